What follows belongs to an exercise in optimizing a design on an open flow for small area; a production flow would make more cautious choices. In this exercise RTL edits were held to simulation tests only and were not proved equivalent to the original. The runs stand in the order in which they began. Some may have run side by side, so a run need not build on the results above it, and the first need not be the original design. The series may have gaps, and a smaller design here may also do less where the tests do not look.

==> design.v <==
module full_adder (input logic a, input logic b, input logic c, output logic s, output logic co);
    assign s  = a ^ b ^ c;
    assign co = (a & b) | (a & c) | (b & c);
endmodule
module half_adder (input logic a, input logic b, output logic s, output logic co);
    assign s  = a ^ b;
    assign co = a & b;
endmodule
module mac_row0 (
    input  logic [7:0] d,
    input  logic da,
    input  logic [7:0] w,
    input  logic wb,
    output logic [16:0] s,
    output logic [1:0] cout
);
    logic n1, n2, n3, n4, n5, n6, n7, n8, n9, n10, n11, n12, n13, n14, n15, n16, n17, n18, n19, n20, n21, n22, n23, n24, n25, n26, n27, n28, n29, n30, n31, n32, n33, n34, n35, n36, n37, n38, n39, n40, n41, n42, n43, n44, n45, n46, n47, n48, n49, n50, n51, n52, n53, n54, n55, n56, n57, n58, n59, n60, n61, n62, n63, n64, n65, n66, n67, n68, n69, n70, n71, n72, n73, n74, n75, n76, n77, n78, n79, n80, n81, n82, n83, n84, n85, n86, n87, n88, n89, n90, n91, n92, n93, n94, n95, n96, n97, n98, n99, n100, n101, n102, n103, n104, n105, n106, n107, n108, n109, n110, n111, n112, n113, n114, n115, n116, n117, n118, n119, n120, n121, n122, n123, n124, n125, n126, n127, n128, n129, n130, n131, n132, n133, n134, n135, n136, n137, n138, n139, n140, n141, n142, n143, n144, n145, n146;
    full_adder u1 (.a(((d[1] & w[7]))), .b(((d[2] & w[6]))), .c(((d[3] & w[5]))), .s(n1), .co(n2));
    half_adder u2 (.a(((d[0] & w[6]))), .b(((d[1] & w[5]))), .s(n3), .co(n4));
    full_adder u3 (.a(((d[0] & w[7]))), .b(((d[1] & w[6]))), .c(((d[2] & w[5]))), .s(n5), .co(n6));
    half_adder u4 (.a(((d[3] & w[4]))), .b(((d[4] & w[3]))), .s(n7), .co(n8));
    full_adder u5 (.a(((d[4] & w[4]))), .b(((d[5] & w[3]))), .c(((d[6] & w[2]))), .s(n9), .co(n10));
    full_adder u6 (.a(((d[7] & w[1]))), .b(((da & ~w[0]))), .c(((wb & ~d[0]))), .s(n11), .co(n12));
    half_adder u7 (.a(da), .b(wb), .s(n13), .co(n14));
    full_adder u8 (.a(((d[2] & w[7]))), .b(((d[3] & w[6]))), .c(((d[4] & w[5]))), .s(n15), .co(n16));
    full_adder u9 (.a(((d[5] & w[4]))), .b(((d[6] & w[3]))), .c(((d[7] & w[2]))), .s(n17), .co(n18));
    full_adder u10 (.a(((da & ~w[1]))), .b(((wb & ~d[1]))), .c(n2), .s(n19), .co(n20));
    full_adder u11 (.a(((d[3] & w[7]))), .b(((d[4] & w[6]))), .c(((d[5] & w[5]))), .s(n21), .co(n22));
    full_adder u12 (.a(((d[6] & w[4]))), .b(((d[7] & w[3]))), .c(((da & ~w[2]))), .s(n23), .co(n24));
    full_adder u13 (.a(((d[4] & w[7]))), .b(((d[5] & w[6]))), .c(((d[6] & w[5]))), .s(n25), .co(n26));
    half_adder u14 (.a(((d[0] & w[4]))), .b(((d[1] & w[3]))), .s(n27), .co(n28));
    full_adder u15 (.a(((d[0] & w[5]))), .b(((d[1] & w[4]))), .c(((d[2] & w[3]))), .s(n29), .co(n30));
    half_adder u16 (.a(((d[3] & w[2]))), .b(((d[4] & w[1]))), .s(n31), .co(n32));
    full_adder u17 (.a(((d[2] & w[4]))), .b(((d[3] & w[3]))), .c(((d[4] & w[2]))), .s(n33), .co(n34));
    full_adder u18 (.a(((d[5] & w[1]))), .b(((d[6] & w[0]))), .c(n3), .s(n35), .co(n36));
    full_adder u19 (.a(((d[5] & w[2]))), .b(((d[6] & w[1]))), .c(((d[7] & w[0]))), .s(n37), .co(n38));
    full_adder u20 (.a(n4), .b(n7), .c(n5), .s(n39), .co(n40));
    full_adder u21 (.a(n8), .b(n13), .c(n6), .s(n41), .co(n42));
    full_adder u22 (.a(n9), .b(n11), .c(n1), .s(n43), .co(n44));
    full_adder u23 (.a(n14), .b(n10), .c(n12), .s(n45), .co(n46));
    full_adder u24 (.a(n15), .b(n17), .c(n19), .s(n47), .co(n48));
    full_adder u25 (.a(((wb & ~d[2]))), .b(n16), .c(n18), .s(n49), .co(n50));
    full_adder u26 (.a(n21), .b(n23), .c(n20), .s(n51), .co(n52));
    full_adder u27 (.a(((d[7] & w[4]))), .b(((da & ~w[3]))), .c(((wb & ~d[3]))), .s(n53), .co(n54));
    full_adder u28 (.a(n22), .b(n24), .c(n25), .s(n55), .co(n56));
    full_adder u29 (.a(((d[5] & w[7]))), .b(((d[6] & w[6]))), .c(((d[7] & w[5]))), .s(n57), .co(n58));
    full_adder u30 (.a(((da & ~w[4]))), .b(((wb & ~d[4]))), .c(n26), .s(n59), .co(n60));
    full_adder u31 (.a(((d[6] & w[7]))), .b(((d[7] & w[6]))), .c(((da & ~w[5]))), .s(n61), .co(n62));
    half_adder u32 (.a(((d[0] & w[3]))), .b(((d[1] & w[2]))), .s(n63), .co(n64));
    full_adder u33 (.a(((d[2] & w[2]))), .b(((d[3] & w[1]))), .c(((d[4] & w[0]))), .s(n65), .co(n66));
    full_adder u34 (.a(((d[5] & w[0]))), .b(n28), .c(n31), .s(n67), .co(n68));
    full_adder u35 (.a(n32), .b(n30), .c(n33), .s(n69), .co(n70));
    full_adder u36 (.a(n34), .b(n37), .c(n36), .s(n71), .co(n72));
    full_adder u37 (.a(n38), .b(n40), .c(n41), .s(n73), .co(n74));
    full_adder u38 (.a(n42), .b(n44), .c(n45), .s(n75), .co(n76));
    full_adder u39 (.a(n46), .b(n49), .c(n48), .s(n77), .co(n78));
    full_adder u40 (.a(n53), .b(n50), .c(n55), .s(n79), .co(n80));
    full_adder u41 (.a(n54), .b(n57), .c(n56), .s(n81), .co(n82));
    full_adder u42 (.a(((wb & ~d[5]))), .b(n58), .c(n61), .s(n83), .co(n84));
    full_adder u43 (.a(((d[7] & w[7]))), .b(((da & ~w[6]))), .c(((wb & ~d[6]))), .s(n85), .co(n86));
    half_adder u44 (.a(((d[0] & w[2]))), .b(((d[1] & w[1]))), .s(n87), .co(n88));
    full_adder u45 (.a(((d[2] & w[1]))), .b(((d[3] & w[0]))), .c(n63), .s(n89), .co(n90));
    full_adder u46 (.a(n64), .b(n27), .c(n65), .s(n91), .co(n92));
    full_adder u47 (.a(n66), .b(n29), .c(n67), .s(n93), .co(n94));
    full_adder u48 (.a(n68), .b(n35), .c(n69), .s(n95), .co(n96));
    full_adder u49 (.a(n70), .b(n39), .c(n71), .s(n97), .co(n98));
    full_adder u50 (.a(n43), .b(n72), .c(n73), .s(n99), .co(n100));
    full_adder u51 (.a(n74), .b(n75), .c(n47), .s(n101), .co(n102));
    full_adder u52 (.a(n76), .b(n51), .c(n77), .s(n103), .co(n104));
    full_adder u53 (.a(n52), .b(n79), .c(n78), .s(n105), .co(n106));
    full_adder u54 (.a(n59), .b(n80), .c(n81), .s(n107), .co(n108));
    full_adder u55 (.a(n60), .b(n83), .c(n82), .s(n109), .co(n110));
    full_adder u56 (.a(n62), .b(n85), .c(n84), .s(n111), .co(n112));
    full_adder u57 (.a(((da & ~w[7]))), .b(((wb & ~d[7]))), .c(n86), .s(n113), .co(n114));
    half_adder u58 (.a(((d[0] & w[1]))), .b(((d[1] & w[0]))), .s(n115), .co(n116));
    full_adder u59 (.a(n87), .b(((d[2] & w[0]))), .c(n116), .s(n117), .co(n118));
    full_adder u60 (.a(n88), .b(n89), .c(n118), .s(n119), .co(n120));
    full_adder u61 (.a(n90), .b(n91), .c(n120), .s(n121), .co(n122));
    full_adder u62 (.a(n92), .b(n93), .c(n122), .s(n123), .co(n124));
    full_adder u63 (.a(n94), .b(n95), .c(n124), .s(n125), .co(n126));
    full_adder u64 (.a(n96), .b(n97), .c(n126), .s(n127), .co(n128));
    full_adder u65 (.a(n98), .b(n99), .c(n128), .s(n129), .co(n130));
    half_adder u66 (.a(n100), .b(n101), .s(n131), .co(n132));
    full_adder u67 (.a(n102), .b(n103), .c(n132), .s(n133), .co(n134));
    full_adder u68 (.a(n104), .b(n105), .c(n134), .s(n135), .co(n136));
    full_adder u69 (.a(n106), .b(n107), .c(n136), .s(n137), .co(n138));
    half_adder u70 (.a(n108), .b(n109), .s(n139), .co(n140));
    full_adder u71 (.a(n110), .b(n111), .c(n140), .s(n141), .co(n142));
    full_adder u72 (.a(n112), .b(n113), .c(n142), .s(n143), .co(n144));
    full_adder u73 (.a(n114), .b((~(da | wb))), .c(n144), .s(n145), .co(n146));
    assign s = {n145, n143, n141, n139, n137, n135, n133, n131, n129, n127, n125, n123, n121, n119, n117, n115, (d[0] & w[0])};
    assign cout = {n138, n130};
endmodule
module mac_row1 (
    input  logic [7:0] d,
    input  logic da,
    input  logic [7:0] w,
    input  logic wb,
    input  logic [16:0] uin,
    input  logic [1:0] cin,
    output logic [17:0] s,
    output logic [1:0] cout
);
    logic n1, n2, n3, n4, n5, n6, n7, n8, n9, n10, n11, n12, n13, n14, n15, n16, n17, n18, n19, n20, n21, n22, n23, n24, n25, n26, n27, n28, n29, n30, n31, n32, n33, n34, n35, n36, n37, n38, n39, n40, n41, n42, n43, n44, n45, n46, n47, n48, n49, n50, n51, n52, n53, n54, n55, n56, n57, n58, n59, n60, n61, n62, n63, n64, n65, n66, n67, n68, n69, n70, n71, n72, n73, n74, n75, n76, n77, n78, n79, n80, n81, n82, n83, n84, n85, n86, n87, n88, n89, n90, n91, n92, n93, n94, n95, n96, n97, n98, n99, n100, n101, n102, n103, n104, n105, n106, n107, n108, n109, n110, n111, n112, n113, n114, n115, n116, n117, n118, n119, n120, n121, n122, n123, n124, n125, n126, n127, n128, n129, n130, n131, n132, n133, n134, n135, n136, n137, n138, n139, n140, n141, n142, n143, n144, n145, n146, n147, n148, n149, n150, n151, n152, n153, n154, n155, n156, n157, n158, n159, n160, n161, n162, n163, n164, n165, n166, n167, n168, n169, n170, n171, n172, n173, n174, n175, n176, n177, n178, n179, n180, n181, n182, n183, n184, n185, n186, n187, n188, n189, n190, n191, n192, n193, n194, n195, n196, n197, n198;
    full_adder u1 (.a(uin[8]), .b(((d[1] & w[7]))), .c(((d[2] & w[6]))), .s(n1), .co(n2));
    half_adder u2 (.a(((d[3] & w[5]))), .b(((d[4] & w[4]))), .s(n3), .co(n4));
    full_adder u3 (.a(uin[9]), .b(cin[0]), .c(((d[2] & w[7]))), .s(n5), .co(n6));
    half_adder u4 (.a(((d[3] & w[6]))), .b(((d[4] & w[5]))), .s(n7), .co(n8));
    half_adder u5 (.a(uin[10]), .b(((d[3] & w[7]))), .s(n9), .co(n10));
    half_adder u6 (.a(uin[5]), .b(((d[0] & w[5]))), .s(n11), .co(n12));
    full_adder u7 (.a(uin[6]), .b(((d[0] & w[6]))), .c(((d[1] & w[5]))), .s(n13), .co(n14));
    half_adder u8 (.a(((d[2] & w[4]))), .b(((d[3] & w[3]))), .s(n15), .co(n16));
    full_adder u9 (.a(uin[7]), .b(((d[0] & w[7]))), .c(((d[1] & w[6]))), .s(n17), .co(n18));
    full_adder u10 (.a(((d[2] & w[5]))), .b(((d[3] & w[4]))), .c(((d[4] & w[3]))), .s(n19), .co(n20));
    half_adder u11 (.a(((d[5] & w[2]))), .b(((d[6] & w[1]))), .s(n21), .co(n22));
    full_adder u12 (.a(((d[5] & w[3]))), .b(((d[6] & w[2]))), .c(((d[7] & w[1]))), .s(n23), .co(n24));
    full_adder u13 (.a(((da & ~w[0]))), .b(((wb & ~d[0]))), .c(da), .s(n25), .co(n26));
    full_adder u14 (.a(wb), .b(n3), .c(n1), .s(n27), .co(n28));
    full_adder u15 (.a(((d[5] & w[4]))), .b(((d[6] & w[3]))), .c(((d[7] & w[2]))), .s(n29), .co(n30));
    full_adder u16 (.a(((da & ~w[1]))), .b(((wb & ~d[1]))), .c(n4), .s(n31), .co(n32));
    full_adder u17 (.a(n7), .b(n2), .c(n5), .s(n33), .co(n34));
    full_adder u18 (.a(((d[4] & w[6]))), .b(((d[5] & w[5]))), .c(((d[6] & w[4]))), .s(n35), .co(n36));
    full_adder u19 (.a(((d[7] & w[3]))), .b(((da & ~w[2]))), .c(((wb & ~d[2]))), .s(n37), .co(n38));
    full_adder u20 (.a(n8), .b(n9), .c(n6), .s(n39), .co(n40));
    full_adder u21 (.a(uin[11]), .b(((d[4] & w[7]))), .c(((d[5] & w[6]))), .s(n41), .co(n42));
    full_adder u22 (.a(((d[6] & w[5]))), .b(((d[7] & w[4]))), .c(((da & ~w[3]))), .s(n43), .co(n44));
    half_adder u23 (.a(((wb & ~d[3]))), .b(n10), .s(n45), .co(n46));
    full_adder u24 (.a(uin[12]), .b(((d[5] & w[7]))), .c(((d[6] & w[6]))), .s(n47), .co(n48));
    half_adder u25 (.a(((d[7] & w[5]))), .b(((da & ~w[4]))), .s(n49), .co(n50));
    full_adder u26 (.a(uin[13]), .b(cin[1]), .c(((d[6] & w[7]))), .s(n51), .co(n52));
    half_adder u27 (.a(uin[3]), .b(((d[0] & w[3]))), .s(n53), .co(n54));
    full_adder u28 (.a(uin[4]), .b(((d[0] & w[4]))), .c(((d[1] & w[3]))), .s(n55), .co(n56));
    half_adder u29 (.a(((d[2] & w[2]))), .b(((d[3] & w[1]))), .s(n57), .co(n58));
    full_adder u30 (.a(((d[1] & w[4]))), .b(((d[2] & w[3]))), .c(((d[3] & w[2]))), .s(n59), .co(n60));
    full_adder u31 (.a(((d[4] & w[1]))), .b(((d[5] & w[0]))), .c(n11), .s(n61), .co(n62));
    full_adder u32 (.a(((d[4] & w[2]))), .b(((d[5] & w[1]))), .c(((d[6] & w[0]))), .s(n63), .co(n64));
    full_adder u33 (.a(n12), .b(n15), .c(n13), .s(n65), .co(n66));
    full_adder u34 (.a(((d[7] & w[0]))), .b(n16), .c(n21), .s(n67), .co(n68));
    full_adder u35 (.a(n14), .b(n17), .c(n19), .s(n69), .co(n70));
    full_adder u36 (.a(n22), .b(n18), .c(n20), .s(n71), .co(n72));
    full_adder u37 (.a(n23), .b(n25), .c(n27), .s(n73), .co(n74));
    full_adder u38 (.a(n24), .b(n26), .c(n29), .s(n75), .co(n76));
    full_adder u39 (.a(n31), .b(n28), .c(n33), .s(n77), .co(n78));
    full_adder u40 (.a(n30), .b(n35), .c(n37), .s(n79), .co(n80));
    full_adder u41 (.a(n32), .b(n34), .c(n39), .s(n81), .co(n82));
    full_adder u42 (.a(n36), .b(n38), .c(n41), .s(n83), .co(n84));
    full_adder u43 (.a(n43), .b(n45), .c(n40), .s(n85), .co(n86));
    full_adder u44 (.a(((wb & ~d[4]))), .b(n49), .c(n42), .s(n87), .co(n88));
    full_adder u45 (.a(n44), .b(n46), .c(n47), .s(n89), .co(n90));
    full_adder u46 (.a(((d[7] & w[6]))), .b(((da & ~w[5]))), .c(((wb & ~d[5]))), .s(n91), .co(n92));
    full_adder u47 (.a(n50), .b(n48), .c(n51), .s(n93), .co(n94));
    full_adder u48 (.a(uin[14]), .b(((d[7] & w[7]))), .c(((da & ~w[6]))), .s(n95), .co(n96));
    half_adder u49 (.a(((wb & ~d[6]))), .b(n52), .s(n97), .co(n98));
    half_adder u50 (.a(uin[15]), .b(((da & ~w[7]))), .s(n99), .co(n100));
    half_adder u51 (.a(uin[2]), .b(((d[0] & w[2]))), .s(n101), .co(n102));
    full_adder u52 (.a(((d[1] & w[2]))), .b(((d[2] & w[1]))), .c(((d[3] & w[0]))), .s(n103), .co(n104));
    full_adder u53 (.a(((d[4] & w[0]))), .b(n54), .c(n57), .s(n105), .co(n106));
    full_adder u54 (.a(n58), .b(n56), .c(n59), .s(n107), .co(n108));
    full_adder u55 (.a(n60), .b(n63), .c(n62), .s(n109), .co(n110));
    full_adder u56 (.a(n64), .b(n67), .c(n66), .s(n111), .co(n112));
    full_adder u57 (.a(n68), .b(n70), .c(n71), .s(n113), .co(n114));
    full_adder u58 (.a(n72), .b(n75), .c(n74), .s(n115), .co(n116));
    full_adder u59 (.a(n76), .b(n79), .c(n78), .s(n117), .co(n118));
    full_adder u60 (.a(n80), .b(n83), .c(n82), .s(n119), .co(n120));
    full_adder u61 (.a(n84), .b(n87), .c(n89), .s(n121), .co(n122));
    full_adder u62 (.a(n91), .b(n88), .c(n90), .s(n123), .co(n124));
    full_adder u63 (.a(n92), .b(n95), .c(n97), .s(n125), .co(n126));
    full_adder u64 (.a(((wb & ~d[7]))), .b(n99), .c(n96), .s(n127), .co(n128));
    half_adder u65 (.a(uin[16]), .b((~(da | wb))), .s(n129), .co(n130));
    half_adder u66 (.a(uin[1]), .b(((d[0] & w[1]))), .s(n131), .co(n132));
    full_adder u67 (.a(((d[1] & w[1]))), .b(((d[2] & w[0]))), .c(n101), .s(n133), .co(n134));
    full_adder u68 (.a(n102), .b(n53), .c(n103), .s(n135), .co(n136));
    full_adder u69 (.a(n104), .b(n55), .c(n105), .s(n137), .co(n138));
    full_adder u70 (.a(n106), .b(n61), .c(n107), .s(n139), .co(n140));
    full_adder u71 (.a(n108), .b(n65), .c(n109), .s(n141), .co(n142));
    full_adder u72 (.a(n69), .b(n110), .c(n111), .s(n143), .co(n144));
    full_adder u73 (.a(n112), .b(n113), .c(n73), .s(n145), .co(n146));
    full_adder u74 (.a(n114), .b(n77), .c(n115), .s(n147), .co(n148));
    full_adder u75 (.a(n81), .b(n116), .c(n117), .s(n149), .co(n150));
    full_adder u76 (.a(n85), .b(n118), .c(n119), .s(n151), .co(n152));
    full_adder u77 (.a(n86), .b(n121), .c(n120), .s(n153), .co(n154));
    full_adder u78 (.a(n93), .b(n122), .c(n123), .s(n155), .co(n156));
    full_adder u79 (.a(n94), .b(n125), .c(n124), .s(n157), .co(n158));
    full_adder u80 (.a(n98), .b(n127), .c(n126), .s(n159), .co(n160));
    full_adder u81 (.a(n100), .b(n129), .c(n128), .s(n161), .co(n162));
    half_adder u82 (.a(uin[0]), .b(((d[0] & w[0]))), .s(n163), .co(n164));
    full_adder u83 (.a(n131), .b(((d[1] & w[0]))), .c(n164), .s(n165), .co(n166));
    full_adder u84 (.a(n132), .b(n133), .c(n166), .s(n167), .co(n168));
    full_adder u85 (.a(n134), .b(n135), .c(n168), .s(n169), .co(n170));
    full_adder u86 (.a(n136), .b(n137), .c(n170), .s(n171), .co(n172));
    full_adder u87 (.a(n138), .b(n139), .c(n172), .s(n173), .co(n174));
    full_adder u88 (.a(n140), .b(n141), .c(n174), .s(n175), .co(n176));
    full_adder u89 (.a(n142), .b(n143), .c(n176), .s(n177), .co(n178));
    half_adder u90 (.a(n144), .b(n145), .s(n179), .co(n180));
    full_adder u91 (.a(n146), .b(n147), .c(n180), .s(n181), .co(n182));
    full_adder u92 (.a(n148), .b(n149), .c(n182), .s(n183), .co(n184));
    full_adder u93 (.a(n150), .b(n151), .c(n184), .s(n185), .co(n186));
    full_adder u94 (.a(n152), .b(n153), .c(n186), .s(n187), .co(n188));
    half_adder u95 (.a(n154), .b(n155), .s(n189), .co(n190));
    full_adder u96 (.a(n156), .b(n157), .c(n190), .s(n191), .co(n192));
    full_adder u97 (.a(n158), .b(n159), .c(n192), .s(n193), .co(n194));
    full_adder u98 (.a(n160), .b(n161), .c(n194), .s(n195), .co(n196));
    full_adder u99 (.a(n162), .b(n130), .c(n196), .s(n197), .co(n198));
    assign s = {n197, n195, n193, n191, n189, n187, n185, n183, n181, n179, n177, n175, n173, n171, n169, n167, n165, n163};
    assign cout = {n188, n178};
endmodule
module mac_row2 (
    input  logic [7:0] d,
    input  logic da,
    input  logic [7:0] w,
    input  logic wb,
    input  logic [17:0] uin,
    input  logic [1:0] cin,
    output logic [18:0] s,
    output logic [1:0] cout
);
    logic n1, n2, n3, n4, n5, n6, n7, n8, n9, n10, n11, n12, n13, n14, n15, n16, n17, n18, n19, n20, n21, n22, n23, n24, n25, n26, n27, n28, n29, n30, n31, n32, n33, n34, n35, n36, n37, n38, n39, n40, n41, n42, n43, n44, n45, n46, n47, n48, n49, n50, n51, n52, n53, n54, n55, n56, n57, n58, n59, n60, n61, n62, n63, n64, n65, n66, n67, n68, n69, n70, n71, n72, n73, n74, n75, n76, n77, n78, n79, n80, n81, n82, n83, n84, n85, n86, n87, n88, n89, n90, n91, n92, n93, n94, n95, n96, n97, n98, n99, n100, n101, n102, n103, n104, n105, n106, n107, n108, n109, n110, n111, n112, n113, n114, n115, n116, n117, n118, n119, n120, n121, n122, n123, n124, n125, n126, n127, n128, n129, n130, n131, n132, n133, n134, n135, n136, n137, n138, n139, n140, n141, n142, n143, n144, n145, n146, n147, n148, n149, n150, n151, n152, n153, n154, n155, n156, n157, n158, n159, n160, n161, n162, n163, n164, n165, n166, n167, n168, n169, n170, n171, n172, n173, n174, n175, n176, n177, n178, n179, n180, n181, n182, n183, n184, n185, n186, n187, n188, n189, n190, n191, n192, n193;
    full_adder u1 (.a(uin[8]), .b(cin[0]), .c(((d[1] & w[7]))), .s(n1), .co(n2));
    full_adder u2 (.a(((d[2] & w[6]))), .b(((d[3] & w[5]))), .c(((d[4] & w[4]))), .s(n3), .co(n4));
    full_adder u3 (.a(uin[9]), .b(((d[2] & w[7]))), .c(((d[3] & w[6]))), .s(n5), .co(n6));
    half_adder u4 (.a(uin[5]), .b(((d[0] & w[5]))), .s(n7), .co(n8));
    full_adder u5 (.a(uin[6]), .b(((d[0] & w[6]))), .c(((d[1] & w[5]))), .s(n9), .co(n10));
    half_adder u6 (.a(((d[2] & w[4]))), .b(((d[3] & w[3]))), .s(n11), .co(n12));
    full_adder u7 (.a(uin[7]), .b(((d[0] & w[7]))), .c(((d[1] & w[6]))), .s(n13), .co(n14));
    full_adder u8 (.a(((d[2] & w[5]))), .b(((d[3] & w[4]))), .c(((d[4] & w[3]))), .s(n15), .co(n16));
    half_adder u9 (.a(((d[5] & w[2]))), .b(((d[6] & w[1]))), .s(n17), .co(n18));
    full_adder u10 (.a(((d[5] & w[3]))), .b(((d[6] & w[2]))), .c(((d[7] & w[1]))), .s(n19), .co(n20));
    full_adder u11 (.a(((da & ~w[0]))), .b(((wb & ~d[0]))), .c(da), .s(n21), .co(n22));
    full_adder u12 (.a(wb), .b(n1), .c(n3), .s(n23), .co(n24));
    full_adder u13 (.a(((d[4] & w[5]))), .b(((d[5] & w[4]))), .c(((d[6] & w[3]))), .s(n25), .co(n26));
    full_adder u14 (.a(((d[7] & w[2]))), .b(((da & ~w[1]))), .c(((wb & ~d[1]))), .s(n27), .co(n28));
    full_adder u15 (.a(n2), .b(n4), .c(n5), .s(n29), .co(n30));
    full_adder u16 (.a(uin[10]), .b(((d[3] & w[7]))), .c(((d[4] & w[6]))), .s(n31), .co(n32));
    full_adder u17 (.a(((d[5] & w[5]))), .b(((d[6] & w[4]))), .c(((d[7] & w[3]))), .s(n33), .co(n34));
    full_adder u18 (.a(((da & ~w[2]))), .b(((wb & ~d[2]))), .c(n6), .s(n35), .co(n36));
    full_adder u19 (.a(uin[11]), .b(((d[4] & w[7]))), .c(((d[5] & w[6]))), .s(n37), .co(n38));
    full_adder u20 (.a(((d[6] & w[5]))), .b(((d[7] & w[4]))), .c(((da & ~w[3]))), .s(n39), .co(n40));
    full_adder u21 (.a(uin[12]), .b(((d[5] & w[7]))), .c(((d[6] & w[6]))), .s(n41), .co(n42));
    half_adder u22 (.a(uin[13]), .b(cin[1]), .s(n43), .co(n44));
    half_adder u23 (.a(uin[3]), .b(((d[0] & w[3]))), .s(n45), .co(n46));
    full_adder u24 (.a(uin[4]), .b(((d[0] & w[4]))), .c(((d[1] & w[3]))), .s(n47), .co(n48));
    half_adder u25 (.a(((d[2] & w[2]))), .b(((d[3] & w[1]))), .s(n49), .co(n50));
    full_adder u26 (.a(((d[1] & w[4]))), .b(((d[2] & w[3]))), .c(((d[3] & w[2]))), .s(n51), .co(n52));
    full_adder u27 (.a(((d[4] & w[1]))), .b(((d[5] & w[0]))), .c(n7), .s(n53), .co(n54));
    full_adder u28 (.a(((d[4] & w[2]))), .b(((d[5] & w[1]))), .c(((d[6] & w[0]))), .s(n55), .co(n56));
    full_adder u29 (.a(n8), .b(n11), .c(n9), .s(n57), .co(n58));
    full_adder u30 (.a(((d[7] & w[0]))), .b(n12), .c(n17), .s(n59), .co(n60));
    full_adder u31 (.a(n10), .b(n13), .c(n15), .s(n61), .co(n62));
    full_adder u32 (.a(n18), .b(n14), .c(n16), .s(n63), .co(n64));
    full_adder u33 (.a(n19), .b(n21), .c(n23), .s(n65), .co(n66));
    full_adder u34 (.a(n20), .b(n22), .c(n25), .s(n67), .co(n68));
    full_adder u35 (.a(n27), .b(n24), .c(n29), .s(n69), .co(n70));
    full_adder u36 (.a(n26), .b(n28), .c(n31), .s(n71), .co(n72));
    full_adder u37 (.a(n33), .b(n30), .c(n35), .s(n73), .co(n74));
    full_adder u38 (.a(((wb & ~d[3]))), .b(n32), .c(n34), .s(n75), .co(n76));
    full_adder u39 (.a(n37), .b(n39), .c(n36), .s(n77), .co(n78));
    full_adder u40 (.a(((d[7] & w[5]))), .b(((da & ~w[4]))), .c(((wb & ~d[4]))), .s(n79), .co(n80));
    full_adder u41 (.a(n38), .b(n40), .c(n41), .s(n81), .co(n82));
    full_adder u42 (.a(n43), .b(((d[6] & w[7]))), .c(((d[7] & w[6]))), .s(n83), .co(n84));
    full_adder u43 (.a(((da & ~w[5]))), .b(((wb & ~d[5]))), .c(n42), .s(n85), .co(n86));
    full_adder u44 (.a(uin[14]), .b(n44), .c(((d[7] & w[7]))), .s(n87), .co(n88));
    half_adder u45 (.a(((da & ~w[6]))), .b(((wb & ~d[6]))), .s(n89), .co(n90));
    half_adder u46 (.a(uin[15]), .b(((da & ~w[7]))), .s(n91), .co(n92));
    half_adder u47 (.a(uin[2]), .b(((d[0] & w[2]))), .s(n93), .co(n94));
    full_adder u48 (.a(((d[1] & w[2]))), .b(((d[2] & w[1]))), .c(((d[3] & w[0]))), .s(n95), .co(n96));
    full_adder u49 (.a(((d[4] & w[0]))), .b(n46), .c(n49), .s(n97), .co(n98));
    full_adder u50 (.a(n50), .b(n48), .c(n51), .s(n99), .co(n100));
    full_adder u51 (.a(n52), .b(n55), .c(n54), .s(n101), .co(n102));
    full_adder u52 (.a(n56), .b(n59), .c(n58), .s(n103), .co(n104));
    full_adder u53 (.a(n60), .b(n62), .c(n63), .s(n105), .co(n106));
    full_adder u54 (.a(n64), .b(n67), .c(n66), .s(n107), .co(n108));
    full_adder u55 (.a(n68), .b(n71), .c(n70), .s(n109), .co(n110));
    full_adder u56 (.a(n72), .b(n75), .c(n74), .s(n111), .co(n112));
    full_adder u57 (.a(n79), .b(n76), .c(n81), .s(n113), .co(n114));
    full_adder u58 (.a(n80), .b(n83), .c(n82), .s(n115), .co(n116));
    full_adder u59 (.a(n89), .b(n84), .c(n87), .s(n117), .co(n118));
    full_adder u60 (.a(((wb & ~d[7]))), .b(n90), .c(n91), .s(n119), .co(n120));
    half_adder u61 (.a(uin[16]), .b((~(da | wb))), .s(n121), .co(n122));
    half_adder u62 (.a(uin[1]), .b(((d[0] & w[1]))), .s(n123), .co(n124));
    full_adder u63 (.a(((d[1] & w[1]))), .b(((d[2] & w[0]))), .c(n93), .s(n125), .co(n126));
    full_adder u64 (.a(n94), .b(n45), .c(n95), .s(n127), .co(n128));
    full_adder u65 (.a(n96), .b(n47), .c(n97), .s(n129), .co(n130));
    full_adder u66 (.a(n98), .b(n53), .c(n99), .s(n131), .co(n132));
    full_adder u67 (.a(n100), .b(n57), .c(n101), .s(n133), .co(n134));
    full_adder u68 (.a(n61), .b(n102), .c(n103), .s(n135), .co(n136));
    full_adder u69 (.a(n104), .b(n105), .c(n65), .s(n137), .co(n138));
    full_adder u70 (.a(n106), .b(n69), .c(n107), .s(n139), .co(n140));
    full_adder u71 (.a(n73), .b(n108), .c(n109), .s(n141), .co(n142));
    full_adder u72 (.a(n77), .b(n110), .c(n111), .s(n143), .co(n144));
    full_adder u73 (.a(n78), .b(n113), .c(n112), .s(n145), .co(n146));
    full_adder u74 (.a(n85), .b(n114), .c(n115), .s(n147), .co(n148));
    full_adder u75 (.a(n86), .b(n117), .c(n116), .s(n149), .co(n150));
    full_adder u76 (.a(n88), .b(n119), .c(n118), .s(n151), .co(n152));
    full_adder u77 (.a(n92), .b(n121), .c(n120), .s(n153), .co(n154));
    half_adder u78 (.a(uin[17]), .b(n122), .s(n155), .co(n156));
    half_adder u79 (.a(uin[0]), .b(((d[0] & w[0]))), .s(n157), .co(n158));
    full_adder u80 (.a(n123), .b(((d[1] & w[0]))), .c(n158), .s(n159), .co(n160));
    full_adder u81 (.a(n124), .b(n125), .c(n160), .s(n161), .co(n162));
    full_adder u82 (.a(n126), .b(n127), .c(n162), .s(n163), .co(n164));
    full_adder u83 (.a(n128), .b(n129), .c(n164), .s(n165), .co(n166));
    full_adder u84 (.a(n130), .b(n131), .c(n166), .s(n167), .co(n168));
    full_adder u85 (.a(n132), .b(n133), .c(n168), .s(n169), .co(n170));
    full_adder u86 (.a(n134), .b(n135), .c(n170), .s(n171), .co(n172));
    full_adder u87 (.a(n136), .b(n137), .c(n172), .s(n173), .co(n174));
    full_adder u88 (.a(n138), .b(n139), .c(n174), .s(n175), .co(n176));
    half_adder u89 (.a(n140), .b(n141), .s(n177), .co(n178));
    full_adder u90 (.a(n142), .b(n143), .c(n178), .s(n179), .co(n180));
    full_adder u91 (.a(n144), .b(n145), .c(n180), .s(n181), .co(n182));
    full_adder u92 (.a(n146), .b(n147), .c(n182), .s(n183), .co(n184));
    half_adder u93 (.a(n148), .b(n149), .s(n185), .co(n186));
    full_adder u94 (.a(n150), .b(n151), .c(n186), .s(n187), .co(n188));
    full_adder u95 (.a(n152), .b(n153), .c(n188), .s(n189), .co(n190));
    full_adder u96 (.a(n154), .b(n155), .c(n190), .s(n191), .co(n192));
    assign n193 = n156 ^ n192;
    assign s = {n193, n191, n189, n187, n185, n183, n181, n179, n177, n175, n173, n171, n169, n167, n165, n163, n161, n159, n157};
    assign cout = {n184, n176};
endmodule
module mac_row3 (
    input  logic [7:0] d,
    input  logic da,
    input  logic [7:0] w,
    input  logic wb,
    input  logic [18:0] uin,
    input  logic [1:0] cin,
    output logic [18:0] s,
    output logic [1:0] cout
);
    logic n1, n2, n3, n4, n5, n6, n7, n8, n9, n10, n11, n12, n13, n14, n15, n16, n17, n18, n19, n20, n21, n22, n23, n24, n25, n26, n27, n28, n29, n30, n31, n32, n33, n34, n35, n36, n37, n38, n39, n40, n41, n42, n43, n44, n45, n46, n47, n48, n49, n50, n51, n52, n53, n54, n55, n56, n57, n58, n59, n60, n61, n62, n63, n64, n65, n66, n67, n68, n69, n70, n71, n72, n73, n74, n75, n76, n77, n78, n79, n80, n81, n82, n83, n84, n85, n86, n87, n88, n89, n90, n91, n92, n93, n94, n95, n96, n97, n98, n99, n100, n101, n102, n103, n104, n105, n106, n107, n108, n109, n110, n111, n112, n113, n114, n115, n116, n117, n118, n119, n120, n121, n122, n123, n124, n125, n126, n127, n128, n129, n130, n131, n132, n133, n134, n135, n136, n137, n138, n139, n140, n141, n142, n143, n144, n145, n146, n147, n148, n149, n150, n151, n152, n153, n154, n155, n156, n157, n158, n159, n160, n161, n162, n163, n164, n165, n166, n167, n168, n169, n170, n171, n172, n173, n174, n175, n176, n177, n178, n179, n180, n181, n182, n183, n184, n185, n186, n187, n188, n189, n190, n191, n192, n193, n194, n195, n196, n197, n198, n199, n200;
    full_adder u1 (.a(uin[8]), .b(((d[1] & w[7]))), .c(((d[2] & w[6]))), .s(n1), .co(n2));
    half_adder u2 (.a(((d[3] & w[5]))), .b(((d[4] & w[4]))), .s(n3), .co(n4));
    full_adder u3 (.a(uin[9]), .b(((d[2] & w[7]))), .c(((d[3] & w[6]))), .s(n5), .co(n6));
    half_adder u4 (.a(uin[10]), .b(cin[0]), .s(n7), .co(n8));
    half_adder u5 (.a(uin[5]), .b(((d[0] & w[5]))), .s(n9), .co(n10));
    full_adder u6 (.a(uin[6]), .b(((d[0] & w[6]))), .c(((d[1] & w[5]))), .s(n11), .co(n12));
    half_adder u7 (.a(((d[2] & w[4]))), .b(((d[3] & w[3]))), .s(n13), .co(n14));
    full_adder u8 (.a(uin[7]), .b(((d[0] & w[7]))), .c(((d[1] & w[6]))), .s(n15), .co(n16));
    full_adder u9 (.a(((d[2] & w[5]))), .b(((d[3] & w[4]))), .c(((d[4] & w[3]))), .s(n17), .co(n18));
    half_adder u10 (.a(((d[5] & w[2]))), .b(((d[6] & w[1]))), .s(n19), .co(n20));
    full_adder u11 (.a(((d[5] & w[3]))), .b(((d[6] & w[2]))), .c(((d[7] & w[1]))), .s(n21), .co(n22));
    full_adder u12 (.a(((da & ~w[0]))), .b(((wb & ~d[0]))), .c(da), .s(n23), .co(n24));
    full_adder u13 (.a(wb), .b(n3), .c(n1), .s(n25), .co(n26));
    full_adder u14 (.a(((d[4] & w[5]))), .b(((d[5] & w[4]))), .c(((d[6] & w[3]))), .s(n27), .co(n28));
    full_adder u15 (.a(((d[7] & w[2]))), .b(((da & ~w[1]))), .c(((wb & ~d[1]))), .s(n29), .co(n30));
    full_adder u16 (.a(n4), .b(n2), .c(n5), .s(n31), .co(n32));
    full_adder u17 (.a(n7), .b(((d[3] & w[7]))), .c(((d[4] & w[6]))), .s(n33), .co(n34));
    full_adder u18 (.a(((d[5] & w[5]))), .b(((d[6] & w[4]))), .c(((d[7] & w[3]))), .s(n35), .co(n36));
    full_adder u19 (.a(((da & ~w[2]))), .b(((wb & ~d[2]))), .c(n6), .s(n37), .co(n38));
    full_adder u20 (.a(uin[11]), .b(n8), .c(((d[4] & w[7]))), .s(n39), .co(n40));
    full_adder u21 (.a(((d[5] & w[6]))), .b(((d[6] & w[5]))), .c(((d[7] & w[4]))), .s(n41), .co(n42));
    half_adder u22 (.a(((da & ~w[3]))), .b(((wb & ~d[3]))), .s(n43), .co(n44));
    full_adder u23 (.a(uin[12]), .b(((d[5] & w[7]))), .c(((d[6] & w[6]))), .s(n45), .co(n46));
    half_adder u24 (.a(((d[7] & w[5]))), .b(((da & ~w[4]))), .s(n47), .co(n48));
    half_adder u25 (.a(uin[13]), .b(((d[6] & w[7]))), .s(n49), .co(n50));
    half_adder u26 (.a(uin[3]), .b(((d[0] & w[3]))), .s(n51), .co(n52));
    full_adder u27 (.a(uin[4]), .b(((d[0] & w[4]))), .c(((d[1] & w[3]))), .s(n53), .co(n54));
    half_adder u28 (.a(((d[2] & w[2]))), .b(((d[3] & w[1]))), .s(n55), .co(n56));
    full_adder u29 (.a(((d[1] & w[4]))), .b(((d[2] & w[3]))), .c(((d[3] & w[2]))), .s(n57), .co(n58));
    full_adder u30 (.a(((d[4] & w[1]))), .b(((d[5] & w[0]))), .c(n9), .s(n59), .co(n60));
    full_adder u31 (.a(((d[4] & w[2]))), .b(((d[5] & w[1]))), .c(((d[6] & w[0]))), .s(n61), .co(n62));
    full_adder u32 (.a(n10), .b(n13), .c(n11), .s(n63), .co(n64));
    full_adder u33 (.a(((d[7] & w[0]))), .b(n14), .c(n19), .s(n65), .co(n66));
    full_adder u34 (.a(n12), .b(n15), .c(n17), .s(n67), .co(n68));
    full_adder u35 (.a(n20), .b(n16), .c(n18), .s(n69), .co(n70));
    full_adder u36 (.a(n21), .b(n23), .c(n25), .s(n71), .co(n72));
    full_adder u37 (.a(n22), .b(n24), .c(n27), .s(n73), .co(n74));
    full_adder u38 (.a(n29), .b(n26), .c(n31), .s(n75), .co(n76));
    full_adder u39 (.a(n28), .b(n30), .c(n33), .s(n77), .co(n78));
    full_adder u40 (.a(n35), .b(n32), .c(n37), .s(n79), .co(n80));
    full_adder u41 (.a(n43), .b(n34), .c(n36), .s(n81), .co(n82));
    full_adder u42 (.a(n39), .b(n41), .c(n38), .s(n83), .co(n84));
    full_adder u43 (.a(((wb & ~d[4]))), .b(n44), .c(n47), .s(n85), .co(n86));
    full_adder u44 (.a(n40), .b(n42), .c(n45), .s(n87), .co(n88));
    full_adder u45 (.a(((d[7] & w[6]))), .b(((da & ~w[5]))), .c(((wb & ~d[5]))), .s(n89), .co(n90));
    full_adder u46 (.a(n48), .b(n49), .c(n46), .s(n91), .co(n92));
    full_adder u47 (.a(uin[14]), .b(cin[1]), .c(((d[7] & w[7]))), .s(n93), .co(n94));
    full_adder u48 (.a(((da & ~w[6]))), .b(((wb & ~d[6]))), .c(n50), .s(n95), .co(n96));
    half_adder u49 (.a(uin[15]), .b(((da & ~w[7]))), .s(n97), .co(n98));
    half_adder u50 (.a(uin[2]), .b(((d[0] & w[2]))), .s(n99), .co(n100));
    full_adder u51 (.a(((d[1] & w[2]))), .b(((d[2] & w[1]))), .c(((d[3] & w[0]))), .s(n101), .co(n102));
    full_adder u52 (.a(((d[4] & w[0]))), .b(n52), .c(n55), .s(n103), .co(n104));
    full_adder u53 (.a(n56), .b(n54), .c(n57), .s(n105), .co(n106));
    full_adder u54 (.a(n58), .b(n61), .c(n60), .s(n107), .co(n108));
    full_adder u55 (.a(n62), .b(n65), .c(n64), .s(n109), .co(n110));
    full_adder u56 (.a(n66), .b(n68), .c(n69), .s(n111), .co(n112));
    full_adder u57 (.a(n70), .b(n73), .c(n72), .s(n113), .co(n114));
    full_adder u58 (.a(n74), .b(n77), .c(n76), .s(n115), .co(n116));
    full_adder u59 (.a(n78), .b(n81), .c(n80), .s(n117), .co(n118));
    full_adder u60 (.a(n85), .b(n82), .c(n87), .s(n119), .co(n120));
    full_adder u61 (.a(n89), .b(n86), .c(n88), .s(n121), .co(n122));
    full_adder u62 (.a(n90), .b(n93), .c(n95), .s(n123), .co(n124));
    full_adder u63 (.a(((wb & ~d[7]))), .b(n97), .c(n94), .s(n125), .co(n126));
    half_adder u64 (.a(uin[16]), .b((~(da | wb))), .s(n127), .co(n128));
    half_adder u65 (.a(uin[1]), .b(((d[0] & w[1]))), .s(n129), .co(n130));
    full_adder u66 (.a(((d[1] & w[1]))), .b(((d[2] & w[0]))), .c(n99), .s(n131), .co(n132));
    full_adder u67 (.a(n100), .b(n51), .c(n101), .s(n133), .co(n134));
    full_adder u68 (.a(n102), .b(n53), .c(n103), .s(n135), .co(n136));
    full_adder u69 (.a(n104), .b(n59), .c(n105), .s(n137), .co(n138));
    full_adder u70 (.a(n106), .b(n63), .c(n107), .s(n139), .co(n140));
    full_adder u71 (.a(n67), .b(n108), .c(n109), .s(n141), .co(n142));
    full_adder u72 (.a(n110), .b(n111), .c(n71), .s(n143), .co(n144));
    full_adder u73 (.a(n112), .b(n75), .c(n113), .s(n145), .co(n146));
    full_adder u74 (.a(n79), .b(n114), .c(n115), .s(n147), .co(n148));
    full_adder u75 (.a(n83), .b(n116), .c(n117), .s(n149), .co(n150));
    full_adder u76 (.a(n84), .b(n119), .c(n118), .s(n151), .co(n152));
    full_adder u77 (.a(n91), .b(n120), .c(n121), .s(n153), .co(n154));
    full_adder u78 (.a(n92), .b(n123), .c(n122), .s(n155), .co(n156));
    full_adder u79 (.a(n96), .b(n125), .c(n124), .s(n157), .co(n158));
    full_adder u80 (.a(n98), .b(n127), .c(n126), .s(n159), .co(n160));
    half_adder u81 (.a(uin[17]), .b(n128), .s(n161), .co(n162));
    half_adder u82 (.a(uin[0]), .b(((d[0] & w[0]))), .s(n163), .co(n164));
    full_adder u83 (.a(n129), .b(((d[1] & w[0]))), .c(n164), .s(n165), .co(n166));
    full_adder u84 (.a(n130), .b(n131), .c(n166), .s(n167), .co(n168));
    full_adder u85 (.a(n132), .b(n133), .c(n168), .s(n169), .co(n170));
    full_adder u86 (.a(n134), .b(n135), .c(n170), .s(n171), .co(n172));
    full_adder u87 (.a(n136), .b(n137), .c(n172), .s(n173), .co(n174));
    full_adder u88 (.a(n138), .b(n139), .c(n174), .s(n175), .co(n176));
    full_adder u89 (.a(n140), .b(n141), .c(n176), .s(n177), .co(n178));
    full_adder u90 (.a(n142), .b(n143), .c(n178), .s(n179), .co(n180));
    full_adder u91 (.a(n144), .b(n145), .c(n180), .s(n181), .co(n182));
    half_adder u92 (.a(n146), .b(n147), .s(n183), .co(n184));
    full_adder u93 (.a(n148), .b(n149), .c(n184), .s(n185), .co(n186));
    full_adder u94 (.a(n150), .b(n151), .c(n186), .s(n187), .co(n188));
    full_adder u95 (.a(n152), .b(n153), .c(n188), .s(n189), .co(n190));
    half_adder u96 (.a(n154), .b(n155), .s(n191), .co(n192));
    full_adder u97 (.a(n156), .b(n157), .c(n192), .s(n193), .co(n194));
    full_adder u98 (.a(n158), .b(n159), .c(n194), .s(n195), .co(n196));
    full_adder u99 (.a(n160), .b(n161), .c(n196), .s(n197), .co(n198));
    full_adder u100 (.a(n162), .b(uin[18]), .c(n198), .s(n199), .co(n200));
    assign s = {n199, n197, n195, n193, n191, n189, n187, n185, n183, n181, n179, n177, n175, n173, n171, n169, n167, n165, n163};
    assign cout = {n190, n182};
endmodule
module mac_row4 (
    input  logic [7:0] d,
    input  logic da,
    input  logic [7:0] w,
    input  logic wb,
    input  logic [18:0] uin,
    input  logic [1:0] cin,
    output logic [19:0] s,
    output logic [1:0] cout
);
    logic n1, n2, n3, n4, n5, n6, n7, n8, n9, n10, n11, n12, n13, n14, n15, n16, n17, n18, n19, n20, n21, n22, n23, n24, n25, n26, n27, n28, n29, n30, n31, n32, n33, n34, n35, n36, n37, n38, n39, n40, n41, n42, n43, n44, n45, n46, n47, n48, n49, n50, n51, n52, n53, n54, n55, n56, n57, n58, n59, n60, n61, n62, n63, n64, n65, n66, n67, n68, n69, n70, n71, n72, n73, n74, n75, n76, n77, n78, n79, n80, n81, n82, n83, n84, n85, n86, n87, n88, n89, n90, n91, n92, n93, n94, n95, n96, n97, n98, n99, n100, n101, n102, n103, n104, n105, n106, n107, n108, n109, n110, n111, n112, n113, n114, n115, n116, n117, n118, n119, n120, n121, n122, n123, n124, n125, n126, n127, n128, n129, n130, n131, n132, n133, n134, n135, n136, n137, n138, n139, n140, n141, n142, n143, n144, n145, n146, n147, n148, n149, n150, n151, n152, n153, n154, n155, n156, n157, n158, n159, n160, n161, n162, n163, n164, n165, n166, n167, n168, n169, n170, n171, n172, n173, n174, n175, n176, n177, n178, n179, n180, n181, n182, n183, n184, n185, n186, n187, n188, n189, n190, n191, n192, n193, n194, n195, n196, n197, n198, n199, n200;
    full_adder u1 (.a(uin[8]), .b(((d[1] & w[7]))), .c(((d[2] & w[6]))), .s(n1), .co(n2));
    half_adder u2 (.a(((d[3] & w[5]))), .b(((d[4] & w[4]))), .s(n3), .co(n4));
    full_adder u3 (.a(uin[9]), .b(((d[2] & w[7]))), .c(((d[3] & w[6]))), .s(n5), .co(n6));
    half_adder u4 (.a(uin[10]), .b(cin[0]), .s(n7), .co(n8));
    half_adder u5 (.a(uin[5]), .b(((d[0] & w[5]))), .s(n9), .co(n10));
    full_adder u6 (.a(uin[6]), .b(((d[0] & w[6]))), .c(((d[1] & w[5]))), .s(n11), .co(n12));
    half_adder u7 (.a(((d[2] & w[4]))), .b(((d[3] & w[3]))), .s(n13), .co(n14));
    full_adder u8 (.a(uin[7]), .b(((d[0] & w[7]))), .c(((d[1] & w[6]))), .s(n15), .co(n16));
    full_adder u9 (.a(((d[2] & w[5]))), .b(((d[3] & w[4]))), .c(((d[4] & w[3]))), .s(n17), .co(n18));
    half_adder u10 (.a(((d[5] & w[2]))), .b(((d[6] & w[1]))), .s(n19), .co(n20));
    full_adder u11 (.a(((d[5] & w[3]))), .b(((d[6] & w[2]))), .c(((d[7] & w[1]))), .s(n21), .co(n22));
    full_adder u12 (.a(((da & ~w[0]))), .b(((wb & ~d[0]))), .c(da), .s(n23), .co(n24));
    full_adder u13 (.a(wb), .b(n3), .c(n1), .s(n25), .co(n26));
    full_adder u14 (.a(((d[4] & w[5]))), .b(((d[5] & w[4]))), .c(((d[6] & w[3]))), .s(n27), .co(n28));
    full_adder u15 (.a(((d[7] & w[2]))), .b(((da & ~w[1]))), .c(((wb & ~d[1]))), .s(n29), .co(n30));
    full_adder u16 (.a(n4), .b(n2), .c(n5), .s(n31), .co(n32));
    full_adder u17 (.a(n7), .b(((d[3] & w[7]))), .c(((d[4] & w[6]))), .s(n33), .co(n34));
    full_adder u18 (.a(((d[5] & w[5]))), .b(((d[6] & w[4]))), .c(((d[7] & w[3]))), .s(n35), .co(n36));
    full_adder u19 (.a(((da & ~w[2]))), .b(((wb & ~d[2]))), .c(n6), .s(n37), .co(n38));
    full_adder u20 (.a(uin[11]), .b(n8), .c(((d[4] & w[7]))), .s(n39), .co(n40));
    full_adder u21 (.a(((d[5] & w[6]))), .b(((d[6] & w[5]))), .c(((d[7] & w[4]))), .s(n41), .co(n42));
    half_adder u22 (.a(((da & ~w[3]))), .b(((wb & ~d[3]))), .s(n43), .co(n44));
    full_adder u23 (.a(uin[12]), .b(((d[5] & w[7]))), .c(((d[6] & w[6]))), .s(n45), .co(n46));
    half_adder u24 (.a(((d[7] & w[5]))), .b(((da & ~w[4]))), .s(n47), .co(n48));
    half_adder u25 (.a(uin[13]), .b(((d[6] & w[7]))), .s(n49), .co(n50));
    half_adder u26 (.a(uin[3]), .b(((d[0] & w[3]))), .s(n51), .co(n52));
    full_adder u27 (.a(uin[4]), .b(((d[0] & w[4]))), .c(((d[1] & w[3]))), .s(n53), .co(n54));
    half_adder u28 (.a(((d[2] & w[2]))), .b(((d[3] & w[1]))), .s(n55), .co(n56));
    full_adder u29 (.a(((d[1] & w[4]))), .b(((d[2] & w[3]))), .c(((d[3] & w[2]))), .s(n57), .co(n58));
    full_adder u30 (.a(((d[4] & w[1]))), .b(((d[5] & w[0]))), .c(n9), .s(n59), .co(n60));
    full_adder u31 (.a(((d[4] & w[2]))), .b(((d[5] & w[1]))), .c(((d[6] & w[0]))), .s(n61), .co(n62));
    full_adder u32 (.a(n10), .b(n13), .c(n11), .s(n63), .co(n64));
    full_adder u33 (.a(((d[7] & w[0]))), .b(n14), .c(n19), .s(n65), .co(n66));
    full_adder u34 (.a(n12), .b(n15), .c(n17), .s(n67), .co(n68));
    full_adder u35 (.a(n20), .b(n16), .c(n18), .s(n69), .co(n70));
    full_adder u36 (.a(n21), .b(n23), .c(n25), .s(n71), .co(n72));
    full_adder u37 (.a(n22), .b(n24), .c(n27), .s(n73), .co(n74));
    full_adder u38 (.a(n29), .b(n26), .c(n31), .s(n75), .co(n76));
    full_adder u39 (.a(n28), .b(n30), .c(n33), .s(n77), .co(n78));
    full_adder u40 (.a(n35), .b(n32), .c(n37), .s(n79), .co(n80));
    full_adder u41 (.a(n43), .b(n34), .c(n36), .s(n81), .co(n82));
    full_adder u42 (.a(n39), .b(n41), .c(n38), .s(n83), .co(n84));
    full_adder u43 (.a(((wb & ~d[4]))), .b(n44), .c(n47), .s(n85), .co(n86));
    full_adder u44 (.a(n40), .b(n42), .c(n45), .s(n87), .co(n88));
    full_adder u45 (.a(((d[7] & w[6]))), .b(((da & ~w[5]))), .c(((wb & ~d[5]))), .s(n89), .co(n90));
    full_adder u46 (.a(n48), .b(n49), .c(n46), .s(n91), .co(n92));
    full_adder u47 (.a(uin[14]), .b(cin[1]), .c(((d[7] & w[7]))), .s(n93), .co(n94));
    full_adder u48 (.a(((da & ~w[6]))), .b(((wb & ~d[6]))), .c(n50), .s(n95), .co(n96));
    half_adder u49 (.a(uin[15]), .b(((da & ~w[7]))), .s(n97), .co(n98));
    half_adder u50 (.a(uin[2]), .b(((d[0] & w[2]))), .s(n99), .co(n100));
    full_adder u51 (.a(((d[1] & w[2]))), .b(((d[2] & w[1]))), .c(((d[3] & w[0]))), .s(n101), .co(n102));
    full_adder u52 (.a(((d[4] & w[0]))), .b(n52), .c(n55), .s(n103), .co(n104));
    full_adder u53 (.a(n56), .b(n54), .c(n57), .s(n105), .co(n106));
    full_adder u54 (.a(n58), .b(n61), .c(n60), .s(n107), .co(n108));
    full_adder u55 (.a(n62), .b(n65), .c(n64), .s(n109), .co(n110));
    full_adder u56 (.a(n66), .b(n68), .c(n69), .s(n111), .co(n112));
    full_adder u57 (.a(n70), .b(n73), .c(n72), .s(n113), .co(n114));
    full_adder u58 (.a(n74), .b(n77), .c(n76), .s(n115), .co(n116));
    full_adder u59 (.a(n78), .b(n81), .c(n80), .s(n117), .co(n118));
    full_adder u60 (.a(n85), .b(n82), .c(n87), .s(n119), .co(n120));
    full_adder u61 (.a(n89), .b(n86), .c(n88), .s(n121), .co(n122));
    full_adder u62 (.a(n90), .b(n93), .c(n95), .s(n123), .co(n124));
    full_adder u63 (.a(((wb & ~d[7]))), .b(n97), .c(n94), .s(n125), .co(n126));
    half_adder u64 (.a(uin[16]), .b((~(da | wb))), .s(n127), .co(n128));
    half_adder u65 (.a(uin[1]), .b(((d[0] & w[1]))), .s(n129), .co(n130));
    full_adder u66 (.a(((d[1] & w[1]))), .b(((d[2] & w[0]))), .c(n99), .s(n131), .co(n132));
    full_adder u67 (.a(n100), .b(n51), .c(n101), .s(n133), .co(n134));
    full_adder u68 (.a(n102), .b(n53), .c(n103), .s(n135), .co(n136));
    full_adder u69 (.a(n104), .b(n59), .c(n105), .s(n137), .co(n138));
    full_adder u70 (.a(n106), .b(n63), .c(n107), .s(n139), .co(n140));
    full_adder u71 (.a(n67), .b(n108), .c(n109), .s(n141), .co(n142));
    full_adder u72 (.a(n110), .b(n111), .c(n71), .s(n143), .co(n144));
    full_adder u73 (.a(n112), .b(n75), .c(n113), .s(n145), .co(n146));
    full_adder u74 (.a(n79), .b(n114), .c(n115), .s(n147), .co(n148));
    full_adder u75 (.a(n83), .b(n116), .c(n117), .s(n149), .co(n150));
    full_adder u76 (.a(n84), .b(n119), .c(n118), .s(n151), .co(n152));
    full_adder u77 (.a(n91), .b(n120), .c(n121), .s(n153), .co(n154));
    full_adder u78 (.a(n92), .b(n123), .c(n122), .s(n155), .co(n156));
    full_adder u79 (.a(n96), .b(n125), .c(n124), .s(n157), .co(n158));
    full_adder u80 (.a(n98), .b(n127), .c(n126), .s(n159), .co(n160));
    half_adder u81 (.a(uin[17]), .b(n128), .s(n161), .co(n162));
    half_adder u82 (.a(uin[0]), .b(((d[0] & w[0]))), .s(n163), .co(n164));
    full_adder u83 (.a(n129), .b(((d[1] & w[0]))), .c(n164), .s(n165), .co(n166));
    full_adder u84 (.a(n130), .b(n131), .c(n166), .s(n167), .co(n168));
    full_adder u85 (.a(n132), .b(n133), .c(n168), .s(n169), .co(n170));
    full_adder u86 (.a(n134), .b(n135), .c(n170), .s(n171), .co(n172));
    full_adder u87 (.a(n136), .b(n137), .c(n172), .s(n173), .co(n174));
    full_adder u88 (.a(n138), .b(n139), .c(n174), .s(n175), .co(n176));
    full_adder u89 (.a(n140), .b(n141), .c(n176), .s(n177), .co(n178));
    full_adder u90 (.a(n142), .b(n143), .c(n178), .s(n179), .co(n180));
    full_adder u91 (.a(n144), .b(n145), .c(n180), .s(n181), .co(n182));
    half_adder u92 (.a(n146), .b(n147), .s(n183), .co(n184));
    full_adder u93 (.a(n148), .b(n149), .c(n184), .s(n185), .co(n186));
    full_adder u94 (.a(n150), .b(n151), .c(n186), .s(n187), .co(n188));
    full_adder u95 (.a(n152), .b(n153), .c(n188), .s(n189), .co(n190));
    half_adder u96 (.a(n154), .b(n155), .s(n191), .co(n192));
    full_adder u97 (.a(n156), .b(n157), .c(n192), .s(n193), .co(n194));
    full_adder u98 (.a(n158), .b(n159), .c(n194), .s(n195), .co(n196));
    full_adder u99 (.a(n160), .b(n161), .c(n196), .s(n197), .co(n198));
    full_adder u100 (.a(n162), .b(uin[18]), .c(n198), .s(n199), .co(n200));
    assign s = {n200, n199, n197, n195, n193, n191, n189, n187, n185, n183, n181, n179, n177, n175, n173, n171, n169, n167, n165, n163};
    assign cout = {n190, n182};
endmodule
module mac_row5 (
    input  logic [7:0] d,
    input  logic da,
    input  logic [7:0] w,
    input  logic wb,
    input  logic [19:0] uin,
    input  logic [1:0] cin,
    output logic [19:0] s,
    output logic [1:0] cout
);
    logic n1, n2, n3, n4, n5, n6, n7, n8, n9, n10, n11, n12, n13, n14, n15, n16, n17, n18, n19, n20, n21, n22, n23, n24, n25, n26, n27, n28, n29, n30, n31, n32, n33, n34, n35, n36, n37, n38, n39, n40, n41, n42, n43, n44, n45, n46, n47, n48, n49, n50, n51, n52, n53, n54, n55, n56, n57, n58, n59, n60, n61, n62, n63, n64, n65, n66, n67, n68, n69, n70, n71, n72, n73, n74, n75, n76, n77, n78, n79, n80, n81, n82, n83, n84, n85, n86, n87, n88, n89, n90, n91, n92, n93, n94, n95, n96, n97, n98, n99, n100, n101, n102, n103, n104, n105, n106, n107, n108, n109, n110, n111, n112, n113, n114, n115, n116, n117, n118, n119, n120, n121, n122, n123, n124, n125, n126, n127, n128, n129, n130, n131, n132, n133, n134, n135, n136, n137, n138, n139, n140, n141, n142, n143, n144, n145, n146, n147, n148, n149, n150, n151, n152, n153, n154, n155, n156, n157, n158, n159, n160, n161, n162, n163, n164, n165, n166, n167, n168, n169, n170, n171, n172, n173, n174, n175, n176, n177, n178, n179, n180, n181, n182, n183, n184, n185, n186, n187, n188, n189, n190, n191, n192, n193, n194, n195, n196, n197, n198, n199, n200, n201, n202;
    full_adder u1 (.a(uin[8]), .b(((d[1] & w[7]))), .c(((d[2] & w[6]))), .s(n1), .co(n2));
    half_adder u2 (.a(((d[3] & w[5]))), .b(((d[4] & w[4]))), .s(n3), .co(n4));
    full_adder u3 (.a(uin[9]), .b(((d[2] & w[7]))), .c(((d[3] & w[6]))), .s(n5), .co(n6));
    half_adder u4 (.a(uin[10]), .b(cin[0]), .s(n7), .co(n8));
    half_adder u5 (.a(uin[5]), .b(((d[0] & w[5]))), .s(n9), .co(n10));
    full_adder u6 (.a(uin[6]), .b(((d[0] & w[6]))), .c(((d[1] & w[5]))), .s(n11), .co(n12));
    half_adder u7 (.a(((d[2] & w[4]))), .b(((d[3] & w[3]))), .s(n13), .co(n14));
    full_adder u8 (.a(uin[7]), .b(((d[0] & w[7]))), .c(((d[1] & w[6]))), .s(n15), .co(n16));
    full_adder u9 (.a(((d[2] & w[5]))), .b(((d[3] & w[4]))), .c(((d[4] & w[3]))), .s(n17), .co(n18));
    half_adder u10 (.a(((d[5] & w[2]))), .b(((d[6] & w[1]))), .s(n19), .co(n20));
    full_adder u11 (.a(((d[5] & w[3]))), .b(((d[6] & w[2]))), .c(((d[7] & w[1]))), .s(n21), .co(n22));
    full_adder u12 (.a(((da & ~w[0]))), .b(((wb & ~d[0]))), .c(da), .s(n23), .co(n24));
    full_adder u13 (.a(wb), .b(n3), .c(n1), .s(n25), .co(n26));
    full_adder u14 (.a(((d[4] & w[5]))), .b(((d[5] & w[4]))), .c(((d[6] & w[3]))), .s(n27), .co(n28));
    full_adder u15 (.a(((d[7] & w[2]))), .b(((da & ~w[1]))), .c(((wb & ~d[1]))), .s(n29), .co(n30));
    full_adder u16 (.a(n4), .b(n2), .c(n5), .s(n31), .co(n32));
    full_adder u17 (.a(n7), .b(((d[3] & w[7]))), .c(((d[4] & w[6]))), .s(n33), .co(n34));
    full_adder u18 (.a(((d[5] & w[5]))), .b(((d[6] & w[4]))), .c(((d[7] & w[3]))), .s(n35), .co(n36));
    full_adder u19 (.a(((da & ~w[2]))), .b(((wb & ~d[2]))), .c(n6), .s(n37), .co(n38));
    full_adder u20 (.a(uin[11]), .b(n8), .c(((d[4] & w[7]))), .s(n39), .co(n40));
    full_adder u21 (.a(((d[5] & w[6]))), .b(((d[6] & w[5]))), .c(((d[7] & w[4]))), .s(n41), .co(n42));
    half_adder u22 (.a(((da & ~w[3]))), .b(((wb & ~d[3]))), .s(n43), .co(n44));
    full_adder u23 (.a(uin[12]), .b(((d[5] & w[7]))), .c(((d[6] & w[6]))), .s(n45), .co(n46));
    half_adder u24 (.a(((d[7] & w[5]))), .b(((da & ~w[4]))), .s(n47), .co(n48));
    half_adder u25 (.a(uin[13]), .b(((d[6] & w[7]))), .s(n49), .co(n50));
    half_adder u26 (.a(uin[3]), .b(((d[0] & w[3]))), .s(n51), .co(n52));
    full_adder u27 (.a(uin[4]), .b(((d[0] & w[4]))), .c(((d[1] & w[3]))), .s(n53), .co(n54));
    half_adder u28 (.a(((d[2] & w[2]))), .b(((d[3] & w[1]))), .s(n55), .co(n56));
    full_adder u29 (.a(((d[1] & w[4]))), .b(((d[2] & w[3]))), .c(((d[3] & w[2]))), .s(n57), .co(n58));
    full_adder u30 (.a(((d[4] & w[1]))), .b(((d[5] & w[0]))), .c(n9), .s(n59), .co(n60));
    full_adder u31 (.a(((d[4] & w[2]))), .b(((d[5] & w[1]))), .c(((d[6] & w[0]))), .s(n61), .co(n62));
    full_adder u32 (.a(n10), .b(n13), .c(n11), .s(n63), .co(n64));
    full_adder u33 (.a(((d[7] & w[0]))), .b(n14), .c(n19), .s(n65), .co(n66));
    full_adder u34 (.a(n12), .b(n15), .c(n17), .s(n67), .co(n68));
    full_adder u35 (.a(n20), .b(n16), .c(n18), .s(n69), .co(n70));
    full_adder u36 (.a(n21), .b(n23), .c(n25), .s(n71), .co(n72));
    full_adder u37 (.a(n22), .b(n24), .c(n27), .s(n73), .co(n74));
    full_adder u38 (.a(n29), .b(n26), .c(n31), .s(n75), .co(n76));
    full_adder u39 (.a(n28), .b(n30), .c(n33), .s(n77), .co(n78));
    full_adder u40 (.a(n35), .b(n32), .c(n37), .s(n79), .co(n80));
    full_adder u41 (.a(n43), .b(n34), .c(n36), .s(n81), .co(n82));
    full_adder u42 (.a(n39), .b(n41), .c(n38), .s(n83), .co(n84));
    full_adder u43 (.a(((wb & ~d[4]))), .b(n44), .c(n47), .s(n85), .co(n86));
    full_adder u44 (.a(n40), .b(n42), .c(n45), .s(n87), .co(n88));
    full_adder u45 (.a(((d[7] & w[6]))), .b(((da & ~w[5]))), .c(((wb & ~d[5]))), .s(n89), .co(n90));
    full_adder u46 (.a(n48), .b(n49), .c(n46), .s(n91), .co(n92));
    full_adder u47 (.a(uin[14]), .b(cin[1]), .c(((d[7] & w[7]))), .s(n93), .co(n94));
    full_adder u48 (.a(((da & ~w[6]))), .b(((wb & ~d[6]))), .c(n50), .s(n95), .co(n96));
    half_adder u49 (.a(uin[15]), .b(((da & ~w[7]))), .s(n97), .co(n98));
    half_adder u50 (.a(uin[2]), .b(((d[0] & w[2]))), .s(n99), .co(n100));
    full_adder u51 (.a(((d[1] & w[2]))), .b(((d[2] & w[1]))), .c(((d[3] & w[0]))), .s(n101), .co(n102));
    full_adder u52 (.a(((d[4] & w[0]))), .b(n52), .c(n55), .s(n103), .co(n104));
    full_adder u53 (.a(n56), .b(n54), .c(n57), .s(n105), .co(n106));
    full_adder u54 (.a(n58), .b(n61), .c(n60), .s(n107), .co(n108));
    full_adder u55 (.a(n62), .b(n65), .c(n64), .s(n109), .co(n110));
    full_adder u56 (.a(n66), .b(n68), .c(n69), .s(n111), .co(n112));
    full_adder u57 (.a(n70), .b(n73), .c(n72), .s(n113), .co(n114));
    full_adder u58 (.a(n74), .b(n77), .c(n76), .s(n115), .co(n116));
    full_adder u59 (.a(n78), .b(n81), .c(n80), .s(n117), .co(n118));
    full_adder u60 (.a(n85), .b(n82), .c(n87), .s(n119), .co(n120));
    full_adder u61 (.a(n89), .b(n86), .c(n88), .s(n121), .co(n122));
    full_adder u62 (.a(n90), .b(n93), .c(n95), .s(n123), .co(n124));
    full_adder u63 (.a(((wb & ~d[7]))), .b(n97), .c(n94), .s(n125), .co(n126));
    half_adder u64 (.a(uin[16]), .b((~(da | wb))), .s(n127), .co(n128));
    half_adder u65 (.a(uin[1]), .b(((d[0] & w[1]))), .s(n129), .co(n130));
    full_adder u66 (.a(((d[1] & w[1]))), .b(((d[2] & w[0]))), .c(n99), .s(n131), .co(n132));
    full_adder u67 (.a(n100), .b(n51), .c(n101), .s(n133), .co(n134));
    full_adder u68 (.a(n102), .b(n53), .c(n103), .s(n135), .co(n136));
    full_adder u69 (.a(n104), .b(n59), .c(n105), .s(n137), .co(n138));
    full_adder u70 (.a(n106), .b(n63), .c(n107), .s(n139), .co(n140));
    full_adder u71 (.a(n67), .b(n108), .c(n109), .s(n141), .co(n142));
    full_adder u72 (.a(n110), .b(n111), .c(n71), .s(n143), .co(n144));
    full_adder u73 (.a(n112), .b(n75), .c(n113), .s(n145), .co(n146));
    full_adder u74 (.a(n79), .b(n114), .c(n115), .s(n147), .co(n148));
    full_adder u75 (.a(n83), .b(n116), .c(n117), .s(n149), .co(n150));
    full_adder u76 (.a(n84), .b(n119), .c(n118), .s(n151), .co(n152));
    full_adder u77 (.a(n91), .b(n120), .c(n121), .s(n153), .co(n154));
    full_adder u78 (.a(n92), .b(n123), .c(n122), .s(n155), .co(n156));
    full_adder u79 (.a(n96), .b(n125), .c(n124), .s(n157), .co(n158));
    full_adder u80 (.a(n98), .b(n127), .c(n126), .s(n159), .co(n160));
    assign n161 = ~(uin[17] ^ n128);
    assign n162 = uin[17] | n128;
    half_adder u81 (.a(uin[0]), .b(((d[0] & w[0]))), .s(n163), .co(n164));
    full_adder u82 (.a(n129), .b(((d[1] & w[0]))), .c(n164), .s(n165), .co(n166));
    full_adder u83 (.a(n130), .b(n131), .c(n166), .s(n167), .co(n168));
    full_adder u84 (.a(n132), .b(n133), .c(n168), .s(n169), .co(n170));
    full_adder u85 (.a(n134), .b(n135), .c(n170), .s(n171), .co(n172));
    full_adder u86 (.a(n136), .b(n137), .c(n172), .s(n173), .co(n174));
    full_adder u87 (.a(n138), .b(n139), .c(n174), .s(n175), .co(n176));
    full_adder u88 (.a(n140), .b(n141), .c(n176), .s(n177), .co(n178));
    full_adder u89 (.a(n142), .b(n143), .c(n178), .s(n179), .co(n180));
    full_adder u90 (.a(n144), .b(n145), .c(n180), .s(n181), .co(n182));
    half_adder u91 (.a(n146), .b(n147), .s(n183), .co(n184));
    full_adder u92 (.a(n148), .b(n149), .c(n184), .s(n185), .co(n186));
    full_adder u93 (.a(n150), .b(n151), .c(n186), .s(n187), .co(n188));
    full_adder u94 (.a(n152), .b(n153), .c(n188), .s(n189), .co(n190));
    half_adder u95 (.a(n154), .b(n155), .s(n191), .co(n192));
    full_adder u96 (.a(n156), .b(n157), .c(n192), .s(n193), .co(n194));
    full_adder u97 (.a(n158), .b(n159), .c(n194), .s(n195), .co(n196));
    full_adder u98 (.a(n160), .b(n161), .c(n196), .s(n197), .co(n198));
    full_adder u99 (.a(n162), .b(uin[18]), .c(n198), .s(n199), .co(n200));
    assign n201 = ~(uin[19] ^ n200);
    assign n202 = uin[19] | n200;
    assign s = {n201, n199, n197, n195, n193, n191, n189, n187, n185, n183, n181, n179, n177, n175, n173, n171, n169, n167, n165, n163};
    assign cout = {n190, n182};
endmodule
module mac_fixup (input logic [19:0] u, input logic [1:0] c, output logic [19:0] r);
    logic n1, n2, n3, n4, n5, n6, n7, n8, n9, n10, n11, n12, n13, n14, n15, n16, n17, n18, n19;
    half_adder u1 (.a(u[10]), .b(c[0]), .s(n1), .co(n2));
    half_adder u2 (.a(u[11]), .b(n2), .s(n3), .co(n4));
    half_adder u3 (.a(u[12]), .b(n4), .s(n5), .co(n6));
    half_adder u4 (.a(u[13]), .b(n6), .s(n7), .co(n8));
    full_adder u5 (.a(u[14]), .b(c[1]), .c(n8), .s(n9), .co(n10));
    half_adder u6 (.a(u[15]), .b(n10), .s(n11), .co(n12));
    half_adder u7 (.a(u[16]), .b(n12), .s(n13), .co(n14));
    half_adder u8 (.a(u[17]), .b(n14), .s(n15), .co(n16));
    half_adder u9 (.a(u[18]), .b(n16), .s(n17), .co(n18));
    assign n19 = u[19] ^ n18;
    assign r = {n19, n17, n15, n13, n11, n9, n7, n5, n3, n1, u[9], u[8], u[7], u[6], u[5], u[4], u[3], u[2], u[1], u[0]};
endmodule
module systolic_data_setup_unit
    #(
        parameter int MATRIX_WIDTH = 6
    )(
        input  logic clk,
        input  logic rst,
        input  logic enable,
        input  logic [8*MATRIX_WIDTH-1:0] data_in,
        output logic [8*MATRIX_WIDTH-1:0] systolic_data_out
    );
    logic [2:0] filled;
    always_ff @(posedge clk) begin
        if (rst)
            filled <= '0;
        else if (enable && filled != 3'(MATRIX_WIDTH-1))
            filled <= filled + 3'd1;
    end
    assign systolic_data_out[7:0] = data_in[7:0];
    genvar g;
    generate
        for (g = 1; g < MATRIX_WIDTH; g++) begin : g_row
            logic [7:0] stage [g];
            always_ff @(posedge clk) begin
                if (enable) begin
                    stage[0] <= data_in[8*g +: 8];
                    for (int k = 1; k < g; k++) stage[k] <= stage[k-1];
                end
            end
            assign systolic_data_out[8*g +: 8] = (filled >= 3'(g)) ? stage[g-1] : 8'd0;
        end
    endgenerate
endmodule
module matrix_multiply_unit
    #(
        parameter int MATRIX_WIDTH = 6
    )(
        input   logic clk,
        input   logic rst,
        input   logic enable,
        input   logic [8*MATRIX_WIDTH-1:0] weight_data,
        input   logic weight_signed,
        input   logic [8*MATRIX_WIDTH-1:0] systolic_data,
        input   logic systolic_signed,
        input   logic activate_weight,
        input   logic load_weight,
        input   logic [7:0] weight_addr,
        output  logic [32*MATRIX_WIDTH-1:0] result
    );
    localparam int MW = 6;
    logic [MW-2:0] act_cs;
    logic [MW+1:0] sgn_cs;
    logic [MW-1:0] act_row;      
    logic [MW-1:0] sgn_row;      
    always_ff @(posedge clk) begin
        if (rst) begin
            act_cs <= '0;
            sgn_cs <= '0;
        end else begin
            act_cs <= {act_cs[MW-3:0], activate_weight};
            sgn_cs <= {sgn_cs[MW:0], systolic_signed};
        end
    end
    assign act_row = {act_cs, activate_weight};
    assign sgn_row = {sgn_cs[MW-2:0], systolic_signed};
    logic [8*MW-1:0] pre_w [MW];
    logic [MW-1:0]   pre_s;
    logic [8*MW-1:0] act_w [MW];
    logic [MW-1:0]   act_s;
    logic [7:0]      d_byte [MW];
    logic [MW-1:0]   d_sgn;
    logic [8*MW-1:0] wd_gated;
    logic            ws_gated;
    assign wd_gated = rst ? '0 : weight_data;
    assign ws_gated = rst ? 1'b0 : weight_signed;
    logic rst_q;
    always_ff @(posedge clk)
        rst_q <= rst;
    genvar i, j;
    generate
        for (i = 0; i < MW; i++) begin : g_row
            always_ff @(posedge clk) begin
                if (rst || (load_weight && weight_addr == i)) begin
                    pre_w[i] <= wd_gated;
                    pre_s[i] <= ws_gated;
                end
            end
            always_ff @(posedge clk) begin
                if (act_row[i] || rst_q)
                    act_w[i] <= pre_w[i];
            end
            always_ff @(posedge clk) begin
                if (rst)
                    act_s[i] <= 1'b0;
                else if (act_row[i] || rst_q)
                    act_s[i] <= pre_s[i];
            end
            always_ff @(posedge clk) begin
                if (rst) begin
                    d_byte[i] <= '0;
                    d_sgn[i]  <= 1'b0;
                end else if (enable) begin
                    d_byte[i] <= systolic_data[8*i +: 8];
                    d_sgn[i]  <= sgn_row[i] & systolic_data[8*i+7];
                end
            end
        end
        for (j = 0; j < MW; j++) begin : g_col
            logic [16:0] u0, s0;
            logic [17:0] u1, s1;
            logic [18:0] u2, u3, s2, s3;
            logic [19:0] u4, u5, s4, s5, r5, r5_ns;
            logic [1:0]  c0, c1, c2, c3, c4, c5, co0, co1, co2, co3, co4, co5;
            mac_row0 m0 (.d(d_byte[0]), .da(d_sgn[0]), .w(act_w[0][8*j +: 8]), .wb(act_s[0] & act_w[0][8*j+7]), .s(s0), .cout(co0));
            mac_row1 m1 (.d(d_byte[1]), .da(d_sgn[1]), .w(act_w[1][8*j +: 8]), .wb(act_s[1] & act_w[1][8*j+7]), .uin(u0), .cin(c0), .s(s1), .cout(co1));
            mac_row2 m2 (.d(d_byte[2]), .da(d_sgn[2]), .w(act_w[2][8*j +: 8]), .wb(act_s[2] & act_w[2][8*j+7]), .uin(u1), .cin(c1), .s(s2), .cout(co2));
            mac_row3 m3 (.d(d_byte[3]), .da(d_sgn[3]), .w(act_w[3][8*j +: 8]), .wb(act_s[3] & act_w[3][8*j+7]), .uin(u2), .cin(c2), .s(s3), .cout(co3));
            mac_row4 m4 (.d(d_byte[4]), .da(d_sgn[4]), .w(act_w[4][8*j +: 8]), .wb(act_s[4] & act_w[4][8*j+7]), .uin(u3), .cin(c3), .s(s4), .cout(co4));
            mac_row5 m5 (.d(d_byte[5]), .da(d_sgn[5]), .w(act_w[5][8*j +: 8]), .wb(act_s[5] & act_w[5][8*j+7]), .uin(u4), .cin(c4), .s(s5), .cout(co5));
            mac_fixup fx (.u(u5), .c(c5), .r(r5_ns));
            always_ff @(posedge clk) begin
                if (rst) begin
                    u0 <= 17'd65536;
                    u1 <= 18'd131072;
                    u2 <= 19'd196608;
                    u3 <= 19'd262144;
                    u4 <= 20'd327680;
                    u5 <= '0;
                    {c0, c1, c2, c3, c4, c5} <= '0;
                    r5 <= '0;
                end else if (enable) begin
                    u0 <= s0;
                    u1 <= s1;
                    u2 <= s2;
                    u3 <= s3;
                    u4 <= s4;
                    u5 <= s5;
                    {c0, c1, c2, c3, c4, c5} <= {co0, co1, co2, co3, co4, co5};
                    r5 <= r5_ns;
                end
            end
            assign result[32*j +: 32] = {{9{r5[19] & sgn_cs[MW+1]}}, {3{r5[19]}}, r5};
        end
    endgenerate
endmodule
module mmu_top
    #(
        parameter int MATRIX_WIDTH = 6
    )(
        input   logic clk,
        input   logic rst,
        input   logic enable,
        input   logic [8*MATRIX_WIDTH-1:0] weight_data,
        input   logic weight_signed,
        input   logic load_weight,
        input   logic [7:0] weight_addr,
        input   logic activate_weight,
        input   logic [8*MATRIX_WIDTH-1:0] data_in,
        input   logic data_signed,
        output  logic [32*MATRIX_WIDTH-1:0] result
    );
    logic [8*MATRIX_WIDTH-1:0] sds_systolic_output;
    systolic_data_setup_unit #(
        .MATRIX_WIDTH(MATRIX_WIDTH)
    ) systolic_data_setup_unit_tpu_core (
        .clk                (clk),
        .rst                (rst),
        .enable             (enable),
        .data_in            (data_in),
        .systolic_data_out  (sds_systolic_output)
    );
    matrix_multiply_unit #(
        .MATRIX_WIDTH(MATRIX_WIDTH)
    ) matrix_multiply_unit_tpu_core (
        .clk                (clk),
        .rst                (rst),
        .enable             (enable),
        .weight_data        (weight_data),
        .weight_signed      (weight_signed),
        .systolic_data      (sds_systolic_output),
        .systolic_signed    (data_signed),
        .activate_weight    (activate_weight),
        .load_weight        (load_weight),
        .weight_addr        (weight_addr),
        .result             (result)
    );
endmodule
==> run.sh <==
#!/bin/bash
# synth_recipe.tcl (not shown) runs the flow's synth.tcl, then flattens the netlist and writes it again
# the make line also repeats each setting of config.mk as NAME=value (left out here)
make -C /OpenROAD-flow-scripts/flow DESIGN_CONFIG=/design/flow/config.mk WORK_HOME=/design/flow/orfs CLKGATE_MAP_FILE= SYNTH_SCRIPT=/design/flow/synth_recipe.tcl finish
==> config.mk <==
export PLATFORM = sky130hd
export DESIGN_NAME = mmu_top
export DESIGN_NICKNAME = mmu_top
export VERILOG_FILES = /design/flow/design.v
export SDC_FILE = /design/flow/constraint.sdc
export NUM_CORES = 4
export LEC_CHECK = 0
export CAP_MARGIN = 20
export CORE_MARGIN = 2
export CORE_UTILIZATION = 40
export SLEW_MARGIN = 20
export SYNTH_HIERARCHICAL = 1
export SYNTH_MINIMUM_KEEP_SIZE = 0
==> constraint.sdc <==
create_clock -name core_clock -period 7.0 [get_ports {clk}]
set_input_delay 1.4000 -clock core_clock [delete_from_list [all_inputs] [get_ports {clk}]]
set_output_delay 1.4000 -clock core_clock [all_outputs]
set_load 0.01 [all_outputs]
==> results of run 1 <==
-- logic make-up (layout without fill, tap and decap cells) --
| group | after synthesis | in the layout | synth area share (%) |
|---|---|---|---|
| XOR/XNOR | 19 | 19 | 0.114 |
| AO/OA/AOI/OAI | 29 | 29 | 0.127 |
| flip-flops | 1649 | 1649 | 27.5 |
| other | 0 | 40 | 0 |
| buffers and inverters | 1185 | 837 | 5.97 |
| adder cells (fa/ha/maj) | 3466 | 3466 | 44.4 |
| multiplexers | 918 | 918 | 6.31 |
| AND/OR/NAND/NOR | 4013 | 4013 | 15.6 |
-- metrics by stage --
step	instances	setup WS (ns)	TNS, ns	hold slack, ns	util [%]
4_1_cts	15700	1.33	0	0.370	42.5
2_1_floorplan	11300	-0.578	-56.69	0.400	-
5_1_grt	15800	1.13	0	0.383	42.5
3_3_place_gp	15400	1.39	0	0.400	40.8
3_5_place_dp	15400	1.37	0	0.405	40.8
6_report	15800	1.32	0	0.378	42.5
-- per-module statistics from Yosys, one instance, submodules excluded, excerpt --
module,cells,area (um^2)
half_adder,1,12.5
full_adder,1,20.0
mac_row0,99,639
mac_row1,101,654
mac_row4,103,669
mac_row5,109,706
mac_row3,102,662
mac_row2,103,671
mac_fixup,21,159
-- layout make-up --
type                    instances  area, um^2
fillers                     33100      208000
multi-input cells            8445       97000
clock buffers                 237        5120
diodes                         40         100
repair buffers                469        4570
clock inverters               100        1010
inverters                      31         118
well taps                    4794        6000
flip-flops and latches       1649       40100
-- registers in the layout, summed over array words and instances, names as in the netlist, 48 cells and up --
name                                           count
matrix_multiply_unit_tpu_core.act_w              288
matrix_multiply_unit_tpu_core.pre_w              288
matrix_multiply_unit_tpu_core.g_col.r5           120
matrix_multiply_unit_tpu_core.g_col.u4           120
matrix_multiply_unit_tpu_core.g_col.u5           120
systolic_data_setup_unit_tpu_core.g_row.stage    120
matrix_multiply_unit_tpu_core.g_col.u2           114
matrix_multiply_unit_tpu_core.g_col.u3           114
matrix_multiply_unit_tpu_core.g_col.u1           108
matrix_multiply_unit_tpu_core.g_col.u0           102
matrix_multiply_unit_tpu_core.d_byte              48
-- metal layers --
layer	global-route usage, %	vias to the layer above
met5	0	-
met4	6.45	0
met3	1.97	491
met2	30.5	1659
met1	25.6	41700
li1	-	34500
-- cell usage after synthesis (6+ instances only) --
library cell / instances / area (um^2)
o21ai_0: 6 / 30.0
clkbuf_1: 55 / 206
dfxtp_1: 947 / 19000
buf_6: 77 / 867
nand2_1: 42 / 158
nor2b_1: 662 / 4140
ha_1: 634 / 7930
mux2i_1: 918 / 9190
or3b_2: 6 / 52.6
a21oi_1: 13 / 65.1
buf_4: 960 / 7210
edfxtp_1: 702 / 21100
xor2_1: 12 / 105
nand2b_1: 7 / 43.8
nor2_1: 914 / 3430
nand3_1: 6 / 30.0
fa_1: 2832 / 56700
xnor2_1: 7 / 61.3
buf_2: 58 / 290
inv_1: 29 / 109
or2_2: 6 / 37.5
and2_1: 2362 / 14800
-- worst max-delay path: stages, from the launching register on --
cell and delay (ns):
dfxtp_2 0.87, buf_4 0.33, and2_1 0.17, fa_1 0.43, fa_1 0.47, fa_1 0.42
fa_1 0.53, fa_1 0.44, fa_1 0.42, fa_1 0.39, fa_1 0.39, fa_1 0.44
mux2i_1 0.15, nor2_1 0.05
-- path summary, 6_finish.rpt --
kind | from | endpoint | slack, ns | cells after the start
hold reg to reg | matrix_multiply_unit_tpu_core.pre_w[5][28]$_DFFE_PP_ | matrix_multiply_unit_tpu_core.act_w[5][28]$_DFFE_PP_ | 0.38 | 0
hold / removal | matrix_multiply_unit_tpu_core.pre_w[5][28]$_DFFE_PP_ | matrix_multiply_unit_tpu_core.act_w[5][28]$_DFFE_PP_ | 0.38 | 0
setup reg to reg | matrix_multiply_unit_tpu_core.d_byte[1][1]$_SDFFE_PP0P_ | matrix_multiply_unit_tpu_core.g_col[3].u1[12]$_SDFFE_PP0P_ | 1.32 | 13
setup / recovery | matrix_multiply_unit_tpu_core.d_byte[1][1]$_SDFFE_PP0P_ | matrix_multiply_unit_tpu_core.g_col[3].u1[12]$_SDFFE_PP0P_ | 1.32 | 13
==> impl_metrics.env, run 1 <==
export IMPL_tightest_slew_ns=1.18
export IMPL_synth_cells=11300
export IMPL_port_buffer_count=302
export IMPL_cts_sinks=1649
export IMPL_finalCritPeriodShare_pct=81.1
export IMPL_synth_seq_cells=1649
export IMPL_maxCapViolCount=0
export IMPL_top_layer_used="met4"
export IMPL_antenna_found_initial=34
export IMPL_routed_wl_mm=337
export IMPL_root_buffer="clkbuf_16"
export IMPL_cts_tree="built"
export IMPL_design_area_um2=154000
export IMPL_async_flop_share_pct=0
export IMPL_synth_flop_cell="dfxtp_1"
export IMPL_layout_drive_gt1_share_pct=5.05
export IMPL_startpoint_type="flop"
export IMPL_grt_start_max_net_pins=165
export IMPL_firstDrtPassIters=7
export IMPL_io_pin_count=303
export IMPL_relSlewSlack_pct=21.3
export IMPL_arrival_ns=6.40
export IMPL_finalCriticalPeriod_ns=5.68
export IMPL_fin_skew_ns=0.0730
export IMPL_cp_required_ns=7.72
export IMPL_synth_nets=14900
export IMPL_critPathKind="reg2reg"
export IMPL_ys_warn_count=19
export IMPL_gp_congestion=0.856
export IMPL_wl_met3_mm=14.3
export IMPL_ys_seq_area_share_pct=27.5
export IMPL_coreArea_um2=363000
export IMPL_hpwl_mm=258
export IMPL_finalMaxSlewViolations=0
export IMPL_drc=0
export IMPL_clockBufferDepth=4
export IMPL_max_freq_mhz=176
export IMPL_met1_length_mm=152
export IMPL_grt_overflow=0
export IMPL_cts_resized=0
export IMPL_viasPerCell=4.97
export IMPL_rsz0062_at_grt="false"
export IMPL_status="timing/DRC/antenna clean"
export IMPL_grtUsageTotal_pct=18.6
export IMPL_layout_common_cells="2832 x fa_1, 2362 x and2_1, 918 x mux2i_1"
export IMPL_drt_iter0_drc=4665
export IMPL_rows=221
export IMPL_area_delta_synth_final_pct=5.76
export IMPL_path_clk_slew_ns=0.06
export IMPL_synth_edf_count=702
export IMPL_clk_latency_ns=0.90
export IMPL_nNetsFinal=14400
export IMPL_vias=78300
export IMPL_crit_fanout=37
export IMPL_syn_area_um2=146000
export IMPL_die_area_um2=369000
export IMPL_layout_commonest_cell="fa_1"
export IMPL_placed_area_um2=148000
export IMPL_hp_class="reg2reg"
export IMPL_cts_setup_buffers=0
export IMPL_chipWidth_um=607
export IMPL_cts_buffers=188
export IMPL_grt_pass1_wl_mm=537
export IMPL_synth_distinct_cells=39
export IMPL_wl_per_cell_um=21.4
export IMPL_die_y_um=607
export IMPL_htree_levels=4
export IMPL_ant_nets=0
export IMPL_end_kind="flop"
export IMPL_syn_area_per_cell_um2=12.9
export IMPL_hold_viol_final=0
export IMPL_final_setup_viol_count=0
export IMPL_met2_length_mm=159
export IMPL_grt_pass1_vias=89300
export IMPL_floorplan_initialDensity_pct=40.2
export IMPL_ctsHoldBuffers=0
Power of run 1 is not shown: the default activity estimate is doubtful for this run.
==> run 2: changes to the inputs <==
--- a/config.mk
+++ b/config.mk
@@ -8,5 +8,6 @@
 export CAP_MARGIN = 20
 export CORE_MARGIN = 2
-export CORE_UTILIZATION = 40
+export CORE_UTILIZATION = 55
+export CTS_BUF_LIST = sky130_fd_sc_hd__clkbuf_4 sky130_fd_sc_hd__clkbuf_8
 export SLEW_MARGIN = 20
 export SYNTH_HIERARCHICAL = 1
==> run 2 against run 1 <==
Compared with the run above: via count rose by 0.96%; synthesized cell count did not move; routed wire length fell by 1.8%; die area fell by 27%; clock skew fell by 0.0099 ns; flip-flop and latch count did not move; critical path type unchanged.
==> impl_metrics.env, run 2 <==
export IMPL_synth_xor_area_share_pct=0.114
export IMPL_htree_levels=5
export IMPL_synth_edf_count=702
export IMPL_status="timing/DRC/antenna clean"
export IMPL_grt_overflow=0
export IMPL_gp_congestion=0.833
export IMPL_grt_pass1_vias=88200
export IMPL_startpoint_type="flop"
export IMPL_hp_start="matrix_multiply_unit_tpu_core.pre_w[0][40]$_DFFE_PP_"
export IMPL_yosys_area_top_type_share_pct=38.9
export IMPL_fillers=21400
export IMPL_firstDrtPassIters=7
export IMPL_max_freq_mhz=172
export IMPL_drc=0
export IMPL_grt_pass1_wl_mm=525
export IMPL_synth_commonest_cells="2832 x fa_1, 2362 x and2_1, 960 x buf_4, 947 x dfxtp_1, 918 x mux2i_1"
export IMPL_cts_sinks=1649
export IMPL_rsz0062_at_grt="false"
export IMPL_synthMuxAreaShare_pct=6.31
export IMPL_critical_path_max_stage_delay_ns=0.96
export IMPL_ys_warn_count=19
export IMPL_layout_drive_gt1_share_pct=6.85
export IMPL_async_flop_share_pct=0
export IMPL_grt_start_max_net_pins=162
export IMPL_synth_compound_area_share_pct=0.127
export IMPL_synth_top_family_by_area="adder cells"
export IMPL_ys_seq_area_share_pct=27.5
export IMPL_floorplan_initialDensity_pct=55.4
export IMPL_path_cells="buf_4 > and2_1 > fa_1 > fa_1 > fa_1 > fa_1 > fa_1 > fa_1 > fa_1 > fa_1 > fa_1 > mux2i_1 > nor2_1"
export IMPL_synth_cells=11300
export IMPL_clk_latency_ns=0.97
export IMPL_layout_commonest_cell="fa_1"
export IMPL_yosysMostFrequentCell="fa_1"
export IMPL_final_setup_viol_count=0
export IMPL_cts_setup_buffers=0
export IMPL_placedCellCount=14100
export IMPL_maxCapViolCount=0
export IMPL_multi_input_area_um2=97000
export IMPL_yosys_area_share_simple_pct=15.6
export IMPL_end_kind="flop"
export IMPL_r2r_setup_slack_ns=1.20
export IMPL_synth_seq_cells=1649
export IMPL_layout_common_cells="2832 x fa_1, 2362 x and2_1, 918 x mux2i_1"
export IMPL_vias=79100
export IMPL_rows=188
export IMPL_nNetsFinal=14500
export IMPL_port_buffer_count=302
export IMPL_synth_flop_cell="dfxtp_1"
export IMPL_relSlewSlack_pct=22.5
export IMPL_synth_distinct_cells=39
export IMPL_finalMaxSlewViolations=0
export IMPL_reg_top3="matrix_multiply_unit_tpu_core.act_w x288, matrix_multiply_unit_tpu_core.pre_w x288"
export IMPL_routed_wl_mm=331
export IMPL_coreArea_um2=263000
export IMPL_wl_per_cell_um=22.5
export IMPL_crit_top_cell="fa_1"
export IMPL_synthAdderAreaFrac_pct=44.4
export IMPL_clockBufferDepth=4
export IMPL_tightest_slew_ns=1.16
export IMPL_syn_area_per_cell_um2=12.9
export IMPL_die_y_um=519
export IMPL_synthTopCellsByArea="fa_1 39%, edfxtp_1 14%, dfxtp_1 13%"
export IMPL_cts_buffers=308
export IMPL_viasPerCell=5.39
export IMPL_synth_nets=14900
export IMPL_ctsHoldBuffers=0
export IMPL_cts_tree="built"
export IMPL_regArea_um2=40100
export IMPL_grtUsageTotal_pct=25.1
export IMPL_antenna_found_initial=34
export IMPL_die_area_um2=269000
export IMPL_r2r_start="matrix_multiply_unit_tpu_core.d_byte[1][2]$_SDFFE_PP0P_"
export IMPL_hold_viol_final=0
export IMPL_drt_iter0_drc=4347
export IMPL_synth_top_cell_by_area="fa_1"
export IMPL_hold_ws_ns=0.386
export IMPL_ant_nets=0
export IMPL_finalCritPeriodShare_pct=82.9
export IMPL_arrival_ns=6.60
export IMPL_hpwl_mm=245
export IMPL_finalCriticalPeriod_ns=5.80
export IMPL_area_delta_synth_final_pct=4.94
export IMPL_syn_area_um2=146000
export IMPL_critPathLaunch="matrix_multiply_unit_tpu_core.d_byte[1][2]$_SDFFE_PP0P_"
export IMPL_root_buffer="clkbuf_8"
export IMPL_path_clk_slew_ns=0.07
export IMPL_io_pin_count=303
export IMPL_cp_required_ns=7.80
export IMPL_critPathKind="reg2reg"
export IMPL_hp_class="reg2reg"
export IMPL_crit_fanout=40
export IMPL_chipWidth_um=519
export IMPL_cts_resized=0
export IMPL_finalNonFillerCells=14700
export IMPL_fin_skew_ns=0.0631
export IMPL_slowest_stage="dfxtp_2"
-- run 2: worst max-delay path: cells and delay by family (launching register included) --
kind,cells,cell delay (ns)
multiplexers,1,0.15
buffers and inverters,1,0.37
AND/OR/NAND/NOR,2,0.22
flip-flops,1,0.96
adder cells (fa/ha/maj),9,3.90
-- run 2: final timing paths --
kind / to / cells past startpoint
worst max-delay path: matrix_multiply_unit_tpu_core.g_col[2].u1[12]$_SDFFE_PP0P_ / 13
worst min-delay path: matrix_multiply_unit_tpu_core.act_w[0][40]$_DFFE_PP_ / 0
worst max register to register: matrix_multiply_unit_tpu_core.g_col[2].u1[12]$_SDFFE_PP0P_ / 13
worst min register to register: matrix_multiply_unit_tpu_core.act_w[0][40]$_DFFE_PP_ / 0
-- run 2: cells by family after synthesis --
group / Yosys count
AOI/OAI and AO/OA: 29
xor gates and xnor gates: 19
adders and majority gates: 3466
buffers and inverters: 1185
DFF: 1649
muxes: 918
and+or+nand+nor: 4013
-- run 2: metal layers --
layer / vias up / GRT usage (%) / part of all wire (%)
li1: 34700 / - / -
met1: 41900 / 37.7 / 47
met5: - / 0 / 0.0054
met4: 2 / 6.64 / 2.5
met2: 1987 / 37.9 / 44
met3: 460 / 4.30 / 5.9
-- run 2: final cells by class --
cell class	instances	share of cell area, %
Multi-Input combinational cell	8445	63.5
Clock inverter	131	0.921
Tap cell	3515	2.88
Antenna cell	15	0.0246
Sequential cell	1649	26.2
Clock buffer	432	3.52
Inverter	31	0.0769
Timing Repair Buffer	456	2.90
-- run 2: stage by stage --
| step | cell area, um^2 | setup slack, ns | utilization (%) | TNS [ns] |
|---|---|---|---|---|
| 2_1_floorplan | 146000 | -0.578 | - | -56.69 |
| 3_3_place_gp | 146000 | 1.27 | 55.5 | 0 |
| 3_5_place_dp | 146000 | 1.23 | 55.5 | 0 |
| 4_1_cts | 153000 | 1.19 | 58.1 | 0 |
| 5_1_grt | 153000 | 0.973 | 58.1 | 0 |
| 6_report | 153000 | 1.20 | 58.1 | 0 |
-- run 2: Yosys stat by module, one instance, submodules excluded, excerpt --
module	flip-flops and latches	times used
mac_fixup	0	6
half_adder	0	624
mac_row3	0	6
mac_row5	0	6
mac_row2	0	6
mac_row0	0	6
full_adder	0	2832
mac_row4	0	6
mac_row1	0	6
Power of run 2 is not shown: the default activity estimate is doubtful for this run.
==> run 3: changes to the inputs <==
==> design.v (replaced) <==
module full_adder (input logic a, input logic b, input logic c, output logic s, output logic co);
    assign s  = a ^ b ^ c;
    assign co = (a & b) | (a & c) | (b & c);
endmodule
module half_adder (input logic a, input logic b, output logic s, output logic co);
    assign s  = a ^ b;
    assign co = a & b;
endmodule
module mac_row0 (
    input  logic [7:0] dn,
    input  logic da,
    input  logic [7:0] wn,
    input  logic wb,
    output logic [16:0] s,
    output logic [1:0] cout
);
    logic n1, n2, n3, n4, n5, n6, n7, n8, n9, n10, n11, n12, n13, n14, n15, n16, n17, n18, n19, n20, n21, n22, n23, n24, n25, n26, n27, n28, n29, n30, n31, n32, n33, n34, n35, n36, n37, n38, n39, n40, n41, n42, n43, n44, n45, n46, n47, n48, n49, n50, n51, n52, n53, n54, n55, n56, n57, n58, n59, n60, n61, n62, n63, n64, n65, n66, n67, n68, n69, n70, n71, n72, n73, n74, n75, n76, n77, n78, n79, n80, n81, n82, n83, n84, n85, n86, n87, n88, n89, n90, n91, n92, n93, n94, n95, n96, n97, n98, n99, n100, n101, n102, n103, n104, n105, n106, n107, n108, n109, n110, n111, n112, n113, n114, n115, n116, n117, n118, n119, n120, n121, n122, n123, n124, n125, n126, n127, n128, n129, n130, n131, n132, n133, n134, n135;
    half_adder u1 (.a((~(dn[0] | wn[1]))), .b((~(dn[1] | wn[0]))), .s(n1), .co(n2));
    full_adder u2 (.a((~(dn[0] | wn[2]))), .b((~(dn[1] | wn[1]))), .c((~(dn[2] | wn[0]))), .s(n3), .co(n4));
    half_adder u3 (.a(n2), .b(n3), .s(n5), .co(n6));
    full_adder u4 (.a((~(dn[0] | wn[3]))), .b((~(dn[1] | wn[2]))), .c((~(dn[2] | wn[1]))), .s(n7), .co(n8));
    full_adder u5 (.a((~(dn[3] | wn[0]))), .b(n4), .c(n7), .s(n9), .co(n10));
    half_adder u6 (.a(n6), .b(n9), .s(n11), .co(n12));
    full_adder u7 (.a((~(dn[0] | wn[4]))), .b((~(dn[1] | wn[3]))), .c((~(dn[2] | wn[2]))), .s(n13), .co(n14));
    full_adder u8 (.a((~(dn[3] | wn[1]))), .b((~(dn[4] | wn[0]))), .c(n8), .s(n15), .co(n16));
    full_adder u9 (.a(n13), .b(n10), .c(n15), .s(n17), .co(n18));
    full_adder u10 (.a((~(dn[0] | wn[5]))), .b((~(dn[1] | wn[4]))), .c((~(dn[2] | wn[3]))), .s(n19), .co(n20));
    full_adder u11 (.a((~(dn[3] | wn[2]))), .b((~(dn[4] | wn[1]))), .c((~(dn[5] | wn[0]))), .s(n21), .co(n22));
    full_adder u12 (.a(n14), .b(n19), .c(n21), .s(n23), .co(n24));
    full_adder u13 (.a(n16), .b(n23), .c(n18), .s(n25), .co(n26));
    full_adder u14 (.a((~(dn[0] | wn[6]))), .b((~(dn[1] | wn[5]))), .c((~(dn[2] | wn[4]))), .s(n27), .co(n28));
    full_adder u15 (.a((~(dn[3] | wn[3]))), .b((~(dn[4] | wn[2]))), .c((~(dn[5] | wn[1]))), .s(n29), .co(n30));
    full_adder u16 (.a((~(dn[6] | wn[0]))), .b(n20), .c(n22), .s(n31), .co(n32));
    full_adder u17 (.a(n27), .b(n29), .c(n24), .s(n33), .co(n34));
    full_adder u18 (.a(n31), .b(n33), .c(n26), .s(n35), .co(n36));
    full_adder u19 (.a((~(dn[0] | wn[7]))), .b((~(dn[1] | wn[6]))), .c((~(dn[2] | wn[5]))), .s(n37), .co(n38));
    full_adder u20 (.a((~(dn[3] | wn[4]))), .b((~(dn[4] | wn[3]))), .c((~(dn[5] | wn[2]))), .s(n39), .co(n40));
    full_adder u21 (.a((~(dn[6] | wn[1]))), .b((~(dn[7] | wn[0]))), .c(n28), .s(n41), .co(n42));
    full_adder u22 (.a(n30), .b(n37), .c(n39), .s(n43), .co(n44));
    full_adder u23 (.a(n32), .b(n41), .c(n43), .s(n45), .co(n46));
    full_adder u24 (.a(n34), .b(n45), .c(n36), .s(n47), .co(n48));
    full_adder u25 (.a((~(dn[1] | wn[7]))), .b((~(dn[2] | wn[6]))), .c((~(dn[3] | wn[5]))), .s(n49), .co(n50));
    full_adder u26 (.a((~(dn[4] | wn[4]))), .b((~(dn[5] | wn[3]))), .c((~(dn[6] | wn[2]))), .s(n51), .co(n52));
    full_adder u27 (.a((~(dn[7] | wn[1]))), .b(((da & wn[0]))), .c(((wb & dn[0]))), .s(n53), .co(n54));
    full_adder u28 (.a(da), .b(wb), .c(n38), .s(n55), .co(n56));
    full_adder u29 (.a(n40), .b(n49), .c(n51), .s(n57), .co(n58));
    full_adder u30 (.a(n53), .b(n42), .c(n44), .s(n59), .co(n60));
    full_adder u31 (.a(n55), .b(n57), .c(n46), .s(n61), .co(n62));
    full_adder u32 (.a(n59), .b(n61), .c(n48), .s(n63), .co(n64));
    full_adder u33 (.a((~(dn[2] | wn[7]))), .b((~(dn[3] | wn[6]))), .c((~(dn[4] | wn[5]))), .s(n65), .co(n66));
    full_adder u34 (.a((~(dn[5] | wn[4]))), .b((~(dn[6] | wn[3]))), .c((~(dn[7] | wn[2]))), .s(n67), .co(n68));
    full_adder u35 (.a(((da & wn[1]))), .b(((wb & dn[1]))), .c(n50), .s(n69), .co(n70));
    full_adder u36 (.a(n52), .b(n54), .c(n65), .s(n71), .co(n72));
    full_adder u37 (.a(n67), .b(n56), .c(n58), .s(n73), .co(n74));
    full_adder u38 (.a(n69), .b(n71), .c(n60), .s(n75), .co(n76));
    full_adder u39 (.a(n73), .b(n62), .c(n75), .s(n77), .co(n78));
    half_adder u40 (.a(n77), .b(n64), .s(n79), .co(n80));
    full_adder u41 (.a((~(dn[3] | wn[7]))), .b((~(dn[4] | wn[6]))), .c((~(dn[5] | wn[5]))), .s(n81), .co(n82));
    full_adder u42 (.a((~(dn[6] | wn[4]))), .b((~(dn[7] | wn[3]))), .c(((da & wn[2]))), .s(n83), .co(n84));
    full_adder u43 (.a(((wb & dn[2]))), .b(n66), .c(n68), .s(n85), .co(n86));
    full_adder u44 (.a(n81), .b(n83), .c(n70), .s(n87), .co(n88));
    full_adder u45 (.a(n72), .b(n85), .c(n74), .s(n89), .co(n90));
    full_adder u46 (.a(n87), .b(n76), .c(n89), .s(n91), .co(n92));
    full_adder u47 (.a(n78), .b(n91), .c(n80), .s(n93), .co(n94));
    full_adder u48 (.a((~(dn[4] | wn[7]))), .b((~(dn[5] | wn[6]))), .c((~(dn[6] | wn[5]))), .s(n95), .co(n96));
    full_adder u49 (.a((~(dn[7] | wn[4]))), .b(((da & wn[3]))), .c(((wb & dn[3]))), .s(n97), .co(n98));
    full_adder u50 (.a(n82), .b(n84), .c(n95), .s(n99), .co(n100));
    full_adder u51 (.a(n97), .b(n86), .c(n99), .s(n101), .co(n102));
    full_adder u52 (.a(n88), .b(n101), .c(n90), .s(n103), .co(n104));
    full_adder u53 (.a(n92), .b(n103), .c(n94), .s(n105), .co(n106));
    full_adder u54 (.a((~(dn[5] | wn[7]))), .b((~(dn[6] | wn[6]))), .c((~(dn[7] | wn[5]))), .s(n107), .co(n108));
    full_adder u55 (.a(((da & wn[4]))), .b(((wb & dn[4]))), .c(n96), .s(n109), .co(n110));
    full_adder u56 (.a(n98), .b(n107), .c(n100), .s(n111), .co(n112));
    full_adder u57 (.a(n109), .b(n102), .c(n111), .s(n113), .co(n114));
    full_adder u58 (.a(n113), .b(n104), .c(n106), .s(n115), .co(n116));
    full_adder u59 (.a((~(dn[6] | wn[7]))), .b((~(dn[7] | wn[6]))), .c(((da & wn[5]))), .s(n117), .co(n118));
    full_adder u60 (.a(((wb & dn[5]))), .b(n108), .c(n117), .s(n119), .co(n120));
    full_adder u61 (.a(n110), .b(n119), .c(n112), .s(n121), .co(n122));
    half_adder u62 (.a(n114), .b(n121), .s(n123), .co(n124));
    full_adder u63 (.a((~(dn[7] | wn[7]))), .b(((da & wn[6]))), .c(((wb & dn[6]))), .s(n125), .co(n126));
    full_adder u64 (.a(n118), .b(n125), .c(n120), .s(n127), .co(n128));
    full_adder u65 (.a(n127), .b(n122), .c(n124), .s(n129), .co(n130));
    full_adder u66 (.a(((da & wn[7]))), .b(((wb & dn[7]))), .c(n126), .s(n131), .co(n132));
    full_adder u67 (.a(n131), .b(n128), .c(n130), .s(n133), .co(n134));
    assign n135 = ~(da | wb) ^ n132 ^ n134;
    assign s = {n135, n133, n129, n123, n115, n105, n93, n79, n63, n47, n35, n25, n17, n11, n5, n1, ~(dn[0] | wn[0])};
    assign cout = {n116, n12};
endmodule
module mac_row1 (
    input  logic [7:0] dn,
    input  logic da,
    input  logic [7:0] wn,
    input  logic wb,
    input  logic [16:0] uin,
    input  logic [1:0] cin,
    output logic [17:0] s,
    output logic [1:0] cout
);
    logic n1, n2, n3, n4, n5, n6, n7, n8, n9, n10, n11, n12, n13, n14, n15, n16, n17, n18, n19, n20, n21, n22, n23, n24, n25, n26, n27, n28, n29, n30, n31, n32, n33, n34, n35, n36, n37, n38, n39, n40, n41, n42, n43, n44, n45, n46, n47, n48, n49, n50, n51, n52, n53, n54, n55, n56, n57, n58, n59, n60, n61, n62, n63, n64, n65, n66, n67, n68, n69, n70, n71, n72, n73, n74, n75, n76, n77, n78, n79, n80, n81, n82, n83, n84, n85, n86, n87, n88, n89, n90, n91, n92, n93, n94, n95, n96, n97, n98, n99, n100, n101, n102, n103, n104, n105, n106, n107, n108, n109, n110, n111, n112, n113, n114, n115, n116, n117, n118, n119, n120, n121, n122, n123, n124, n125, n126, n127, n128, n129, n130, n131, n132, n133, n134, n135, n136, n137, n138, n139, n140, n141, n142, n143, n144, n145, n146, n147, n148, n149, n150, n151, n152, n153, n154, n155, n156, n157, n158, n159, n160, n161, n162, n163, n164, n165, n166, n167, n168, n169, n170, n171, n172, n173, n174, n175;
    half_adder u1 (.a(uin[0]), .b((~(dn[0] | wn[0]))), .s(n1), .co(n2));
    full_adder u2 (.a(uin[1]), .b((~(dn[0] | wn[1]))), .c((~(dn[1] | wn[0]))), .s(n3), .co(n4));
    half_adder u3 (.a(n2), .b(n3), .s(n5), .co(n6));
    full_adder u4 (.a(uin[2]), .b((~(dn[0] | wn[2]))), .c((~(dn[1] | wn[1]))), .s(n7), .co(n8));
    full_adder u5 (.a((~(dn[2] | wn[0]))), .b(n4), .c(n7), .s(n9), .co(n10));
    half_adder u6 (.a(n6), .b(n9), .s(n11), .co(n12));
    full_adder u7 (.a(uin[3]), .b((~(dn[0] | wn[3]))), .c((~(dn[1] | wn[2]))), .s(n13), .co(n14));
    full_adder u8 (.a((~(dn[2] | wn[1]))), .b((~(dn[3] | wn[0]))), .c(n8), .s(n15), .co(n16));
    full_adder u9 (.a(n13), .b(n10), .c(n15), .s(n17), .co(n18));
    half_adder u10 (.a(n12), .b(n17), .s(n19), .co(n20));
    full_adder u11 (.a(uin[4]), .b(cin[0]), .c((~(dn[0] | wn[4]))), .s(n21), .co(n22));
    full_adder u12 (.a((~(dn[1] | wn[3]))), .b((~(dn[2] | wn[2]))), .c((~(dn[3] | wn[1]))), .s(n23), .co(n24));
    full_adder u13 (.a((~(dn[4] | wn[0]))), .b(n14), .c(n21), .s(n25), .co(n26));
    full_adder u14 (.a(n23), .b(n16), .c(n25), .s(n27), .co(n28));
    full_adder u15 (.a(n18), .b(n27), .c(n20), .s(n29), .co(n30));
    full_adder u16 (.a(uin[5]), .b((~(dn[0] | wn[5]))), .c((~(dn[1] | wn[4]))), .s(n31), .co(n32));
    full_adder u17 (.a((~(dn[2] | wn[3]))), .b((~(dn[3] | wn[2]))), .c((~(dn[4] | wn[1]))), .s(n33), .co(n34));
    full_adder u18 (.a((~(dn[5] | wn[0]))), .b(n22), .c(n24), .s(n35), .co(n36));
    full_adder u19 (.a(n31), .b(n33), .c(n26), .s(n37), .co(n38));
    full_adder u20 (.a(n35), .b(n28), .c(n37), .s(n39), .co(n40));
    half_adder u21 (.a(n39), .b(n30), .s(n41), .co(n42));
    full_adder u22 (.a(uin[6]), .b((~(dn[0] | wn[6]))), .c((~(dn[1] | wn[5]))), .s(n43), .co(n44));
    full_adder u23 (.a((~(dn[2] | wn[4]))), .b((~(dn[3] | wn[3]))), .c((~(dn[4] | wn[2]))), .s(n45), .co(n46));
    full_adder u24 (.a((~(dn[5] | wn[1]))), .b((~(dn[6] | wn[0]))), .c(n32), .s(n47), .co(n48));
    full_adder u25 (.a(n34), .b(n43), .c(n45), .s(n49), .co(n50));
    full_adder u26 (.a(n36), .b(n47), .c(n49), .s(n51), .co(n52));
    full_adder u27 (.a(n38), .b(n51), .c(n40), .s(n53), .co(n54));
    full_adder u28 (.a(uin[7]), .b((~(dn[0] | wn[7]))), .c((~(dn[1] | wn[6]))), .s(n55), .co(n56));
    full_adder u29 (.a((~(dn[2] | wn[5]))), .b((~(dn[3] | wn[4]))), .c((~(dn[4] | wn[3]))), .s(n57), .co(n58));
    full_adder u30 (.a((~(dn[5] | wn[2]))), .b((~(dn[6] | wn[1]))), .c((~(dn[7] | wn[0]))), .s(n59), .co(n60));
    full_adder u31 (.a(n44), .b(n46), .c(n55), .s(n61), .co(n62));
    full_adder u32 (.a(n57), .b(n59), .c(n48), .s(n63), .co(n64));
    full_adder u33 (.a(n50), .b(n61), .c(n63), .s(n65), .co(n66));
    full_adder u34 (.a(n52), .b(n65), .c(n54), .s(n67), .co(n68));
    full_adder u35 (.a(uin[8]), .b((~(dn[1] | wn[7]))), .c((~(dn[2] | wn[6]))), .s(n69), .co(n70));
    full_adder u36 (.a((~(dn[3] | wn[5]))), .b((~(dn[4] | wn[4]))), .c((~(dn[5] | wn[3]))), .s(n71), .co(n72));
    full_adder u37 (.a((~(dn[6] | wn[2]))), .b((~(dn[7] | wn[1]))), .c(((da & wn[0]))), .s(n73), .co(n74));
    full_adder u38 (.a(((wb & dn[0]))), .b(da), .c(wb), .s(n75), .co(n76));
    full_adder u39 (.a(n56), .b(n58), .c(n60), .s(n77), .co(n78));
    full_adder u40 (.a(n69), .b(n71), .c(n73), .s(n79), .co(n80));
    full_adder u41 (.a(n75), .b(n62), .c(n77), .s(n81), .co(n82));
    full_adder u42 (.a(n79), .b(n64), .c(n81), .s(n83), .co(n84));
    full_adder u43 (.a(n66), .b(n83), .c(n68), .s(n85), .co(n86));
    full_adder u44 (.a(uin[9]), .b((~(dn[2] | wn[7]))), .c((~(dn[3] | wn[6]))), .s(n87), .co(n88));
    full_adder u45 (.a((~(dn[4] | wn[5]))), .b((~(dn[5] | wn[4]))), .c((~(dn[6] | wn[3]))), .s(n89), .co(n90));
    full_adder u46 (.a((~(dn[7] | wn[2]))), .b(((da & wn[1]))), .c(((wb & dn[1]))), .s(n91), .co(n92));
    full_adder u47 (.a(n70), .b(n72), .c(n74), .s(n93), .co(n94));
    full_adder u48 (.a(n76), .b(n87), .c(n89), .s(n95), .co(n96));
    full_adder u49 (.a(n91), .b(n78), .c(n80), .s(n97), .co(n98));
    full_adder u50 (.a(n93), .b(n95), .c(n82), .s(n99), .co(n100));
    full_adder u51 (.a(n97), .b(n84), .c(n99), .s(n101), .co(n102));
    half_adder u52 (.a(n101), .b(n86), .s(n103), .co(n104));
    full_adder u53 (.a(uin[10]), .b((~(dn[3] | wn[7]))), .c((~(dn[4] | wn[6]))), .s(n105), .co(n106));
    full_adder u54 (.a((~(dn[5] | wn[5]))), .b((~(dn[6] | wn[4]))), .c((~(dn[7] | wn[3]))), .s(n107), .co(n108));
    full_adder u55 (.a(((da & wn[2]))), .b(((wb & dn[2]))), .c(n88), .s(n109), .co(n110));
    full_adder u56 (.a(n90), .b(n92), .c(n105), .s(n111), .co(n112));
    full_adder u57 (.a(n107), .b(n94), .c(n96), .s(n113), .co(n114));
    full_adder u58 (.a(n109), .b(n111), .c(n98), .s(n115), .co(n116));
    full_adder u59 (.a(n113), .b(n100), .c(n115), .s(n117), .co(n118));
    full_adder u60 (.a(n102), .b(n117), .c(n104), .s(n119), .co(n120));
    full_adder u61 (.a(uin[11]), .b((~(dn[4] | wn[7]))), .c((~(dn[5] | wn[6]))), .s(n121), .co(n122));
    full_adder u62 (.a((~(dn[6] | wn[5]))), .b((~(dn[7] | wn[4]))), .c(((da & wn[3]))), .s(n123), .co(n124));
    full_adder u63 (.a(((wb & dn[3]))), .b(n106), .c(n108), .s(n125), .co(n126));
    full_adder u64 (.a(n121), .b(n123), .c(n110), .s(n127), .co(n128));
    full_adder u65 (.a(n112), .b(n125), .c(n114), .s(n129), .co(n130));
    full_adder u66 (.a(n127), .b(n116), .c(n129), .s(n131), .co(n132));
    full_adder u67 (.a(n118), .b(n131), .c(n120), .s(n133), .co(n134));
    full_adder u68 (.a(uin[12]), .b((~(dn[5] | wn[7]))), .c((~(dn[6] | wn[6]))), .s(n135), .co(n136));
    full_adder u69 (.a((~(dn[7] | wn[5]))), .b(((da & wn[4]))), .c(((wb & dn[4]))), .s(n137), .co(n138));
    full_adder u70 (.a(n122), .b(n124), .c(n135), .s(n139), .co(n140));
    full_adder u71 (.a(n137), .b(n126), .c(n139), .s(n141), .co(n142));
    full_adder u72 (.a(n128), .b(n141), .c(n130), .s(n143), .co(n144));
    full_adder u73 (.a(n132), .b(n143), .c(n134), .s(n145), .co(n146));
    full_adder u74 (.a(uin[13]), .b(cin[1]), .c((~(dn[6] | wn[7]))), .s(n147), .co(n148));
    full_adder u75 (.a((~(dn[7] | wn[6]))), .b(((da & wn[5]))), .c(((wb & dn[5]))), .s(n149), .co(n150));
    full_adder u76 (.a(n136), .b(n138), .c(n147), .s(n151), .co(n152));
    full_adder u77 (.a(n149), .b(n140), .c(n151), .s(n153), .co(n154));
    full_adder u78 (.a(n142), .b(n153), .c(n144), .s(n155), .co(n156));
    full_adder u79 (.a(uin[14]), .b((~(dn[7] | wn[7]))), .c(((da & wn[6]))), .s(n157), .co(n158));
    full_adder u80 (.a(((wb & dn[6]))), .b(n148), .c(n150), .s(n159), .co(n160));
    full_adder u81 (.a(n157), .b(n152), .c(n159), .s(n161), .co(n162));
    full_adder u82 (.a(n154), .b(n161), .c(n156), .s(n163), .co(n164));
    full_adder u83 (.a(uin[15]), .b(((da & wn[7]))), .c(((wb & dn[7]))), .s(n165), .co(n166));
    full_adder u84 (.a(n158), .b(n165), .c(n160), .s(n167), .co(n168));
    full_adder u85 (.a(n162), .b(n167), .c(n164), .s(n169), .co(n170));
    full_adder u86 (.a(uin[16]), .b((~(da | wb))), .c(n166), .s(n171), .co(n172));
    full_adder u87 (.a(n171), .b(n168), .c(n170), .s(n173), .co(n174));
    assign n175 = n172 ^ n174;
    assign s = {n175, n173, n169, n163, n155, n145, n133, n119, n103, n85, n67, n53, n41, n29, n19, n11, n5, n1};
    assign cout = {n146, n42};
endmodule
module mac_row2 (
    input  logic [7:0] dn,
    input  logic da,
    input  logic [7:0] wn,
    input  logic wb,
    input  logic [17:0] uin,
    input  logic [1:0] cin,
    output logic [18:0] s,
    output logic [1:0] cout
);
    logic n1, n2, n3, n4, n5, n6, n7, n8, n9, n10, n11, n12, n13, n14, n15, n16, n17, n18, n19, n20, n21, n22, n23, n24, n25, n26, n27, n28, n29, n30, n31, n32, n33, n34, n35, n36, n37, n38, n39, n40, n41, n42, n43, n44, n45, n46, n47, n48, n49, n50, n51, n52, n53, n54, n55, n56, n57, n58, n59, n60, n61, n62, n63, n64, n65, n66, n67, n68, n69, n70, n71, n72, n73, n74, n75, n76, n77, n78, n79, n80, n81, n82, n83, n84, n85, n86, n87, n88, n89, n90, n91, n92, n93, n94, n95, n96, n97, n98, n99, n100, n101, n102, n103, n104, n105, n106, n107, n108, n109, n110, n111, n112, n113, n114, n115, n116, n117, n118, n119, n120, n121, n122, n123, n124, n125, n126, n127, n128, n129, n130, n131, n132, n133, n134, n135, n136, n137, n138, n139, n140, n141, n142, n143, n144, n145, n146, n147, n148, n149, n150, n151, n152, n153, n154, n155, n156, n157, n158, n159, n160, n161, n162, n163, n164, n165, n166, n167, n168, n169, n170, n171, n172, n173, n174, n175, n176, n177, n178;
    half_adder u1 (.a(uin[0]), .b((~(dn[0] | wn[0]))), .s(n1), .co(n2));
    full_adder u2 (.a(uin[1]), .b((~(dn[0] | wn[1]))), .c((~(dn[1] | wn[0]))), .s(n3), .co(n4));
    half_adder u3 (.a(n2), .b(n3), .s(n5), .co(n6));
    full_adder u4 (.a(uin[2]), .b((~(dn[0] | wn[2]))), .c((~(dn[1] | wn[1]))), .s(n7), .co(n8));
    full_adder u5 (.a((~(dn[2] | wn[0]))), .b(n4), .c(n7), .s(n9), .co(n10));
    half_adder u6 (.a(n6), .b(n9), .s(n11), .co(n12));
    full_adder u7 (.a(uin[3]), .b((~(dn[0] | wn[3]))), .c((~(dn[1] | wn[2]))), .s(n13), .co(n14));
    full_adder u8 (.a((~(dn[2] | wn[1]))), .b((~(dn[3] | wn[0]))), .c(n8), .s(n15), .co(n16));
    full_adder u9 (.a(n13), .b(n10), .c(n15), .s(n17), .co(n18));
    half_adder u10 (.a(n12), .b(n17), .s(n19), .co(n20));
    full_adder u11 (.a(uin[4]), .b((~(dn[0] | wn[4]))), .c((~(dn[1] | wn[3]))), .s(n21), .co(n22));
    full_adder u12 (.a((~(dn[2] | wn[2]))), .b((~(dn[3] | wn[1]))), .c((~(dn[4] | wn[0]))), .s(n23), .co(n24));
    full_adder u13 (.a(n14), .b(n21), .c(n23), .s(n25), .co(n26));
    full_adder u14 (.a(n16), .b(n25), .c(n18), .s(n27), .co(n28));
    full_adder u15 (.a(uin[5]), .b((~(dn[0] | wn[5]))), .c((~(dn[1] | wn[4]))), .s(n29), .co(n30));
    full_adder u16 (.a((~(dn[2] | wn[3]))), .b((~(dn[3] | wn[2]))), .c((~(dn[4] | wn[1]))), .s(n31), .co(n32));
    full_adder u17 (.a((~(dn[5] | wn[0]))), .b(n22), .c(n24), .s(n33), .co(n34));
    full_adder u18 (.a(n29), .b(n31), .c(n26), .s(n35), .co(n36));
    full_adder u19 (.a(n33), .b(n35), .c(n28), .s(n37), .co(n38));
    full_adder u20 (.a(uin[6]), .b(cin[0]), .c((~(dn[0] | wn[6]))), .s(n39), .co(n40));
    full_adder u21 (.a((~(dn[1] | wn[5]))), .b((~(dn[2] | wn[4]))), .c((~(dn[3] | wn[3]))), .s(n41), .co(n42));
    full_adder u22 (.a((~(dn[4] | wn[2]))), .b((~(dn[5] | wn[1]))), .c((~(dn[6] | wn[0]))), .s(n43), .co(n44));
    full_adder u23 (.a(n30), .b(n32), .c(n39), .s(n45), .co(n46));
    full_adder u24 (.a(n41), .b(n43), .c(n34), .s(n47), .co(n48));
    full_adder u25 (.a(n45), .b(n36), .c(n47), .s(n49), .co(n50));
    half_adder u26 (.a(n49), .b(n38), .s(n51), .co(n52));
    full_adder u27 (.a(uin[7]), .b((~(dn[0] | wn[7]))), .c((~(dn[1] | wn[6]))), .s(n53), .co(n54));
    full_adder u28 (.a((~(dn[2] | wn[5]))), .b((~(dn[3] | wn[4]))), .c((~(dn[4] | wn[3]))), .s(n55), .co(n56));
    full_adder u29 (.a((~(dn[5] | wn[2]))), .b((~(dn[6] | wn[1]))), .c((~(dn[7] | wn[0]))), .s(n57), .co(n58));
    full_adder u30 (.a(n40), .b(n42), .c(n44), .s(n59), .co(n60));
    full_adder u31 (.a(n53), .b(n55), .c(n57), .s(n61), .co(n62));
    full_adder u32 (.a(n46), .b(n59), .c(n61), .s(n63), .co(n64));
    full_adder u33 (.a(n48), .b(n63), .c(n50), .s(n65), .co(n66));
    half_adder u34 (.a(n65), .b(n52), .s(n67), .co(n68));
    full_adder u35 (.a(uin[8]), .b((~(dn[1] | wn[7]))), .c((~(dn[2] | wn[6]))), .s(n69), .co(n70));
    full_adder u36 (.a((~(dn[3] | wn[5]))), .b((~(dn[4] | wn[4]))), .c((~(dn[5] | wn[3]))), .s(n71), .co(n72));
    full_adder u37 (.a((~(dn[6] | wn[2]))), .b((~(dn[7] | wn[1]))), .c(((da & wn[0]))), .s(n73), .co(n74));
    full_adder u38 (.a(((wb & dn[0]))), .b(da), .c(wb), .s(n75), .co(n76));
    full_adder u39 (.a(n54), .b(n56), .c(n58), .s(n77), .co(n78));
    full_adder u40 (.a(n69), .b(n71), .c(n73), .s(n79), .co(n80));
    full_adder u41 (.a(n75), .b(n60), .c(n62), .s(n81), .co(n82));
    full_adder u42 (.a(n77), .b(n79), .c(n64), .s(n83), .co(n84));
    full_adder u43 (.a(n81), .b(n83), .c(n66), .s(n85), .co(n86));
    half_adder u44 (.a(n68), .b(n85), .s(n87), .co(n88));
    full_adder u45 (.a(uin[9]), .b((~(dn[2] | wn[7]))), .c((~(dn[3] | wn[6]))), .s(n89), .co(n90));
    full_adder u46 (.a((~(dn[4] | wn[5]))), .b((~(dn[5] | wn[4]))), .c((~(dn[6] | wn[3]))), .s(n91), .co(n92));
    full_adder u47 (.a((~(dn[7] | wn[2]))), .b(((da & wn[1]))), .c(((wb & dn[1]))), .s(n93), .co(n94));
    full_adder u48 (.a(n70), .b(n72), .c(n74), .s(n95), .co(n96));
    full_adder u49 (.a(n76), .b(n89), .c(n91), .s(n97), .co(n98));
    full_adder u50 (.a(n93), .b(n78), .c(n80), .s(n99), .co(n100));
    full_adder u51 (.a(n95), .b(n97), .c(n82), .s(n101), .co(n102));
    full_adder u52 (.a(n99), .b(n84), .c(n101), .s(n103), .co(n104));
    full_adder u53 (.a(n103), .b(n86), .c(n88), .s(n105), .co(n106));
    full_adder u54 (.a(uin[10]), .b((~(dn[3] | wn[7]))), .c((~(dn[4] | wn[6]))), .s(n107), .co(n108));
    full_adder u55 (.a((~(dn[5] | wn[5]))), .b((~(dn[6] | wn[4]))), .c((~(dn[7] | wn[3]))), .s(n109), .co(n110));
    full_adder u56 (.a(((da & wn[2]))), .b(((wb & dn[2]))), .c(n90), .s(n111), .co(n112));
    full_adder u57 (.a(n92), .b(n94), .c(n107), .s(n113), .co(n114));
    full_adder u58 (.a(n109), .b(n96), .c(n98), .s(n115), .co(n116));
    full_adder u59 (.a(n111), .b(n113), .c(n100), .s(n117), .co(n118));
    full_adder u60 (.a(n115), .b(n102), .c(n117), .s(n119), .co(n120));
    full_adder u61 (.a(n104), .b(n119), .c(n106), .s(n121), .co(n122));
    full_adder u62 (.a(uin[11]), .b((~(dn[4] | wn[7]))), .c((~(dn[5] | wn[6]))), .s(n123), .co(n124));
    full_adder u63 (.a((~(dn[6] | wn[5]))), .b((~(dn[7] | wn[4]))), .c(((da & wn[3]))), .s(n125), .co(n126));
    full_adder u64 (.a(((wb & dn[3]))), .b(n108), .c(n110), .s(n127), .co(n128));
    full_adder u65 (.a(n123), .b(n125), .c(n112), .s(n129), .co(n130));
    full_adder u66 (.a(n114), .b(n127), .c(n116), .s(n131), .co(n132));
    full_adder u67 (.a(n129), .b(n118), .c(n131), .s(n133), .co(n134));
    full_adder u68 (.a(n120), .b(n133), .c(n122), .s(n135), .co(n136));
    full_adder u69 (.a(uin[12]), .b((~(dn[5] | wn[7]))), .c((~(dn[6] | wn[6]))), .s(n137), .co(n138));
    full_adder u70 (.a((~(dn[7] | wn[5]))), .b(((da & wn[4]))), .c(((wb & dn[4]))), .s(n139), .co(n140));
    full_adder u71 (.a(n124), .b(n126), .c(n137), .s(n141), .co(n142));
    full_adder u72 (.a(n139), .b(n128), .c(n141), .s(n143), .co(n144));
    full_adder u73 (.a(n130), .b(n143), .c(n132), .s(n145), .co(n146));
    full_adder u74 (.a(n134), .b(n145), .c(n136), .s(n147), .co(n148));
    full_adder u75 (.a(uin[13]), .b(cin[1]), .c((~(dn[6] | wn[7]))), .s(n149), .co(n150));
    full_adder u76 (.a((~(dn[7] | wn[6]))), .b(((da & wn[5]))), .c(((wb & dn[5]))), .s(n151), .co(n152));
    full_adder u77 (.a(n138), .b(n140), .c(n149), .s(n153), .co(n154));
    full_adder u78 (.a(n151), .b(n142), .c(n153), .s(n155), .co(n156));
    full_adder u79 (.a(n144), .b(n155), .c(n146), .s(n157), .co(n158));
    full_adder u80 (.a(uin[14]), .b((~(dn[7] | wn[7]))), .c(((da & wn[6]))), .s(n159), .co(n160));
    full_adder u81 (.a(((wb & dn[6]))), .b(n150), .c(n152), .s(n161), .co(n162));
    full_adder u82 (.a(n159), .b(n154), .c(n161), .s(n163), .co(n164));
    full_adder u83 (.a(n156), .b(n163), .c(n158), .s(n165), .co(n166));
    full_adder u84 (.a(uin[15]), .b(((da & wn[7]))), .c(((wb & dn[7]))), .s(n167), .co(n168));
    full_adder u85 (.a(n160), .b(n167), .c(n162), .s(n169), .co(n170));
    full_adder u86 (.a(n164), .b(n169), .c(n166), .s(n171), .co(n172));
    full_adder u87 (.a(uin[16]), .b((~(da | wb))), .c(n168), .s(n173), .co(n174));
    full_adder u88 (.a(n173), .b(n170), .c(n172), .s(n175), .co(n176));
    full_adder u89 (.a(uin[17]), .b(n174), .c(n176), .s(n177), .co(n178));
    assign s = {n178, n177, n175, n171, n165, n157, n147, n135, n121, n105, n87, n67, n51, n37, n27, n19, n11, n5, n1};
    assign cout = {n148, n20};
endmodule
module mac_row3 (
    input  logic [7:0] dn,
    input  logic da,
    input  logic [7:0] wn,
    input  logic wb,
    input  logic [18:0] uin,
    input  logic [1:0] cin,
    output logic [18:0] s,
    output logic [1:0] cout
);
    logic n1, n2, n3, n4, n5, n6, n7, n8, n9, n10, n11, n12, n13, n14, n15, n16, n17, n18, n19, n20, n21, n22, n23, n24, n25, n26, n27, n28, n29, n30, n31, n32, n33, n34, n35, n36, n37, n38, n39, n40, n41, n42, n43, n44, n45, n46, n47, n48, n49, n50, n51, n52, n53, n54, n55, n56, n57, n58, n59, n60, n61, n62, n63, n64, n65, n66, n67, n68, n69, n70, n71, n72, n73, n74, n75, n76, n77, n78, n79, n80, n81, n82, n83, n84, n85, n86, n87, n88, n89, n90, n91, n92, n93, n94, n95, n96, n97, n98, n99, n100, n101, n102, n103, n104, n105, n106, n107, n108, n109, n110, n111, n112, n113, n114, n115, n116, n117, n118, n119, n120, n121, n122, n123, n124, n125, n126, n127, n128, n129, n130, n131, n132, n133, n134, n135, n136, n137, n138, n139, n140, n141, n142, n143, n144, n145, n146, n147, n148, n149, n150, n151, n152, n153, n154, n155, n156, n157, n158, n159, n160, n161, n162, n163, n164, n165, n166, n167, n168, n169, n170, n171, n172, n173, n174, n175;
    half_adder u1 (.a(uin[0]), .b((~(dn[0] | wn[0]))), .s(n1), .co(n2));
    full_adder u2 (.a(uin[1]), .b((~(dn[0] | wn[1]))), .c((~(dn[1] | wn[0]))), .s(n3), .co(n4));
    half_adder u3 (.a(n2), .b(n3), .s(n5), .co(n6));
    full_adder u4 (.a(uin[2]), .b((~(dn[0] | wn[2]))), .c((~(dn[1] | wn[1]))), .s(n7), .co(n8));
    full_adder u5 (.a((~(dn[2] | wn[0]))), .b(n4), .c(n7), .s(n9), .co(n10));
    half_adder u6 (.a(n6), .b(n9), .s(n11), .co(n12));
    full_adder u7 (.a(uin[3]), .b((~(dn[0] | wn[3]))), .c((~(dn[1] | wn[2]))), .s(n13), .co(n14));
    full_adder u8 (.a((~(dn[2] | wn[1]))), .b((~(dn[3] | wn[0]))), .c(n8), .s(n15), .co(n16));
    full_adder u9 (.a(n13), .b(n10), .c(n15), .s(n17), .co(n18));
    half_adder u10 (.a(n12), .b(n17), .s(n19), .co(n20));
    full_adder u11 (.a(uin[4]), .b(cin[0]), .c((~(dn[0] | wn[4]))), .s(n21), .co(n22));
    full_adder u12 (.a((~(dn[1] | wn[3]))), .b((~(dn[2] | wn[2]))), .c((~(dn[3] | wn[1]))), .s(n23), .co(n24));
    full_adder u13 (.a((~(dn[4] | wn[0]))), .b(n14), .c(n21), .s(n25), .co(n26));
    full_adder u14 (.a(n23), .b(n16), .c(n25), .s(n27), .co(n28));
    full_adder u15 (.a(n18), .b(n27), .c(n20), .s(n29), .co(n30));
    full_adder u16 (.a(uin[5]), .b((~(dn[0] | wn[5]))), .c((~(dn[1] | wn[4]))), .s(n31), .co(n32));
    full_adder u17 (.a((~(dn[2] | wn[3]))), .b((~(dn[3] | wn[2]))), .c((~(dn[4] | wn[1]))), .s(n33), .co(n34));
    full_adder u18 (.a((~(dn[5] | wn[0]))), .b(n22), .c(n24), .s(n35), .co(n36));
    full_adder u19 (.a(n31), .b(n33), .c(n26), .s(n37), .co(n38));
    full_adder u20 (.a(n35), .b(n28), .c(n37), .s(n39), .co(n40));
    full_adder u21 (.a(uin[6]), .b((~(dn[0] | wn[6]))), .c((~(dn[1] | wn[5]))), .s(n41), .co(n42));
    full_adder u22 (.a((~(dn[2] | wn[4]))), .b((~(dn[3] | wn[3]))), .c((~(dn[4] | wn[2]))), .s(n43), .co(n44));
    full_adder u23 (.a((~(dn[5] | wn[1]))), .b((~(dn[6] | wn[0]))), .c(n32), .s(n45), .co(n46));
    full_adder u24 (.a(n34), .b(n41), .c(n43), .s(n47), .co(n48));
    full_adder u25 (.a(n36), .b(n45), .c(n47), .s(n49), .co(n50));
    full_adder u26 (.a(n38), .b(n49), .c(n40), .s(n51), .co(n52));
    full_adder u27 (.a(uin[7]), .b((~(dn[0] | wn[7]))), .c((~(dn[1] | wn[6]))), .s(n53), .co(n54));
    full_adder u28 (.a((~(dn[2] | wn[5]))), .b((~(dn[3] | wn[4]))), .c((~(dn[4] | wn[3]))), .s(n55), .co(n56));
    full_adder u29 (.a((~(dn[5] | wn[2]))), .b((~(dn[6] | wn[1]))), .c((~(dn[7] | wn[0]))), .s(n57), .co(n58));
    full_adder u30 (.a(n42), .b(n44), .c(n53), .s(n59), .co(n60));
    full_adder u31 (.a(n55), .b(n57), .c(n46), .s(n61), .co(n62));
    full_adder u32 (.a(n48), .b(n59), .c(n61), .s(n63), .co(n64));
    full_adder u33 (.a(n50), .b(n63), .c(n52), .s(n65), .co(n66));
    full_adder u34 (.a(uin[8]), .b((~(dn[1] | wn[7]))), .c((~(dn[2] | wn[6]))), .s(n67), .co(n68));
    full_adder u35 (.a((~(dn[3] | wn[5]))), .b((~(dn[4] | wn[4]))), .c((~(dn[5] | wn[3]))), .s(n69), .co(n70));
    full_adder u36 (.a((~(dn[6] | wn[2]))), .b((~(dn[7] | wn[1]))), .c(((da & wn[0]))), .s(n71), .co(n72));
    full_adder u37 (.a(((wb & dn[0]))), .b(da), .c(wb), .s(n73), .co(n74));
    full_adder u38 (.a(n54), .b(n56), .c(n58), .s(n75), .co(n76));
    full_adder u39 (.a(n67), .b(n69), .c(n71), .s(n77), .co(n78));
    full_adder u40 (.a(n73), .b(n60), .c(n75), .s(n79), .co(n80));
    full_adder u41 (.a(n77), .b(n62), .c(n79), .s(n81), .co(n82));
    full_adder u42 (.a(n64), .b(n81), .c(n66), .s(n83), .co(n84));
    full_adder u43 (.a(uin[9]), .b((~(dn[2] | wn[7]))), .c((~(dn[3] | wn[6]))), .s(n85), .co(n86));
    full_adder u44 (.a((~(dn[4] | wn[5]))), .b((~(dn[5] | wn[4]))), .c((~(dn[6] | wn[3]))), .s(n87), .co(n88));
    full_adder u45 (.a((~(dn[7] | wn[2]))), .b(((da & wn[1]))), .c(((wb & dn[1]))), .s(n89), .co(n90));
    full_adder u46 (.a(n68), .b(n70), .c(n72), .s(n91), .co(n92));
    full_adder u47 (.a(n74), .b(n85), .c(n87), .s(n93), .co(n94));
    full_adder u48 (.a(n89), .b(n76), .c(n78), .s(n95), .co(n96));
    full_adder u49 (.a(n91), .b(n93), .c(n80), .s(n97), .co(n98));
    full_adder u50 (.a(n95), .b(n82), .c(n97), .s(n99), .co(n100));
    half_adder u51 (.a(n99), .b(n84), .s(n101), .co(n102));
    full_adder u52 (.a(uin[10]), .b((~(dn[3] | wn[7]))), .c((~(dn[4] | wn[6]))), .s(n103), .co(n104));
    full_adder u53 (.a((~(dn[5] | wn[5]))), .b((~(dn[6] | wn[4]))), .c((~(dn[7] | wn[3]))), .s(n105), .co(n106));
    full_adder u54 (.a(((da & wn[2]))), .b(((wb & dn[2]))), .c(n86), .s(n107), .co(n108));
    full_adder u55 (.a(n88), .b(n90), .c(n103), .s(n109), .co(n110));
    full_adder u56 (.a(n105), .b(n92), .c(n94), .s(n111), .co(n112));
    full_adder u57 (.a(n107), .b(n109), .c(n96), .s(n113), .co(n114));
    full_adder u58 (.a(n111), .b(n98), .c(n113), .s(n115), .co(n116));
    full_adder u59 (.a(n100), .b(n115), .c(n102), .s(n117), .co(n118));
    full_adder u60 (.a(uin[11]), .b((~(dn[4] | wn[7]))), .c((~(dn[5] | wn[6]))), .s(n119), .co(n120));
    full_adder u61 (.a((~(dn[6] | wn[5]))), .b((~(dn[7] | wn[4]))), .c(((da & wn[3]))), .s(n121), .co(n122));
    full_adder u62 (.a(((wb & dn[3]))), .b(n104), .c(n106), .s(n123), .co(n124));
    full_adder u63 (.a(n119), .b(n121), .c(n108), .s(n125), .co(n126));
    full_adder u64 (.a(n110), .b(n123), .c(n112), .s(n127), .co(n128));
    full_adder u65 (.a(n125), .b(n114), .c(n127), .s(n129), .co(n130));
    full_adder u66 (.a(n116), .b(n129), .c(n118), .s(n131), .co(n132));
    full_adder u67 (.a(uin[12]), .b((~(dn[5] | wn[7]))), .c((~(dn[6] | wn[6]))), .s(n133), .co(n134));
    full_adder u68 (.a((~(dn[7] | wn[5]))), .b(((da & wn[4]))), .c(((wb & dn[4]))), .s(n135), .co(n136));
    full_adder u69 (.a(n120), .b(n122), .c(n133), .s(n137), .co(n138));
    full_adder u70 (.a(n135), .b(n124), .c(n137), .s(n139), .co(n140));
    full_adder u71 (.a(n126), .b(n139), .c(n128), .s(n141), .co(n142));
    full_adder u72 (.a(n130), .b(n141), .c(n132), .s(n143), .co(n144));
    full_adder u73 (.a(uin[13]), .b(cin[1]), .c((~(dn[6] | wn[7]))), .s(n145), .co(n146));
    full_adder u74 (.a((~(dn[7] | wn[6]))), .b(((da & wn[5]))), .c(((wb & dn[5]))), .s(n147), .co(n148));
    full_adder u75 (.a(n134), .b(n136), .c(n145), .s(n149), .co(n150));
    full_adder u76 (.a(n147), .b(n138), .c(n149), .s(n151), .co(n152));
    full_adder u77 (.a(n140), .b(n151), .c(n142), .s(n153), .co(n154));
    full_adder u78 (.a(uin[14]), .b((~(dn[7] | wn[7]))), .c(((da & wn[6]))), .s(n155), .co(n156));
    full_adder u79 (.a(((wb & dn[6]))), .b(n146), .c(n148), .s(n157), .co(n158));
    full_adder u80 (.a(n155), .b(n150), .c(n157), .s(n159), .co(n160));
    full_adder u81 (.a(n152), .b(n159), .c(n154), .s(n161), .co(n162));
    full_adder u82 (.a(uin[15]), .b(((da & wn[7]))), .c(((wb & dn[7]))), .s(n163), .co(n164));
    full_adder u83 (.a(n156), .b(n163), .c(n158), .s(n165), .co(n166));
    full_adder u84 (.a(n160), .b(n165), .c(n162), .s(n167), .co(n168));
    full_adder u85 (.a(uin[16]), .b((~(da | wb))), .c(n164), .s(n169), .co(n170));
    full_adder u86 (.a(n169), .b(n166), .c(n168), .s(n171), .co(n172));
    full_adder u87 (.a(uin[17]), .b(n170), .c(n172), .s(n173), .co(n174));
    assign n175 = uin[18] ^ n174;
    assign s = {n175, n173, n171, n167, n161, n153, n143, n131, n117, n101, n83, n65, n51, n39, n29, n19, n11, n5, n1};
    assign cout = {n144, n30};
endmodule
module mac_row4 (
    input  logic [7:0] dn,
    input  logic da,
    input  logic [7:0] wn,
    input  logic wb,
    input  logic [18:0] uin,
    input  logic [1:0] cin,
    output logic [19:0] s,
    output logic [1:0] cout
);
    logic n1, n2, n3, n4, n5, n6, n7, n8, n9, n10, n11, n12, n13, n14, n15, n16, n17, n18, n19, n20, n21, n22, n23, n24, n25, n26, n27, n28, n29, n30, n31, n32, n33, n34, n35, n36, n37, n38, n39, n40, n41, n42, n43, n44, n45, n46, n47, n48, n49, n50, n51, n52, n53, n54, n55, n56, n57, n58, n59, n60, n61, n62, n63, n64, n65, n66, n67, n68, n69, n70, n71, n72, n73, n74, n75, n76, n77, n78, n79, n80, n81, n82, n83, n84, n85, n86, n87, n88, n89, n90, n91, n92, n93, n94, n95, n96, n97, n98, n99, n100, n101, n102, n103, n104, n105, n106, n107, n108, n109, n110, n111, n112, n113, n114, n115, n116, n117, n118, n119, n120, n121, n122, n123, n124, n125, n126, n127, n128, n129, n130, n131, n132, n133, n134, n135, n136, n137, n138, n139, n140, n141, n142, n143, n144, n145, n146, n147, n148, n149, n150, n151, n152, n153, n154, n155, n156, n157, n158, n159, n160, n161, n162, n163, n164, n165, n166, n167, n168, n169, n170, n171, n172, n173, n174, n175, n176, n177, n178, n179, n180;
    half_adder u1 (.a(uin[0]), .b((~(dn[0] | wn[0]))), .s(n1), .co(n2));
    full_adder u2 (.a(uin[1]), .b((~(dn[0] | wn[1]))), .c((~(dn[1] | wn[0]))), .s(n3), .co(n4));
    half_adder u3 (.a(n2), .b(n3), .s(n5), .co(n6));
    full_adder u4 (.a(uin[2]), .b((~(dn[0] | wn[2]))), .c((~(dn[1] | wn[1]))), .s(n7), .co(n8));
    full_adder u5 (.a((~(dn[2] | wn[0]))), .b(n4), .c(n7), .s(n9), .co(n10));
    half_adder u6 (.a(n6), .b(n9), .s(n11), .co(n12));
    full_adder u7 (.a(uin[3]), .b((~(dn[0] | wn[3]))), .c((~(dn[1] | wn[2]))), .s(n13), .co(n14));
    full_adder u8 (.a((~(dn[2] | wn[1]))), .b((~(dn[3] | wn[0]))), .c(n8), .s(n15), .co(n16));
    full_adder u9 (.a(n13), .b(n10), .c(n15), .s(n17), .co(n18));
    half_adder u10 (.a(n12), .b(n17), .s(n19), .co(n20));
    full_adder u11 (.a(uin[4]), .b((~(dn[0] | wn[4]))), .c((~(dn[1] | wn[3]))), .s(n21), .co(n22));
    full_adder u12 (.a((~(dn[2] | wn[2]))), .b((~(dn[3] | wn[1]))), .c((~(dn[4] | wn[0]))), .s(n23), .co(n24));
    full_adder u13 (.a(n14), .b(n21), .c(n23), .s(n25), .co(n26));
    full_adder u14 (.a(n16), .b(n25), .c(n18), .s(n27), .co(n28));
    half_adder u15 (.a(n20), .b(n27), .s(n29), .co(n30));
    full_adder u16 (.a(uin[5]), .b(cin[0]), .c((~(dn[0] | wn[5]))), .s(n31), .co(n32));
    full_adder u17 (.a((~(dn[1] | wn[4]))), .b((~(dn[2] | wn[3]))), .c((~(dn[3] | wn[2]))), .s(n33), .co(n34));
    full_adder u18 (.a((~(dn[4] | wn[1]))), .b((~(dn[5] | wn[0]))), .c(n22), .s(n35), .co(n36));
    full_adder u19 (.a(n24), .b(n31), .c(n33), .s(n37), .co(n38));
    full_adder u20 (.a(n26), .b(n35), .c(n37), .s(n39), .co(n40));
    full_adder u21 (.a(n39), .b(n28), .c(n30), .s(n41), .co(n42));
    full_adder u22 (.a(uin[6]), .b((~(dn[0] | wn[6]))), .c((~(dn[1] | wn[5]))), .s(n43), .co(n44));
    full_adder u23 (.a((~(dn[2] | wn[4]))), .b((~(dn[3] | wn[3]))), .c((~(dn[4] | wn[2]))), .s(n45), .co(n46));
    full_adder u24 (.a((~(dn[5] | wn[1]))), .b((~(dn[6] | wn[0]))), .c(n32), .s(n47), .co(n48));
    full_adder u25 (.a(n34), .b(n43), .c(n45), .s(n49), .co(n50));
    full_adder u26 (.a(n36), .b(n38), .c(n47), .s(n51), .co(n52));
    full_adder u27 (.a(n49), .b(n40), .c(n51), .s(n53), .co(n54));
    full_adder u28 (.a(uin[7]), .b((~(dn[0] | wn[7]))), .c((~(dn[1] | wn[6]))), .s(n55), .co(n56));
    full_adder u29 (.a((~(dn[2] | wn[5]))), .b((~(dn[3] | wn[4]))), .c((~(dn[4] | wn[3]))), .s(n57), .co(n58));
    full_adder u30 (.a((~(dn[5] | wn[2]))), .b((~(dn[6] | wn[1]))), .c((~(dn[7] | wn[0]))), .s(n59), .co(n60));
    full_adder u31 (.a(n44), .b(n46), .c(n55), .s(n61), .co(n62));
    full_adder u32 (.a(n57), .b(n59), .c(n48), .s(n63), .co(n64));
    full_adder u33 (.a(n50), .b(n61), .c(n52), .s(n65), .co(n66));
    full_adder u34 (.a(n63), .b(n54), .c(n65), .s(n67), .co(n68));
    full_adder u35 (.a(uin[8]), .b((~(dn[1] | wn[7]))), .c((~(dn[2] | wn[6]))), .s(n69), .co(n70));
    full_adder u36 (.a((~(dn[3] | wn[5]))), .b((~(dn[4] | wn[4]))), .c((~(dn[5] | wn[3]))), .s(n71), .co(n72));
    full_adder u37 (.a((~(dn[6] | wn[2]))), .b((~(dn[7] | wn[1]))), .c(((da & wn[0]))), .s(n73), .co(n74));
    full_adder u38 (.a(((wb & dn[0]))), .b(da), .c(wb), .s(n75), .co(n76));
    full_adder u39 (.a(n56), .b(n58), .c(n60), .s(n77), .co(n78));
    full_adder u40 (.a(n69), .b(n71), .c(n73), .s(n79), .co(n80));
    full_adder u41 (.a(n75), .b(n62), .c(n77), .s(n81), .co(n82));
    full_adder u42 (.a(n79), .b(n64), .c(n81), .s(n83), .co(n84));
    full_adder u43 (.a(n66), .b(n83), .c(n68), .s(n85), .co(n86));
    full_adder u44 (.a(uin[9]), .b((~(dn[2] | wn[7]))), .c((~(dn[3] | wn[6]))), .s(n87), .co(n88));
    full_adder u45 (.a((~(dn[4] | wn[5]))), .b((~(dn[5] | wn[4]))), .c((~(dn[6] | wn[3]))), .s(n89), .co(n90));
    full_adder u46 (.a((~(dn[7] | wn[2]))), .b(((da & wn[1]))), .c(((wb & dn[1]))), .s(n91), .co(n92));
    full_adder u47 (.a(n70), .b(n72), .c(n74), .s(n93), .co(n94));
    full_adder u48 (.a(n76), .b(n87), .c(n89), .s(n95), .co(n96));
    full_adder u49 (.a(n91), .b(n78), .c(n80), .s(n97), .co(n98));
    full_adder u50 (.a(n93), .b(n95), .c(n82), .s(n99), .co(n100));
    full_adder u51 (.a(n97), .b(n84), .c(n99), .s(n101), .co(n102));
    half_adder u52 (.a(n101), .b(n86), .s(n103), .co(n104));
    full_adder u53 (.a(uin[10]), .b((~(dn[3] | wn[7]))), .c((~(dn[4] | wn[6]))), .s(n105), .co(n106));
    full_adder u54 (.a((~(dn[5] | wn[5]))), .b((~(dn[6] | wn[4]))), .c((~(dn[7] | wn[3]))), .s(n107), .co(n108));
    full_adder u55 (.a(((da & wn[2]))), .b(((wb & dn[2]))), .c(n88), .s(n109), .co(n110));
    full_adder u56 (.a(n90), .b(n92), .c(n105), .s(n111), .co(n112));
    full_adder u57 (.a(n107), .b(n94), .c(n96), .s(n113), .co(n114));
    full_adder u58 (.a(n109), .b(n111), .c(n98), .s(n115), .co(n116));
    full_adder u59 (.a(n113), .b(n100), .c(n115), .s(n117), .co(n118));
    full_adder u60 (.a(n102), .b(n117), .c(n104), .s(n119), .co(n120));
    full_adder u61 (.a(uin[11]), .b((~(dn[4] | wn[7]))), .c((~(dn[5] | wn[6]))), .s(n121), .co(n122));
    full_adder u62 (.a((~(dn[6] | wn[5]))), .b((~(dn[7] | wn[4]))), .c(((da & wn[3]))), .s(n123), .co(n124));
    full_adder u63 (.a(((wb & dn[3]))), .b(n106), .c(n108), .s(n125), .co(n126));
    full_adder u64 (.a(n121), .b(n123), .c(n110), .s(n127), .co(n128));
    full_adder u65 (.a(n112), .b(n125), .c(n114), .s(n129), .co(n130));
    full_adder u66 (.a(n127), .b(n116), .c(n129), .s(n131), .co(n132));
    full_adder u67 (.a(n118), .b(n131), .c(n120), .s(n133), .co(n134));
    full_adder u68 (.a(uin[12]), .b((~(dn[5] | wn[7]))), .c((~(dn[6] | wn[6]))), .s(n135), .co(n136));
    full_adder u69 (.a((~(dn[7] | wn[5]))), .b(((da & wn[4]))), .c(((wb & dn[4]))), .s(n137), .co(n138));
    full_adder u70 (.a(n122), .b(n124), .c(n135), .s(n139), .co(n140));
    full_adder u71 (.a(n137), .b(n126), .c(n139), .s(n141), .co(n142));
    full_adder u72 (.a(n128), .b(n141), .c(n130), .s(n143), .co(n144));
    full_adder u73 (.a(n132), .b(n143), .c(n134), .s(n145), .co(n146));
    full_adder u74 (.a(uin[13]), .b(cin[1]), .c((~(dn[6] | wn[7]))), .s(n147), .co(n148));
    full_adder u75 (.a((~(dn[7] | wn[6]))), .b(((da & wn[5]))), .c(((wb & dn[5]))), .s(n149), .co(n150));
    full_adder u76 (.a(n136), .b(n138), .c(n147), .s(n151), .co(n152));
    full_adder u77 (.a(n149), .b(n140), .c(n151), .s(n153), .co(n154));
    full_adder u78 (.a(n142), .b(n153), .c(n144), .s(n155), .co(n156));
    half_adder u79 (.a(n155), .b(n146), .s(n157), .co(n158));
    full_adder u80 (.a(uin[14]), .b((~(dn[7] | wn[7]))), .c(((da & wn[6]))), .s(n159), .co(n160));
    full_adder u81 (.a(((wb & dn[6]))), .b(n148), .c(n150), .s(n161), .co(n162));
    full_adder u82 (.a(n159), .b(n152), .c(n161), .s(n163), .co(n164));
    full_adder u83 (.a(n154), .b(n163), .c(n156), .s(n165), .co(n166));
    full_adder u84 (.a(uin[15]), .b(((da & wn[7]))), .c(((wb & dn[7]))), .s(n167), .co(n168));
    full_adder u85 (.a(n160), .b(n167), .c(n162), .s(n169), .co(n170));
    full_adder u86 (.a(n164), .b(n169), .c(n166), .s(n171), .co(n172));
    full_adder u87 (.a(uin[16]), .b((~(da | wb))), .c(n168), .s(n173), .co(n174));
    full_adder u88 (.a(n173), .b(n170), .c(n172), .s(n175), .co(n176));
    full_adder u89 (.a(uin[17]), .b(n174), .c(n176), .s(n177), .co(n178));
    half_adder u90 (.a(uin[18]), .b(n178), .s(n179), .co(n180));
    assign s = {n180, n179, n177, n175, n171, n165, n157, n145, n133, n119, n103, n85, n67, n53, n41, n29, n19, n11, n5, n1};
    assign cout = {n158, n42};
endmodule
module mac_row5 (
    input  logic [7:0] dn,
    input  logic da,
    input  logic [7:0] wn,
    input  logic wb,
    input  logic [19:0] uin,
    input  logic [1:0] cin,
    output logic [19:0] s,
    output logic [1:0] cout
);
    logic n1, n2, n3, n4, n5, n6, n7, n8, n9, n10, n11, n12, n13, n14, n15, n16, n17, n18, n19, n20, n21, n22, n23, n24, n25, n26, n27, n28, n29, n30, n31, n32, n33, n34, n35, n36, n37, n38, n39, n40, n41, n42, n43, n44, n45, n46, n47, n48, n49, n50, n51, n52, n53, n54, n55, n56, n57, n58, n59, n60, n61, n62, n63, n64, n65, n66, n67, n68, n69, n70, n71, n72, n73, n74, n75, n76, n77, n78, n79, n80, n81, n82, n83, n84, n85, n86, n87, n88, n89, n90, n91, n92, n93, n94, n95, n96, n97, n98, n99, n100, n101, n102, n103, n104, n105, n106, n107, n108, n109, n110, n111, n112, n113, n114, n115, n116, n117, n118, n119, n120, n121, n122, n123, n124, n125, n126, n127, n128, n129, n130, n131, n132, n133, n134, n135, n136, n137, n138, n139, n140, n141, n142, n143, n144, n145, n146, n147, n148, n149, n150, n151, n152, n153, n154, n155, n156, n157, n158, n159, n160, n161, n162, n163, n164, n165, n166, n167, n168, n169, n170, n171, n172, n173, n174, n175, n176, n177, n178, n179, n180, n181, n182, n183;
    half_adder u1 (.a(uin[0]), .b((~(dn[0] | wn[0]))), .s(n1), .co(n2));
    full_adder u2 (.a(uin[1]), .b((~(dn[0] | wn[1]))), .c((~(dn[1] | wn[0]))), .s(n3), .co(n4));
    half_adder u3 (.a(n2), .b(n3), .s(n5), .co(n6));
    full_adder u4 (.a(uin[2]), .b((~(dn[0] | wn[2]))), .c((~(dn[1] | wn[1]))), .s(n7), .co(n8));
    full_adder u5 (.a((~(dn[2] | wn[0]))), .b(n4), .c(n7), .s(n9), .co(n10));
    half_adder u6 (.a(n6), .b(n9), .s(n11), .co(n12));
    full_adder u7 (.a(uin[3]), .b((~(dn[0] | wn[3]))), .c((~(dn[1] | wn[2]))), .s(n13), .co(n14));
    full_adder u8 (.a((~(dn[2] | wn[1]))), .b((~(dn[3] | wn[0]))), .c(n8), .s(n15), .co(n16));
    full_adder u9 (.a(n13), .b(n10), .c(n15), .s(n17), .co(n18));
    half_adder u10 (.a(n12), .b(n17), .s(n19), .co(n20));
    full_adder u11 (.a(uin[4]), .b((~(dn[0] | wn[4]))), .c((~(dn[1] | wn[3]))), .s(n21), .co(n22));
    full_adder u12 (.a((~(dn[2] | wn[2]))), .b((~(dn[3] | wn[1]))), .c((~(dn[4] | wn[0]))), .s(n23), .co(n24));
    full_adder u13 (.a(n14), .b(n21), .c(n23), .s(n25), .co(n26));
    full_adder u14 (.a(n16), .b(n25), .c(n18), .s(n27), .co(n28));
    half_adder u15 (.a(n20), .b(n27), .s(n29), .co(n30));
    full_adder u16 (.a(uin[5]), .b((~(dn[0] | wn[5]))), .c((~(dn[1] | wn[4]))), .s(n31), .co(n32));
    full_adder u17 (.a((~(dn[2] | wn[3]))), .b((~(dn[3] | wn[2]))), .c((~(dn[4] | wn[1]))), .s(n33), .co(n34));
    full_adder u18 (.a((~(dn[5] | wn[0]))), .b(n22), .c(n24), .s(n35), .co(n36));
    full_adder u19 (.a(n31), .b(n33), .c(n26), .s(n37), .co(n38));
    full_adder u20 (.a(n35), .b(n37), .c(n28), .s(n39), .co(n40));
    half_adder u21 (.a(n30), .b(n39), .s(n41), .co(n42));
    full_adder u22 (.a(uin[6]), .b(cin[0]), .c((~(dn[0] | wn[6]))), .s(n43), .co(n44));
    full_adder u23 (.a((~(dn[1] | wn[5]))), .b((~(dn[2] | wn[4]))), .c((~(dn[3] | wn[3]))), .s(n45), .co(n46));
    full_adder u24 (.a((~(dn[4] | wn[2]))), .b((~(dn[5] | wn[1]))), .c((~(dn[6] | wn[0]))), .s(n47), .co(n48));
    full_adder u25 (.a(n32), .b(n34), .c(n43), .s(n49), .co(n50));
    full_adder u26 (.a(n45), .b(n47), .c(n36), .s(n51), .co(n52));
    full_adder u27 (.a(n49), .b(n38), .c(n51), .s(n53), .co(n54));
    full_adder u28 (.a(n53), .b(n40), .c(n42), .s(n55), .co(n56));
    full_adder u29 (.a(uin[7]), .b((~(dn[0] | wn[7]))), .c((~(dn[1] | wn[6]))), .s(n57), .co(n58));
    full_adder u30 (.a((~(dn[2] | wn[5]))), .b((~(dn[3] | wn[4]))), .c((~(dn[4] | wn[3]))), .s(n59), .co(n60));
    full_adder u31 (.a((~(dn[5] | wn[2]))), .b((~(dn[6] | wn[1]))), .c((~(dn[7] | wn[0]))), .s(n61), .co(n62));
    full_adder u32 (.a(n44), .b(n46), .c(n48), .s(n63), .co(n64));
    full_adder u33 (.a(n57), .b(n59), .c(n61), .s(n65), .co(n66));
    full_adder u34 (.a(n50), .b(n63), .c(n65), .s(n67), .co(n68));
    full_adder u35 (.a(n52), .b(n67), .c(n54), .s(n69), .co(n70));
    full_adder u36 (.a(uin[8]), .b((~(dn[1] | wn[7]))), .c((~(dn[2] | wn[6]))), .s(n71), .co(n72));
    full_adder u37 (.a((~(dn[3] | wn[5]))), .b((~(dn[4] | wn[4]))), .c((~(dn[5] | wn[3]))), .s(n73), .co(n74));
    full_adder u38 (.a((~(dn[6] | wn[2]))), .b((~(dn[7] | wn[1]))), .c(((da & wn[0]))), .s(n75), .co(n76));
    full_adder u39 (.a(((wb & dn[0]))), .b(da), .c(wb), .s(n77), .co(n78));
    full_adder u40 (.a(n58), .b(n60), .c(n62), .s(n79), .co(n80));
    full_adder u41 (.a(n71), .b(n73), .c(n75), .s(n81), .co(n82));
    full_adder u42 (.a(n77), .b(n64), .c(n66), .s(n83), .co(n84));
    full_adder u43 (.a(n79), .b(n81), .c(n68), .s(n85), .co(n86));
    full_adder u44 (.a(n83), .b(n85), .c(n70), .s(n87), .co(n88));
    full_adder u45 (.a(uin[9]), .b((~(dn[2] | wn[7]))), .c((~(dn[3] | wn[6]))), .s(n89), .co(n90));
    full_adder u46 (.a((~(dn[4] | wn[5]))), .b((~(dn[5] | wn[4]))), .c((~(dn[6] | wn[3]))), .s(n91), .co(n92));
    full_adder u47 (.a((~(dn[7] | wn[2]))), .b(((da & wn[1]))), .c(((wb & dn[1]))), .s(n93), .co(n94));
    full_adder u48 (.a(n72), .b(n74), .c(n76), .s(n95), .co(n96));
    full_adder u49 (.a(n78), .b(n89), .c(n91), .s(n97), .co(n98));
    full_adder u50 (.a(n93), .b(n80), .c(n82), .s(n99), .co(n100));
    full_adder u51 (.a(n95), .b(n97), .c(n84), .s(n101), .co(n102));
    full_adder u52 (.a(n99), .b(n86), .c(n101), .s(n103), .co(n104));
    half_adder u53 (.a(n103), .b(n88), .s(n105), .co(n106));
    full_adder u54 (.a(uin[10]), .b((~(dn[3] | wn[7]))), .c((~(dn[4] | wn[6]))), .s(n107), .co(n108));
    full_adder u55 (.a((~(dn[5] | wn[5]))), .b((~(dn[6] | wn[4]))), .c((~(dn[7] | wn[3]))), .s(n109), .co(n110));
    full_adder u56 (.a(((da & wn[2]))), .b(((wb & dn[2]))), .c(n90), .s(n111), .co(n112));
    full_adder u57 (.a(n92), .b(n94), .c(n107), .s(n113), .co(n114));
    full_adder u58 (.a(n109), .b(n96), .c(n98), .s(n115), .co(n116));
    full_adder u59 (.a(n111), .b(n113), .c(n100), .s(n117), .co(n118));
    full_adder u60 (.a(n115), .b(n102), .c(n117), .s(n119), .co(n120));
    full_adder u61 (.a(n104), .b(n119), .c(n106), .s(n121), .co(n122));
    full_adder u62 (.a(uin[11]), .b((~(dn[4] | wn[7]))), .c((~(dn[5] | wn[6]))), .s(n123), .co(n124));
    full_adder u63 (.a((~(dn[6] | wn[5]))), .b((~(dn[7] | wn[4]))), .c(((da & wn[3]))), .s(n125), .co(n126));
    full_adder u64 (.a(((wb & dn[3]))), .b(n108), .c(n110), .s(n127), .co(n128));
    full_adder u65 (.a(n123), .b(n125), .c(n112), .s(n129), .co(n130));
    full_adder u66 (.a(n114), .b(n127), .c(n116), .s(n131), .co(n132));
    full_adder u67 (.a(n129), .b(n118), .c(n131), .s(n133), .co(n134));
    full_adder u68 (.a(n120), .b(n133), .c(n122), .s(n135), .co(n136));
    full_adder u69 (.a(uin[12]), .b((~(dn[5] | wn[7]))), .c((~(dn[6] | wn[6]))), .s(n137), .co(n138));
    full_adder u70 (.a((~(dn[7] | wn[5]))), .b(((da & wn[4]))), .c(((wb & dn[4]))), .s(n139), .co(n140));
    full_adder u71 (.a(n124), .b(n126), .c(n137), .s(n141), .co(n142));
    full_adder u72 (.a(n139), .b(n128), .c(n141), .s(n143), .co(n144));
    full_adder u73 (.a(n130), .b(n143), .c(n132), .s(n145), .co(n146));
    full_adder u74 (.a(n134), .b(n145), .c(n136), .s(n147), .co(n148));
    full_adder u75 (.a(uin[13]), .b((~(dn[6] | wn[7]))), .c((~(dn[7] | wn[6]))), .s(n149), .co(n150));
    full_adder u76 (.a(((da & wn[5]))), .b(((wb & dn[5]))), .c(n138), .s(n151), .co(n152));
    full_adder u77 (.a(n140), .b(n149), .c(n142), .s(n153), .co(n154));
    full_adder u78 (.a(n151), .b(n144), .c(n153), .s(n155), .co(n156));
    full_adder u79 (.a(n155), .b(n146), .c(n148), .s(n157), .co(n158));
    full_adder u80 (.a(uin[14]), .b(cin[1]), .c((~(dn[7] | wn[7]))), .s(n159), .co(n160));
    full_adder u81 (.a(((da & wn[6]))), .b(((wb & dn[6]))), .c(n150), .s(n161), .co(n162));
    full_adder u82 (.a(n159), .b(n152), .c(n161), .s(n163), .co(n164));
    full_adder u83 (.a(n154), .b(n163), .c(n156), .s(n165), .co(n166));
    full_adder u84 (.a(uin[15]), .b(((da & wn[7]))), .c(((wb & dn[7]))), .s(n167), .co(n168));
    full_adder u85 (.a(n160), .b(n167), .c(n162), .s(n169), .co(n170));
    full_adder u86 (.a(n164), .b(n169), .c(n166), .s(n171), .co(n172));
    full_adder u87 (.a(uin[16]), .b((~(da | wb))), .c(n168), .s(n173), .co(n174));
    full_adder u88 (.a(n173), .b(n170), .c(n172), .s(n175), .co(n176));
    assign n177 = ~(uin[17] ^ n174);
    assign n178 = uin[17] | n174;
    half_adder u89 (.a(n177), .b(n176), .s(n179), .co(n180));
    full_adder u90 (.a(uin[18]), .b(n178), .c(n180), .s(n181), .co(n182));
    assign n183 = uin[19] ^ 1'b1 ^ n182;
    assign s = {n183, n181, n179, n175, n171, n165, n157, n147, n135, n121, n105, n87, n69, n55, n41, n29, n19, n11, n5, n1};
    assign cout = {n158, n56};
endmodule
module mac_fixup (input logic [19:0] u, input logic [1:0] c, output logic [19:0] r);
    logic n1, n2, n3, n4, n5, n6, n7, n8, n9, n10, n11, n12, n13, n14, n15, n16, n17, n18, n19, n20, n21, n22, n23, n24, n25;
    half_adder u1 (.a(u[7]), .b(c[0]), .s(n1), .co(n2));
    half_adder u2 (.a(u[8]), .b(n2), .s(n3), .co(n4));
    half_adder u3 (.a(u[9]), .b(n4), .s(n5), .co(n6));
    half_adder u4 (.a(u[10]), .b(n6), .s(n7), .co(n8));
    half_adder u5 (.a(u[11]), .b(n8), .s(n9), .co(n10));
    half_adder u6 (.a(u[12]), .b(n10), .s(n11), .co(n12));
    half_adder u7 (.a(u[13]), .b(n12), .s(n13), .co(n14));
    full_adder u8 (.a(u[14]), .b(c[1]), .c(n14), .s(n15), .co(n16));
    half_adder u9 (.a(u[15]), .b(n16), .s(n17), .co(n18));
    half_adder u10 (.a(u[16]), .b(n18), .s(n19), .co(n20));
    half_adder u11 (.a(u[17]), .b(n20), .s(n21), .co(n22));
    half_adder u12 (.a(u[18]), .b(n22), .s(n23), .co(n24));
    assign n25 = u[19] ^ n24;
    assign r = {n25, n23, n21, n19, n17, n15, n13, n11, n9, n7, n5, n3, n1, u[6], u[5], u[4], u[3], u[2], u[1], u[0]};
endmodule
module systolic_data_setup_unit
    #(
        parameter int MATRIX_WIDTH = 6
    )(
        input  logic clk,
        input  logic rst,
        input  logic enable,
        input  logic [8*MATRIX_WIDTH-1:0] data_in,
        output logic [8*MATRIX_WIDTH-1:0] systolic_data_out_n,     
        output logic [2:0] filled
    );
    always_ff @(posedge clk) begin
        if (rst)
            filled <= '0;
        else if (enable && filled != 3'(MATRIX_WIDTH))
            filled <= filled + 3'd1;
    end
    assign systolic_data_out_n[7:0] = ~data_in[7:0];
    genvar g;
    generate
        for (g = 1; g < MATRIX_WIDTH; g++) begin : g_row
            logic [7:0] stage [g];
            always_ff @(posedge clk) begin
                if (enable) begin
                    stage[0] <= ~data_in[8*g +: 8];
                    for (int k = 1; k < g; k++) stage[k] <= stage[k-1];
                end
            end
            assign systolic_data_out_n[8*g +: 8] = (filled >= 3'(g)) ? stage[g-1] : 8'hff;
        end
    endgenerate
endmodule
module matrix_multiply_unit
    #(
        parameter int MATRIX_WIDTH = 6
    )(
        input   logic clk,
        input   logic rst,
        input   logic enable,
        input   logic [8*MATRIX_WIDTH-1:0] weight_data,
        input   logic weight_signed,
        input   logic [8*MATRIX_WIDTH-1:0] systolic_data_n,    
        input   logic [2:0] warm,      
        input   logic systolic_signed,
        input   logic activate_weight,
        input   logic load_weight,
        input   logic [7:0] weight_addr,
        output  logic [32*MATRIX_WIDTH-1:0] result
    );
    localparam int MW = 6;
    logic [MW-2:0] act_cs;
    logic [MW+1:0] sgn_cs;
    logic [MW-1:0] act_row;      
    logic [MW-1:0] sgn_row;      
    always_ff @(posedge clk) begin
        if (rst) begin
            act_cs <= '0;
            sgn_cs <= '0;
        end else begin
            act_cs <= {act_cs[MW-3:0], activate_weight};
            sgn_cs <= {sgn_cs[MW:0], systolic_signed};
        end
    end
    assign act_row = {act_cs, activate_weight};
    assign sgn_row = {sgn_cs[MW-2:0], systolic_signed};
    logic [8*MW-1:0] pre_wn [MW];
    logic [MW-1:0]   pre_s;
    logic [8*MW-1:0] act_wn [MW];
    logic [MW-1:0]   act_s;
    logic [7:0]      d_byten [MW];
    logic [MW-1:0]   d_sgn;
    logic [8*MW-1:0] wdn_gated;
    logic            ws_gated;
    assign wdn_gated = rst ? '1 : ~weight_data;
    assign ws_gated = rst ? 1'b0 : weight_signed;
    logic rst_q;
    always_ff @(posedge clk)
        rst_q <= rst;
    genvar i, j;
    generate
        for (i = 0; i < MW; i++) begin : g_row
            always_ff @(posedge clk) begin
                if (rst || (load_weight && weight_addr == i)) begin
                    pre_wn[i] <= wdn_gated;
                    pre_s[i] <= ws_gated;
                end
            end
            always_ff @(posedge clk) begin
                if (act_row[i] || rst_q)
                    act_wn[i] <= pre_wn[i];
            end
            always_ff @(posedge clk) begin
                if (rst)
                    act_s[i] <= 1'b0;
                else if (act_row[i] || rst_q)
                    act_s[i] <= pre_s[i];
            end
            always_ff @(posedge clk) begin
                if (rst) begin
                    d_byten[i] <= '1;
                    d_sgn[i]  <= 1'b0;
                end else if (enable) begin
                    d_byten[i] <= systolic_data_n[8*i +: 8];
                    d_sgn[i]  <= sgn_row[i] & ~systolic_data_n[8*i+7];
                end
            end
        end
        for (j = 0; j < MW; j++) begin : g_col
            logic [16:0] u0, s0;
            logic [17:0] u1, s1;
            logic [18:0] u2, u3, s2, s3;
            logic [19:0] u4, u5, s4, s5, r5, r5_ns;
            logic [1:0]  c0, c1, c2, c3, c4, c5, co0, co1, co2, co3, co4, co5;
            mac_row0 m0 (.dn(d_byten[0]), .da(d_sgn[0]), .wn(act_wn[0][8*j +: 8]), .wb(act_s[0] & ~act_wn[0][8*j+7]), .s(s0), .cout(co0));
            mac_row1 m1 (.dn(d_byten[1]), .da(d_sgn[1]), .wn(act_wn[1][8*j +: 8]), .wb(act_s[1] & ~act_wn[1][8*j+7]), .uin(u0), .cin(c0), .s(s1), .cout(co1));
            mac_row2 m2 (.dn(d_byten[2]), .da(d_sgn[2]), .wn(act_wn[2][8*j +: 8]), .wb(act_s[2] & ~act_wn[2][8*j+7]), .uin(u1), .cin(c1), .s(s2), .cout(co2));
            mac_row3 m3 (.dn(d_byten[3]), .da(d_sgn[3]), .wn(act_wn[3][8*j +: 8]), .wb(act_s[3] & ~act_wn[3][8*j+7]), .uin(u2), .cin(c2), .s(s3), .cout(co3));
            mac_row4 m4 (.dn(d_byten[4]), .da(d_sgn[4]), .wn(act_wn[4][8*j +: 8]), .wb(act_s[4] & ~act_wn[4][8*j+7]), .uin(u3), .cin(c3), .s(s4), .cout(co4));
            mac_row5 m5 (.dn(d_byten[5]), .da(d_sgn[5]), .wn(act_wn[5][8*j +: 8]), .wb(act_s[5] & ~act_wn[5][8*j+7]), .uin(u4), .cin(c4), .s(s5), .cout(co5));
            mac_fixup fx (.u(u5), .c(c5), .r(r5_ns));
            always_ff @(posedge clk) begin
                if (enable) begin
                    u0 <= s0;
                    u1 <= s1;
                    u2 <= s2;
                    u3 <= s3;
                    u4 <= s4;
                    u5 <= s5;
                    {c0, c1, c2, c3, c4, c5} <= {co0, co1, co2, co3, co4, co5};
                end
            end
            always_ff @(posedge clk) begin
                if (rst || (enable && warm != 3'd6))
                    r5 <= '0;
                else if (enable)
                    r5 <= r5_ns;
            end
            assign result[32*j +: 32] = {{9{r5[19] & sgn_cs[MW+1]}}, {3{r5[19]}}, r5};
        end
    endgenerate
endmodule
module mmu_top
    #(
        parameter int MATRIX_WIDTH = 6
    )(
        input   logic clk,
        input   logic rst,
        input   logic enable,
        input   logic [8*MATRIX_WIDTH-1:0] weight_data,
        input   logic weight_signed,
        input   logic load_weight,
        input   logic [7:0] weight_addr,
        input   logic activate_weight,
        input   logic [8*MATRIX_WIDTH-1:0] data_in,
        input   logic data_signed,
        output  logic [32*MATRIX_WIDTH-1:0] result
    );
    logic [8*MATRIX_WIDTH-1:0] sds_systolic_output_n;
    logic [2:0] sds_filled;
    systolic_data_setup_unit #(
        .MATRIX_WIDTH(MATRIX_WIDTH)
    ) systolic_data_setup_unit_tpu_core (
        .clk                (clk),
        .rst                (rst),
        .enable             (enable),
        .data_in            (data_in),
        .systolic_data_out_n (sds_systolic_output_n),
        .filled             (sds_filled)
    );
    matrix_multiply_unit #(
        .MATRIX_WIDTH(MATRIX_WIDTH)
    ) matrix_multiply_unit_tpu_core (
        .clk                (clk),
        .rst                (rst),
        .enable             (enable),
        .weight_data        (weight_data),
        .weight_signed      (weight_signed),
        .systolic_data_n    (sds_systolic_output_n),
        .warm               (sds_filled),
        .systolic_signed    (data_signed),
        .activate_weight    (activate_weight),
        .load_weight        (load_weight),
        .weight_addr        (weight_addr),
        .result             (result)
    );
endmodule
--- a/config.mk
+++ b/config.mk
@@ -9,5 +9,7 @@
 export CORE_MARGIN = 2
 export CORE_UTILIZATION = 55
-export CTS_BUF_LIST = sky130_fd_sc_hd__clkbuf_4 sky130_fd_sc_hd__clkbuf_8
+export CTS_BUF_LIST = sky130_fd_sc_hd__clkbuf_16
+export CTS_CLUSTER_DIAMETER = 80
+export CTS_CLUSTER_SIZE = 20
 export SLEW_MARGIN = 20
 export SYNTH_HIERARCHICAL = 1
==> run 3 against run 2 <==
Compared with the run above: routed wire length decreased by 12%; core utilization fell by 3.0 points; global-route usage down 1.5 points; register-to-register slack worse by 0.18 ns; design area is 9.7% lower; critical path type unchanged.
==> impl_metrics.env, run 3 <==
export IMPL_status="timing/DRC/antenna clean"
export IMPL_cts_resized=0
export IMPL_startpoint_type="flop"
export IMPL_drc=0
export IMPL_wl_per_cell_um=23.6
export IMPL_hold_viol_final=0
export IMPL_routed_wl_mm=292
export IMPL_synth_flop_cell="edfxtp_1"
export IMPL_path_clk_slew_ns=0.08
export IMPL_end_kind="flop"
export IMPL_grt_overflow=0
export IMPL_ys_seq_area_share_pct=34.4
export IMPL_critPathLaunch="matrix_multiply_unit_tpu_core.d_byten[4][1]$_SDFFE_PP1P_"
export IMPL_cts_tree="built"
export IMPL_layout_common_cells="2832 x fa_1, 2343 x nor2_1, 1452 x edfxtp_1"
export IMPL_synthTopCellsByArea="fa_1 41%, edfxtp_1 32%, nor2_1 6.4%"
export IMPL_drt_iter0_drc=5680
export IMPL_synth_commonest_cells="2832 x fa_1, 2343 x nor2_1, 1452 x edfxtp_1, 962 x buf_4, 582 x and2_1"
export IMPL_layout_drive_gt1_share_pct=4.92
export IMPL_r2r_start="matrix_multiply_unit_tpu_core.d_byten[4][1]$_SDFFE_PP1P_"
export IMPL_critPathKind="reg2reg"
export IMPL_finalCriticalPeriod_ns=5.98
export IMPL_maxCapViolCount=0
export IMPL_clk_latency_ns=0.81
export IMPL_floorplan_initialDensity_pct=55.2
export IMPL_ctsHoldBuffers=0
export IMPL_finalMaxSlewViolations=0
export IMPL_async_flop_share_pct=0
export IMPL_relSlewSlack_pct=25.4
export IMPL_coreArea_um2=251000
export IMPL_yosysMostFrequentCell="fa_1"
export IMPL_firstDrtPassIters=6
export IMPL_final_util_pct=55.1
export IMPL_setup_tns_ns=0
export IMPL_synth_cells=9949
export IMPL_grt_start_max_net_pins=151
export IMPL_crit_fanout=41
export IMPL_cts_sinks=1649
export IMPL_hp_class="reg2reg"
export IMPL_final_setup_viol_count=0
export IMPL_syn_area_um2=138000
export IMPL_clockBufferDepth=3
export IMPL_synth_distinct_cells=35
export IMPL_yosys_area_top_type_share_pct=41.0
export IMPL_root_buffer="clkbuf_16"
export IMPL_placedCellCount=12200
export IMPL_rsz0062_at_grt="false"
export IMPL_ys_warn_count=19
export IMPL_die_area_um2=255000
export IMPL_reg_top3="matrix_multiply_unit_tpu_core.act_wn x288, matrix_multiply_unit_tpu_core.pre_wn x288"
export IMPL_finalCritPeriodShare_pct=85.4
export IMPL_nNetsFinal=12200
export IMPL_area_delta_synth_final_pct=-0.133
export IMPL_synth_seq_cells=1649
export IMPL_fin_skew_ns=0.0417
export IMPL_viasPerCell=5.53
export IMPL_vias=68600
export IMPL_rows=184
export IMPL_grtUsageTotal_pct=23.6
export IMPL_cp_required_ns=7.54
export IMPL_tightest_slew_ns=1.12
export IMPL_synth_top_cell_by_area="fa_1"
export IMPL_io_pin_count=303
export IMPL_antenna_found_initial=27
export IMPL_htree_levels=3
export IMPL_cts_setup_buffers=0
export IMPL_gp_congestion=0.889
export IMPL_syn_area_per_cell_um2=13.9
export IMPL_arrival_ns=6.52
export IMPL_grt_pass1_vias=76400
export IMPL_die_y_um=505
export IMPL_chipWidth_um=505
export IMPL_max_freq_mhz=167
export IMPL_layout_commonest_cell="fa_1"
export IMPL_hp_start="matrix_multiply_unit_tpu_core.pre_wn[3][34]$_DFFE_PP_"
export IMPL_cts_buffers=119
export IMPL_grt_pass1_wl_mm=460
export IMPL_port_buffer_count=302
export IMPL_synth_nets=13200
export IMPL_finalNonFillerCells=12400
export IMPL_synth_edf_count=1452
export IMPL_hpwl_mm=221
export IMPL_ant_nets=0
[run 3: logic make-up after synthesis]
group	after synthesis	share of synthesized area [%]
compound gates	150	0.792
simple gates	3142	9.83
fa+ha+maj	3142	43.8
flops	1649	34.4
buf+inv	1661	9.74
mux	168	1.22
xor+xnor	37	0.234
[run 3: critical path, cell delays in order, from the launching register on]
cell     delay [ns]
dfxtp_2        1.04
buf_4          0.31
nor2_1         0.07
fa_1           0.47
fa_1           0.43
fa_1           0.47
fa_1           0.43
fa_1           0.41
fa_1           0.39
ha_1           0.21
fa_1           0.39
fa_1           0.39
fa_1           0.38
ha_1           0.29
[run 3: through the flow]
step / hold slack [ns] / cell area, um^2 / worst slack (ns)
2_1_floorplan: 0.400 / 138000 / -0.578
3_3_place_gp: 0.400 / 134000 / 1.09
3_5_place_dp: 0.405 / 134000 / 1.02
4_1_cts: 0.398 / 138000 / 1.02
5_1_grt: 0.407 / 138000 / 0.857
6_report: 0.390 / 138000 / 1.02
[run 3: metal layers]
layer	share of wire [%]	GRT usage (%)	vias up
met3	7.0	3.35	427
met2	46	36.0	2485
met4	3.4	7.63	4
met5	0.011	0	-
met1	44	35.2	37000
li1	-	-	28700
[run 3: path summary, 6_finish.rpt]
path,to,slack [ns],depth (start not counted)
max,matrix_multiply_unit_tpu_core.g_col[0].u4[13]$_DFFE_PP_,1.02,13
min,matrix_multiply_unit_tpu_core.act_wn[3][34]$_DFFE_PP_,0.39,0
max reg2reg,matrix_multiply_unit_tpu_core.g_col[0].u4[13]$_DFFE_PP_,1.02,13
min reg2reg,matrix_multiply_unit_tpu_core.act_wn[3][34]$_DFFE_PP_,0.39,0
[run 3: final cells by class]
type | instances | area [um^2]
diodes | 13 | 32.5
clock buffers | 122 | 3050
clock inverters | 102 | 988
fillers | 20100 | 113000
inverters | 79 | 299
multi-input cells | 6639 | 77300
flip-flops and latches | 1649 | 47600
well taps | 3348 | 4190
repair buffers | 457 | 4590
[run 3: per-module statistics from Yosys, one instance, submodules excluded, a selection]
module      copies in the design  cell area [um^2]  flops+latches
mac_row5                       6               722              0
mac_row3                       6               687              0
mac_row4                       6               686              0
mac_row1                       6               679              0
mac_fixup                      6               159              0
half_adder                   300              12.5              0
Power of run 3 is not shown: the default activity estimate is doubtful for this run.
==> run 4: changes to the inputs <==
--- a/config.mk
+++ b/config.mk
@@ -10,6 +10,6 @@
 export CORE_UTILIZATION = 55
 export CTS_BUF_LIST = sky130_fd_sc_hd__clkbuf_16
-export CTS_CLUSTER_DIAMETER = 80
-export CTS_CLUSTER_SIZE = 20
+export CTS_CLUSTER_DIAMETER = 100
+export CTS_CLUSTER_SIZE = 28
 export SLEW_MARGIN = 20
 export SYNTH_HIERARCHICAL = 1
==> run 4 against run 3 <==
Compared with the run above: synthesized area did not move; via count fell by 0.22%; routed wire length fell by 0.48%; core utilization fell by 0.46 points; flip-flop and latch count did not move; critical path type unchanged; critical endpoint is now matrix_multiply_unit_tpu_core.g_col[5].u2[12]$_DFFE_PP_; largest cell class unchanged.
==> impl_metrics.env, run 4 <==
export IMPL_floorplan_initialDensity_pct=55.2
export IMPL_die_area_um2=255000
export IMPL_grtUsageTotal_pct=23.4
export IMPL_nNetsFinal=12200
export IMPL_grt_start_max_net_pins=151
export IMPL_yosys_area_top_type_share_pct=41.0
export IMPL_worst_path_stages=12
export IMPL_syn_area_um2=138000
export IMPL_synth_xor_area_share_pct=0.234
export IMPL_rows=184
export IMPL_hold_viol_final=0
export IMPL_cts_buffers=84
export IMPL_coreArea_um2=251000
export IMPL_crit_path_end="matrix_multiply_unit_tpu_core.g_col[5].u2[12]$_DFFE_PP_"
export IMPL_synth_seq_cells=1649
export IMPL_startpoint_type="flop"
export IMPL_port_buffer_count=302
export IMPL_root_buffer="clkbuf_16"
export IMPL_cp_num_buf_inv=1
export IMPL_grt_pass1_wl_mm=458
export IMPL_design_area_um2=137000
export IMPL_chipWidth_um=505
export IMPL_die_y_um=505
export IMPL_fin_skew_ns=0.0365
export IMPL_r2r_start="matrix_multiply_unit_tpu_core.d_byten[2][0]$_SDFFE_PP1P_"
export IMPL_firstDrtPassIters=7
export IMPL_fillers=20200
export IMPL_tightest_slew_ns=1.11
export IMPL_layout_drive_gt1_share_pct=4.27
export IMPL_critPathKind="reg2reg"
export IMPL_cp_required_ns=7.49
export IMPL_htree_levels=3
export IMPL_synth_nets=13200
export IMPL_maxCapViolCount=0
export IMPL_io_pin_count=303
export IMPL_hold_depth=0
export IMPL_synth_compound_area_share_pct=0.792
export IMPL_final_setup_viol_count=0
export IMPL_slowest_stage="dfxtp_2"
export IMPL_crit_fanout=44
export IMPL_synth_commonest_cells="2832 x fa_1, 2343 x nor2_1, 1452 x edfxtp_1, 962 x buf_4, 582 x and2_1"
export IMPL_synthTopCellsByArea="fa_1 41%, edfxtp_1 32%, nor2_1 6.4%"
export IMPL_critical_path_max_stage_delay_ns=1.06
export IMPL_ant_nets=0
export IMPL_regArea_um2=47600
export IMPL_area_delta_synth_final_pct=-0.973
export IMPL_hpwl_mm=221
export IMPL_hp_class="reg2reg"
export IMPL_synthMuxAreaShare_pct=1.22
export IMPL_syn_area_per_cell_um2=13.9
export IMPL_cts_resized=0
export IMPL_synth_top_cell_by_area="fa_1"
export IMPL_gp_congestion=0.889
export IMPL_clockBufferDepth=3
export IMPL_cts_setup_buffers=0
export IMPL_critical_path_top_delay_family="adder cells"
export IMPL_ctsHoldBuffers=0
export IMPL_end_kind="flop"
export IMPL_grt_overflow=0
export IMPL_reg_top3="matrix_multiply_unit_tpu_core.act_wn x288, matrix_multiply_unit_tpu_core.pre_wn x288"
export IMPL_ys_warn_count=19
export IMPL_relSlewSlack_pct=26.2
export IMPL_viasPerCell=5.55
export IMPL_multi_input_area_um2=77300
export IMPL_antenna_found_initial=25
export IMPL_finalCritPeriodShare_pct=85.1
export IMPL_r2r_setup_slack_ns=1.04
export IMPL_arrival_ns=6.45
export IMPL_critPathLaunch="matrix_multiply_unit_tpu_core.d_byten[2][0]$_SDFFE_PP1P_"
export IMPL_cts_sinks=1649
export IMPL_path_cells="buf_4 > nor2_1 > fa_1 > fa_1 > fa_1 > fa_1 > fa_1 > ha_1 > fa_1 > fa_1 > fa_1 > fa_1"
export IMPL_rsz0062_at_grt="false"
export IMPL_vias=68500
export IMPL_rr_endpoint="matrix_multiply_unit_tpu_core.g_col[5].u2[12]$_DFFE_PP_"
export IMPL_synth_cells=9949
export IMPL_synth_flop_cell="edfxtp_1"
export IMPL_grt_pass1_vias=76000
export IMPL_routed_wl_mm=291
export IMPL_finalMaxSlewViolations=0
export IMPL_reg2reg_depth=12
export IMPL_synth_top_family_by_area="adder cells"
export IMPL_synth_distinct_cells=35
export IMPL_max_freq_mhz=168
export IMPL_async_flop_share_pct=0
export IMPL_finalCriticalPeriod_ns=5.96
export IMPL_yosysMostFrequentCell="fa_1"
export IMPL_cts_tree="built"
export IMPL_crit_top_cell="fa_1"
export IMPL_placed_area_um2=134000
export IMPL_synth_edf_count=1452
export IMPL_synthAdderAreaFrac_pct=43.8
export IMPL_wl_per_cell_um=23.6
export IMPL_ys_seq_area_share_pct=34.4
export IMPL_yosys_area_share_simple_pct=9.83
export IMPL_layout_commonest_cell="fa_1"
export IMPL_drt_iter0_drc=5763
export IMPL_drc=0
export IMPL_status="timing/DRC/antenna clean"
export IMPL_clk_latency_ns=0.77
export IMPL_path_clk_slew_ns=0.11
export IMPL_layout_common_cells="2832 x fa_1, 2343 x nor2_1, 1452 x edfxtp_1"
-- run 4: cell counts after synthesis --
Identical to the previous run, type by type.
-- run 4: per-module statistics from Yosys, one instance, submodules excluded, a selection --
module / cells inside / flops+latches / area (um^2) / times used
mac_row1: 118 / 0 / 679 / 6
mac_row0: 117 / 0 / 577 / 6
full_adder: 1 / 0 / 20.0 / 2832
mac_row4: 119 / 0 / 686 / 6
mac_row3: 119 / 0 / 687 / 6
mac_fixup: 21 / 0 / 159 / 6
mac_row5: 125 / 0 / 722 / 6
mac_row2: 118 / 0 / 678 / 6
half_adder: 1 / 0 / 12.5 / 300
-- run 4: logic make-up (layout without fill, tap and decap cells) --
group,count (synthesis),in the layout
other,0,13
multiplexers,168,168
flip-flops,1649,1649
buffers and inverters,1661,689
AO/OA/AOI/OAI,150,150
XOR/XNOR,37,37
AND/OR/NAND/NOR,3142,3142
adder cells (fa/ha/maj),3142,3142
-- run 4: layout make-up --
class                   instances  area share, %
diodes                         13         0.0238
clock buffers                  87           1.59
clock inverters                65          0.510
inverters                      79          0.218
multi-input cells            6639           56.5
flip-flops and latches       1649           34.8
well taps                    3348           3.06
repair buffers                458           3.35
-- run 4: stage by stage --
step           cells  hold slack (ns)  setup slack (ns)  TNS, ns  util [%]
2_1_floorplan   9949            0.400            -0.578   -56.69         -
3_3_place_gp   12200            0.400              1.09        0      53.5
3_5_place_dp   12200            0.405              1.02        0      53.5
4_1_cts        12300            0.402             0.995        0      54.6
5_1_grt        12300            0.417             0.845        0      54.6
6_report       12300            0.410              1.04        0      54.6
-- run 4: worst min-delay path by stage --
stage	endpoint	from	slack [ns]
global route	matrix_multiply_unit_tpu_core.act_wn[3][24]$_DFFE_PP_	matrix_multiply_unit_tpu_core.pre_wn[3][24]$_DFFE_PP_	0.42
global placement	matrix_multiply_unit_tpu_core.act_wn[2][13]$_DFFE_PP_	matrix_multiply_unit_tpu_core.pre_wn[2][13]$_DFFE_PP_	0.40
finish	matrix_multiply_unit_tpu_core.act_wn[0][47]$_DFFE_PP_	matrix_multiply_unit_tpu_core.pre_wn[0][47]$_DFFE_PP_	0.41
floorplan	matrix_multiply_unit_tpu_core.act_wn[0][0]$_DFFE_PP_	matrix_multiply_unit_tpu_core.pre_wn[0][0]$_DFFE_PP_	0.40
CTS	matrix_multiply_unit_tpu_core.act_wn[3][24]$_DFFE_PP_	matrix_multiply_unit_tpu_core.pre_wn[3][24]$_DFFE_PP_	0.40
detailed placement	matrix_multiply_unit_tpu_core.act_wn[0][17]$_DFFE_PP_	matrix_multiply_unit_tpu_core.pre_wn[0][17]$_DFFE_PP_	0.40
-- run 4: layer usage --
| metal | track usage [%] | vias to the layer above | routed length (um) |
|---|---|---|---|
| li1 | - | 28600 | - |
| met1 | 35.2 | 37100 | 129000 |
| met2 | 35.9 | 2464 | 132000 |
| met3 | 3.25 | 404 | 20100 |
| met4 | 7.31 | 4 | 9730 |
| met5 | 0 | - | 27 |
Power of run 4 is not shown: the default activity estimate is doubtful for this run.
==> run 5: changes to the inputs <==
==> flow/run.sh (new file) <==
#!/bin/bash
# Layout flow: the standard flow (standard.sh, unchanged synthesis, floorplan,
# power grid, placement, routing) with two settings changed:
#  - the port buffers that global placement inserts on every input and output are
#    the smallest buffer, sky130_fd_sc_hd__buf_1 (repair may still resize them);
#  - clock tree synthesis clusters up to 24 sinks within 90 um per clkbuf_16 leaf
#    buffer and inserts no dummy loads.
# Each make step's full log stays in orfs/logs/; standard.sh's own output is in flow.log.
set -euo pipefail
cd "$(dirname "$0")/.."
bash standard.sh \
  "BUFFER_PORTS_ARGS=-buffer_cell sky130_fd_sc_hd__buf_1" \
  "CTS_ARGS=-sink_clustering_enable -repair_clock_nets -sink_clustering_size 24 -sink_clustering_max_diameter 90 -buf_list sky130_fd_sc_hd__clkbuf_16 -dont_use_dummy_load" \
  finish > flow.log 2>&1
test -s out/final.def
==> standard.sh (new file) <==
#!/bin/bash
# synth_recipe.tcl (not shown) runs the flow's synth.tcl, then flattens the netlist and writes it again
# the make line also repeats each setting of config.mk as NAME=value (left out here)
make -C /OpenROAD-flow-scripts/flow DESIGN_CONFIG=/design/flow/config.mk WORK_HOME=/design/flow/orfs CLKGATE_MAP_FILE= SYNTH_SCRIPT=/design/flow/synth_recipe.tcl "${@:-finish}"
--- a/config.mk
+++ b/config.mk
@@ -8,8 +8,8 @@
 export CAP_MARGIN = 20
 export CORE_MARGIN = 2
-export CORE_UTILIZATION = 55
+export CORE_UTILIZATION = 65
 export CTS_BUF_LIST = sky130_fd_sc_hd__clkbuf_16
-export CTS_CLUSTER_DIAMETER = 100
-export CTS_CLUSTER_SIZE = 28
+export CTS_CLUSTER_DIAMETER = 80
+export CTS_CLUSTER_SIZE = 20
 export SLEW_MARGIN = 20
 export SYNTH_HIERARCHICAL = 1
removed: run.sh
==> run 5 against run 4 <==
Compared with the run above: routed wire length decreased by 0.96%; largest cell class unchanged; highest routed layer is now met4; cell count decreased by 4.8%; still clean; via count increased by 0.19%; worst hold slack got worse by 0.035 ns; flip-flop and latch count unchanged; count of clock-buffer cells in the layout increased by 12; core utilization increased by 8.7 points; clock skew increased by 0.044 ns.
==> impl_metrics.env, run 5 <==
export IMPL_startpoint_type="flop"
export IMPL_end_kind="flop"
export IMPL_cts_sinks=1649
export IMPL_syn_area_per_cell_um2=13.9
export IMPL_yosysMostFrequentCell="fa_1"
export IMPL_regArea_um2=47600
export IMPL_top_layer_used="met4"
export IMPL_reg2reg_depth=13
export IMPL_hold_depth=0
export IMPL_die_y_um=465
export IMPL_ant_nets=0
export IMPL_cts_resized=0
export IMPL_hp_class="reg2reg"
export IMPL_hpwl_mm=217
export IMPL_floorplan_initialDensity_pct=65.3
export IMPL_reg_top3="matrix_multiply_unit_tpu_core.act_wn x288, matrix_multiply_unit_tpu_core.pre_wn x288"
export IMPL_maxCapViolCount=0
export IMPL_die_area_um2=216000
export IMPL_status="timing/DRC/antenna clean"
export IMPL_root_buffer="clkbuf_16"
export IMPL_finalMaxSlewViolations=0
export IMPL_synthTopCellsByArea="fa_1 41%, edfxtp_1 32%, nor2_1 6.4%"
export IMPL_synth_cells=9949
export IMPL_synth_seq_cells=1649
export IMPL_tightest_slew_ns=1.15
export IMPL_viasPerCell=5.84
export IMPL_synth_top_cell_by_area="fa_1"
export IMPL_layout_common_cells="2832 x fa_1, 2343 x nor2_1, 1452 x edfxtp_1"
export IMPL_cts_setup_buffers=0
export IMPL_final_util_pct=63.3
export IMPL_syn_area_um2=138000
export IMPL_grt_overflow=0
export IMPL_layout_drive_gt1_share_pct=3.90
export IMPL_ys_seq_area_share_pct=34.4
export IMPL_multi_input_area_um2=77300
export IMPL_rr_endpoint="matrix_multiply_unit_tpu_core.g_col[5].u3[12]$_DFFE_PP_"
export IMPL_clockBufferDepth=3
export IMPL_rows=169
export IMPL_vias=68600
export IMPL_drc=0
export IMPL_arrival_ns=6.47
export IMPL_hold_viol_final=0
export IMPL_cts_tree="built"
export IMPL_cp_required_ns=7.50
export IMPL_crit_fanout=33
export IMPL_finalCritPeriodShare_pct=85.3
export IMPL_wl_met3_mm=19.4
export IMPL_layout_commonest_cell="fa_1"
export IMPL_chipWidth_um=465
export IMPL_fin_skew_ns=0.0807
export IMPL_nNetsFinal=12200
export IMPL_grt_pass1_wl_mm=453
export IMPL_clk_latency_ns=0.79
export IMPL_grt_start_max_net_pins=158
export IMPL_synth_edf_count=1452
export IMPL_synth_nets=13200
export IMPL_finalCriticalPeriod_ns=5.97
export IMPL_final_setup_viol_count=0
export IMPL_r2r_start="matrix_multiply_unit_tpu_core.d_byten[3][1]$_SDFFE_PP1P_"
export IMPL_hp_start="matrix_multiply_unit_tpu_core.pre_wn[0][45]$_DFFE_PP_"
export IMPL_synth_distinct_cells=35
export IMPL_synth_flop_cell="edfxtp_1"
export IMPL_synth_commonest_cells="2832 x fa_1, 2343 x nor2_1, 1452 x edfxtp_1, 962 x buf_4, 582 x and2_1"
export IMPL_firstDrtPassIters=6
export IMPL_routed_wl_mm=288
export IMPL_drt_iter0_drc=5452
export IMPL_relSlewSlack_pct=23.1
export IMPL_cts_buffers=99
export IMPL_antenna_found_initial=19
export IMPL_fillers=15900
export IMPL_ys_warn_count=19
export IMPL_htree_levels=3
export IMPL_io_pin_count=303
export IMPL_setup_tns_ns=0
export IMPL_r2r_setup_slack_ns=1.03
export IMPL_met1_length_mm=129
export IMPL_gp_congestion=0.887
export IMPL_yosys_area_top_type_share_pct=41.0
export IMPL_critPathKind="reg2reg"
export IMPL_wl_per_cell_um=24.5
export IMPL_max_freq_mhz=168
export IMPL_grtUsageTotal_pct=27.6
export IMPL_port_buffer_count=302
export IMPL_grt_pass1_vias=76300
export IMPL_ctsHoldBuffers=0
export IMPL_rsz0062_at_grt="false"
export IMPL_path_clk_slew_ns=0.10
export IMPL_holdPathEnd="matrix_multiply_unit_tpu_core.act_wn[0][45]$_DFFE_PP_"
export IMPL_area_delta_synth_final_pct=-3.15
export IMPL_met2_length_mm=131
export IMPL_coreArea_um2=212000
export IMPL_async_flop_share_pct=0
run 5: cell counts after synthesis:
No cell type changed its count.
run 5: Yosys stat by module, one instance, submodules excluded, excerpt:
module      cell area (um^2)  flops+latches  copies in the design
mac_row4                 686              0                     6
full_adder              20.0              0                  2832
mac_row3                 687              0                     6
mac_row2                 678              0                     6
mac_fixup                159              0                     6
mac_row0                 577              0                     6
run 5: layer usage:
layer	global-route usage, %	vias to the layer above
met2	42.3	2618
li1	-	28500
met1	42.6	37100
met4	7.40	0
met3	3.65	386
met5	0	-
run 5: worst max-delay path by stage:
stage	startpoint	depth (start not counted)	to	slack [ns]
after floorplan	weight_addr[5]	2	matrix_multiply_unit_tpu_core.pre_s[4]$_DFFE_PP_	-0.58
after global placement	matrix_multiply_unit_tpu_core.d_byten[4][1]$_SDFFE_PP1P_	13	matrix_multiply_unit_tpu_core.g_col[0].u4[13]$_DFFE_PP_	1.13
after detailed placement	matrix_multiply_unit_tpu_core.d_byten[4][1]$_SDFFE_PP1P_	13	matrix_multiply_unit_tpu_core.g_col[0].u4[13]$_DFFE_PP_	1.06
after CTS	matrix_multiply_unit_tpu_core.d_byten[4][1]$_SDFFE_PP1P_	13	matrix_multiply_unit_tpu_core.g_col[0].u4[13]$_DFFE_PP_	1.02
after global routing	matrix_multiply_unit_tpu_core.d_byten[4][1]$_SDFFE_PP1P_	13	matrix_multiply_unit_tpu_core.g_col[0].u4[13]$_DFFE_PP_	0.82
final	matrix_multiply_unit_tpu_core.d_byten[3][1]$_SDFFE_PP1P_	13	matrix_multiply_unit_tpu_core.g_col[5].u3[12]$_DFFE_PP_	1.03
run 5: critical path, stage by stage, from the launching register on:
cell     delay (ns)
dfxtp_2        0.82
buf_4          0.43
nor2_1         0.11
fa_1           0.41
fa_1           0.49
fa_1           0.40
fa_1           0.42
fa_1           0.39
fa_1           0.39
fa_1           0.38
ha_1           0.20
fa_1           0.38
fa_1           0.39
fa_1           0.43
run 5: cells by family (layout without fill, tap and decap cells):
family	Yosys count	after routing	share of synthesized area, %
AO/OA/AOI/OAI	150	150	0.792
buffers and inverters	1661	633	9.74
AND/OR/NAND/NOR	3142	3142	9.83
other	0	4	0
multiplexers	168	168	1.22
XOR/XNOR	37	37	0.234
adder cells (fa/ha/maj)	3142	3142	43.8
flip-flops	1649	1649	34.4
run 5: through the flow:
stage | area [um^2] | worst slack, ns | cells | hold WS [ns]
floorplan | 138000 | -0.578 | 9949 | 0.400
global placement | 131000 | 1.13 | 11600 | 0.400
detailed placement | 131000 | 1.06 | 11600 | 0.405
CTS | 134000 | 1.02 | 11700 | 0.372
global route | 134000 | 0.816 | 11700 | 0.367
finish | 134000 | 1.03 | 11700 | 0.375
run 5: area by class of cell:
cell class,instances,area share [%]
Antenna cell,4,0.00747
Clock buffer,99,1.85
Inverter,79,0.223
Multi-Input combinational cell,6639,57.7
Sequential cell,1649,35.6
Tap cell,2821,2.64
Timing Repair Buffer,455,2.00
Power of run 5 is not shown: the default activity estimate is doubtful for this run.
==> run 6: changes to the inputs <==
==> flow/run.sh (replaced) <==
#!/bin/bash
# Layout flow: the standard flow (standard.sh, unchanged synthesis, floorplan,
# power grid, placement, routing) with two settings changed:
#  - the port buffers that global placement inserts on every input and output are
#    the smallest buffer, sky130_fd_sc_hd__buf_1 (repair may still resize them);
#  - clock tree synthesis clusters up to 20 sinks within 80 um per clkbuf_16 leaf
#    buffer and inserts no dummy loads.
# Each make step's full log stays in orfs/logs/; standard.sh's own output is in flow.log.
set -euo pipefail
cd "$(dirname "$0")/.."
bash standard.sh \
  "BUFFER_PORTS_ARGS=-buffer_cell sky130_fd_sc_hd__buf_1" \
  "CTS_ARGS=-sink_clustering_enable -repair_clock_nets -sink_clustering_size 20 -sink_clustering_max_diameter 80 -buf_list sky130_fd_sc_hd__clkbuf_16 -dont_use_dummy_load" \
  finish > flow.log 2>&1
test -s out/final.def
--- a/config.mk
+++ b/config.mk
@@ -8,5 +8,5 @@
 export CAP_MARGIN = 20
 export CORE_MARGIN = 2
-export CORE_UTILIZATION = 65
+export CORE_UTILIZATION = 55
 export CTS_BUF_LIST = sky130_fd_sc_hd__clkbuf_16
 export CTS_CLUSTER_DIAMETER = 80
==> run 6 against run 5 <==
Compared with the run above: still clean; routed wire length grew 2.5%; worst hold slack better by 0.012 ns; global-route usage shrank 3.9 points; setup slack better by 0.060 ns; synthesized cell count unchanged; design area rose by 1.1%; core utilization fell by 9.3 points; non-clock buffer count is 20 higher; critical endpoint unchanged; highest routed layer unchanged.
==> impl_metrics.env, run 6 <==
export IMPL_synth_nets=13200
export IMPL_grtUsageTotal_pct=23.7
export IMPL_hold_viol_final=0
export IMPL_cts_setup_buffers=0
export IMPL_viasPerCell=5.57
export IMPL_fillers=20400
export IMPL_synth_cells=9949
export IMPL_yosysMostFrequentCell="fa_1"
export IMPL_synthTopCellsByArea="fa_1 41%, edfxtp_1 32%, nor2_1 6.4%"
export IMPL_port_buffer_count=302
export IMPL_clk_latency_ns=0.79
export IMPL_critPathKind="reg2reg"
export IMPL_finalMaxSlewViolations=0
export IMPL_cp_required_ns=7.48
export IMPL_synth_flop_cell="edfxtp_1"
export IMPL_reg2reg_depth=13
export IMPL_grt_pass1_vias=77000
export IMPL_busiest_layer="met2"
export IMPL_cts_resized=0
export IMPL_synth_commonest_cells="2832 x fa_1, 2343 x nor2_1, 1452 x edfxtp_1, 962 x buf_4, 582 x and2_1"
export IMPL_r2r_start="matrix_multiply_unit_tpu_core.d_byten[3][0]$_SDFFE_PP1P_"
export IMPL_gr_usage_met2_pct=36.6
export IMPL_cts_buffers=121
export IMPL_layout_drive_gt1_share_pct=4.34
export IMPL_grt_start_max_net_pins=161
export IMPL_multi_input_area_um2=77300
export IMPL_maxCapViolCount=0
export IMPL_reg_top3="matrix_multiply_unit_tpu_core.act_wn x288, matrix_multiply_unit_tpu_core.pre_wn x288"
export IMPL_ctsHoldBuffers=0
export IMPL_status="timing/DRC/antenna clean"
export IMPL_syn_area_um2=138000
export IMPL_regArea_um2=47600
export IMPL_fin_skew_ns=0.0525
export IMPL_tightest_slew_ns=1.10
export IMPL_finalCriticalPeriod_ns=5.91
export IMPL_rsz0062_at_grt="false"
export IMPL_coreArea_um2=251000
export IMPL_cts_tree="built"
export IMPL_grt_util_met1_pct=35.0
export IMPL_area_delta_synth_final_pct=-2.10
export IMPL_relSlewSlack_pct=26.6
export IMPL_grt_pass1_wl_mm=464
export IMPL_syn_area_per_cell_um2=13.9
export IMPL_end_kind="flop"
export IMPL_setup_tns_ns=0
export IMPL_ys_warn_count=19
export IMPL_floorplan_initialDensity_pct=55.2
export IMPL_r2r_setup_slack_ns=1.09
export IMPL_die_y_um=505
export IMPL_wl_per_cell_um=24.0
export IMPL_routed_wl_mm=295
export IMPL_layout_common_cells="2832 x fa_1, 2343 x nor2_1, 1452 x edfxtp_1"
export IMPL_crit_fanout=38
export IMPL_chipWidth_um=505
export IMPL_ant_nets=0
export IMPL_hold_depth=0
export IMPL_finalCritPeriodShare_pct=84.4
export IMPL_nNetsFinal=12200
export IMPL_hp_start="matrix_multiply_unit_tpu_core.pre_wn[5][38]$_DFFE_PP_"
export IMPL_htree_levels=3
export IMPL_startpoint_type="flop"
export IMPL_design_area_um2=135000
export IMPL_io_pin_count=303
export IMPL_vias=68600
export IMPL_antenna_found_initial=20
export IMPL_drt_iter0_drc=5787
export IMPL_path_clk_slew_ns=0.07
export IMPL_synth_distinct_cells=35
export IMPL_final_setup_viol_count=0
export IMPL_cts_sinks=1649
export IMPL_firstDrtPassIters=6
export IMPL_rows=184
export IMPL_placed_area_um2=132000
export IMPL_synth_seq_cells=1649
export IMPL_grt_overflow=0
export IMPL_final_util_pct=54.0
export IMPL_max_freq_mhz=169
export IMPL_holdPathEnd="matrix_multiply_unit_tpu_core.act_wn[5][38]$_DFFE_PP_"
export IMPL_hp_class="reg2reg"
export IMPL_root_buffer="clkbuf_16"
export IMPL_grt_use_met3_pct=3.24
export IMPL_yosys_area_top_type_share_pct=41.0
export IMPL_gp_congestion=0.903
export IMPL_clockBufferDepth=3
export IMPL_arrival_ns=6.38
export IMPL_drc=0
export IMPL_rr_endpoint="matrix_multiply_unit_tpu_core.g_col[5].u3[12]$_DFFE_PP_"
export IMPL_async_flop_share_pct=0
export IMPL_synth_top_cell_by_area="fa_1"
export IMPL_die_area_um2=255000
export IMPL_ys_seq_area_share_pct=34.4
export IMPL_layout_commonest_cell="fa_1"
export IMPL_hpwl_mm=225
export IMPL_synth_edf_count=1452
==> run 6: cell families (layout without fill, tap and decap cells) <==
kind of cell	Yosys count	count (layout)	share of synthesized area, %
buffers and inverters	1661	675	9.74
AND/OR/NAND/NOR	3142	3142	9.83
multiplexers	168	168	1.22
AO/OA/AOI/OAI	150	150	0.792
flip-flops	1649	1649	34.4
other	0	14	0
adder cells (fa/ha/maj)	3142	3142	43.8
XOR/XNOR	37	37	0.234
==> run 6: cell type report <==
class | instances | share of cell area, %
diodes | 14 | 0.0259
clock buffers | 121 | 2.24
inverters | 79 | 0.221
multi-input cells | 6639 | 57.1
flip-flops and latches | 1649 | 35.2
well taps | 3348 | 3.09
repair buffers | 475 | 2.12
==> run 6: critical path: stages, from the launching register on <==
cell,delay [ns]
dfxtp_2,0.93
buf_12,0.25
nor2_1,0.07
fa_1,0.52
fa_1,0.44
fa_1,0.40
fa_1,0.42
fa_1,0.39
fa_1,0.40
fa_1,0.38
ha_1,0.20
fa_1,0.38
fa_1,0.39
fa_1,0.44
==> run 6: worst max-delay path by stage <==
stage / from / to / cells after the start
floorplan: weight_addr[5] / matrix_multiply_unit_tpu_core.pre_s[4]$_DFFE_PP_ / 2
global placement: matrix_multiply_unit_tpu_core.d_byten[4][0]$_SDFFE_PP1P_ / matrix_multiply_unit_tpu_core.g_col[0].u4[13]$_DFFE_PP_ / 13
detailed placement: matrix_multiply_unit_tpu_core.d_byten[4][1]$_SDFFE_PP1P_ / matrix_multiply_unit_tpu_core.g_col[3].u4[13]$_DFFE_PP_ / 13
CTS: matrix_multiply_unit_tpu_core.d_byten[2][1]$_SDFFE_PP1P_ / matrix_multiply_unit_tpu_core.g_col[3].u2[12]$_DFFE_PP_ / 14
global route: matrix_multiply_unit_tpu_core.d_byten[2][1]$_SDFFE_PP1P_ / matrix_multiply_unit_tpu_core.g_col[3].u2[12]$_DFFE_PP_ / 14
finish: matrix_multiply_unit_tpu_core.d_byten[3][0]$_SDFFE_PP1P_ / matrix_multiply_unit_tpu_core.g_col[5].u3[12]$_DFFE_PP_ / 13
==> run 6: modules after synthesis (local to each module, per instance), excerpt <==
module      cell area [um^2]  flip-flops and latches  copies in the design
full_adder              20.0                       0                  2832
half_adder              12.5                       0                   300
mac_fixup                159                       0                     6
mac_row0                 577                       0                     6
mac_row1                 679                       0                     6
mac_row2                 678                       0                     6
mac_row3                 687                       0                     6
mac_row4                 686                       0                     6
mac_row5                 722                       0                     6
==> run 6: metrics by stage <==
stage               setup slack [ns]  hold slack (ns)  std cells
CTS                             1.10            0.382      12300
global route                   0.855            0.383      12300
global placement                1.12            0.400      12200
finish                          1.09            0.386      12300
floorplan                     -0.578            0.400       9949
detailed placement              1.07            0.405      12200
==> run 6: routing by layer <==
| metal | share of wire, % | wire length, um |
|---|---|---|
| met1 | 44 | 130000 |
| met2 | 45 | 134000 |
| met3 | 6.7 | 19800 |
| met4 | 3.9 | 11400 |
| met5 | 0 | 0 |
Power of run 6 is not shown: the default activity estimate is doubtful for this run.
==> run 7: changes to the inputs <==
--- a/design.v
+++ b/design.v
@@ -627,16 +627,8 @@
     )(
         input  logic clk,
-        input  logic rst,
         input  logic enable,
         input  logic [8*MATRIX_WIDTH-1:0] data_in,
-        output logic [8*MATRIX_WIDTH-1:0] systolic_data_out_n,     
-        output logic [2:0] filled
+        output logic [8*MATRIX_WIDTH-1:0] systolic_data_out_n      
     );
-    always_ff @(posedge clk) begin
-        if (rst)
-            filled <= '0;
-        else if (enable && filled != 3'(MATRIX_WIDTH))
-            filled <= filled + 3'd1;
-    end
     assign systolic_data_out_n[7:0] = ~data_in[7:0];
     genvar g;
@@ -650,5 +642,5 @@
                 end
             end
-            assign systolic_data_out_n[8*g +: 8] = (filled >= 3'(g)) ? stage[g-1] : 8'hff;
+            assign systolic_data_out_n[8*g +: 8] = stage[g-1];
         end
     endgenerate
@@ -664,5 +656,4 @@
         input   logic weight_signed,
         input   logic [8*MATRIX_WIDTH-1:0] systolic_data_n,    
-        input   logic [2:0] warm,      
         input   logic systolic_signed,
         input   logic activate_weight,
@@ -700,4 +691,11 @@
     always_ff @(posedge clk)
         rst_q <= rst;
+    logic [2:0] warm;
+    always_ff @(posedge clk) begin
+        if (rst)
+            warm <= '0;
+        else if (enable && warm != 3'd7)
+            warm <= warm + 3'd1;
+    end
     genvar i, j;
     generate
@@ -714,14 +712,9 @@
             end
             always_ff @(posedge clk) begin
-                if (rst)
-                    act_s[i] <= 1'b0;
-                else if (act_row[i] || rst_q)
+                if (act_row[i] || rst_q)
                     act_s[i] <= pre_s[i];
             end
             always_ff @(posedge clk) begin
-                if (rst) begin
-                    d_byten[i] <= '1;
-                    d_sgn[i]  <= 1'b0;
-                end else if (enable) begin
+                if (enable) begin
                     d_byten[i] <= systolic_data_n[8*i +: 8];
                     d_sgn[i]  <= sgn_row[i] & ~systolic_data_n[8*i+7];
@@ -754,5 +747,5 @@
             end
             always_ff @(posedge clk) begin
-                if (rst || (enable && warm != 3'd6))
+                if (rst || (enable && warm != 3'd7))
                     r5 <= '0;
                 else if (enable)
@@ -780,14 +773,11 @@
     );
     logic [8*MATRIX_WIDTH-1:0] sds_systolic_output_n;
-    logic [2:0] sds_filled;
     systolic_data_setup_unit #(
         .MATRIX_WIDTH(MATRIX_WIDTH)
     ) systolic_data_setup_unit_tpu_core (
         .clk                (clk),
-        .rst                (rst),
         .enable             (enable),
         .data_in            (data_in),
-        .systolic_data_out_n (sds_systolic_output_n),
-        .filled             (sds_filled)
+        .systolic_data_out_n (sds_systolic_output_n)
     );
     matrix_multiply_unit #(
@@ -800,5 +790,4 @@
         .weight_signed      (weight_signed),
         .systolic_data_n    (sds_systolic_output_n),
-        .warm               (sds_filled),
         .systolic_signed    (data_signed),
         .activate_weight    (activate_weight),
==> flow/run.sh (replaced) <==
#!/bin/bash
# Layout flow: the standard flow (standard.sh, unchanged synthesis, floorplan,
# power grid, placement, routing) with two settings changed:
#  - the port buffers that global placement inserts on every input and output are
#    the smallest buffer, sky130_fd_sc_hd__buf_1 (repair may still resize them);
#  - clock tree synthesis clusters up to 24 sinks within 90 um per clkbuf_16 leaf
#    buffer and inserts no dummy loads.
# Each make step's full log stays in orfs/logs/; standard.sh's own output is in flow.log.
set -euo pipefail
cd "$(dirname "$0")/.."
bash standard.sh \
  "BUFFER_PORTS_ARGS=-buffer_cell sky130_fd_sc_hd__buf_1" \
  "CTS_ARGS=-sink_clustering_enable -repair_clock_nets -sink_clustering_size 24 -sink_clustering_max_diameter 90 -buf_list sky130_fd_sc_hd__clkbuf_16 -dont_use_dummy_load" \
  finish > flow.log 2>&1
test -s out/final.def
--- a/config.mk
+++ b/config.mk
@@ -8,5 +8,5 @@
 export CAP_MARGIN = 20
 export CORE_MARGIN = 2
-export CORE_UTILIZATION = 55
+export CORE_UTILIZATION = 65
 export CTS_BUF_LIST = sky130_fd_sc_hd__clkbuf_16
 export CTS_CLUSTER_DIAMETER = 80
==> run 7 against run 6 <==
Compared with the run above: still clean on timing, DRC and antenna; register-to-register slack improved by 0.11 ns; via count shrank 3.3%; setup slack improved by 0.11 ns; count of clock-buffer cells in the layout down 23; sequential share of layout area rose by 1.1 points; highest routed layer unchanged.
==> impl_metrics.env, run 7 <==
export IMPL_status="timing/DRC/antenna clean"
export IMPL_routed_wl_mm=277
export IMPL_critPathLaunch="matrix_multiply_unit_tpu_core.d_byten[5][3]$_DFFE_PP_"
export IMPL_syn_area_um2=137000
export IMPL_vias=66400
export IMPL_ys_warn_count=19
export IMPL_rows=168
export IMPL_drc=0
export IMPL_ys_seq_area_share_pct=35.1
export IMPL_synth_edf_count=1512
export IMPL_rsz0062_at_grt="false"
export IMPL_reg_top3="matrix_multiply_unit_tpu_core.act_wn x288, matrix_multiply_unit_tpu_core.pre_wn x288"
export IMPL_max_freq_mhz=172
export IMPL_reg2reg_depth=12
export IMPL_r2r_setup_slack_ns=1.20
export IMPL_layout_common_cells="2832 x fa_1, 2464 x nor2_1, 1512 x edfxtp_1"
export IMPL_chipWidth_um=463
export IMPL_ctsHoldBuffers=0
export IMPL_antenna_found_initial=19
export IMPL_startpoint_type="flop"
export IMPL_critPathKind="reg2reg"
export IMPL_synth_top_cell_by_area="fa_1"
export IMPL_cts_sinks=1649
export IMPL_crit_top_cell="fa_1"
export IMPL_io_pin_count=303
export IMPL_die_area_um2=215000
export IMPL_worst_path_stages=12
export IMPL_hp_class="reg2reg"
export IMPL_cts_setup_buffers=0
export IMPL_met1_length_mm=125
export IMPL_synth_distinct_cells=28
export IMPL_wl_met3_mm=19.6
export IMPL_drt_iter0_drc=5291
export IMPL_floorplan_initialDensity_pct=65.4
export IMPL_synth_cells=9731
export IMPL_final_setup_viol_count=0
export IMPL_tightest_slew_ns=1.08
export IMPL_synth_commonest_cells="2832 x fa_1, 2464 x nor2_1, 1512 x edfxtp_1, 960 x buf_4, 582 x and2_1"
export IMPL_cp_num_buf_inv=1
export IMPL_critical_path_top_delay_family="adder cells"
export IMPL_synthTopCellsByArea="fa_1 41%, edfxtp_1 33%, nor2_1 6.7%"
export IMPL_top_layer_used="met4"
export IMPL_r2r_start="matrix_multiply_unit_tpu_core.d_byten[5][3]$_DFFE_PP_"
export IMPL_gp_congestion=0.851
export IMPL_crit_fanout=16
export IMPL_cp_required_ns=7.53
export IMPL_end_kind="flop"
export IMPL_setup_slack_ns=1.20
export IMPL_nNetsFinal=11900
export IMPL_maxCapViolCount=0
export IMPL_multi_input_area_um2=75800
export IMPL_syn_area_per_cell_um2=14.1
export IMPL_hold_viol_final=0
export IMPL_regArea_um2=48100
export IMPL_yosysMostFrequentCell="fa_1"
export IMPL_fin_skew_ns=0.0644
export IMPL_htree_levels=3
export IMPL_grt_overflow=0
export IMPL_layout_commonest_cell="fa_1"
export IMPL_yosys_area_top_type_share_pct=41.3
export IMPL_setup_tns_ns=0
export IMPL_layout_drive_gt1_share_pct=2.53
export IMPL_rr_endpoint="matrix_multiply_unit_tpu_core.g_col[5].u5[13]$_DFFE_PP_"
export IMPL_synth_nets=13000
export IMPL_async_flop_share_pct=0
export IMPL_path_cells="buf_4 > nor2_1 > fa_1 > fa_1 > fa_1 > fa_1 > fa_1 > ha_1 > fa_1 > fa_1 > fa_1 > fa_1"
export IMPL_clockBufferDepth=3
export IMPL_fillers=15800
export IMPL_viasPerCell=5.77
export IMPL_synth_seq_cells=1649
export IMPL_pre_cts_slack_ns=1.10
export IMPL_root_buffer="clkbuf_16"
export IMPL_cts_tree="built"
export IMPL_arrival_ns=6.33
export IMPL_hpwl_mm=208
export IMPL_grtUsageTotal_pct=26.9
export IMPL_cts_resized=0
export IMPL_firstDrtPassIters=6
export IMPL_port_buffer_count=302
export IMPL_cts_buffers=98
export IMPL_synth_flop_cell="edfxtp_1"
export IMPL_path_clk_slew_ns=0.09
export IMPL_grt_start_max_net_pins=158
export IMPL_wl_per_cell_um=24.1
export IMPL_finalCriticalPeriod_ns=5.80
export IMPL_relSlewSlack_pct=28.1
export IMPL_clk_latency_ns=0.78
export IMPL_finalCritPeriodShare_pct=82.9
export IMPL_met2_length_mm=126
export IMPL_finalMaxSlewViolations=0
export IMPL_ant_nets=0
export IMPL_grt_pass1_vias=74100
export IMPL_coreArea_um2=210000
export IMPL_grt_pass1_wl_mm=440
export IMPL_slowest_stage="edfxtp_1"
export IMPL_critical_path_max_stage_delay_ns=1.02
export IMPL_die_y_um=463
export IMPL_area_delta_synth_final_pct=-3.26
export IMPL_crit_path_end="matrix_multiply_unit_tpu_core.g_col[5].u5[13]$_DFFE_PP_"
-- run 7: cell types whose count changed after synthesis, moves of 33 or more --
cell | before | now
a211oi_1 | 121 | 0
nor2_1 | 2343 | 2464
nand2_1 | 96 | 0
dfxtp_1 | 197 | 137
edfxtp_1 | 1452 | 1512
mux2i_1 | 168 | 122
nand2b_1 | 15 | 48
-- run 7: kinds of logic (layout without fill, tap and decap cells) --
| family | after synthesis | after routing | synth area share (%) |
|---|---|---|---|
| fa+ha+maj | 3140 | 3140 | 44.1 |
| other cells | 0 | 9 | 0 |
| compound gates | 6 | 6 | 0.0383 |
| flops | 1649 | 1649 | 35.1 |
| xor+xnor | 37 | 37 | 0.236 |
| buf+inv | 1613 | 578 | 9.66 |
| simple gates | 3164 | 3164 | 9.94 |
| mux | 122 | 122 | 0.890 |
-- run 7: cell type report --
class,instances,share of cell area (%)
antenna,9,0.0170
clock buffer,98,1.85
inverter,72,0.204
multi-input combinational,6469,57.1
sequential,1649,36.3
tap,2805,2.64
timing repair buffer,408,1.88
-- run 7: worst min-delay path by stage --
stage	depth (start not counted)	endpoint	slack, ns	startpoint
after floorplan	0	matrix_multiply_unit_tpu_core.act_s[0]$_DFFE_PP_	0.40	matrix_multiply_unit_tpu_core.pre_s[0]$_DFFE_PP_
after global placement	0	flop	0.40	flop
after detailed placement	0	matrix_multiply_unit_tpu_core.act_wn[0][28]$_DFFE_PP_	0.40	matrix_multiply_unit_tpu_core.pre_wn[0][28]$_DFFE_PP_
after CTS	0	matrix_multiply_unit_tpu_core.act_wn[2][8]$_DFFE_PP_	0.38	matrix_multiply_unit_tpu_core.pre_wn[2][8]$_DFFE_PP_
after global routing	0	matrix_multiply_unit_tpu_core.act_wn[2][8]$_DFFE_PP_	0.38	matrix_multiply_unit_tpu_core.pre_wn[2][8]$_DFFE_PP_
final	0	matrix_multiply_unit_tpu_core.act_wn[0][22]$_DFFE_PP_	0.39	matrix_multiply_unit_tpu_core.pre_wn[0][22]$_DFFE_PP_
-- run 7: through the flow --
step	instance area [um^2]	hold slack [ns]	cells	util, %
6_report	133000	0.387	11500	63.3
5_1_grt	133000	0.382	11500	63.3
4_1_cts	133000	0.382	11500	63.3
3_5_place_dp	130000	0.405	11400	62.1
3_3_place_gp	130000	0.400	11400	62.1
2_1_floorplan	137000	0.400	9731	-
-- run 7: metal layers --
| metal | global-route usage, % | vias to the layer above |
|---|---|---|
| li1 | - | 27600 |
| met1 | 41.9 | 36100 |
| met2 | 41.0 | 2414 |
| met3 | 3.79 | 323 |
| met4 | 6.42 | 0 |
| met5 | 0 | - |
-- run 7: Yosys stat by module (local to each module, per instance), excerpt --
module | area [um^2] | cells inside | times used
mac_row2 | 678 | 118 | 6
mac_row5 | 722 | 125 | 6
mac_row3 | 687 | 119 | 6
full_adder | 20.0 | 1 | 2832
mac_row4 | 686 | 119 | 6
mac_fixup | 159 | 21 | 6
half_adder | 12.5 | 1 | 300
mac_row1 | 679 | 118 | 6
mac_row0 | 577 | 117 | 6
Power of run 7 is not shown: the default activity estimate is doubtful for this run.
==> run 8: changes to the inputs <==
--- a/design.v
+++ b/design.v
@@ -401,8 +401,8 @@
     input  logic [18:0] uin,
     input  logic [1:0] cin,
-    output logic [19:0] s,
+    output logic [18:0] s,
     output logic [1:0] cout
 );
-    logic n1, n2, n3, n4, n5, n6, n7, n8, n9, n10, n11, n12, n13, n14, n15, n16, n17, n18, n19, n20, n21, n22, n23, n24, n25, n26, n27, n28, n29, n30, n31, n32, n33, n34, n35, n36, n37, n38, n39, n40, n41, n42, n43, n44, n45, n46, n47, n48, n49, n50, n51, n52, n53, n54, n55, n56, n57, n58, n59, n60, n61, n62, n63, n64, n65, n66, n67, n68, n69, n70, n71, n72, n73, n74, n75, n76, n77, n78, n79, n80, n81, n82, n83, n84, n85, n86, n87, n88, n89, n90, n91, n92, n93, n94, n95, n96, n97, n98, n99, n100, n101, n102, n103, n104, n105, n106, n107, n108, n109, n110, n111, n112, n113, n114, n115, n116, n117, n118, n119, n120, n121, n122, n123, n124, n125, n126, n127, n128, n129, n130, n131, n132, n133, n134, n135, n136, n137, n138, n139, n140, n141, n142, n143, n144, n145, n146, n147, n148, n149, n150, n151, n152, n153, n154, n155, n156, n157, n158, n159, n160, n161, n162, n163, n164, n165, n166, n167, n168, n169, n170, n171, n172, n173, n174, n175, n176, n177, n178, n179, n180;
+    logic n1, n2, n3, n4, n5, n6, n7, n8, n9, n10, n11, n12, n13, n14, n15, n16, n17, n18, n19, n20, n21, n22, n23, n24, n25, n26, n27, n28, n29, n30, n31, n32, n33, n34, n35, n36, n37, n38, n39, n40, n41, n42, n43, n44, n45, n46, n47, n48, n49, n50, n51, n52, n53, n54, n55, n56, n57, n58, n59, n60, n61, n62, n63, n64, n65, n66, n67, n68, n69, n70, n71, n72, n73, n74, n75, n76, n77, n78, n79, n80, n81, n82, n83, n84, n85, n86, n87, n88, n89, n90, n91, n92, n93, n94, n95, n96, n97, n98, n99, n100, n101, n102, n103, n104, n105, n106, n107, n108, n109, n110, n111, n112, n113, n114, n115, n116, n117, n118, n119, n120, n121, n122, n123, n124, n125, n126, n127, n128, n129, n130, n131, n132, n133, n134, n135, n136, n137, n138, n139, n140, n141, n142, n143, n144, n145, n146, n147, n148, n149, n150, n151, n152, n153, n154, n155, n156, n157, n158, n159, n160, n161, n162, n163, n164, n165, n166, n167, n168, n169, n170, n171, n172, n173, n174, n175, n176, n177, n178, n179, n180, n181, n182, n183;
     half_adder u1 (.a(uin[0]), .b((~(dn[0] | wn[0]))), .s(n1), .co(n2));
     full_adder u2 (.a(uin[1]), .b((~(dn[0] | wn[1]))), .c((~(dn[1] | wn[0]))), .s(n3), .co(n4));
@@ -493,7 +493,11 @@
     full_adder u87 (.a(uin[16]), .b((~(da | wb))), .c(n168), .s(n173), .co(n174));
     full_adder u88 (.a(n173), .b(n170), .c(n172), .s(n175), .co(n176));
-    full_adder u89 (.a(uin[17]), .b(n174), .c(n176), .s(n177), .co(n178));
-    half_adder u90 (.a(uin[18]), .b(n178), .s(n179), .co(n180));
-    assign s = {n180, n179, n177, n175, n171, n165, n157, n145, n133, n119, n103, n85, n67, n53, n41, n29, n19, n11, n5, n1};
+    assign n177 = ~(uin[17] ^ n174);
+    assign n178 = uin[17] | n174;
+    half_adder u89 (.a(n177), .b(n176), .s(n179), .co(n180));
+    assign n181 = ~(uin[18] ^ n178);
+    assign n182 = uin[18] | n178;
+    assign n183 = n181 ^ n180;
+    assign s = {n183, n179, n175, n171, n165, n157, n145, n133, n119, n103, n85, n67, n53, n41, n29, n19, n11, n5, n1};
     assign cout = {n158, n42};
 endmodule
@@ -503,10 +507,10 @@
     input  logic [7:0] wn,
     input  logic wb,
-    input  logic [19:0] uin,
+    input  logic [18:0] uin,
     input  logic [1:0] cin,
     output logic [19:0] s,
     output logic [1:0] cout
 );
-    logic n1, n2, n3, n4, n5, n6, n7, n8, n9, n10, n11, n12, n13, n14, n15, n16, n17, n18, n19, n20, n21, n22, n23, n24, n25, n26, n27, n28, n29, n30, n31, n32, n33, n34, n35, n36, n37, n38, n39, n40, n41, n42, n43, n44, n45, n46, n47, n48, n49, n50, n51, n52, n53, n54, n55, n56, n57, n58, n59, n60, n61, n62, n63, n64, n65, n66, n67, n68, n69, n70, n71, n72, n73, n74, n75, n76, n77, n78, n79, n80, n81, n82, n83, n84, n85, n86, n87, n88, n89, n90, n91, n92, n93, n94, n95, n96, n97, n98, n99, n100, n101, n102, n103, n104, n105, n106, n107, n108, n109, n110, n111, n112, n113, n114, n115, n116, n117, n118, n119, n120, n121, n122, n123, n124, n125, n126, n127, n128, n129, n130, n131, n132, n133, n134, n135, n136, n137, n138, n139, n140, n141, n142, n143, n144, n145, n146, n147, n148, n149, n150, n151, n152, n153, n154, n155, n156, n157, n158, n159, n160, n161, n162, n163, n164, n165, n166, n167, n168, n169, n170, n171, n172, n173, n174, n175, n176, n177, n178, n179, n180, n181, n182, n183;
+    logic n1, n2, n3, n4, n5, n6, n7, n8, n9, n10, n11, n12, n13, n14, n15, n16, n17, n18, n19, n20, n21, n22, n23, n24, n25, n26, n27, n28, n29, n30, n31, n32, n33, n34, n35, n36, n37, n38, n39, n40, n41, n42, n43, n44, n45, n46, n47, n48, n49, n50, n51, n52, n53, n54, n55, n56, n57, n58, n59, n60, n61, n62, n63, n64, n65, n66, n67, n68, n69, n70, n71, n72, n73, n74, n75, n76, n77, n78, n79, n80, n81, n82, n83, n84, n85, n86, n87, n88, n89, n90, n91, n92, n93, n94, n95, n96, n97, n98, n99, n100, n101, n102, n103, n104, n105, n106, n107, n108, n109, n110, n111, n112, n113, n114, n115, n116, n117, n118, n119, n120, n121, n122, n123, n124, n125, n126, n127, n128, n129, n130, n131, n132, n133, n134, n135, n136, n137, n138, n139, n140, n141, n142, n143, n144, n145, n146, n147, n148, n149, n150, n151, n152, n153, n154, n155, n156, n157, n158, n159, n160, n161, n162, n163, n164, n165, n166, n167, n168, n169, n170, n171, n172, n173, n174, n175, n176, n177, n178, n179, n180, n181, n182, n183, n184, n185;
     half_adder u1 (.a(uin[0]), .b((~(dn[0] | wn[0]))), .s(n1), .co(n2));
     full_adder u2 (.a(uin[1]), .b((~(dn[0] | wn[1]))), .c((~(dn[1] | wn[0]))), .s(n3), .co(n4));
@@ -544,81 +548,77 @@
     full_adder u34 (.a(n50), .b(n63), .c(n65), .s(n67), .co(n68));
     full_adder u35 (.a(n52), .b(n67), .c(n54), .s(n69), .co(n70));
-    full_adder u36 (.a(uin[8]), .b((~(dn[1] | wn[7]))), .c((~(dn[2] | wn[6]))), .s(n71), .co(n72));
-    full_adder u37 (.a((~(dn[3] | wn[5]))), .b((~(dn[4] | wn[4]))), .c((~(dn[5] | wn[3]))), .s(n73), .co(n74));
-    full_adder u38 (.a((~(dn[6] | wn[2]))), .b((~(dn[7] | wn[1]))), .c(((da & wn[0]))), .s(n75), .co(n76));
-    full_adder u39 (.a(((wb & dn[0]))), .b(da), .c(wb), .s(n77), .co(n78));
-    full_adder u40 (.a(n58), .b(n60), .c(n62), .s(n79), .co(n80));
-    full_adder u41 (.a(n71), .b(n73), .c(n75), .s(n81), .co(n82));
-    full_adder u42 (.a(n77), .b(n64), .c(n66), .s(n83), .co(n84));
-    full_adder u43 (.a(n79), .b(n81), .c(n68), .s(n85), .co(n86));
-    full_adder u44 (.a(n83), .b(n85), .c(n70), .s(n87), .co(n88));
-    full_adder u45 (.a(uin[9]), .b((~(dn[2] | wn[7]))), .c((~(dn[3] | wn[6]))), .s(n89), .co(n90));
-    full_adder u46 (.a((~(dn[4] | wn[5]))), .b((~(dn[5] | wn[4]))), .c((~(dn[6] | wn[3]))), .s(n91), .co(n92));
-    full_adder u47 (.a((~(dn[7] | wn[2]))), .b(((da & wn[1]))), .c(((wb & dn[1]))), .s(n93), .co(n94));
-    full_adder u48 (.a(n72), .b(n74), .c(n76), .s(n95), .co(n96));
-    full_adder u49 (.a(n78), .b(n89), .c(n91), .s(n97), .co(n98));
-    full_adder u50 (.a(n93), .b(n80), .c(n82), .s(n99), .co(n100));
-    full_adder u51 (.a(n95), .b(n97), .c(n84), .s(n101), .co(n102));
-    full_adder u52 (.a(n99), .b(n86), .c(n101), .s(n103), .co(n104));
-    half_adder u53 (.a(n103), .b(n88), .s(n105), .co(n106));
-    full_adder u54 (.a(uin[10]), .b((~(dn[3] | wn[7]))), .c((~(dn[4] | wn[6]))), .s(n107), .co(n108));
-    full_adder u55 (.a((~(dn[5] | wn[5]))), .b((~(dn[6] | wn[4]))), .c((~(dn[7] | wn[3]))), .s(n109), .co(n110));
-    full_adder u56 (.a(((da & wn[2]))), .b(((wb & dn[2]))), .c(n90), .s(n111), .co(n112));
-    full_adder u57 (.a(n92), .b(n94), .c(n107), .s(n113), .co(n114));
-    full_adder u58 (.a(n109), .b(n96), .c(n98), .s(n115), .co(n116));
-    full_adder u59 (.a(n111), .b(n113), .c(n100), .s(n117), .co(n118));
-    full_adder u60 (.a(n115), .b(n102), .c(n117), .s(n119), .co(n120));
-    full_adder u61 (.a(n104), .b(n119), .c(n106), .s(n121), .co(n122));
-    full_adder u62 (.a(uin[11]), .b((~(dn[4] | wn[7]))), .c((~(dn[5] | wn[6]))), .s(n123), .co(n124));
-    full_adder u63 (.a((~(dn[6] | wn[5]))), .b((~(dn[7] | wn[4]))), .c(((da & wn[3]))), .s(n125), .co(n126));
-    full_adder u64 (.a(((wb & dn[3]))), .b(n108), .c(n110), .s(n127), .co(n128));
-    full_adder u65 (.a(n123), .b(n125), .c(n112), .s(n129), .co(n130));
-    full_adder u66 (.a(n114), .b(n127), .c(n116), .s(n131), .co(n132));
-    full_adder u67 (.a(n129), .b(n118), .c(n131), .s(n133), .co(n134));
-    full_adder u68 (.a(n120), .b(n133), .c(n122), .s(n135), .co(n136));
-    full_adder u69 (.a(uin[12]), .b((~(dn[5] | wn[7]))), .c((~(dn[6] | wn[6]))), .s(n137), .co(n138));
-    full_adder u70 (.a((~(dn[7] | wn[5]))), .b(((da & wn[4]))), .c(((wb & dn[4]))), .s(n139), .co(n140));
-    full_adder u71 (.a(n124), .b(n126), .c(n137), .s(n141), .co(n142));
-    full_adder u72 (.a(n139), .b(n128), .c(n141), .s(n143), .co(n144));
-    full_adder u73 (.a(n130), .b(n143), .c(n132), .s(n145), .co(n146));
-    full_adder u74 (.a(n134), .b(n145), .c(n136), .s(n147), .co(n148));
-    full_adder u75 (.a(uin[13]), .b((~(dn[6] | wn[7]))), .c((~(dn[7] | wn[6]))), .s(n149), .co(n150));
-    full_adder u76 (.a(((da & wn[5]))), .b(((wb & dn[5]))), .c(n138), .s(n151), .co(n152));
-    full_adder u77 (.a(n140), .b(n149), .c(n142), .s(n153), .co(n154));
-    full_adder u78 (.a(n151), .b(n144), .c(n153), .s(n155), .co(n156));
-    full_adder u79 (.a(n155), .b(n146), .c(n148), .s(n157), .co(n158));
-    full_adder u80 (.a(uin[14]), .b(cin[1]), .c((~(dn[7] | wn[7]))), .s(n159), .co(n160));
-    full_adder u81 (.a(((da & wn[6]))), .b(((wb & dn[6]))), .c(n150), .s(n161), .co(n162));
-    full_adder u82 (.a(n159), .b(n152), .c(n161), .s(n163), .co(n164));
-    full_adder u83 (.a(n154), .b(n163), .c(n156), .s(n165), .co(n166));
-    full_adder u84 (.a(uin[15]), .b(((da & wn[7]))), .c(((wb & dn[7]))), .s(n167), .co(n168));
-    full_adder u85 (.a(n160), .b(n167), .c(n162), .s(n169), .co(n170));
-    full_adder u86 (.a(n164), .b(n169), .c(n166), .s(n171), .co(n172));
-    full_adder u87 (.a(uin[16]), .b((~(da | wb))), .c(n168), .s(n173), .co(n174));
-    full_adder u88 (.a(n173), .b(n170), .c(n172), .s(n175), .co(n176));
-    assign n177 = ~(uin[17] ^ n174);
-    assign n178 = uin[17] | n174;
-    half_adder u89 (.a(n177), .b(n176), .s(n179), .co(n180));
-    full_adder u90 (.a(uin[18]), .b(n178), .c(n180), .s(n181), .co(n182));
-    assign n183 = uin[19] ^ 1'b1 ^ n182;
-    assign s = {n183, n181, n179, n175, n171, n165, n157, n147, n135, n121, n105, n87, n69, n55, n41, n29, n19, n11, n5, n1};
-    assign cout = {n158, n56};
+    half_adder u36 (.a(n69), .b(n56), .s(n71), .co(n72));
+    full_adder u37 (.a(uin[8]), .b((~(dn[1] | wn[7]))), .c((~(dn[2] | wn[6]))), .s(n73), .co(n74));
+    full_adder u38 (.a((~(dn[3] | wn[5]))), .b((~(dn[4] | wn[4]))), .c((~(dn[5] | wn[3]))), .s(n75), .co(n76));
+    full_adder u39 (.a((~(dn[6] | wn[2]))), .b((~(dn[7] | wn[1]))), .c(((da & wn[0]))), .s(n77), .co(n78));
+    full_adder u40 (.a(((wb & dn[0]))), .b(da), .c(wb), .s(n79), .co(n80));
+    full_adder u41 (.a(n58), .b(n60), .c(n62), .s(n81), .co(n82));
+    full_adder u42 (.a(n73), .b(n75), .c(n77), .s(n83), .co(n84));
+    full_adder u43 (.a(n79), .b(n64), .c(n66), .s(n85), .co(n86));
+    full_adder u44 (.a(n81), .b(n83), .c(n68), .s(n87), .co(n88));
+    full_adder u45 (.a(n85), .b(n87), .c(n70), .s(n89), .co(n90));
+    half_adder u46 (.a(n89), .b(n72), .s(n91), .co(n92));
+    full_adder u47 (.a(uin[9]), .b((~(dn[2] | wn[7]))), .c((~(dn[3] | wn[6]))), .s(n93), .co(n94));
+    full_adder u48 (.a((~(dn[4] | wn[5]))), .b((~(dn[5] | wn[4]))), .c((~(dn[6] | wn[3]))), .s(n95), .co(n96));
+    full_adder u49 (.a((~(dn[7] | wn[2]))), .b(((da & wn[1]))), .c(((wb & dn[1]))), .s(n97), .co(n98));
+    full_adder u50 (.a(n74), .b(n76), .c(n78), .s(n99), .co(n100));
+    full_adder u51 (.a(n80), .b(n93), .c(n95), .s(n101), .co(n102));
+    full_adder u52 (.a(n97), .b(n82), .c(n84), .s(n103), .co(n104));
+    full_adder u53 (.a(n99), .b(n101), .c(n86), .s(n105), .co(n106));
+    full_adder u54 (.a(n103), .b(n88), .c(n105), .s(n107), .co(n108));
+    full_adder u55 (.a(n107), .b(n90), .c(n92), .s(n109), .co(n110));
+    full_adder u56 (.a(uin[10]), .b((~(dn[3] | wn[7]))), .c((~(dn[4] | wn[6]))), .s(n111), .co(n112));
+    full_adder u57 (.a((~(dn[5] | wn[5]))), .b((~(dn[6] | wn[4]))), .c((~(dn[7] | wn[3]))), .s(n113), .co(n114));
+    full_adder u58 (.a(((da & wn[2]))), .b(((wb & dn[2]))), .c(n94), .s(n115), .co(n116));
+    full_adder u59 (.a(n96), .b(n98), .c(n111), .s(n117), .co(n118));
+    full_adder u60 (.a(n113), .b(n100), .c(n102), .s(n119), .co(n120));
+    full_adder u61 (.a(n115), .b(n117), .c(n104), .s(n121), .co(n122));
+    full_adder u62 (.a(n119), .b(n106), .c(n121), .s(n123), .co(n124));
+    full_adder u63 (.a(n108), .b(n123), .c(n110), .s(n125), .co(n126));
+    full_adder u64 (.a(uin[11]), .b((~(dn[4] | wn[7]))), .c((~(dn[5] | wn[6]))), .s(n127), .co(n128));
+    full_adder u65 (.a((~(dn[6] | wn[5]))), .b((~(dn[7] | wn[4]))), .c(((da & wn[3]))), .s(n129), .co(n130));
+    full_adder u66 (.a(((wb & dn[3]))), .b(n112), .c(n114), .s(n131), .co(n132));
+    full_adder u67 (.a(n127), .b(n129), .c(n116), .s(n133), .co(n134));
+    full_adder u68 (.a(n118), .b(n131), .c(n120), .s(n135), .co(n136));
+    full_adder u69 (.a(n133), .b(n122), .c(n135), .s(n137), .co(n138));
+    full_adder u70 (.a(n124), .b(n137), .c(n126), .s(n139), .co(n140));
+    full_adder u71 (.a(uin[12]), .b((~(dn[5] | wn[7]))), .c((~(dn[6] | wn[6]))), .s(n141), .co(n142));
+    full_adder u72 (.a((~(dn[7] | wn[5]))), .b(((da & wn[4]))), .c(((wb & dn[4]))), .s(n143), .co(n144));
+    full_adder u73 (.a(n128), .b(n130), .c(n141), .s(n145), .co(n146));
+    full_adder u74 (.a(n143), .b(n132), .c(n145), .s(n147), .co(n148));
+    full_adder u75 (.a(n134), .b(n147), .c(n136), .s(n149), .co(n150));
+    half_adder u76 (.a(n138), .b(n149), .s(n151), .co(n152));
+    full_adder u77 (.a(uin[13]), .b((~(dn[6] | wn[7]))), .c((~(dn[7] | wn[6]))), .s(n153), .co(n154));
+    full_adder u78 (.a(((da & wn[5]))), .b(((wb & dn[5]))), .c(n142), .s(n155), .co(n156));
+    full_adder u79 (.a(n144), .b(n153), .c(n146), .s(n157), .co(n158));
+    full_adder u80 (.a(n155), .b(n148), .c(n157), .s(n159), .co(n160));
+    full_adder u81 (.a(n159), .b(n150), .c(n152), .s(n161), .co(n162));
+    full_adder u82 (.a(uin[14]), .b(cin[1]), .c((~(dn[7] | wn[7]))), .s(n163), .co(n164));
+    full_adder u83 (.a(((da & wn[6]))), .b(((wb & dn[6]))), .c(n154), .s(n165), .co(n166));
+    full_adder u84 (.a(n163), .b(n156), .c(n165), .s(n167), .co(n168));
+    full_adder u85 (.a(n158), .b(n167), .c(n160), .s(n169), .co(n170));
+    full_adder u86 (.a(uin[15]), .b(((da & wn[7]))), .c(((wb & dn[7]))), .s(n171), .co(n172));
+    full_adder u87 (.a(n164), .b(n171), .c(n166), .s(n173), .co(n174));
+    full_adder u88 (.a(n168), .b(n173), .c(n170), .s(n175), .co(n176));
+    full_adder u89 (.a(uin[16]), .b((~(da | wb))), .c(n172), .s(n177), .co(n178));
+    full_adder u90 (.a(n177), .b(n174), .c(n176), .s(n179), .co(n180));
+    full_adder u91 (.a(uin[17]), .b(n178), .c(n180), .s(n181), .co(n182));
+    assign n183 = ~(uin[18] ^ n182);
+    assign n184 = uin[18] | n182;
+    assign n185 = 1'b1 ^ n184;
+    assign s = {n185, n183, n181, n179, n175, n169, n161, n151, n139, n125, n109, n91, n71, n55, n41, n29, n19, n11, n5, n1};
+    assign cout = {n162, n140};
 endmodule
 module mac_fixup (input logic [19:0] u, input logic [1:0] c, output logic [19:0] r);
-    logic n1, n2, n3, n4, n5, n6, n7, n8, n9, n10, n11, n12, n13, n14, n15, n16, n17, n18, n19, n20, n21, n22, n23, n24, n25;
-    half_adder u1 (.a(u[7]), .b(c[0]), .s(n1), .co(n2));
-    half_adder u2 (.a(u[8]), .b(n2), .s(n3), .co(n4));
-    half_adder u3 (.a(u[9]), .b(n4), .s(n5), .co(n6));
-    half_adder u4 (.a(u[10]), .b(n6), .s(n7), .co(n8));
-    half_adder u5 (.a(u[11]), .b(n8), .s(n9), .co(n10));
-    half_adder u6 (.a(u[12]), .b(n10), .s(n11), .co(n12));
-    half_adder u7 (.a(u[13]), .b(n12), .s(n13), .co(n14));
-    full_adder u8 (.a(u[14]), .b(c[1]), .c(n14), .s(n15), .co(n16));
-    half_adder u9 (.a(u[15]), .b(n16), .s(n17), .co(n18));
-    half_adder u10 (.a(u[16]), .b(n18), .s(n19), .co(n20));
-    half_adder u11 (.a(u[17]), .b(n20), .s(n21), .co(n22));
-    half_adder u12 (.a(u[18]), .b(n22), .s(n23), .co(n24));
-    assign n25 = u[19] ^ n24;
-    assign r = {n25, n23, n21, n19, n17, n15, n13, n11, n9, n7, n5, n3, n1, u[6], u[5], u[4], u[3], u[2], u[1], u[0]};
+    logic n1, n2, n3, n4, n5, n6, n7, n8, n9, n10, n11, n12, n13, n14, n15;
+    half_adder u1 (.a(u[12]), .b(c[0]), .s(n1), .co(n2));
+    half_adder u2 (.a(u[13]), .b(n2), .s(n3), .co(n4));
+    full_adder u3 (.a(u[14]), .b(c[1]), .c(n4), .s(n5), .co(n6));
+    half_adder u4 (.a(u[15]), .b(n6), .s(n7), .co(n8));
+    half_adder u5 (.a(u[16]), .b(n8), .s(n9), .co(n10));
+    half_adder u6 (.a(u[17]), .b(n10), .s(n11), .co(n12));
+    half_adder u7 (.a(u[18]), .b(n12), .s(n13), .co(n14));
+    assign n15 = u[19] ^ n14;
+    assign r = {n15, n13, n11, n9, n7, n5, n3, n1, u[11], u[10], u[9], u[8], u[7], u[6], u[5], u[4], u[3], u[2], u[1], u[0]};
 endmodule
 module systolic_data_setup_unit
@@ -725,6 +725,6 @@
             logic [16:0] u0, s0;
             logic [17:0] u1, s1;
-            logic [18:0] u2, u3, s2, s3;
-            logic [19:0] u4, u5, s4, s5, r5, r5_ns;
+            logic [18:0] u2, u3, u4, s2, s3, s4;
+            logic [19:0] u5, s5, r5, r5_ns;
             logic [1:0]  c0, c1, c2, c3, c4, c5, co0, co1, co2, co3, co4, co5;
             mac_row0 m0 (.dn(d_byten[0]), .da(d_sgn[0]), .wn(act_wn[0][8*j +: 8]), .wb(act_s[0] & ~act_wn[0][8*j+7]), .s(s0), .cout(co0));
==> run 8 against run 7 <==
Compared with the run above: still clean; fmax about the same; routed wire length decreased by 1.0%; die area decreased by 0.73%; sequential share of layout area about the same; critical path depth increased by 2; via count decreased by 0.50%; design area decreased by 0.35%; count of clock-buffer cells in the layout decreased by 2; register-to-register slack about the same; synthesized area decreased by 0.74%; critical path type unchanged; critical endpoint is now matrix_multiply_unit_tpu_core.g_col[0].u5[11]$_DFFE_PP_.
==> impl_metrics.env, run 8 <==
export IMPL_status="timing/DRC/antenna clean"
export IMPL_yosys_area_top_type_share_pct=41.5
export IMPL_wl_per_cell_um=23.9
export IMPL_syn_area_um2=136000
export IMPL_synthTopCellsByArea="fa_1 42%, edfxtp_1 33%, nor2_1 6.8%"
export IMPL_finalMaxSlewViolations=0
export IMPL_ys_seq_area_share_pct=35.2
export IMPL_io_pin_count=303
export IMPL_hold_viol_final=0
export IMPL_synth_distinct_cells=29
export IMPL_cts_tree="built"
export IMPL_synth_commonest_cells="2826 x fa_1, 2464 x nor2_1, 1506 x edfxtp_1, 948 x buf_4, 582 x and2_1"
export IMPL_reg_top3="matrix_multiply_unit_tpu_core.act_wn x288, matrix_multiply_unit_tpu_core.pre_wn x288"
export IMPL_grt_pass1_wl_mm=437
export IMPL_finalCriticalPeriod_ns=5.80
export IMPL_coreArea_um2=209000
export IMPL_yosysMostFrequentCell="fa_1"
export IMPL_critPathLaunch="matrix_multiply_unit_tpu_core.d_byten[5][0]$_DFFE_PP_"
export IMPL_hpwl_mm=206
export IMPL_cts_buffers=96
export IMPL_grtUsageTotal_pct=27.1
export IMPL_fin_skew_ns=0.0878
export IMPL_critPathKind="reg2reg"
export IMPL_fillers=15600
export IMPL_grt_start_max_net_pins=150
export IMPL_nNetsFinal=11900
export IMPL_r2r_start="matrix_multiply_unit_tpu_core.d_byten[5][0]$_DFFE_PP_"
export IMPL_final_setup_viol_count=0
export IMPL_synth_seq_cells=1643
export IMPL_arrival_ns=6.31
export IMPL_path_clk_slew_ns=0.10
export IMPL_grt_overflow=0
export IMPL_finalCritPeriodShare_pct=82.8
export IMPL_synth_cells=9707
export IMPL_area_delta_synth_final_pct=-2.87
export IMPL_hp_start="matrix_multiply_unit_tpu_core.pre_wn[3][38]$_DFFE_PP_"
export IMPL_synth_flop_cell="edfxtp_1"
export IMPL_relSlewSlack_pct=24.4
export IMPL_clk_latency_ns=0.79
export IMPL_rsz0062_at_grt="false"
export IMPL_ys_warn_count=19
export IMPL_multi_input_area_um2=75600
export IMPL_cts_sinks=1643
export IMPL_synth_nets=12900
export IMPL_gp_congestion=0.834
export IMPL_layout_common_cells="2826 x fa_1, 2464 x nor2_1, 1506 x edfxtp_1"
export IMPL_maxCapViolCount=0
export IMPL_hp_class="reg2reg"
export IMPL_root_buffer="clkbuf_16"
export IMPL_crit_fanout=36
export IMPL_chipWidth_um=462
export IMPL_async_flop_share_pct=0
export IMPL_cp_required_ns=7.51
export IMPL_ctsHoldBuffers=0
export IMPL_clockBufferDepth=3
export IMPL_grt_pass1_vias=73800
export IMPL_ant_nets=0
export IMPL_layout_drive_gt1_share_pct=2.47
export IMPL_tightest_slew_ns=1.13
export IMPL_antenna_found_initial=25
export IMPL_die_area_um2=213000
export IMPL_layout_commonest_cell="fa_1"
export IMPL_firstDrtPassIters=5
export IMPL_hold_ws_ns=0.379
export IMPL_vias=66100
export IMPL_rows=168
export IMPL_drc=0
export IMPL_setup_tns_ns=0
export IMPL_final_util_pct=63.3
export IMPL_drt_iter0_drc=5502
export IMPL_syn_area_per_cell_um2=14.0
export IMPL_floorplan_initialDensity_pct=65.2
export IMPL_design_area_um2=132000
export IMPL_viasPerCell=5.76
export IMPL_htree_levels=3
export IMPL_port_buffer_count=302
export IMPL_max_freq_mhz=172
export IMPL_placed_area_um2=130000
export IMPL_cts_resized=0
export IMPL_cts_setup_buffers=0
export IMPL_regArea_um2=48000
export IMPL_synth_top_cell_by_area="fa_1"
export IMPL_end_kind="flop"
export IMPL_die_y_um=462
export IMPL_synth_edf_count=1506
export IMPL_startpoint_type="flop"
export IMPL_routed_wl_mm=274
## run 8: cell count changes after synthesis, moves of 12 or more
cell   before  now
ha_1      308  290
buf_6     461  371
buf_2     111  207
inv_1      72   84
buf_4     960  948
## run 8: area by class of cell
class                   instances  area share, %
repair buffers                403           1.89
multi-input cells            6445           57.1
flip-flops and latches       1643           36.3
diodes                          5        0.00946
clock buffers                  96           1.82
inverters                      84          0.238
well taps                    2805           2.65
## run 8: stage by stage
step	std cells	setup WS (ns)
floorplan	9707	1.47
global placement	11400	1.28
detailed placement	11400	1.18
CTS	11500	1.17
global route	11500	0.945
finish	11500	1.20
## run 8: modules after synthesis, one instance, submodules excluded, a selection
module	area, um^2	cells inside
mac_row5	709	123
mac_row3	687	119
mac_row1	679	118
mac_row2	678	118
mac_row4	629	123
mac_row0	577	117
mac_fixup	159	21
full_adder	20.0	1
half_adder	12.5	1
## run 8: final timing paths
| check | end | slack [ns] | cells past startpoint |
|---|---|---|---|
| worst max-delay path | matrix_multiply_unit_tpu_core.g_col[0].u5[11]$_DFFE_PP_ | 1.20 | 14 |
| worst min-delay path | matrix_multiply_unit_tpu_core.act_wn[3][38]$_DFFE_PP_ | 0.38 | 0 |
| worst max register to register | matrix_multiply_unit_tpu_core.g_col[0].u5[11]$_DFFE_PP_ | 1.20 | 14 |
| worst min register to register | matrix_multiply_unit_tpu_core.act_wn[3][38]$_DFFE_PP_ | 0.38 | 0 |
## run 8: logic make-up (layout without fill, tap and decap cells)
family / Yosys count / count (layout) / synth area share (%)
flops: 1643 / 1643 / 35.2
xor+xnor: 37 / 37 / 0.304
other cells: 0 / 5 / 0
buf+inv: 1619 / 583 / 9.31
fa+ha+maj: 3116 / 3116 / 44.2
compound gates: 6 / 6 / 0.0386
simple gates: 3164 / 3164 / 10.0
mux: 122 / 122 / 0.897
## run 8: metal layers
metal / vias up / global-route usage [%] / wire (um)
met2: 2426 / 41.2 / 124000
met1: 35900 / 42.6 / 125000
li1: 27500 / - / -
met4: 4 / 5.96 / 6520
met5: - / 0 / 27
met3: 313 / 3.82 / 19100
## run 8: worst max-delay path, cell delays in order (launching register included)
cell	delay, ns
edfxtp_1	0.79
buf_12	0.29
nor2_1	0.09
fa_1	0.49
fa_1	0.40
fa_1	0.42
fa_1	0.39
fa_1	0.44
ha_1	0.20
fa_1	0.36
ha_1	0.19
ha_1	0.19
fa_1	0.38
fa_1	0.40
fa_1	0.45
Power of run 8 is not shown: the default activity estimate is doubtful for this run.
==> run 9: changes to the inputs <==
--- a/design.v
+++ b/design.v
@@ -9,7 +9,9 @@
 module mac_row0 (
     input  logic [7:0] dn,
+    input  logic [7:0] d,
     input  logic da,
     input  logic [7:0] wn,
     input  logic wb,
+    input  logic wbn,
     output logic [16:0] s,
     output logic [1:0] cout
@@ -42,5 +44,5 @@
     full_adder u25 (.a((~(dn[1] | wn[7]))), .b((~(dn[2] | wn[6]))), .c((~(dn[3] | wn[5]))), .s(n49), .co(n50));
     full_adder u26 (.a((~(dn[4] | wn[4]))), .b((~(dn[5] | wn[3]))), .c((~(dn[6] | wn[2]))), .s(n51), .co(n52));
-    full_adder u27 (.a((~(dn[7] | wn[1]))), .b(((da & wn[0]))), .c(((wb & dn[0]))), .s(n53), .co(n54));
+    full_adder u27 (.a((~(dn[7] | wn[1]))), .b(((da & wn[0]))), .c((~(wbn | d[0]))), .s(n53), .co(n54));
     full_adder u28 (.a(da), .b(wb), .c(n38), .s(n55), .co(n56));
     full_adder u29 (.a(n40), .b(n49), .c(n51), .s(n57), .co(n58));
@@ -50,5 +52,5 @@
     full_adder u33 (.a((~(dn[2] | wn[7]))), .b((~(dn[3] | wn[6]))), .c((~(dn[4] | wn[5]))), .s(n65), .co(n66));
     full_adder u34 (.a((~(dn[5] | wn[4]))), .b((~(dn[6] | wn[3]))), .c((~(dn[7] | wn[2]))), .s(n67), .co(n68));
-    full_adder u35 (.a(((da & wn[1]))), .b(((wb & dn[1]))), .c(n50), .s(n69), .co(n70));
+    full_adder u35 (.a(((da & wn[1]))), .b((~(wbn | d[1]))), .c(n50), .s(n69), .co(n70));
     full_adder u36 (.a(n52), .b(n54), .c(n65), .s(n71), .co(n72));
     full_adder u37 (.a(n67), .b(n56), .c(n58), .s(n73), .co(n74));
@@ -58,5 +60,5 @@
     full_adder u41 (.a((~(dn[3] | wn[7]))), .b((~(dn[4] | wn[6]))), .c((~(dn[5] | wn[5]))), .s(n81), .co(n82));
     full_adder u42 (.a((~(dn[6] | wn[4]))), .b((~(dn[7] | wn[3]))), .c(((da & wn[2]))), .s(n83), .co(n84));
-    full_adder u43 (.a(((wb & dn[2]))), .b(n66), .c(n68), .s(n85), .co(n86));
+    full_adder u43 (.a((~(wbn | d[2]))), .b(n66), .c(n68), .s(n85), .co(n86));
     full_adder u44 (.a(n81), .b(n83), .c(n70), .s(n87), .co(n88));
     full_adder u45 (.a(n72), .b(n85), .c(n74), .s(n89), .co(n90));
@@ -64,5 +66,5 @@
     full_adder u47 (.a(n78), .b(n91), .c(n80), .s(n93), .co(n94));
     full_adder u48 (.a((~(dn[4] | wn[7]))), .b((~(dn[5] | wn[6]))), .c((~(dn[6] | wn[5]))), .s(n95), .co(n96));
-    full_adder u49 (.a((~(dn[7] | wn[4]))), .b(((da & wn[3]))), .c(((wb & dn[3]))), .s(n97), .co(n98));
+    full_adder u49 (.a((~(dn[7] | wn[4]))), .b(((da & wn[3]))), .c((~(wbn | d[3]))), .s(n97), .co(n98));
     full_adder u50 (.a(n82), .b(n84), .c(n95), .s(n99), .co(n100));
     full_adder u51 (.a(n97), .b(n86), .c(n99), .s(n101), .co(n102));
@@ -70,16 +72,16 @@
     full_adder u53 (.a(n92), .b(n103), .c(n94), .s(n105), .co(n106));
     full_adder u54 (.a((~(dn[5] | wn[7]))), .b((~(dn[6] | wn[6]))), .c((~(dn[7] | wn[5]))), .s(n107), .co(n108));
-    full_adder u55 (.a(((da & wn[4]))), .b(((wb & dn[4]))), .c(n96), .s(n109), .co(n110));
+    full_adder u55 (.a(((da & wn[4]))), .b((~(wbn | d[4]))), .c(n96), .s(n109), .co(n110));
     full_adder u56 (.a(n98), .b(n107), .c(n100), .s(n111), .co(n112));
     full_adder u57 (.a(n109), .b(n102), .c(n111), .s(n113), .co(n114));
     full_adder u58 (.a(n113), .b(n104), .c(n106), .s(n115), .co(n116));
     full_adder u59 (.a((~(dn[6] | wn[7]))), .b((~(dn[7] | wn[6]))), .c(((da & wn[5]))), .s(n117), .co(n118));
-    full_adder u60 (.a(((wb & dn[5]))), .b(n108), .c(n117), .s(n119), .co(n120));
+    full_adder u60 (.a((~(wbn | d[5]))), .b(n108), .c(n117), .s(n119), .co(n120));
     full_adder u61 (.a(n110), .b(n119), .c(n112), .s(n121), .co(n122));
     half_adder u62 (.a(n114), .b(n121), .s(n123), .co(n124));
-    full_adder u63 (.a((~(dn[7] | wn[7]))), .b(((da & wn[6]))), .c(((wb & dn[6]))), .s(n125), .co(n126));
+    full_adder u63 (.a((~(dn[7] | wn[7]))), .b(((da & wn[6]))), .c((~(wbn | d[6]))), .s(n125), .co(n126));
     full_adder u64 (.a(n118), .b(n125), .c(n120), .s(n127), .co(n128));
     full_adder u65 (.a(n127), .b(n122), .c(n124), .s(n129), .co(n130));
-    full_adder u66 (.a(((da & wn[7]))), .b(((wb & dn[7]))), .c(n126), .s(n131), .co(n132));
+    full_adder u66 (.a(((da & wn[7]))), .b((~(wbn | d[7]))), .c(n126), .s(n131), .co(n132));
     full_adder u67 (.a(n131), .b(n128), .c(n130), .s(n133), .co(n134));
     assign n135 = ~(da | wb) ^ n132 ^ n134;
@@ -89,7 +91,9 @@
 module mac_row1 (
     input  logic [7:0] dn,
+    input  logic [7:0] d,
     input  logic da,
     input  logic [7:0] wn,
     input  logic wb,
+    input  logic wbn,
     input  logic [16:0] uin,
     input  logic [1:0] cin,
@@ -135,5 +139,5 @@
     full_adder u36 (.a((~(dn[3] | wn[5]))), .b((~(dn[4] | wn[4]))), .c((~(dn[5] | wn[3]))), .s(n71), .co(n72));
     full_adder u37 (.a((~(dn[6] | wn[2]))), .b((~(dn[7] | wn[1]))), .c(((da & wn[0]))), .s(n73), .co(n74));
-    full_adder u38 (.a(((wb & dn[0]))), .b(da), .c(wb), .s(n75), .co(n76));
+    full_adder u38 (.a((~(wbn | d[0]))), .b(da), .c(wb), .s(n75), .co(n76));
     full_adder u39 (.a(n56), .b(n58), .c(n60), .s(n77), .co(n78));
     full_adder u40 (.a(n69), .b(n71), .c(n73), .s(n79), .co(n80));
@@ -143,5 +147,5 @@
     full_adder u44 (.a(uin[9]), .b((~(dn[2] | wn[7]))), .c((~(dn[3] | wn[6]))), .s(n87), .co(n88));
     full_adder u45 (.a((~(dn[4] | wn[5]))), .b((~(dn[5] | wn[4]))), .c((~(dn[6] | wn[3]))), .s(n89), .co(n90));
-    full_adder u46 (.a((~(dn[7] | wn[2]))), .b(((da & wn[1]))), .c(((wb & dn[1]))), .s(n91), .co(n92));
+    full_adder u46 (.a((~(dn[7] | wn[2]))), .b(((da & wn[1]))), .c((~(wbn | d[1]))), .s(n91), .co(n92));
     full_adder u47 (.a(n70), .b(n72), .c(n74), .s(n93), .co(n94));
     full_adder u48 (.a(n76), .b(n87), .c(n89), .s(n95), .co(n96));
@@ -152,5 +156,5 @@
     full_adder u53 (.a(uin[10]), .b((~(dn[3] | wn[7]))), .c((~(dn[4] | wn[6]))), .s(n105), .co(n106));
     full_adder u54 (.a((~(dn[5] | wn[5]))), .b((~(dn[6] | wn[4]))), .c((~(dn[7] | wn[3]))), .s(n107), .co(n108));
-    full_adder u55 (.a(((da & wn[2]))), .b(((wb & dn[2]))), .c(n88), .s(n109), .co(n110));
+    full_adder u55 (.a(((da & wn[2]))), .b((~(wbn | d[2]))), .c(n88), .s(n109), .co(n110));
     full_adder u56 (.a(n90), .b(n92), .c(n105), .s(n111), .co(n112));
     full_adder u57 (.a(n107), .b(n94), .c(n96), .s(n113), .co(n114));
@@ -160,5 +164,5 @@
     full_adder u61 (.a(uin[11]), .b((~(dn[4] | wn[7]))), .c((~(dn[5] | wn[6]))), .s(n121), .co(n122));
     full_adder u62 (.a((~(dn[6] | wn[5]))), .b((~(dn[7] | wn[4]))), .c(((da & wn[3]))), .s(n123), .co(n124));
-    full_adder u63 (.a(((wb & dn[3]))), .b(n106), .c(n108), .s(n125), .co(n126));
+    full_adder u63 (.a((~(wbn | d[3]))), .b(n106), .c(n108), .s(n125), .co(n126));
     full_adder u64 (.a(n121), .b(n123), .c(n110), .s(n127), .co(n128));
     full_adder u65 (.a(n112), .b(n125), .c(n114), .s(n129), .co(n130));
@@ -166,5 +170,5 @@
     full_adder u67 (.a(n118), .b(n131), .c(n120), .s(n133), .co(n134));
     full_adder u68 (.a(uin[12]), .b((~(dn[5] | wn[7]))), .c((~(dn[6] | wn[6]))), .s(n135), .co(n136));
-    full_adder u69 (.a((~(dn[7] | wn[5]))), .b(((da & wn[4]))), .c(((wb & dn[4]))), .s(n137), .co(n138));
+    full_adder u69 (.a((~(dn[7] | wn[5]))), .b(((da & wn[4]))), .c((~(wbn | d[4]))), .s(n137), .co(n138));
     full_adder u70 (.a(n122), .b(n124), .c(n135), .s(n139), .co(n140));
     full_adder u71 (.a(n137), .b(n126), .c(n139), .s(n141), .co(n142));
@@ -172,13 +176,13 @@
     full_adder u73 (.a(n132), .b(n143), .c(n134), .s(n145), .co(n146));
     full_adder u74 (.a(uin[13]), .b(cin[1]), .c((~(dn[6] | wn[7]))), .s(n147), .co(n148));
-    full_adder u75 (.a((~(dn[7] | wn[6]))), .b(((da & wn[5]))), .c(((wb & dn[5]))), .s(n149), .co(n150));
+    full_adder u75 (.a((~(dn[7] | wn[6]))), .b(((da & wn[5]))), .c((~(wbn | d[5]))), .s(n149), .co(n150));
     full_adder u76 (.a(n136), .b(n138), .c(n147), .s(n151), .co(n152));
     full_adder u77 (.a(n149), .b(n140), .c(n151), .s(n153), .co(n154));
     full_adder u78 (.a(n142), .b(n153), .c(n144), .s(n155), .co(n156));
     full_adder u79 (.a(uin[14]), .b((~(dn[7] | wn[7]))), .c(((da & wn[6]))), .s(n157), .co(n158));
-    full_adder u80 (.a(((wb & dn[6]))), .b(n148), .c(n150), .s(n159), .co(n160));
+    full_adder u80 (.a((~(wbn | d[6]))), .b(n148), .c(n150), .s(n159), .co(n160));
     full_adder u81 (.a(n157), .b(n152), .c(n159), .s(n161), .co(n162));
     full_adder u82 (.a(n154), .b(n161), .c(n156), .s(n163), .co(n164));
-    full_adder u83 (.a(uin[15]), .b(((da & wn[7]))), .c(((wb & dn[7]))), .s(n165), .co(n166));
+    full_adder u83 (.a(uin[15]), .b(((da & wn[7]))), .c((~(wbn | d[7]))), .s(n165), .co(n166));
     full_adder u84 (.a(n158), .b(n165), .c(n160), .s(n167), .co(n168));
     full_adder u85 (.a(n162), .b(n167), .c(n164), .s(n169), .co(n170));
@@ -191,7 +195,9 @@
 module mac_row2 (
     input  logic [7:0] dn,
+    input  logic [7:0] d,
     input  logic da,
     input  logic [7:0] wn,
     input  logic wb,
+    input  logic wbn,
     input  logic [17:0] uin,
     input  logic [1:0] cin,
@@ -237,5 +243,5 @@
     full_adder u36 (.a((~(dn[3] | wn[5]))), .b((~(dn[4] | wn[4]))), .c((~(dn[5] | wn[3]))), .s(n71), .co(n72));
     full_adder u37 (.a((~(dn[6] | wn[2]))), .b((~(dn[7] | wn[1]))), .c(((da & wn[0]))), .s(n73), .co(n74));
-    full_adder u38 (.a(((wb & dn[0]))), .b(da), .c(wb), .s(n75), .co(n76));
+    full_adder u38 (.a((~(wbn | d[0]))), .b(da), .c(wb), .s(n75), .co(n76));
     full_adder u39 (.a(n54), .b(n56), .c(n58), .s(n77), .co(n78));
     full_adder u40 (.a(n69), .b(n71), .c(n73), .s(n79), .co(n80));
@@ -246,5 +252,5 @@
     full_adder u45 (.a(uin[9]), .b((~(dn[2] | wn[7]))), .c((~(dn[3] | wn[6]))), .s(n89), .co(n90));
     full_adder u46 (.a((~(dn[4] | wn[5]))), .b((~(dn[5] | wn[4]))), .c((~(dn[6] | wn[3]))), .s(n91), .co(n92));
-    full_adder u47 (.a((~(dn[7] | wn[2]))), .b(((da & wn[1]))), .c(((wb & dn[1]))), .s(n93), .co(n94));
+    full_adder u47 (.a((~(dn[7] | wn[2]))), .b(((da & wn[1]))), .c((~(wbn | d[1]))), .s(n93), .co(n94));
     full_adder u48 (.a(n70), .b(n72), .c(n74), .s(n95), .co(n96));
     full_adder u49 (.a(n76), .b(n89), .c(n91), .s(n97), .co(n98));
@@ -255,5 +261,5 @@
     full_adder u54 (.a(uin[10]), .b((~(dn[3] | wn[7]))), .c((~(dn[4] | wn[6]))), .s(n107), .co(n108));
     full_adder u55 (.a((~(dn[5] | wn[5]))), .b((~(dn[6] | wn[4]))), .c((~(dn[7] | wn[3]))), .s(n109), .co(n110));
-    full_adder u56 (.a(((da & wn[2]))), .b(((wb & dn[2]))), .c(n90), .s(n111), .co(n112));
+    full_adder u56 (.a(((da & wn[2]))), .b((~(wbn | d[2]))), .c(n90), .s(n111), .co(n112));
     full_adder u57 (.a(n92), .b(n94), .c(n107), .s(n113), .co(n114));
     full_adder u58 (.a(n109), .b(n96), .c(n98), .s(n115), .co(n116));
@@ -263,5 +269,5 @@
     full_adder u62 (.a(uin[11]), .b((~(dn[4] | wn[7]))), .c((~(dn[5] | wn[6]))), .s(n123), .co(n124));
     full_adder u63 (.a((~(dn[6] | wn[5]))), .b((~(dn[7] | wn[4]))), .c(((da & wn[3]))), .s(n125), .co(n126));
-    full_adder u64 (.a(((wb & dn[3]))), .b(n108), .c(n110), .s(n127), .co(n128));
+    full_adder u64 (.a((~(wbn | d[3]))), .b(n108), .c(n110), .s(n127), .co(n128));
     full_adder u65 (.a(n123), .b(n125), .c(n112), .s(n129), .co(n130));
     full_adder u66 (.a(n114), .b(n127), .c(n116), .s(n131), .co(n132));
@@ -269,5 +275,5 @@
     full_adder u68 (.a(n120), .b(n133), .c(n122), .s(n135), .co(n136));
     full_adder u69 (.a(uin[12]), .b((~(dn[5] | wn[7]))), .c((~(dn[6] | wn[6]))), .s(n137), .co(n138));
-    full_adder u70 (.a((~(dn[7] | wn[5]))), .b(((da & wn[4]))), .c(((wb & dn[4]))), .s(n139), .co(n140));
+    full_adder u70 (.a((~(dn[7] | wn[5]))), .b(((da & wn[4]))), .c((~(wbn | d[4]))), .s(n139), .co(n140));
     full_adder u71 (.a(n124), .b(n126), .c(n137), .s(n141), .co(n142));
     full_adder u72 (.a(n139), .b(n128), .c(n141), .s(n143), .co(n144));
@@ -275,13 +281,13 @@
     full_adder u74 (.a(n134), .b(n145), .c(n136), .s(n147), .co(n148));
     full_adder u75 (.a(uin[13]), .b(cin[1]), .c((~(dn[6] | wn[7]))), .s(n149), .co(n150));
-    full_adder u76 (.a((~(dn[7] | wn[6]))), .b(((da & wn[5]))), .c(((wb & dn[5]))), .s(n151), .co(n152));
+    full_adder u76 (.a((~(dn[7] | wn[6]))), .b(((da & wn[5]))), .c((~(wbn | d[5]))), .s(n151), .co(n152));
     full_adder u77 (.a(n138), .b(n140), .c(n149), .s(n153), .co(n154));
     full_adder u78 (.a(n151), .b(n142), .c(n153), .s(n155), .co(n156));
     full_adder u79 (.a(n144), .b(n155), .c(n146), .s(n157), .co(n158));
     full_adder u80 (.a(uin[14]), .b((~(dn[7] | wn[7]))), .c(((da & wn[6]))), .s(n159), .co(n160));
-    full_adder u81 (.a(((wb & dn[6]))), .b(n150), .c(n152), .s(n161), .co(n162));
+    full_adder u81 (.a((~(wbn | d[6]))), .b(n150), .c(n152), .s(n161), .co(n162));
     full_adder u82 (.a(n159), .b(n154), .c(n161), .s(n163), .co(n164));
     full_adder u83 (.a(n156), .b(n163), .c(n158), .s(n165), .co(n166));
-    full_adder u84 (.a(uin[15]), .b(((da & wn[7]))), .c(((wb & dn[7]))), .s(n167), .co(n168));
+    full_adder u84 (.a(uin[15]), .b(((da & wn[7]))), .c((~(wbn | d[7]))), .s(n167), .co(n168));
     full_adder u85 (.a(n160), .b(n167), .c(n162), .s(n169), .co(n170));
     full_adder u86 (.a(n164), .b(n169), .c(n166), .s(n171), .co(n172));
@@ -294,7 +300,9 @@
 module mac_row3 (
     input  logic [7:0] dn,
+    input  logic [7:0] d,
     input  logic da,
     input  logic [7:0] wn,
     input  logic wb,
+    input  logic wbn,
     input  logic [18:0] uin,
     input  logic [1:0] cin,
@@ -339,5 +347,5 @@
     full_adder u35 (.a((~(dn[3] | wn[5]))), .b((~(dn[4] | wn[4]))), .c((~(dn[5] | wn[3]))), .s(n69), .co(n70));
     full_adder u36 (.a((~(dn[6] | wn[2]))), .b((~(dn[7] | wn[1]))), .c(((da & wn[0]))), .s(n71), .co(n72));
-    full_adder u37 (.a(((wb & dn[0]))), .b(da), .c(wb), .s(n73), .co(n74));
+    full_adder u37 (.a((~(wbn | d[0]))), .b(da), .c(wb), .s(n73), .co(n74));
     full_adder u38 (.a(n54), .b(n56), .c(n58), .s(n75), .co(n76));
     full_adder u39 (.a(n67), .b(n69), .c(n71), .s(n77), .co(n78));
@@ -347,5 +355,5 @@
     full_adder u43 (.a(uin[9]), .b((~(dn[2] | wn[7]))), .c((~(dn[3] | wn[6]))), .s(n85), .co(n86));
     full_adder u44 (.a((~(dn[4] | wn[5]))), .b((~(dn[5] | wn[4]))), .c((~(dn[6] | wn[3]))), .s(n87), .co(n88));
-    full_adder u45 (.a((~(dn[7] | wn[2]))), .b(((da & wn[1]))), .c(((wb & dn[1]))), .s(n89), .co(n90));
+    full_adder u45 (.a((~(dn[7] | wn[2]))), .b(((da & wn[1]))), .c((~(wbn | d[1]))), .s(n89), .co(n90));
     full_adder u46 (.a(n68), .b(n70), .c(n72), .s(n91), .co(n92));
     full_adder u47 (.a(n74), .b(n85), .c(n87), .s(n93), .co(n94));
@@ -356,5 +364,5 @@
     full_adder u52 (.a(uin[10]), .b((~(dn[3] | wn[7]))), .c((~(dn[4] | wn[6]))), .s(n103), .co(n104));
     full_adder u53 (.a((~(dn[5] | wn[5]))), .b((~(dn[6] | wn[4]))), .c((~(dn[7] | wn[3]))), .s(n105), .co(n106));
-    full_adder u54 (.a(((da & wn[2]))), .b(((wb & dn[2]))), .c(n86), .s(n107), .co(n108));
+    full_adder u54 (.a(((da & wn[2]))), .b((~(wbn | d[2]))), .c(n86), .s(n107), .co(n108));
     full_adder u55 (.a(n88), .b(n90), .c(n103), .s(n109), .co(n110));
     full_adder u56 (.a(n105), .b(n92), .c(n94), .s(n111), .co(n112));
@@ -364,5 +372,5 @@
     full_adder u60 (.a(uin[11]), .b((~(dn[4] | wn[7]))), .c((~(dn[5] | wn[6]))), .s(n119), .co(n120));
     full_adder u61 (.a((~(dn[6] | wn[5]))), .b((~(dn[7] | wn[4]))), .c(((da & wn[3]))), .s(n121), .co(n122));
-    full_adder u62 (.a(((wb & dn[3]))), .b(n104), .c(n106), .s(n123), .co(n124));
+    full_adder u62 (.a((~(wbn | d[3]))), .b(n104), .c(n106), .s(n123), .co(n124));
     full_adder u63 (.a(n119), .b(n121), .c(n108), .s(n125), .co(n126));
     full_adder u64 (.a(n110), .b(n123), .c(n112), .s(n127), .co(n128));
@@ -370,5 +378,5 @@
     full_adder u66 (.a(n116), .b(n129), .c(n118), .s(n131), .co(n132));
     full_adder u67 (.a(uin[12]), .b((~(dn[5] | wn[7]))), .c((~(dn[6] | wn[6]))), .s(n133), .co(n134));
-    full_adder u68 (.a((~(dn[7] | wn[5]))), .b(((da & wn[4]))), .c(((wb & dn[4]))), .s(n135), .co(n136));
+    full_adder u68 (.a((~(dn[7] | wn[5]))), .b(((da & wn[4]))), .c((~(wbn | d[4]))), .s(n135), .co(n136));
     full_adder u69 (.a(n120), .b(n122), .c(n133), .s(n137), .co(n138));
     full_adder u70 (.a(n135), .b(n124), .c(n137), .s(n139), .co(n140));
@@ -376,13 +384,13 @@
     full_adder u72 (.a(n130), .b(n141), .c(n132), .s(n143), .co(n144));
     full_adder u73 (.a(uin[13]), .b(cin[1]), .c((~(dn[6] | wn[7]))), .s(n145), .co(n146));
-    full_adder u74 (.a((~(dn[7] | wn[6]))), .b(((da & wn[5]))), .c(((wb & dn[5]))), .s(n147), .co(n148));
+    full_adder u74 (.a((~(dn[7] | wn[6]))), .b(((da & wn[5]))), .c((~(wbn | d[5]))), .s(n147), .co(n148));
     full_adder u75 (.a(n134), .b(n136), .c(n145), .s(n149), .co(n150));
     full_adder u76 (.a(n147), .b(n138), .c(n149), .s(n151), .co(n152));
     full_adder u77 (.a(n140), .b(n151), .c(n142), .s(n153), .co(n154));
     full_adder u78 (.a(uin[14]), .b((~(dn[7] | wn[7]))), .c(((da & wn[6]))), .s(n155), .co(n156));
-    full_adder u79 (.a(((wb & dn[6]))), .b(n146), .c(n148), .s(n157), .co(n158));
+    full_adder u79 (.a((~(wbn | d[6]))), .b(n146), .c(n148), .s(n157), .co(n158));
     full_adder u80 (.a(n155), .b(n150), .c(n157), .s(n159), .co(n160));
     full_adder u81 (.a(n152), .b(n159), .c(n154), .s(n161), .co(n162));
-    full_adder u82 (.a(uin[15]), .b(((da & wn[7]))), .c(((wb & dn[7]))), .s(n163), .co(n164));
+    full_adder u82 (.a(uin[15]), .b(((da & wn[7]))), .c((~(wbn | d[7]))), .s(n163), .co(n164));
     full_adder u83 (.a(n156), .b(n163), .c(n158), .s(n165), .co(n166));
     full_adder u84 (.a(n160), .b(n165), .c(n162), .s(n167), .co(n168));
@@ -396,7 +404,9 @@
 module mac_row4 (
     input  logic [7:0] dn,
+    input  logic [7:0] d,
     input  logic da,
     input  logic [7:0] wn,
     input  logic wb,
+    input  logic wbn,
     input  logic [18:0] uin,
     input  logic [1:0] cin,
@@ -442,5 +452,5 @@
     full_adder u36 (.a((~(dn[3] | wn[5]))), .b((~(dn[4] | wn[4]))), .c((~(dn[5] | wn[3]))), .s(n71), .co(n72));
     full_adder u37 (.a((~(dn[6] | wn[2]))), .b((~(dn[7] | wn[1]))), .c(((da & wn[0]))), .s(n73), .co(n74));
-    full_adder u38 (.a(((wb & dn[0]))), .b(da), .c(wb), .s(n75), .co(n76));
+    full_adder u38 (.a((~(wbn | d[0]))), .b(da), .c(wb), .s(n75), .co(n76));
     full_adder u39 (.a(n56), .b(n58), .c(n60), .s(n77), .co(n78));
     full_adder u40 (.a(n69), .b(n71), .c(n73), .s(n79), .co(n80));
@@ -450,5 +460,5 @@
     full_adder u44 (.a(uin[9]), .b((~(dn[2] | wn[7]))), .c((~(dn[3] | wn[6]))), .s(n87), .co(n88));
     full_adder u45 (.a((~(dn[4] | wn[5]))), .b((~(dn[5] | wn[4]))), .c((~(dn[6] | wn[3]))), .s(n89), .co(n90));
-    full_adder u46 (.a((~(dn[7] | wn[2]))), .b(((da & wn[1]))), .c(((wb & dn[1]))), .s(n91), .co(n92));
+    full_adder u46 (.a((~(dn[7] | wn[2]))), .b(((da & wn[1]))), .c((~(wbn | d[1]))), .s(n91), .co(n92));
     full_adder u47 (.a(n70), .b(n72), .c(n74), .s(n93), .co(n94));
     full_adder u48 (.a(n76), .b(n87), .c(n89), .s(n95), .co(n96));
@@ -459,5 +469,5 @@
     full_adder u53 (.a(uin[10]), .b((~(dn[3] | wn[7]))), .c((~(dn[4] | wn[6]))), .s(n105), .co(n106));
     full_adder u54 (.a((~(dn[5] | wn[5]))), .b((~(dn[6] | wn[4]))), .c((~(dn[7] | wn[3]))), .s(n107), .co(n108));
-    full_adder u55 (.a(((da & wn[2]))), .b(((wb & dn[2]))), .c(n88), .s(n109), .co(n110));
+    full_adder u55 (.a(((da & wn[2]))), .b((~(wbn | d[2]))), .c(n88), .s(n109), .co(n110));
     full_adder u56 (.a(n90), .b(n92), .c(n105), .s(n111), .co(n112));
     full_adder u57 (.a(n107), .b(n94), .c(n96), .s(n113), .co(n114));
@@ -467,5 +477,5 @@
     full_adder u61 (.a(uin[11]), .b((~(dn[4] | wn[7]))), .c((~(dn[5] | wn[6]))), .s(n121), .co(n122));
     full_adder u62 (.a((~(dn[6] | wn[5]))), .b((~(dn[7] | wn[4]))), .c(((da & wn[3]))), .s(n123), .co(n124));
-    full_adder u63 (.a(((wb & dn[3]))), .b(n106), .c(n108), .s(n125), .co(n126));
+    full_adder u63 (.a((~(wbn | d[3]))), .b(n106), .c(n108), .s(n125), .co(n126));
     full_adder u64 (.a(n121), .b(n123), .c(n110), .s(n127), .co(n128));
     full_adder u65 (.a(n112), .b(n125), .c(n114), .s(n129), .co(n130));
@@ -473,5 +483,5 @@
     full_adder u67 (.a(n118), .b(n131), .c(n120), .s(n133), .co(n134));
     full_adder u68 (.a(uin[12]), .b((~(dn[5] | wn[7]))), .c((~(dn[6] | wn[6]))), .s(n135), .co(n136));
-    full_adder u69 (.a((~(dn[7] | wn[5]))), .b(((da & wn[4]))), .c(((wb & dn[4]))), .s(n137), .co(n138));
+    full_adder u69 (.a((~(dn[7] | wn[5]))), .b(((da & wn[4]))), .c((~(wbn | d[4]))), .s(n137), .co(n138));
     full_adder u70 (.a(n122), .b(n124), .c(n135), .s(n139), .co(n140));
     full_adder u71 (.a(n137), .b(n126), .c(n139), .s(n141), .co(n142));
@@ -479,5 +489,5 @@
     full_adder u73 (.a(n132), .b(n143), .c(n134), .s(n145), .co(n146));
     full_adder u74 (.a(uin[13]), .b(cin[1]), .c((~(dn[6] | wn[7]))), .s(n147), .co(n148));
-    full_adder u75 (.a((~(dn[7] | wn[6]))), .b(((da & wn[5]))), .c(((wb & dn[5]))), .s(n149), .co(n150));
+    full_adder u75 (.a((~(dn[7] | wn[6]))), .b(((da & wn[5]))), .c((~(wbn | d[5]))), .s(n149), .co(n150));
     full_adder u76 (.a(n136), .b(n138), .c(n147), .s(n151), .co(n152));
     full_adder u77 (.a(n149), .b(n140), .c(n151), .s(n153), .co(n154));
@@ -485,8 +495,8 @@
     half_adder u79 (.a(n155), .b(n146), .s(n157), .co(n158));
     full_adder u80 (.a(uin[14]), .b((~(dn[7] | wn[7]))), .c(((da & wn[6]))), .s(n159), .co(n160));
-    full_adder u81 (.a(((wb & dn[6]))), .b(n148), .c(n150), .s(n161), .co(n162));
+    full_adder u81 (.a((~(wbn | d[6]))), .b(n148), .c(n150), .s(n161), .co(n162));
     full_adder u82 (.a(n159), .b(n152), .c(n161), .s(n163), .co(n164));
     full_adder u83 (.a(n154), .b(n163), .c(n156), .s(n165), .co(n166));
-    full_adder u84 (.a(uin[15]), .b(((da & wn[7]))), .c(((wb & dn[7]))), .s(n167), .co(n168));
+    full_adder u84 (.a(uin[15]), .b(((da & wn[7]))), .c((~(wbn | d[7]))), .s(n167), .co(n168));
     full_adder u85 (.a(n160), .b(n167), .c(n162), .s(n169), .co(n170));
     full_adder u86 (.a(n164), .b(n169), .c(n166), .s(n171), .co(n172));
@@ -504,7 +514,9 @@
 module mac_row5 (
     input  logic [7:0] dn,
+    input  logic [7:0] d,
     input  logic da,
     input  logic [7:0] wn,
     input  logic wb,
+    input  logic wbn,
     input  logic [18:0] uin,
     input  logic [1:0] cin,
@@ -552,5 +564,5 @@
     full_adder u38 (.a((~(dn[3] | wn[5]))), .b((~(dn[4] | wn[4]))), .c((~(dn[5] | wn[3]))), .s(n75), .co(n76));
     full_adder u39 (.a((~(dn[6] | wn[2]))), .b((~(dn[7] | wn[1]))), .c(((da & wn[0]))), .s(n77), .co(n78));
-    full_adder u40 (.a(((wb & dn[0]))), .b(da), .c(wb), .s(n79), .co(n80));
+    full_adder u40 (.a((~(wbn | d[0]))), .b(da), .c(wb), .s(n79), .co(n80));
     full_adder u41 (.a(n58), .b(n60), .c(n62), .s(n81), .co(n82));
     full_adder u42 (.a(n73), .b(n75), .c(n77), .s(n83), .co(n84));
@@ -561,5 +573,5 @@
     full_adder u47 (.a(uin[9]), .b((~(dn[2] | wn[7]))), .c((~(dn[3] | wn[6]))), .s(n93), .co(n94));
     full_adder u48 (.a((~(dn[4] | wn[5]))), .b((~(dn[5] | wn[4]))), .c((~(dn[6] | wn[3]))), .s(n95), .co(n96));
-    full_adder u49 (.a((~(dn[7] | wn[2]))), .b(((da & wn[1]))), .c(((wb & dn[1]))), .s(n97), .co(n98));
+    full_adder u49 (.a((~(dn[7] | wn[2]))), .b(((da & wn[1]))), .c((~(wbn | d[1]))), .s(n97), .co(n98));
     full_adder u50 (.a(n74), .b(n76), .c(n78), .s(n99), .co(n100));
     full_adder u51 (.a(n80), .b(n93), .c(n95), .s(n101), .co(n102));
@@ -570,5 +582,5 @@
     full_adder u56 (.a(uin[10]), .b((~(dn[3] | wn[7]))), .c((~(dn[4] | wn[6]))), .s(n111), .co(n112));
     full_adder u57 (.a((~(dn[5] | wn[5]))), .b((~(dn[6] | wn[4]))), .c((~(dn[7] | wn[3]))), .s(n113), .co(n114));
-    full_adder u58 (.a(((da & wn[2]))), .b(((wb & dn[2]))), .c(n94), .s(n115), .co(n116));
+    full_adder u58 (.a(((da & wn[2]))), .b((~(wbn | d[2]))), .c(n94), .s(n115), .co(n116));
     full_adder u59 (.a(n96), .b(n98), .c(n111), .s(n117), .co(n118));
     full_adder u60 (.a(n113), .b(n100), .c(n102), .s(n119), .co(n120));
@@ -578,5 +590,5 @@
     full_adder u64 (.a(uin[11]), .b((~(dn[4] | wn[7]))), .c((~(dn[5] | wn[6]))), .s(n127), .co(n128));
     full_adder u65 (.a((~(dn[6] | wn[5]))), .b((~(dn[7] | wn[4]))), .c(((da & wn[3]))), .s(n129), .co(n130));
-    full_adder u66 (.a(((wb & dn[3]))), .b(n112), .c(n114), .s(n131), .co(n132));
+    full_adder u66 (.a((~(wbn | d[3]))), .b(n112), .c(n114), .s(n131), .co(n132));
     full_adder u67 (.a(n127), .b(n129), .c(n116), .s(n133), .co(n134));
     full_adder u68 (.a(n118), .b(n131), .c(n120), .s(n135), .co(n136));
@@ -584,5 +596,5 @@
     full_adder u70 (.a(n124), .b(n137), .c(n126), .s(n139), .co(n140));
     full_adder u71 (.a(uin[12]), .b((~(dn[5] | wn[7]))), .c((~(dn[6] | wn[6]))), .s(n141), .co(n142));
-    full_adder u72 (.a((~(dn[7] | wn[5]))), .b(((da & wn[4]))), .c(((wb & dn[4]))), .s(n143), .co(n144));
+    full_adder u72 (.a((~(dn[7] | wn[5]))), .b(((da & wn[4]))), .c((~(wbn | d[4]))), .s(n143), .co(n144));
     full_adder u73 (.a(n128), .b(n130), .c(n141), .s(n145), .co(n146));
     full_adder u74 (.a(n143), .b(n132), .c(n145), .s(n147), .co(n148));
@@ -590,13 +602,13 @@
     half_adder u76 (.a(n138), .b(n149), .s(n151), .co(n152));
     full_adder u77 (.a(uin[13]), .b((~(dn[6] | wn[7]))), .c((~(dn[7] | wn[6]))), .s(n153), .co(n154));
-    full_adder u78 (.a(((da & wn[5]))), .b(((wb & dn[5]))), .c(n142), .s(n155), .co(n156));
+    full_adder u78 (.a(((da & wn[5]))), .b((~(wbn | d[5]))), .c(n142), .s(n155), .co(n156));
     full_adder u79 (.a(n144), .b(n153), .c(n146), .s(n157), .co(n158));
     full_adder u80 (.a(n155), .b(n148), .c(n157), .s(n159), .co(n160));
     full_adder u81 (.a(n159), .b(n150), .c(n152), .s(n161), .co(n162));
     full_adder u82 (.a(uin[14]), .b(cin[1]), .c((~(dn[7] | wn[7]))), .s(n163), .co(n164));
-    full_adder u83 (.a(((da & wn[6]))), .b(((wb & dn[6]))), .c(n154), .s(n165), .co(n166));
+    full_adder u83 (.a(((da & wn[6]))), .b((~(wbn | d[6]))), .c(n154), .s(n165), .co(n166));
     full_adder u84 (.a(n163), .b(n156), .c(n165), .s(n167), .co(n168));
     full_adder u85 (.a(n158), .b(n167), .c(n160), .s(n169), .co(n170));
-    full_adder u86 (.a(uin[15]), .b(((da & wn[7]))), .c(((wb & dn[7]))), .s(n171), .co(n172));
+    full_adder u86 (.a(uin[15]), .b(((da & wn[7]))), .c((~(wbn | d[7]))), .s(n171), .co(n172));
     full_adder u87 (.a(n164), .b(n171), .c(n166), .s(n173), .co(n174));
     full_adder u88 (.a(n168), .b(n173), .c(n170), .s(n175), .co(n176));
@@ -728,10 +740,10 @@
             logic [19:0] u5, s5, r5, r5_ns;
             logic [1:0]  c0, c1, c2, c3, c4, c5, co0, co1, co2, co3, co4, co5;
-            mac_row0 m0 (.dn(d_byten[0]), .da(d_sgn[0]), .wn(act_wn[0][8*j +: 8]), .wb(act_s[0] & ~act_wn[0][8*j+7]), .s(s0), .cout(co0));
-            mac_row1 m1 (.dn(d_byten[1]), .da(d_sgn[1]), .wn(act_wn[1][8*j +: 8]), .wb(act_s[1] & ~act_wn[1][8*j+7]), .uin(u0), .cin(c0), .s(s1), .cout(co1));
-            mac_row2 m2 (.dn(d_byten[2]), .da(d_sgn[2]), .wn(act_wn[2][8*j +: 8]), .wb(act_s[2] & ~act_wn[2][8*j+7]), .uin(u1), .cin(c1), .s(s2), .cout(co2));
-            mac_row3 m3 (.dn(d_byten[3]), .da(d_sgn[3]), .wn(act_wn[3][8*j +: 8]), .wb(act_s[3] & ~act_wn[3][8*j+7]), .uin(u2), .cin(c2), .s(s3), .cout(co3));
-            mac_row4 m4 (.dn(d_byten[4]), .da(d_sgn[4]), .wn(act_wn[4][8*j +: 8]), .wb(act_s[4] & ~act_wn[4][8*j+7]), .uin(u3), .cin(c3), .s(s4), .cout(co4));
-            mac_row5 m5 (.dn(d_byten[5]), .da(d_sgn[5]), .wn(act_wn[5][8*j +: 8]), .wb(act_s[5] & ~act_wn[5][8*j+7]), .uin(u4), .cin(c4), .s(s5), .cout(co5));
+            mac_row0 m0 (.dn(d_byten[0]), .d(~d_byten[0]), .da(d_sgn[0]), .wn(act_wn[0][8*j +: 8]), .wb(act_s[0] & ~act_wn[0][8*j+7]), .wbn(~(act_s[0] & ~act_wn[0][8*j+7])), .s(s0), .cout(co0));
+            mac_row1 m1 (.dn(d_byten[1]), .d(~d_byten[1]), .da(d_sgn[1]), .wn(act_wn[1][8*j +: 8]), .wb(act_s[1] & ~act_wn[1][8*j+7]), .wbn(~(act_s[1] & ~act_wn[1][8*j+7])), .uin(u0), .cin(c0), .s(s1), .cout(co1));
+            mac_row2 m2 (.dn(d_byten[2]), .d(~d_byten[2]), .da(d_sgn[2]), .wn(act_wn[2][8*j +: 8]), .wb(act_s[2] & ~act_wn[2][8*j+7]), .wbn(~(act_s[2] & ~act_wn[2][8*j+7])), .uin(u1), .cin(c1), .s(s2), .cout(co2));
+            mac_row3 m3 (.dn(d_byten[3]), .d(~d_byten[3]), .da(d_sgn[3]), .wn(act_wn[3][8*j +: 8]), .wb(act_s[3] & ~act_wn[3][8*j+7]), .wbn(~(act_s[3] & ~act_wn[3][8*j+7])), .uin(u2), .cin(c2), .s(s3), .cout(co3));
+            mac_row4 m4 (.dn(d_byten[4]), .d(~d_byten[4]), .da(d_sgn[4]), .wn(act_wn[4][8*j +: 8]), .wb(act_s[4] & ~act_wn[4][8*j+7]), .wbn(~(act_s[4] & ~act_wn[4][8*j+7])), .uin(u3), .cin(c3), .s(s4), .cout(co4));
+            mac_row5 m5 (.dn(d_byten[5]), .d(~d_byten[5]), .da(d_sgn[5]), .wn(act_wn[5][8*j +: 8]), .wb(act_s[5] & ~act_wn[5][8*j+7]), .wbn(~(act_s[5] & ~act_wn[5][8*j+7])), .uin(u4), .cin(c4), .s(s5), .cout(co5));
             mac_fixup fx (.u(u5), .c(c5), .r(r5_ns));
             always_ff @(posedge clk) begin
==> run 9 against run 8 <==
Compared with the run above: still clean; synthesized area shrank 0.98%; core utilization grew 0.45 points; count of clock-buffer cells in the layout grew 4; synthesized cell count grew 1.2%; cell count shrank 0.14%; critical path depth shrank 1; setup slack gained 0.048 ns; worst hold slack gained 0.0053 ns; clock skew shrank 0.021 ns; critical endpoint is now matrix_multiply_unit_tpu_core.g_col[2].u3[18]$_DFFE_PP_; highest routed layer unchanged.
==> impl_metrics.env, run 9 <==
export IMPL_status="timing/DRC/antenna clean"
export IMPL_startpoint_type="flop"
export IMPL_syn_area_um2=135000
export IMPL_clockBufferDepth=3
export IMPL_gp_congestion=0.881
export IMPL_chipWidth_um=459
export IMPL_nNetsFinal=12000
export IMPL_layout_commonest_cell="fa_1"
export IMPL_grt_overflow=0
export IMPL_crit_top_cell="fa_1"
export IMPL_firstDrtPassIters=6
export IMPL_yosys_area_top_type_share_pct=42.0
export IMPL_max_freq_mhz=174
export IMPL_async_flop_share_pct=0
export IMPL_r2r_setup_slack_ns=1.25
export IMPL_cp_required_ns=7.53
export IMPL_synthTopCellsByArea="fa_1 42%, edfxtp_1 34%, nor2_1 7.7%"
export IMPL_ys_warn_count=19
export IMPL_viasPerCell=5.85
export IMPL_reg_top3="matrix_multiply_unit_tpu_core.act_wn x288, matrix_multiply_unit_tpu_core.pre_wn x288"
export IMPL_clk_latency_ns=0.78
export IMPL_final_util_pct=63.7
export IMPL_gr_usage_met2_pct=44.7
export IMPL_grt_start_max_net_pins=163
export IMPL_synth_cells=9827
export IMPL_finalCritPeriodShare_pct=82.2
export IMPL_critPathKind="reg2reg"
export IMPL_synth_nets=13100
export IMPL_cts_buffers=100
export IMPL_fillers=15400
export IMPL_cts_tree="built"
export IMPL_rsz0062_at_grt="false"
export IMPL_hpwl_mm=223
export IMPL_fin_skew_ns=0.0671
export IMPL_busiest_layer="met2"
export IMPL_synth_commonest_cells="2826 x fa_1, 2752 x nor2_1, 1506 x edfxtp_1, 924 x buf_4, 435 x buf_2"
export IMPL_hold_depth=0
export IMPL_synth_flop_cell="edfxtp_1"
export IMPL_synth_top_cell_by_area="fa_1"
export IMPL_antenna_found_initial=18
export IMPL_syn_area_per_cell_um2=13.7
export IMPL_io_pin_count=303
export IMPL_drc=0
export IMPL_routed_wl_mm=293
export IMPL_layout_drive_gt1_share_pct=2.44
export IMPL_grtUsageTotal_pct=29.0
export IMPL_reg2reg_depth=13
export IMPL_coreArea_um2=207000
export IMPL_wl_per_cell_um=25.6
export IMPL_crit_fanout=40
export IMPL_end_kind="flop"
export IMPL_rows=167
export IMPL_finalCriticalPeriod_ns=5.75
export IMPL_vias=67000
export IMPL_setup_tns_ns=0
export IMPL_grt_pass1_wl_mm=456
export IMPL_die_area_um2=211000
export IMPL_layout_common_cells="2826 x fa_1, 2752 x nor2_1, 1506 x edfxtp_1"
export IMPL_relSlewSlack_pct=28.2
export IMPL_floorplan_initialDensity_pct=65.2
export IMPL_path_cells="buf_12 > and2_1 > fa_1 > fa_1 > fa_1 > fa_1 > fa_1 > fa_1 > fa_1 > fa_1 > fa_1 > fa_1 > xor2_1"
export IMPL_drt_iter0_drc=5843
export IMPL_htree_levels=3
export IMPL_slowest_stage="edfxtp_1"
export IMPL_grt_use_met3_pct=4.12
export IMPL_yosysMostFrequentCell="fa_1"
export IMPL_critical_path_max_stage_delay_ns=0.77
export IMPL_hp_class="reg2reg"
export IMPL_ant_nets=0
export IMPL_final_setup_viol_count=0
export IMPL_grt_pass1_vias=75400
export IMPL_port_buffer_count=302
export IMPL_hold_viol_final=0
export IMPL_maxCapViolCount=0
export IMPL_root_buffer="clkbuf_16"
export IMPL_tightest_slew_ns=1.08
export IMPL_synth_edf_count=1506
export IMPL_area_delta_synth_final_pct=-2.30
export IMPL_finalMaxSlewViolations=0
export IMPL_grt_util_met1_pct=43.2
export IMPL_synth_distinct_cells=29
export IMPL_arrival_ns=6.28
export IMPL_cts_sinks=1643
export IMPL_path_clk_slew_ns=0.10
export IMPL_ctsHoldBuffers=0
export IMPL_cts_resized=0
export IMPL_cts_setup_buffers=0
export IMPL_ys_seq_area_share_pct=35.6
export IMPL_synth_seq_cells=1643
export IMPL_die_y_um=459
run 9: changes by cell type in the layout (fill, tap and decap cells not counted), sizes merged, moves of 3 or more:
cell,change
clkbuf,+3
nand2b,+36
and2,-288
inv,+84
nor2b,-36
nor2,+288
run 9: cell families after synthesis:
family	share of synthesized area (%)
xor gates and xnor gates	0.307
muxes	0.906
and+or+nand+nor	9.58
AOI/OAI and AO/OA	0.0390
DFF	35.6
buffers and inverters	8.95
adders and majority gates	44.6
run 9: modules after synthesis, one instance, submodules excluded, a selection:
| module | cells | copies in the design | flip-flops and latches |
|---|---|---|---|
| mac_row3 | 120 | 6 | 0 |
| mac_row5 | 124 | 6 | 0 |
| mac_row4 | 124 | 6 | 0 |
| mac_row0 | 118 | 6 | 0 |
| full_adder | 1 | 2826 | 0 |
| mac_row1 | 119 | 6 | 0 |
| half_adder | 1 | 276 | 0 |
| mac_row2 | 119 | 6 | 0 |
| mac_fixup | 21 | 6 | 0 |
run 9: worst paths after layout:
| path | to | start |
|---|---|---|
| max | matrix_multiply_unit_tpu_core.g_col[2].u3[18]$_DFFE_PP_ | matrix_multiply_unit_tpu_core.d_sgn[3]$_DFFE_PP_ |
| min | matrix_multiply_unit_tpu_core.act_wn[2][8]$_DFFE_PP_ | matrix_multiply_unit_tpu_core.pre_wn[2][8]$_DFFE_PP_ |
| max reg2reg | matrix_multiply_unit_tpu_core.g_col[2].u3[18]$_DFFE_PP_ | matrix_multiply_unit_tpu_core.d_sgn[3]$_DFFE_PP_ |
| min reg2reg | matrix_multiply_unit_tpu_core.act_wn[2][8]$_DFFE_PP_ | matrix_multiply_unit_tpu_core.pre_wn[2][8]$_DFFE_PP_ |
run 9: per-layer routing:
layer / vias to the layer above / share of wire, %
met1: 36100 / 43
met5: - / 0.0044
li1: 27700 / -
met3: 490 / 7.2
met4: 2 / 3.9
met2: 2803 / 46
run 9: worst max-delay path, delay by kind of cell, from the launching register on:
kind          cells  cell delay (ns)
fa+ha+maj        10             3.99
flops             1             0.77
buf+inv           1             0.34
xor+xnor          1             0.17
simple gates      1             0.22
run 9: cell type report:
type,count,area (um^2),area share (%)
clock buffers,100,2500,1.90
diodes,5,12.5,0.00950
repair buffers,400,2410,1.83
flip-flops and latches,1643,48000,36.4
inverters,168,631,0.479
well taps,2704,3380,2.57
multi-input cells,6445,74800,56.8
run 9: stage by stage:
stage,hold slack (ns),worst slack [ns],std cells,area [um^2]
detailed placement,0.405,1.26,11400,129000
global placement,0.400,1.38,11400,129000
CTS,0.379,1.28,11500,132000
floorplan,0.400,1.47,9827,135000
finish,0.384,1.25,11500,132000
global route,0.380,1.11,11500,132000
Power of run 9 is not shown: the default activity estimate is doubtful for this run.
==> run 10: changes to the inputs <==
--- a/config.mk
+++ b/config.mk
@@ -8,5 +8,5 @@
 export CAP_MARGIN = 20
 export CORE_MARGIN = 2
-export CORE_UTILIZATION = 65
+export CORE_UTILIZATION = 72
 export CTS_BUF_LIST = sky130_fd_sc_hd__clkbuf_16
 export CTS_CLUSTER_DIAMETER = 80
==> run 10 against run 9 <==
Compared with the run above: still clean on timing, DRC and antenna; sequential share of layout area grew 0.15 points; design area shrank 0.40%; clock skew shrank 0.020 ns; highest routed layer is now met4.
==> impl_metrics.env, run 10 <==
export IMPL_hpwl_mm=218
export IMPL_cts_tree="built"
export IMPL_yosys_area_top_type_share_pct=42.0
export IMPL_finalMaxSlewViolations=0
export IMPL_relSlewSlack_pct=30.2
export IMPL_grtUsageTotal_pct=31.4
export IMPL_grt_pass1_wl_mm=447
export IMPL_coreArea_um2=186000
export IMPL_yosysMostFrequentCell="fa_1"
export IMPL_antenna_found_initial=19
export IMPL_arrival_ns=6.25
export IMPL_rsz0062_at_grt="false"
export IMPL_cts_buffers=92
export IMPL_io_pin_count=303
export IMPL_die_y_um=437
export IMPL_reg2reg_depth=13
export IMPL_grt_overflow=0
export IMPL_cts_setup_buffers=0
export IMPL_wl_per_cell_um=25.4
export IMPL_r2r_start="matrix_multiply_unit_tpu_core.act_wn[4][31]$_DFFE_PP_"
export IMPL_drc=0
export IMPL_rows=158
export IMPL_hold_viol_final=0
export IMPL_ys_seq_area_share_pct=35.6
export IMPL_cp_required_ns=7.50
export IMPL_gp_congestion=0.904
export IMPL_htree_levels=3
export IMPL_syn_area_per_cell_um2=13.7
export IMPL_vias=67600
export IMPL_layout_drive_gt1_share_pct=2.42
export IMPL_holdPathEnd="matrix_multiply_unit_tpu_core.act_wn[5][46]$_DFFE_PP_"
export IMPL_synth_seq_cells=1643
export IMPL_status="timing/DRC/antenna clean"
export IMPL_drt_iter0_drc=5976
export IMPL_startpoint_type="flop"
export IMPL_finalCriticalPeriod_ns=5.76
export IMPL_max_freq_mhz=174
export IMPL_synth_commonest_cells="2826 x fa_1, 2752 x nor2_1, 1506 x edfxtp_1, 924 x buf_4, 435 x buf_2"
export IMPL_cts_sinks=1643
export IMPL_floorplan_initialDensity_pct=72.6
export IMPL_tightest_slew_ns=1.05
export IMPL_clockBufferDepth=3
export IMPL_fin_skew_ns=0.0471
export IMPL_hp_start="matrix_multiply_unit_tpu_core.pre_wn[5][46]$_DFFE_PP_"
export IMPL_viasPerCell=6.01
export IMPL_ctsHoldBuffers=0
export IMPL_finalCritPeriodShare_pct=82.2
export IMPL_routed_wl_mm=285
export IMPL_area_delta_synth_final_pct=-2.69
export IMPL_crit_fanout=10
export IMPL_rr_endpoint="matrix_multiply_unit_tpu_core.g_col[3].u4[18]$_DFFE_PP_"
export IMPL_clk_latency_ns=0.76
export IMPL_grt_pass1_vias=76200
export IMPL_nNetsFinal=12000
export IMPL_layout_commonest_cell="fa_1"
export IMPL_synthTopCellsByArea="fa_1 42%, edfxtp_1 34%, nor2_1 7.7%"
export IMPL_synth_nets=13100
export IMPL_critPathKind="reg2reg"
export IMPL_end_kind="flop"
export IMPL_synth_distinct_cells=29
export IMPL_path_clk_slew_ns=0.09
export IMPL_synth_edf_count=1506
export IMPL_reg_top3="matrix_multiply_unit_tpu_core.act_wn x288, matrix_multiply_unit_tpu_core.pre_wn x288"
export IMPL_synth_flop_cell="edfxtp_1"
export IMPL_cts_resized=0
export IMPL_setup_tns_ns=0
export IMPL_maxCapViolCount=0
export IMPL_chipWidth_um=437
export IMPL_synth_top_cell_by_area="fa_1"
export IMPL_ys_warn_count=19
export IMPL_grt_start_max_net_pins=159
export IMPL_firstDrtPassIters=5
export IMPL_port_buffer_count=302
export IMPL_syn_area_um2=135000
export IMPL_synth_cells=9827
export IMPL_die_area_um2=191000
export IMPL_layout_common_cells="2826 x fa_1, 2752 x nor2_1, 1506 x edfxtp_1"
export IMPL_ant_nets=0
export IMPL_hold_depth=0
export IMPL_r2r_setup_slack_ns=1.24
export IMPL_hp_class="reg2reg"
export IMPL_root_buffer="clkbuf_16"
export IMPL_final_setup_viol_count=0
export IMPL_async_flop_share_pct=0
## run 10: worst max path at each step
stage	startpoint	to	slack, ns
after detailed placement	matrix_multiply_unit_tpu_core.act_wn[4][31]$_DFFE_PP_	matrix_multiply_unit_tpu_core.g_col[3].u4[18]$_DFFE_PP_	1.26
after CTS	matrix_multiply_unit_tpu_core.act_wn[4][31]$_DFFE_PP_	matrix_multiply_unit_tpu_core.g_col[3].u4[18]$_DFFE_PP_	1.24
after global placement	matrix_multiply_unit_tpu_core.act_wn[4][31]$_DFFE_PP_	matrix_multiply_unit_tpu_core.g_col[3].u4[18]$_DFFE_PP_	1.37
final	matrix_multiply_unit_tpu_core.act_wn[4][31]$_DFFE_PP_	matrix_multiply_unit_tpu_core.g_col[3].u4[18]$_DFFE_PP_	1.24
after global routing	matrix_multiply_unit_tpu_core.act_wn[4][31]$_DFFE_PP_	matrix_multiply_unit_tpu_core.g_col[3].u4[18]$_DFFE_PP_	1.10
after floorplan	matrix_multiply_unit_tpu_core.d_sgn[3]$_DFFE_PP_	matrix_multiply_unit_tpu_core.g_col[0].u3[18]$_DFFE_PP_	1.47
## run 10: cell type report
class / count / area (um^2)
multi-input cells: 6445 / 74800
clock buffers: 92 / 2300
flip-flops and latches: 1643 / 48000
diodes: 7 / 17.5
repair buffers: 405 / 2360
well taps: 2480 / 3100
inverters: 168 / 631
fillers: 12700 / 54600
## run 10: metal layers
metal	vias to the layer above	wire length, um	GRT usage (%)
li1	27600	-	-
met1	36000	115000	45.7
met2	3349	132000	48.5
met3	616	24300	5.14
met4	0	13700	13.3
met5	-	0	0
## run 10: metrics by stage
step	area, um^2	instances	hold slack, ns	worst slack, ns	utilization, %
after global routing	131000	11200	0.400	1.10	70.6
after global placement	129000	11100	0.400	1.37	69.4
final	131000	11200	0.393	1.24	70.6
after CTS	131000	11200	0.395	1.24	70.6
after detailed placement	129000	11100	0.405	1.26	69.4
after floorplan	135000	9827	0.400	1.47	-
## run 10: cells by family (layout without fill, tap and decap cells)
family / Yosys count / in the layout / synth area share [%]
buffers and inverters: 1739 / 665 / 8.95
and+or+nand+nor: 3164 / 3164 / 9.58
other: 0 / 7 / 0
DFF: 1643 / 1643 / 35.6
muxes: 122 / 122 / 0.906
xor gates and xnor gates: 37 / 37 / 0.307
AOI/OAI and AO/OA: 6 / 6 / 0.0390
adders and majority gates: 3116 / 3116 / 44.6
## run 10: Yosys stat by module, one instance, submodules excluded, a selection
module	cells inside	cell area, um^2	copies in the design
full_adder	1	20.0	2826
half_adder	1	12.5	276
mac_fixup	21	159	6
mac_row0	118	562	6
mac_row1	119	618	6
mac_row2	119	617	6
mac_row3	120	626	6
mac_row4	124	614	6
mac_row5	124	648	6
## run 10: critical path, stage by stage, from the launching register on
cell	delay, ns
edfxtp_1	0.67
nand2b_1	0.53
nor2_1	0.22
fa_1	0.50
fa_1	0.47
fa_1	0.40
fa_1	0.39
fa_1	0.38
fa_1	0.38
fa_1	0.39
fa_1	0.39
fa_1	0.39
ha_1	0.21
xor3_1	0.18
Power of run 10 is not shown: the default activity estimate is doubtful for this run.
==> run 11: changes to the inputs <==
==> flow/run.sh (replaced) <==
#!/bin/bash
# Layout flow: the standard flow (standard.sh, unchanged synthesis, floorplan,
# power grid, placement, routing) with two settings changed:
#  - the port buffers that global placement inserts on every input and output are
#    the smallest buffer, sky130_fd_sc_hd__buf_1 (repair may still resize them);
#  - clock tree synthesis clusters up to 28 sinks within 100 um per clkbuf_16 leaf
#    buffer and inserts no dummy loads.
# Each make step's full log stays in orfs/logs/; standard.sh's own output is in flow.log.
set -euo pipefail
cd "$(dirname "$0")/.."
bash standard.sh \
  "BUFFER_PORTS_ARGS=-buffer_cell sky130_fd_sc_hd__buf_1" \
  "CTS_ARGS=-sink_clustering_enable -repair_clock_nets -sink_clustering_size 28 -sink_clustering_max_diameter 100 -buf_list sky130_fd_sc_hd__clkbuf_16 -dont_use_dummy_load" \
  finish > flow.log 2>&1
test -s out/final.def
==> config.mk (replaced) <==
export PLATFORM = sky130hd
export DESIGN_NAME = mmu_top
export DESIGN_NICKNAME = mmu_top
export VERILOG_FILES = /design/flow/design.v
export SDC_FILE = /design/flow/constraint.sdc
export NUM_CORES = 4
export LEC_CHECK = 0
export CAP_MARGIN = 10
export CORE_MARGIN = 2
export CORE_UTILIZATION = 65
export SLEW_MARGIN = 10
export SYNTH_HIERARCHICAL = 1
export SYNTH_MINIMUM_KEEP_SIZE = 0
==> run 11 against run 10 <==
Compared with the run above: still clean; non-clock buffer count is 5 lower; via count is 1.1% lower; routed wire length is 2.6% higher; critical endpoint is now matrix_multiply_unit_tpu_core.g_col[2].u3[18]$_DFFE_PP_; largest cell class unchanged.
==> impl_metrics.env, run 11 <==
export IMPL_status="timing/DRC/antenna clean"
export IMPL_chipWidth_um=459
export IMPL_yosys_area_share_simple_pct=9.58
export IMPL_synthTopCellsByArea="fa_1 42%, edfxtp_1 34%, nor2_1 7.7%"
export IMPL_busiest_layer="met2"
export IMPL_grt_overflow=0
export IMPL_synth_xor_area_share_pct=0.307
export IMPL_ctsHoldBuffers=0
export IMPL_maxCapViolCount=0
export IMPL_cp_required_ns=7.51
export IMPL_rr_endpoint="matrix_multiply_unit_tpu_core.g_col[2].u3[18]$_DFFE_PP_"
export IMPL_cts_buffers=81
export IMPL_holdPathEnd="matrix_multiply_unit_tpu_core.act_wn[4][15]$_DFFE_PP_"
export IMPL_relSlewSlack_pct=29.3
export IMPL_finalMaxSlewViolations=0
export IMPL_path_cells="buf_12 > and2_1 > fa_1 > fa_1 > fa_1 > fa_1 > fa_1 > fa_1 > fa_1 > fa_1 > fa_1 > fa_1 > xor2_1"
export IMPL_io_pin_count=303
export IMPL_synthAdderAreaFrac_pct=44.6
export IMPL_clk_latency_ns=0.77
export IMPL_port_buffer_count=302
export IMPL_slowest_stage="edfxtp_1"
export IMPL_rsz0062_at_grt="false"
export IMPL_floorplan_initialDensity_pct=65.2
export IMPL_cts_tree="built"
export IMPL_critical_path_max_stage_delay_ns=0.77
export IMPL_layout_common_cells="2826 x fa_1, 2752 x nor2_1, 1506 x edfxtp_1"
export IMPL_synth_distinct_cells=29
export IMPL_r2r_start="matrix_multiply_unit_tpu_core.d_sgn[3]$_DFFE_PP_"
export IMPL_grt_use_met3_pct=3.96
export IMPL_regArea_um2=48000
export IMPL_grt_pass1_vias=75200
export IMPL_startpoint_type="flop"
export IMPL_antenna_found_initial=15
export IMPL_synth_nets=13100
export IMPL_die_y_um=459
export IMPL_root_buffer="clkbuf_16"
export IMPL_hpwl_mm=223
export IMPL_yosys_area_top_type_share_pct=42.0
export IMPL_wl_per_cell_um=25.6
export IMPL_grt_pass1_wl_mm=456
export IMPL_drc=0
export IMPL_rows=167
export IMPL_drt_iter0_drc=5959
export IMPL_synth_flop_cell="edfxtp_1"
export IMPL_end_kind="flop"
export IMPL_syn_area_um2=135000
export IMPL_gp_congestion=0.881
export IMPL_synth_compound_area_share_pct=0.0390
export IMPL_syn_area_per_cell_um2=13.7
export IMPL_firstDrtPassIters=6
export IMPL_synth_cells=9827
export IMPL_coreArea_um2=207000
export IMPL_fillers=15400
export IMPL_tightest_slew_ns=1.06
export IMPL_multi_input_area_um2=74800
export IMPL_layout_drive_gt1_share_pct=2.23
export IMPL_grt_start_max_net_pins=163
export IMPL_reg_top3="matrix_multiply_unit_tpu_core.act_wn x288, matrix_multiply_unit_tpu_core.pre_wn x288"
export IMPL_layout_commonest_cell="fa_1"
export IMPL_hp_class="reg2reg"
export IMPL_synthMuxAreaShare_pct=0.906
export IMPL_crit_top_cell="fa_1"
export IMPL_gr_usage_met2_pct=44.8
export IMPL_hold_depth=0
export IMPL_vias=66800
export IMPL_critical_path_top_delay_family="adder cells"
export IMPL_nNetsFinal=12000
export IMPL_synth_commonest_cells="2826 x fa_1, 2752 x nor2_1, 1506 x edfxtp_1, 924 x buf_4, 435 x buf_2"
export IMPL_clockBufferDepth=3
export IMPL_r2r_setup_slack_ns=1.24
export IMPL_synth_edf_count=1506
export IMPL_viasPerCell=5.84
export IMPL_area_delta_synth_final_pct=-2.65
export IMPL_max_freq_mhz=174
export IMPL_reg2reg_depth=13
export IMPL_finalCritPeriodShare_pct=82.2
export IMPL_ant_nets=0
export IMPL_hp_start="matrix_multiply_unit_tpu_core.pre_wn[4][15]$_DFFE_PP_"
export IMPL_ys_warn_count=19
export IMPL_ys_seq_area_share_pct=35.6
export IMPL_final_setup_viol_count=0
export IMPL_synth_top_family_by_area="adder cells"
export IMPL_arrival_ns=6.27
export IMPL_cts_resized=0
export IMPL_finalCriticalPeriod_ns=5.76
export IMPL_yosysMostFrequentCell="fa_1"
export IMPL_cts_sinks=1643
export IMPL_critPathKind="reg2reg"
export IMPL_crit_fanout=40
export IMPL_setup_tns_ns=0
export IMPL_synth_top_cell_by_area="fa_1"
export IMPL_cp_num_buf_inv=1
export IMPL_synth_seq_cells=1643
export IMPL_routed_wl_mm=293
export IMPL_htree_levels=3
export IMPL_path_clk_slew_ns=0.11
export IMPL_hold_viol_final=0
export IMPL_hold_ws_ns=0.327
export IMPL_cts_setup_buffers=0
export IMPL_fin_skew_ns=0.0933
export IMPL_die_area_um2=211000
export IMPL_async_flop_share_pct=0
export IMPL_grtUsageTotal_pct=29.0
export IMPL_grt_util_met1_pct=43.3
[run 11: cell counts after synthesis]
No cell type changed its count.
[run 11: worst max-delay path by stage]
stage | startpoint | endpoint | depth (start not counted)
2_1_floorplan | matrix_multiply_unit_tpu_core.d_sgn[3]$_DFFE_PP_ | matrix_multiply_unit_tpu_core.g_col[0].u3[18]$_DFFE_PP_ | 13
3_5_place_dp | matrix_multiply_unit_tpu_core.d_sgn[3]$_DFFE_PP_ | matrix_multiply_unit_tpu_core.g_col[2].u3[18]$_DFFE_PP_ | 13
5_1_grt | matrix_multiply_unit_tpu_core.d_byten[3][1]$_DFFE_PP_ | matrix_multiply_unit_tpu_core.g_col[5].u3[12]$_DFFE_PP_ | 13
6_report | matrix_multiply_unit_tpu_core.d_sgn[3]$_DFFE_PP_ | matrix_multiply_unit_tpu_core.g_col[2].u3[18]$_DFFE_PP_ | 13
3_3_place_gp | matrix_multiply_unit_tpu_core.act_s[4]$_DFFE_PP_ | matrix_multiply_unit_tpu_core.g_col[3].u4[18]$_DFFE_PP_ | 13
4_1_cts | matrix_multiply_unit_tpu_core.d_sgn[3]$_DFFE_PP_ | matrix_multiply_unit_tpu_core.g_col[2].u3[18]$_DFFE_PP_ | 13
[run 11: logic make-up (layout without fill, tap and decap cells)]
| group | after synthesis | in the layout |
|---|---|---|
| other cells | 0 | 6 |
| xor+xnor | 37 | 37 |
| compound gates | 6 | 6 |
| mux | 122 | 122 |
| flops | 1643 | 1643 |
| simple gates | 3164 | 3164 |
| buf+inv | 1739 | 649 |
| fa+ha+maj | 3116 | 3116 |
[run 11: worst register-to-register path: stages, from the launching register on]
cell	delay (ns)
edfxtp_1	0.77
buf_12	0.36
and2_1	0.25
fa_1	0.39
fa_1	0.42
fa_1	0.44
fa_1	0.41
fa_1	0.39
fa_1	0.39
fa_1	0.39
fa_1	0.39
fa_1	0.39
fa_1	0.38
xor2_1	0.17
[run 11: area by class of cell]
cell class / instances / share of cell area, %
Antenna cell: 6 / 0.0114
Clock buffer: 81 / 1.54
Inverter: 168 / 0.480
Multi-Input combinational cell: 6445 / 57.0
Sequential cell: 1643 / 36.5
Tap cell: 2704 / 2.58
Timing Repair Buffer: 400 / 1.84
[run 11: modules after synthesis (local to each module, per instance), a selection]
module / flip-flops and latches / cell area (um^2)
mac_row5: 0 / 648
mac_fixup: 0 / 159
half_adder: 0 / 12.5
mac_row0: 0 / 562
mac_row1: 0 / 618
mac_row4: 0 / 614
mac_row2: 0 / 617
mac_row3: 0 / 626
full_adder: 0 / 20.0
[run 11: through the flow]
step                worst slack, ns  instance area, um^2  util [%]  instances
floorplan                      1.47               135000         -       9827
global placement               1.38               129000      62.5      11400
detailed placement             1.26               129000      62.5      11400
CTS                            1.26               131000      63.5      11400
global route                   1.07               131000      63.5      11400
finish                         1.24               131000      63.5      11400
[run 11: layer usage]
metal | part of all wire, % | vias up
li1 | - | 27600
met1 | 43 | 36100
met2 | 46 | 2715
met3 | 7.2 | 431
met4 | 3.8 | 0
met5 | 0 | -
Power of run 11 is not shown: the default activity estimate is doubtful for this run.
==> run 12: changes to the inputs <==
--- a/config.mk
+++ b/config.mk
@@ -8,5 +8,5 @@
 export CAP_MARGIN = 10
 export CORE_MARGIN = 2
-export CORE_UTILIZATION = 65
+export CORE_UTILIZATION = 75
 export SLEW_MARGIN = 10
 export SYNTH_HIERARCHICAL = 1
==> run 12 against run 11 <==
Compared with the run above: still clean on timing, DRC and antenna; register-to-register slack got worse by 0.19 ns; global-route usage grew 3.3 points; critical path depth fell by 1; worst hold slack better by 0.070 ns; via count up 0.95%; first-iteration DRC count shrank 1.4%; count of clock-buffer cells in the layout is 9 lower; clock skew shrank 0.048 ns; sequential share of layout area grew 0.21 points; design area shrank 0.58%; die area down 13%; setup slack worse by 0.19 ns.
==> impl_metrics.env, run 12 <==
export IMPL_synth_edf_count=1506
export IMPL_fin_skew_ns=0.0455
export IMPL_cp_required_ns=7.48
export IMPL_layout_drive_gt1_share_pct=2.27
export IMPL_yosysMostFrequentCell="fa_1"
export IMPL_clockBufferDepth=3
export IMPL_critPathKind="reg2reg"
export IMPL_relSlewSlack_pct=29.6
export IMPL_grt_pass1_wl_mm=442
export IMPL_finalMaxSlewViolations=0
export IMPL_rows=155
export IMPL_synth_cells=9827
export IMPL_gp_congestion=0.906
export IMPL_cts_sinks=1643
export IMPL_die_area_um2=183000
export IMPL_synth_nets=13100
export IMPL_ant_nets=0
export IMPL_crit_path_end="matrix_multiply_unit_tpu_core.g_col[0].u2[12]$_DFFE_PP_"
export IMPL_fillers=11600
export IMPL_port_buffer_count=302
export IMPL_met2_length_mm=132
export IMPL_hold_depth=0
export IMPL_ys_seq_area_share_pct=35.6
export IMPL_chipWidth_um=428
export IMPL_async_flop_share_pct=0
export IMPL_antenna_found_initial=15
export IMPL_vias=67500
export IMPL_status="timing/DRC/antenna clean"
export IMPL_cts_resized=0
export IMPL_ctsHoldBuffers=0
export IMPL_wl_met3_mm=24.7
export IMPL_grtUsageTotal_pct=32.2
export IMPL_cts_tree="built"
export IMPL_top_layer_used="met5"
export IMPL_ys_warn_count=19
export IMPL_reg2reg_depth=12
export IMPL_crit_fanout=18
export IMPL_synth_distinct_cells=29
export IMPL_rsz0062_at_grt="false"
export IMPL_finalCritPeriodShare_pct=84.9
export IMPL_firstDrtPassIters=8
export IMPL_r2r_setup_slack_ns=1.05
export IMPL_hpwl_mm=216
export IMPL_wl_per_cell_um=25.4
export IMPL_syn_area_per_cell_um2=13.7
export IMPL_root_buffer="clkbuf_16"
export IMPL_met1_length_mm=112
export IMPL_hp_class="reg2reg"
export IMPL_drc=0
export IMPL_drt_iter0_drc=5876
export IMPL_yosys_area_top_type_share_pct=42.0
export IMPL_reg_top3="matrix_multiply_unit_tpu_core.act_wn x288, matrix_multiply_unit_tpu_core.pre_wn x288"
export IMPL_die_y_um=428
export IMPL_startpoint_type="flop"
export IMPL_end_kind="flop"
export IMPL_hold_viol_final=0
export IMPL_arrival_ns=6.43
export IMPL_floorplan_initialDensity_pct=75.5
export IMPL_cts_buffers=72
export IMPL_routed_wl_mm=282
export IMPL_synth_top_cell_by_area="fa_1"
export IMPL_rr_endpoint="matrix_multiply_unit_tpu_core.g_col[0].u2[12]$_DFFE_PP_"
export IMPL_synth_commonest_cells="2826 x fa_1, 2752 x nor2_1, 1506 x edfxtp_1, 924 x buf_4, 435 x buf_2"
export IMPL_synth_flop_cell="edfxtp_1"
export IMPL_cts_setup_buffers=0
export IMPL_synth_seq_cells=1643
export IMPL_finalCriticalPeriod_ns=5.95
export IMPL_clk_latency_ns=0.74
export IMPL_maxCapViolCount=0
export IMPL_layout_commonest_cell="fa_1"
export IMPL_setup_tns_ns=0
export IMPL_grt_start_max_net_pins=159
export IMPL_critPathLaunch="matrix_multiply_unit_tpu_core.d_byten[2][2]$_DFFE_PP_"
export IMPL_tightest_slew_ns=1.06
export IMPL_layout_common_cells="2826 x fa_1, 2752 x nor2_1, 1506 x edfxtp_1"
export IMPL_area_delta_synth_final_pct=-3.21
export IMPL_synthTopCellsByArea="fa_1 42%, edfxtp_1 34%, nor2_1 7.7%"
export IMPL_grt_pass1_vias=75700
export IMPL_nNetsFinal=12000
export IMPL_r2r_start="matrix_multiply_unit_tpu_core.d_byten[2][2]$_DFFE_PP_"
export IMPL_grt_overflow=0
export IMPL_io_pin_count=303
export IMPL_viasPerCell=6.08
export IMPL_final_setup_viol_count=0
export IMPL_syn_area_um2=135000
export IMPL_htree_levels=3
export IMPL_max_freq_mhz=168
export IMPL_path_clk_slew_ns=0.10
export IMPL_coreArea_um2=179000
## run 12: cells by family (layout without fill, tap and decap cells)
kind of cell | after synthesis | after routing | synth area share (%)
other cells | 0 | 3 | 0
compound gates | 6 | 6 | 0.0390
xor+xnor | 37 | 37 | 0.307
flops | 1643 | 1643 | 35.6
simple gates | 3164 | 3164 | 9.58
fa+ha+maj | 3116 | 3116 | 44.6
mux | 122 | 122 | 0.906
buf+inv | 1739 | 652 | 8.95
## run 12: worst min-delay path by stage
stage | from | endpoint | slack (ns)
floorplan | matrix_multiply_unit_tpu_core.pre_s[0]$_DFFE_PP_ | matrix_multiply_unit_tpu_core.act_s[0]$_DFFE_PP_ | 0.40
global placement | matrix_multiply_unit_tpu_core.pre_wn[1][6]$_DFFE_PP_ | matrix_multiply_unit_tpu_core.act_wn[1][6]$_DFFE_PP_ | 0.40
detailed placement | matrix_multiply_unit_tpu_core.pre_wn[0][19]$_DFFE_PP_ | matrix_multiply_unit_tpu_core.act_wn[0][19]$_DFFE_PP_ | 0.40
CTS | matrix_multiply_unit_tpu_core.pre_wn[5][16]$_DFFE_PP_ | matrix_multiply_unit_tpu_core.act_wn[5][16]$_DFFE_PP_ | 0.39
global route | matrix_multiply_unit_tpu_core.pre_wn[5][16]$_DFFE_PP_ | matrix_multiply_unit_tpu_core.act_wn[5][16]$_DFFE_PP_ | 0.41
finish | matrix_multiply_unit_tpu_core.pre_wn[5][16]$_DFFE_PP_ | matrix_multiply_unit_tpu_core.act_wn[5][16]$_DFFE_PP_ | 0.40
## run 12: layout make-up
class	instances	area [um^2]	share of cell area, %
diodes	3	7.51	0.00575
clock buffers	72	1800	1.38
inverters	168	631	0.483
multi-input cells	6445	74800	57.3
flip-flops and latches	1643	48000	36.8
well taps	2355	2950	2.26
repair buffers	412	2330	1.78
## run 12: critical path: stages, from the launching register on
cell and delay [ns]:
edfxtp_1 1.05, nor2_1 0.20, fa_1 0.55, fa_1 0.40, fa_1 0.40, fa_1 0.42
fa_1 0.39, fa_1 0.44, ha_1 0.20, fa_1 0.38, fa_1 0.39, fa_1 0.39
fa_1 0.44
## run 12: Yosys stat by module, one instance, submodules excluded, a selection
module,cells inside,cell area [um^2],copies in the design
mac_fixup,21,159,6
mac_row0,118,562,6
mac_row3,120,626,6
full_adder,1,20.0,2826
mac_row5,124,648,6
mac_row1,119,618,6
half_adder,1,12.5,276
mac_row2,119,617,6
mac_row4,124,614,6
## run 12: stage by stage
stage               worst slack [ns]  hold WS (ns)  util (%)  std cells  instance area [um^2]
floorplan                       1.47         0.400         -       9827                135000
global placement                1.10         0.400      72.1      11000                129000
detailed placement              1.03         0.405      72.1      11000                129000
CTS                             1.01         0.394      73.1      11100                130000
global route                   0.857         0.413      73.1      11100                130000
finish                          1.05         0.397      73.1      11100                131000
## run 12: metal layers
metal  track usage, %  vias to the layer above
li1                 -                    27600
met1             46.9                    35800
met2             50.3                     3494
met3             5.20                      592
met4             12.8                        2
met5                0                        -
Power of run 12 is not shown: the default activity estimate is doubtful for this run.
==> run 13: changes to the inputs <==
--- a/design.v
+++ b/design.v
@@ -17,5 +17,5 @@
     output logic [1:0] cout
 );
-    logic n1, n2, n3, n4, n5, n6, n7, n8, n9, n10, n11, n12, n13, n14, n15, n16, n17, n18, n19, n20, n21, n22, n23, n24, n25, n26, n27, n28, n29, n30, n31, n32, n33, n34, n35, n36, n37, n38, n39, n40, n41, n42, n43, n44, n45, n46, n47, n48, n49, n50, n51, n52, n53, n54, n55, n56, n57, n58, n59, n60, n61, n62, n63, n64, n65, n66, n67, n68, n69, n70, n71, n72, n73, n74, n75, n76, n77, n78, n79, n80, n81, n82, n83, n84, n85, n86, n87, n88, n89, n90, n91, n92, n93, n94, n95, n96, n97, n98, n99, n100, n101, n102, n103, n104, n105, n106, n107, n108, n109, n110, n111, n112, n113, n114, n115, n116, n117, n118, n119, n120, n121, n122, n123, n124, n125, n126, n127, n128, n129, n130, n131, n132, n133, n134, n135;
+    logic n1, n2, n3, n4, n5, n6, n7, n8, n9, n10, n11, n12, n13, n14, n15, n16, n17, n18, n19, n20, n21, n22, n23, n24, n25, n26, n27, n28, n29, n30, n31, n32, n33, n34, n35, n36, n37, n38, n39, n40, n41, n42, n43, n44, n45, n46, n47, n48, n49, n50, n51, n52, n53, n54, n55, n56, n57, n58, n59, n60, n61, n62, n63, n64, n65, n66, n67, n68, n69, n70, n71, n72, n73, n74, n75, n76, n77, n78, n79, n80, n81, n82, n83, n84, n85, n86, n87, n88, n89, n90, n91, n92, n93, n94, n95, n96, n97, n98, n99, n100, n101, n102, n103, n104, n105, n106, n107, n108, n109, n110, n111, n112, n113, n114, n115, n116, n117, n118, n119, n120, n121, n122, n123, n124, n125, n126, n127, n128, n129, n130, n131, n132, n133;
     half_adder u1 (.a((~(dn[0] | wn[1]))), .b((~(dn[1] | wn[0]))), .s(n1), .co(n2));
     full_adder u2 (.a((~(dn[0] | wn[2]))), .b((~(dn[1] | wn[1]))), .c((~(dn[2] | wn[0]))), .s(n3), .co(n4));
@@ -57,35 +57,34 @@
     full_adder u38 (.a(n69), .b(n71), .c(n60), .s(n75), .co(n76));
     full_adder u39 (.a(n73), .b(n62), .c(n75), .s(n77), .co(n78));
-    half_adder u40 (.a(n77), .b(n64), .s(n79), .co(n80));
-    full_adder u41 (.a((~(dn[3] | wn[7]))), .b((~(dn[4] | wn[6]))), .c((~(dn[5] | wn[5]))), .s(n81), .co(n82));
-    full_adder u42 (.a((~(dn[6] | wn[4]))), .b((~(dn[7] | wn[3]))), .c(((da & wn[2]))), .s(n83), .co(n84));
-    full_adder u43 (.a((~(wbn | d[2]))), .b(n66), .c(n68), .s(n85), .co(n86));
-    full_adder u44 (.a(n81), .b(n83), .c(n70), .s(n87), .co(n88));
-    full_adder u45 (.a(n72), .b(n85), .c(n74), .s(n89), .co(n90));
-    full_adder u46 (.a(n87), .b(n76), .c(n89), .s(n91), .co(n92));
-    full_adder u47 (.a(n78), .b(n91), .c(n80), .s(n93), .co(n94));
-    full_adder u48 (.a((~(dn[4] | wn[7]))), .b((~(dn[5] | wn[6]))), .c((~(dn[6] | wn[5]))), .s(n95), .co(n96));
-    full_adder u49 (.a((~(dn[7] | wn[4]))), .b(((da & wn[3]))), .c((~(wbn | d[3]))), .s(n97), .co(n98));
-    full_adder u50 (.a(n82), .b(n84), .c(n95), .s(n99), .co(n100));
-    full_adder u51 (.a(n97), .b(n86), .c(n99), .s(n101), .co(n102));
-    full_adder u52 (.a(n88), .b(n101), .c(n90), .s(n103), .co(n104));
-    full_adder u53 (.a(n92), .b(n103), .c(n94), .s(n105), .co(n106));
-    full_adder u54 (.a((~(dn[5] | wn[7]))), .b((~(dn[6] | wn[6]))), .c((~(dn[7] | wn[5]))), .s(n107), .co(n108));
-    full_adder u55 (.a(((da & wn[4]))), .b((~(wbn | d[4]))), .c(n96), .s(n109), .co(n110));
-    full_adder u56 (.a(n98), .b(n107), .c(n100), .s(n111), .co(n112));
-    full_adder u57 (.a(n109), .b(n102), .c(n111), .s(n113), .co(n114));
-    full_adder u58 (.a(n113), .b(n104), .c(n106), .s(n115), .co(n116));
-    full_adder u59 (.a((~(dn[6] | wn[7]))), .b((~(dn[7] | wn[6]))), .c(((da & wn[5]))), .s(n117), .co(n118));
-    full_adder u60 (.a((~(wbn | d[5]))), .b(n108), .c(n117), .s(n119), .co(n120));
-    full_adder u61 (.a(n110), .b(n119), .c(n112), .s(n121), .co(n122));
-    half_adder u62 (.a(n114), .b(n121), .s(n123), .co(n124));
-    full_adder u63 (.a((~(dn[7] | wn[7]))), .b(((da & wn[6]))), .c((~(wbn | d[6]))), .s(n125), .co(n126));
-    full_adder u64 (.a(n118), .b(n125), .c(n120), .s(n127), .co(n128));
-    full_adder u65 (.a(n127), .b(n122), .c(n124), .s(n129), .co(n130));
-    full_adder u66 (.a(((da & wn[7]))), .b((~(wbn | d[7]))), .c(n126), .s(n131), .co(n132));
-    full_adder u67 (.a(n131), .b(n128), .c(n130), .s(n133), .co(n134));
-    assign n135 = ~(da | wb) ^ n132 ^ n134;
-    assign s = {n135, n133, n129, n123, n115, n105, n93, n79, n63, n47, n35, n25, n17, n11, n5, n1, ~(dn[0] | wn[0])};
-    assign cout = {n116, n12};
+    full_adder u40 (.a((~(dn[3] | wn[7]))), .b((~(dn[4] | wn[6]))), .c((~(dn[5] | wn[5]))), .s(n79), .co(n80));
+    full_adder u41 (.a((~(dn[6] | wn[4]))), .b((~(dn[7] | wn[3]))), .c(((da & wn[2]))), .s(n81), .co(n82));
+    full_adder u42 (.a((~(wbn | d[2]))), .b(n66), .c(n68), .s(n83), .co(n84));
+    full_adder u43 (.a(n79), .b(n81), .c(n70), .s(n85), .co(n86));
+    full_adder u44 (.a(n72), .b(n83), .c(n74), .s(n87), .co(n88));
+    full_adder u45 (.a(n85), .b(n76), .c(n87), .s(n89), .co(n90));
+    half_adder u46 (.a(n78), .b(n89), .s(n91), .co(n92));
+    full_adder u47 (.a((~(dn[4] | wn[7]))), .b((~(dn[5] | wn[6]))), .c((~(dn[6] | wn[5]))), .s(n93), .co(n94));
+    full_adder u48 (.a((~(dn[7] | wn[4]))), .b(((da & wn[3]))), .c((~(wbn | d[3]))), .s(n95), .co(n96));
+    full_adder u49 (.a(n80), .b(n82), .c(n93), .s(n97), .co(n98));
+    full_adder u50 (.a(n95), .b(n84), .c(n97), .s(n99), .co(n100));
+    full_adder u51 (.a(n86), .b(n99), .c(n88), .s(n101), .co(n102));
+    full_adder u52 (.a(n90), .b(n101), .c(n92), .s(n103), .co(n104));
+    full_adder u53 (.a((~(dn[5] | wn[7]))), .b((~(dn[6] | wn[6]))), .c((~(dn[7] | wn[5]))), .s(n105), .co(n106));
+    full_adder u54 (.a(((da & wn[4]))), .b((~(wbn | d[4]))), .c(n94), .s(n107), .co(n108));
+    full_adder u55 (.a(n96), .b(n105), .c(n98), .s(n109), .co(n110));
+    full_adder u56 (.a(n107), .b(n100), .c(n109), .s(n111), .co(n112));
+    full_adder u57 (.a(n111), .b(n102), .c(n104), .s(n113), .co(n114));
+    full_adder u58 (.a((~(dn[6] | wn[7]))), .b((~(dn[7] | wn[6]))), .c(((da & wn[5]))), .s(n115), .co(n116));
+    full_adder u59 (.a((~(wbn | d[5]))), .b(n106), .c(n115), .s(n117), .co(n118));
+    full_adder u60 (.a(n108), .b(n117), .c(n110), .s(n119), .co(n120));
+    full_adder u61 (.a(n112), .b(n119), .c(n114), .s(n121), .co(n122));
+    full_adder u62 (.a((~(dn[7] | wn[7]))), .b(((da & wn[6]))), .c((~(wbn | d[6]))), .s(n123), .co(n124));
+    full_adder u63 (.a(n116), .b(n123), .c(n118), .s(n125), .co(n126));
+    full_adder u64 (.a(n125), .b(n120), .c(n122), .s(n127), .co(n128));
+    full_adder u65 (.a(((da & wn[7]))), .b((~(wbn | d[7]))), .c(n124), .s(n129), .co(n130));
+    full_adder u66 (.a(n129), .b(n126), .c(n128), .s(n131), .co(n132));
+    assign n133 = ~(da | wb) ^ n130 ^ n132;
+    assign s = {n133, n131, n127, n121, n113, n103, n91, n77, n63, n47, n35, n25, n17, n11, n5, n1, ~(dn[0] | wn[0])};
+    assign cout = {n64, n12};
 endmodule
 module mac_row1 (
@@ -101,5 +100,5 @@
     output logic [1:0] cout
 );
-    logic n1, n2, n3, n4, n5, n6, n7, n8, n9, n10, n11, n12, n13, n14, n15, n16, n17, n18, n19, n20, n21, n22, n23, n24, n25, n26, n27, n28, n29, n30, n31, n32, n33, n34, n35, n36, n37, n38, n39, n40, n41, n42, n43, n44, n45, n46, n47, n48, n49, n50, n51, n52, n53, n54, n55, n56, n57, n58, n59, n60, n61, n62, n63, n64, n65, n66, n67, n68, n69, n70, n71, n72, n73, n74, n75, n76, n77, n78, n79, n80, n81, n82, n83, n84, n85, n86, n87, n88, n89, n90, n91, n92, n93, n94, n95, n96, n97, n98, n99, n100, n101, n102, n103, n104, n105, n106, n107, n108, n109, n110, n111, n112, n113, n114, n115, n116, n117, n118, n119, n120, n121, n122, n123, n124, n125, n126, n127, n128, n129, n130, n131, n132, n133, n134, n135, n136, n137, n138, n139, n140, n141, n142, n143, n144, n145, n146, n147, n148, n149, n150, n151, n152, n153, n154, n155, n156, n157, n158, n159, n160, n161, n162, n163, n164, n165, n166, n167, n168, n169, n170, n171, n172, n173, n174, n175;
+    logic n1, n2, n3, n4, n5, n6, n7, n8, n9, n10, n11, n12, n13, n14, n15, n16, n17, n18, n19, n20, n21, n22, n23, n24, n25, n26, n27, n28, n29, n30, n31, n32, n33, n34, n35, n36, n37, n38, n39, n40, n41, n42, n43, n44, n45, n46, n47, n48, n49, n50, n51, n52, n53, n54, n55, n56, n57, n58, n59, n60, n61, n62, n63, n64, n65, n66, n67, n68, n69, n70, n71, n72, n73, n74, n75, n76, n77, n78, n79, n80, n81, n82, n83, n84, n85, n86, n87, n88, n89, n90, n91, n92, n93, n94, n95, n96, n97, n98, n99, n100, n101, n102, n103, n104, n105, n106, n107, n108, n109, n110, n111, n112, n113, n114, n115, n116, n117, n118, n119, n120, n121, n122, n123, n124, n125, n126, n127, n128, n129, n130, n131, n132, n133, n134, n135, n136, n137, n138, n139, n140, n141, n142, n143, n144, n145, n146, n147, n148, n149, n150, n151, n152, n153, n154, n155, n156, n157, n158, n159, n160, n161, n162, n163, n164, n165, n166, n167, n168, n169, n170, n171, n172, n173;
     half_adder u1 (.a(uin[0]), .b((~(dn[0] | wn[0]))), .s(n1), .co(n2));
     full_adder u2 (.a(uin[1]), .b((~(dn[0] | wn[1]))), .c((~(dn[1] | wn[0]))), .s(n3), .co(n4));
@@ -122,11 +121,114 @@
     full_adder u19 (.a(n31), .b(n33), .c(n26), .s(n37), .co(n38));
     full_adder u20 (.a(n35), .b(n28), .c(n37), .s(n39), .co(n40));
-    half_adder u21 (.a(n39), .b(n30), .s(n41), .co(n42));
+    full_adder u21 (.a(uin[6]), .b((~(dn[0] | wn[6]))), .c((~(dn[1] | wn[5]))), .s(n41), .co(n42));
+    full_adder u22 (.a((~(dn[2] | wn[4]))), .b((~(dn[3] | wn[3]))), .c((~(dn[4] | wn[2]))), .s(n43), .co(n44));
+    full_adder u23 (.a((~(dn[5] | wn[1]))), .b((~(dn[6] | wn[0]))), .c(n32), .s(n45), .co(n46));
+    full_adder u24 (.a(n34), .b(n41), .c(n43), .s(n47), .co(n48));
+    full_adder u25 (.a(n36), .b(n45), .c(n47), .s(n49), .co(n50));
+    full_adder u26 (.a(n38), .b(n49), .c(n40), .s(n51), .co(n52));
+    full_adder u27 (.a(uin[7]), .b((~(dn[0] | wn[7]))), .c((~(dn[1] | wn[6]))), .s(n53), .co(n54));
+    full_adder u28 (.a((~(dn[2] | wn[5]))), .b((~(dn[3] | wn[4]))), .c((~(dn[4] | wn[3]))), .s(n55), .co(n56));
+    full_adder u29 (.a((~(dn[5] | wn[2]))), .b((~(dn[6] | wn[1]))), .c((~(dn[7] | wn[0]))), .s(n57), .co(n58));
+    full_adder u30 (.a(n42), .b(n44), .c(n53), .s(n59), .co(n60));
+    full_adder u31 (.a(n55), .b(n57), .c(n46), .s(n61), .co(n62));
+    full_adder u32 (.a(n48), .b(n59), .c(n61), .s(n63), .co(n64));
+    full_adder u33 (.a(n50), .b(n63), .c(n52), .s(n65), .co(n66));
+    full_adder u34 (.a(uin[8]), .b((~(dn[1] | wn[7]))), .c((~(dn[2] | wn[6]))), .s(n67), .co(n68));
+    full_adder u35 (.a((~(dn[3] | wn[5]))), .b((~(dn[4] | wn[4]))), .c((~(dn[5] | wn[3]))), .s(n69), .co(n70));
+    full_adder u36 (.a((~(dn[6] | wn[2]))), .b((~(dn[7] | wn[1]))), .c(((da & wn[0]))), .s(n71), .co(n72));
+    full_adder u37 (.a((~(wbn | d[0]))), .b(da), .c(wb), .s(n73), .co(n74));
+    full_adder u38 (.a(n54), .b(n56), .c(n58), .s(n75), .co(n76));
+    full_adder u39 (.a(n67), .b(n69), .c(n71), .s(n77), .co(n78));
+    full_adder u40 (.a(n73), .b(n60), .c(n75), .s(n79), .co(n80));
+    full_adder u41 (.a(n77), .b(n62), .c(n79), .s(n81), .co(n82));
+    full_adder u42 (.a(n64), .b(n81), .c(n66), .s(n83), .co(n84));
+    full_adder u43 (.a(uin[9]), .b(cin[1]), .c((~(dn[2] | wn[7]))), .s(n85), .co(n86));
+    full_adder u44 (.a((~(dn[3] | wn[6]))), .b((~(dn[4] | wn[5]))), .c((~(dn[5] | wn[4]))), .s(n87), .co(n88));
+    full_adder u45 (.a((~(dn[6] | wn[3]))), .b((~(dn[7] | wn[2]))), .c(((da & wn[1]))), .s(n89), .co(n90));
+    full_adder u46 (.a((~(wbn | d[1]))), .b(n68), .c(n70), .s(n91), .co(n92));
+    full_adder u47 (.a(n72), .b(n74), .c(n85), .s(n93), .co(n94));
+    full_adder u48 (.a(n87), .b(n89), .c(n76), .s(n95), .co(n96));
+    full_adder u49 (.a(n78), .b(n91), .c(n93), .s(n97), .co(n98));
+    full_adder u50 (.a(n80), .b(n95), .c(n97), .s(n99), .co(n100));
+    full_adder u51 (.a(n82), .b(n99), .c(n84), .s(n101), .co(n102));
+    full_adder u52 (.a(uin[10]), .b((~(dn[3] | wn[7]))), .c((~(dn[4] | wn[6]))), .s(n103), .co(n104));
+    full_adder u53 (.a((~(dn[5] | wn[5]))), .b((~(dn[6] | wn[4]))), .c((~(dn[7] | wn[3]))), .s(n105), .co(n106));
+    full_adder u54 (.a(((da & wn[2]))), .b((~(wbn | d[2]))), .c(n86), .s(n107), .co(n108));
+    full_adder u55 (.a(n88), .b(n90), .c(n103), .s(n109), .co(n110));
+    full_adder u56 (.a(n105), .b(n92), .c(n94), .s(n111), .co(n112));
+    full_adder u57 (.a(n107), .b(n109), .c(n96), .s(n113), .co(n114));
+    full_adder u58 (.a(n98), .b(n111), .c(n113), .s(n115), .co(n116));
+    full_adder u59 (.a(n100), .b(n115), .c(n102), .s(n117), .co(n118));
+    full_adder u60 (.a(uin[11]), .b((~(dn[4] | wn[7]))), .c((~(dn[5] | wn[6]))), .s(n119), .co(n120));
+    full_adder u61 (.a((~(dn[6] | wn[5]))), .b((~(dn[7] | wn[4]))), .c(((da & wn[3]))), .s(n121), .co(n122));
+    full_adder u62 (.a((~(wbn | d[3]))), .b(n104), .c(n106), .s(n123), .co(n124));
+    full_adder u63 (.a(n119), .b(n121), .c(n108), .s(n125), .co(n126));
+    full_adder u64 (.a(n110), .b(n123), .c(n112), .s(n127), .co(n128));
+    full_adder u65 (.a(n125), .b(n114), .c(n127), .s(n129), .co(n130));
+    full_adder u66 (.a(n116), .b(n129), .c(n118), .s(n131), .co(n132));
+    full_adder u67 (.a(uin[12]), .b((~(dn[5] | wn[7]))), .c((~(dn[6] | wn[6]))), .s(n133), .co(n134));
+    full_adder u68 (.a((~(dn[7] | wn[5]))), .b(((da & wn[4]))), .c((~(wbn | d[4]))), .s(n135), .co(n136));
+    full_adder u69 (.a(n120), .b(n122), .c(n133), .s(n137), .co(n138));
+    full_adder u70 (.a(n135), .b(n124), .c(n137), .s(n139), .co(n140));
+    full_adder u71 (.a(n126), .b(n139), .c(n128), .s(n141), .co(n142));
+    full_adder u72 (.a(n130), .b(n141), .c(n132), .s(n143), .co(n144));
+    full_adder u73 (.a(uin[13]), .b((~(dn[6] | wn[7]))), .c((~(dn[7] | wn[6]))), .s(n145), .co(n146));
+    full_adder u74 (.a(((da & wn[5]))), .b((~(wbn | d[5]))), .c(n134), .s(n147), .co(n148));
+    full_adder u75 (.a(n136), .b(n145), .c(n138), .s(n149), .co(n150));
+    full_adder u76 (.a(n147), .b(n140), .c(n149), .s(n151), .co(n152));
+    full_adder u77 (.a(n151), .b(n142), .c(n144), .s(n153), .co(n154));
+    full_adder u78 (.a(uin[14]), .b((~(dn[7] | wn[7]))), .c(((da & wn[6]))), .s(n155), .co(n156));
+    full_adder u79 (.a((~(wbn | d[6]))), .b(n146), .c(n155), .s(n157), .co(n158));
+    full_adder u80 (.a(n148), .b(n157), .c(n150), .s(n159), .co(n160));
+    half_adder u81 (.a(n152), .b(n159), .s(n161), .co(n162));
+    full_adder u82 (.a(uin[15]), .b(((da & wn[7]))), .c((~(wbn | d[7]))), .s(n163), .co(n164));
+    full_adder u83 (.a(n156), .b(n163), .c(n158), .s(n165), .co(n166));
+    full_adder u84 (.a(n165), .b(n160), .c(n162), .s(n167), .co(n168));
+    full_adder u85 (.a(uin[16]), .b((~(da | wb))), .c(n164), .s(n169), .co(n170));
+    full_adder u86 (.a(n169), .b(n166), .c(n168), .s(n171), .co(n172));
+    assign n173 = n170 ^ n172;
+    assign s = {n173, n171, n167, n161, n153, n143, n131, n117, n101, n83, n65, n51, n39, n29, n19, n11, n5, n1};
+    assign cout = {n154, n30};
+endmodule
+module mac_row2 (
+    input  logic [7:0] dn,
+    input  logic [7:0] d,
+    input  logic da,
+    input  logic [7:0] wn,
+    input  logic wb,
+    input  logic wbn,
+    input  logic [17:0] uin,
+    input  logic [1:0] cin,
+    output logic [18:0] s,
+    output logic [1:0] cout
+);
+    logic n1, n2, n3, n4, n5, n6, n7, n8, n9, n10, n11, n12, n13, n14, n15, n16, n17, n18, n19, n20, n21, n22, n23, n24, n25, n26, n27, n28, n29, n30, n31, n32, n33, n34, n35, n36, n37, n38, n39, n40, n41, n42, n43, n44, n45, n46, n47, n48, n49, n50, n51, n52, n53, n54, n55, n56, n57, n58, n59, n60, n61, n62, n63, n64, n65, n66, n67, n68, n69, n70, n71, n72, n73, n74, n75, n76, n77, n78, n79, n80, n81, n82, n83, n84, n85, n86, n87, n88, n89, n90, n91, n92, n93, n94, n95, n96, n97, n98, n99, n100, n101, n102, n103, n104, n105, n106, n107, n108, n109, n110, n111, n112, n113, n114, n115, n116, n117, n118, n119, n120, n121, n122, n123, n124, n125, n126, n127, n128, n129, n130, n131, n132, n133, n134, n135, n136, n137, n138, n139, n140, n141, n142, n143, n144, n145, n146, n147, n148, n149, n150, n151, n152, n153, n154, n155, n156, n157, n158, n159, n160, n161, n162, n163, n164, n165, n166, n167, n168, n169, n170, n171, n172, n173, n174, n175, n176;
+    half_adder u1 (.a(uin[0]), .b((~(dn[0] | wn[0]))), .s(n1), .co(n2));
+    full_adder u2 (.a(uin[1]), .b((~(dn[0] | wn[1]))), .c((~(dn[1] | wn[0]))), .s(n3), .co(n4));
+    half_adder u3 (.a(n2), .b(n3), .s(n5), .co(n6));
+    full_adder u4 (.a(uin[2]), .b((~(dn[0] | wn[2]))), .c((~(dn[1] | wn[1]))), .s(n7), .co(n8));
+    full_adder u5 (.a((~(dn[2] | wn[0]))), .b(n4), .c(n7), .s(n9), .co(n10));
+    half_adder u6 (.a(n6), .b(n9), .s(n11), .co(n12));
+    full_adder u7 (.a(uin[3]), .b((~(dn[0] | wn[3]))), .c((~(dn[1] | wn[2]))), .s(n13), .co(n14));
+    full_adder u8 (.a((~(dn[2] | wn[1]))), .b((~(dn[3] | wn[0]))), .c(n8), .s(n15), .co(n16));
+    full_adder u9 (.a(n13), .b(n10), .c(n15), .s(n17), .co(n18));
+    half_adder u10 (.a(n12), .b(n17), .s(n19), .co(n20));
+    full_adder u11 (.a(uin[4]), .b((~(dn[0] | wn[4]))), .c((~(dn[1] | wn[3]))), .s(n21), .co(n22));
+    full_adder u12 (.a((~(dn[2] | wn[2]))), .b((~(dn[3] | wn[1]))), .c((~(dn[4] | wn[0]))), .s(n23), .co(n24));
+    full_adder u13 (.a(n14), .b(n21), .c(n23), .s(n25), .co(n26));
+    full_adder u14 (.a(n16), .b(n25), .c(n18), .s(n27), .co(n28));
+    half_adder u15 (.a(n20), .b(n27), .s(n29), .co(n30));
+    full_adder u16 (.a(uin[5]), .b(cin[0]), .c((~(dn[0] | wn[5]))), .s(n31), .co(n32));
+    full_adder u17 (.a((~(dn[1] | wn[4]))), .b((~(dn[2] | wn[3]))), .c((~(dn[3] | wn[2]))), .s(n33), .co(n34));
+    full_adder u18 (.a((~(dn[4] | wn[1]))), .b((~(dn[5] | wn[0]))), .c(n22), .s(n35), .co(n36));
+    full_adder u19 (.a(n24), .b(n31), .c(n33), .s(n37), .co(n38));
+    full_adder u20 (.a(n26), .b(n35), .c(n37), .s(n39), .co(n40));
+    full_adder u21 (.a(n39), .b(n28), .c(n30), .s(n41), .co(n42));
     full_adder u22 (.a(uin[6]), .b((~(dn[0] | wn[6]))), .c((~(dn[1] | wn[5]))), .s(n43), .co(n44));
     full_adder u23 (.a((~(dn[2] | wn[4]))), .b((~(dn[3] | wn[3]))), .c((~(dn[4] | wn[2]))), .s(n45), .co(n46));
     full_adder u24 (.a((~(dn[5] | wn[1]))), .b((~(dn[6] | wn[0]))), .c(n32), .s(n47), .co(n48));
     full_adder u25 (.a(n34), .b(n43), .c(n45), .s(n49), .co(n50));
-    full_adder u26 (.a(n36), .b(n47), .c(n49), .s(n51), .co(n52));
-    full_adder u27 (.a(n38), .b(n51), .c(n40), .s(n53), .co(n54));
+    full_adder u26 (.a(n36), .b(n38), .c(n47), .s(n51), .co(n52));
+    full_adder u27 (.a(n49), .b(n40), .c(n51), .s(n53), .co(n54));
     full_adder u28 (.a(uin[7]), .b((~(dn[0] | wn[7]))), .c((~(dn[1] | wn[6]))), .s(n55), .co(n56));
     full_adder u29 (.a((~(dn[2] | wn[5]))), .b((~(dn[3] | wn[4]))), .c((~(dn[4] | wn[3]))), .s(n57), .co(n58));
@@ -134,6 +236,6 @@
     full_adder u31 (.a(n44), .b(n46), .c(n55), .s(n61), .co(n62));
     full_adder u32 (.a(n57), .b(n59), .c(n48), .s(n63), .co(n64));
-    full_adder u33 (.a(n50), .b(n61), .c(n63), .s(n65), .co(n66));
-    full_adder u34 (.a(n52), .b(n65), .c(n54), .s(n67), .co(n68));
+    full_adder u33 (.a(n50), .b(n61), .c(n52), .s(n65), .co(n66));
+    full_adder u34 (.a(n63), .b(n54), .c(n65), .s(n67), .co(n68));
     full_adder u35 (.a(uin[8]), .b((~(dn[1] | wn[7]))), .c((~(dn[2] | wn[6]))), .s(n69), .co(n70));
     full_adder u36 (.a((~(dn[3] | wn[5]))), .b((~(dn[4] | wn[4]))), .c((~(dn[5] | wn[3]))), .s(n71), .co(n72));
@@ -175,13 +277,13 @@
     full_adder u72 (.a(n128), .b(n141), .c(n130), .s(n143), .co(n144));
     full_adder u73 (.a(n132), .b(n143), .c(n134), .s(n145), .co(n146));
-    full_adder u74 (.a(uin[13]), .b(cin[1]), .c((~(dn[6] | wn[7]))), .s(n147), .co(n148));
-    full_adder u75 (.a((~(dn[7] | wn[6]))), .b(((da & wn[5]))), .c((~(wbn | d[5]))), .s(n149), .co(n150));
-    full_adder u76 (.a(n136), .b(n138), .c(n147), .s(n151), .co(n152));
-    full_adder u77 (.a(n149), .b(n140), .c(n151), .s(n153), .co(n154));
-    full_adder u78 (.a(n142), .b(n153), .c(n144), .s(n155), .co(n156));
-    full_adder u79 (.a(uin[14]), .b((~(dn[7] | wn[7]))), .c(((da & wn[6]))), .s(n157), .co(n158));
-    full_adder u80 (.a((~(wbn | d[6]))), .b(n148), .c(n150), .s(n159), .co(n160));
-    full_adder u81 (.a(n157), .b(n152), .c(n159), .s(n161), .co(n162));
-    full_adder u82 (.a(n154), .b(n161), .c(n156), .s(n163), .co(n164));
+    full_adder u74 (.a(uin[13]), .b((~(dn[6] | wn[7]))), .c((~(dn[7] | wn[6]))), .s(n147), .co(n148));
+    full_adder u75 (.a(((da & wn[5]))), .b((~(wbn | d[5]))), .c(n136), .s(n149), .co(n150));
+    full_adder u76 (.a(n138), .b(n147), .c(n140), .s(n151), .co(n152));
+    full_adder u77 (.a(n149), .b(n142), .c(n151), .s(n153), .co(n154));
+    full_adder u78 (.a(n153), .b(n144), .c(n146), .s(n155), .co(n156));
+    full_adder u79 (.a(uin[14]), .b(cin[1]), .c((~(dn[7] | wn[7]))), .s(n157), .co(n158));
+    full_adder u80 (.a(((da & wn[6]))), .b((~(wbn | d[6]))), .c(n148), .s(n159), .co(n160));
+    full_adder u81 (.a(n157), .b(n150), .c(n159), .s(n161), .co(n162));
+    full_adder u82 (.a(n152), .b(n161), .c(n154), .s(n163), .co(n164));
     full_adder u83 (.a(uin[15]), .b(((da & wn[7]))), .c((~(wbn | d[7]))), .s(n165), .co(n166));
     full_adder u84 (.a(n158), .b(n165), .c(n160), .s(n167), .co(n168));
@@ -189,9 +291,9 @@
     full_adder u86 (.a(uin[16]), .b((~(da | wb))), .c(n166), .s(n171), .co(n172));
     full_adder u87 (.a(n171), .b(n168), .c(n170), .s(n173), .co(n174));
-    assign n175 = n172 ^ n174;
-    assign s = {n175, n173, n169, n163, n155, n145, n133, n119, n103, n85, n67, n53, n41, n29, n19, n11, n5, n1};
-    assign cout = {n146, n42};
+    full_adder u88 (.a(uin[17]), .b(n172), .c(n174), .s(n175), .co(n176));
+    assign s = {n176, n175, n173, n169, n163, n155, n145, n133, n119, n103, n85, n67, n53, n41, n29, n19, n11, n5, n1};
+    assign cout = {n156, n42};
 endmodule
-module mac_row2 (
+module mac_row3 (
     input  logic [7:0] dn,
     input  logic [7:0] d,
@@ -200,10 +302,10 @@
     input  logic wb,
     input  logic wbn,
-    input  logic [17:0] uin,
+    input  logic [18:0] uin,
     input  logic [1:0] cin,
     output logic [18:0] s,
     output logic [1:0] cout
 );
-    logic n1, n2, n3, n4, n5, n6, n7, n8, n9, n10, n11, n12, n13, n14, n15, n16, n17, n18, n19, n20, n21, n22, n23, n24, n25, n26, n27, n28, n29, n30, n31, n32, n33, n34, n35, n36, n37, n38, n39, n40, n41, n42, n43, n44, n45, n46, n47, n48, n49, n50, n51, n52, n53, n54, n55, n56, n57, n58, n59, n60, n61, n62, n63, n64, n65, n66, n67, n68, n69, n70, n71, n72, n73, n74, n75, n76, n77, n78, n79, n80, n81, n82, n83, n84, n85, n86, n87, n88, n89, n90, n91, n92, n93, n94, n95, n96, n97, n98, n99, n100, n101, n102, n103, n104, n105, n106, n107, n108, n109, n110, n111, n112, n113, n114, n115, n116, n117, n118, n119, n120, n121, n122, n123, n124, n125, n126, n127, n128, n129, n130, n131, n132, n133, n134, n135, n136, n137, n138, n139, n140, n141, n142, n143, n144, n145, n146, n147, n148, n149, n150, n151, n152, n153, n154, n155, n156, n157, n158, n159, n160, n161, n162, n163, n164, n165, n166, n167, n168, n169, n170, n171, n172, n173, n174, n175, n176, n177, n178;
+    logic n1, n2, n3, n4, n5, n6, n7, n8, n9, n10, n11, n12, n13, n14, n15, n16, n17, n18, n19, n20, n21, n22, n23, n24, n25, n26, n27, n28, n29, n30, n31, n32, n33, n34, n35, n36, n37, n38, n39, n40, n41, n42, n43, n44, n45, n46, n47, n48, n49, n50, n51, n52, n53, n54, n55, n56, n57, n58, n59, n60, n61, n62, n63, n64, n65, n66, n67, n68, n69, n70, n71, n72, n73, n74, n75, n76, n77, n78, n79, n80, n81, n82, n83, n84, n85, n86, n87, n88, n89, n90, n91, n92, n93, n94, n95, n96, n97, n98, n99, n100, n101, n102, n103, n104, n105, n106, n107, n108, n109, n110, n111, n112, n113, n114, n115, n116, n117, n118, n119, n120, n121, n122, n123, n124, n125, n126, n127, n128, n129, n130, n131, n132, n133, n134, n135, n136, n137, n138, n139, n140, n141, n142, n143, n144, n145, n146, n147, n148, n149, n150, n151, n152, n153, n154, n155, n156, n157, n158, n159, n160, n161, n162, n163, n164, n165, n166, n167, n168, n169, n170, n171, n172, n173, n174, n175, n176, n177, n178, n179;
     half_adder u1 (.a(uin[0]), .b((~(dn[0] | wn[0]))), .s(n1), .co(n2));
     full_adder u2 (.a(uin[1]), .b((~(dn[0] | wn[1]))), .c((~(dn[1] | wn[0]))), .s(n3), .co(n4));
@@ -280,13 +382,13 @@
     full_adder u73 (.a(n130), .b(n143), .c(n132), .s(n145), .co(n146));
     full_adder u74 (.a(n134), .b(n145), .c(n136), .s(n147), .co(n148));
-    full_adder u75 (.a(uin[13]), .b(cin[1]), .c((~(dn[6] | wn[7]))), .s(n149), .co(n150));
-    full_adder u76 (.a((~(dn[7] | wn[6]))), .b(((da & wn[5]))), .c((~(wbn | d[5]))), .s(n151), .co(n152));
-    full_adder u77 (.a(n138), .b(n140), .c(n149), .s(n153), .co(n154));
-    full_adder u78 (.a(n151), .b(n142), .c(n153), .s(n155), .co(n156));
-    full_adder u79 (.a(n144), .b(n155), .c(n146), .s(n157), .co(n158));
-    full_adder u80 (.a(uin[14]), .b((~(dn[7] | wn[7]))), .c(((da & wn[6]))), .s(n159), .co(n160));
-    full_adder u81 (.a((~(wbn | d[6]))), .b(n150), .c(n152), .s(n161), .co(n162));
-    full_adder u82 (.a(n159), .b(n154), .c(n161), .s(n163), .co(n164));
-    full_adder u83 (.a(n156), .b(n163), .c(n158), .s(n165), .co(n166));
+    full_adder u75 (.a(uin[13]), .b((~(dn[6] | wn[7]))), .c((~(dn[7] | wn[6]))), .s(n149), .co(n150));
+    full_adder u76 (.a(((da & wn[5]))), .b((~(wbn | d[5]))), .c(n138), .s(n151), .co(n152));
+    full_adder u77 (.a(n140), .b(n149), .c(n142), .s(n153), .co(n154));
+    full_adder u78 (.a(n151), .b(n144), .c(n153), .s(n155), .co(n156));
+    full_adder u79 (.a(n155), .b(n146), .c(n148), .s(n157), .co(n158));
+    full_adder u80 (.a(uin[14]), .b(cin[1]), .c((~(dn[7] | wn[7]))), .s(n159), .co(n160));
+    full_adder u81 (.a(((da & wn[6]))), .b((~(wbn | d[6]))), .c(n150), .s(n161), .co(n162));
+    full_adder u82 (.a(n159), .b(n152), .c(n161), .s(n163), .co(n164));
+    full_adder u83 (.a(n154), .b(n163), .c(n156), .s(n165), .co(n166));
     full_adder u84 (.a(uin[15]), .b(((da & wn[7]))), .c((~(wbn | d[7]))), .s(n167), .co(n168));
     full_adder u85 (.a(n160), .b(n167), .c(n162), .s(n169), .co(n170));
@@ -295,8 +397,9 @@
     full_adder u88 (.a(n173), .b(n170), .c(n172), .s(n175), .co(n176));
     full_adder u89 (.a(uin[17]), .b(n174), .c(n176), .s(n177), .co(n178));
-    assign s = {n178, n177, n175, n171, n165, n157, n147, n135, n121, n105, n87, n67, n51, n37, n27, n19, n11, n5, n1};
-    assign cout = {n148, n20};
+    assign n179 = uin[18] ^ n178;
+    assign s = {n179, n177, n175, n171, n165, n157, n147, n135, n121, n105, n87, n67, n51, n37, n27, n19, n11, n5, n1};
+    assign cout = {n158, n20};
 endmodule
-module mac_row3 (
+module mac_row4 (
     input  logic [7:0] dn,
     input  logic [7:0] d,
@@ -310,5 +413,5 @@
     output logic [1:0] cout
 );
-    logic n1, n2, n3, n4, n5, n6, n7, n8, n9, n10, n11, n12, n13, n14, n15, n16, n17, n18, n19, n20, n21, n22, n23, n24, n25, n26, n27, n28, n29, n30, n31, n32, n33, n34, n35, n36, n37, n38, n39, n40, n41, n42, n43, n44, n45, n46, n47, n48, n49, n50, n51, n52, n53, n54, n55, n56, n57, n58, n59, n60, n61, n62, n63, n64, n65, n66, n67, n68, n69, n70, n71, n72, n73, n74, n75, n76, n77, n78, n79, n80, n81, n82, n83, n84, n85, n86, n87, n88, n89, n90, n91, n92, n93, n94, n95, n96, n97, n98, n99, n100, n101, n102, n103, n104, n105, n106, n107, n108, n109, n110, n111, n112, n113, n114, n115, n116, n117, n118, n119, n120, n121, n122, n123, n124, n125, n126, n127, n128, n129, n130, n131, n132, n133, n134, n135, n136, n137, n138, n139, n140, n141, n142, n143, n144, n145, n146, n147, n148, n149, n150, n151, n152, n153, n154, n155, n156, n157, n158, n159, n160, n161, n162, n163, n164, n165, n166, n167, n168, n169, n170, n171, n172, n173, n174, n175;
+    logic n1, n2, n3, n4, n5, n6, n7, n8, n9, n10, n11, n12, n13, n14, n15, n16, n17, n18, n19, n20, n21, n22, n23, n24, n25, n26, n27, n28, n29, n30, n31, n32, n33, n34, n35, n36, n37, n38, n39, n40, n41, n42, n43, n44, n45, n46, n47, n48, n49, n50, n51, n52, n53, n54, n55, n56, n57, n58, n59, n60, n61, n62, n63, n64, n65, n66, n67, n68, n69, n70, n71, n72, n73, n74, n75, n76, n77, n78, n79, n80, n81, n82, n83, n84, n85, n86, n87, n88, n89, n90, n91, n92, n93, n94, n95, n96, n97, n98, n99, n100, n101, n102, n103, n104, n105, n106, n107, n108, n109, n110, n111, n112, n113, n114, n115, n116, n117, n118, n119, n120, n121, n122, n123, n124, n125, n126, n127, n128, n129, n130, n131, n132, n133, n134, n135, n136, n137, n138, n139, n140, n141, n142, n143, n144, n145, n146, n147, n148, n149, n150, n151, n152, n153, n154, n155, n156, n157, n158, n159, n160, n161, n162, n163, n164, n165, n166, n167, n168, n169, n170, n171, n172, n173, n174, n175, n176, n177, n178, n179;
     half_adder u1 (.a(uin[0]), .b((~(dn[0] | wn[0]))), .s(n1), .co(n2));
     full_adder u2 (.a(uin[1]), .b((~(dn[0] | wn[1]))), .c((~(dn[1] | wn[0]))), .s(n3), .co(n4));
@@ -383,13 +486,13 @@
     full_adder u71 (.a(n126), .b(n139), .c(n128), .s(n141), .co(n142));
     full_adder u72 (.a(n130), .b(n141), .c(n132), .s(n143), .co(n144));
-    full_adder u73 (.a(uin[13]), .b(cin[1]), .c((~(dn[6] | wn[7]))), .s(n145), .co(n146));
-    full_adder u74 (.a((~(dn[7] | wn[6]))), .b(((da & wn[5]))), .c((~(wbn | d[5]))), .s(n147), .co(n148));
-    full_adder u75 (.a(n134), .b(n136), .c(n145), .s(n149), .co(n150));
-    full_adder u76 (.a(n147), .b(n138), .c(n149), .s(n151), .co(n152));
-    full_adder u77 (.a(n140), .b(n151), .c(n142), .s(n153), .co(n154));
-    full_adder u78 (.a(uin[14]), .b((~(dn[7] | wn[7]))), .c(((da & wn[6]))), .s(n155), .co(n156));
-    full_adder u79 (.a((~(wbn | d[6]))), .b(n146), .c(n148), .s(n157), .co(n158));
-    full_adder u80 (.a(n155), .b(n150), .c(n157), .s(n159), .co(n160));
-    full_adder u81 (.a(n152), .b(n159), .c(n154), .s(n161), .co(n162));
+    full_adder u73 (.a(uin[13]), .b((~(dn[6] | wn[7]))), .c((~(dn[7] | wn[6]))), .s(n145), .co(n146));
+    full_adder u74 (.a(((da & wn[5]))), .b((~(wbn | d[5]))), .c(n134), .s(n147), .co(n148));
+    full_adder u75 (.a(n136), .b(n145), .c(n138), .s(n149), .co(n150));
+    full_adder u76 (.a(n147), .b(n140), .c(n149), .s(n151), .co(n152));
+    full_adder u77 (.a(n151), .b(n142), .c(n144), .s(n153), .co(n154));
+    full_adder u78 (.a(uin[14]), .b(cin[1]), .c((~(dn[7] | wn[7]))), .s(n155), .co(n156));
+    full_adder u79 (.a(((da & wn[6]))), .b((~(wbn | d[6]))), .c(n146), .s(n157), .co(n158));
+    full_adder u80 (.a(n155), .b(n148), .c(n157), .s(n159), .co(n160));
+    full_adder u81 (.a(n150), .b(n159), .c(n152), .s(n161), .co(n162));
     full_adder u82 (.a(uin[15]), .b(((da & wn[7]))), .c((~(wbn | d[7]))), .s(n163), .co(n164));
     full_adder u83 (.a(n156), .b(n163), .c(n158), .s(n165), .co(n166));
@@ -397,10 +500,14 @@
     full_adder u85 (.a(uin[16]), .b((~(da | wb))), .c(n164), .s(n169), .co(n170));
     full_adder u86 (.a(n169), .b(n166), .c(n168), .s(n171), .co(n172));
-    full_adder u87 (.a(uin[17]), .b(n170), .c(n172), .s(n173), .co(n174));
-    assign n175 = uin[18] ^ n174;
-    assign s = {n175, n173, n171, n167, n161, n153, n143, n131, n117, n101, n83, n65, n51, n39, n29, n19, n11, n5, n1};
-    assign cout = {n144, n30};
+    assign n173 = ~(uin[17] ^ n170);
+    assign n174 = uin[17] | n170;
+    half_adder u87 (.a(n173), .b(n172), .s(n175), .co(n176));
+    assign n177 = ~(uin[18] ^ n174);
+    assign n178 = uin[18] | n174;
+    assign n179 = n177 ^ n176;
+    assign s = {n179, n175, n171, n167, n161, n153, n143, n131, n117, n101, n83, n65, n51, n39, n29, n19, n11, n5, n1};
+    assign cout = {n154, n30};
 endmodule
-module mac_row4 (
+module mac_row5 (
     input  logic [7:0] dn,
     input  logic [7:0] d,
@@ -411,8 +518,8 @@
     input  logic [18:0] uin,
     input  logic [1:0] cin,
-    output logic [18:0] s,
+    output logic [19:0] s,
     output logic [1:0] cout
 );
-    logic n1, n2, n3, n4, n5, n6, n7, n8, n9, n10, n11, n12, n13, n14, n15, n16, n17, n18, n19, n20, n21, n22, n23, n24, n25, n26, n27, n28, n29, n30, n31, n32, n33, n34, n35, n36, n37, n38, n39, n40, n41, n42, n43, n44, n45, n46, n47, n48, n49, n50, n51, n52, n53, n54, n55, n56, n57, n58, n59, n60, n61, n62, n63, n64, n65, n66, n67, n68, n69, n70, n71, n72, n73, n74, n75, n76, n77, n78, n79, n80, n81, n82, n83, n84, n85, n86, n87, n88, n89, n90, n91, n92, n93, n94, n95, n96, n97, n98, n99, n100, n101, n102, n103, n104, n105, n106, n107, n108, n109, n110, n111, n112, n113, n114, n115, n116, n117, n118, n119, n120, n121, n122, n123, n124, n125, n126, n127, n128, n129, n130, n131, n132, n133, n134, n135, n136, n137, n138, n139, n140, n141, n142, n143, n144, n145, n146, n147, n148, n149, n150, n151, n152, n153, n154, n155, n156, n157, n158, n159, n160, n161, n162, n163, n164, n165, n166, n167, n168, n169, n170, n171, n172, n173, n174, n175, n176, n177, n178, n179, n180, n181, n182, n183;
+    logic n1, n2, n3, n4, n5, n6, n7, n8, n9, n10, n11, n12, n13, n14, n15, n16, n17, n18, n19, n20, n21, n22, n23, n24, n25, n26, n27, n28, n29, n30, n31, n32, n33, n34, n35, n36, n37, n38, n39, n40, n41, n42, n43, n44, n45, n46, n47, n48, n49, n50, n51, n52, n53, n54, n55, n56, n57, n58, n59, n60, n61, n62, n63, n64, n65, n66, n67, n68, n69, n70, n71, n72, n73, n74, n75, n76, n77, n78, n79, n80, n81, n82, n83, n84, n85, n86, n87, n88, n89, n90, n91, n92, n93, n94, n95, n96, n97, n98, n99, n100, n101, n102, n103, n104, n105, n106, n107, n108, n109, n110, n111, n112, n113, n114, n115, n116, n117, n118, n119, n120, n121, n122, n123, n124, n125, n126, n127, n128, n129, n130, n131, n132, n133, n134, n135, n136, n137, n138, n139, n140, n141, n142, n143, n144, n145, n146, n147, n148, n149, n150, n151, n152, n153, n154, n155, n156, n157, n158, n159, n160, n161, n162, n163, n164, n165, n166, n167, n168, n169, n170, n171, n172, n173, n174, n175, n176, n177, n178, n179, n180, n181, n182, n183, n184, n185;
     half_adder u1 (.a(uin[0]), .b((~(dn[0] | wn[0]))), .s(n1), .co(n2));
     full_adder u2 (.a(uin[1]), .b((~(dn[0] | wn[1]))), .c((~(dn[1] | wn[0]))), .s(n3), .co(n4));
@@ -442,122 +549,12 @@
     full_adder u26 (.a(n36), .b(n38), .c(n47), .s(n51), .co(n52));
     full_adder u27 (.a(n49), .b(n40), .c(n51), .s(n53), .co(n54));
-    full_adder u28 (.a(uin[7]), .b((~(dn[0] | wn[7]))), .c((~(dn[1] | wn[6]))), .s(n55), .co(n56));
-    full_adder u29 (.a((~(dn[2] | wn[5]))), .b((~(dn[3] | wn[4]))), .c((~(dn[4] | wn[3]))), .s(n57), .co(n58));
-    full_adder u30 (.a((~(dn[5] | wn[2]))), .b((~(dn[6] | wn[1]))), .c((~(dn[7] | wn[0]))), .s(n59), .co(n60));
-    full_adder u31 (.a(n44), .b(n46), .c(n55), .s(n61), .co(n62));
-    full_adder u32 (.a(n57), .b(n59), .c(n48), .s(n63), .co(n64));
-    full_adder u33 (.a(n50), .b(n61), .c(n52), .s(n65), .co(n66));
-    full_adder u34 (.a(n63), .b(n54), .c(n65), .s(n67), .co(n68));
-    full_adder u35 (.a(uin[8]), .b((~(dn[1] | wn[7]))), .c((~(dn[2] | wn[6]))), .s(n69), .co(n70));
-    full_adder u36 (.a((~(dn[3] | wn[5]))), .b((~(dn[4] | wn[4]))), .c((~(dn[5] | wn[3]))), .s(n71), .co(n72));
-    full_adder u37 (.a((~(dn[6] | wn[2]))), .b((~(dn[7] | wn[1]))), .c(((da & wn[0]))), .s(n73), .co(n74));
-    full_adder u38 (.a((~(wbn | d[0]))), .b(da), .c(wb), .s(n75), .co(n76));
-    full_adder u39 (.a(n56), .b(n58), .c(n60), .s(n77), .co(n78));
-    full_adder u40 (.a(n69), .b(n71), .c(n73), .s(n79), .co(n80));
-    full_adder u41 (.a(n75), .b(n62), .c(n77), .s(n81), .co(n82));
-    full_adder u42 (.a(n79), .b(n64), .c(n81), .s(n83), .co(n84));
-    full_adder u43 (.a(n66), .b(n83), .c(n68), .s(n85), .co(n86));
-    full_adder u44 (.a(uin[9]), .b((~(dn[2] | wn[7]))), .c((~(dn[3] | wn[6]))), .s(n87), .co(n88));
-    full_adder u45 (.a((~(dn[4] | wn[5]))), .b((~(dn[5] | wn[4]))), .c((~(dn[6] | wn[3]))), .s(n89), .co(n90));
-    full_adder u46 (.a((~(dn[7] | wn[2]))), .b(((da & wn[1]))), .c((~(wbn | d[1]))), .s(n91), .co(n92));
-    full_adder u47 (.a(n70), .b(n72), .c(n74), .s(n93), .co(n94));
-    full_adder u48 (.a(n76), .b(n87), .c(n89), .s(n95), .co(n96));
-    full_adder u49 (.a(n91), .b(n78), .c(n80), .s(n97), .co(n98));
-    full_adder u50 (.a(n93), .b(n95), .c(n82), .s(n99), .co(n100));
-    full_adder u51 (.a(n97), .b(n84), .c(n99), .s(n101), .co(n102));
-    half_adder u52 (.a(n101), .b(n86), .s(n103), .co(n104));
-    full_adder u53 (.a(uin[10]), .b((~(dn[3] | wn[7]))), .c((~(dn[4] | wn[6]))), .s(n105), .co(n106));
-    full_adder u54 (.a((~(dn[5] | wn[5]))), .b((~(dn[6] | wn[4]))), .c((~(dn[7] | wn[3]))), .s(n107), .co(n108));
-    full_adder u55 (.a(((da & wn[2]))), .b((~(wbn | d[2]))), .c(n88), .s(n109), .co(n110));
-    full_adder u56 (.a(n90), .b(n92), .c(n105), .s(n111), .co(n112));
-    full_adder u57 (.a(n107), .b(n94), .c(n96), .s(n113), .co(n114));
-    full_adder u58 (.a(n109), .b(n111), .c(n98), .s(n115), .co(n116));
-    full_adder u59 (.a(n113), .b(n100), .c(n115), .s(n117), .co(n118));
-    full_adder u60 (.a(n102), .b(n117), .c(n104), .s(n119), .co(n120));
-    full_adder u61 (.a(uin[11]), .b((~(dn[4] | wn[7]))), .c((~(dn[5] | wn[6]))), .s(n121), .co(n122));
-    full_adder u62 (.a((~(dn[6] | wn[5]))), .b((~(dn[7] | wn[4]))), .c(((da & wn[3]))), .s(n123), .co(n124));
-    full_adder u63 (.a((~(wbn | d[3]))), .b(n106), .c(n108), .s(n125), .co(n126));
-    full_adder u64 (.a(n121), .b(n123), .c(n110), .s(n127), .co(n128));
-    full_adder u65 (.a(n112), .b(n125), .c(n114), .s(n129), .co(n130));
-    full_adder u66 (.a(n127), .b(n116), .c(n129), .s(n131), .co(n132));
-    full_adder u67 (.a(n118), .b(n131), .c(n120), .s(n133), .co(n134));
-    full_adder u68 (.a(uin[12]), .b((~(dn[5] | wn[7]))), .c((~(dn[6] | wn[6]))), .s(n135), .co(n136));
-    full_adder u69 (.a((~(dn[7] | wn[5]))), .b(((da & wn[4]))), .c((~(wbn | d[4]))), .s(n137), .co(n138));
-    full_adder u70 (.a(n122), .b(n124), .c(n135), .s(n139), .co(n140));
-    full_adder u71 (.a(n137), .b(n126), .c(n139), .s(n141), .co(n142));
-    full_adder u72 (.a(n128), .b(n141), .c(n130), .s(n143), .co(n144));
-    full_adder u73 (.a(n132), .b(n143), .c(n134), .s(n145), .co(n146));
-    full_adder u74 (.a(uin[13]), .b(cin[1]), .c((~(dn[6] | wn[7]))), .s(n147), .co(n148));
-    full_adder u75 (.a((~(dn[7] | wn[6]))), .b(((da & wn[5]))), .c((~(wbn | d[5]))), .s(n149), .co(n150));
-    full_adder u76 (.a(n136), .b(n138), .c(n147), .s(n151), .co(n152));
-    full_adder u77 (.a(n149), .b(n140), .c(n151), .s(n153), .co(n154));
-    full_adder u78 (.a(n142), .b(n153), .c(n144), .s(n155), .co(n156));
-    half_adder u79 (.a(n155), .b(n146), .s(n157), .co(n158));
-    full_adder u80 (.a(uin[14]), .b((~(dn[7] | wn[7]))), .c(((da & wn[6]))), .s(n159), .co(n160));
-    full_adder u81 (.a((~(wbn | d[6]))), .b(n148), .c(n150), .s(n161), .co(n162));
-    full_adder u82 (.a(n159), .b(n152), .c(n161), .s(n163), .co(n164));
-    full_adder u83 (.a(n154), .b(n163), .c(n156), .s(n165), .co(n166));
-    full_adder u84 (.a(uin[15]), .b(((da & wn[7]))), .c((~(wbn | d[7]))), .s(n167), .co(n168));
-    full_adder u85 (.a(n160), .b(n167), .c(n162), .s(n169), .co(n170));
-    full_adder u86 (.a(n164), .b(n169), .c(n166), .s(n171), .co(n172));
-    full_adder u87 (.a(uin[16]), .b((~(da | wb))), .c(n168), .s(n173), .co(n174));
-    full_adder u88 (.a(n173), .b(n170), .c(n172), .s(n175), .co(n176));
-    assign n177 = ~(uin[17] ^ n174);
-    assign n178 = uin[17] | n174;
-    half_adder u89 (.a(n177), .b(n176), .s(n179), .co(n180));
-    assign n181 = ~(uin[18] ^ n178);
-    assign n182 = uin[18] | n178;
-    assign n183 = n181 ^ n180;
-    assign s = {n183, n179, n175, n171, n165, n157, n145, n133, n119, n103, n85, n67, n53, n41, n29, n19, n11, n5, n1};
-    assign cout = {n158, n42};
-endmodule
-module mac_row5 (
-    input  logic [7:0] dn,
-    input  logic [7:0] d,
-    input  logic da,
-    input  logic [7:0] wn,
-    input  logic wb,
-    input  logic wbn,
-    input  logic [18:0] uin,
-    input  logic [1:0] cin,
-    output logic [19:0] s,
-    output logic [1:0] cout
-);
-    logic n1, n2, n3, n4, n5, n6, n7, n8, n9, n10, n11, n12, n13, n14, n15, n16, n17, n18, n19, n20, n21, n22, n23, n24, n25, n26, n27, n28, n29, n30, n31, n32, n33, n34, n35, n36, n37, n38, n39, n40, n41, n42, n43, n44, n45, n46, n47, n48, n49, n50, n51, n52, n53, n54, n55, n56, n57, n58, n59, n60, n61, n62, n63, n64, n65, n66, n67, n68, n69, n70, n71, n72, n73, n74, n75, n76, n77, n78, n79, n80, n81, n82, n83, n84, n85, n86, n87, n88, n89, n90, n91, n92, n93, n94, n95, n96, n97, n98, n99, n100, n101, n102, n103, n104, n105, n106, n107, n108, n109, n110, n111, n112, n113, n114, n115, n116, n117, n118, n119, n120, n121, n122, n123, n124, n125, n126, n127, n128, n129, n130, n131, n132, n133, n134, n135, n136, n137, n138, n139, n140, n141, n142, n143, n144, n145, n146, n147, n148, n149, n150, n151, n152, n153, n154, n155, n156, n157, n158, n159, n160, n161, n162, n163, n164, n165, n166, n167, n168, n169, n170, n171, n172, n173, n174, n175, n176, n177, n178, n179, n180, n181, n182, n183, n184, n185;
-    half_adder u1 (.a(uin[0]), .b((~(dn[0] | wn[0]))), .s(n1), .co(n2));
-    full_adder u2 (.a(uin[1]), .b((~(dn[0] | wn[1]))), .c((~(dn[1] | wn[0]))), .s(n3), .co(n4));
-    half_adder u3 (.a(n2), .b(n3), .s(n5), .co(n6));
-    full_adder u4 (.a(uin[2]), .b((~(dn[0] | wn[2]))), .c((~(dn[1] | wn[1]))), .s(n7), .co(n8));
-    full_adder u5 (.a((~(dn[2] | wn[0]))), .b(n4), .c(n7), .s(n9), .co(n10));
-    half_adder u6 (.a(n6), .b(n9), .s(n11), .co(n12));
-    full_adder u7 (.a(uin[3]), .b((~(dn[0] | wn[3]))), .c((~(dn[1] | wn[2]))), .s(n13), .co(n14));
-    full_adder u8 (.a((~(dn[2] | wn[1]))), .b((~(dn[3] | wn[0]))), .c(n8), .s(n15), .co(n16));
-    full_adder u9 (.a(n13), .b(n10), .c(n15), .s(n17), .co(n18));
-    half_adder u10 (.a(n12), .b(n17), .s(n19), .co(n20));
-    full_adder u11 (.a(uin[4]), .b((~(dn[0] | wn[4]))), .c((~(dn[1] | wn[3]))), .s(n21), .co(n22));
-    full_adder u12 (.a((~(dn[2] | wn[2]))), .b((~(dn[3] | wn[1]))), .c((~(dn[4] | wn[0]))), .s(n23), .co(n24));
-    full_adder u13 (.a(n14), .b(n21), .c(n23), .s(n25), .co(n26));
-    full_adder u14 (.a(n16), .b(n25), .c(n18), .s(n27), .co(n28));
-    half_adder u15 (.a(n20), .b(n27), .s(n29), .co(n30));
-    full_adder u16 (.a(uin[5]), .b((~(dn[0] | wn[5]))), .c((~(dn[1] | wn[4]))), .s(n31), .co(n32));
-    full_adder u17 (.a((~(dn[2] | wn[3]))), .b((~(dn[3] | wn[2]))), .c((~(dn[4] | wn[1]))), .s(n33), .co(n34));
-    full_adder u18 (.a((~(dn[5] | wn[0]))), .b(n22), .c(n24), .s(n35), .co(n36));
-    full_adder u19 (.a(n31), .b(n33), .c(n26), .s(n37), .co(n38));
-    full_adder u20 (.a(n35), .b(n37), .c(n28), .s(n39), .co(n40));
-    half_adder u21 (.a(n30), .b(n39), .s(n41), .co(n42));
-    full_adder u22 (.a(uin[6]), .b(cin[0]), .c((~(dn[0] | wn[6]))), .s(n43), .co(n44));
-    full_adder u23 (.a((~(dn[1] | wn[5]))), .b((~(dn[2] | wn[4]))), .c((~(dn[3] | wn[3]))), .s(n45), .co(n46));
-    full_adder u24 (.a((~(dn[4] | wn[2]))), .b((~(dn[5] | wn[1]))), .c((~(dn[6] | wn[0]))), .s(n47), .co(n48));
-    full_adder u25 (.a(n32), .b(n34), .c(n43), .s(n49), .co(n50));
-    full_adder u26 (.a(n45), .b(n47), .c(n36), .s(n51), .co(n52));
-    full_adder u27 (.a(n49), .b(n38), .c(n51), .s(n53), .co(n54));
-    full_adder u28 (.a(n53), .b(n40), .c(n42), .s(n55), .co(n56));
+    half_adder u28 (.a(n53), .b(n42), .s(n55), .co(n56));
     full_adder u29 (.a(uin[7]), .b((~(dn[0] | wn[7]))), .c((~(dn[1] | wn[6]))), .s(n57), .co(n58));
     full_adder u30 (.a((~(dn[2] | wn[5]))), .b((~(dn[3] | wn[4]))), .c((~(dn[4] | wn[3]))), .s(n59), .co(n60));
     full_adder u31 (.a((~(dn[5] | wn[2]))), .b((~(dn[6] | wn[1]))), .c((~(dn[7] | wn[0]))), .s(n61), .co(n62));
-    full_adder u32 (.a(n44), .b(n46), .c(n48), .s(n63), .co(n64));
-    full_adder u33 (.a(n57), .b(n59), .c(n61), .s(n65), .co(n66));
-    full_adder u34 (.a(n50), .b(n63), .c(n65), .s(n67), .co(n68));
-    full_adder u35 (.a(n52), .b(n67), .c(n54), .s(n69), .co(n70));
+    full_adder u32 (.a(n44), .b(n46), .c(n57), .s(n63), .co(n64));
+    full_adder u33 (.a(n59), .b(n61), .c(n48), .s(n65), .co(n66));
+    full_adder u34 (.a(n50), .b(n63), .c(n52), .s(n67), .co(n68));
+    full_adder u35 (.a(n65), .b(n54), .c(n67), .s(n69), .co(n70));
     half_adder u36 (.a(n69), .b(n56), .s(n71), .co(n72));
     full_adder u37 (.a(uin[8]), .b((~(dn[1] | wn[7]))), .c((~(dn[2] | wn[6]))), .s(n73), .co(n74));
@@ -567,7 +564,7 @@
     full_adder u41 (.a(n58), .b(n60), .c(n62), .s(n81), .co(n82));
     full_adder u42 (.a(n73), .b(n75), .c(n77), .s(n83), .co(n84));
-    full_adder u43 (.a(n79), .b(n64), .c(n66), .s(n85), .co(n86));
-    full_adder u44 (.a(n81), .b(n83), .c(n68), .s(n87), .co(n88));
-    full_adder u45 (.a(n85), .b(n87), .c(n70), .s(n89), .co(n90));
+    full_adder u43 (.a(n79), .b(n64), .c(n81), .s(n85), .co(n86));
+    full_adder u44 (.a(n83), .b(n66), .c(n85), .s(n87), .co(n88));
+    full_adder u45 (.a(n68), .b(n87), .c(n70), .s(n89), .co(n90));
     half_adder u46 (.a(n89), .b(n72), .s(n91), .co(n92));
     full_adder u47 (.a(uin[9]), .b((~(dn[2] | wn[7]))), .c((~(dn[3] | wn[6]))), .s(n93), .co(n94));
@@ -600,5 +597,5 @@
     full_adder u74 (.a(n143), .b(n132), .c(n145), .s(n147), .co(n148));
     full_adder u75 (.a(n134), .b(n147), .c(n136), .s(n149), .co(n150));
-    half_adder u76 (.a(n138), .b(n149), .s(n151), .co(n152));
+    full_adder u76 (.a(n138), .b(n149), .c(n140), .s(n151), .co(n152));
     full_adder u77 (.a(uin[13]), .b((~(dn[6] | wn[7]))), .c((~(dn[7] | wn[6]))), .s(n153), .co(n154));
     full_adder u78 (.a(((da & wn[5]))), .b((~(wbn | d[5]))), .c(n142), .s(n155), .co(n156));
@@ -612,5 +609,5 @@
     full_adder u86 (.a(uin[15]), .b(((da & wn[7]))), .c((~(wbn | d[7]))), .s(n171), .co(n172));
     full_adder u87 (.a(n164), .b(n171), .c(n166), .s(n173), .co(n174));
-    full_adder u88 (.a(n168), .b(n173), .c(n170), .s(n175), .co(n176));
+    half_adder u88 (.a(n168), .b(n173), .s(n175), .co(n176));
     full_adder u89 (.a(uin[16]), .b((~(da | wb))), .c(n172), .s(n177), .co(n178));
     full_adder u90 (.a(n177), .b(n174), .c(n176), .s(n179), .co(n180));
@@ -620,17 +617,15 @@
     assign n185 = 1'b1 ^ n184;
     assign s = {n185, n183, n181, n179, n175, n169, n161, n151, n139, n125, n109, n91, n71, n55, n41, n29, n19, n11, n5, n1};
-    assign cout = {n162, n140};
+    assign cout = {n170, n162};
 endmodule
 module mac_fixup (input logic [19:0] u, input logic [1:0] c, output logic [19:0] r);
-    logic n1, n2, n3, n4, n5, n6, n7, n8, n9, n10, n11, n12, n13, n14, n15;
-    half_adder u1 (.a(u[12]), .b(c[0]), .s(n1), .co(n2));
-    half_adder u2 (.a(u[13]), .b(n2), .s(n3), .co(n4));
-    full_adder u3 (.a(u[14]), .b(c[1]), .c(n4), .s(n5), .co(n6));
-    half_adder u4 (.a(u[15]), .b(n6), .s(n7), .co(n8));
-    half_adder u5 (.a(u[16]), .b(n8), .s(n9), .co(n10));
-    half_adder u6 (.a(u[17]), .b(n10), .s(n11), .co(n12));
-    half_adder u7 (.a(u[18]), .b(n12), .s(n13), .co(n14));
-    assign n15 = u[19] ^ n14;
-    assign r = {n15, n13, n11, n9, n7, n5, n3, n1, u[11], u[10], u[9], u[8], u[7], u[6], u[5], u[4], u[3], u[2], u[1], u[0]};
+    logic n1, n2, n3, n4, n5, n6, n7, n8, n9, n10, n11;
+    half_adder u1 (.a(u[14]), .b(c[0]), .s(n1), .co(n2));
+    full_adder u2 (.a(u[15]), .b(c[1]), .c(n2), .s(n3), .co(n4));
+    half_adder u3 (.a(u[16]), .b(n4), .s(n5), .co(n6));
+    half_adder u4 (.a(u[17]), .b(n6), .s(n7), .co(n8));
+    half_adder u5 (.a(u[18]), .b(n8), .s(n9), .co(n10));
+    assign n11 = u[19] ^ n10;
+    assign r = {n11, n9, n7, n5, n3, n1, u[13], u[12], u[11], u[10], u[9], u[8], u[7], u[6], u[5], u[4], u[3], u[2], u[1], u[0]};
 endmodule
 module systolic_data_setup_unit
--- a/config.mk
+++ b/config.mk
@@ -8,5 +8,5 @@
 export CAP_MARGIN = 10
 export CORE_MARGIN = 2
-export CORE_UTILIZATION = 75
+export CORE_UTILIZATION = 72
 export SLEW_MARGIN = 10
 export SYNTH_HIERARCHICAL = 1
==> run 13 against run 12 <==
Compared with the run above: non-clock buffer count rose by 1; largest cell class unchanged; still clean on timing, DRC and antenna; register-to-register slack lost 0.29 ns; die area rose by 3.8%; synthesized area decreased by 0.28%; sequential share of layout area barely moved; fmax decreased by 4.6%; setup slack worse by 0.29 ns; critical path depth rose by 1; global-route usage fell by 1.3 points; flip-flop and latch count unchanged.
==> impl_metrics.env, run 13 <==
export IMPL_status="timing/DRC/antenna clean"
export IMPL_hold_viol_final=0
export IMPL_drc=0
export IMPL_finalCritPeriodShare_pct=89.0
export IMPL_chipWidth_um=436
export IMPL_grtUsageTotal_pct=30.9
export IMPL_gp_congestion=0.909
export IMPL_io_pin_count=303
export IMPL_ys_warn_count=19
export IMPL_async_flop_share_pct=0
export IMPL_multi_input_area_um2=74500
export IMPL_regArea_um2=48000
export IMPL_viasPerCell=5.96
export IMPL_fin_skew_ns=0.0444
export IMPL_startpoint_type="flop"
export IMPL_hp_class="reg2reg"
export IMPL_cts_setup_buffers=0
export IMPL_crit_fanout=17
export IMPL_rows=158
export IMPL_grt_pass1_vias=74800
export IMPL_nNetsFinal=11900
export IMPL_arrival_ns=6.71
export IMPL_synth_top_cell_by_area="fa_1"
export IMPL_drt_iter0_drc=5829
export IMPL_layout_common_cells="2826 x fa_1, 2752 x nor2_1, 1506 x edfxtp_1"
export IMPL_routed_wl_mm=281
export IMPL_clockBufferDepth=3
export IMPL_ys_seq_area_share_pct=35.7
export IMPL_root_buffer="clkbuf_16"
export IMPL_cts_resized=0
export IMPL_cp_required_ns=7.47
export IMPL_end_kind="flop"
export IMPL_die_y_um=436
export IMPL_synth_nets=13000
export IMPL_firstDrtPassIters=5
export IMPL_tightest_slew_ns=1.23
export IMPL_floorplan_initialDensity_pct=72.5
export IMPL_vias=66800
export IMPL_critPathKind="reg2reg"
export IMPL_grt_overflow=0
export IMPL_relSlewSlack_pct=17.7
export IMPL_yosys_area_top_type_share_pct=42.1
export IMPL_finalCriticalPeriod_ns=6.23
export IMPL_coreArea_um2=185000
export IMPL_layout_drive_gt1_share_pct=2.33
export IMPL_clk_latency_ns=0.74
export IMPL_synthTopCellsByArea="fa_1 42%, edfxtp_1 34%, nor2_1 7.7%"
export IMPL_max_freq_mhz=160
export IMPL_synth_commonest_cells="2826 x fa_1, 2752 x nor2_1, 1506 x edfxtp_1, 924 x buf_4, 435 x buf_2"
export IMPL_htree_levels=3
export IMPL_grt_start_max_net_pins=143
export IMPL_synth_cells=9797
export IMPL_finalMaxSlewViolations=0
export IMPL_antenna_found_initial=10
export IMPL_cts_sinks=1643
export IMPL_ant_nets=0
export IMPL_rsz0062_at_grt="false"
export IMPL_synth_distinct_cells=29
export IMPL_final_setup_viol_count=0
export IMPL_path_clk_slew_ns=0.11
export IMPL_synth_seq_cells=1643
export IMPL_cts_tree="built"
export IMPL_syn_area_per_cell_um2=13.7
export IMPL_synth_edf_count=1506
export IMPL_cts_buffers=75
export IMPL_setup_tns_ns=0
export IMPL_maxCapViolCount=0
export IMPL_grt_pass1_wl_mm=441
export IMPL_fillers=12600
export IMPL_reg_top3="matrix_multiply_unit_tpu_core.act_wn x288, matrix_multiply_unit_tpu_core.pre_wn x288"
export IMPL_syn_area_um2=134000
export IMPL_area_delta_synth_final_pct=-2.92
export IMPL_port_buffer_count=302
export IMPL_synth_flop_cell="edfxtp_1"
export IMPL_wl_per_cell_um=25.1
export IMPL_ctsHoldBuffers=0
export IMPL_die_area_um2=190000
export IMPL_layout_commonest_cell="fa_1"
export IMPL_yosysMostFrequentCell="fa_1"
export IMPL_hpwl_mm=216
-- run 13: metal layers --
metal  global-route usage (%)  share of wire, %
met1                     45.4                41
met2                     47.5                46
met3                     4.95               8.2
met4                     12.5               4.7
met5                        0                 0
-- run 13: worst paths after layout --
path | startpoint | end | slack [ns] | cells after the start
worst max-delay path | matrix_multiply_unit_tpu_core.d_byten[3][3]$_DFFE_PP_ | matrix_multiply_unit_tpu_core.g_col[3].u3[13]$_DFFE_PP_ | 0.77 | 13
worst max register to register | matrix_multiply_unit_tpu_core.d_byten[3][3]$_DFFE_PP_ | matrix_multiply_unit_tpu_core.g_col[3].u3[13]$_DFFE_PP_ | 0.77 | 13
worst min-delay path | matrix_multiply_unit_tpu_core.pre_wn[0][7]$_DFFE_PP_ | matrix_multiply_unit_tpu_core.act_wn[0][7]$_DFFE_PP_ | 0.38 | 0
worst min register to register | matrix_multiply_unit_tpu_core.pre_wn[0][7]$_DFFE_PP_ | matrix_multiply_unit_tpu_core.act_wn[0][7]$_DFFE_PP_ | 0.38 | 0
-- run 13: worst max-delay path, cell delays in order, from the launching register on --
cell,delay [ns]
edfxtp_1,1.01
buf_4,0.35
nor2_1,0.09
fa_1,0.56
fa_1,0.44
fa_1,0.40
fa_1,0.53
fa_1,0.42
ha_1,0.20
fa_1,0.38
fa_1,0.38
fa_1,0.40
fa_1,0.39
fa_1,0.42
-- run 13: layout make-up --
type / instances / share of cell area (%)
multi-input cells: 6415 / 57.0
flip-flops and latches: 1643 / 36.7
well taps: 2480 / 2.38
repair buffers: 413 / 1.89
clock buffers: 75 / 1.44
inverters: 168 / 0.483
diodes: 8 / 0.0153
-- run 13: metrics by stage --
| stage | area, um^2 | worst slack (ns) | utilization, % | std cells | hold slack [ns] |
|---|---|---|---|---|---|
| after floorplan | 134000 | 1.15 | - | 9797 | 0.400 |
| after global placement | 129000 | 0.789 | 69.4 | 11100 | 0.400 |
| after detailed placement | 129000 | 0.696 | 69.4 | 11100 | 0.405 |
| after CTS | 131000 | 0.699 | 70.4 | 11200 | 0.381 |
| after global routing | 131000 | 0.570 | 70.4 | 11200 | 0.379 |
| final | 131000 | 0.768 | 70.4 | 11200 | 0.384 |
-- run 13: kinds of logic after synthesis --
logic type / after synthesis / synth area share, %
flops: 1643 / 35.7
fa+ha+maj: 3086 / 44.5
mux: 122 / 0.908
compound gates: 6 / 0.0391
buf+inv: 1739 / 8.97
simple gates: 3164 / 9.60
xor+xnor: 37 / 0.308
-- run 13: modules after synthesis (local to each module, per instance), excerpt --
module      area, um^2  flops+latches  times used
full_adder        20.0              0        2826
mac_fixup          159              0           6
mac_row0           562              0           6
mac_row2           617              0           6
mac_row3           626              0           6
mac_row4           614              0           6
mac_row5           648              0           6
Power of run 13 is not shown: the default activity estimate is doubtful for this run.
==> run 14: changes to the inputs <==
--- a/config.mk
+++ b/config.mk
@@ -8,5 +8,5 @@
 export CAP_MARGIN = 10
 export CORE_MARGIN = 2
-export CORE_UTILIZATION = 72
+export CORE_UTILIZATION = 75
 export SLEW_MARGIN = 10
 export SYNTH_HIERARCHICAL = 1
==> run 14 against run 13 <==
Compared with the run above: critical path depth increased by 1; count of clock-buffer cells in the layout decreased by 1; flip-flop and latch count unchanged; synthesized cell count unchanged; critical path type unchanged.
==> impl_metrics.env, run 14 <==
export IMPL_hold_depth=0
export IMPL_startpoint_type="flop"
export IMPL_fillers=11600
export IMPL_tightest_slew_ns=1.08
export IMPL_maxCapViolCount=0
export IMPL_rows=155
export IMPL_ctsHoldBuffers=0
export IMPL_critPathKind="reg2reg"
export IMPL_reg2reg_depth=14
export IMPL_end_kind="flop"
export IMPL_cts_sinks=1643
export IMPL_yosys_area_share_simple_pct=9.60
export IMPL_grt_start_max_net_pins=142
export IMPL_synth_commonest_cells="2826 x fa_1, 2752 x nor2_1, 1506 x edfxtp_1, 924 x buf_4, 435 x buf_2"
export IMPL_finalMaxSlewViolations=0
export IMPL_synth_flop_cell="edfxtp_1"
export IMPL_synthTopCellsByArea="fa_1 42%, edfxtp_1 34%, nor2_1 7.7%"
export IMPL_die_y_um=427
export IMPL_viasPerCell=6.09
export IMPL_synth_edf_count=1506
export IMPL_syn_area_um2=134000
export IMPL_coreArea_um2=178000
export IMPL_layout_common_cells="2826 x fa_1, 2752 x nor2_1, 1506 x edfxtp_1"
export IMPL_ant_nets=0
export IMPL_floorplan_initialDensity_pct=75.4
export IMPL_max_freq_mhz=164
export IMPL_antenna_found_initial=13
export IMPL_regArea_um2=48000
export IMPL_io_pin_count=303
export IMPL_reg_top3="matrix_multiply_unit_tpu_core.act_wn x288, matrix_multiply_unit_tpu_core.pre_wn x288"
export IMPL_rr_endpoint="matrix_multiply_unit_tpu_core.g_col[1].u5[13]$_DFFE_PP_"
export IMPL_htree_levels=3
export IMPL_wl_per_cell_um=25.5
export IMPL_cts_buffers=74
export IMPL_final_setup_viol_count=0
export IMPL_r2r_start="matrix_multiply_unit_tpu_core.d_byten[5][0]$_DFFE_PP_"
export IMPL_die_area_um2=183000
export IMPL_multi_input_area_um2=74500
export IMPL_yosysMostFrequentCell="fa_1"
export IMPL_clk_latency_ns=0.74
export IMPL_finalCritPeriodShare_pct=86.9
export IMPL_hp_start="matrix_multiply_unit_tpu_core.pre_wn[3][2]$_DFFE_PP_"
export IMPL_cp_required_ns=7.47
export IMPL_layout_drive_gt1_share_pct=2.17
export IMPL_port_buffer_count=302
export IMPL_status="timing/DRC/antenna clean"
export IMPL_cts_setup_buffers=0
export IMPL_gp_congestion=0.915
export IMPL_grt_overflow=0
export IMPL_finalCriticalPeriod_ns=6.08
export IMPL_routed_wl_mm=282
export IMPL_grtUsageTotal_pct=32.5
export IMPL_synthAdderAreaFrac_pct=44.5
export IMPL_layout_commonest_cell="fa_1"
export IMPL_ys_seq_area_share_pct=35.7
export IMPL_synth_top_cell_by_area="fa_1"
export IMPL_firstDrtPassIters=7
export IMPL_setup_tns_ns=0
export IMPL_drt_iter0_drc=6163
export IMPL_vias=67300
export IMPL_clockBufferDepth=3
export IMPL_synthMuxAreaShare_pct=0.908
export IMPL_hpwl_mm=215
export IMPL_yosys_area_top_type_share_pct=42.1
export IMPL_r2r_setup_slack_ns=0.92
export IMPL_cts_resized=0
export IMPL_hp_class="reg2reg"
export IMPL_drc=0
export IMPL_rsz0062_at_grt="false"
export IMPL_synth_distinct_cells=29
export IMPL_area_delta_synth_final_pct=-3.09
export IMPL_holdPathEnd="matrix_multiply_unit_tpu_core.act_wn[3][2]$_DFFE_PP_"
export IMPL_synth_cells=9797
export IMPL_root_buffer="clkbuf_16"
export IMPL_crit_fanout=49
export IMPL_synth_seq_cells=1643
export IMPL_ys_warn_count=19
export IMPL_syn_area_per_cell_um2=13.7
export IMPL_fin_skew_ns=0.0487
export IMPL_crit_top_cell="fa_1"
export IMPL_grt_pass1_wl_mm=439
export IMPL_grt_pass1_vias=74900
export IMPL_final_util_pct=73.1
export IMPL_hold_viol_final=0
export IMPL_path_cells="buf_12 > nor2_1 > fa_1 > fa_1 > fa_1 > fa_1 > fa_1 > fa_1 > ha_1 > fa_1 > fa_1 > fa_1 > fa_1 > fa_1"
export IMPL_synth_xor_area_share_pct=0.308
export IMPL_arrival_ns=6.55
export IMPL_synth_top_family_by_area="adder cells"
export IMPL_synth_nets=13000
export IMPL_slowest_stage="fa_1"
export IMPL_cts_tree="built"
export IMPL_chipWidth_um=427
export IMPL_relSlewSlack_pct=28.3
export IMPL_async_flop_share_pct=0
export IMPL_nNetsFinal=11900
export IMPL_critical_path_max_stage_delay_ns=0.47
export IMPL_path_clk_slew_ns=0.10
export IMPL_synth_compound_area_share_pct=0.0391
## run 14: layout make-up
| cell class | count | area share (%) |
|---|---|---|
| multi-input cells | 6415 | 57.1 |
| flip-flops and latches | 1643 | 36.8 |
| clock buffers | 74 | 1.42 |
| well taps | 2355 | 2.26 |
| repair buffers | 401 | 1.87 |
| inverters | 168 | 0.484 |
| diodes | 6 | 0.0115 |
## run 14: metrics by stage
step | hold WS, ns | std cells | cell area (um^2) | setup WS, ns
final | 0.403 | 11100 | 130000 | 0.918
after global routing | 0.407 | 11100 | 130000 | 0.706
after CTS | 0.397 | 11100 | 130000 | 0.897
after detailed placement | 0.405 | 11000 | 128000 | 0.918
after global placement | 0.400 | 11000 | 128000 | 1.03
after floorplan | 0.400 | 9797 | 134000 | 1.15
## run 14: per-module statistics from Yosys (local to each module, per instance), excerpt
module / cell area, um^2 / flops+latches / copies in the design / cells inside
mac_row5: 648 / 0 / 6 / 124
mac_row3: 626 / 0 / 6 / 120
mac_row1: 618 / 0 / 6 / 119
mac_row2: 617 / 0 / 6 / 119
mac_row4: 614 / 0 / 6 / 124
mac_row0: 562 / 0 / 6 / 118
mac_fixup: 159 / 0 / 6 / 21
full_adder: 20.0 / 0 / 2826 / 1
half_adder: 12.5 / 0 / 246 / 1
## run 14: routing by layer
layer	track usage (%)	part of all wire [%]
met1	47.1	40
met5	0	0
met4	13.6	4.9
met2	50.3	47
met3	5.27	8.5
## run 14: worst max-delay path: cells and delay by family (launching register included)
kind	cells	cell delay (ns)
buffers and inverters	1	0.20
flip-flops	1	0.43
adder cells (fa/ha/maj)	12	4.94
AND/OR/NAND/NOR	1	0.19
## run 14: how the worst max path moves through the flow
| stage | endpoint | cells past startpoint | slack, ns | from |
|---|---|---|---|---|
| 4_1_cts | matrix_multiply_unit_tpu_core.g_col[1].u5[13]$_DFFE_PP_ | 14 | 0.90 | matrix_multiply_unit_tpu_core.d_byten[5][0]$_DFFE_PP_ |
| 5_1_grt | matrix_multiply_unit_tpu_core.g_col[0].u0[16]$_DFFE_PP_ | 15 | 0.71 | matrix_multiply_unit_tpu_core.d_byten[0][1]$_DFFE_PP_ |
| 6_report | matrix_multiply_unit_tpu_core.g_col[1].u5[13]$_DFFE_PP_ | 14 | 0.92 | matrix_multiply_unit_tpu_core.d_byten[5][0]$_DFFE_PP_ |
| 3_5_place_dp | matrix_multiply_unit_tpu_core.g_col[1].u5[13]$_DFFE_PP_ | 14 | 0.92 | matrix_multiply_unit_tpu_core.d_byten[5][0]$_DFFE_PP_ |
| 3_3_place_gp | matrix_multiply_unit_tpu_core.g_col[1].u0[16]$_DFFE_PP_ | 16 | 1.03 | matrix_multiply_unit_tpu_core.d_byten[0][1]$_DFFE_PP_ |
| 2_1_floorplan | matrix_multiply_unit_tpu_core.g_col[0].u1[13]$_DFFE_PP_ | 15 | 1.15 | matrix_multiply_unit_tpu_core.d_byten[1][0]$_DFFE_PP_ |
## run 14: kinds of logic (layout without fill, tap and decap cells)
logic type	after synthesis	count (layout)
adders and majority gates	3086	3086
and+or+nand+nor	3164	3164
DFF	1643	1643
other	0	6
xor gates and xnor gates	37	37
AOI/OAI and AO/OA	6	6
buffers and inverters	1739	643
muxes	122	122
Power of run 14 is not shown: the default activity estimate is doubtful for this run.

==> what the ideal ports hide <==
In the flow no input, the clock included, has a driving cell. The finished layouts below were timed again as built, in two steps.
Step 1 (the two cells are an assumption about what drives the block):
set clk [get_ports {clk}]
set_driving_cell -lib_cell sky130_fd_sc_hd__clkbuf_16 $clk
set_driving_cell -lib_cell sky130_fd_sc_hd__buf_2 [delete_from_list [all_inputs] $clk]
Step 2 times the ports against the registers' clock, not the clock port: input delays grow and output delays shrink by t, the midpoint of the rising clock arrivals with the driver on.
Slacks: no drivers / after step 1 / after step 2; pairs: no drivers / after step 1.
run | t, ns | setup WS [ns] | hold WS [ns] | worst slew at a driven data input, ns
run 1 | 0.963 | 1.320 / 1.320 / 1.320 | 0.378 / 0.378 / 0.378 | 0.17
run 2 | 1.033 | 1.200 / 1.200 / 1.200 | 0.386 / 0.386 / 0.386 | 0.10
run 3 | 0.885 | 1.022 / 1.022 / 1.022 | 0.390 / 0.390 / 0.390 | 0.06
run 4 | 0.845 | 1.043 / 1.043 / 1.043 | 0.410 / 0.410 / 0.410 | 0.06
run 5 | 0.855 | 1.032 / 1.032 / 1.032 | 0.375 / 0.375 / 0.375 | 0.06
run 6 | 0.853 | 1.092 / 1.092 / 1.092 | 0.386 / 0.386 / 0.386 | 0.10
run 7 | 0.840 | 1.200 / 1.200 / 1.200 | 0.387 / 0.387 / 0.387 | 0.11
run 8 | 0.834 | 1.202 / 1.202 / 1.202 | 0.379 / 0.379 / 0.379 | 0.10
run 9 | 0.839 | 1.250 / 1.250 / 1.250 | 0.384 / 0.384 / 0.384 | 0.12
run 10 | 0.827 | 1.244 / 1.244 / 1.244 | 0.393 / 0.393 / 0.393 | 0.04
run 11 | 0.812 | 1.243 / 1.243 / 1.243 | 0.327 / 0.327 / 0.327 | 0.13
run 12 | 0.811 | 1.054 / 1.054 / 1.054 | 0.397 / 0.397 / 0.397 | 0.11
run 13 | 0.815 | 0.768 / 0.768 / 0.768 | 0.384 / 0.384 / 0.384 | 0.05
run 14 | 0.808 | 0.918 / 0.918 / 0.918 | 0.403 / 0.403 / 0.403 | 0.08
After both steps setup and hold are still met in every run listed.
